This design comes from an exercise in tuning for small area and a short achievable clock period on the open sky130 flow, not from production work.
Where RTL was checked, it was by simulation tests only, not by an equivalence proof against the original.
The runs stand in the order in which they began. Some may have run side by side, so a run need not build on the results above it, and the first need not be the original design.
The series may have gaps, and a smaller design here may also do less where the tests do not look.
The RTL of runs 2 and 3 was laid out without a check of its function.

## design/flow/run.sh

```bash
#!/bin/bash
# synth_recipe.tcl (not shown) runs the flow's synth.tcl, then flattens the netlist and writes it again
# the make line also repeats each setting of config.mk as NAME=value (left out here)
make -C /OpenROAD-flow-scripts/flow DESIGN_CONFIG=/design/flow/config.mk WORK_HOME=/design/flow/orfs CLKGATE_MAP_FILE= SYNTH_SCRIPT=/design/flow/synth_recipe.tcl finish
```

## design/flow/config.mk

```make
export PLATFORM = sky130hd
export DESIGN_NAME = ABC2
export DESIGN_NICKNAME = ABC2
export VERILOG_FILES = /design/flow/design.v
export SDC_FILE = /design/flow/constraint.sdc
export NUM_CORES = 4
export LEC_CHECK = 0
export CAP_MARGIN = 20
export CORE_MARGIN = 2
export CORE_UTILIZATION = 40
export PLACE_DENSITY = 0.6
export SLEW_MARGIN = 20
```

## design/flow/constraint.sdc

```tcl
create_clock -name core_clock -period 18.0 [get_ports {CLOCK_50}]
set_input_delay 3.6000 -clock core_clock [delete_from_list [all_inputs] [get_ports {CLOCK_50}]]
set_output_delay 3.6000 -clock core_clock [all_outputs]
set_load 0.01 [all_outputs]
```

## design/flow/design.v

```verilog
`timescale 1ns/10ps
module lsfr (
    o0,
    o3,
    clock,
    reset
);
output [31:0] o0;
reg [31:0] o0;
output [31:0] o3;
reg [31:0] o3;
input clock;
input reset;
reg [31:0] z3;
reg [31:0] z2;
reg [31:0] z1;
reg [31:0] z0;
always @(posedge clock, negedge reset) begin: LSFR_WORK
    if (reset == 0) begin
        z0 <= 364;
        o0 <= 0;
        o3 <= 0;
        z2 <= 2;
        z3 <= 3;
        z1 <= 1;
    end
    else begin
        z0 <= z1;
        z1 <= z2;
        z2 <= z3;
        z3 <= ((z2 ^ (z1 << 31)) ^ (z0 >>> 1));
        o0 <= z0;
        o3 <= z3;
    end
end
endmodule
module Register (input [31:0] D, input Clk, output reg [31:0] Q);
 always @(posedge Clk)
 Q <= D;
endmodule 
`timescale 1ns/10ps
module adder (
    out,
    y,
    z,
    clock,
    reset
);
output [31:0] out;
reg [31:0] out;
input [31:0] y;
input [31:0] z;
input clock;
input reset;
always @(posedge clock, negedge reset) begin: ADDER_ADDE
    if (reset == 0) begin
        out <= 0;
    end
    else begin
        out <= (y + z);
    end
end
endmodule
`timescale 1ns/10ps
module B (
    out,
    x,
    clock,
    reset
);
output [31:0] out;
reg [31:0] out;
input [31:0] x;
input clock;
input reset;
wire [31:0] d0;
wire [31:0] d1;
wire [31:0] d2;
assign d0 = 32'd1238144;
assign d1 = 32'd12738209;
assign d2 = 32'd281023108;
always @(posedge clock, negedge reset) begin: B_T
    if (reset == 0) begin
        out <= 0;
    end
    else begin
        out <= (((x ^ d0) + d1) ^ d2);
    end
end
endmodule
`timescale 1ns/10ps
module splitter (
    out1,
    out2,
    in
);
output [31:0] out1;
wire [31:0] out1;
output [31:0] out2;
wire [31:0] out2;
input [31:0] in;
assign out1 = in;
assign out2 = in;
endmodule
module pi( in, out );
input wire [31:0]in;
output wire [31:0]out;
genvar i;
generate
  for(i=0; i<32; i=i+1)
  begin  : generate_block
    assign out[31-i] = in[i];
  end
endgenerate
endmodule
`timescale 1ns/10ps
module C (
    out,
    x,
    a,
    clock,
    reset
);
output [31:0] out;
reg [31:0] out;
input [31:0] x;
input [31:0] a;
input clock;
input reset;
wire [31:0] e_0;
reg [31:0] e_1;
reg [31:0] e_2;
assign e_0 = 32'd23456297;
always @(posedge clock, negedge reset) begin: C_S
    if (reset == 0) begin
        e_2 <= 56456;
        e_1 <= 43017;
        out <= 0;
    end
    else begin
        e_1[32-1:16] <= a[32-1:16];
        e_2[32-1:16] <= a[16-1:0];
        out <= (($signed({1'b0, x}) * ($signed({1'b0, e_1}) + ($signed({1'b0, e_2}) * ($signed({1'b0, x}) - 32'h1)))) + e_0);
    end
end
endmodule
`timescale 1ns/10ps
module ABC2 (
    OUT,
    CLOCK_50,
    RESET_N
);
input CLOCK_50;
input RESET_N;
output [31:0] OUT;
wire reset;
wire clock;
assign reset = RESET_N;
assign clock = CLOCK_50;
wire [31:0] z0;
wire [31:0] z3;
wire  [31:0]  x_in_wire;
wire  [31:0] x_out_wire;
wire  [31:0] B_out_wire;
wire  [31:0]  B_in_wire;
wire  [31:0] pi_in_wire;
wire  [31:0] pol_out_wire;
wire  [31:0] pol_in_wire;
lsfr A(.o0(z0), .o3(z3), .clock(clock), .reset(reset));
Register x(
			.D(x_in_wire),
			.Q(x_out_wire),
			.Clk(clock)
			);
adder Add(
			.out(x_in_wire),
			.y(z0),
			.z(B_out_wire),
			.clock(clock),
			.reset(reset)
		);
B B_1(
		 .out(B_out_wire),
		 .x(B_in_wire),
		 .clock(clock),
		 .reset(reset)
		);
splitter S(
		 .out1(B_in_wire),
		 .out2(pi_in_wire),
		 .in(x_out_wire)
		);	
pi Pi(
		 .in(pi_in_wire),
		 .out(pol_in_wire)
);
C C_1(
		 .out(pol_out_wire),
		 .x(pol_in_wire),
		 .a(z3),
		 .clock(clock),
		 .reset(reset)
);
assign OUT = pol_out_wire;
endmodule
```

==> notes.md, run 1 <==
Buffers inserted to repair hold after CTS numbered 0. On the final layout, the worst clock skew is 0.0477 ns. The leftover overflow at the end of global routing came out at 0.

Global routing consumed, over all layers together, 20.7% of the routing resources. STA classifies the critical path endpoint as a flop. The share of synthesized flip-flops with an asynchronous set or reset came out at 89.0%.

The core footprint is 83600 um2. 34 I/O pins were placed. The run finished with no timing, DRC or antenna violations. After synthesis the cells add up to 33700 um2. The detailed-route vias per instance is 4.86. The critical path's most frequent cell is xnor2_1. The maximum cell stage delay along the critical path came out at ~0.55 ns. The first TritonRoute pass finished after 5 iterations. The max-slew violation count came out at 0.

The number of clock buffers inserted by TritonCTS came out at 36. In the final routed layout, each cell accounts on average for 18.9 um. The count of different cell masters after synthesis is 73. After clock tree synthesis, the repair step resized 0 gates.

The total wire length came out at 84600 um. The wire length of the first global-routing pass is 137000 um. The global-route track usage on met2 came out at 35.6%. The CTS tree is yes.

In this run the remaining antenna-violating nets after routing total 0. The worst hold margin came out at 0.339 ns. The area of all placed cells without fillers came out at 36800 um2. The gate count of the mapped netlist is 3342. 0 antenna diodes ended up in the layout.

The maximum number of pins on one net before global-route repair came out at roughly 120. The x dimension of the die is 294 um. The worst setup slack after layout is between 1 and 1.5 ns.

The sequential share of the synthesized area is 21.2%. Across all layers, the routed design uses 21.8k vias. The total of endpoints with negative setup slack in the final report is 0. The number of cell rows came out at approximately 110. After synthesis, the mean cell area works out to 10.1 um2. After detailed routing, the number of remaining DRC violations is 0.

The clock insertion delay at the later pin of the skew report is just under 0.6 ns. The half-perimeter wire length after detailed placement came out at 64800 um. In the final design database the tool counted 4270 nets. For this run, the leading register cell type out of synthesis is dfrtp_1.

During synthesis, Yosys emitted a total of 5 warnings. Data arrives at the worst endpoint at 16.96 ns. The standard cell area after detailed placement came out at 35500 um2. The slowest cell on the critical path is fa_1. The global-route track usage on met3 is around 2.7%. For the worst setup path, the data required time is 18.40 ns.

The headroom to the max-slew limit is a little over a quarter. The clock input transition at the sequential cells of the worst setup and hold paths is roughly 0.06 ns. The initial antenna violation count is 1. The max-cap violation count is 0. Dividing the final minimum period by the clock period gives 92.0%. The final RePlAce weighted congestion is 0.878. The class of the tightest hold or removal check is reg -> reg. The count of H-tree levels built during CTS is 2. Based on the critical path, the design can be clocked at up to 0.0604 GHz. The area of the die came out at 86600 um2.

The count of flip-flops with a built-in enable after synthesis came out at 0. The floorplan step set the die height to 294 um. STA classifies the critical path startpoint as a flop. The time the worst path needs with I/O delays and setup came out at around 17 ns. The busiest metal layer after global routing is met2. The number of setup buffers added after CTS is 0.

Setup repair after global routing left no endpoint under its margin. The fraction of final layout cells sized beyond drive strength 1 came out at 5.03%. In this run the worst path has a maximum fanout of 16. The CTS sink count is roughly 290. The tree is rooted in a clkbuf_16.

The area overhead of the layout relative to synthesis is 9.23%. Before CTS, the worst setup slack after placement is 1.47 ns. The met1 routing resource usage after global routing came out at a little over a quarter. The clock passes through at most 3 buffers. The count of input and output buffers came out at 33.

The number of global-route vias before repair is 24.0k. Summed over all failing endpoints, the final setup total negative slack is 0 ns. The slew at the pin closest to its max-slew limit is between 1 and 1.5 ns. The number of failing hold endpoints at the final stage is 0. The number of DRC violations after detailed-routing iteration 0 is 1293. The total of flip-flops plus latches after synthesis came out at a little under 300.

Once the floorplan was initialized, standard cells occupied 40.3% of the core. The worst setup path is of the reg -> reg kind.
## worst max-delay path, delay by kind of cell (launching register included)
family	cells	cell delay (ns)
buffers and inverters	9	0.91
adder cells (fa/ha/maj)	19	7.76
AND/OR/NAND/NOR	4	0.71
flip-flops	1	0.36
XOR/XNOR	22	4.69
AO/OA/AOI/OAI	10	1.92
## flip-flops by register name, indices dropped and copies added (netlist names)
register	cells
x.Q	32
A.z3	32
A.o3	32
C_1.e_1	1
A.z1	31
A.z2	1
C_1.out	32
B_1.out	32
A.z0	32
A.o0	32
C_1.e_2	2
Add.out	32
## cell type report
type,instances,area (um2)
Fill cell,7925,46700
Multi-Input combinational cell,2202,23400
Sequential cell,291,7130
Inverter,745,2800
Tap cell,1080,1350
Clock buffer,39,922
Timing Repair Buffer,96,808
Clock inverter,27,393
## Yosys cell counts (42+ instances only)
library cell	instances	area (um2)
xnor2_1	199	1740
inv_1	745	2800
nand2_1	311	1170
nor2b_1	50	313
dfrtp_1	250	6260
o21ai_0	42	210
xor2_1	77	674
clkbuf_1	98	368
nor2_1	100	375
fa_1	551	11000
ha_1	345	4320
and2_1	236	1480
a21oi_1	59	295
## logic make-up after synthesis
family	after synthesis	synth area share (%)
AOI/OAI and AO/OA	200	3.81
xor gates and xnor gates	284	7.70
adders and majority gates	896	45.5
buffers and inverters	849	9.49
DFF	291	21.2
muxes	2	0.0594
and+or+nand+nor	820	12.2
## layer usage
| layer | part of all wire [%] | up-vias |
|---|---|---|
| li1 | - | 10000 |
| met1 | 44 | 11200 |
| met2 | 49 | 464 |
| met3 | 4.8 | 147 |
| met4 | 3.0 | 0 |
| met5 | 0 | - |
## layout by cell type, fill, tap and decap left out, types with 32 or more instances in the layout
| master | Yosys | final |
|---|---|---|
| inv_1 | 745 | 745 |
| fa_1 | 551 | 551 |
| ha_1 | 345 | 345 |
| nand2_1 | 311 | 311 |
| dfrtp_1 | 250 | 250 |
| and2_1 | 236 | 236 |
| xnor2_1 | 199 | 195 |
| nor2_1 | 100 | 100 |
| xor2_1 | 77 | 76 |
| buf_4 | 0 | 63 |
| a21oi_1 | 59 | 59 |
| nor2b_1 | 50 | 50 |
| o21ai_0 | 42 | 41 |
| clkbuf_16 | 0 | 36 |
| nor3_1 | 32 | 32 |
| clkdlybuf4s50_1 | 0 | 32 |
## path summary, 6_finish.rpt
path | from | depth (start not counted) | endpoint | slack (ns)
max in group asynchronous | RESET_N | 3 | A.o0[9]$_DFF_PN0_ | 12.49
hold reg to reg | Add.out[18]$_DFF_PN0_ | 0 | x.Q[18]$_DFF_P_ | 0.34
setup reg to reg | x.Q[30]$_DFF_P_ | 64 | C_1.out[31]$_DFF_PN0_ | 1.45
min in group asynchronous | RESET_N | 1 | C_1.out[6]$_DFF_PN0_ | 3.08
setup / recovery | x.Q[30]$_DFF_P_ | 64 | C_1.out[31]$_DFF_PN0_ | 1.45
hold / removal | Add.out[18]$_DFF_PN0_ | 0 | x.Q[18]$_DFF_P_ | 0.34
## metrics by stage
stage,util (%),cells
floorplan,-,3342
global placement,42.5,4414
detailed placement,42.5,4414
finish,44.1,4480
global route,44.1,4480
CTS,44.1,4480
Power of run 1 is not shown: the default activity estimate is doubtful for this run.
--- run 2: outline of the changes from run 1 ---
design/flow/design.v: 205 -> 3277 lines; modules unchanged: 0
  ABC2: edited, 58 -> 3277 lines, shown in part
  removed: lsfr, Register, adder, B, splitter, pi, C
  code outside the modules changed too, not shown
==> module ABC2, changes in run 2, first 117 of 3322 lines <==
@@ -6,53 +6,3272 @@
 input CLOCK_50;
 input RESET_N;
 output [31:0] OUT;
-wire reset;
-wire clock;
-assign reset = RESET_N;
-assign clock = CLOCK_50;
-wire [31:0] z0;
-wire [31:0] z3;
-wire  [31:0]  x_in_wire;
-wire  [31:0] x_out_wire;
-wire  [31:0] B_out_wire;
-wire  [31:0]  B_in_wire;
-wire  [31:0] pi_in_wire;
-wire  [31:0] pol_out_wire;
-wire  [31:0] pol_in_wire;
-lsfr A(.o0(z0), .o3(z3), .clock(clock), .reset(reset));
-Register x(
-			.D(x_in_wire),
-			.Q(x_out_wire),
-			.Clk(clock)
-			);
-adder Add(
-			.out(x_in_wire),
-			.y(z0),
-			.z(B_out_wire),
-			.clock(clock),
-			.reset(reset)
-		);
-B B_1(
-		 .out(B_out_wire),
-		 .x(B_in_wire),
-		 .clock(clock),
-		 .reset(reset)
-		);
-splitter S(
-		 .out1(B_in_wire),
-		 .out2(pi_in_wire),
-		 .in(x_out_wire)
-		);	
-pi Pi(
-		 .in(pi_in_wire),
-		 .out(pol_in_wire)
-);
-C C_1(
-		 .out(pol_out_wire),
-		 .x(pol_in_wire),
-		 .a(z3),
-		 .clock(clock),
-		 .reset(reset)
-);
-assign OUT = pol_out_wire;
+reg [31:0] L0, L1, L2, L3;
+reg [31:0] XA, XB, BF;
+reg [28:1] PA;    
+reg [15:0] RA;    
+reg [31:0] TB;    
+reg [15:1] PL;    
+reg [31:0] OUT;
+wire pa1;
+wire pa2;
+wire pa3;
+wire pa4;
+wire pa5;
+wire pa6;
+wire pa7;
+wire pa8;
+wire pa9;
+wire pa10;
+wire pa11;
+wire pa12;
+wire pa13;
+wire pa14;
+wire pa15;
+wire pa16;
+wire pa17;
+wire pa18;
+wire pa19;
+wire pa20;
+wire pa21;
+wire pa22;
+wire pa23;
+wire pa24;
+wire pa25;
+wire pa26;
+wire pa27;
+wire pa28;
+wire pa29;
+wire pa30;
+wire pa31;
+wire pa32;
+wire pa33;
+wire pa34;
+wire pa35;
+wire pa36;
+wire pa37;
+wire pa38;
+wire pa39;
+wire pa40;
+wire pa41;
+wire pa42;
+wire pa43;
+wire pa44;
+wire pa45;
+wire pa46;
+wire pa47;
+wire pa48;
+wire pa49;
+wire pa50;
+wire pa51;
+wire pa52;
+wire pa53;
+wire pa54;
+wire pa55;
+wire pa56;
+wire pa57;
--- a/design/flow/config.mk
+++ b/design/flow/config.mk
@@ -5,6 +5,7 @@
 export SDC_FILE = /design/flow/constraint.sdc
 export NUM_CORES = 4
 export LEC_CHECK = 0
+export ABC_CLOCK_PERIOD_IN_PS = 4500
 export CAP_MARGIN = 20
 export CORE_MARGIN = 2
 export CORE_UTILIZATION = 40
==> run 2 against run 1 <==
Global-route usage down 1.3 points. Critical endpoint is now PA[27]$_DFF_P_. Clock skew shrank 0.018 ns. Flip-flop and latch count grew 56. Final area is 11% lower. First-iteration DRC count is 5.4% lower. Critical path depth decreased by 46. Largest cell class unchanged. Routed wire length down 15%. Non-clock buffer count decreased by 45.
==> notes.md, run 2 <==
The run finished with no timing, DRC or antenna violations. The cell count after placement is about 3.9k. At the worst endpoint, the required time is 18.47 ns.

The max-cap violation count came out at 0. The count of input and output buffers is 33. The setup slack of the most critical reg-to-reg path is 12.37 ns.

The maximum number of pins on one net before global-route repair is 92. The number of clock buffers inserted by TritonCTS is 39. In this run, distinct cell masters in the synthesized netlist total 71. The portion of synthesized cell area occupied by the leading cell type is 31.7%. The area overhead of the layout relative to synthesis came out at 9.18%. The sequential share of the synthesized area is 26.8%.

The post-synthesis area per instance came out at between 10 and 15 um2. The global-route usage over all layers came out at between 10% and 20%. The number of remaining DRC errors is 0. At the end of routability-driven placement, the weighted congestion stood at approximately 0.9. The time the worst path needs with I/O delays and setup is 5.63 ns. The core footprint came out at 74600 um2. The detail-routed net length per standard cell came out at 18.3 um. Once layout is complete, the cells apart from fillers number just under 4k. By startpoint and endpoint, the worst setup path is classified as reg -> reg.

The startpoint type of the worst setup path is a flop. The critical path capture point type is a flop. The number of antenna-violating nets in the routed design came out at 0. The achievable frequency is between 0.15 and 0.2 GHz. Summing every instance area after synthesis gives 30200 um2.

The number of failing hold endpoints at the final stage is 0. The die covers 77600 um2. The number of setup buffers added after CTS came out at 0.

The hold-fix buffer count after cts came out at 0. The initial antenna violation count is 2. The clock arrives with 0.0299 ns of skew.

Setup violations remaining at the end of the flow were counted as 0. The max-slew violation count came out at 0. Leaving out fill and tap cells, the most frequent cell in the layout is inv_1.

For the pin with the worst max-slew slack, the measured transition is 0.843 ns. The worst endpoint data arrival time came out at 6.10 ns. The clock input transition at the sequential cells of the worst setup and hold paths is 0.06 ns.

In the final layout, the share of cells above drive strength 1 is between 4 and 5%. Setup repair after global routing left no endpoint under its margin. The buffer depth of the longest clock path is 3. The overall via count from detail_route came out at 19.1k.

The headroom to the max-slew limit came out at a little over two fifths. The total of flip-flops plus latches after synthesis is 347. The count of cells resized by post-cts repair came out at 0.

The count of H-tree levels built during CTS is 2. The pre-antenna-repair detailed-routing pass consisted of 5 iterations. The half-perimeter wire length after detailed placement is about 56000 um. The clock insertion delay at the later pin of the skew report is 0.56 ns. For this block, the routed nets add up to about 72000 um of wire. Hold is met by 0.327 ns. The largest total area in the synthesized netlist belongs to fa_1. The CTS sink count came out at 347. TritonCTS built the clock tree. By area the synthesized netlist is led by fa_1, dfrtp_1, ha_1, dfxtp_1, inv_1. The tree is rooted in a clkbuf_16. Ranked by instance count, the synthesized netlist is headed by inv_1, fa_1, nand2_1, dfrtp_1, ha_1. The share of synthesized flip-flops with an asynchronous set or reset is 64.6%. The net count of the finished layout is between 3k and 4k. The worst setup slack after layout is 12.37 ns.

In this run the count of I/O pins placed on the die edge is 34. The detailed-route vias per instance is approximately 4.8. The worst-case reg-to-reg path depth is 18. Yosys mapped a number of flops with a built-in enable equal to 0.

The number of cell rows came out at 100. The x dimension of the die is between 200 and 300 um. By instance count, the leading cell after synthesis is inv_1. The gate count of the mapped netlist came out at 2913.

Leaving out fill and tap cells, the most frequent cells in the layout are inv_1, fa_1, nand2_1. The class of the tightest hold or removal check is reg -> reg. The biggest fanout along the worst timing path is 34.

The y dimension of the die is approximately 280 um. The number of global-route vias before repair is 20.4k. The starting density of the core came out at 40.4%. The worst setup slack before clock tree synthesis came out at 12.04 ns. Counting instances, the worst hold path has a depth of 0.

The warning count from the yosys run came out at 1. The number of DRC violations after detailed-routing iteration 0 came out at 1223. The aggregate negative setup slack came out at 0 ns. The leftover overflow at the end of global routing came out at 0. The wire length of the first global-routing pass came out at 117000 um. The most instantiated flip-flop cell in the synthesis netlist is dfrtp_1. The total inserted antenna cells is 0.

The fraction of the cycle the final worst path needs came out at 31.3%.
-- run 2: cells by family after synthesis --
group,Yosys count,synth area share [%]
xor+xnor,270,7.84
compound gates,267,5.95
fa+ha+maj,681,40.2
flops,347,26.8
simple gates,669,10.7
buf+inv,679,8.46
-- run 2: layout make-up --
class,count,area (um2)
well taps,969,1210
multi-input cells,1887,19500
repair buffers,51,470
clock inverters,15,145
clock buffers,57,1140
flip-flops and latches,347,8090
fillers,7122,41700
inverters,625,2350
-- run 2: stage by stage --
stage / util, % / cell area [um2]
finish: 44.1 / 32900
CTS: 44.1 / 32900
global placement: 42.4 / 31600
global route: 44.1 / 32900
detailed placement: 42.4 / 31600
floorplan: - / 30200
-- run 2: worst max-delay path, stage by stage, from the launching register on --
cell and delay (ns):
dfrtp_1 0.32, buf_4 0.44, inv_1 0.47, nor2_1 0.26, fa_1 0.46, fa_1 0.49, inv_1 0.05, fa_1 0.36
inv_1 0.08, fa_1 0.44, fa_1 0.46, ha_1 0.24, or2_2 0.33, nor2_1 0.10, o2111ai_1 0.16, a2111oi_2 0.40
o31ai_1 0.13, a21oi_1 0.19, xnor2_1 0.14
-- run 2: worst paths after layout --
kind                             startpoint                end
hold / removal               TB[10]$_DFF_P_  OUT[10]$_DFF_PN0_
min in group asynchronous           RESET_N    L3[2]$_DFF_PN0_
hold reg to reg              TB[10]$_DFF_P_  OUT[10]$_DFF_PN0_
setup reg to reg           XA[30]$_DFF_PN0_     PA[27]$_DFF_P_
max in group asynchronous           RESET_N   L3[28]$_DFF_PN0_
setup / recovery           XA[30]$_DFF_PN0_     PA[27]$_DFF_P_
-- run 2: per-layer routing --
metal	GRT usage, %	routed length, um	part of all wire, %	vias to the layer above
met2	32.1	33900	47	411
met1	27.4	33500	46	9667
met4	5.42	1810	2.5	0
met3	1.81	2970	4.1	116
met5	0	0	0	-
li1	-	-	-	8891
Power of run 2 is not shown: the default activity estimate is doubtful for this run.
==> run 3, diff against run 2 <==
--- a/design/flow/config.mk
+++ b/design/flow/config.mk
@@ -5,7 +5,6 @@
 export SDC_FILE = /design/flow/constraint.sdc
 export NUM_CORES = 4
 export LEC_CHECK = 0
-export ABC_CLOCK_PERIOD_IN_PS = 4500
 export CAP_MARGIN = 20
 export CORE_MARGIN = 2
 export CORE_UTILIZATION = 40
==> run 3 against run 2 <==
Via count unchanged. Die area unchanged. Global-route usage stayed put. Core utilization is the same. Worst setup slack did not move. Synthesized area stayed put. Sequential share of layout area is the same. Critical path depth did not move. Clock-buffer cell count is the same. First-iteration DRC count did not move. Critical endpoint unchanged. Synthesized cell count stayed put. Hold slack unchanged. Highest routed layer unchanged.
==> notes.md, run 3 <==
The routed design could run at a clock period as short as 5.63 ns. The number of failing hold endpoints at the final stage is 0. STA classifies the critical path startpoint as a flop. The library cell used most frequently in the layout, excluding fill and tap cells, is inv_1. The final RePlAce weighted congestion is just under 0.9. The leading cell type by number of instances after synthesis is inv_1. In this run, the number of DRC markers left after iteration 0 of detailed routing was about 1.2k. The count of different cell masters after synthesis is just over 70. The post-route clock skew came out at approximately 0.030 ns.

At the pin with the least slew margin, the transition time is 0.843 ns. The startpoint of the tightest hold check path is TB[10]$_DFF_P_. The CTS sink count came out at ~350.

The core footprint is 74600 um2. The number of clock buffers inserted by TritonCTS came out at 39. The most instantiated flip-flop cell in the synthesis netlist is dfrtp_1. The adder-cell area share of the yosys netlist is 40.2%.

The initial antenna violation count is 2. In this run the critical register-to-register path is captured at PA[27]$_DFF_P_. In the post-synthesis netlist, the biggest area contributors are fa_1, dfrtp_1, ha_1, dfxtp_1, inv_1.

The total wire length came out at 72200 um. Setup repair after global routing left no endpoint under its margin. Global routing used 19.4% of the available tracks.

The library cells used most frequently in the layout, excluding fill and tap cells, are inv_1, fa_1, nand2_1. The startpoint-to-endpoint class of the critical path is reg -> reg. The worst endpoint data arrival time is approximately 6.1 ns. The path with the worst hold slack has its endpoint at OUT[10]$_DFF_PN0_. In the final timing run, aggregate negative setup slack is 0 ns.

The number of global-route vias before repair came to 20.4k. The area of the die came out at 77600 um2. The gate count of the mapped netlist came out at just under 3k. The first detailed-routing pass ran for 5 iterations. The number of setup buffers added after CTS came out at 0. The setup slack of the most critical reg-to-reg path is about 12 ns. The worst register-to-register path begins at XA[30]$_DFF_PN0_. The overall via count from detail_route came out at between 15k and 20k.

The share of synthesized flip-flops with an asynchronous set or reset is 64.6%. Measured along the y axis, the die boundary spans 279 um. The number of antenna-violating nets in the routed design is 0. The number of cell rows came out at 100. The commonest cells after synthesis are inv_1, fa_1, nand2_1, dfrtp_1, ha_1. In the final design database the tool counted between 3k and 4k nets. The biggest fanout along the worst timing path is 34. The biggest area contributor in the post-synthesis netlist is fa_1.

The clock input transition at the sequential cells of the worst setup and hold paths is around 0.060 ns. Detailed placement ended at an HPWL of 55700 um. The count of H-tree levels built during CTS is 2. The max-cap violation count is 0. The detail-routed net length per standard cell is 18.3 um.

The area overhead of the layout relative to synthesis is 9.18%. The post-synthesis area per instance is ~10 um2. The max-slew violation count is 0. The hold-fix buffer count after cts is 0.

The portion of synthesized cell area occupied by the leading cell type came out at 31.7%. The x dimension of the die came out at 279 um. The total of flip-flops plus latches after synthesis is 347.

The total inserted antenna cells came out at 0. For this run, the top clock speed supported by timing is 0.178 GHz. The simple-gate share of the synthesized area came out at 10.7%. The total of endpoints with negative setup slack in the final report came out at 0.

The worst path uses 31.3% of the clock period. The first global-routing pass estimated 117000 um of wire. The worst setup path is captured at a flop. The clock root buffer is clkbuf_16.

The cell area that synthesis handed to floorplanning was 30200 um2. For this run, the register share of the synthesized area comes to a little over a quarter. The area fraction in compound gates after synthesis is 5.95%. The class of the tightest hold or removal check is reg -> reg. Counting cells, the worst reg-to-reg path comes to 18. The clock insertion delay at the later pin of the skew report came out at 0.56 ns. The xor and xnor fraction of the mapped netlist area is 7.84%. After synthesis, the share of cell area in mux cells is 0%. The maximum number of pins on one net before global-route repair came out at 92.

The starting density of the core is 40.4%. The count of input and output buffers is 33. The detailed-route vias per instance is 4.83.

The buffer depth of the longest clock path came out at 3. The count of flip-flops with a built-in enable after synthesis is 0. The headroom to the max-slew limit is 43.8%. The fraction of final layout cells sized beyond drive strength 1 is 4.53%. The run finished with no timing, DRC or antenna violations. The count of cells resized by post-cts repair is 0.

Global routing finished with a remaining overflow of 0. For this run, the number of Yosys warnings is 1. TritonCTS built the clock tree. The number of top-level pins is 34.

The number of cells traversed by the worst hold path is 0. In the routed design, unresolved DRC markers number 0. The required time of the worst setup path came out at between 15 and 20 ns. After synthesis, the largest family of logic cells by area is adder cells.
run 3: cell counts after synthesis:
Identical to the previous run, type by type.
run 3: layout make-up:
type / count / area [um2]
multi-input cells: 1887 / 19500
clock buffers: 57 / 1140
fillers: 7122 / 41700
well taps: 969 / 1210
inverters: 625 / 2350
flip-flops and latches: 347 / 8090
clock inverters: 15 / 145
repair buffers: 51 / 470
run 3: worst max-delay path by stage:
stage	startpoint	end	slack (ns)	cells after the start
after floorplan	XA[30]$_DFF_PN0_	PA[28]$_DFF_P_	13.01	20
after global placement	RESET_N	L2[28]$_DFF_PN0_	12.08	3
after detailed placement	RESET_N	L3[29]$_DFF_PN0_	12.04	3
after CTS	XA[30]$_DFF_PN0_	PA[27]$_DFF_P_	12.44	18
after global routing	XA[30]$_DFF_PN0_	PA[27]$_DFF_P_	12.18	18
final	XA[30]$_DFF_PN0_	PA[27]$_DFF_P_	12.37	18
run 3: logic make-up (layout without fill, tap and decap cells):
| group | Yosys count | after routing |
|---|---|---|
| fa+ha+maj | 681 | 681 |
| buf+inv | 679 | 748 |
| simple gates | 669 | 669 |
| flops | 347 | 347 |
| xor+xnor | 270 | 270 |
| compound gates | 267 | 267 |
run 3: worst max-delay path, stage by stage, from the launching register on:
cell and delay (ns):
dfrtp_1 0.32, buf_4 0.44, inv_1 0.47, nor2_1 0.26
fa_1 0.46, fa_1 0.49, inv_1 0.05, fa_1 0.36
inv_1 0.08, fa_1 0.44, fa_1 0.46, ha_1 0.24
or2_2 0.33, nor2_1 0.10, o2111ai_1 0.16, a2111oi_2 0.40
o31ai_1 0.13, a21oi_1 0.19, xnor2_1 0.14
run 3: metrics by stage:
step / setup slack [ns] / instance area [um2] / hold slack (ns) / cells / utilization [%]
global route: 12.18 / 32900 / 0.332 / 3951 / 44.1
CTS: 12.44 / 32900 / 0.328 / 3951 / 44.1
floorplan: 13.01 / 30200 / 0.316 / 2913 / -
finish: 12.37 / 32900 / 0.327 / 3951 / 44.1
detailed placement: 12.04 / 31600 / 0.320 / 3879 / 42.4
global placement: 12.08 / 31600 / 0.318 / 3879 / 42.4
run 3: routing by layer:
metal	share of wire [%]	routed length (um)	vias up	GRT usage, %
met1	46	33500	9667	27.4
met5	0	0	-	0
met4	2.5	1810	0	5.42
li1	-	-	8891	-
met2	47	33900	411	32.1
met3	4.1	2970	116	1.81
Power of run 3 is not shown: the default activity estimate is doubtful for this run.
==> run 4: too many edits to list; what changed since run 3 <==
design/flow/design.v: 3277 -> 2740 lines; modules unchanged: 0
  ABC2: edited, 3277 -> 2732 lines, shown in part
  FA: new, 4 lines
  HA: new, 4 lines
==> module ABC2, changes in run 4, first 127 of 4983 lines <==
@@ -211,1427 +211,1427 @@
 wire pa196;
 wire qas197;
 wire qac198;
-wire qas199;
-wire qac200;
-wire qas201;
-wire qac202;
+wire qas200;
+wire qac201;
 wire qas203;
 wire qac204;
-wire qas205;
-wire qac206;
-wire qas207;
-wire qac208;
+wire qas206;
+wire qac207;
 wire qas209;
-wire qas210;
-wire qas211;
+wire qac210;
 wire qas212;
 wire qac213;
-wire qas214;
-wire qac215;
+wire qas215;
 wire qas216;
-wire qac217;
+wire qas217;
 wire qas218;
 wire qac219;
-wire qas220;
-wire qac221;
-wire qas222;
-wire qac223;
+wire qas221;
+wire qac222;
 wire qas224;
 wire qac225;
-wire qas226;
-wire qac227;
-wire qas228;
-wire qac229;
+wire qas227;
+wire qac228;
 wire qas230;
 wire qac231;
-wire qas232;
-wire qac233;
-wire qas234;
-wire qac235;
+wire qas233;
+wire qac234;
 wire qas236;
 wire qac237;
-wire qas238;
-wire qac239;
-wire qas240;
-wire qac241;
+wire qas239;
+wire qac240;
 wire qas242;
 wire qac243;
-wire qas244;
-wire qac245;
-wire qas246;
-wire qac247;
+wire qas245;
+wire qac246;
 wire qas248;
 wire qac249;
-wire qas250;
-wire qac251;
-wire qas252;
-wire qac253;
+wire qas251;
+wire qac252;
 wire qas254;
 wire qac255;
-wire qas256;
-wire qac257;
-wire qas258;
-wire qac259;
+wire qas257;
+wire qac258;
 wire qas260;
 wire qac261;
-wire qas262;
-wire qac263;
-wire qas264;
-wire qac265;
+wire qas263;
+wire qac264;
 wire qas266;
 wire qac267;
-wire qas268;
-wire qac269;
-wire qas270;
-wire qac271;
+wire qas269;
+wire qac270;
 wire qas272;
 wire qac273;
-wire qas274;
-wire qac275;
-wire qas276;
-wire qac277;
+wire qas275;
+wire qac276;
 wire qas278;
 wire qac279;
-wire qas280;
-wire qac281;
-wire qas282;
-wire qac283;
+wire qas281;
+wire qac282;
 wire qas284;
-wire qas285;
-wire qas286;
+wire qac285;
 wire qas287;
-wire qas288;
-wire qac289;
+wire qac288;
 wire qas290;
==> module FA as of run 4 <==
module FA (input a, input b, input c, output s, output co);
assign s = a ^ b ^ c;
assign co = (a & b) | (a & c) | (b & c);
endmodule
==> module HA as of run 4 <==
module HA (input a, input b, output s, output co);
assign s = a ^ b;
assign co = a & b;
endmodule
--- a/design/flow/config.mk
+++ b/design/flow/config.mk
@@ -10,3 +10,4 @@
 export CORE_UTILIZATION = 40
 export PLACE_DENSITY = 0.6
 export SLEW_MARGIN = 20
+export SYNTH_HIERARCHICAL = 1
==> run 4 against run 3 <==
Largest cell class unchanged. Register-to-register slack got worse by 0.56 ns. Final area fell by 6.0%. Core utilization barely moved. Flip-flop and latch count did not move. Non-clock buffer count fell by 3. First-iteration DRC count fell by 9.2%.
==> notes.md, run 4 <==
Post-CTS repair changed the size of 0 cells. Yosys printed 7 warnings. Among all cell types in the netlist, the one instantiated most often is fa_1.

The CTS sink count came out at 347. TritonCTS built the clock tree. The clock insertion delay at the later pin of the skew report came out at between 0.5 and 0.6 ns. The overall via count from detail_route came out at 17.7k. The count of H-tree levels built during CTS came out at 2. The max-slew violation count was 0.

The total inserted antenna cells is 0. The number of remaining DRC errors is 0. The total wire length is around 71000 um. The core region is around 70000 um2. With fillers left out, the area of the finished cells amounts to ~31000 um2. Setup repair after global routing left no endpoint under its margin.

The sequential share of the synthesized area came out at roughly 29%. The library cells used most frequently in the layout, excluding fill and tap cells, are fa_1, and2_1, nor2_1. Yosys mapped the design onto 62 distinct sky130hd cell types.

The number of setup buffers added after CTS is 0. The total of endpoints with negative setup slack in the final report is 0. The time the worst path needs with I/O delays and setup came out at ~6.2 ns. Summed over its instances, the top area cell type makes up 33.9% of the synthesized netlist area. The standard cell area after detailed placement came out at 29700 um2.

The worst setup path is captured at a flop. The hold-fix buffer count after cts is 0. The biggest area contributor in the post-synthesis netlist is fa_1.

The number of global-route vias before repair is 19.7k. The achievable frequency came out at 0.162 GHz. After synthesis, the cell types taking the most area are fa_1, dfrtp_1, dfxtp_1, ha_1, xnor2_1.

The fraction of the cycle the final worst path needs came out at 34.4%. Row generation in the floorplan step produced 97 rows. The count of input and output buffers is 33.

After detailed routing, the average wire length per cell comes to 20.8 um. After routing, the total negative slack on setup checks comes to 0 ns. The gate count of the mapped netlist is 2397. The detailed-route vias per instance is 5.22.

Among all flip-flop cells after synthesis, the most frequent one is dfrtp_1. The worst endpoint data arrival time is 6.68 ns. The library cell used most frequently in the layout, excluding fill and tap cells, is fa_1. The number of clock buffers inserted by TritonCTS is 38.

The number of antenna-violating nets in the routed design is 0. The number of failing hold endpoints at the final stage came to 0. The clock root buffer is clkbuf_16.

The headroom to the max-slew limit came out at 31.9%. The mapped cell area came out at 28300 um2. The starting density of the core is 40.4%. After the first detailed-routing iteration, the DRC count stood at 1111. Each instance of the synthesized netlist takes up on average 11.8 um2. The count of flip-flops with a built-in enable after synthesis came out at 0. Entering global routing, the biggest net connects 94 pins. 34 I/O pins were placed. The run finished with no timing, DRC or antenna violations. The clock input transition at the sequential cells of the worst setup and hold paths is 0.06 ns. In this run the worst path has a maximum fanout of 26. The initial antenna violation count came to 0.

The die covers 72800 um2. The die is 270 um wide. The slew at the pin closest to its max-slew limit is 1.02 ns. Measured along the y axis, the die boundary spans 270 um. Cells with a size suffix above 1 make up 4.36% of the layout. The commonest cells after synthesis are fa_1, and2_1, nor2_1, dfrtp_1, ha_1. For the worst setup path, the data required time is about 18 ns. The synthesized design contains ~350 register bits.

The number of nets at the end of the flow came out at just over 3k. The wire length of the first global-routing pass is between 100000 and 150000 um. The number of fill cells in the layout came out at approximately 6.4k. Of all flip-flops after synthesis, the portion carrying an async set or reset was 64.6%.

The area overhead of the layout relative to synthesis is 9.51%. The final RePlAce weighted congestion is 0.902. The max-cap violation count came out at 0. The startpoint-to-endpoint class of the critical path is reg -> reg.

The first detailed-routing pass took 5 iterations. The total overflow left after global routing is 0. The buffer depth of the longest clock path is 3.

Once detailed placement completed, the half-perimeter wirelength came to 54400 um. The post-route clock skew came out at 0.0299 ns. The global-route usage over all layers came out at around 20%.

The tightest min-delay check is of the reg -> reg type. The startpoint type of the worst setup path is a flop. The setup slack of the most critical reg-to-reg path came out at 11.81 ns.
[run 4: cell count changes after synthesis, moves of 6 or more]
cell,previous run,this run
nor2_1,131,225
inv_1,617,84
nor3_1,18,11
xnor2_1,195,186
o21ai_0,34,25
nand2_1,229,96
a21o_1,38,60
xor2_1,75,84
buf_1,1,7
o21ai_1,4,21
nand3_1,32,22
and2_1,198,233
ha_1,203,193
[run 4: final timing paths]
path / cells past startpoint / end / startpoint
setup / recovery: 16 / PA[28]$_DFF_P_ / XA[30]$_DFF_PN0_
hold / removal: 0 / OUT[5]$_DFF_PN0_ / TB[5]$_DFF_P_
setup reg to reg: 16 / PA[28]$_DFF_P_ / XA[30]$_DFF_PN0_
hold reg to reg: 0 / OUT[5]$_DFF_PN0_ / TB[5]$_DFF_P_
max in group asynchronous: 3 / L2[3]$_DFF_PN0_ / RESET_N
min in group asynchronous: 1 / L3[26]$_DFF_PN0_ / RESET_N
[run 4: layer usage]
layer | track usage [%] | share of wire (%) | up-vias
met5 | 0 | 0 | -
met4 | 5.70 | 2.6 | 0
met3 | 2.45 | 4.5 | 83
met2 | 32.7 | 48 | 456
met1 | 27.9 | 45 | 9303
li1 | - | - | 7871
[run 4: critical path: stages (launching register included)]
cell and delay [ns]:
dfrtp_1 0.80, clkinv_1 0.95, nor2_1 0.40, fa_1 0.46
fa_1 0.48, fa_1 0.54, fa_1 0.42, ha_1 0.37
a21o_1 0.18, a21o_1 0.17, a21oi_1 0.14, o21ai_0 0.16
a31o_1 0.26, a21oi_1 0.26, o2111ai_1 0.18, a21oi_1 0.22
xnor2_1 0.13
[run 4: Yosys stat by module (local to each module, per instance)]
module / cell area (um2) / times used / flops+latches
FA: 20.0 / 476 / 0
HA: 12.5 / 69 / 0
ABC2: 17900 / 1 / 347
[run 4: cell type report]
cell class	count	area, um2	area share, %
Sequential cell	347	8090	26.2
Clock inverter	13	155	0.501
Timing Repair Buffer	48	448	1.45
Tap cell	940	1180	3.80
Clock buffer	56	1140	3.68
Multi-Input combinational cell	1897	19600	63.3
Inverter	93	349	1.13
[run 4: cells by family (layout without fill, tap and decap cells)]
group	count (synthesis)	in the layout	synth area share [%]
compound gates	293	293	6.71
xor+xnor	270	270	8.37
flops	347	347	28.6
simple gates	662	662	11.8
fa+ha+maj	672	672	42.5
buf+inv	153	210	2.06
[run 4: per-stage QoR]
stage               cells  hold WS [ns]  utilization [%]  setup WS, ns
floorplan            2397         0.316                -         13.06
global placement     3325         0.316             42.3         12.03
detailed placement   3325         0.320             42.3         11.90
CTS                  3394         0.328             44.2         11.89
global route         3394         0.333             44.2         11.49
finish               3394         0.327             44.2         11.81
Power of run 4 is not shown: the default activity estimate is doubtful for this run.
==> run 5, diff against run 4 <==
==> design/flow/flow/run.sh (new file) <==
#!/bin/bash
# Standard ORFS layout (standard.sh, unchanged synthesis), asking the
# resizer's repair_timing for a larger setup margin at the same clock and SDC.
set -euo pipefail
bash standard.sh SETUP_SLACK_MARGIN=13.2 finish > flow_make.log 2>&1
==> design/flow/standard.sh (new file) <==
#!/bin/bash
# synth_recipe.tcl (not shown) runs the flow's synth.tcl, then flattens the netlist and writes it again
# the make line also repeats each setting of config.mk as NAME=value (left out here)
make -C /OpenROAD-flow-scripts/flow DESIGN_CONFIG=/design/flow/config.mk WORK_HOME=/design/flow/orfs CLKGATE_MAP_FILE= SYNTH_SCRIPT=/design/flow/synth_recipe.tcl "${@:-finish}"
removed: design/flow/run.sh
==> run 5 against run 4 <==
Core utilization up 2.4 points. Global-route usage rose by 0.63 points. Die area did not move. Clock skew increased by 0.0023 ns. Synthesized area unchanged. Synthesized cell count unchanged. Fmax is 28% higher. Final cell count increased by 3.2%. Critical path type unchanged. Non-clock buffer count up 100. Routed wire length up 5.9%. Clock-buffer cell count fell by 3.
==> notes.md, run 5 <==
Relative to the synthesized area, the layout overhead comes to 15.3%. In this run the biggest area consumer among cell types represents 33.9% of the synthesized area. The buffer depth of the longest clock path is 3. The share of synthesized flip-flops with an asynchronous set or reset is 64.6%. The worst setup path is of the reg -> reg kind. The starting density of the core is 40.4%. Counting every sink on the clock net gives 347.

The number of failing hold endpoints at the final stage is 0. The maximum number of pins on one net before global-route repair came out at 87. The number of clock buffers inserted by TritonCTS came out at 39.

The min-delay analysis places its worst path in the category reg -> reg. The number of nets at the end of the flow came out at 3206. The library cell used most frequently in the layout, excluding fill and tap cells, is fa_1. The count of input and output buffers is 33. Of the cells placed in the final design, the portion with a size suffix greater than 1 is 14.4%. The half-perimeter wire length after detailed placement came out at 54800 um. The pre-antenna-repair detailed-routing pass consisted of 5 iterations.

Once placement completed, the tool counted placed cells totaling 3325. The finished layout holds 3504 standard cells, fillers aside. The footprint of the multi-input gates is 20000 um2.

The total of endpoints with negative setup slack in the final report is 0. In the post-synthesis netlist, the cell with the most instances is fa_1. Among all flip-flop cells after synthesis, the most frequent one is dfrtp_1. The tree is rooted in a clkbuf_16.

The critical path capture point type is a flop. Each instance of the synthesized netlist takes up on average ~12 um2. Setup repair after global routing could not meet its margin everywhere. The gate count of the mapped netlist came out at 2397. At the end of routability-driven placement, the weighted congestion stood at 0.914. The number of fill cells in the layout is between 6k and 7k. The time the worst path needs with I/O delays and setup came out at 4.84 ns. The number of antenna-violating nets in the routed design is 0. The area of the die is around 73000 um2.

The initial antenna violation count came out at 0. The number of DRC violations after detailed-routing iteration 0 is approximately 1.3k. The hold-fix buffer count after cts is 0. The count of H-tree levels built during CTS is 2. The warning count from the yosys run came out at 7. The biggest fanout along the worst timing path came out at 9. The mapped cell area is 28300 um2. For the worst setup path, the data required time is 18.43 ns. The x dimension of the die is 270 um. Clock-pin slew was measured on the worst setup and hold paths at ~0.060 ns. The area used by sequential logic in the layout is 8160 um2. The total wire length came out at about 75000 um. The core footprint is 70000 um2.

The aggregate negative setup slack came out at 0 ns. In the layout the commonest cells are fa_1, and2_1, nor2_1. The count of different cell masters after synthesis is 62. The first global-routing pass estimated approximately 120000 um of wire.

The startpoint type of the worst setup path is a flop. The max-cap violation count is 0. The max-slew violation count came out at 0. The global-route usage over all layers is 20.6%. In the post-synthesis netlist, the biggest area contributors are fa_1, dfrtp_1, dfxtp_1, ha_1, xnor2_1. The clock insertion delay at the later pin of the skew report is between 0.5 and 0.6 ns. The achievable frequency is ~0.21 GHz.

The leftover overflow at the end of global routing is 0. The overall via count from detail_route is 18.3k. The y dimension of the die came out at 270 um. The setup check on the worst reg-to-reg path leaves a slack of 13.16 ns. The total of flip-flops plus latches after synthesis is 347.

The headroom to the max-slew limit is 50.5%. Dividing the detail-routed via count by the number of cells gives between 5 and 6. The post-route clock skew came out at roughly 0.032 ns. Sequential cells were found to cover about 29% of the synthesized design area.

The worst endpoint data arrival time came out at 5.27 ns. The number of global-route vias before repair was 19.9k. By count the netlist is led by fa_1, and2_1, nor2_1, dfrtp_1, ha_1. The number of remaining DRC errors is 0.

The run finished with no timing, DRC or antenna violations. Dividing the detail-routed wire length by the instance count gives 21.3 um. The CTS tree is yes. The slew at the pin closest to its max-slew limit is 0.737 ns.

After floorplanning, the core was divided into between 90 and 100 placement rows. The most area-hungry cell type in the Yosys netlist is fa_1. The fraction of the cycle the final worst path needs came out at 26.9%.

The number of top-level pins is 34. The count of flip-flops with a built-in enable after synthesis is 0.
## run 5: cell count changes in the layout (fill, tap and decap cells not counted), sizes merged
cell,delta
inv,-11
diode,+1
clkdlybuf4s15,+17
buf,+108
clkinvlp,+19
clkbuf,+4
bufinv,+3
clkinv,+1
clkdlybuf4s50,-32
## run 5: worst paths after layout
path	cells after the start	from	end
min in group asynchronous	1	RESET_N	L0[26]$_DFF_PN0_
hold reg to reg	0	TB[2]$_DFF_P_	OUT[2]$_DFF_PN0_
max in group asynchronous	3	RESET_N	XA[14]$_DFF_PN0_
hold / removal	0	TB[2]$_DFF_P_	OUT[2]$_DFF_PN0_
setup / recovery	16	XA[20]$_DFF_PN0_	PA[27]$_DFF_P_
setup reg to reg	16	XA[20]$_DFF_PN0_	PA[27]$_DFF_P_
## run 5: cells by family (layout without fill, tap and decap cells)
| family | count (synthesis) | in the layout | share of synthesized area (%) |
|---|---|---|---|
| flip-flops | 347 | 347 | 28.6 |
| other | 0 | 1 | 0 |
| AO/OA/AOI/OAI | 293 | 293 | 6.71 |
| XOR/XNOR | 270 | 270 | 8.37 |
| buffers and inverters | 153 | 319 | 2.06 |
| adder cells (fa/ha/maj) | 672 | 672 | 42.5 |
| AND/OR/NAND/NOR | 662 | 662 | 11.8 |
## run 5: layer usage
layer,track usage [%],vias to the layer above,wire (um)
li1,-,8087,-
met1,28.3,9553,33300
met2,33.6,554,35300
met3,3.10,131,3730
met4,6.29,0,2350
met5,0,-,0
## run 5: per-stage QoR
stage | utilization (%) | cell area, um2 | setup slack [ns] | hold WS [ns]
2_1_floorplan | - | 28300 | 13.21 | 0.316
3_3_place_gp | 42.3 | 29700 | 12.05 | 0.317
3_5_place_dp | 42.3 | 29700 | 11.95 | 0.320
4_1_cts | 45.4 | 31800 | 13.18 | 0.315
5_1_grt | 46.5 | 32600 | 13.07 | 0.323
6_report | 46.5 | 32600 | 13.16 | 0.317
## run 5: cell type report
class,count,area share [%]
repair buffers,148,4.03
clock buffers,53,3.37
flip-flops and latches,347,25.0
inverters,93,1.47
diodes,1,0.00768
repair inverters,6,0.142
multi-input cells,1897,61.5
clock inverters,19,0.837
well taps,940,3.61
## run 5: Yosys stat by module, one instance, submodules excluded
module,flops+latches,cells,times used
ABC2,347,1852,1
HA,0,1,69
FA,0,1,476
## run 5: repair_timing
item | CTS | global route
gates resized for setup | 196 | 111
gates cloned | 5 | 2
pin swaps | 3 | 44
endpoints found under the hold margin | 0 | 0
setup buffers | 43 | 56
setup endpoints to repair | 139 | 109
## run 5: critical path: stages, from the launching register on
cell and delay, ns:
dfrtp_1 0.38, buf_12 0.15, clkinvlp_4 0.19, buf_4 0.21, buf_4 0.18, nor2_1 0.14
fa_1 0.46, fa_1 0.49, fa_1 0.41, fa_1 0.54, fa_1 0.46, ha_4 0.34
and3b_1 0.18, a21oi_1 0.04, o21ai_1 0.12, nor4_1 0.08, a311o_1 0.32
Power of run 5 is not shown: the default activity estimate is doubtful for this run.
==> run 6, diff against run 5 <==
--- a/design/flow/config.mk
+++ b/design/flow/config.mk
@@ -7,7 +7,7 @@
 export LEC_CHECK = 0
 export CAP_MARGIN = 20
 export CORE_MARGIN = 2
-export CORE_UTILIZATION = 40
-export PLACE_DENSITY = 0.6
+export CORE_UTILIZATION = 65
+export PLACE_DENSITY = 0.8
 export SLEW_MARGIN = 20
 export SYNTH_HIERARCHICAL = 1
==> run 6 against run 5 <==
Final area down 1.9%. Clock skew up 0.0011 ns. Largest cell class unchanged. Worst setup slack better by 0.010 ns. Critical endpoint is now PA[28]$_DFF_P_. Routed wire length up 0.86%. Synthesized area unchanged. Via count up 4.0%. Critical path depth up 1. Global-route usage up 13 points. Core utilization up 28 points. Final cell count down 11%. Non-clock buffer count down 18.
==> notes.md, run 6 <==
The mapped cell area came out at about 28000 um2. The number of top-level pins came out at 34. The global-route track usage on met3 is 6.22%. The total of endpoints with negative setup slack in the final report is 0. TritonCTS built the clock tree. Walking the worst path, the cells encountered are buf_12, clkinvlp_4, buf_4, nor2_1, fa_1, fa_1, fa_1, fa_1, ha_2, a21o_1, a21oi_2, o21ai_1, a31o_1, a21oi_2, o2111ai_1, a21oi_1, xnor2_1. The fraction of final layout cells sized beyond drive strength 1 is between 10 and 15%. The count of H-tree levels built during CTS is 2. The count of different cell masters after synthesis is 62.

Data on the critical path is required at its endpoint by 18.46 ns. The number of antenna-violating nets in the routed design is 0. The area of the die is 45200 um2. The starting density of the core is 65.7%. The met1 routing resource usage after global routing came out at a little over two fifths.

Counting instances, the worst hold path has a depth of 0. The biggest fanout along the worst timing path came out at 8. The critical path's most frequent cell is fa_1. The flow ran to the end and the layout has no timing, DRC or antenna violations. Summed over all instances, the cell type with the most area after synthesis is fa_1. The busiest metal layer after global routing is met2. The half-perimeter wire length after detailed placement is about 53000 um. The cell count after synthesis came out at 2397. STA classifies the critical path startpoint as a flop. The tree is rooted in a clkbuf_16. The final RePlAce weighted congestion is 0.958.

The leftover overflow at the end of global routing is 0. The number of failing hold endpoints at the final stage came out at 0. The total wire length came out at 75300 um. The aggregate negative setup slack came out at 0 ns. The share of synthesized flip-flops with an asynchronous set or reset is 64.6%. The y dimension of the die is 213 um. The max-cap violation count came out at 0. Buffers inserted during clock tree synthesis total 35. The achievable frequency came out at 0.207 GHz.

For this design, the slowest cell found on the critical path is fa_1. The net count of the finished layout is about 3.2k. The warning count from the yosys run is 7. The maximum number of pins on one net before global-route repair is 91.

The initialized floorplan defines between 70 and 80 standard-cell rows. The detailed-router iteration count before antenna repair is 6. The worst setup path is captured at a flop.

The global-route usage over all layers came out at 34.0%. In this run the horizontal extent of the chip is 213 um. The CTS sink count is 347. After layout, the minimum clock period comes to 4.83 ns.

The first routing iteration left 1573 violations. The clock insertion delay at the later pin of the skew report came out at 0.55 ns. A synthesized cell averages 11.8 um2.

The count of flip-flops with a built-in enable after synthesis came out at 0. The count of input and output buffers is 33. The fraction of the cycle the final worst path needs is 26.8%. The headroom to the max-slew limit is 45.0%. After detailed routing, the average wire length per cell comes to 24.1 um.

After clock tree synthesis, the clock-pin slew on the worst setup and hold paths is 0.07 ns. The area overhead of the layout relative to synthesis came out at 13.2%. The slew at the pin closest to its max-slew limit came out at a little over 0.8 ns.

Leaving out fill and tap cells, the most frequent cell in the layout is fa_1. The buffer depth of the longest clock path is 3. The commonest cells after synthesis are fa_1, and2_1, nor2_1, dfrtp_1, ha_1. After detailed routing, the number of remaining DRC violations is 0. The total of flip-flops plus latches after synthesis came out at 347. The overall via count from detail_route is 19.1k.

The number of global-route vias before repair is 20.8k. The worst-case reg-to-reg path depth is 17. The tightest min-delay check is of the reg -> reg type. Setup repair after global routing could not meet its margin everywhere. Across the routed clock network, the largest skew measured is 0.0333 ns.

After synthesis, flip-flops and latches occupy roughly 29% of the total area. The initial antenna violation count is 2. The global-route track usage on met2 is 56.2%. The critical path in this run is classified as reg -> reg. Yosys instantiated no cell more often than fa_1.

The wire length of the first global-routing pass came out at 115000 um. The maximum cell stage delay along the critical path came out at around 0.54 ns. In the post-synthesis netlist, the biggest area contributors are fa_1, dfrtp_1, dfxtp_1, ha_1, xnor2_1. The portion of synthesized cell area occupied by the leading cell type is 33.9%. The max-slew violation count was 0. In the synthesized netlist the dominant register cell turns out to be dfrtp_1. The worst endpoint data arrival time is 5.29 ns. The detailed-route vias per instance is 6.10. The core footprint is 43000 um2. The top cell types in the final layout, fill and taps aside, are fa_1, and2_1, nor2_1.
run 6: cell counts after synthesis:
No cell type changed its count.
run 6: layout make-up:
type | instances | area, um2
Multi-Input combinational cell | 1897 | 20100
Fill cell | 2718 | 11000
Sequential cell | 347 | 8170
Timing Repair Buffer | 130 | 1250
Clock buffer | 49 | 970
Tap cell | 585 | 732
Inverter | 93 | 467
Clock inverter | 15 | 221
Timing Repair inverter | 6 | 45.0
Antenna cell | 1 | 2.50
run 6: per-stage QoR:
stage	setup slack (ns)	std cells	hold slack (ns)	instance area, um2	utilization [%]
2_1_floorplan	13.21	2397	0.316	28300	-
3_3_place_gp	12.31	2969	0.317	29200	67.9
3_5_place_dp	12.14	2969	0.321	29200	67.9
4_1_cts	13.12	3074	0.325	31100	72.3
5_1_grt	13.07	3122	0.333	32000	74.4
6_report	13.17	3123	0.323	32000	74.4
run 6: critical path, delay by kind of cell, from the launching register on:
family | cells | cell delay [ns]
adders and majority gates | 5 | 2.25
AOI/OAI and AO/OA | 7 | 1.21
buffers and inverters | 3 | 0.64
DFF | 1 | 0.37
xor gates and xnor gates | 1 | 0.14
and+or+nand+nor | 1 | 0.12
run 6: logic make-up (layout without fill, tap and decap cells):
group,count (synthesis),in the layout,synth area share [%]
AO/OA/AOI/OAI,293,293,6.71
buffers and inverters,153,293,2.06
XOR/XNOR,270,270,8.37
other,0,1,0
flip-flops,347,347,28.6
AND/OR/NAND/NOR,662,662,11.8
adder cells (fa/ha/maj),672,672,42.5
run 6: metal layers:
metal / up-vias / routed length [um]
li1: 8052 / -
met1: 9692 / 28300
met2: 1031 / 36000
met3: 275 / 6450
met4: 2 / 4490
met5: - / 8
run 6: final timing paths:
kind,from,slack (ns),endpoint
setup / recovery,XA[19]$_DFF_PN0_,13.17,PA[28]$_DFF_P_
hold / removal,TB[7]$_DFF_P_,0.32,OUT[7]$_DFF_PN0_
setup reg to reg,XA[19]$_DFF_PN0_,13.17,PA[28]$_DFF_P_
hold reg to reg,TB[7]$_DFF_P_,0.32,OUT[7]$_DFF_PN0_
max in group asynchronous,RESET_N,13.68,XA[29]$_DFF_PN0_
min in group asynchronous,RESET_N,3.02,OUT[6]$_DFF_PN0_
run 6: repair_timing:
action,CTS,global route
gates resized for setup,144,144
gates cloned,6,1
buffers inserted,35,47
pin swaps,6,53
hold buffers,0,0
setup endpoints to repair,55,28
run 6: per-module statistics from Yosys (local to each module, per instance):
module	times used	cell area, um2	flops+latches
ABC2	1	17900	347
HA	69	12.5	0
FA	476	20.0	0
Power of run 6 is not shown: the default activity estimate is doubtful for this run.
## Run 7: large edit since run 6, in outline
design/flow/design.v: 2740 -> 3168 lines; modules unchanged: 2
  ABC2: edited, 2732 -> 3160 lines, shown in part
==> module ABC2 as of run 7, first 153 of 3160 lines <==
module ABC2 (
    OUT,
    CLOCK_50,
    RESET_N
);
input CLOCK_50;
input RESET_N;
output [31:0] OUT;
reg [31:0] L0, L1, L2, L3;
reg [31:0] XA, XB, BF;
reg [28:1] PA;    
reg [15:0] RA;     
reg [31:0] TB;     
reg [15:1] PL;    
reg [31:0] OUT;
wire pt1;
wire pt2;
wire pt3;
wire pt4;
wire pt5;
wire pt6;
wire pt7;
wire pt8;
wire pt9;
wire pt10;
wire pt11;
wire pt12;
wire pt13;
wire pt14;
wire pt15;
wire pt16;
wire pt17;
wire pt18;
wire pt19;
wire pt20;
wire pt21;
wire pt22;
wire pt23;
wire pt24;
wire pt25;
wire pt26;
wire pt27;
wire pt28;
wire pt29;
wire pt30;
wire pt31;
wire pt32;
wire pt33;
wire pt34;
wire pt35;
wire pt36;
wire pt37;
wire pt38;
wire pt39;
wire pt40;
wire pt41;
wire pt42;
wire pt43;
wire pt44;
wire pt45;
wire pt46;
wire pt47;
wire pt48;
wire pt49;
wire pt50;
wire pt51;
wire pt52;
wire pt53;
wire pt54;
wire pt55;
wire pt56;
wire pt57;
wire pt58;
wire pt59;
wire pt60;
wire pt61;
wire pt62;
wire pt63;
wire pt64;
wire pt65;
wire pt66;
wire pt67;
wire pt68;
wire pt69;
wire pt70;
wire pt71;
wire pt72;
wire pt73;
wire pt74;
wire pt75;
wire pt76;
wire pt77;
wire pt78;
wire pt79;
wire pt80;
wire pt81;
wire pt82;
wire pt83;
wire pt84;
wire pt85;
wire pt86;
wire pt87;
wire pt88;
wire pt89;
wire pt90;
wire pt91;
wire pt92;
wire pt93;
wire pt94;
wire pt95;
wire pt96;
wire pt97;
wire pt98;
wire pt99;
wire pt100;
wire pt101;
wire pt102;
wire pt103;
wire pt104;
wire pt105;
wire pt106;
wire pt107;
wire pt108;
wire pt109;
wire pt110;
wire pt111;
wire pt112;
wire pt113;
wire pt114;
wire pt115;
wire pt116;
wire pt117;
wire pt118;
wire pt119;
wire pt120;
wire pt121;
wire pt122;
wire pt123;
wire pt124;
wire pt125;
wire pt126;
wire pt127;
wire pt128;
wire pt129;
wire pt130;
wire pt131;
wire pt132;
wire pt133;
wire pt134;
wire pt135;
wire pt136;
wire pt137;
wire pt138;
--- a/design/flow/config.mk
+++ b/design/flow/config.mk
@@ -8,6 +8,8 @@
 export CAP_MARGIN = 20
 export CORE_MARGIN = 2
 export CORE_UTILIZATION = 65
+export CTS_CLUSTER_DIAMETER = 60
+export CTS_CLUSTER_SIZE = 40
 export PLACE_DENSITY = 0.8
 export SLEW_MARGIN = 20
 export SYNTH_HIERARCHICAL = 1
==> run 7 against run 6 <==
Still clean on timing, DRC and antenna. Hold slack improved by 0.0077 ns. Final cell count rose by 0.29%. Final area fell by 1.2%. Die area rose by 0.11%. Fmax fell by 0.35%. Core utilization fell by 0.92 points. Non-clock buffer count rose by 13. First-iteration DRC count rose by 9.7%. Critical path type unchanged. Highest routed layer is now met4.
==> notes.md, run 7 <==
The run finished with no timing, DRC or antenna violations. After technology mapping, the gate count stands at 2411. The detailed-router iteration count before antenna repair is 6.

The global-route usage over all layers came out at 33.3%. The number of cell rows is 76. On the critical path, the stage with the largest delay is an instance of fa_2. The detail-routed net length per standard cell is roughly 23 um. The worst pin sits at a relative slew slack of 36.2%.

The max-cap violation count is 0. The total of flip-flops plus latches after synthesis came out at around 350. After synthesis, the most frequently instantiated cells are fa_1, nor2_1, and2_1, dfrtp_1, ha_1. The final instance count without filler cells is 3132. The smallest clock period supported by the final layout is computed as about 4.8 ns. The core footprint is approximately 43000 um2. The hold-fix buffer count after cts is 0. The standard cell area after detailed placement is 29200 um2.

The x dimension of the die came out at roughly 210 um. Setup repair after global routing could not meet its margin everywhere. The leftover overflow at the end of global routing is 0. The initial antenna violation count is 0. The critical path capture point type is a flop. The maximum number of pins on one net before global-route repair came out at between 80 and 90.

The starting density of the core came out at approximately 66%. On the worst path, the slowest cell contributes a delay of 0.56 ns. Along the worst path, the maximum fanout reaches 4.

The number of global-route vias before repair came out at 20.6k. The area of the die is 45200 um2. The count of input and output buffers came out at 33. The required time of the worst setup path came out at 18.44 ns.

The portion of synthesized cell area occupied by the leading cell type came out at 33.9%. The number of DRC violations after detailed-routing iteration 0 came out at 1726. The clock input transition at the sequential cells of the worst setup and hold paths is 0.09 ns. The cell count after placement came out at 2984. Routability-driven placement finished with a final weighted congestion of 0.957.

The slew at the pin closest to its max-slew limit is 0.957 ns. The most instantiated flip-flop cell in the synthesis netlist is dfrtp_1. The total of endpoints with negative setup slack in the final report came out at 0. The sequential share of the synthesized area came out at 28.6%.

The clock insertion delay at the later pin of the skew report came out at ~0.58 ns. The achievable frequency is 0.207 GHz. Wires add up to 73200 um.

In this run the number of H-tree levels came out at 1. By instance count, the leading cell after synthesis is fa_1. The y dimension of the die came out at approximately 210 um. TritonCTS built the clock tree.

The number of antenna-violating nets in the routed design came out at 0. The final core utilization is 73.5%. The overall via count from detail_route is ~19k. The count of flip-flops with a built-in enable after synthesis is 0. The worst endpoint data arrival time came out at 5.28 ns.

The CTS sink count is ~350. The buffer depth of the longest clock path is 3. Leaving out fill and tap cells, the most frequent cell in the layout is fa_1. The worst hold path belongs to the class reg -> reg. After the last flow step, the layout net total stands at 3202.

The signal on the critical path passes through clkinvlp_4, ha_1, inv_1, fa_1, fa_2, fa_2, fa_1, ha_4, and2_4, and4_1, and2_4, nand3_1, a31oi_4, o221ai_2, a31o_2, mux2i_1, o2111ai_1. The tree is rooted in a clkbuf_16. The wire length of the first global-routing pass came out at 113000 um. The worst path uses 26.9% of the clock period. Synthesis instantiated 74 different standard cells from the library.

Counting the buffers created by CTS gives 24. On the final layout, the worst clock skew is 0.0236 ns. The mapped cell area is 28300 um2.

Sorting the synthesized cells by area gives the leading types as fa_1, dfrtp_1, dfxtp_1, ha_1, and2_1. STA classifies the critical path startpoint as a flop. The detailed-route vias per instance came out at between 6 and 7. The number of fill cells in the layout is 2787. The max-slew violation count came out at 0.

The area of all placed cells without fillers came out at approximately 32000 um2. In the routed design, unresolved DRC markers number 0. The aggregate negative setup slack is 0 ns. The fraction of final layout cells sized beyond drive strength 1 came out at 12.9%. The most area-hungry cell type in the Yosys netlist is fa_1. The area overhead of the layout relative to synthesis came out at 11.6%. The share of synthesized flip-flops with an asynchronous set or reset is 64.6%.

The number of failing hold endpoints at the final stage came out at 0. The critical path in this run is classified as reg -> reg. The half-perimeter wire length after detailed placement came out at 51800 um. The setup slack of the most critical reg-to-reg path came out at 13.16 ns. The top cell types in the final layout, fill and taps aside, are fa_1, nor2_1, and2_1. Dividing the synthesized area by the synthesized cell count gives 11.7 um2. The number of top-level pins came out at 34. The warning count from the yosys run is 7.
==> run 7: cell types whose count changed in the layout (fill, tap and decap cells not counted), moves of 14 or more <==
| cell | change |
|---|---|
| a21o_1 | -28 |
| nor3_1 | +14 |
| xnor2_1 | -18 |
| buf_4 | +18 |
| nor2_1 | +34 |
| o21ai_0 | +17 |
| o21ai_1 | -18 |
==> run 7: final timing paths <==
path                            cells past startpoint            from               end
worst min register to register                      0   TB[2]$_DFF_P_  OUT[2]$_DFF_PN0_
worst min-delay path                                0   TB[2]$_DFF_P_  OUT[2]$_DFF_PN0_
min in group asynchronous                           1         RESET_N  OUT[4]$_DFF_PN0_
max in group asynchronous                           2         RESET_N   BF[1]$_DFF_PN0_
worst max-delay path                               17  PA[10]$_DFF_P_    TB[30]$_DFF_P_
worst max register to register                     17  PA[10]$_DFF_P_    TB[30]$_DFF_P_
==> run 7: what timing repair did <==
action	in CTS	in global routing
gates cloned	5	3
endpoints found under the setup margin	59	25
resized for setup	178	88
pin swaps	16	31
buffers inserted	51	44
==> run 7: area by class of cell <==
cell class / instances / area [um2] / share of cell area [%]
Antenna cell: 1 / 2.50 / 0.00792
Clock buffer: 28 / 637 / 2.02
Clock inverter: 16 / 238 / 0.753
Inverter: 89 / 455 / 1.44
Multi-Input combinational cell: 1918 / 20000 / 63.3
Sequential cell: 347 / 8170 / 25.9
Tap cell: 585 / 732 / 2.32
Timing Repair Buffer: 143 / 1310 / 4.16
Timing Repair inverter: 5 / 37.5 / 0.119
==> run 7: cell families after synthesis <==
| group | count (synthesis) | synth area share (%) |
|---|---|---|
| AO/OA/AOI/OAI | 271 | 6.40 |
| AND/OR/NAND/NOR | 718 | 12.6 |
| adder cells (fa/ha/maj) | 672 | 42.4 |
| buffers and inverters | 146 | 1.95 |
| flip-flops | 347 | 28.6 |
| XOR/XNOR | 256 | 7.93 |
| multiplexers | 1 | 0.0354 |
==> run 7: Yosys stat by module, one instance, submodules excluded <==
module,copies in the design,flip-flops and latches
ABC2,1,347
HA,69,0
FA,476,0
==> run 7: worst max-delay path: cells and delay by family, from the launching register on <==
kind            cells  cell delay [ns]
fa+ha+maj           6             2.50
flops               1             0.39
mux                 1             0.16
buf+inv             2             0.22
simple gates        4             0.68
compound gates      4             0.77
==> run 7: metrics by stage <==
stage	hold WS [ns]	worst slack, ns
global placement	0.317	12.02
global route	0.334	13.00
floorplan	0.316	13.21
CTS	0.332	13.12
finish	0.331	13.16
detailed placement	0.320	11.85
==> run 7: routing by layer <==
metal	track usage (%)	routed length [um]
met1	44.0	29100
met2	55.6	36000
met3	5.17	5210
met4	13.5	2840
met5	0	0
Power of run 7 is not shown: the default activity estimate is doubtful for this run.
## Run 8: large edit since run 7, in outline
design/flow/design.v: 3168 -> 3602 lines; modules unchanged: 2
  ABC2: edited, 3160 -> 3591 lines, shown in part
  GC: new, 3 lines
==> module ABC2, changes in run 8, first 121 of 4332 lines <==
@@ -6,12 +6,13 @@
 input CLOCK_50;
 input RESET_N;
 output [31:0] OUT;
-reg [31:0] L0, L1, L2, L3;
-reg [31:0] XA, XB, BF;
-reg [28:1] PA;    
-reg [15:0] RA;     
-reg [31:0] TB;     
-reg [15:1] PL;    
+reg [31:0] L0, L1, L2, L3;    
+reg [31:0] XA, XB;            
+reg [31:0] BF;                
+reg [28:1] PA;        
+reg [15:0] RA;        
+reg [31:0] TB;        
+reg [15:1] PL;        
 reg [31:0] OUT;
 wire pt1;
 wire pt2;
@@ -616,341 +617,341 @@
 wire s601;
 wire c602;
 wire s603;
-wire [28:0] pay604;
-wire pas605;
-wire pas606;
-wire pas607;
-wire pas608;
-wire pas609;
-wire pas610;
-wire pas611;
-wire pas612;
-wire pas613;
-wire pas614;
-wire pas615;
-wire pas616;
-wire pas617;
-wire pas618;
-wire pas619;
-wire pas620;
-wire pas621;
-wire pas622;
-wire pas623;
-wire pas624;
-wire pas625;
-wire pas626;
-wire pas627;
-wire pas628;
-wire pas629;
-wire pas630;
-wire pas631;
-wire pas632;
-wire pas633;
-wire pt634;
-wire pt635;
-wire pt636;
-wire pt637;
-wire pt638;
-wire pt639;
-wire pt640;
-wire pt641;
-wire pt642;
-wire pt643;
-wire pt644;
-wire pt645;
-wire pt646;
-wire pt647;
-wire pt648;
-wire pt649;
-wire pt650;
-wire pt651;
-wire pt652;
-wire pt653;
-wire pt654;
-wire pt655;
-wire pt656;
-wire pt657;
-wire pt658;
-wire pt659;
-wire pt660;
-wire pt661;
-wire pt662;
-wire pt663;
-wire pt664;
-wire pt665;
-wire pt666;
-wire pt667;
-wire pt668;
-wire pt669;
-wire pt670;
-wire pt671;
-wire pt672;
-wire pt673;
-wire pt674;
-wire pt675;
-wire pt676;
-wire pt677;
-wire pt678;
-wire pt679;
-wire pt680;
-wire pt681;
-wire pt682;
-wire pt683;
-wire pt684;
-wire pt685;
-wire pt686;
-wire pt687;
-wire pt688;
-wire pt689;
-wire pt690;
-wire pt691;
-wire pt692;
-wire pt693;
-wire pt694;
-wire pt695;
-wire pt696;
-wire pt697;
-wire pt698;
-wire pt699;
-wire pt700;
==> module GC as of run 8 <==
module GC (input gh, input ph, input gl, output g);
assign g = gh | (ph & gl);
endmodule
==> run 8 against run 7 <==
Routed wire length shrank 1.7%. Critical path type unchanged. Critical path depth shrank 2. Global-route usage shrank 1.6 points. Register-to-register slack gained 0.097 ns. Clock skew grew 0.022 ns. Core utilization shrank 0.33 points. Largest cell class unchanged. Non-clock buffer count shrank 2.
==> notes.md, run 8 <==
The aggregate negative setup slack is 0 ns. The clock root buffer is clkbuf_16. At the later pin of the worst-skew pair, clock insertion delay measures 0.62 ns. In the global route stage, overall resource usage came out at 31.7%. The number of global-route vias before repair is 20.7k. The total of endpoints with negative setup slack in the final report came out at 0. The area overhead of the layout relative to synthesis came out at 11.8%. The post-route clock skew is 0.0459 ns. From left edge to right edge, the die measures 214 um. The mapped cell area is 28700 um2. The sequential share of the synthesized area is 28.2%. The share of synthesized flip-flops with an asynchronous set or reset came out at 64.6%. STA puts the critical path data required time at 18.47 ns. A synthesized cell averages ~12 um2.

The most common cell in the synthesized netlist is fa_1. The fraction of final layout cells sized beyond drive strength 1 is 13.4%. The max-cap violation count is 0. The class of the tightest hold or removal check is reg -> reg. Of all cell types, the one taking the most synthesized area is fa_1. The area of the die came out at 45900 um2. The time the worst path needs with I/O delays and setup is 4.75 ns. In the layout the commonest cells are fa_1, and2_1, nor2_1. The startpoint-to-endpoint class of the critical path is reg -> reg.

In this run the deepest clock path goes through 3 buffers. The routed design has ~70000 um of wire. By count the netlist is led by fa_1, and2_1, nor2_1, dfrtp_1, ha_1. The family with the most delay on the worst path is adder cells.

The number of top-level pins came out at 34. The synthesized design contains 0 enable-type register cells. The tree built by TritonCTS fans out to 347 sinks. The number of clock buffers inserted by TritonCTS came out at 26.

Setup repair after global routing could not meet its margin everywhere. The maximum number of pins on one net before global-route repair is 110. After floorplanning, the core was sized to cover 43900 um2. The first global-routing pass estimated about 110000 um of wire.

The overall via count from detail_route is 19.0k. Timing would allow up to ~0.21 GHz. In the routed design, unresolved DRC markers number 0. The max-slew violation count was 0. After synthesis, the cell types taking the most area are fa_1, dfrtp_1, dfxtp_1, ha_1, and2_1.

The clock input transition at the sequential cells of the worst setup and hold paths came out at ~0.10 ns. The number of buffer and inverter stages on the critical path is 2. The detail-routed net length per standard cell came out at roughly 23 um.

The worst endpoint data arrival time came out at ~5.2 ns. On the critical path, the stage with the largest delay is an instance of fa_1. The worst setup path is launched from a flop. After the first detailed-routing iteration, the DRC count stood at 1572. At the end of routability-driven placement, the weighted congestion stood at 0.960. The warning count from the yosys run came out at 7.

For this run, the leading register cell type out of synthesis is dfrtp_1. The detailed-route vias per instance is 6.02. The biggest fanout along the worst timing path came out at 28. For this run, the slowest stage of the critical path takes 0.54 ns.

The portion of synthesized cell area occupied by the leading cell type is 33.4%. In the finished design, the share of the clock period the worst path needs comes to approximately a quarter. The worst setup path is captured at a flop.

The starting density of the core came out at approximately 65%. The final layout contains 3223 nets. Synthesis handed over a netlist of roughly 2.4k instances. The slew at the pin closest to its max-slew limit is 0.949 ns. The number of antenna-violating nets in the routed design came out at 0. The headroom to the max-slew limit came out at 36.4%.

The leftover overflow at the end of global routing is 0. The count of H-tree levels built during CTS came out at 1. The initial antenna violation count is 4. The number of failing hold endpoints at the final stage is 0. The count of input and output buffers is 33. The y dimension of the die came out at 214 um. Synthesis inferred 347 register bits. The number of cell rows came out at between 70 and 80.

The critical path's most frequent cell is fa_1. The half-perimeter wire length after detailed placement came out at 52600 um. The flow ran to the end and the layout has no timing, DRC or antenna violations. Before antenna repair, the detailed router went through 7 iterations. The most common library cell in the layout ignoring fill and taps is fa_1. TritonCTS built the clock tree. The count of different cell masters after synthesis came out at 62. The signal on the critical path passes through buf_12, clkinv_16, nor2_1, fa_1, fa_1, fa_1, fa_1, fa_1, ha_4, and3_1, and2_4, a21o_4, a21o_1, a21o_1, xor2_1.
-- run 8: repair_timing --
action,in CTS,in global routing
buffers inserted,33,57
hold buffers,0,0
resized for setup,187,114
endpoints found under the setup margin,112,45
cloned,5,2
pin swaps,1,22
-- run 8: worst paths after layout --
| check | startpoint | end | slack (ns) | cells past startpoint |
|---|---|---|---|---|
| max | XA[31]$_DFF_PN0_ | PA[28]$_DFF_P_ | 13.25 | 15 |
| max in group asynchronous | RESET_N | XA[27]$_DFF_PN0_ | 13.66 | 3 |
| min in group asynchronous | RESET_N | OUT[23]$_DFF_PN0_ | 2.89 | 1 |
| max reg2reg | XA[31]$_DFF_PN0_ | PA[28]$_DFF_P_ | 13.25 | 15 |
| min | TB[12]$_DFF_P_ | OUT[12]$_DFF_PN0_ | 0.31 | 0 |
| min reg2reg | TB[12]$_DFF_P_ | OUT[12]$_DFF_PN0_ | 0.31 | 0 |
-- run 8: metal layers --
layer | GRT usage (%) | share of wire [%]
met4 | 12.4 | 3.8
met2 | 53.1 | 50
met3 | 5.62 | 7.3
met5 | 0 | 0.038
met1 | 41.5 | 39
-- run 8: per-module statistics from Yosys (local to each module, per instance) --
module	times used	cell area (um2)	flops+latches
GC	144	7.51	0
ABC2	1	16500	347
HA	127	12.5	0
FA	476	20.0	0
-- run 8: worst reg2reg max path: stages (launching register included) --
cell	delay, ns
dfrtp_2	0.40
buf_12	0.17
clkinv_16	0.13
nor2_1	0.18
fa_1	0.48
fa_1	0.49
fa_1	0.40
fa_1	0.46
fa_1	0.54
ha_4	0.22
and3_1	0.22
and2_4	0.20
a21o_4	0.24
a21o_1	0.17
a21o_1	0.16
xor2_1	0.15
-- run 8: area by class of cell --
type | count | area [um2]
Clock buffer | 26 | 651
Sequential cell | 347 | 8160
Antenna cell | 3 | 7.51
Timing Repair inverter | 4 | 27.5
Timing Repair Buffer | 141 | 1220
Tap cell | 592 | 741
Fill cell | 2858 | 11800
Inverter | 82 | 435
Multi-Input combinational cell | 1947 | 20400
Clock inverter | 22 | 465
-- run 8: logic make-up (layout without fill, tap and decap cells) --
logic type      after synthesis  in the layout  synth area share (%)
fa+ha+maj                   672            672                  41.8
simple gates                712            712                  12.7
xor+xnor                    271            271                  8.26
compound gates              290            290                  7.25
flops                       347            347                  28.2
other cells                   1              5                0.0130
buf+inv                     140            275                  1.85
-- run 8: through the flow --
stage	hold WS, ns	util, %	worst slack [ns]	instances	instance area [um2]
3_3_place_gp	0.316	67.6	12.39	3016	29700
3_5_place_dp	0.320	67.6	12.29	3016	29700
2_1_floorplan	0.316	-	13.20	2434	28800
4_1_cts	0.320	71.1	13.16	3102	31300
5_1_grt	0.310	73.1	13.14	3161	32100
6_report	0.312	73.2	13.25	3164	32100
Power of run 8 is not shown: the default activity estimate is doubtful for this run.
==> run 9, diff against run 8 <==
==> design/flow/design.v (replaced) <==
module ABC2 (
    OUT,
    CLOCK_50,
    RESET_N
);
input CLOCK_50;
input RESET_N;
output [31:0] OUT;
reg [31:0] L0, L1, L2, L3;    
reg [31:0] XA, XB;            
reg [31:0] BF;                
reg [28:2] PA;        
reg [15:0] RA;        
reg [31:0] TB;        
reg [15:1] PL;        
reg [31:0] OUT;
wire pt1;
wire pt2;
wire pt3;
wire pt4;
wire pt5;
wire pt6;
wire pt7;
wire pt8;
wire pt9;
wire pt10;
wire pt11;
wire pt12;
wire pt13;
wire pt14;
wire pt15;
wire pt16;
wire pt17;
wire pt18;
wire pt19;
wire pt20;
wire pt21;
wire pt22;
wire pt23;
wire pt24;
wire pt25;
wire pt26;
wire pt27;
wire pt28;
wire pt29;
wire pt30;
wire pt31;
wire pt32;
wire pt33;
wire pt34;
wire pt35;
wire pt36;
wire pt37;
wire pt38;
wire pt39;
wire pt40;
wire pt41;
wire pt42;
wire pt43;
wire pt44;
wire pt45;
wire pt46;
wire pt47;
wire pt48;
wire pt49;
wire pt50;
wire pt51;
wire pt52;
wire pt53;
wire pt54;
wire pt55;
wire pt56;
wire pt57;
wire pt58;
wire pt59;
wire pt60;
wire pt61;
wire pt62;
wire pt63;
wire pt64;
wire pt65;
wire pt66;
wire pt67;
wire pt68;
wire pt69;
wire pt70;
wire pt71;
wire pt72;
wire pt73;
wire pt74;
wire pt75;
wire pt76;
wire pt77;
wire pt78;
wire pt79;
wire pt80;
wire pt81;
wire pt82;
wire pt83;
wire pt84;
wire pt85;
wire pt86;
wire pt87;
wire pt88;
wire pt89;
wire pt90;
wire pt91;
wire pt92;
wire pt93;
wire pt94;
wire pt95;
wire pt96;
wire pt97;
wire pt98;
wire pt99;
wire pt100;
wire pt101;
wire pt102;
wire pt103;
wire pt104;
wire pt105;
wire pt106;
wire pt107;
wire pt108;
wire pt109;
wire pt110;
wire pt111;
wire pt112;
wire pt113;
wire pt114;
wire pt115;
wire pt116;
wire pt117;
wire pt118;
wire pt119;
wire pt120;
wire pt121;
wire pt122;
wire pt123;
wire pt124;
wire pt125;
wire pt126;
wire pt127;
wire pt128;
wire pt129;
wire pt130;
wire pt131;
wire pt132;
wire pt133;
wire pt134;
wire pt135;
wire pt136;
wire pt137;
wire pt138;
wire pt139;
wire pt140;
wire pt141;
wire pt142;
wire pt143;
wire pt144;
wire pt145;
wire pt146;
wire pt147;
wire pt148;
wire pt149;
wire pt150;
wire pt151;
wire pt152;
wire pt153;
wire pt154;
wire pt155;
wire pt156;
wire pt157;
wire pt158;
wire pt159;
wire pt160;
wire pt161;
wire pt162;
wire pt163;
wire pt164;
wire pt165;
wire pt166;
wire pt167;
wire pt168;
wire pt169;
wire pt170;
wire pt171;
wire pt172;
wire pt173;
wire pt174;
wire pt175;
wire pt176;
wire pt177;
wire pt178;
wire pt179;
wire pt180;
wire pt181;
wire pt182;
wire pt183;
wire pt184;
wire pt185;
wire pt186;
wire pt187;
wire pt188;
wire pt189;
wire pt190;
wire pt191;
wire pt192;
wire pt193;
wire pt194;
wire pt195;
wire pt196;
wire s197;
wire c198;
wire s199;
wire c200;
wire s201;
wire s202;
wire s203;
wire c204;
wire s205;
wire c206;
wire s207;
wire c208;
wire s209;
wire c210;
wire s211;
wire c212;
wire s213;
wire c214;
wire s215;
wire c216;
wire s217;
wire c218;
wire s219;
wire c220;
wire s221;
wire c222;
wire s223;
wire c224;
wire s225;
wire c226;
wire s227;
wire c228;
wire s229;
wire c230;
wire s231;
wire c232;
wire s233;
wire c234;
wire s235;
wire c236;
wire s237;
wire c238;
wire s239;
wire c240;
wire s241;
wire c242;
wire s243;
wire c244;
wire s245;
wire c246;
wire s247;
wire c248;
wire s249;
wire c250;
wire s251;
wire c252;
wire s253;
wire c254;
wire s255;
wire c256;
wire s257;
wire c258;
wire s259;
wire s260;
wire s261;
wire s262;
wire s263;
wire c264;
wire s265;
wire c266;
wire s267;
wire c268;
wire s269;
wire c270;
wire s271;
wire c272;
wire s273;
wire c274;
wire s275;
wire c276;
wire s277;
wire c278;
wire s279;
wire c280;
wire s281;
wire c282;
wire s283;
wire c284;
wire s285;
wire c286;
wire s287;
wire c288;
wire s289;
wire c290;
wire s291;
wire c292;
wire s293;
wire c294;
wire s295;
wire c296;
wire s297;
wire c298;
wire s299;
wire c300;
wire s301;
wire c302;
wire s303;
wire c304;
wire s305;
wire c306;
wire s307;
wire c308;
wire s309;
wire c310;
wire s311;
wire c312;
wire s313;
wire c314;
wire s315;
wire c316;
wire s317;
wire c318;
wire s319;
wire c320;
wire s321;
wire c322;
wire s323;
wire c324;
wire s325;
wire c326;
wire s327;
wire c328;
wire s329;
wire c330;
wire s331;
wire c332;
wire s333;
wire c334;
wire s335;
wire c336;
wire s337;
wire c338;
wire s339;
wire c340;
wire s341;
wire c342;
wire s343;
wire c344;
wire s345;
wire c346;
wire s347;
wire s348;
wire s349;
wire s350;
wire c351;
wire s352;
wire c353;
wire s354;
wire c355;
wire s356;
wire c357;
wire s358;
wire c359;
wire s360;
wire c361;
wire s362;
wire c363;
wire s364;
wire c365;
wire s366;
wire c367;
wire s368;
wire c369;
wire s370;
wire c371;
wire s372;
wire c373;
wire s374;
wire c375;
wire s376;
wire c377;
wire s378;
wire c379;
wire s380;
wire c381;
wire s382;
wire c383;
wire s384;
wire c385;
wire s386;
wire c387;
wire s388;
wire c389;
wire s390;
wire c391;
wire s392;
wire c393;
wire s394;
wire c395;
wire s396;
wire c397;
wire s398;
wire c399;
wire s400;
wire c401;
wire s402;
wire c403;
wire s404;
wire c405;
wire s406;
wire c407;
wire s408;
wire c409;
wire s410;
wire c411;
wire s412;
wire c413;
wire s414;
wire c415;
wire s416;
wire c417;
wire s418;
wire c419;
wire s420;
wire c421;
wire s422;
wire c423;
wire s424;
wire c425;
wire s426;
wire s427;
wire s428;
wire c429;
wire s430;
wire c431;
wire s432;
wire c433;
wire s434;
wire c435;
wire s436;
wire c437;
wire s438;
wire c439;
wire s440;
wire c441;
wire s442;
wire c443;
wire s444;
wire c445;
wire s446;
wire c447;
wire s448;
wire c449;
wire s450;
wire c451;
wire s452;
wire c453;
wire s454;
wire c455;
wire s456;
wire c457;
wire s458;
wire c459;
wire s460;
wire c461;
wire s462;
wire c463;
wire s464;
wire c465;
wire s466;
wire c467;
wire s468;
wire c469;
wire s470;
wire c471;
wire s472;
wire s473;
wire c474;
wire s475;
wire c476;
wire s477;
wire c478;
wire s479;
wire c480;
wire s481;
wire c482;
wire s483;
wire c484;
wire s485;
wire c486;
wire s487;
wire c488;
wire s489;
wire c490;
wire s491;
wire c492;
wire s493;
wire c494;
wire s495;
wire c496;
wire s497;
wire c498;
wire s499;
wire c500;
wire s501;
wire c502;
wire s503;
wire c504;
wire s505;
wire c506;
wire s507;
wire c508;
wire s509;
wire c510;
wire s511;
wire c512;
wire s513;
wire c514;
wire s515;
wire c516;
wire s517;
wire c518;
wire s519;
wire c520;
wire s521;
wire [28:0] qay522;
wire pt523;
wire pt524;
wire pt525;
wire pt526;
wire pt527;
wire pt528;
wire pt529;
wire pt530;
wire pt531;
wire pt532;
wire pt533;
wire pt534;
wire pt535;
wire pt536;
wire pt537;
wire pt538;
wire pt539;
wire pt540;
wire pt541;
wire pt542;
wire pt543;
wire pt544;
wire pt545;
wire pt546;
wire pt547;
wire pt548;
wire pt549;
wire pt550;
wire pt551;
wire pt552;
wire pt553;
wire pt554;
wire pt555;
wire pt556;
wire pt557;
wire pt558;
wire pt559;
wire pt560;
wire pt561;
wire pt562;
wire pt563;
wire pt564;
wire pt565;
wire pt566;
wire pt567;
wire pt568;
wire pt569;
wire pt570;
wire pt571;
wire pt572;
wire pt573;
wire pt574;
wire pt575;
wire pt576;
wire pt577;
wire pt578;
wire pt579;
wire pt580;
wire pt581;
wire pt582;
wire pt583;
wire pt584;
wire pt585;
wire pt586;
wire pt587;
wire pt588;
wire pt589;
wire pt590;
wire pt591;
wire pt592;
wire pt593;
wire pt594;
wire pt595;
wire pt596;
wire pt597;
wire pt598;
wire pt599;
wire pt600;
wire pt601;
wire pt602;
wire pt603;
wire pt604;
wire pt605;
wire pt606;
wire pt607;
wire pt608;
wire pt609;
wire pt610;
wire pt611;
wire pt612;
wire pt613;
wire pt614;
wire pt615;
wire pt616;
wire pt617;
wire pt618;
wire pt619;
wire pt620;
wire pt621;
wire pt622;
wire pt623;
wire pt624;
wire pt625;
wire pt626;
wire pt627;
wire pt628;
wire pt629;
wire pt630;
wire pt631;
wire pt632;
wire pt633;
wire pt634;
wire pt635;
wire pt636;
wire pt637;
wire pt638;
wire pt639;
wire pt640;
wire pt641;
wire pt642;
wire pt643;
wire pt644;
wire pt645;
wire pt646;
wire pt647;
wire pt648;
wire pt649;
wire pt650;
wire pt651;
wire pt652;
wire pt653;
wire pt654;
wire pt655;
wire pt656;
wire pt657;
wire pt658;
wire s659;
wire c660;
wire s661;
wire c662;
wire s663;
wire c664;
wire s665;
wire s666;
wire s667;
wire s668;
wire c669;
wire s670;
wire c671;
wire s672;
wire c673;
wire s674;
wire c675;
wire s676;
wire c677;
wire s678;
wire c679;
wire s680;
wire c681;
wire s682;
wire c683;
wire s684;
wire c685;
wire s686;
wire c687;
wire s688;
wire c689;
wire s690;
wire c691;
wire s692;
wire c693;
wire s694;
wire c695;
wire s696;
wire c697;
wire s698;
wire c699;
wire s700;
wire c701;
wire s702;
wire c703;
wire s704;
wire s705;
wire s706;
wire s707;
wire s708;
wire c709;
wire s710;
wire c711;
wire s712;
wire c713;
wire s714;
wire c715;
wire s716;
wire c717;
wire s718;
wire c719;
wire s720;
wire c721;
wire s722;
wire c723;
wire s724;
wire c725;
wire s726;
wire c727;
wire s728;
wire c729;
wire s730;
wire c731;
wire s732;
wire c733;
wire s734;
wire c735;
wire s736;
wire c737;
wire s738;
wire c739;
wire s740;
wire c741;
wire s742;
wire c743;
wire s744;
wire c745;
wire s746;
wire c747;
wire s748;
wire c749;
wire s750;
wire c751;
wire s752;
wire c753;
wire s754;
wire c755;
wire s756;
wire s757;
wire s758;
wire s759;
wire c760;
wire s761;
wire c762;
wire s763;
wire c764;
wire s765;
wire c766;
wire s767;
wire c768;
wire s769;
wire c770;
wire s771;
wire c772;
wire s773;
wire c774;
wire s775;
wire c776;
wire s777;
wire c778;
wire s779;
wire c780;
wire s781;
wire c782;
wire s783;
wire c784;
wire s785;
wire c786;
wire s787;
wire c788;
wire s789;
wire c790;
wire s791;
wire c792;
wire s793;
wire c794;
wire s795;
wire c796;
wire s797;
wire c798;
wire s799;
wire c800;
wire s801;
wire s802;
wire s803;
wire c804;
wire s805;
wire c806;
wire s807;
wire c808;
wire s809;
wire c810;
wire s811;
wire c812;
wire s813;
wire c814;
wire s815;
wire c816;
wire s817;
wire c818;
wire s819;
wire c820;
wire s821;
wire c822;
wire s823;
wire c824;
wire s825;
wire c826;
wire s827;
wire s828;
wire c829;
wire s830;
wire c831;
wire s832;
wire c833;
wire s834;
wire c835;
wire s836;
wire c837;
wire s838;
wire c839;
wire s840;
wire c841;
wire s842;
wire c843;
wire s844;
wire c845;
wire s846;
wire c847;
wire s848;
wire c849;
wire s850;
wire c851;
wire s852;
wire c853;
wire s854;
wire [15:0] ray855;
wire iv856;
wire iv857;
wire iv858;
wire iv859;
wire iv860;
wire iv861;
wire iv862;
wire iv863;
wire iv864;
wire iv865;
wire iv866;
wire iv867;
wire iv868;
wire iv869;
wire iv870;
wire iv871;
wire iv872;
wire iv873;
wire iv874;
wire iv875;
wire iv876;
wire iv877;
wire iv878;
wire iv879;
wire iv880;
wire iv881;
wire iv882;
wire iv883;
wire iv884;
wire iv885;
wire iv886;
wire iv887;
wire iv888;
wire iv889;
wire iv890;
wire iv891;
wire iv892;
wire iv893;
wire iv894;
wire iv895;
wire iv896;
wire iv897;
wire iv898;
wire iv899;
wire iv900;
wire [15:0] plw901;
wire s902;
wire c903;
wire s904;
wire c905;
wire s906;
wire c907;
wire s908;
wire c909;
wire s910;
wire c911;
wire s912;
wire c913;
wire s914;
wire c915;
wire s916;
wire c917;
wire s918;
wire c919;
wire s920;
wire c921;
wire s922;
wire c923;
wire s924;
wire c925;
wire s926;
wire c927;
wire s928;
wire c929;
wire s930;
wire c931;
wire s932;
wire c933;
wire s934;
wire c935;
wire s936;
wire c937;
wire s938;
wire c939;
wire s940;
wire c941;
wire s942;
wire c943;
wire s944;
wire c945;
wire s946;
wire c947;
wire s948;
wire c949;
wire s950;
wire c951;
wire s952;
wire c953;
wire s954;
wire c955;
wire s956;
wire c957;
wire s958;
wire c959;
wire s960;
wire c961;
wire s962;
wire c963;
wire s964;
wire c965;
wire s966;
wire c967;
wire s968;
wire c969;
wire s970;
wire c971;
wire s972;
wire c973;
wire s974;
wire c975;
wire s976;
wire c977;
wire s978;
wire c979;
wire s980;
wire c981;
wire s982;
wire c983;
wire s984;
wire c985;
wire s986;
wire c987;
wire s988;
wire s989;
wire s990;
wire s991;
wire c992;
wire s993;
wire c994;
wire s995;
wire c996;
wire s997;
wire c998;
wire s999;
wire c1000;
wire s1001;
wire c1002;
wire s1003;
wire c1004;
wire s1005;
wire c1006;
wire s1007;
wire c1008;
wire s1009;
wire c1010;
wire s1011;
wire c1012;
wire s1013;
wire c1014;
wire s1015;
wire c1016;
wire s1017;
wire c1018;
wire s1019;
wire c1020;
wire s1021;
wire c1022;
wire s1023;
wire c1024;
wire s1025;
wire c1026;
wire s1027;
wire c1028;
wire s1029;
wire c1030;
wire s1031;
wire c1032;
wire s1033;
wire c1034;
wire s1035;
wire c1036;
wire s1037;
wire c1038;
wire s1039;
wire c1040;
wire s1041;
wire c1042;
wire s1043;
wire c1044;
wire s1045;
wire c1046;
wire s1047;
wire c1048;
wire s1049;
wire c1050;
wire s1051;
wire c1052;
wire s1053;
wire c1054;
wire s1055;
wire c1056;
wire s1057;
wire c1058;
wire s1059;
wire c1060;
wire s1061;
wire c1062;
wire s1063;
wire c1064;
wire s1065;
wire c1066;
wire s1067;
wire c1068;
wire s1069;
wire c1070;
wire s1071;
wire c1072;
wire s1073;
wire c1074;
wire s1075;
wire c1076;
wire s1077;
wire c1078;
wire s1079;
wire c1080;
wire s1081;
wire c1082;
wire s1083;
wire c1084;
wire s1085;
wire c1086;
wire s1087;
wire c1088;
wire s1089;
wire c1090;
wire s1091;
wire c1092;
wire s1093;
wire c1094;
wire s1095;
wire c1096;
wire s1097;
wire s1098;
wire s1099;
wire s1100;
wire c1101;
wire s1102;
wire c1103;
wire s1104;
wire c1105;
wire s1106;
wire c1107;
wire s1108;
wire c1109;
wire s1110;
wire c1111;
wire s1112;
wire c1113;
wire s1114;
wire c1115;
wire s1116;
wire c1117;
wire s1118;
wire c1119;
wire s1120;
wire c1121;
wire s1122;
wire c1123;
wire s1124;
wire c1125;
wire s1126;
wire c1127;
wire s1128;
wire c1129;
wire s1130;
wire c1131;
wire s1132;
wire c1133;
wire s1134;
wire c1135;
wire s1136;
wire c1137;
wire s1138;
wire c1139;
wire s1140;
wire c1141;
wire s1142;
wire c1143;
wire s1144;
wire c1145;
wire s1146;
wire c1147;
wire s1148;
wire c1149;
wire s1150;
wire c1151;
wire s1152;
wire c1153;
wire s1154;
wire c1155;
wire s1156;
wire c1157;
wire s1158;
wire c1159;
wire s1160;
wire c1161;
wire s1162;
wire c1163;
wire s1164;
wire c1165;
wire s1166;
wire c1167;
wire s1168;
wire c1169;
wire s1170;
wire c1171;
wire s1172;
wire c1173;
wire s1174;
wire c1175;
wire s1176;
wire c1177;
wire s1178;
wire c1179;
wire s1180;
wire c1181;
wire s1182;
wire c1183;
wire s1184;
wire s1185;
wire s1186;
wire c1187;
wire s1188;
wire c1189;
wire s1190;
wire c1191;
wire s1192;
wire c1193;
wire s1194;
wire c1195;
wire s1196;
wire c1197;
wire s1198;
wire c1199;
wire s1200;
wire c1201;
wire s1202;
wire c1203;
wire s1204;
wire c1205;
wire s1206;
wire c1207;
wire s1208;
wire c1209;
wire s1210;
wire c1211;
wire s1212;
wire c1213;
wire s1214;
wire c1215;
wire s1216;
wire c1217;
wire s1218;
wire c1219;
wire s1220;
wire c1221;
wire s1222;
wire c1223;
wire s1224;
wire c1225;
wire s1226;
wire c1227;
wire s1228;
wire c1229;
wire s1230;
wire c1231;
wire s1232;
wire c1233;
wire s1234;
wire s1235;
wire c1236;
wire s1237;
wire c1238;
wire s1239;
wire c1240;
wire s1241;
wire c1242;
wire s1243;
wire c1244;
wire s1245;
wire c1246;
wire s1247;
wire c1248;
wire s1249;
wire c1250;
wire s1251;
wire c1252;
wire s1253;
wire c1254;
wire s1255;
wire c1256;
wire s1257;
wire c1258;
wire s1259;
wire c1260;
wire s1261;
wire c1262;
wire s1263;
wire c1264;
wire s1265;
wire c1266;
wire s1267;
wire c1268;
wire s1269;
wire c1270;
wire s1271;
wire c1272;
wire s1273;
wire c1274;
wire s1275;
wire c1276;
wire s1277;
wire c1278;
wire s1279;
wire c1280;
wire s1281;
wire c1282;
wire s1283;
wire c1284;
wire s1285;
wire [31:0] tby1286;
wire pt1287;
wire pt1288;
wire pt1289;
wire pt1290;
wire pt1291;
wire pt1292;
wire pt1293;
wire pt1294;
wire pt1295;
wire pt1296;
wire pt1297;
wire pt1298;
wire pt1299;
wire pt1300;
wire pt1301;
wire pt1302;
wire pt1303;
wire pt1304;
wire pt1305;
wire pt1306;
wire pt1307;
wire pt1308;
wire pt1309;
wire pt1310;
wire pt1311;
wire pt1312;
wire pt1313;
wire pt1314;
wire pt1315;
wire pt1316;
wire pt1317;
wire pt1318;
wire pt1319;
wire pt1320;
wire pt1321;
wire pt1322;
wire pt1323;
wire pt1324;
wire pt1325;
wire pt1326;
wire pt1327;
wire pt1328;
wire pt1329;
wire pt1330;
wire pt1331;
wire pt1332;
wire pt1333;
wire pt1334;
wire pt1335;
wire pt1336;
wire pt1337;
wire pt1338;
wire pt1339;
wire pt1340;
wire pt1341;
wire pt1342;
wire pt1343;
wire pt1344;
wire pt1345;
wire pt1346;
wire pt1347;
wire pt1348;
wire pt1349;
wire pt1350;
wire pt1351;
wire pt1352;
wire pt1353;
wire pt1354;
wire pt1355;
wire pt1356;
wire pt1357;
wire pt1358;
wire pt1359;
wire pt1360;
wire pt1361;
wire pt1362;
wire pt1363;
wire pt1364;
wire pt1365;
wire pt1366;
wire pt1367;
wire pt1368;
wire pt1369;
wire pt1370;
wire pt1371;
wire pt1372;
wire pt1373;
wire pt1374;
wire pt1375;
wire pt1376;
wire pt1377;
wire pt1378;
wire pt1379;
wire pt1380;
wire pt1381;
wire pt1382;
wire pt1383;
wire pt1384;
wire pt1385;
wire pt1386;
wire pt1387;
wire pt1388;
wire pt1389;
wire pt1390;
wire pt1391;
wire pt1392;
wire pt1393;
wire pt1394;
wire pt1395;
wire pt1396;
wire pt1397;
wire pt1398;
wire pt1399;
wire pt1400;
wire pt1401;
wire pt1402;
wire pt1403;
wire pt1404;
wire pt1405;
wire pt1406;
wire s1407;
wire c1408;
wire s1409;
wire c1410;
wire s1411;
wire c1412;
wire s1413;
wire s1414;
wire s1415;
wire s1416;
wire c1417;
wire s1418;
wire c1419;
wire s1420;
wire c1421;
wire s1422;
wire c1423;
wire s1424;
wire c1425;
wire s1426;
wire c1427;
wire s1428;
wire c1429;
wire s1430;
wire c1431;
wire s1432;
wire c1433;
wire s1434;
wire c1435;
wire s1436;
wire c1437;
wire s1438;
wire c1439;
wire s1440;
wire c1441;
wire s1442;
wire c1443;
wire s1444;
wire c1445;
wire s1446;
wire c1447;
wire s1448;
wire c1449;
wire s1450;
wire c1451;
wire s1452;
wire s1453;
wire s1454;
wire s1455;
wire s1456;
wire c1457;
wire s1458;
wire c1459;
wire s1460;
wire c1461;
wire s1462;
wire c1463;
wire s1464;
wire c1465;
wire s1466;
wire c1467;
wire s1468;
wire c1469;
wire s1470;
wire c1471;
wire s1472;
wire c1473;
wire s1474;
wire c1475;
wire s1476;
wire c1477;
wire s1478;
wire c1479;
wire s1480;
wire c1481;
wire s1482;
wire c1483;
wire s1484;
wire c1485;
wire s1486;
wire c1487;
wire s1488;
wire c1489;
wire s1490;
wire c1491;
wire s1492;
wire c1493;
wire s1494;
wire c1495;
wire s1496;
wire c1497;
wire s1498;
wire c1499;
wire s1500;
wire c1501;
wire s1502;
wire c1503;
wire s1504;
wire s1505;
wire s1506;
wire s1507;
wire c1508;
wire s1509;
wire c1510;
wire s1511;
wire c1512;
wire s1513;
wire c1514;
wire s1515;
wire c1516;
wire s1517;
wire c1518;
wire s1519;
wire c1520;
wire s1521;
wire c1522;
wire s1523;
wire c1524;
wire s1525;
wire c1526;
wire s1527;
wire c1528;
wire s1529;
wire c1530;
wire s1531;
wire c1532;
wire s1533;
wire c1534;
wire s1535;
wire c1536;
wire s1537;
wire c1538;
wire s1539;
wire c1540;
wire s1541;
wire c1542;
wire s1543;
wire c1544;
wire s1545;
wire c1546;
wire s1547;
wire c1548;
wire s1549;
wire s1550;
wire s1551;
wire c1552;
wire s1553;
wire c1554;
wire s1555;
wire c1556;
wire s1557;
wire c1558;
wire s1559;
wire c1560;
wire s1561;
wire c1562;
wire s1563;
wire c1564;
wire s1565;
wire c1566;
wire s1567;
wire c1568;
wire s1569;
wire c1570;
wire s1571;
wire c1572;
wire s1573;
wire c1574;
wire s1575;
wire s1576;
wire c1577;
wire s1578;
wire c1579;
wire s1580;
wire c1581;
wire s1582;
wire c1583;
wire s1584;
wire c1585;
wire s1586;
wire c1587;
wire s1588;
wire c1589;
wire s1590;
wire c1591;
wire s1592;
wire c1593;
wire s1594;
wire c1595;
wire s1596;
wire c1597;
wire s1598;
wire c1599;
wire s1600;
wire c1601;
wire s1602;
wire [15:0] ocy1603;
wire [31:0] fx1604;
assign pt1 = XA[31] & XA[30];
assign pt2 = XA[31] & XA[29];
assign pt3 = XA[31] & XA[28];
assign pt4 = XA[31] & XA[27];
assign pt5 = XA[31] & XA[26];
assign pt6 = XA[31] & XA[25];
assign pt7 = XA[31] & XA[24];
assign pt8 = XA[31] & XA[23];
assign pt9 = XA[31] & XA[22];
assign pt10 = XA[31] & XA[21];
assign pt11 = XA[31] & XA[20];
assign pt12 = XA[31] & XA[19];
assign pt13 = XA[31] & XA[18];
assign pt14 = XA[31] & XA[17];
assign pt15 = XA[31] & XA[16];
assign pt16 = XA[31] & XA[15];
assign pt17 = XA[31] & XA[14];
assign pt18 = XA[31] & XA[13];
assign pt19 = XA[31] & XA[12];
assign pt20 = XA[31] & XA[11];
assign pt21 = XA[31] & XA[10];
assign pt22 = XA[31] & XA[9];
assign pt23 = XA[31] & XA[8];
assign pt24 = XA[31] & XA[7];
assign pt25 = XA[31] & XA[6];
assign pt26 = XA[31] & XA[5];
assign pt27 = XA[31] & XA[4];
assign pt28 = XA[30] & XA[29];
assign pt29 = XA[30] & XA[28];
assign pt30 = XA[30] & XA[27];
assign pt31 = XA[30] & XA[26];
assign pt32 = XA[30] & XA[25];
assign pt33 = XA[30] & XA[24];
assign pt34 = XA[30] & XA[23];
assign pt35 = XA[30] & XA[22];
assign pt36 = XA[30] & XA[21];
assign pt37 = XA[30] & XA[20];
assign pt38 = XA[30] & XA[19];
assign pt39 = XA[30] & XA[18];
assign pt40 = XA[30] & XA[17];
assign pt41 = XA[30] & XA[16];
assign pt42 = XA[30] & XA[15];
assign pt43 = XA[30] & XA[14];
assign pt44 = XA[30] & XA[13];
assign pt45 = XA[30] & XA[12];
assign pt46 = XA[30] & XA[11];
assign pt47 = XA[30] & XA[10];
assign pt48 = XA[30] & XA[9];
assign pt49 = XA[30] & XA[8];
assign pt50 = XA[30] & XA[7];
assign pt51 = XA[30] & XA[6];
assign pt52 = XA[30] & XA[5];
assign pt53 = XA[29] & XA[28];
assign pt54 = XA[29] & XA[27];
assign pt55 = XA[29] & XA[26];
assign pt56 = XA[29] & XA[25];
assign pt57 = XA[29] & XA[24];
assign pt58 = XA[29] & XA[23];
assign pt59 = XA[29] & XA[22];
assign pt60 = XA[29] & XA[21];
assign pt61 = XA[29] & XA[20];
assign pt62 = XA[29] & XA[19];
assign pt63 = XA[29] & XA[18];
assign pt64 = XA[29] & XA[17];
assign pt65 = XA[29] & XA[16];
assign pt66 = XA[29] & XA[15];
assign pt67 = XA[29] & XA[14];
assign pt68 = XA[29] & XA[13];
assign pt69 = XA[29] & XA[12];
assign pt70 = XA[29] & XA[11];
assign pt71 = XA[29] & XA[10];
assign pt72 = XA[29] & XA[9];
assign pt73 = XA[29] & XA[8];
assign pt74 = XA[29] & XA[7];
assign pt75 = XA[29] & XA[6];
assign pt76 = XA[28] & XA[27];
assign pt77 = XA[28] & XA[26];
assign pt78 = XA[28] & XA[25];
assign pt79 = XA[28] & XA[24];
assign pt80 = XA[28] & XA[23];
assign pt81 = XA[28] & XA[22];
assign pt82 = XA[28] & XA[21];
assign pt83 = XA[28] & XA[20];
assign pt84 = XA[28] & XA[19];
assign pt85 = XA[28] & XA[18];
assign pt86 = XA[28] & XA[17];
assign pt87 = XA[28] & XA[16];
assign pt88 = XA[28] & XA[15];
assign pt89 = XA[28] & XA[14];
assign pt90 = XA[28] & XA[13];
assign pt91 = XA[28] & XA[12];
assign pt92 = XA[28] & XA[11];
assign pt93 = XA[28] & XA[10];
assign pt94 = XA[28] & XA[9];
assign pt95 = XA[28] & XA[8];
assign pt96 = XA[28] & XA[7];
assign pt97 = XA[27] & XA[26];
assign pt98 = XA[27] & XA[25];
assign pt99 = XA[27] & XA[24];
assign pt100 = XA[27] & XA[23];
assign pt101 = XA[27] & XA[22];
assign pt102 = XA[27] & XA[21];
assign pt103 = XA[27] & XA[20];
assign pt104 = XA[27] & XA[19];
assign pt105 = XA[27] & XA[18];
assign pt106 = XA[27] & XA[17];
assign pt107 = XA[27] & XA[16];
assign pt108 = XA[27] & XA[15];
assign pt109 = XA[27] & XA[14];
assign pt110 = XA[27] & XA[13];
assign pt111 = XA[27] & XA[12];
assign pt112 = XA[27] & XA[11];
assign pt113 = XA[27] & XA[10];
assign pt114 = XA[27] & XA[9];
assign pt115 = XA[27] & XA[8];
assign pt116 = XA[26] & XA[25];
assign pt117 = XA[26] & XA[24];
assign pt118 = XA[26] & XA[23];
assign pt119 = XA[26] & XA[22];
assign pt120 = XA[26] & XA[21];
assign pt121 = XA[26] & XA[20];
assign pt122 = XA[26] & XA[19];
assign pt123 = XA[26] & XA[18];
assign pt124 = XA[26] & XA[17];
assign pt125 = XA[26] & XA[16];
assign pt126 = XA[26] & XA[15];
assign pt127 = XA[26] & XA[14];
assign pt128 = XA[26] & XA[13];
assign pt129 = XA[26] & XA[12];
assign pt130 = XA[26] & XA[11];
assign pt131 = XA[26] & XA[10];
assign pt132 = XA[26] & XA[9];
assign pt133 = XA[25] & XA[24];
assign pt134 = XA[25] & XA[23];
assign pt135 = XA[25] & XA[22];
assign pt136 = XA[25] & XA[21];
assign pt137 = XA[25] & XA[20];
assign pt138 = XA[25] & XA[19];
assign pt139 = XA[25] & XA[18];
assign pt140 = XA[25] & XA[17];
assign pt141 = XA[25] & XA[16];
assign pt142 = XA[25] & XA[15];
assign pt143 = XA[25] & XA[14];
assign pt144 = XA[25] & XA[13];
assign pt145 = XA[25] & XA[12];
assign pt146 = XA[25] & XA[11];
assign pt147 = XA[25] & XA[10];
assign pt148 = XA[24] & XA[23];
assign pt149 = XA[24] & XA[22];
assign pt150 = XA[24] & XA[21];
assign pt151 = XA[24] & XA[20];
assign pt152 = XA[24] & XA[19];
assign pt153 = XA[24] & XA[18];
assign pt154 = XA[24] & XA[17];
assign pt155 = XA[24] & XA[16];
assign pt156 = XA[24] & XA[15];
assign pt157 = XA[24] & XA[14];
assign pt158 = XA[24] & XA[13];
assign pt159 = XA[24] & XA[12];
assign pt160 = XA[24] & XA[11];
assign pt161 = XA[23] & XA[22];
assign pt162 = XA[23] & XA[21];
assign pt163 = XA[23] & XA[20];
assign pt164 = XA[23] & XA[19];
assign pt165 = XA[23] & XA[18];
assign pt166 = XA[23] & XA[17];
assign pt167 = XA[23] & XA[16];
assign pt168 = XA[23] & XA[15];
assign pt169 = XA[23] & XA[14];
assign pt170 = XA[23] & XA[13];
assign pt171 = XA[23] & XA[12];
assign pt172 = XA[22] & XA[21];
assign pt173 = XA[22] & XA[20];
assign pt174 = XA[22] & XA[19];
assign pt175 = XA[22] & XA[18];
assign pt176 = XA[22] & XA[17];
assign pt177 = XA[22] & XA[16];
assign pt178 = XA[22] & XA[15];
assign pt179 = XA[22] & XA[14];
assign pt180 = XA[22] & XA[13];
assign pt181 = XA[21] & XA[20];
assign pt182 = XA[21] & XA[19];
assign pt183 = XA[21] & XA[18];
assign pt184 = XA[21] & XA[17];
assign pt185 = XA[21] & XA[16];
assign pt186 = XA[21] & XA[15];
assign pt187 = XA[21] & XA[14];
assign pt188 = XA[20] & XA[19];
assign pt189 = XA[20] & XA[18];
assign pt190 = XA[20] & XA[17];
assign pt191 = XA[20] & XA[16];
assign pt192 = XA[20] & XA[15];
assign pt193 = XA[19] & XA[18];
assign pt194 = XA[19] & XA[17];
assign pt195 = XA[19] & XA[16];
assign pt196 = XA[18] & XA[17];
HA u198 (.a(XA[18]), .b(pt25), .s(s197), .co(c198));
HA u200 (.a(pt26), .b(pt51), .s(s199), .co(c200));
assign s201 = XA[17] ^ pt27 ^ pt52;
assign s202 = pt75 ^ pt96;
HA u204 (.a(XA[22]), .b(pt17), .s(s203), .co(c204));
HA u206 (.a(pt18), .b(pt43), .s(s205), .co(c206));
FA u208 (.a(XA[21]), .b(pt19), .c(pt44), .s(s207), .co(c208));
HA u210 (.a(pt67), .b(pt88), .s(s209), .co(c210));
FA u212 (.a(pt20), .b(pt45), .c(pt68), .s(s211), .co(c212));
HA u214 (.a(pt89), .b(pt108), .s(s213), .co(c214));
FA u216 (.a(XA[20]), .b(pt21), .c(pt46), .s(s215), .co(c216));
FA u218 (.a(pt69), .b(pt90), .c(pt109), .s(s217), .co(c218));
HA u220 (.a(pt126), .b(pt141), .s(s219), .co(c220));
FA u222 (.a(pt22), .b(pt47), .c(pt70), .s(s221), .co(c222));
FA u224 (.a(pt91), .b(pt110), .c(pt127), .s(s223), .co(c224));
HA u226 (.a(pt142), .b(pt155), .s(s225), .co(c226));
FA u228 (.a(XA[19]), .b(pt23), .c(pt48), .s(s227), .co(c228));
FA u230 (.a(pt71), .b(pt92), .c(pt111), .s(s229), .co(c230));
FA u232 (.a(pt128), .b(pt143), .c(pt156), .s(s231), .co(c232));
HA u234 (.a(pt167), .b(pt176), .s(s233), .co(c234));
FA u236 (.a(pt24), .b(pt49), .c(pt72), .s(s235), .co(c236));
FA u238 (.a(pt93), .b(pt112), .c(pt129), .s(s237), .co(c238));
FA u240 (.a(pt144), .b(pt157), .c(pt168), .s(s239), .co(c240));
HA u242 (.a(pt177), .b(pt184), .s(s241), .co(c242));
FA u244 (.a(pt50), .b(pt73), .c(pt94), .s(s243), .co(c244));
FA u246 (.a(pt113), .b(pt130), .c(pt145), .s(s245), .co(c246));
FA u248 (.a(pt158), .b(pt169), .c(pt178), .s(s247), .co(c248));
FA u250 (.a(pt185), .b(pt190), .c(pt193), .s(s249), .co(c250));
FA u252 (.a(pt74), .b(pt95), .c(pt114), .s(s251), .co(c252));
FA u254 (.a(pt131), .b(pt146), .c(pt159), .s(s253), .co(c254));
FA u256 (.a(pt170), .b(pt179), .c(pt186), .s(s255), .co(c256));
FA u258 (.a(pt191), .b(pt194), .c(c198), .s(s257), .co(c258));
assign s259 = pt115 ^ pt132 ^ pt147;
assign s260 = pt160 ^ pt171 ^ pt180;
assign s261 = pt187 ^ pt192 ^ pt195;
assign s262 = pt196 ^ c200 ^ s202;
HA u264 (.a(XA[25]), .b(pt11), .s(s263), .co(c264));
HA u266 (.a(pt12), .b(pt37), .s(s265), .co(c266));
FA u268 (.a(XA[24]), .b(pt13), .c(pt38), .s(s267), .co(c268));
HA u270 (.a(pt61), .b(pt82), .s(s269), .co(c270));
FA u272 (.a(pt14), .b(pt39), .c(pt62), .s(s271), .co(c272));
HA u274 (.a(pt83), .b(pt102), .s(s273), .co(c274));
FA u276 (.a(XA[23]), .b(pt15), .c(pt40), .s(s275), .co(c276));
FA u278 (.a(pt63), .b(pt84), .c(pt103), .s(s277), .co(c278));
HA u280 (.a(pt120), .b(pt135), .s(s279), .co(c280));
FA u282 (.a(pt16), .b(pt41), .c(pt64), .s(s281), .co(c282));
FA u284 (.a(pt85), .b(pt104), .c(pt121), .s(s283), .co(c284));
HA u286 (.a(pt136), .b(pt149), .s(s285), .co(c286));
FA u288 (.a(pt42), .b(pt65), .c(pt86), .s(s287), .co(c288));
FA u290 (.a(pt105), .b(pt122), .c(pt137), .s(s289), .co(c290));
FA u292 (.a(pt150), .b(pt161), .c(s203), .s(s291), .co(c292));
FA u294 (.a(pt66), .b(pt87), .c(pt106), .s(s293), .co(c294));
FA u296 (.a(pt123), .b(pt138), .c(pt151), .s(s295), .co(c296));
FA u298 (.a(pt162), .b(c204), .c(s205), .s(s297), .co(c298));
FA u300 (.a(pt107), .b(pt124), .c(pt139), .s(s299), .co(c300));
FA u302 (.a(pt152), .b(pt163), .c(pt172), .s(s301), .co(c302));
FA u304 (.a(c206), .b(s209), .c(s207), .s(s303), .co(c304));
FA u306 (.a(pt125), .b(pt140), .c(pt153), .s(s305), .co(c306));
FA u308 (.a(pt164), .b(pt173), .c(c210), .s(s307), .co(c308));
FA u310 (.a(s213), .b(c208), .c(s211), .s(s309), .co(c310));
FA u312 (.a(pt154), .b(pt165), .c(pt174), .s(s311), .co(c312));
FA u314 (.a(pt181), .b(c214), .c(s219), .s(s313), .co(c314));
FA u316 (.a(c212), .b(s215), .c(s217), .s(s315), .co(c316));
FA u318 (.a(pt166), .b(pt175), .c(pt182), .s(s317), .co(c318));
FA u320 (.a(c220), .b(s225), .c(c216), .s(s319), .co(c320));
FA u322 (.a(c218), .b(s221), .c(s223), .s(s321), .co(c322));
FA u324 (.a(pt183), .b(pt188), .c(c226), .s(s323), .co(c324));
FA u326 (.a(s233), .b(c222), .c(c224), .s(s325), .co(c326));
FA u328 (.a(s227), .b(s229), .c(s231), .s(s327), .co(c328));
FA u330 (.a(pt189), .b(c234), .c(s241), .s(s329), .co(c330));
FA u332 (.a(c228), .b(c230), .c(c232), .s(s331), .co(c332));
FA u334 (.a(s235), .b(s237), .c(s239), .s(s333), .co(c334));
FA u336 (.a(c242), .b(s197), .c(c236), .s(s335), .co(c336));
FA u338 (.a(c238), .b(c240), .c(s243), .s(s337), .co(c338));
FA u340 (.a(s245), .b(s247), .c(s249), .s(s339), .co(c340));
FA u342 (.a(s199), .b(c244), .c(c246), .s(s341), .co(c342));
FA u344 (.a(c248), .b(c250), .c(s251), .s(s343), .co(c344));
FA u346 (.a(s253), .b(s255), .c(s257), .s(s345), .co(c346));
assign s347 = c252 ^ c254 ^ c256;
assign s348 = s259 ^ s260 ^ s261;
assign s349 = s201 ^ c258 ^ s262;
HA u351 (.a(XA[27]), .b(pt7), .s(s350), .co(c351));
HA u353 (.a(pt8), .b(pt33), .s(s352), .co(c353));
FA u355 (.a(XA[26]), .b(pt9), .c(pt34), .s(s354), .co(c355));
HA u357 (.a(pt57), .b(pt78), .s(s356), .co(c357));
FA u359 (.a(pt10), .b(pt35), .c(pt58), .s(s358), .co(c359));
HA u361 (.a(pt79), .b(pt98), .s(s360), .co(c361));
FA u363 (.a(pt36), .b(pt59), .c(pt80), .s(s362), .co(c363));
FA u365 (.a(pt99), .b(pt116), .c(s263), .s(s364), .co(c365));
FA u367 (.a(pt60), .b(pt81), .c(pt100), .s(s366), .co(c367));
FA u369 (.a(pt117), .b(c264), .c(s265), .s(s368), .co(c369));
FA u371 (.a(pt101), .b(pt118), .c(pt133), .s(s370), .co(c371));
FA u373 (.a(c266), .b(s269), .c(s267), .s(s372), .co(c373));
FA u375 (.a(pt119), .b(pt134), .c(c270), .s(s374), .co(c375));
FA u377 (.a(s273), .b(c268), .c(s271), .s(s376), .co(c377));
FA u379 (.a(pt148), .b(c274), .c(s279), .s(s378), .co(c379));
FA u381 (.a(c272), .b(s275), .c(s277), .s(s380), .co(c381));
FA u383 (.a(c280), .b(s285), .c(c276), .s(s382), .co(c383));
FA u385 (.a(c278), .b(s281), .c(s283), .s(s384), .co(c385));
FA u387 (.a(c286), .b(c282), .c(c284), .s(s386), .co(c387));
FA u389 (.a(s287), .b(s289), .c(s291), .s(s388), .co(c389));
FA u391 (.a(c288), .b(c290), .c(s293), .s(s390), .co(c391));
FA u393 (.a(s295), .b(c292), .c(s297), .s(s392), .co(c393));
FA u395 (.a(c294), .b(c296), .c(s299), .s(s394), .co(c395));
FA u397 (.a(s301), .b(c298), .c(s303), .s(s396), .co(c397));
FA u399 (.a(c300), .b(c302), .c(s305), .s(s398), .co(c399));
FA u401 (.a(s307), .b(c304), .c(s309), .s(s400), .co(c401));
FA u403 (.a(c306), .b(s311), .c(c308), .s(s402), .co(c403));
FA u405 (.a(s313), .b(c310), .c(s315), .s(s404), .co(c405));
FA u407 (.a(c312), .b(s317), .c(c314), .s(s406), .co(c407));
FA u409 (.a(c316), .b(s319), .c(s321), .s(s408), .co(c409));
FA u411 (.a(c318), .b(s323), .c(c320), .s(s410), .co(c411));
FA u413 (.a(c322), .b(s325), .c(s327), .s(s412), .co(c413));
FA u415 (.a(c324), .b(s329), .c(c326), .s(s414), .co(c415));
FA u417 (.a(c328), .b(s331), .c(s333), .s(s416), .co(c417));
FA u419 (.a(c330), .b(c332), .c(c334), .s(s418), .co(c419));
FA u421 (.a(s335), .b(s337), .c(s339), .s(s420), .co(c421));
FA u423 (.a(c336), .b(c338), .c(c340), .s(s422), .co(c423));
FA u425 (.a(s341), .b(s343), .c(s345), .s(s424), .co(c425));
assign s426 = c342 ^ c344 ^ s347;
assign s427 = s348 ^ c346 ^ s349;
HA u429 (.a(XA[28]), .b(pt5), .s(s428), .co(c429));
HA u431 (.a(pt6), .b(pt31), .s(s430), .co(c431));
FA u433 (.a(pt32), .b(pt55), .c(pt76), .s(s432), .co(c433));
FA u435 (.a(pt56), .b(pt77), .c(c351), .s(s434), .co(c435));
FA u437 (.a(pt97), .b(c353), .c(s356), .s(s436), .co(c437));
FA u439 (.a(c357), .b(s360), .c(c355), .s(s438), .co(c439));
FA u441 (.a(c361), .b(c359), .c(s362), .s(s440), .co(c441));
FA u443 (.a(c363), .b(s366), .c(c365), .s(s442), .co(c443));
FA u445 (.a(c367), .b(s370), .c(c369), .s(s444), .co(c445));
FA u447 (.a(c371), .b(s374), .c(c373), .s(s446), .co(c447));
FA u449 (.a(c375), .b(s378), .c(c377), .s(s448), .co(c449));
FA u451 (.a(c379), .b(c381), .c(s382), .s(s450), .co(c451));
FA u453 (.a(c383), .b(c385), .c(s386), .s(s452), .co(c453));
FA u455 (.a(c387), .b(s390), .c(c389), .s(s454), .co(c455));
FA u457 (.a(c391), .b(s394), .c(c393), .s(s456), .co(c457));
FA u459 (.a(c395), .b(s398), .c(c397), .s(s458), .co(c459));
FA u461 (.a(c399), .b(s402), .c(c401), .s(s460), .co(c461));
FA u463 (.a(c403), .b(s406), .c(c405), .s(s462), .co(c463));
FA u465 (.a(c407), .b(s410), .c(c409), .s(s464), .co(c465));
FA u467 (.a(c411), .b(s414), .c(c413), .s(s466), .co(c467));
FA u469 (.a(c415), .b(s418), .c(c417), .s(s468), .co(c469));
FA u471 (.a(c419), .b(s422), .c(c421), .s(s470), .co(c471));
assign s472 = c423 ^ s426 ^ c425;
HA u474 (.a(XA[29]), .b(pt3), .s(s473), .co(c474));
HA u476 (.a(pt4), .b(pt29), .s(s475), .co(c476));
FA u478 (.a(pt30), .b(pt53), .c(s428), .s(s477), .co(c478));
FA u480 (.a(pt54), .b(c429), .c(s430), .s(s479), .co(c480));
FA u482 (.a(c431), .b(s350), .c(s432), .s(s481), .co(c482));
FA u484 (.a(s352), .b(c433), .c(s434), .s(s483), .co(c484));
FA u486 (.a(s354), .b(c435), .c(s436), .s(s485), .co(c486));
FA u488 (.a(s358), .b(c437), .c(s438), .s(s487), .co(c488));
FA u490 (.a(s364), .b(c439), .c(s440), .s(s489), .co(c490));
FA u492 (.a(s368), .b(c441), .c(s442), .s(s491), .co(c492));
FA u494 (.a(s372), .b(c443), .c(s444), .s(s493), .co(c494));
FA u496 (.a(s376), .b(c445), .c(s446), .s(s495), .co(c496));
FA u498 (.a(s380), .b(c447), .c(s448), .s(s497), .co(c498));
FA u500 (.a(s384), .b(c449), .c(s450), .s(s499), .co(c500));
FA u502 (.a(s388), .b(c451), .c(s452), .s(s501), .co(c502));
FA u504 (.a(s392), .b(c453), .c(s454), .s(s503), .co(c504));
FA u506 (.a(s396), .b(c455), .c(s456), .s(s505), .co(c506));
FA u508 (.a(s400), .b(c457), .c(s458), .s(s507), .co(c508));
FA u510 (.a(s404), .b(c459), .c(s460), .s(s509), .co(c510));
FA u512 (.a(s408), .b(c461), .c(s462), .s(s511), .co(c512));
FA u514 (.a(s412), .b(c463), .c(s464), .s(s513), .co(c514));
FA u516 (.a(s416), .b(c465), .c(s466), .s(s515), .co(c516));
FA u518 (.a(s420), .b(c467), .c(s468), .s(s517), .co(c518));
FA u520 (.a(s424), .b(c469), .c(s470), .s(s519), .co(c520));
assign s521 = s427 ^ c471 ^ s472;
assign qay522 = {c520, c518, c516, c514, c512, c510, c508, c506, c504, c502, c500, c498, c496, c494, c492, c490, c488, c486, c484, c482, c480, c478, c476, c474, s473, pt2, XA[30], 1'b0, XA[31]} + {s521, s519, s517, s515, s513, s511, s509, s507, s505, s503, s501, s499, s497, s495, s493, s491, s489, s487, s485, s483, s481, s479, s477, s475, pt28, 1'b0, pt1, 1'b0, 1'b0};
assign pt523 = L3[16] & XA[31];
assign pt524 = L3[16] & XA[30];
assign pt525 = L3[16] & XA[29];
assign pt526 = L3[16] & XA[28];
assign pt527 = L3[16] & XA[27];
assign pt528 = L3[16] & XA[26];
assign pt529 = L3[16] & XA[25];
assign pt530 = L3[16] & XA[24];
assign pt531 = L3[16] & XA[23];
assign pt532 = L3[16] & XA[22];
assign pt533 = L3[16] & XA[21];
assign pt534 = L3[16] & XA[20];
assign pt535 = L3[16] & XA[19];
assign pt536 = L3[16] & XA[18];
assign pt537 = L3[16] & XA[17];
assign pt538 = L3[16] & XA[16];
assign pt539 = L3[17] & XA[31];
assign pt540 = L3[17] & XA[30];
assign pt541 = L3[17] & XA[29];
assign pt542 = L3[17] & XA[28];
assign pt543 = L3[17] & XA[27];
assign pt544 = L3[17] & XA[26];
assign pt545 = L3[17] & XA[25];
assign pt546 = L3[17] & XA[24];
assign pt547 = L3[17] & XA[23];
assign pt548 = L3[17] & XA[22];
assign pt549 = L3[17] & XA[21];
assign pt550 = L3[17] & XA[20];
assign pt551 = L3[17] & XA[19];
assign pt552 = L3[17] & XA[18];
assign pt553 = L3[17] & XA[17];
assign pt554 = L3[18] & XA[31];
assign pt555 = L3[18] & XA[30];
assign pt556 = L3[18] & XA[29];
assign pt557 = L3[18] & XA[28];
assign pt558 = L3[18] & XA[27];
assign pt559 = L3[18] & XA[26];
assign pt560 = L3[18] & XA[25];
assign pt561 = L3[18] & XA[24];
assign pt562 = L3[18] & XA[23];
assign pt563 = L3[18] & XA[22];
assign pt564 = L3[18] & XA[21];
assign pt565 = L3[18] & XA[20];
assign pt566 = L3[18] & XA[19];
assign pt567 = L3[18] & XA[18];
assign pt568 = L3[19] & XA[31];
assign pt569 = L3[19] & XA[30];
assign pt570 = L3[19] & XA[29];
assign pt571 = L3[19] & XA[28];
assign pt572 = L3[19] & XA[27];
assign pt573 = L3[19] & XA[26];
assign pt574 = L3[19] & XA[25];
assign pt575 = L3[19] & XA[24];
assign pt576 = L3[19] & XA[23];
assign pt577 = L3[19] & XA[22];
assign pt578 = L3[19] & XA[21];
assign pt579 = L3[19] & XA[20];
assign pt580 = L3[19] & XA[19];
assign pt581 = L3[20] & XA[31];
assign pt582 = L3[20] & XA[30];
assign pt583 = L3[20] & XA[29];
assign pt584 = L3[20] & XA[28];
assign pt585 = L3[20] & XA[27];
assign pt586 = L3[20] & XA[26];
assign pt587 = L3[20] & XA[25];
assign pt588 = L3[20] & XA[24];
assign pt589 = L3[20] & XA[23];
assign pt590 = L3[20] & XA[22];
assign pt591 = L3[20] & XA[21];
assign pt592 = L3[20] & XA[20];
assign pt593 = L3[21] & XA[31];
assign pt594 = L3[21] & XA[30];
assign pt595 = L3[21] & XA[29];
assign pt596 = L3[21] & XA[28];
assign pt597 = L3[21] & XA[27];
assign pt598 = L3[21] & XA[26];
assign pt599 = L3[21] & XA[25];
assign pt600 = L3[21] & XA[24];
assign pt601 = L3[21] & XA[23];
assign pt602 = L3[21] & XA[22];
assign pt603 = L3[21] & XA[21];
assign pt604 = L3[22] & XA[31];
assign pt605 = L3[22] & XA[30];
assign pt606 = L3[22] & XA[29];
assign pt607 = L3[22] & XA[28];
assign pt608 = L3[22] & XA[27];
assign pt609 = L3[22] & XA[26];
assign pt610 = L3[22] & XA[25];
assign pt611 = L3[22] & XA[24];
assign pt612 = L3[22] & XA[23];
assign pt613 = L3[22] & XA[22];
assign pt614 = L3[23] & XA[31];
assign pt615 = L3[23] & XA[30];
assign pt616 = L3[23] & XA[29];
assign pt617 = L3[23] & XA[28];
assign pt618 = L3[23] & XA[27];
assign pt619 = L3[23] & XA[26];
assign pt620 = L3[23] & XA[25];
assign pt621 = L3[23] & XA[24];
assign pt622 = L3[23] & XA[23];
assign pt623 = L3[24] & XA[31];
assign pt624 = L3[24] & XA[30];
assign pt625 = L3[24] & XA[29];
assign pt626 = L3[24] & XA[28];
assign pt627 = L3[24] & XA[27];
assign pt628 = L3[24] & XA[26];
assign pt629 = L3[24] & XA[25];
assign pt630 = L3[24] & XA[24];
assign pt631 = L3[25] & XA[31];
assign pt632 = L3[25] & XA[30];
assign pt633 = L3[25] & XA[29];
assign pt634 = L3[25] & XA[28];
assign pt635 = L3[25] & XA[27];
assign pt636 = L3[25] & XA[26];
assign pt637 = L3[25] & XA[25];
assign pt638 = L3[26] & XA[31];
assign pt639 = L3[26] & XA[30];
assign pt640 = L3[26] & XA[29];
assign pt641 = L3[26] & XA[28];
assign pt642 = L3[26] & XA[27];
assign pt643 = L3[26] & XA[26];
assign pt644 = L3[27] & XA[31];
assign pt645 = L3[27] & XA[30];
assign pt646 = L3[27] & XA[29];
assign pt647 = L3[27] & XA[28];
assign pt648 = L3[27] & XA[27];
assign pt649 = L3[28] & XA[31];
assign pt650 = L3[28] & XA[30];
assign pt651 = L3[28] & XA[29];
assign pt652 = L3[28] & XA[28];
assign pt653 = L3[29] & XA[31];
assign pt654 = L3[29] & XA[30];
assign pt655 = L3[29] & XA[29];
assign pt656 = L3[30] & XA[31];
assign pt657 = L3[30] & XA[30];
assign pt658 = L3[31] & XA[31];
HA u660 (.a(pt536), .b(pt551), .s(s659), .co(c660));
FA u662 (.a(pt537), .b(pt552), .c(pt566), .s(s661), .co(c662));
HA u664 (.a(pt579), .b(pt591), .s(s663), .co(c664));
assign s665 = pt538 ^ pt553 ^ pt567;
assign s666 = pt580 ^ pt592 ^ pt603;
assign s667 = pt613 ^ pt622;
HA u669 (.a(pt532), .b(pt547), .s(s668), .co(c669));
FA u671 (.a(pt533), .b(pt548), .c(pt562), .s(s670), .co(c671));
HA u673 (.a(pt575), .b(pt587), .s(s672), .co(c673));
FA u675 (.a(pt534), .b(pt549), .c(pt563), .s(s674), .co(c675));
FA u677 (.a(pt576), .b(pt588), .c(pt599), .s(s676), .co(c677));
HA u679 (.a(pt609), .b(pt618), .s(s678), .co(c679));
FA u681 (.a(pt535), .b(pt550), .c(pt564), .s(s680), .co(c681));
FA u683 (.a(pt577), .b(pt589), .c(pt600), .s(s682), .co(c683));
FA u685 (.a(pt610), .b(pt619), .c(pt627), .s(s684), .co(c685));
HA u687 (.a(pt634), .b(pt640), .s(s686), .co(c687));
FA u689 (.a(pt565), .b(pt578), .c(pt590), .s(s688), .co(c689));
FA u691 (.a(pt601), .b(pt611), .c(pt620), .s(s690), .co(c691));
FA u693 (.a(pt628), .b(pt635), .c(pt641), .s(s692), .co(c693));
FA u695 (.a(pt646), .b(pt650), .c(pt653), .s(s694), .co(c695));
FA u697 (.a(pt602), .b(pt612), .c(pt621), .s(s696), .co(c697));
FA u699 (.a(pt629), .b(pt636), .c(pt642), .s(s698), .co(c699));
FA u701 (.a(pt647), .b(pt651), .c(pt654), .s(s700), .co(c701));
FA u703 (.a(pt656), .b(c660), .c(s663), .s(s702), .co(c703));
assign s704 = pt630 ^ pt637 ^ pt643;
assign s705 = pt648 ^ pt652 ^ pt655;
assign s706 = pt657 ^ pt658 ^ c664;
assign s707 = s667 ^ c662 ^ s665;
HA u709 (.a(pt529), .b(pt544), .s(s708), .co(c709));
FA u711 (.a(pt530), .b(pt545), .c(pt559), .s(s710), .co(c711));
HA u713 (.a(pt572), .b(pt584), .s(s712), .co(c713));
FA u715 (.a(pt531), .b(pt546), .c(pt560), .s(s714), .co(c715));
FA u717 (.a(pt573), .b(pt585), .c(pt596), .s(s716), .co(c717));
HA u719 (.a(pt606), .b(pt615), .s(s718), .co(c719));
FA u721 (.a(pt561), .b(pt574), .c(pt586), .s(s720), .co(c721));
FA u723 (.a(pt597), .b(pt607), .c(pt616), .s(s722), .co(c723));
FA u725 (.a(pt624), .b(pt631), .c(s668), .s(s724), .co(c725));
FA u727 (.a(pt598), .b(pt608), .c(pt617), .s(s726), .co(c727));
FA u729 (.a(pt625), .b(pt632), .c(pt638), .s(s728), .co(c729));
FA u731 (.a(c669), .b(s672), .c(s670), .s(s730), .co(c731));
FA u733 (.a(pt626), .b(pt633), .c(pt639), .s(s732), .co(c733));
FA u735 (.a(pt644), .b(c673), .c(s678), .s(s734), .co(c735));
FA u737 (.a(c671), .b(s674), .c(s676), .s(s736), .co(c737));
FA u739 (.a(pt645), .b(pt649), .c(c679), .s(s738), .co(c739));
FA u741 (.a(s686), .b(c675), .c(c677), .s(s740), .co(c741));
FA u743 (.a(s680), .b(s682), .c(s684), .s(s742), .co(c743));
FA u745 (.a(c687), .b(s659), .c(c681), .s(s744), .co(c745));
FA u747 (.a(c683), .b(c685), .c(s688), .s(s746), .co(c747));
FA u749 (.a(s690), .b(s692), .c(s694), .s(s748), .co(c749));
FA u751 (.a(c689), .b(c691), .c(c693), .s(s750), .co(c751));
FA u753 (.a(c695), .b(s696), .c(s698), .s(s752), .co(c753));
FA u755 (.a(s700), .b(s661), .c(s702), .s(s754), .co(c755));
assign s756 = c697 ^ c699 ^ c701;
assign s757 = s704 ^ s705 ^ s666;
assign s758 = c703 ^ s706 ^ s707;
HA u760 (.a(pt527), .b(pt542), .s(s759), .co(c760));
FA u762 (.a(pt528), .b(pt543), .c(pt557), .s(s761), .co(c762));
HA u764 (.a(pt570), .b(pt582), .s(s763), .co(c764));
FA u766 (.a(pt558), .b(pt571), .c(pt583), .s(s765), .co(c766));
FA u768 (.a(pt594), .b(pt604), .c(s708), .s(s767), .co(c768));
FA u770 (.a(pt595), .b(pt605), .c(pt614), .s(s769), .co(c770));
FA u772 (.a(c709), .b(s712), .c(s710), .s(s771), .co(c772));
FA u774 (.a(pt623), .b(c713), .c(s718), .s(s773), .co(c774));
FA u776 (.a(c711), .b(s714), .c(s716), .s(s775), .co(c776));
FA u778 (.a(c719), .b(c715), .c(c717), .s(s777), .co(c778));
FA u780 (.a(s720), .b(s722), .c(s724), .s(s779), .co(c780));
FA u782 (.a(c721), .b(c723), .c(s726), .s(s781), .co(c782));
FA u784 (.a(s728), .b(c725), .c(s730), .s(s783), .co(c784));
FA u786 (.a(c727), .b(c729), .c(s732), .s(s785), .co(c786));
FA u788 (.a(s734), .b(c731), .c(s736), .s(s787), .co(c788));
FA u790 (.a(c733), .b(c735), .c(s738), .s(s789), .co(c790));
FA u792 (.a(c737), .b(s740), .c(s742), .s(s791), .co(c792));
FA u794 (.a(c739), .b(c741), .c(c743), .s(s793), .co(c794));
FA u796 (.a(s744), .b(s746), .c(s748), .s(s795), .co(c796));
FA u798 (.a(c745), .b(c747), .c(c749), .s(s797), .co(c798));
FA u800 (.a(s750), .b(s752), .c(s754), .s(s799), .co(c800));
assign s801 = c751 ^ c753 ^ s756;
assign s802 = s757 ^ c755 ^ s758;
HA u804 (.a(pt526), .b(pt541), .s(s803), .co(c804));
FA u806 (.a(pt556), .b(pt569), .c(pt581), .s(s805), .co(c806));
FA u808 (.a(pt593), .b(c760), .c(s763), .s(s807), .co(c808));
FA u810 (.a(c764), .b(c762), .c(s765), .s(s809), .co(c810));
FA u812 (.a(c766), .b(s769), .c(c768), .s(s811), .co(c812));
FA u814 (.a(c770), .b(s773), .c(c772), .s(s813), .co(c814));
FA u816 (.a(c774), .b(c776), .c(s777), .s(s815), .co(c816));
FA u818 (.a(c778), .b(s781), .c(c780), .s(s817), .co(c818));
FA u820 (.a(c782), .b(s785), .c(c784), .s(s819), .co(c820));
FA u822 (.a(c786), .b(s789), .c(c788), .s(s821), .co(c822));
FA u824 (.a(c790), .b(s793), .c(c792), .s(s823), .co(c824));
FA u826 (.a(c794), .b(s797), .c(c796), .s(s825), .co(c826));
assign s827 = c798 ^ s801 ^ c800;
HA u829 (.a(pt525), .b(pt540), .s(s828), .co(c829));
FA u831 (.a(pt555), .b(pt568), .c(s803), .s(s830), .co(c831));
FA u833 (.a(c804), .b(s759), .c(s805), .s(s832), .co(c833));
FA u835 (.a(c806), .b(s761), .c(s807), .s(s834), .co(c835));
FA u837 (.a(c808), .b(s767), .c(s809), .s(s836), .co(c837));
FA u839 (.a(c810), .b(s771), .c(s811), .s(s838), .co(c839));
FA u841 (.a(s775), .b(c812), .c(s813), .s(s840), .co(c841));
FA u843 (.a(s779), .b(c814), .c(s815), .s(s842), .co(c843));
FA u845 (.a(c816), .b(s783), .c(s817), .s(s844), .co(c845));
FA u847 (.a(s787), .b(c818), .c(s819), .s(s846), .co(c847));
FA u849 (.a(s791), .b(c820), .c(s821), .s(s848), .co(c849));
FA u851 (.a(s795), .b(c822), .c(s823), .s(s850), .co(c851));
FA u853 (.a(s799), .b(c824), .c(s825), .s(s852), .co(c853));
assign s854 = c826 ^ s802 ^ s827;
assign ray855 = {c853, c851, c849, c847, c845, c843, c841, c839, c837, c835, c833, c831, c829, s828, pt524, pt523} + {s854, s852, s850, s848, s846, s844, s842, s840, s838, s836, s834, s832, s830, pt554, pt539, 1'b0};
assign iv856 = ~XB[31];
assign iv857 = ~PA[2];
assign iv858 = ~PA[3];
assign iv859 = ~PA[4];
assign iv860 = ~PA[5];
assign iv861 = ~PA[6];
assign iv862 = ~PA[7];
assign iv863 = ~PA[8];
assign iv864 = ~PA[9];
assign iv865 = ~PA[10];
assign iv866 = ~PA[11];
assign iv867 = ~PA[12];
assign iv868 = ~PA[13];
assign iv869 = ~PA[14];
assign iv870 = ~PA[15];
assign iv871 = ~PA[16];
assign iv872 = ~PA[17];
assign iv873 = ~PA[18];
assign iv874 = ~PA[19];
assign iv875 = ~PA[20];
assign iv876 = ~PA[21];
assign iv877 = ~XB[30];
assign iv878 = ~XB[29];
assign iv879 = ~XB[28];
assign iv880 = ~XB[27];
assign iv881 = ~XB[26];
assign iv882 = ~XB[25];
assign iv883 = ~XB[24];
assign iv884 = ~XB[23];
assign iv885 = ~XB[22];
assign iv886 = ~XB[21];
assign iv887 = ~XB[20];
assign iv888 = ~XB[19];
assign iv889 = ~XB[18];
assign iv890 = ~XB[17];
assign iv891 = ~XB[16];
assign iv892 = ~XB[15];
assign iv893 = ~XB[14];
assign iv894 = ~XB[13];
assign iv895 = ~XB[12];
assign iv896 = ~XB[11];
assign iv897 = ~XB[10];
assign iv898 = ~XB[9];
assign iv899 = ~XB[8];
assign iv900 = ~XB[7];
assign plw901 = {PA[15], PA[14], PA[13], PA[12], PA[11], PA[10], PA[9], PA[8], PA[7], PA[6], PA[5], PA[4], PA[3], PA[2], 1'b0, XB[31]} - {XB[16], XB[17], XB[18], XB[19], XB[20], XB[21], XB[22], XB[23], XB[24], XB[25], XB[26], XB[27], XB[28], XB[29], XB[30], XB[31]};
FA u903 (.a(PA[13]), .b(PA[9]), .c(iv861), .s(s902), .co(c903));
HA u905 (.a(iv858), .b(XB[31]), .s(s904), .co(c905));
assign s906 = ~(PA[14] ^ PA[10]);
assign c907 = PA[14] | PA[10];
FA u909 (.a(iv862), .b(iv859), .c(RA[1]), .s(s908), .co(c909));
assign s910 = ~(PA[15] ^ PA[11]);
assign c911 = PA[15] | PA[11];
FA u913 (.a(iv863), .b(iv860), .c(PA[2]), .s(s912), .co(c913));
HA u915 (.a(RA[2]), .b(XB[13]), .s(s914), .co(c915));
FA u917 (.a(PA[16]), .b(PA[12]), .c(iv864), .s(s916), .co(c917));
FA u919 (.a(iv861), .b(PA[3]), .c(RA[3]), .s(s918), .co(c919));
HA u921 (.a(XB[12]), .b(iv888), .s(s920), .co(c921));
FA u923 (.a(PA[17]), .b(PA[13]), .c(iv865), .s(s922), .co(c923));
FA u925 (.a(iv862), .b(PA[4]), .c(RA[4]), .s(s924), .co(c925));
HA u927 (.a(XB[11]), .b(iv889), .s(s926), .co(c927));
assign s928 = ~(PA[18] ^ PA[14]);
assign c929 = PA[18] | PA[14];
FA u931 (.a(iv866), .b(iv863), .c(PA[5]), .s(s930), .co(c931));
FA u933 (.a(RA[5]), .b(XB[10]), .c(iv890), .s(s932), .co(c933));
assign s934 = ~(PA[19] ^ PA[15]);
assign c935 = PA[19] | PA[15];
FA u937 (.a(iv867), .b(iv864), .c(PA[6]), .s(s936), .co(c937));
FA u939 (.a(RA[6]), .b(XB[9]), .c(iv891), .s(s938), .co(c939));
FA u941 (.a(PA[20]), .b(PA[16]), .c(iv868), .s(s940), .co(c941));
FA u943 (.a(iv865), .b(PA[7]), .c(RA[7]), .s(s942), .co(c943));
HA u945 (.a(XB[8]), .b(iv892), .s(s944), .co(c945));
assign s946 = ~(PA[21] ^ PA[17]);
assign c947 = PA[21] | PA[17];
FA u949 (.a(iv869), .b(iv866), .c(PA[8]), .s(s948), .co(c949));
FA u951 (.a(RA[8]), .b(XB[7]), .c(iv893), .s(s950), .co(c951));
FA u953 (.a(PA[22]), .b(PA[18]), .c(iv870), .s(s952), .co(c953));
FA u955 (.a(iv867), .b(PA[9]), .c(RA[9]), .s(s954), .co(c955));
HA u957 (.a(XB[6]), .b(iv894), .s(s956), .co(c957));
FA u959 (.a(PA[23]), .b(PA[19]), .c(iv871), .s(s958), .co(c959));
FA u961 (.a(iv868), .b(PA[10]), .c(RA[10]), .s(s960), .co(c961));
HA u963 (.a(XB[5]), .b(iv895), .s(s962), .co(c963));
FA u965 (.a(PA[24]), .b(PA[20]), .c(iv872), .s(s964), .co(c965));
FA u967 (.a(iv869), .b(PA[11]), .c(RA[11]), .s(s966), .co(c967));
HA u969 (.a(XB[4]), .b(iv896), .s(s968), .co(c969));
FA u971 (.a(PA[25]), .b(PA[21]), .c(iv873), .s(s970), .co(c971));
FA u973 (.a(iv870), .b(PA[12]), .c(RA[12]), .s(s972), .co(c973));
HA u975 (.a(XB[3]), .b(iv897), .s(s974), .co(c975));
FA u977 (.a(PA[26]), .b(PA[22]), .c(iv874), .s(s976), .co(c977));
FA u979 (.a(iv871), .b(PA[13]), .c(RA[13]), .s(s978), .co(c979));
HA u981 (.a(XB[2]), .b(iv898), .s(s980), .co(c981));
FA u983 (.a(PA[27]), .b(PA[23]), .c(iv875), .s(s982), .co(c983));
FA u985 (.a(iv872), .b(PA[14]), .c(RA[14]), .s(s984), .co(c985));
HA u987 (.a(XB[1]), .b(iv899), .s(s986), .co(c987));
assign s988 = PA[28] ^ PA[24] ^ iv876;
assign s989 = iv873 ^ PA[15] ^ RA[15];
assign s990 = XB[0] ^ iv900;
assign s991 = ~(PA[9] ^ PA[5]);
assign c992 = PA[9] | PA[5];
FA u994 (.a(PA[10]), .b(PA[6]), .c(iv858), .s(s993), .co(c994));
HA u996 (.a(iv856), .b(XB[18]), .s(s995), .co(c996));
FA u998 (.a(PA[11]), .b(PA[7]), .c(iv859), .s(s997), .co(c998));
FA u1000 (.a(XB[17]), .b(iv883), .c(iv880), .s(s999), .co(c1000));
FA u1002 (.a(PA[8]), .b(iv860), .c(iv857), .s(s1001), .co(c1002));
FA u1004 (.a(XB[16]), .b(iv884), .c(iv881), .s(s1003), .co(c1004));
HA u1006 (.a(XB[28]), .b(iv877), .s(s1005), .co(c1006));
FA u1008 (.a(RA[0]), .b(XB[15]), .c(iv885), .s(s1007), .co(c1008));
FA u1010 (.a(iv882), .b(XB[27]), .c(iv878), .s(s1009), .co(c1010));
FA u1012 (.a(PA[12]), .b(s904), .c(s902), .s(s1011), .co(c1012));
FA u1014 (.a(XB[14]), .b(iv886), .c(iv883), .s(s1013), .co(c1014));
FA u1016 (.a(XB[26]), .b(iv879), .c(c905), .s(s1015), .co(c1016));
FA u1018 (.a(c903), .b(s906), .c(s908), .s(s1017), .co(c1018));
FA u1020 (.a(iv887), .b(iv884), .c(XB[25]), .s(s1019), .co(c1020));
FA u1022 (.a(iv880), .b(c907), .c(c909), .s(s1021), .co(c1022));
FA u1024 (.a(s910), .b(s912), .c(s914), .s(s1023), .co(c1024));
FA u1026 (.a(iv885), .b(XB[24]), .c(iv881), .s(s1025), .co(c1026));
FA u1028 (.a(c911), .b(c913), .c(c915), .s(s1027), .co(c1028));
FA u1030 (.a(s916), .b(s918), .c(s920), .s(s1029), .co(c1030));
FA u1032 (.a(iv886), .b(XB[23]), .c(iv882), .s(s1031), .co(c1032));
FA u1034 (.a(c917), .b(c919), .c(c921), .s(s1033), .co(c1034));
FA u1036 (.a(s922), .b(s924), .c(s926), .s(s1035), .co(c1036));
FA u1038 (.a(iv887), .b(XB[22]), .c(iv883), .s(s1037), .co(c1038));
FA u1040 (.a(c923), .b(c925), .c(c927), .s(s1039), .co(c1040));
FA u1042 (.a(s928), .b(s930), .c(s932), .s(s1041), .co(c1042));
FA u1044 (.a(iv888), .b(XB[21]), .c(iv884), .s(s1043), .co(c1044));
FA u1046 (.a(c929), .b(c931), .c(s934), .s(s1045), .co(c1046));
FA u1048 (.a(s936), .b(c933), .c(s938), .s(s1047), .co(c1048));
FA u1050 (.a(iv889), .b(XB[20]), .c(iv885), .s(s1049), .co(c1050));
FA u1052 (.a(c935), .b(c937), .c(s940), .s(s1051), .co(c1052));
FA u1054 (.a(s942), .b(s944), .c(c939), .s(s1053), .co(c1054));
FA u1056 (.a(iv890), .b(XB[19]), .c(iv886), .s(s1055), .co(c1056));
FA u1058 (.a(c941), .b(c943), .c(c945), .s(s1057), .co(c1058));
FA u1060 (.a(s946), .b(s948), .c(s950), .s(s1059), .co(c1060));
FA u1062 (.a(iv891), .b(XB[18]), .c(iv887), .s(s1061), .co(c1062));
FA u1064 (.a(c947), .b(c949), .c(s952), .s(s1063), .co(c1064));
FA u1066 (.a(s954), .b(s956), .c(c951), .s(s1065), .co(c1066));
FA u1068 (.a(iv892), .b(XB[17]), .c(iv888), .s(s1067), .co(c1068));
FA u1070 (.a(c953), .b(c955), .c(c957), .s(s1069), .co(c1070));
FA u1072 (.a(s958), .b(s960), .c(s962), .s(s1071), .co(c1072));
FA u1074 (.a(iv893), .b(XB[16]), .c(iv889), .s(s1073), .co(c1074));
FA u1076 (.a(c959), .b(c961), .c(c963), .s(s1075), .co(c1076));
FA u1078 (.a(s964), .b(s966), .c(s968), .s(s1077), .co(c1078));
FA u1080 (.a(iv894), .b(XB[15]), .c(iv890), .s(s1079), .co(c1080));
FA u1082 (.a(c965), .b(c967), .c(c969), .s(s1081), .co(c1082));
FA u1084 (.a(s970), .b(s972), .c(s974), .s(s1083), .co(c1084));
FA u1086 (.a(iv895), .b(XB[14]), .c(iv891), .s(s1085), .co(c1086));
FA u1088 (.a(c971), .b(c973), .c(c975), .s(s1087), .co(c1088));
FA u1090 (.a(s976), .b(s978), .c(s980), .s(s1089), .co(c1090));
FA u1092 (.a(iv896), .b(XB[13]), .c(iv892), .s(s1091), .co(c1092));
FA u1094 (.a(c977), .b(c979), .c(c981), .s(s1093), .co(c1094));
FA u1096 (.a(s982), .b(s984), .c(s986), .s(s1095), .co(c1096));
assign s1097 = iv897 ^ XB[12] ^ iv893;
assign s1098 = c983 ^ c985 ^ c987;
assign s1099 = s988 ^ s989 ^ s990;
FA u1101 (.a(PA[7]), .b(PA[3]), .c(iv856), .s(s1100), .co(c1101));
HA u1103 (.a(XB[21]), .b(iv879), .s(s1102), .co(c1103));
assign s1104 = ~(PA[8] ^ PA[4]);
assign c1105 = PA[8] | PA[4];
FA u1107 (.a(XB[20]), .b(iv880), .c(iv877), .s(s1106), .co(c1107));
FA u1109 (.a(iv857), .b(XB[19]), .c(iv881), .s(s1108), .co(c1109));
FA u1111 (.a(iv878), .b(XB[31]), .c(s991), .s(s1110), .co(c1111));
FA u1113 (.a(iv882), .b(iv879), .c(XB[30]), .s(s1112), .co(c1113));
FA u1115 (.a(c992), .b(s993), .c(s995), .s(s1114), .co(c1115));
FA u1117 (.a(XB[29]), .b(iv856), .c(c994), .s(s1116), .co(c1117));
FA u1119 (.a(c996), .b(s997), .c(s999), .s(s1118), .co(c1119));
FA u1121 (.a(iv867), .b(c998), .c(s1001), .s(s1120), .co(c1121));
FA u1123 (.a(s1005), .b(c1000), .c(s1003), .s(s1122), .co(c1123));
FA u1125 (.a(c1002), .b(c1006), .c(c1004), .s(s1124), .co(c1125));
FA u1127 (.a(s1007), .b(s1009), .c(s1011), .s(s1126), .co(c1127));
FA u1129 (.a(c1008), .b(c1010), .c(s1013), .s(s1128), .co(c1129));
FA u1131 (.a(s1015), .b(c1012), .c(s1017), .s(s1130), .co(c1131));
FA u1133 (.a(c1014), .b(c1016), .c(s1019), .s(s1132), .co(c1133));
FA u1135 (.a(s1021), .b(c1018), .c(s1023), .s(s1134), .co(c1135));
FA u1137 (.a(c1020), .b(s1025), .c(c1022), .s(s1136), .co(c1137));
FA u1139 (.a(c1024), .b(s1027), .c(s1029), .s(s1138), .co(c1139));
FA u1141 (.a(c1026), .b(s1031), .c(c1028), .s(s1140), .co(c1141));
FA u1143 (.a(c1030), .b(s1033), .c(s1035), .s(s1142), .co(c1143));
FA u1145 (.a(c1032), .b(s1037), .c(c1034), .s(s1144), .co(c1145));
FA u1147 (.a(c1036), .b(s1039), .c(s1041), .s(s1146), .co(c1147));
FA u1149 (.a(c1038), .b(s1043), .c(c1040), .s(s1148), .co(c1149));
FA u1151 (.a(s1045), .b(c1042), .c(s1047), .s(s1150), .co(c1151));
FA u1153 (.a(c1044), .b(s1049), .c(c1046), .s(s1152), .co(c1153));
FA u1155 (.a(s1051), .b(c1048), .c(s1053), .s(s1154), .co(c1155));
FA u1157 (.a(c1050), .b(s1055), .c(c1052), .s(s1156), .co(c1157));
FA u1159 (.a(s1057), .b(c1054), .c(s1059), .s(s1158), .co(c1159));
FA u1161 (.a(c1056), .b(s1061), .c(c1058), .s(s1160), .co(c1161));
FA u1163 (.a(s1063), .b(c1060), .c(s1065), .s(s1162), .co(c1163));
FA u1165 (.a(c1062), .b(s1067), .c(c1064), .s(s1164), .co(c1165));
FA u1167 (.a(s1069), .b(s1071), .c(c1066), .s(s1166), .co(c1167));
FA u1169 (.a(c1068), .b(s1073), .c(c1070), .s(s1168), .co(c1169));
FA u1171 (.a(c1072), .b(s1075), .c(s1077), .s(s1170), .co(c1171));
FA u1173 (.a(c1074), .b(s1079), .c(c1076), .s(s1172), .co(c1173));
FA u1175 (.a(c1078), .b(s1081), .c(s1083), .s(s1174), .co(c1175));
FA u1177 (.a(c1080), .b(s1085), .c(c1082), .s(s1176), .co(c1177));
FA u1179 (.a(c1084), .b(s1087), .c(s1089), .s(s1178), .co(c1179));
FA u1181 (.a(c1086), .b(s1091), .c(c1088), .s(s1180), .co(c1181));
FA u1183 (.a(c1090), .b(s1093), .c(s1095), .s(s1182), .co(c1183));
assign s1184 = c1092 ^ s1097 ^ c1094;
assign s1185 = c1096 ^ s1098 ^ s1099;
HA u1187 (.a(XB[31]), .b(XB[24]), .s(s1186), .co(c1187));
FA u1189 (.a(PA[5]), .b(XB[23]), .c(iv877), .s(s1188), .co(c1189));
FA u1191 (.a(PA[2]), .b(XB[22]), .c(iv878), .s(s1190), .co(c1191));
FA u1193 (.a(iv856), .b(PA[6]), .c(s1100), .s(s1192), .co(c1193));
FA u1195 (.a(c1101), .b(c1103), .c(s1104), .s(s1194), .co(c1195));
FA u1197 (.a(c1105), .b(c1107), .c(s1108), .s(s1196), .co(c1197));
FA u1199 (.a(c1109), .b(s1112), .c(c1111), .s(s1198), .co(c1199));
FA u1201 (.a(c1113), .b(s1116), .c(c1115), .s(s1200), .co(c1201));
FA u1203 (.a(c1117), .b(s1120), .c(c1119), .s(s1202), .co(c1203));
FA u1205 (.a(c1121), .b(c1123), .c(s1124), .s(s1204), .co(c1205));
FA u1207 (.a(c1125), .b(s1128), .c(c1127), .s(s1206), .co(c1207));
FA u1209 (.a(c1129), .b(s1132), .c(c1131), .s(s1208), .co(c1209));
FA u1211 (.a(c1133), .b(s1136), .c(c1135), .s(s1210), .co(c1211));
FA u1213 (.a(c1137), .b(s1140), .c(c1139), .s(s1212), .co(c1213));
FA u1215 (.a(c1141), .b(s1144), .c(c1143), .s(s1214), .co(c1215));
FA u1217 (.a(c1145), .b(s1148), .c(c1147), .s(s1216), .co(c1217));
FA u1219 (.a(c1149), .b(s1152), .c(s1154), .s(s1218), .co(c1219));
FA u1221 (.a(c1153), .b(s1156), .c(c1155), .s(s1220), .co(c1221));
FA u1223 (.a(c1157), .b(s1160), .c(s1162), .s(s1222), .co(c1223));
FA u1225 (.a(c1161), .b(s1164), .c(c1163), .s(s1224), .co(c1225));
FA u1227 (.a(c1165), .b(s1168), .c(c1167), .s(s1226), .co(c1227));
FA u1229 (.a(c1169), .b(s1172), .c(c1171), .s(s1228), .co(c1229));
FA u1231 (.a(c1173), .b(s1176), .c(c1175), .s(s1230), .co(c1231));
FA u1233 (.a(c1177), .b(s1180), .c(c1179), .s(s1232), .co(c1233));
assign s1234 = c1181 ^ s1184 ^ c1183;
HA u1236 (.a(PA[3]), .b(XB[25]), .s(s1235), .co(c1236));
FA u1238 (.a(iv856), .b(iv859), .c(s1186), .s(s1237), .co(c1238));
FA u1240 (.a(PA[4]), .b(c1187), .c(s1188), .s(s1239), .co(c1240));
FA u1242 (.a(iv861), .b(c1189), .c(s1190), .s(s1241), .co(c1242));
FA u1244 (.a(s1102), .b(c1191), .c(s1192), .s(s1243), .co(c1244));
FA u1246 (.a(s1106), .b(c1193), .c(s1194), .s(s1245), .co(c1246));
FA u1248 (.a(c1195), .b(s1110), .c(s1196), .s(s1247), .co(c1248));
FA u1250 (.a(s1114), .b(c1197), .c(s1198), .s(s1249), .co(c1250));
FA u1252 (.a(s1118), .b(c1199), .c(s1200), .s(s1251), .co(c1252));
FA u1254 (.a(s1122), .b(c1201), .c(s1202), .s(s1253), .co(c1254));
FA u1256 (.a(s1126), .b(c1203), .c(s1204), .s(s1255), .co(c1256));
FA u1258 (.a(s1130), .b(c1205), .c(s1206), .s(s1257), .co(c1258));
FA u1260 (.a(s1134), .b(c1207), .c(s1208), .s(s1259), .co(c1260));
FA u1262 (.a(s1138), .b(c1209), .c(s1210), .s(s1261), .co(c1262));
FA u1264 (.a(s1142), .b(c1211), .c(s1212), .s(s1263), .co(c1264));
FA u1266 (.a(s1146), .b(c1213), .c(s1214), .s(s1265), .co(c1266));
FA u1268 (.a(s1150), .b(c1215), .c(s1216), .s(s1267), .co(c1268));
FA u1270 (.a(c1151), .b(c1217), .c(s1218), .s(s1269), .co(c1270));
FA u1272 (.a(s1158), .b(s1220), .c(c1219), .s(s1271), .co(c1272));
FA u1274 (.a(c1159), .b(c1221), .c(s1222), .s(s1273), .co(c1274));
FA u1276 (.a(s1166), .b(s1224), .c(c1223), .s(s1275), .co(c1276));
FA u1278 (.a(s1170), .b(c1225), .c(s1226), .s(s1277), .co(c1278));
FA u1280 (.a(s1174), .b(c1227), .c(s1228), .s(s1279), .co(c1280));
FA u1282 (.a(s1178), .b(c1229), .c(s1230), .s(s1281), .co(c1282));
FA u1284 (.a(s1182), .b(c1231), .c(s1232), .s(s1283), .co(c1284));
assign s1285 = s1185 ^ c1233 ^ s1234;
assign tby1286 = {c1284, c1282, c1280, c1278, c1276, c1274, c1272, c1270, c1268, c1266, c1264, c1262, c1260, c1258, c1256, c1254, c1252, c1250, c1248, c1246, c1244, c1242, c1240, c1238, c1236, PA[2], iv857, XB[31], iv856, XB[29], XB[30], 1'b1} + {s1285, s1283, s1281, s1279, s1277, s1275, s1273, s1271, s1269, s1267, s1265, s1263, s1261, s1259, s1257, s1255, s1253, s1251, s1249, s1247, s1245, s1243, s1241, s1239, s1237, s1235, XB[26], XB[27], XB[28], 1'b0, 1'b0, XB[31]};
assign pt1287 = L1[0] & PL[1];
assign pt1288 = L1[0] & PL[2];
assign pt1289 = L1[0] & PL[3];
assign pt1290 = L1[0] & PL[4];
assign pt1291 = L1[0] & PL[5];
assign pt1292 = L1[0] & PL[6];
assign pt1293 = L1[0] & PL[7];
assign pt1294 = L1[0] & PL[8];
assign pt1295 = L1[0] & PL[9];
assign pt1296 = L1[0] & PL[10];
assign pt1297 = L1[0] & PL[11];
assign pt1298 = L1[0] & PL[12];
assign pt1299 = L1[0] & PL[13];
assign pt1300 = L1[0] & PL[14];
assign pt1301 = L1[0] & PL[15];
assign pt1302 = L1[1] & PL[1];
assign pt1303 = L1[1] & PL[2];
assign pt1304 = L1[1] & PL[3];
assign pt1305 = L1[1] & PL[4];
assign pt1306 = L1[1] & PL[5];
assign pt1307 = L1[1] & PL[6];
assign pt1308 = L1[1] & PL[7];
assign pt1309 = L1[1] & PL[8];
assign pt1310 = L1[1] & PL[9];
assign pt1311 = L1[1] & PL[10];
assign pt1312 = L1[1] & PL[11];
assign pt1313 = L1[1] & PL[12];
assign pt1314 = L1[1] & PL[13];
assign pt1315 = L1[1] & PL[14];
assign pt1316 = L1[2] & PL[1];
assign pt1317 = L1[2] & PL[2];
assign pt1318 = L1[2] & PL[3];
assign pt1319 = L1[2] & PL[4];
assign pt1320 = L1[2] & PL[5];
assign pt1321 = L1[2] & PL[6];
assign pt1322 = L1[2] & PL[7];
assign pt1323 = L1[2] & PL[8];
assign pt1324 = L1[2] & PL[9];
assign pt1325 = L1[2] & PL[10];
assign pt1326 = L1[2] & PL[11];
assign pt1327 = L1[2] & PL[12];
assign pt1328 = L1[2] & PL[13];
assign pt1329 = L1[3] & PL[1];
assign pt1330 = L1[3] & PL[2];
assign pt1331 = L1[3] & PL[3];
assign pt1332 = L1[3] & PL[4];
assign pt1333 = L1[3] & PL[5];
assign pt1334 = L1[3] & PL[6];
assign pt1335 = L1[3] & PL[7];
assign pt1336 = L1[3] & PL[8];
assign pt1337 = L1[3] & PL[9];
assign pt1338 = L1[3] & PL[10];
assign pt1339 = L1[3] & PL[11];
assign pt1340 = L1[3] & PL[12];
assign pt1341 = L1[4] & PL[1];
assign pt1342 = L1[4] & PL[2];
assign pt1343 = L1[4] & PL[3];
assign pt1344 = L1[4] & PL[4];
assign pt1345 = L1[4] & PL[5];
assign pt1346 = L1[4] & PL[6];
assign pt1347 = L1[4] & PL[7];
assign pt1348 = L1[4] & PL[8];
assign pt1349 = L1[4] & PL[9];
assign pt1350 = L1[4] & PL[10];
assign pt1351 = L1[4] & PL[11];
assign pt1352 = L1[5] & PL[1];
assign pt1353 = L1[5] & PL[2];
assign pt1354 = L1[5] & PL[3];
assign pt1355 = L1[5] & PL[4];
assign pt1356 = L1[5] & PL[5];
assign pt1357 = L1[5] & PL[6];
assign pt1358 = L1[5] & PL[7];
assign pt1359 = L1[5] & PL[8];
assign pt1360 = L1[5] & PL[9];
assign pt1361 = L1[5] & PL[10];
assign pt1362 = L1[6] & PL[1];
assign pt1363 = L1[6] & PL[2];
assign pt1364 = L1[6] & PL[3];
assign pt1365 = L1[6] & PL[4];
assign pt1366 = L1[6] & PL[5];
assign pt1367 = L1[6] & PL[6];
assign pt1368 = L1[6] & PL[7];
assign pt1369 = L1[6] & PL[8];
assign pt1370 = L1[6] & PL[9];
assign pt1371 = L1[7] & PL[1];
assign pt1372 = L1[7] & PL[2];
assign pt1373 = L1[7] & PL[3];
assign pt1374 = L1[7] & PL[4];
assign pt1375 = L1[7] & PL[5];
assign pt1376 = L1[7] & PL[6];
assign pt1377 = L1[7] & PL[7];
assign pt1378 = L1[7] & PL[8];
assign pt1379 = L1[8] & PL[1];
assign pt1380 = L1[8] & PL[2];
assign pt1381 = L1[8] & PL[3];
assign pt1382 = L1[8] & PL[4];
assign pt1383 = L1[8] & PL[5];
assign pt1384 = L1[8] & PL[6];
assign pt1385 = L1[8] & PL[7];
assign pt1386 = L1[9] & PL[1];
assign pt1387 = L1[9] & PL[2];
assign pt1388 = L1[9] & PL[3];
assign pt1389 = L1[9] & PL[4];
assign pt1390 = L1[9] & PL[5];
assign pt1391 = L1[9] & PL[6];
assign pt1392 = L1[10] & PL[1];
assign pt1393 = L1[10] & PL[2];
assign pt1394 = L1[10] & PL[3];
assign pt1395 = L1[10] & PL[4];
assign pt1396 = L1[10] & PL[5];
assign pt1397 = L1[11] & PL[1];
assign pt1398 = L1[11] & PL[2];
assign pt1399 = L1[11] & PL[3];
assign pt1400 = L1[11] & PL[4];
assign pt1401 = L1[12] & PL[1];
assign pt1402 = L1[12] & PL[2];
assign pt1403 = L1[12] & PL[3];
assign pt1404 = L1[13] & PL[1];
assign pt1405 = L1[13] & PL[2];
assign pt1406 = L1[14] & PL[1];
HA u1408 (.a(TB[29]), .b(pt1299), .s(s1407), .co(c1408));
FA u1410 (.a(TB[30]), .b(pt1300), .c(pt1314), .s(s1409), .co(c1410));
HA u1412 (.a(pt1327), .b(pt1339), .s(s1411), .co(c1412));
assign s1413 = TB[31] ^ pt1301 ^ pt1315;
assign s1414 = pt1328 ^ pt1340 ^ pt1351;
assign s1415 = pt1361 ^ pt1370;
HA u1417 (.a(TB[25]), .b(pt1295), .s(s1416), .co(c1417));
FA u1419 (.a(TB[26]), .b(pt1296), .c(pt1310), .s(s1418), .co(c1419));
HA u1421 (.a(pt1323), .b(pt1335), .s(s1420), .co(c1421));
FA u1423 (.a(TB[27]), .b(pt1297), .c(pt1311), .s(s1422), .co(c1423));
FA u1425 (.a(pt1324), .b(pt1336), .c(pt1347), .s(s1424), .co(c1425));
HA u1427 (.a(pt1357), .b(pt1366), .s(s1426), .co(c1427));
FA u1429 (.a(TB[28]), .b(pt1298), .c(pt1312), .s(s1428), .co(c1429));
FA u1431 (.a(pt1325), .b(pt1337), .c(pt1348), .s(s1430), .co(c1431));
FA u1433 (.a(pt1358), .b(pt1367), .c(pt1375), .s(s1432), .co(c1433));
HA u1435 (.a(pt1382), .b(pt1388), .s(s1434), .co(c1435));
FA u1437 (.a(pt1313), .b(pt1326), .c(pt1338), .s(s1436), .co(c1437));
FA u1439 (.a(pt1349), .b(pt1359), .c(pt1368), .s(s1438), .co(c1439));
FA u1441 (.a(pt1376), .b(pt1383), .c(pt1389), .s(s1440), .co(c1441));
FA u1443 (.a(pt1394), .b(pt1398), .c(pt1401), .s(s1442), .co(c1443));
FA u1445 (.a(pt1350), .b(pt1360), .c(pt1369), .s(s1444), .co(c1445));
FA u1447 (.a(pt1377), .b(pt1384), .c(pt1390), .s(s1446), .co(c1447));
FA u1449 (.a(pt1395), .b(pt1399), .c(pt1402), .s(s1448), .co(c1449));
FA u1451 (.a(pt1404), .b(c1408), .c(s1411), .s(s1450), .co(c1451));
assign s1452 = pt1378 ^ pt1385 ^ pt1391;
assign s1453 = pt1396 ^ pt1400 ^ pt1403;
assign s1454 = pt1405 ^ pt1406 ^ c1412;
assign s1455 = s1415 ^ c1410 ^ s1413;
HA u1457 (.a(TB[22]), .b(pt1292), .s(s1456), .co(c1457));
FA u1459 (.a(TB[23]), .b(pt1293), .c(pt1307), .s(s1458), .co(c1459));
HA u1461 (.a(pt1320), .b(pt1332), .s(s1460), .co(c1461));
FA u1463 (.a(TB[24]), .b(pt1294), .c(pt1308), .s(s1462), .co(c1463));
FA u1465 (.a(pt1321), .b(pt1333), .c(pt1344), .s(s1464), .co(c1465));
HA u1467 (.a(pt1354), .b(pt1363), .s(s1466), .co(c1467));
FA u1469 (.a(pt1309), .b(pt1322), .c(pt1334), .s(s1468), .co(c1469));
FA u1471 (.a(pt1345), .b(pt1355), .c(pt1364), .s(s1470), .co(c1471));
FA u1473 (.a(pt1372), .b(pt1379), .c(s1416), .s(s1472), .co(c1473));
FA u1475 (.a(pt1346), .b(pt1356), .c(pt1365), .s(s1474), .co(c1475));
FA u1477 (.a(pt1373), .b(pt1380), .c(pt1386), .s(s1476), .co(c1477));
FA u1479 (.a(c1417), .b(s1420), .c(s1418), .s(s1478), .co(c1479));
FA u1481 (.a(pt1374), .b(pt1381), .c(pt1387), .s(s1480), .co(c1481));
FA u1483 (.a(pt1392), .b(c1421), .c(s1426), .s(s1482), .co(c1483));
FA u1485 (.a(c1419), .b(s1422), .c(s1424), .s(s1484), .co(c1485));
FA u1487 (.a(pt1393), .b(pt1397), .c(c1427), .s(s1486), .co(c1487));
FA u1489 (.a(s1434), .b(c1423), .c(c1425), .s(s1488), .co(c1489));
FA u1491 (.a(s1428), .b(s1430), .c(s1432), .s(s1490), .co(c1491));
FA u1493 (.a(c1435), .b(s1407), .c(c1429), .s(s1492), .co(c1493));
FA u1495 (.a(c1431), .b(c1433), .c(s1436), .s(s1494), .co(c1495));
FA u1497 (.a(s1438), .b(s1440), .c(s1442), .s(s1496), .co(c1497));
FA u1499 (.a(c1437), .b(c1439), .c(c1441), .s(s1498), .co(c1499));
FA u1501 (.a(c1443), .b(s1444), .c(s1446), .s(s1500), .co(c1501));
FA u1503 (.a(s1448), .b(s1409), .c(s1450), .s(s1502), .co(c1503));
assign s1504 = c1445 ^ c1447 ^ c1449;
assign s1505 = s1452 ^ s1453 ^ s1414;
assign s1506 = c1451 ^ s1454 ^ s1455;
HA u1508 (.a(TB[20]), .b(pt1290), .s(s1507), .co(c1508));
FA u1510 (.a(TB[21]), .b(pt1291), .c(pt1305), .s(s1509), .co(c1510));
HA u1512 (.a(pt1318), .b(pt1330), .s(s1511), .co(c1512));
FA u1514 (.a(pt1306), .b(pt1319), .c(pt1331), .s(s1513), .co(c1514));
FA u1516 (.a(pt1342), .b(pt1352), .c(s1456), .s(s1515), .co(c1516));
FA u1518 (.a(pt1343), .b(pt1353), .c(pt1362), .s(s1517), .co(c1518));
FA u1520 (.a(c1457), .b(s1460), .c(s1458), .s(s1519), .co(c1520));
FA u1522 (.a(pt1371), .b(c1461), .c(s1466), .s(s1521), .co(c1522));
FA u1524 (.a(c1459), .b(s1462), .c(s1464), .s(s1523), .co(c1524));
FA u1526 (.a(c1467), .b(c1463), .c(c1465), .s(s1525), .co(c1526));
FA u1528 (.a(s1468), .b(s1470), .c(s1472), .s(s1527), .co(c1528));
FA u1530 (.a(c1469), .b(c1471), .c(s1474), .s(s1529), .co(c1530));
FA u1532 (.a(s1476), .b(c1473), .c(s1478), .s(s1531), .co(c1532));
FA u1534 (.a(c1475), .b(c1477), .c(s1480), .s(s1533), .co(c1534));
FA u1536 (.a(s1482), .b(c1479), .c(s1484), .s(s1535), .co(c1536));
FA u1538 (.a(c1481), .b(c1483), .c(s1486), .s(s1537), .co(c1538));
FA u1540 (.a(c1485), .b(s1488), .c(s1490), .s(s1539), .co(c1540));
FA u1542 (.a(c1487), .b(c1489), .c(c1491), .s(s1541), .co(c1542));
FA u1544 (.a(s1492), .b(s1494), .c(s1496), .s(s1543), .co(c1544));
FA u1546 (.a(c1493), .b(c1495), .c(c1497), .s(s1545), .co(c1546));
FA u1548 (.a(s1498), .b(s1500), .c(s1502), .s(s1547), .co(c1548));
assign s1549 = c1499 ^ c1501 ^ s1504;
assign s1550 = s1505 ^ c1503 ^ s1506;
HA u1552 (.a(TB[19]), .b(pt1289), .s(s1551), .co(c1552));
FA u1554 (.a(pt1304), .b(pt1317), .c(pt1329), .s(s1553), .co(c1554));
FA u1556 (.a(pt1341), .b(c1508), .c(s1511), .s(s1555), .co(c1556));
FA u1558 (.a(c1512), .b(c1510), .c(s1513), .s(s1557), .co(c1558));
FA u1560 (.a(c1514), .b(s1517), .c(c1516), .s(s1559), .co(c1560));
FA u1562 (.a(c1518), .b(s1521), .c(c1520), .s(s1561), .co(c1562));
FA u1564 (.a(c1522), .b(c1524), .c(s1525), .s(s1563), .co(c1564));
FA u1566 (.a(c1526), .b(s1529), .c(c1528), .s(s1565), .co(c1566));
FA u1568 (.a(c1530), .b(s1533), .c(c1532), .s(s1567), .co(c1568));
FA u1570 (.a(c1534), .b(s1537), .c(c1536), .s(s1569), .co(c1570));
FA u1572 (.a(c1538), .b(c1540), .c(s1541), .s(s1571), .co(c1572));
FA u1574 (.a(c1542), .b(c1544), .c(s1545), .s(s1573), .co(c1574));
assign s1575 = c1546 ^ s1549 ^ c1548;
HA u1577 (.a(TB[18]), .b(pt1288), .s(s1576), .co(c1577));
FA u1579 (.a(pt1303), .b(pt1316), .c(s1551), .s(s1578), .co(c1579));
FA u1581 (.a(c1552), .b(s1507), .c(s1553), .s(s1580), .co(c1581));
FA u1583 (.a(c1554), .b(s1509), .c(s1555), .s(s1582), .co(c1583));
FA u1585 (.a(c1556), .b(s1515), .c(s1557), .s(s1584), .co(c1585));
FA u1587 (.a(c1558), .b(s1519), .c(s1559), .s(s1586), .co(c1587));
FA u1589 (.a(s1523), .b(c1560), .c(s1561), .s(s1588), .co(c1589));
FA u1591 (.a(s1527), .b(c1562), .c(s1563), .s(s1590), .co(c1591));
FA u1593 (.a(c1564), .b(s1531), .c(s1565), .s(s1592), .co(c1593));
FA u1595 (.a(s1535), .b(c1566), .c(s1567), .s(s1594), .co(c1595));
FA u1597 (.a(s1539), .b(c1568), .c(s1569), .s(s1596), .co(c1597));
FA u1599 (.a(s1543), .b(c1570), .c(s1571), .s(s1598), .co(c1599));
FA u1601 (.a(s1547), .b(c1572), .c(s1573), .s(s1600), .co(c1601));
assign s1602 = c1574 ^ s1550 ^ s1575;
assign ocy1603 = {c1601, c1599, c1597, c1595, c1593, c1591, c1589, c1587, c1585, c1583, c1581, c1579, c1577, s1576, TB[17], TB[16]} + {s1602, s1600, s1598, s1596, s1594, s1592, s1590, s1588, s1586, s1584, s1582, s1580, s1578, pt1302, pt1287, 1'b0};
assign fx1604 = ((XB ^ 32'd1238144) + 32'd12738209) ^ 32'd281023108;
always @(posedge CLOCK_50, negedge RESET_N) begin
    if (!RESET_N) begin
        L0 <= 32'd364; L1 <= 32'd1; L2 <= 32'd2; L3 <= 32'd3;
        XA <= 32'd0;
        BF <= 32'd269832613;
        OUT <= 32'd0;
    end else begin
        L0 <= L1; L1 <= L2; L2 <= L3;
        L3 <= L2 ^ {L1[0], 31'd0} ^ {1'b0, L0[31:1]};
        XA <= L0 + BF;
        BF <= fx1604;
        OUT <= {{ocy1603[15], ocy1603[14], ocy1603[13], ocy1603[12], ocy1603[11], ocy1603[10], ocy1603[9], ocy1603[8], ocy1603[7], ocy1603[6], ocy1603[5], ocy1603[4], ocy1603[3], ocy1603[2], ocy1603[1], ocy1603[0]}, TB[15:0]};
    end
end
always @(posedge CLOCK_50) begin
    XB <= XA;
    PA <= {qay522[28], qay522[27], qay522[26], qay522[25], qay522[24], qay522[23], qay522[22], qay522[21], qay522[20], qay522[19], qay522[18], qay522[17], qay522[16], qay522[15], qay522[14], qay522[13], qay522[12], qay522[11], qay522[10], qay522[9], qay522[8], qay522[7], qay522[6], qay522[5], qay522[4], qay522[3], qay522[2]};
    RA <= {ray855[15], ray855[14], ray855[13], ray855[12], ray855[11], ray855[10], ray855[9], ray855[8], ray855[7], ray855[6], ray855[5], ray855[4], ray855[3], ray855[2], ray855[1], ray855[0]};
    TB <= {tby1286[31], tby1286[30], tby1286[29], tby1286[28], tby1286[27], tby1286[26], tby1286[25], tby1286[24], tby1286[23], tby1286[22], tby1286[21], tby1286[20], tby1286[19], tby1286[18], tby1286[17], tby1286[16], tby1286[15], tby1286[14], tby1286[13], tby1286[12], tby1286[11], tby1286[10], tby1286[9], tby1286[8], tby1286[7], tby1286[6], tby1286[5], tby1286[4], tby1286[3], tby1286[2], tby1286[1], tby1286[0]};
    PL <= {plw901[15], plw901[14], plw901[13], plw901[12], plw901[11], plw901[10], plw901[9], plw901[8], plw901[7], plw901[6], plw901[5], plw901[4], plw901[3], plw901[2], plw901[1]};
end
endmodule
module FA (input a, input b, input c, output s, output co);
assign s = a ^ b ^ c;
assign co = (a & b) | (a & c) | (b & c);
endmodule
module HA (input a, input b, output s, output co);
assign s = a ^ b;
assign co = a & b;
endmodule
==> run 9 against run 8 <==
Worst setup slack got worse by 0.022 ns. Critical path type is now reg -> out. Non-clock buffer count decreased by 65. Highest routed layer unchanged. Clock-buffer cell count decreased by 4. Largest cell class unchanged. Die area increased by 0.57%. Synthesized area increased by 0.57%. First-iteration DRC count decreased by 4.7%.
==> notes.md, run 9 <==
The initial antenna violation count is 1. The maximum cell stage delay along the critical path is 0.38 ns. On the final layout, the worst clock skew is 0.0233 ns. The area of the die came out at 46200 um2. The detailed-routed wire length on met2 is 35000 um. In this run the clock root is driven by a clkbuf_16.

The half-perimeter wire length after detailed placement is 52700 um. The achievable frequency is 0.210 GHz. The overall via count from detail_route is 19.0k. The post-route netlist has 8.36% of its cells at a drive strength greater than 1. Yosys mapped a number of flops with a built-in enable equal to 0. The number of antenna-violating nets in the routed design came out at 0. The mapped cell area is 28900 um2. The number of nets at the end of the flow came out at 3180. The share of synthesized flip-flops with an asynchronous set or reset came out at approximately two thirds. The number of antenna diodes in the final layout is 0.

Once the floorplan was initialized, standard cells occupied 65.7% of the core. Setup repair after global routing could not meet its margin everywhere. The total of endpoints with negative setup slack in the final report came out at 0. The final RePlAce weighted congestion is 0.961. Following the worst setup path forward leads to its endpoint at OUT[5].

The detailed-router iteration count before antenna repair came out at 6. After floorplanning, the core was sized to cover 44000 um2. The number of failing hold endpoints at the final stage came out at 0. The number of clock buffers inserted by TritonCTS came out at 22. Together, buffers and inverters on the worst path number 1. In the final layout, the multi-input gates occupy 20400 um2.

STA puts the critical path data arrival time at 1.17 ns. The number of cell rows is 77. The leftover overflow at the end of global routing is 0. The most area-hungry cell type in the Yosys netlist is fa_1. The CTS tree is yes. The y dimension of the die is 215 um. By count the netlist is led by fa_1, and2_1, dfrtp_1, ha_1, xnor2_1. The setup slack of the most critical reg-to-reg path came out at 13.28 ns. STA classifies the critical path endpoint as an output port.

The flow ran to the end and the layout has no timing, DRC or antenna violations. The cell count after placement came out at 3062. The x dimension of the die is between 200 and 250 um. Among all stages on the critical path, the largest delay is contributed by dfrtp_1. During synthesis, Yosys emitted a total of 7 warnings.

Using the TritonRoute via totals, the vias-per-cell ratio works out to 6.06. The sequential share of the synthesized area is 27.9%. The headroom to the max-slew limit is between 40% and 50%.

Broken down by cell family, the worst path's largest delay share belongs to flip-flops. The number of fill cells in the layout is 3121. The endpoint of the lowest-slack register-to-register path is TB[25]$_DFF_P_. The clock insertion delay at the later pin of the skew report is just under 0.6 ns. The highest metal layer with signal wires is met5. The number of DRC violations after detailed-routing iteration 0 is 1498. The wire length of the first global-routing pass is 112000 um. The routed metal-1 wirelength is 29000 um. The final layout contains routed wiring with a total length of 70200 um. The count of different cell masters after synthesis is 70. Dividing the detail-routed wire length by the instance count gives 22.4 um. The worst register-to-register path has a depth of 14. After synthesis, the cell types taking the most area are fa_1, dfrtp_1, and2_1, ha_1, dfxtp_1. The max-cap violation count came out at 0. Yosys instantiated no cell more often than fa_1. The max-slew violation count was 0. The smallest clock period supported by the final layout is computed as between 4 and 5 ns.

The area used by sequential logic in the layout came out at ~8000 um2. After clock tree synthesis, the clock-pin slew on the worst setup and hold paths is around 0.10 ns. In this run the worst setup path begins at OUT[5]$_DFF_PN0_. The count of input and output buffers came out at 33. CTS built an H-tree with a depth of 1. The critical path is of the reg -> out type. The portion of synthesized cell area occupied by the leading cell type came out at between 30% and 40%. The post-synthesis area per instance came out at 11.6 um2.

For this run, the leading register cell type out of synthesis is dfrtp_1. The length of routed met3 wiring came out at 4160 um. The startpoint type of the worst setup path is a flop. The number of top-level pins came out at 34. For the pin with the worst max-slew slack, the measured transition is 0.883 ns. In the layout the commonest cells are fa_1, and2_1, ha_1. In this run the worst hold path is classified as reg -> reg. The required time of the worst setup path is 14.40 ns.

The number of global-route vias before repair is 20.6k. The depth of the critical timing path with buffers and inverters included came out at 1. Of the available clock period, the critical path in the final layout requires 26.5%. Traced cell by cell, the critical path runs through clkdlybuf4s15_1. The total of flip-flops plus latches after synthesis is 346. The launch instance of the worst register-to-register path is PA[6]$_DFF_P_. The clock passes through at most 3 buffers. The biggest fanout along the worst timing path is 1. The library cell used most frequently in the layout, excluding fill and tap cells, is fa_1. Across every metal layer, demand over resource in global routing totals 31.0%.

The CTS sink count came out at 346. The maximum number of pins on one net before global-route repair came out at 94. The number of remaining DRC errors came out at 0. The area growth from synthesis to layout is 7.98%. The gate count of the mapped netlist is ~2.5k. Summed over all failing endpoints, the final setup total negative slack is 0 ns. Once layout is complete, the cells apart from fillers number ~3.1k.
## run 9: kinds of logic after synthesis
group / share of synthesized area (%)
buffers and inverters: 2.09
and+or+nand+nor: 14.3
adders and majority gates: 40.3
xor gates and xnor gates: 7.91
AOI/OAI and AO/OA: 7.37
DFF: 27.9
muxes: 0.143
## run 9: through the flow
stage	hold WS, ns	setup slack, ns	utilization, %	area [um2]
2_1_floorplan	0.316	13.33	-	28900
4_1_cts	0.334	13.20	70.2	30900
6_report	0.333	13.23	70.9	31200
3_3_place_gp	0.318	12.33	67.8	29900
5_1_grt	0.338	13.14	70.9	31200
3_5_place_dp	0.320	12.21	67.8	29900
## run 9: worst min-delay path by stage
stage	slack [ns]	cells past startpoint	end	startpoint
2_1_floorplan	0.32	0	OUT[0]$_DFF_PN0_	TB[0]$_DFF_P_
3_3_place_gp	0.32	0	OUT[16]$_DFF_PN0_	TB[16]$_DFF_P_
3_5_place_dp	0.32	0	OUT[2]$_DFF_PN0_	TB[2]$_DFF_P_
4_1_cts	0.33	0	OUT[5]$_DFF_PN0_	TB[5]$_DFF_P_
5_1_grt	0.34	0	OUT[5]$_DFF_PN0_	TB[5]$_DFF_P_
6_report	0.33	0	OUT[7]$_DFF_PN0_	TB[7]$_DFF_P_
## run 9: layer usage
metal	vias up	global-route usage [%]
met5	-	0
met4	2	9.10
met3	152	3.86
met2	736	52.6
met1	9839	42.4
li1	8243	-
## run 9: modules after synthesis, one instance, submodules excluded
module  flip-flops and latches  area [um2]
FA                           0        20.0
ABC2                       346       19000
HA                           0        12.5
## run 9: final cells by class
cell class	count	area share [%]
Multi-Input combinational cell	1982	65.3
Tap cell	592	2.37
Timing Repair Buffer	76	2.22
Clock buffer	22	1.76
Sequential cell	346	26.1
Clock inverter	18	1.01
Inverter	93	1.20
## run 9: timing repair
| item | 4_1_cts | 5_1_grt |
|---|---|---|
| setup endpoints to repair | 104 | 85 |
| pin swaps | 2 | 7 |
| cloned | 0 | 1 |
| setup buffers | 8 | 18 |
| resized for setup | 132 | 76 |
| hold buffers | 0 | 0 |
Power of run 9 is not shown: the default activity estimate is doubtful for this run.
==> run 10, diff against run 9 <==
==> design/flow/design.v (replaced) <==
module ABC2 (
    OUT,
    CLOCK_50,
    RESET_N
);
input CLOCK_50;
input RESET_N;
output [31:0] OUT;
reg [31:0] L0, L1, L2, L3;    
reg [31:0] XA, XB;            
reg [31:0] BF;                
reg [28:1] PA;        
reg [15:0] RA;        
reg [31:0] TB;        
reg [15:1] PL;        
reg [31:0] OUT;
wire pt1;
wire pt2;
wire pt3;
wire pt4;
wire pt5;
wire pt6;
wire pt7;
wire pt8;
wire pt9;
wire pt10;
wire pt11;
wire pt12;
wire pt13;
wire pt14;
wire pt15;
wire pt16;
wire pt17;
wire pt18;
wire pt19;
wire pt20;
wire pt21;
wire pt22;
wire pt23;
wire pt24;
wire pt25;
wire pt26;
wire pt27;
wire pt28;
wire pt29;
wire pt30;
wire pt31;
wire pt32;
wire pt33;
wire pt34;
wire pt35;
wire pt36;
wire pt37;
wire pt38;
wire pt39;
wire pt40;
wire pt41;
wire pt42;
wire pt43;
wire pt44;
wire pt45;
wire pt46;
wire pt47;
wire pt48;
wire pt49;
wire pt50;
wire pt51;
wire pt52;
wire pt53;
wire pt54;
wire pt55;
wire pt56;
wire pt57;
wire pt58;
wire pt59;
wire pt60;
wire pt61;
wire pt62;
wire pt63;
wire pt64;
wire pt65;
wire pt66;
wire pt67;
wire pt68;
wire pt69;
wire pt70;
wire pt71;
wire pt72;
wire pt73;
wire pt74;
wire pt75;
wire pt76;
wire pt77;
wire pt78;
wire pt79;
wire pt80;
wire pt81;
wire pt82;
wire pt83;
wire pt84;
wire pt85;
wire pt86;
wire pt87;
wire pt88;
wire pt89;
wire pt90;
wire pt91;
wire pt92;
wire pt93;
wire pt94;
wire pt95;
wire pt96;
wire pt97;
wire pt98;
wire pt99;
wire pt100;
wire pt101;
wire pt102;
wire pt103;
wire pt104;
wire pt105;
wire pt106;
wire pt107;
wire pt108;
wire pt109;
wire pt110;
wire pt111;
wire pt112;
wire pt113;
wire pt114;
wire pt115;
wire pt116;
wire pt117;
wire pt118;
wire pt119;
wire pt120;
wire pt121;
wire pt122;
wire pt123;
wire pt124;
wire pt125;
wire pt126;
wire pt127;
wire pt128;
wire pt129;
wire pt130;
wire pt131;
wire pt132;
wire pt133;
wire pt134;
wire pt135;
wire pt136;
wire pt137;
wire pt138;
wire pt139;
wire pt140;
wire pt141;
wire pt142;
wire pt143;
wire pt144;
wire pt145;
wire pt146;
wire pt147;
wire pt148;
wire pt149;
wire pt150;
wire pt151;
wire pt152;
wire pt153;
wire pt154;
wire pt155;
wire pt156;
wire pt157;
wire pt158;
wire pt159;
wire pt160;
wire pt161;
wire pt162;
wire pt163;
wire pt164;
wire pt165;
wire pt166;
wire pt167;
wire pt168;
wire pt169;
wire pt170;
wire pt171;
wire pt172;
wire pt173;
wire pt174;
wire pt175;
wire pt176;
wire pt177;
wire pt178;
wire pt179;
wire pt180;
wire pt181;
wire pt182;
wire pt183;
wire pt184;
wire pt185;
wire pt186;
wire pt187;
wire pt188;
wire pt189;
wire pt190;
wire pt191;
wire pt192;
wire pt193;
wire pt194;
wire pt195;
wire pt196;
wire iv197;
wire iv198;
wire iv199;
wire iv200;
wire iv201;
wire iv202;
wire iv203;
wire iv204;
wire iv205;
wire iv206;
wire iv207;
wire iv208;
wire iv209;
wire iv210;
wire iv211;
wire iv212;
wire s213;
wire c214;
wire s215;
wire c216;
wire s217;
wire s218;
wire s219;
wire c220;
wire s221;
wire c222;
wire s223;
wire c224;
wire s225;
wire c226;
wire s227;
wire c228;
wire s229;
wire c230;
wire s231;
wire c232;
wire s233;
wire c234;
wire s235;
wire c236;
wire s237;
wire c238;
wire s239;
wire c240;
wire s241;
wire c242;
wire s243;
wire c244;
wire s245;
wire c246;
wire s247;
wire c248;
wire s249;
wire c250;
wire s251;
wire c252;
wire s253;
wire c254;
wire s255;
wire c256;
wire s257;
wire c258;
wire s259;
wire c260;
wire s261;
wire c262;
wire s263;
wire c264;
wire s265;
wire c266;
wire s267;
wire c268;
wire s269;
wire c270;
wire s271;
wire c272;
wire s273;
wire c274;
wire s275;
wire s276;
wire s277;
wire s278;
wire s279;
wire c280;
wire s281;
wire c282;
wire s283;
wire c284;
wire s285;
wire c286;
wire s287;
wire c288;
wire s289;
wire c290;
wire s291;
wire c292;
wire s293;
wire c294;
wire s295;
wire c296;
wire s297;
wire c298;
wire s299;
wire c300;
wire s301;
wire c302;
wire s303;
wire c304;
wire s305;
wire c306;
wire s307;
wire c308;
wire s309;
wire c310;
wire s311;
wire c312;
wire s313;
wire c314;
wire s315;
wire c316;
wire s317;
wire c318;
wire s319;
wire c320;
wire s321;
wire c322;
wire s323;
wire c324;
wire s325;
wire c326;
wire s327;
wire c328;
wire s329;
wire c330;
wire s331;
wire c332;
wire s333;
wire c334;
wire s335;
wire c336;
wire s337;
wire c338;
wire s339;
wire c340;
wire s341;
wire c342;
wire s343;
wire c344;
wire s345;
wire c346;
wire s347;
wire c348;
wire s349;
wire c350;
wire s351;
wire c352;
wire s353;
wire c354;
wire s355;
wire c356;
wire s357;
wire c358;
wire s359;
wire c360;
wire s361;
wire c362;
wire s363;
wire c364;
wire s365;
wire c366;
wire s367;
wire c368;
wire s369;
wire c370;
wire s371;
wire c372;
wire s373;
wire c374;
wire s375;
wire s376;
wire s377;
wire s378;
wire c379;
wire s380;
wire c381;
wire s382;
wire c383;
wire s384;
wire c385;
wire s386;
wire c387;
wire s388;
wire c389;
wire s390;
wire c391;
wire s392;
wire c393;
wire s394;
wire c395;
wire s396;
wire c397;
wire s398;
wire c399;
wire s400;
wire c401;
wire s402;
wire c403;
wire s404;
wire c405;
wire s406;
wire c407;
wire s408;
wire c409;
wire s410;
wire c411;
wire s412;
wire c413;
wire s414;
wire c415;
wire s416;
wire c417;
wire s418;
wire c419;
wire s420;
wire c421;
wire s422;
wire c423;
wire s424;
wire c425;
wire s426;
wire c427;
wire s428;
wire c429;
wire s430;
wire c431;
wire s432;
wire c433;
wire s434;
wire c435;
wire s436;
wire c437;
wire s438;
wire c439;
wire s440;
wire c441;
wire s442;
wire c443;
wire s444;
wire c445;
wire s446;
wire c447;
wire s448;
wire c449;
wire s450;
wire c451;
wire s452;
wire c453;
wire s454;
wire c455;
wire s456;
wire c457;
wire s458;
wire c459;
wire s460;
wire c461;
wire s462;
wire s463;
wire s464;
wire c465;
wire s466;
wire c467;
wire s468;
wire c469;
wire s470;
wire c471;
wire s472;
wire c473;
wire s474;
wire c475;
wire s476;
wire c477;
wire s478;
wire c479;
wire s480;
wire c481;
wire s482;
wire c483;
wire s484;
wire c485;
wire s486;
wire c487;
wire s488;
wire c489;
wire s490;
wire c491;
wire s492;
wire c493;
wire s494;
wire c495;
wire s496;
wire c497;
wire s498;
wire c499;
wire s500;
wire c501;
wire s502;
wire c503;
wire s504;
wire c505;
wire s506;
wire c507;
wire s508;
wire c509;
wire s510;
wire c511;
wire s512;
wire s513;
wire c514;
wire s515;
wire c516;
wire s517;
wire c518;
wire s519;
wire c520;
wire s521;
wire c522;
wire s523;
wire c524;
wire s525;
wire c526;
wire s527;
wire c528;
wire s529;
wire c530;
wire s531;
wire c532;
wire s533;
wire c534;
wire s535;
wire c536;
wire s537;
wire c538;
wire s539;
wire c540;
wire s541;
wire c542;
wire s543;
wire c544;
wire s545;
wire c546;
wire s547;
wire c548;
wire s549;
wire c550;
wire s551;
wire c552;
wire s553;
wire c554;
wire s555;
wire c556;
wire s557;
wire c558;
wire s559;
wire c560;
wire s561;
wire c562;
wire s563;
wire c564;
wire s565;
wire [28:0] pay566;
wire pt567;
wire pt568;
wire pt569;
wire pt570;
wire pt571;
wire pt572;
wire pt573;
wire pt574;
wire pt575;
wire pt576;
wire pt577;
wire pt578;
wire pt579;
wire pt580;
wire pt581;
wire pt582;
wire pt583;
wire pt584;
wire pt585;
wire pt586;
wire pt587;
wire pt588;
wire pt589;
wire pt590;
wire pt591;
wire pt592;
wire pt593;
wire pt594;
wire pt595;
wire pt596;
wire pt597;
wire pt598;
wire pt599;
wire pt600;
wire pt601;
wire pt602;
wire pt603;
wire pt604;
wire pt605;
wire pt606;
wire pt607;
wire pt608;
wire pt609;
wire pt610;
wire pt611;
wire pt612;
wire pt613;
wire pt614;
wire pt615;
wire pt616;
wire pt617;
wire pt618;
wire pt619;
wire pt620;
wire pt621;
wire pt622;
wire pt623;
wire pt624;
wire pt625;
wire pt626;
wire pt627;
wire pt628;
wire pt629;
wire pt630;
wire pt631;
wire pt632;
wire pt633;
wire pt634;
wire pt635;
wire pt636;
wire pt637;
wire pt638;
wire pt639;
wire pt640;
wire pt641;
wire pt642;
wire pt643;
wire pt644;
wire pt645;
wire pt646;
wire pt647;
wire pt648;
wire pt649;
wire pt650;
wire pt651;
wire pt652;
wire pt653;
wire pt654;
wire pt655;
wire pt656;
wire pt657;
wire pt658;
wire pt659;
wire pt660;
wire pt661;
wire pt662;
wire pt663;
wire pt664;
wire pt665;
wire pt666;
wire pt667;
wire pt668;
wire pt669;
wire pt670;
wire pt671;
wire pt672;
wire pt673;
wire pt674;
wire pt675;
wire pt676;
wire pt677;
wire pt678;
wire pt679;
wire pt680;
wire pt681;
wire pt682;
wire pt683;
wire pt684;
wire pt685;
wire pt686;
wire pt687;
wire pt688;
wire pt689;
wire pt690;
wire pt691;
wire pt692;
wire pt693;
wire pt694;
wire pt695;
wire pt696;
wire pt697;
wire pt698;
wire pt699;
wire pt700;
wire pt701;
wire pt702;
wire s703;
wire c704;
wire s705;
wire c706;
wire s707;
wire c708;
wire s709;
wire s710;
wire s711;
wire s712;
wire c713;
wire s714;
wire c715;
wire s716;
wire c717;
wire s718;
wire c719;
wire s720;
wire c721;
wire s722;
wire c723;
wire s724;
wire c725;
wire s726;
wire c727;
wire s728;
wire c729;
wire s730;
wire c731;
wire s732;
wire c733;
wire s734;
wire c735;
wire s736;
wire c737;
wire s738;
wire c739;
wire s740;
wire c741;
wire s742;
wire c743;
wire s744;
wire c745;
wire s746;
wire c747;
wire s748;
wire s749;
wire s750;
wire s751;
wire s752;
wire c753;
wire s754;
wire c755;
wire s756;
wire c757;
wire s758;
wire c759;
wire s760;
wire c761;
wire s762;
wire c763;
wire s764;
wire c765;
wire s766;
wire c767;
wire s768;
wire c769;
wire s770;
wire c771;
wire s772;
wire c773;
wire s774;
wire c775;
wire s776;
wire c777;
wire s778;
wire c779;
wire s780;
wire c781;
wire s782;
wire c783;
wire s784;
wire c785;
wire s786;
wire c787;
wire s788;
wire c789;
wire s790;
wire c791;
wire s792;
wire c793;
wire s794;
wire c795;
wire s796;
wire c797;
wire s798;
wire c799;
wire s800;
wire s801;
wire s802;
wire s803;
wire c804;
wire s805;
wire c806;
wire s807;
wire c808;
wire s809;
wire c810;
wire s811;
wire c812;
wire s813;
wire c814;
wire s815;
wire c816;
wire s817;
wire c818;
wire s819;
wire c820;
wire s821;
wire c822;
wire s823;
wire c824;
wire s825;
wire c826;
wire s827;
wire c828;
wire s829;
wire c830;
wire s831;
wire c832;
wire s833;
wire c834;
wire s835;
wire c836;
wire s837;
wire c838;
wire s839;
wire c840;
wire s841;
wire c842;
wire s843;
wire c844;
wire s845;
wire s846;
wire s847;
wire c848;
wire s849;
wire c850;
wire s851;
wire c852;
wire s853;
wire c854;
wire s855;
wire c856;
wire s857;
wire c858;
wire s859;
wire c860;
wire s861;
wire c862;
wire s863;
wire c864;
wire s865;
wire c866;
wire s867;
wire c868;
wire s869;
wire c870;
wire s871;
wire s872;
wire c873;
wire s874;
wire c875;
wire s876;
wire c877;
wire s878;
wire c879;
wire s880;
wire c881;
wire s882;
wire c883;
wire s884;
wire c885;
wire s886;
wire c887;
wire s888;
wire c889;
wire s890;
wire c891;
wire s892;
wire c893;
wire s894;
wire c895;
wire s896;
wire c897;
wire s898;
wire [15:0] ray899;
wire iv900;
wire iv901;
wire iv902;
wire iv903;
wire iv904;
wire iv905;
wire iv906;
wire iv907;
wire iv908;
wire iv909;
wire iv910;
wire iv911;
wire iv912;
wire iv913;
wire iv914;
wire iv915;
wire iv916;
wire iv917;
wire iv918;
wire iv919;
wire iv920;
wire iv921;
wire iv922;
wire iv923;
wire iv924;
wire iv925;
wire iv926;
wire iv927;
wire iv928;
wire iv929;
wire s930;
wire c931;
wire s932;
wire c933;
wire s934;
wire c935;
wire s936;
wire c937;
wire s938;
wire c939;
wire s940;
wire c941;
wire s942;
wire c943;
wire s944;
wire c945;
wire s946;
wire c947;
wire s948;
wire c949;
wire s950;
wire c951;
wire s952;
wire c953;
wire s954;
wire c955;
wire s956;
wire c957;
wire s958;
wire c959;
wire s960;
wire c961;
wire s962;
wire c963;
wire s964;
wire c965;
wire s966;
wire c967;
wire s968;
wire c969;
wire s970;
wire c971;
wire s972;
wire c973;
wire s974;
wire c975;
wire s976;
wire c977;
wire s978;
wire c979;
wire s980;
wire c981;
wire s982;
wire c983;
wire s984;
wire c985;
wire s986;
wire c987;
wire s988;
wire c989;
wire s990;
wire c991;
wire s992;
wire c993;
wire s994;
wire c995;
wire s996;
wire c997;
wire s998;
wire c999;
wire s1000;
wire c1001;
wire s1002;
wire c1003;
wire s1004;
wire c1005;
wire s1006;
wire c1007;
wire s1008;
wire c1009;
wire s1010;
wire s1011;
wire s1012;
wire s1013;
wire c1014;
wire s1015;
wire c1016;
wire s1017;
wire c1018;
wire s1019;
wire c1020;
wire s1021;
wire c1022;
wire s1023;
wire c1024;
wire s1025;
wire c1026;
wire s1027;
wire c1028;
wire s1029;
wire c1030;
wire s1031;
wire c1032;
wire s1033;
wire c1034;
wire s1035;
wire c1036;
wire s1037;
wire c1038;
wire s1039;
wire c1040;
wire s1041;
wire c1042;
wire s1043;
wire c1044;
wire s1045;
wire c1046;
wire s1047;
wire c1048;
wire s1049;
wire c1050;
wire s1051;
wire c1052;
wire s1053;
wire c1054;
wire s1055;
wire c1056;
wire s1057;
wire c1058;
wire s1059;
wire c1060;
wire s1061;
wire c1062;
wire s1063;
wire c1064;
wire s1065;
wire c1066;
wire s1067;
wire c1068;
wire s1069;
wire c1070;
wire s1071;
wire c1072;
wire s1073;
wire c1074;
wire s1075;
wire c1076;
wire s1077;
wire c1078;
wire s1079;
wire c1080;
wire s1081;
wire c1082;
wire s1083;
wire c1084;
wire s1085;
wire c1086;
wire s1087;
wire c1088;
wire s1089;
wire c1090;
wire s1091;
wire c1092;
wire s1093;
wire c1094;
wire s1095;
wire c1096;
wire s1097;
wire c1098;
wire s1099;
wire c1100;
wire s1101;
wire c1102;
wire s1103;
wire c1104;
wire s1105;
wire c1106;
wire s1107;
wire c1108;
wire s1109;
wire c1110;
wire s1111;
wire c1112;
wire s1113;
wire c1114;
wire s1115;
wire c1116;
wire s1117;
wire s1118;
wire s1119;
wire s1120;
wire c1121;
wire s1122;
wire c1123;
wire s1124;
wire c1125;
wire s1126;
wire c1127;
wire s1128;
wire c1129;
wire s1130;
wire c1131;
wire s1132;
wire c1133;
wire s1134;
wire c1135;
wire s1136;
wire c1137;
wire s1138;
wire c1139;
wire s1140;
wire c1141;
wire s1142;
wire c1143;
wire s1144;
wire c1145;
wire s1146;
wire c1147;
wire s1148;
wire c1149;
wire s1150;
wire c1151;
wire s1152;
wire c1153;
wire s1154;
wire c1155;
wire s1156;
wire c1157;
wire s1158;
wire c1159;
wire s1160;
wire c1161;
wire s1162;
wire c1163;
wire s1164;
wire c1165;
wire s1166;
wire c1167;
wire s1168;
wire c1169;
wire s1170;
wire c1171;
wire s1172;
wire c1173;
wire s1174;
wire c1175;
wire s1176;
wire c1177;
wire s1178;
wire c1179;
wire s1180;
wire c1181;
wire s1182;
wire c1183;
wire s1184;
wire c1185;
wire s1186;
wire c1187;
wire s1188;
wire c1189;
wire s1190;
wire c1191;
wire s1192;
wire c1193;
wire s1194;
wire c1195;
wire s1196;
wire c1197;
wire s1198;
wire c1199;
wire s1200;
wire c1201;
wire s1202;
wire s1203;
wire s1204;
wire c1205;
wire s1206;
wire c1207;
wire s1208;
wire c1209;
wire s1210;
wire c1211;
wire s1212;
wire c1213;
wire s1214;
wire c1215;
wire s1216;
wire c1217;
wire s1218;
wire c1219;
wire s1220;
wire c1221;
wire s1222;
wire c1223;
wire s1224;
wire c1225;
wire s1226;
wire c1227;
wire s1228;
wire c1229;
wire s1230;
wire c1231;
wire s1232;
wire c1233;
wire s1234;
wire c1235;
wire s1236;
wire c1237;
wire s1238;
wire c1239;
wire s1240;
wire c1241;
wire s1242;
wire c1243;
wire s1244;
wire c1245;
wire s1246;
wire c1247;
wire s1248;
wire c1249;
wire s1250;
wire c1251;
wire s1252;
wire c1253;
wire s1254;
wire iv1255;
wire s1256;
wire c1257;
wire s1258;
wire c1259;
wire s1260;
wire c1261;
wire s1262;
wire c1263;
wire s1264;
wire c1265;
wire s1266;
wire c1267;
wire s1268;
wire c1269;
wire s1270;
wire c1271;
wire s1272;
wire c1273;
wire s1274;
wire c1275;
wire s1276;
wire c1277;
wire s1278;
wire c1279;
wire s1280;
wire c1281;
wire s1282;
wire c1283;
wire s1284;
wire c1285;
wire s1286;
wire c1287;
wire s1288;
wire c1289;
wire s1290;
wire c1291;
wire s1292;
wire c1293;
wire s1294;
wire c1295;
wire s1296;
wire c1297;
wire s1298;
wire c1299;
wire s1300;
wire c1301;
wire s1302;
wire c1303;
wire s1304;
wire c1305;
wire s1306;
wire c1307;
wire s1308;
wire c1309;
wire s1310;
wire [31:0] tby1311;
wire pt1312;
wire pt1313;
wire pt1314;
wire pt1315;
wire pt1316;
wire pt1317;
wire pt1318;
wire pt1319;
wire pt1320;
wire pt1321;
wire pt1322;
wire pt1323;
wire pt1324;
wire pt1325;
wire pt1326;
wire pt1327;
wire pt1328;
wire pt1329;
wire pt1330;
wire pt1331;
wire pt1332;
wire pt1333;
wire pt1334;
wire pt1335;
wire pt1336;
wire pt1337;
wire pt1338;
wire pt1339;
wire pt1340;
wire pt1341;
wire pt1342;
wire pt1343;
wire pt1344;
wire pt1345;
wire pt1346;
wire pt1347;
wire pt1348;
wire pt1349;
wire pt1350;
wire pt1351;
wire pt1352;
wire pt1353;
wire pt1354;
wire pt1355;
wire pt1356;
wire pt1357;
wire pt1358;
wire pt1359;
wire pt1360;
wire pt1361;
wire pt1362;
wire pt1363;
wire pt1364;
wire pt1365;
wire pt1366;
wire pt1367;
wire pt1368;
wire pt1369;
wire pt1370;
wire pt1371;
wire pt1372;
wire pt1373;
wire pt1374;
wire pt1375;
wire pt1376;
wire pt1377;
wire pt1378;
wire pt1379;
wire pt1380;
wire pt1381;
wire pt1382;
wire pt1383;
wire pt1384;
wire pt1385;
wire pt1386;
wire pt1387;
wire pt1388;
wire pt1389;
wire pt1390;
wire pt1391;
wire pt1392;
wire pt1393;
wire pt1394;
wire pt1395;
wire pt1396;
wire pt1397;
wire pt1398;
wire pt1399;
wire pt1400;
wire pt1401;
wire pt1402;
wire pt1403;
wire pt1404;
wire pt1405;
wire pt1406;
wire pt1407;
wire pt1408;
wire pt1409;
wire pt1410;
wire pt1411;
wire pt1412;
wire pt1413;
wire pt1414;
wire pt1415;
wire pt1416;
wire pt1417;
wire pt1418;
wire pt1419;
wire pt1420;
wire pt1421;
wire pt1422;
wire pt1423;
wire pt1424;
wire pt1425;
wire pt1426;
wire pt1427;
wire pt1428;
wire pt1429;
wire pt1430;
wire pt1431;
wire s1432;
wire c1433;
wire s1434;
wire c1435;
wire s1436;
wire c1437;
wire s1438;
wire s1439;
wire s1440;
wire s1441;
wire c1442;
wire s1443;
wire c1444;
wire s1445;
wire c1446;
wire s1447;
wire c1448;
wire s1449;
wire c1450;
wire s1451;
wire c1452;
wire s1453;
wire c1454;
wire s1455;
wire c1456;
wire s1457;
wire c1458;
wire s1459;
wire c1460;
wire s1461;
wire c1462;
wire s1463;
wire c1464;
wire s1465;
wire c1466;
wire s1467;
wire c1468;
wire s1469;
wire c1470;
wire s1471;
wire c1472;
wire s1473;
wire c1474;
wire s1475;
wire c1476;
wire s1477;
wire s1478;
wire s1479;
wire s1480;
wire s1481;
wire c1482;
wire s1483;
wire c1484;
wire s1485;
wire c1486;
wire s1487;
wire c1488;
wire s1489;
wire c1490;
wire s1491;
wire c1492;
wire s1493;
wire c1494;
wire s1495;
wire c1496;
wire s1497;
wire c1498;
wire s1499;
wire c1500;
wire s1501;
wire c1502;
wire s1503;
wire c1504;
wire s1505;
wire c1506;
wire s1507;
wire c1508;
wire s1509;
wire c1510;
wire s1511;
wire c1512;
wire s1513;
wire c1514;
wire s1515;
wire c1516;
wire s1517;
wire c1518;
wire s1519;
wire c1520;
wire s1521;
wire c1522;
wire s1523;
wire c1524;
wire s1525;
wire c1526;
wire s1527;
wire c1528;
wire s1529;
wire s1530;
wire s1531;
wire s1532;
wire c1533;
wire s1534;
wire c1535;
wire s1536;
wire c1537;
wire s1538;
wire c1539;
wire s1540;
wire c1541;
wire s1542;
wire c1543;
wire s1544;
wire c1545;
wire s1546;
wire c1547;
wire s1548;
wire c1549;
wire s1550;
wire c1551;
wire s1552;
wire c1553;
wire s1554;
wire c1555;
wire s1556;
wire c1557;
wire s1558;
wire c1559;
wire s1560;
wire c1561;
wire s1562;
wire c1563;
wire s1564;
wire c1565;
wire s1566;
wire c1567;
wire s1568;
wire c1569;
wire s1570;
wire c1571;
wire s1572;
wire c1573;
wire s1574;
wire s1575;
wire s1576;
wire c1577;
wire s1578;
wire c1579;
wire s1580;
wire c1581;
wire s1582;
wire c1583;
wire s1584;
wire c1585;
wire s1586;
wire c1587;
wire s1588;
wire c1589;
wire s1590;
wire c1591;
wire s1592;
wire c1593;
wire s1594;
wire c1595;
wire s1596;
wire c1597;
wire s1598;
wire c1599;
wire s1600;
wire s1601;
wire c1602;
wire s1603;
wire c1604;
wire s1605;
wire c1606;
wire s1607;
wire c1608;
wire s1609;
wire c1610;
wire s1611;
wire c1612;
wire s1613;
wire c1614;
wire s1615;
wire c1616;
wire s1617;
wire c1618;
wire s1619;
wire c1620;
wire s1621;
wire c1622;
wire s1623;
wire c1624;
wire s1625;
wire c1626;
wire s1627;
wire [15:0] ocy1628;
wire [31:0] fx1629;
assign pt1 = ~XA[31] & ~XA[30];
assign pt2 = ~XA[31] & ~XA[29];
assign pt3 = ~XA[31] & ~XA[28];
assign pt4 = ~XA[31] & ~XA[27];
assign pt5 = ~XA[31] & ~XA[26];
assign pt6 = ~XA[31] & ~XA[25];
assign pt7 = ~XA[31] & ~XA[24];
assign pt8 = ~XA[31] & ~XA[23];
assign pt9 = ~XA[31] & ~XA[22];
assign pt10 = ~XA[31] & ~XA[21];
assign pt11 = ~XA[31] & ~XA[20];
assign pt12 = ~XA[31] & ~XA[19];
assign pt13 = ~XA[31] & ~XA[18];
assign pt14 = ~XA[31] & ~XA[17];
assign pt15 = ~XA[31] & ~XA[16];
assign pt16 = ~XA[31] & ~XA[15];
assign pt17 = ~XA[31] & ~XA[14];
assign pt18 = ~XA[31] & ~XA[13];
assign pt19 = ~XA[31] & ~XA[12];
assign pt20 = ~XA[31] & ~XA[11];
assign pt21 = ~XA[31] & ~XA[10];
assign pt22 = ~XA[31] & ~XA[9];
assign pt23 = ~XA[31] & ~XA[8];
assign pt24 = ~XA[31] & ~XA[7];
assign pt25 = ~XA[31] & ~XA[6];
assign pt26 = ~XA[31] & ~XA[5];
assign pt27 = ~XA[31] & ~XA[4];
assign pt28 = ~XA[30] & ~XA[29];
assign pt29 = ~XA[30] & ~XA[28];
assign pt30 = ~XA[30] & ~XA[27];
assign pt31 = ~XA[30] & ~XA[26];
assign pt32 = ~XA[30] & ~XA[25];
assign pt33 = ~XA[30] & ~XA[24];
assign pt34 = ~XA[30] & ~XA[23];
assign pt35 = ~XA[30] & ~XA[22];
assign pt36 = ~XA[30] & ~XA[21];
assign pt37 = ~XA[30] & ~XA[20];
assign pt38 = ~XA[30] & ~XA[19];
assign pt39 = ~XA[30] & ~XA[18];
assign pt40 = ~XA[30] & ~XA[17];
assign pt41 = ~XA[30] & ~XA[16];
assign pt42 = ~XA[30] & ~XA[15];
assign pt43 = ~XA[30] & ~XA[14];
assign pt44 = ~XA[30] & ~XA[13];
assign pt45 = ~XA[30] & ~XA[12];
assign pt46 = ~XA[30] & ~XA[11];
assign pt47 = ~XA[30] & ~XA[10];
assign pt48 = ~XA[30] & ~XA[9];
assign pt49 = ~XA[30] & ~XA[8];
assign pt50 = ~XA[30] & ~XA[7];
assign pt51 = ~XA[30] & ~XA[6];
assign pt52 = ~XA[30] & ~XA[5];
assign pt53 = ~XA[29] & ~XA[28];
assign pt54 = ~XA[29] & ~XA[27];
assign pt55 = ~XA[29] & ~XA[26];
assign pt56 = ~XA[29] & ~XA[25];
assign pt57 = ~XA[29] & ~XA[24];
assign pt58 = ~XA[29] & ~XA[23];
assign pt59 = ~XA[29] & ~XA[22];
assign pt60 = ~XA[29] & ~XA[21];
assign pt61 = ~XA[29] & ~XA[20];
assign pt62 = ~XA[29] & ~XA[19];
assign pt63 = ~XA[29] & ~XA[18];
assign pt64 = ~XA[29] & ~XA[17];
assign pt65 = ~XA[29] & ~XA[16];
assign pt66 = ~XA[29] & ~XA[15];
assign pt67 = ~XA[29] & ~XA[14];
assign pt68 = ~XA[29] & ~XA[13];
assign pt69 = ~XA[29] & ~XA[12];
assign pt70 = ~XA[29] & ~XA[11];
assign pt71 = ~XA[29] & ~XA[10];
assign pt72 = ~XA[29] & ~XA[9];
assign pt73 = ~XA[29] & ~XA[8];
assign pt74 = ~XA[29] & ~XA[7];
assign pt75 = ~XA[29] & ~XA[6];
assign pt76 = ~XA[28] & ~XA[27];
assign pt77 = ~XA[28] & ~XA[26];
assign pt78 = ~XA[28] & ~XA[25];
assign pt79 = ~XA[28] & ~XA[24];
assign pt80 = ~XA[28] & ~XA[23];
assign pt81 = ~XA[28] & ~XA[22];
assign pt82 = ~XA[28] & ~XA[21];
assign pt83 = ~XA[28] & ~XA[20];
assign pt84 = ~XA[28] & ~XA[19];
assign pt85 = ~XA[28] & ~XA[18];
assign pt86 = ~XA[28] & ~XA[17];
assign pt87 = ~XA[28] & ~XA[16];
assign pt88 = ~XA[28] & ~XA[15];
assign pt89 = ~XA[28] & ~XA[14];
assign pt90 = ~XA[28] & ~XA[13];
assign pt91 = ~XA[28] & ~XA[12];
assign pt92 = ~XA[28] & ~XA[11];
assign pt93 = ~XA[28] & ~XA[10];
assign pt94 = ~XA[28] & ~XA[9];
assign pt95 = ~XA[28] & ~XA[8];
assign pt96 = ~XA[28] & ~XA[7];
assign pt97 = ~XA[27] & ~XA[26];
assign pt98 = ~XA[27] & ~XA[25];
assign pt99 = ~XA[27] & ~XA[24];
assign pt100 = ~XA[27] & ~XA[23];
assign pt101 = ~XA[27] & ~XA[22];
assign pt102 = ~XA[27] & ~XA[21];
assign pt103 = ~XA[27] & ~XA[20];
assign pt104 = ~XA[27] & ~XA[19];
assign pt105 = ~XA[27] & ~XA[18];
assign pt106 = ~XA[27] & ~XA[17];
assign pt107 = ~XA[27] & ~XA[16];
assign pt108 = ~XA[27] & ~XA[15];
assign pt109 = ~XA[27] & ~XA[14];
assign pt110 = ~XA[27] & ~XA[13];
assign pt111 = ~XA[27] & ~XA[12];
assign pt112 = ~XA[27] & ~XA[11];
assign pt113 = ~XA[27] & ~XA[10];
assign pt114 = ~XA[27] & ~XA[9];
assign pt115 = ~XA[27] & ~XA[8];
assign pt116 = ~XA[26] & ~XA[25];
assign pt117 = ~XA[26] & ~XA[24];
assign pt118 = ~XA[26] & ~XA[23];
assign pt119 = ~XA[26] & ~XA[22];
assign pt120 = ~XA[26] & ~XA[21];
assign pt121 = ~XA[26] & ~XA[20];
assign pt122 = ~XA[26] & ~XA[19];
assign pt123 = ~XA[26] & ~XA[18];
assign pt124 = ~XA[26] & ~XA[17];
assign pt125 = ~XA[26] & ~XA[16];
assign pt126 = ~XA[26] & ~XA[15];
assign pt127 = ~XA[26] & ~XA[14];
assign pt128 = ~XA[26] & ~XA[13];
assign pt129 = ~XA[26] & ~XA[12];
assign pt130 = ~XA[26] & ~XA[11];
assign pt131 = ~XA[26] & ~XA[10];
assign pt132 = ~XA[26] & ~XA[9];
assign pt133 = ~XA[25] & ~XA[24];
assign pt134 = ~XA[25] & ~XA[23];
assign pt135 = ~XA[25] & ~XA[22];
assign pt136 = ~XA[25] & ~XA[21];
assign pt137 = ~XA[25] & ~XA[20];
assign pt138 = ~XA[25] & ~XA[19];
assign pt139 = ~XA[25] & ~XA[18];
assign pt140 = ~XA[25] & ~XA[17];
assign pt141 = ~XA[25] & ~XA[16];
assign pt142 = ~XA[25] & ~XA[15];
assign pt143 = ~XA[25] & ~XA[14];
assign pt144 = ~XA[25] & ~XA[13];
assign pt145 = ~XA[25] & ~XA[12];
assign pt146 = ~XA[25] & ~XA[11];
assign pt147 = ~XA[25] & ~XA[10];
assign pt148 = ~XA[24] & ~XA[23];
assign pt149 = ~XA[24] & ~XA[22];
assign pt150 = ~XA[24] & ~XA[21];
assign pt151 = ~XA[24] & ~XA[20];
assign pt152 = ~XA[24] & ~XA[19];
assign pt153 = ~XA[24] & ~XA[18];
assign pt154 = ~XA[24] & ~XA[17];
assign pt155 = ~XA[24] & ~XA[16];
assign pt156 = ~XA[24] & ~XA[15];
assign pt157 = ~XA[24] & ~XA[14];
assign pt158 = ~XA[24] & ~XA[13];
assign pt159 = ~XA[24] & ~XA[12];
assign pt160 = ~XA[24] & ~XA[11];
assign pt161 = ~XA[23] & ~XA[22];
assign pt162 = ~XA[23] & ~XA[21];
assign pt163 = ~XA[23] & ~XA[20];
assign pt164 = ~XA[23] & ~XA[19];
assign pt165 = ~XA[23] & ~XA[18];
assign pt166 = ~XA[23] & ~XA[17];
assign pt167 = ~XA[23] & ~XA[16];
assign pt168 = ~XA[23] & ~XA[15];
assign pt169 = ~XA[23] & ~XA[14];
assign pt170 = ~XA[23] & ~XA[13];
assign pt171 = ~XA[23] & ~XA[12];
assign pt172 = ~XA[22] & ~XA[21];
assign pt173 = ~XA[22] & ~XA[20];
assign pt174 = ~XA[22] & ~XA[19];
assign pt175 = ~XA[22] & ~XA[18];
assign pt176 = ~XA[22] & ~XA[17];
assign pt177 = ~XA[22] & ~XA[16];
assign pt178 = ~XA[22] & ~XA[15];
assign pt179 = ~XA[22] & ~XA[14];
assign pt180 = ~XA[22] & ~XA[13];
assign pt181 = ~XA[21] & ~XA[20];
assign pt182 = ~XA[21] & ~XA[19];
assign pt183 = ~XA[21] & ~XA[18];
assign pt184 = ~XA[21] & ~XA[17];
assign pt185 = ~XA[21] & ~XA[16];
assign pt186 = ~XA[21] & ~XA[15];
assign pt187 = ~XA[21] & ~XA[14];
assign pt188 = ~XA[20] & ~XA[19];
assign pt189 = ~XA[20] & ~XA[18];
assign pt190 = ~XA[20] & ~XA[17];
assign pt191 = ~XA[20] & ~XA[16];
assign pt192 = ~XA[20] & ~XA[15];
assign pt193 = ~XA[19] & ~XA[18];
assign pt194 = ~XA[19] & ~XA[17];
assign pt195 = ~XA[19] & ~XA[16];
assign pt196 = ~XA[18] & ~XA[17];
assign iv197 = ~~XA[31];
assign iv198 = ~~XA[30];
assign iv199 = ~~XA[29];
assign iv200 = ~~XA[28];
assign iv201 = ~~XA[27];
assign iv202 = ~~XA[26];
assign iv203 = ~~XA[25];
assign iv204 = ~~XA[24];
assign iv205 = ~~XA[23];
assign iv206 = ~~XA[22];
assign iv207 = ~~XA[21];
assign iv208 = ~~XA[20];
assign iv209 = ~~XA[19];
assign iv210 = ~~XA[18];
assign iv211 = ~~XA[17];
assign iv212 = ~~XA[16];
HA u214 (.a(~XA[18]), .b(pt25), .s(s213), .co(c214));
HA u216 (.a(pt26), .b(pt51), .s(s215), .co(c216));
assign s217 = ~XA[17] ^ pt27 ^ pt52;
assign s218 = pt75 ^ pt96;
HA u220 (.a(~XA[22]), .b(pt17), .s(s219), .co(c220));
HA u222 (.a(pt18), .b(pt43), .s(s221), .co(c222));
FA u224 (.a(~XA[21]), .b(pt19), .c(pt44), .s(s223), .co(c224));
HA u226 (.a(pt67), .b(pt88), .s(s225), .co(c226));
FA u228 (.a(pt20), .b(pt45), .c(pt68), .s(s227), .co(c228));
HA u230 (.a(pt89), .b(pt108), .s(s229), .co(c230));
FA u232 (.a(~XA[20]), .b(pt21), .c(pt46), .s(s231), .co(c232));
FA u234 (.a(pt69), .b(pt90), .c(pt109), .s(s233), .co(c234));
HA u236 (.a(pt126), .b(pt141), .s(s235), .co(c236));
FA u238 (.a(pt22), .b(pt47), .c(pt70), .s(s237), .co(c238));
FA u240 (.a(pt91), .b(pt110), .c(pt127), .s(s239), .co(c240));
HA u242 (.a(pt142), .b(pt155), .s(s241), .co(c242));
FA u244 (.a(~XA[19]), .b(pt23), .c(pt48), .s(s243), .co(c244));
FA u246 (.a(pt71), .b(pt92), .c(pt111), .s(s245), .co(c246));
FA u248 (.a(pt128), .b(pt143), .c(pt156), .s(s247), .co(c248));
HA u250 (.a(pt167), .b(pt176), .s(s249), .co(c250));
FA u252 (.a(pt24), .b(pt49), .c(pt72), .s(s251), .co(c252));
FA u254 (.a(pt93), .b(pt112), .c(pt129), .s(s253), .co(c254));
FA u256 (.a(pt144), .b(pt157), .c(pt168), .s(s255), .co(c256));
HA u258 (.a(pt177), .b(pt184), .s(s257), .co(c258));
FA u260 (.a(pt50), .b(pt73), .c(pt94), .s(s259), .co(c260));
FA u262 (.a(pt113), .b(pt130), .c(pt145), .s(s261), .co(c262));
FA u264 (.a(pt158), .b(pt169), .c(pt178), .s(s263), .co(c264));
FA u266 (.a(pt185), .b(pt190), .c(pt193), .s(s265), .co(c266));
FA u268 (.a(pt74), .b(pt95), .c(pt114), .s(s267), .co(c268));
FA u270 (.a(pt131), .b(pt146), .c(pt159), .s(s269), .co(c270));
FA u272 (.a(pt170), .b(pt179), .c(pt186), .s(s271), .co(c272));
FA u274 (.a(pt191), .b(pt194), .c(c214), .s(s273), .co(c274));
assign s275 = pt115 ^ pt132 ^ pt147;
assign s276 = pt160 ^ pt171 ^ pt180;
assign s277 = pt187 ^ pt192 ^ pt195;
assign s278 = pt196 ^ c216 ^ s218;
HA u280 (.a(~XA[26]), .b(iv207), .s(s279), .co(c280));
HA u282 (.a(iv208), .b(pt10), .s(s281), .co(c282));
FA u284 (.a(~XA[25]), .b(iv209), .c(pt11), .s(s283), .co(c284));
HA u286 (.a(pt36), .b(pt59), .s(s285), .co(c286));
FA u288 (.a(iv210), .b(pt12), .c(pt37), .s(s287), .co(c288));
HA u290 (.a(pt60), .b(pt81), .s(s289), .co(c290));
FA u292 (.a(~XA[24]), .b(iv211), .c(pt13), .s(s291), .co(c292));
FA u294 (.a(pt38), .b(pt61), .c(pt82), .s(s293), .co(c294));
HA u296 (.a(pt101), .b(pt118), .s(s295), .co(c296));
FA u298 (.a(iv212), .b(pt14), .c(pt39), .s(s297), .co(c298));
FA u300 (.a(pt62), .b(pt83), .c(pt102), .s(s299), .co(c300));
HA u302 (.a(pt119), .b(pt134), .s(s301), .co(c302));
FA u304 (.a(~XA[23]), .b(pt15), .c(pt40), .s(s303), .co(c304));
FA u306 (.a(pt63), .b(pt84), .c(pt103), .s(s305), .co(c306));
FA u308 (.a(pt120), .b(pt135), .c(pt148), .s(s307), .co(c308));
FA u310 (.a(pt16), .b(pt41), .c(pt64), .s(s309), .co(c310));
FA u312 (.a(pt85), .b(pt104), .c(pt121), .s(s311), .co(c312));
HA u314 (.a(pt136), .b(pt149), .s(s313), .co(c314));
FA u316 (.a(pt42), .b(pt65), .c(pt86), .s(s315), .co(c316));
FA u318 (.a(pt105), .b(pt122), .c(pt137), .s(s317), .co(c318));
FA u320 (.a(pt150), .b(pt161), .c(s219), .s(s319), .co(c320));
FA u322 (.a(pt66), .b(pt87), .c(pt106), .s(s321), .co(c322));
FA u324 (.a(pt123), .b(pt138), .c(pt151), .s(s323), .co(c324));
FA u326 (.a(pt162), .b(c220), .c(s221), .s(s325), .co(c326));
FA u328 (.a(pt107), .b(pt124), .c(pt139), .s(s327), .co(c328));
FA u330 (.a(pt152), .b(pt163), .c(pt172), .s(s329), .co(c330));
FA u332 (.a(c222), .b(s225), .c(s223), .s(s331), .co(c332));
FA u334 (.a(pt125), .b(pt140), .c(pt153), .s(s333), .co(c334));
FA u336 (.a(pt164), .b(pt173), .c(c226), .s(s335), .co(c336));
FA u338 (.a(s229), .b(c224), .c(s227), .s(s337), .co(c338));
FA u340 (.a(pt154), .b(pt165), .c(pt174), .s(s339), .co(c340));
FA u342 (.a(pt181), .b(c230), .c(s235), .s(s341), .co(c342));
FA u344 (.a(c228), .b(s231), .c(s233), .s(s343), .co(c344));
FA u346 (.a(pt166), .b(pt175), .c(pt182), .s(s345), .co(c346));
FA u348 (.a(c236), .b(s241), .c(c232), .s(s347), .co(c348));
FA u350 (.a(c234), .b(s237), .c(s239), .s(s349), .co(c350));
FA u352 (.a(pt183), .b(pt188), .c(c242), .s(s351), .co(c352));
FA u354 (.a(s249), .b(c238), .c(c240), .s(s353), .co(c354));
FA u356 (.a(s243), .b(s245), .c(s247), .s(s355), .co(c356));
FA u358 (.a(pt189), .b(c250), .c(s257), .s(s357), .co(c358));
FA u360 (.a(c244), .b(c246), .c(c248), .s(s359), .co(c360));
FA u362 (.a(s251), .b(s253), .c(s255), .s(s361), .co(c362));
FA u364 (.a(c258), .b(s213), .c(c252), .s(s363), .co(c364));
FA u366 (.a(c254), .b(c256), .c(s259), .s(s365), .co(c366));
FA u368 (.a(s261), .b(s263), .c(s265), .s(s367), .co(c368));
FA u370 (.a(s215), .b(c260), .c(c262), .s(s369), .co(c370));
FA u372 (.a(c264), .b(c266), .c(s267), .s(s371), .co(c372));
FA u374 (.a(s269), .b(s271), .c(s273), .s(s373), .co(c374));
assign s375 = c268 ^ c270 ^ c272;
assign s376 = s275 ^ s276 ^ s277;
assign s377 = s217 ^ c274 ^ s278;
HA u379 (.a(~XA[28]), .b(iv203), .s(s378), .co(c379));
HA u381 (.a(iv204), .b(pt6), .s(s380), .co(c381));
FA u383 (.a(~XA[27]), .b(iv205), .c(pt7), .s(s382), .co(c383));
HA u385 (.a(pt32), .b(pt55), .s(s384), .co(c385));
FA u387 (.a(iv206), .b(pt8), .c(pt33), .s(s386), .co(c387));
HA u389 (.a(pt56), .b(pt77), .s(s388), .co(c389));
FA u391 (.a(pt9), .b(pt34), .c(pt57), .s(s390), .co(c391));
FA u393 (.a(pt78), .b(pt97), .c(s279), .s(s392), .co(c393));
FA u395 (.a(pt35), .b(pt58), .c(pt79), .s(s394), .co(c395));
FA u397 (.a(pt98), .b(c280), .c(s281), .s(s396), .co(c397));
FA u399 (.a(pt80), .b(pt99), .c(pt116), .s(s398), .co(c399));
FA u401 (.a(c282), .b(s285), .c(s283), .s(s400), .co(c401));
FA u403 (.a(pt100), .b(pt117), .c(c286), .s(s402), .co(c403));
FA u405 (.a(s289), .b(c284), .c(s287), .s(s404), .co(c405));
FA u407 (.a(pt133), .b(c290), .c(s295), .s(s406), .co(c407));
FA u409 (.a(c288), .b(s291), .c(s293), .s(s408), .co(c409));
FA u411 (.a(c296), .b(s301), .c(c292), .s(s410), .co(c411));
FA u413 (.a(c294), .b(s297), .c(s299), .s(s412), .co(c413));
FA u415 (.a(c302), .b(c298), .c(c300), .s(s414), .co(c415));
FA u417 (.a(s303), .b(s305), .c(s307), .s(s416), .co(c417));
FA u419 (.a(s313), .b(c304), .c(c306), .s(s418), .co(c419));
FA u421 (.a(c308), .b(s309), .c(s311), .s(s420), .co(c421));
FA u423 (.a(c314), .b(c310), .c(c312), .s(s422), .co(c423));
FA u425 (.a(s315), .b(s317), .c(s319), .s(s424), .co(c425));
FA u427 (.a(c316), .b(c318), .c(s321), .s(s426), .co(c427));
FA u429 (.a(s323), .b(c320), .c(s325), .s(s428), .co(c429));
FA u431 (.a(c322), .b(c324), .c(s327), .s(s430), .co(c431));
FA u433 (.a(s329), .b(c326), .c(s331), .s(s432), .co(c433));
FA u435 (.a(c328), .b(c330), .c(s333), .s(s434), .co(c435));
FA u437 (.a(s335), .b(c332), .c(s337), .s(s436), .co(c437));
FA u439 (.a(c334), .b(s339), .c(c336), .s(s438), .co(c439));
FA u441 (.a(s341), .b(c338), .c(s343), .s(s440), .co(c441));
FA u443 (.a(c340), .b(s345), .c(c342), .s(s442), .co(c443));
FA u445 (.a(c344), .b(s347), .c(s349), .s(s444), .co(c445));
FA u447 (.a(c346), .b(s351), .c(c348), .s(s446), .co(c447));
FA u449 (.a(c350), .b(s353), .c(s355), .s(s448), .co(c449));
FA u451 (.a(c352), .b(s357), .c(c354), .s(s450), .co(c451));
FA u453 (.a(c356), .b(s359), .c(s361), .s(s452), .co(c453));
FA u455 (.a(c358), .b(c360), .c(c362), .s(s454), .co(c455));
FA u457 (.a(s363), .b(s365), .c(s367), .s(s456), .co(c457));
FA u459 (.a(c364), .b(c366), .c(c368), .s(s458), .co(c459));
FA u461 (.a(s369), .b(s371), .c(s373), .s(s460), .co(c461));
assign s462 = c370 ^ c372 ^ s375;
assign s463 = s376 ^ c374 ^ s377;
HA u465 (.a(~XA[29]), .b(iv201), .s(s464), .co(c465));
HA u467 (.a(iv202), .b(pt4), .s(s466), .co(c467));
FA u469 (.a(pt5), .b(pt30), .c(pt53), .s(s468), .co(c469));
FA u471 (.a(pt31), .b(pt54), .c(c379), .s(s470), .co(c471));
FA u473 (.a(pt76), .b(c381), .c(s384), .s(s472), .co(c473));
FA u475 (.a(c385), .b(s388), .c(c383), .s(s474), .co(c475));
FA u477 (.a(c389), .b(c387), .c(s390), .s(s476), .co(c477));
FA u479 (.a(c391), .b(s394), .c(c393), .s(s478), .co(c479));
FA u481 (.a(c395), .b(s398), .c(c397), .s(s480), .co(c481));
FA u483 (.a(c399), .b(s402), .c(c401), .s(s482), .co(c483));
FA u485 (.a(c403), .b(s406), .c(c405), .s(s484), .co(c485));
FA u487 (.a(c407), .b(c409), .c(s410), .s(s486), .co(c487));
FA u489 (.a(c411), .b(c413), .c(s414), .s(s488), .co(c489));
FA u491 (.a(c415), .b(c417), .c(s418), .s(s490), .co(c491));
FA u493 (.a(c419), .b(c421), .c(s422), .s(s492), .co(c493));
FA u495 (.a(c423), .b(s426), .c(c425), .s(s494), .co(c495));
FA u497 (.a(c427), .b(s430), .c(c429), .s(s496), .co(c497));
FA u499 (.a(c431), .b(s434), .c(c433), .s(s498), .co(c499));
FA u501 (.a(c435), .b(s438), .c(c437), .s(s500), .co(c501));
FA u503 (.a(c439), .b(s442), .c(c441), .s(s502), .co(c503));
FA u505 (.a(c443), .b(s446), .c(c445), .s(s504), .co(c505));
FA u507 (.a(c447), .b(s450), .c(c449), .s(s506), .co(c507));
FA u509 (.a(c451), .b(s454), .c(c453), .s(s508), .co(c509));
FA u511 (.a(c455), .b(s458), .c(c457), .s(s510), .co(c511));
assign s512 = c459 ^ s462 ^ c461;
HA u514 (.a(~XA[30]), .b(iv199), .s(s513), .co(c514));
HA u516 (.a(iv200), .b(pt2), .s(s515), .co(c516));
FA u518 (.a(pt3), .b(pt28), .c(s464), .s(s517), .co(c518));
FA u520 (.a(pt29), .b(c465), .c(s466), .s(s519), .co(c520));
FA u522 (.a(s378), .b(c467), .c(s468), .s(s521), .co(c522));
FA u524 (.a(s380), .b(c469), .c(s470), .s(s523), .co(c524));
FA u526 (.a(s382), .b(c471), .c(s472), .s(s525), .co(c526));
FA u528 (.a(s386), .b(c473), .c(s474), .s(s527), .co(c528));
FA u530 (.a(s392), .b(c475), .c(s476), .s(s529), .co(c530));
FA u532 (.a(s396), .b(c477), .c(s478), .s(s531), .co(c532));
FA u534 (.a(s400), .b(c479), .c(s480), .s(s533), .co(c534));
FA u536 (.a(s404), .b(c481), .c(s482), .s(s535), .co(c536));
FA u538 (.a(s408), .b(c483), .c(s484), .s(s537), .co(c538));
FA u540 (.a(s412), .b(c485), .c(s486), .s(s539), .co(c540));
FA u542 (.a(s416), .b(c487), .c(s488), .s(s541), .co(c542));
FA u544 (.a(s420), .b(c489), .c(s490), .s(s543), .co(c544));
FA u546 (.a(s424), .b(c491), .c(s492), .s(s545), .co(c546));
FA u548 (.a(s428), .b(c493), .c(s494), .s(s547), .co(c548));
FA u550 (.a(s432), .b(c495), .c(s496), .s(s549), .co(c550));
FA u552 (.a(s436), .b(c497), .c(s498), .s(s551), .co(c552));
FA u554 (.a(s440), .b(c499), .c(s500), .s(s553), .co(c554));
FA u556 (.a(s444), .b(c501), .c(s502), .s(s555), .co(c556));
FA u558 (.a(s448), .b(c503), .c(s504), .s(s557), .co(c558));
FA u560 (.a(s452), .b(c505), .c(s506), .s(s559), .co(c560));
FA u562 (.a(s456), .b(c507), .c(s508), .s(s561), .co(c562));
FA u564 (.a(s460), .b(c509), .c(s510), .s(s563), .co(c564));
assign s565 = s463 ^ c511 ^ s512;
assign pay566 = {c564, c562, c560, c558, c556, c554, c552, c550, c548, c546, c544, c542, c540, c538, c536, c534, c532, c530, c528, c526, c524, c522, c520, c518, c516, c514, s513, ~XA[31], iv197} + {s565, s563, s561, s559, s557, s555, s553, s551, s549, s547, s545, s543, s541, s539, s537, s535, s533, s531, s529, s527, s525, s523, s521, s519, s517, s515, pt1, iv198, iv197};
assign pt567 = ~L3[16] & ~XA[31];
assign pt568 = ~L3[16] & ~XA[30];
assign pt569 = ~L3[16] & ~XA[29];
assign pt570 = ~L3[16] & ~XA[28];
assign pt571 = ~L3[16] & ~XA[27];
assign pt572 = ~L3[16] & ~XA[26];
assign pt573 = ~L3[16] & ~XA[25];
assign pt574 = ~L3[16] & ~XA[24];
assign pt575 = ~L3[16] & ~XA[23];
assign pt576 = ~L3[16] & ~XA[22];
assign pt577 = ~L3[16] & ~XA[21];
assign pt578 = ~L3[16] & ~XA[20];
assign pt579 = ~L3[16] & ~XA[19];
assign pt580 = ~L3[16] & ~XA[18];
assign pt581 = ~L3[16] & ~XA[17];
assign pt582 = ~L3[16] & ~XA[16];
assign pt583 = ~L3[17] & ~XA[31];
assign pt584 = ~L3[17] & ~XA[30];
assign pt585 = ~L3[17] & ~XA[29];
assign pt586 = ~L3[17] & ~XA[28];
assign pt587 = ~L3[17] & ~XA[27];
assign pt588 = ~L3[17] & ~XA[26];
assign pt589 = ~L3[17] & ~XA[25];
assign pt590 = ~L3[17] & ~XA[24];
assign pt591 = ~L3[17] & ~XA[23];
assign pt592 = ~L3[17] & ~XA[22];
assign pt593 = ~L3[17] & ~XA[21];
assign pt594 = ~L3[17] & ~XA[20];
assign pt595 = ~L3[17] & ~XA[19];
assign pt596 = ~L3[17] & ~XA[18];
assign pt597 = ~L3[17] & ~XA[17];
assign pt598 = ~L3[18] & ~XA[31];
assign pt599 = ~L3[18] & ~XA[30];
assign pt600 = ~L3[18] & ~XA[29];
assign pt601 = ~L3[18] & ~XA[28];
assign pt602 = ~L3[18] & ~XA[27];
assign pt603 = ~L3[18] & ~XA[26];
assign pt604 = ~L3[18] & ~XA[25];
assign pt605 = ~L3[18] & ~XA[24];
assign pt606 = ~L3[18] & ~XA[23];
assign pt607 = ~L3[18] & ~XA[22];
assign pt608 = ~L3[18] & ~XA[21];
assign pt609 = ~L3[18] & ~XA[20];
assign pt610 = ~L3[18] & ~XA[19];
assign pt611 = ~L3[18] & ~XA[18];
assign pt612 = ~L3[19] & ~XA[31];
assign pt613 = ~L3[19] & ~XA[30];
assign pt614 = ~L3[19] & ~XA[29];
assign pt615 = ~L3[19] & ~XA[28];
assign pt616 = ~L3[19] & ~XA[27];
assign pt617 = ~L3[19] & ~XA[26];
assign pt618 = ~L3[19] & ~XA[25];
assign pt619 = ~L3[19] & ~XA[24];
assign pt620 = ~L3[19] & ~XA[23];
assign pt621 = ~L3[19] & ~XA[22];
assign pt622 = ~L3[19] & ~XA[21];
assign pt623 = ~L3[19] & ~XA[20];
assign pt624 = ~L3[19] & ~XA[19];
assign pt625 = ~L3[20] & ~XA[31];
assign pt626 = ~L3[20] & ~XA[30];
assign pt627 = ~L3[20] & ~XA[29];
assign pt628 = ~L3[20] & ~XA[28];
assign pt629 = ~L3[20] & ~XA[27];
assign pt630 = ~L3[20] & ~XA[26];
assign pt631 = ~L3[20] & ~XA[25];
assign pt632 = ~L3[20] & ~XA[24];
assign pt633 = ~L3[20] & ~XA[23];
assign pt634 = ~L3[20] & ~XA[22];
assign pt635 = ~L3[20] & ~XA[21];
assign pt636 = ~L3[20] & ~XA[20];
assign pt637 = ~L3[21] & ~XA[31];
assign pt638 = ~L3[21] & ~XA[30];
assign pt639 = ~L3[21] & ~XA[29];
assign pt640 = ~L3[21] & ~XA[28];
assign pt641 = ~L3[21] & ~XA[27];
assign pt642 = ~L3[21] & ~XA[26];
assign pt643 = ~L3[21] & ~XA[25];
assign pt644 = ~L3[21] & ~XA[24];
assign pt645 = ~L3[21] & ~XA[23];
assign pt646 = ~L3[21] & ~XA[22];
assign pt647 = ~L3[21] & ~XA[21];
assign pt648 = ~L3[22] & ~XA[31];
assign pt649 = ~L3[22] & ~XA[30];
assign pt650 = ~L3[22] & ~XA[29];
assign pt651 = ~L3[22] & ~XA[28];
assign pt652 = ~L3[22] & ~XA[27];
assign pt653 = ~L3[22] & ~XA[26];
assign pt654 = ~L3[22] & ~XA[25];
assign pt655 = ~L3[22] & ~XA[24];
assign pt656 = ~L3[22] & ~XA[23];
assign pt657 = ~L3[22] & ~XA[22];
assign pt658 = ~L3[23] & ~XA[31];
assign pt659 = ~L3[23] & ~XA[30];
assign pt660 = ~L3[23] & ~XA[29];
assign pt661 = ~L3[23] & ~XA[28];
assign pt662 = ~L3[23] & ~XA[27];
assign pt663 = ~L3[23] & ~XA[26];
assign pt664 = ~L3[23] & ~XA[25];
assign pt665 = ~L3[23] & ~XA[24];
assign pt666 = ~L3[23] & ~XA[23];
assign pt667 = ~L3[24] & ~XA[31];
assign pt668 = ~L3[24] & ~XA[30];
assign pt669 = ~L3[24] & ~XA[29];
assign pt670 = ~L3[24] & ~XA[28];
assign pt671 = ~L3[24] & ~XA[27];
assign pt672 = ~L3[24] & ~XA[26];
assign pt673 = ~L3[24] & ~XA[25];
assign pt674 = ~L3[24] & ~XA[24];
assign pt675 = ~L3[25] & ~XA[31];
assign pt676 = ~L3[25] & ~XA[30];
assign pt677 = ~L3[25] & ~XA[29];
assign pt678 = ~L3[25] & ~XA[28];
assign pt679 = ~L3[25] & ~XA[27];
assign pt680 = ~L3[25] & ~XA[26];
assign pt681 = ~L3[25] & ~XA[25];
assign pt682 = ~L3[26] & ~XA[31];
assign pt683 = ~L3[26] & ~XA[30];
assign pt684 = ~L3[26] & ~XA[29];
assign pt685 = ~L3[26] & ~XA[28];
assign pt686 = ~L3[26] & ~XA[27];
assign pt687 = ~L3[26] & ~XA[26];
assign pt688 = ~L3[27] & ~XA[31];
assign pt689 = ~L3[27] & ~XA[30];
assign pt690 = ~L3[27] & ~XA[29];
assign pt691 = ~L3[27] & ~XA[28];
assign pt692 = ~L3[27] & ~XA[27];
assign pt693 = ~L3[28] & ~XA[31];
assign pt694 = ~L3[28] & ~XA[30];
assign pt695 = ~L3[28] & ~XA[29];
assign pt696 = ~L3[28] & ~XA[28];
assign pt697 = ~L3[29] & ~XA[31];
assign pt698 = ~L3[29] & ~XA[30];
assign pt699 = ~L3[29] & ~XA[29];
assign pt700 = ~L3[30] & ~XA[31];
assign pt701 = ~L3[30] & ~XA[30];
assign pt702 = ~L3[31] & ~XA[31];
HA u704 (.a(pt580), .b(pt595), .s(s703), .co(c704));
FA u706 (.a(pt581), .b(pt596), .c(pt610), .s(s705), .co(c706));
HA u708 (.a(pt623), .b(pt635), .s(s707), .co(c708));
assign s709 = pt582 ^ pt597 ^ pt611;
assign s710 = pt624 ^ pt636 ^ pt647;
assign s711 = pt657 ^ pt666;
HA u713 (.a(pt576), .b(pt591), .s(s712), .co(c713));
FA u715 (.a(pt577), .b(pt592), .c(pt606), .s(s714), .co(c715));
HA u717 (.a(pt619), .b(pt631), .s(s716), .co(c717));
FA u719 (.a(pt578), .b(pt593), .c(pt607), .s(s718), .co(c719));
FA u721 (.a(pt620), .b(pt632), .c(pt643), .s(s720), .co(c721));
HA u723 (.a(pt653), .b(pt662), .s(s722), .co(c723));
FA u725 (.a(pt579), .b(pt594), .c(pt608), .s(s724), .co(c725));
FA u727 (.a(pt621), .b(pt633), .c(pt644), .s(s726), .co(c727));
FA u729 (.a(pt654), .b(pt663), .c(pt671), .s(s728), .co(c729));
HA u731 (.a(pt678), .b(pt684), .s(s730), .co(c731));
FA u733 (.a(pt609), .b(pt622), .c(pt634), .s(s732), .co(c733));
FA u735 (.a(pt645), .b(pt655), .c(pt664), .s(s734), .co(c735));
FA u737 (.a(pt672), .b(pt679), .c(pt685), .s(s736), .co(c737));
FA u739 (.a(pt690), .b(pt694), .c(pt697), .s(s738), .co(c739));
FA u741 (.a(pt646), .b(pt656), .c(pt665), .s(s740), .co(c741));
FA u743 (.a(pt673), .b(pt680), .c(pt686), .s(s742), .co(c743));
FA u745 (.a(pt691), .b(pt695), .c(pt698), .s(s744), .co(c745));
FA u747 (.a(pt700), .b(c704), .c(s707), .s(s746), .co(c747));
assign s748 = pt674 ^ pt681 ^ pt687;
assign s749 = pt692 ^ pt696 ^ pt699;
assign s750 = pt701 ^ pt702 ^ c708;
assign s751 = s711 ^ c706 ^ s709;
HA u753 (.a(pt573), .b(pt588), .s(s752), .co(c753));
FA u755 (.a(pt574), .b(pt589), .c(pt603), .s(s754), .co(c755));
HA u757 (.a(pt616), .b(pt628), .s(s756), .co(c757));
FA u759 (.a(pt575), .b(pt590), .c(pt604), .s(s758), .co(c759));
FA u761 (.a(pt617), .b(pt629), .c(pt640), .s(s760), .co(c761));
HA u763 (.a(pt650), .b(pt659), .s(s762), .co(c763));
FA u765 (.a(pt605), .b(pt618), .c(pt630), .s(s764), .co(c765));
FA u767 (.a(pt641), .b(pt651), .c(pt660), .s(s766), .co(c767));
FA u769 (.a(pt668), .b(pt675), .c(s712), .s(s768), .co(c769));
FA u771 (.a(pt642), .b(pt652), .c(pt661), .s(s770), .co(c771));
FA u773 (.a(pt669), .b(pt676), .c(pt682), .s(s772), .co(c773));
FA u775 (.a(c713), .b(s716), .c(s714), .s(s774), .co(c775));
FA u777 (.a(pt670), .b(pt677), .c(pt683), .s(s776), .co(c777));
FA u779 (.a(pt688), .b(c717), .c(s722), .s(s778), .co(c779));
FA u781 (.a(c715), .b(s718), .c(s720), .s(s780), .co(c781));
FA u783 (.a(pt689), .b(pt693), .c(c723), .s(s782), .co(c783));
FA u785 (.a(s730), .b(c719), .c(c721), .s(s784), .co(c785));
FA u787 (.a(s724), .b(s726), .c(s728), .s(s786), .co(c787));
FA u789 (.a(c731), .b(s703), .c(c725), .s(s788), .co(c789));
FA u791 (.a(c727), .b(c729), .c(s732), .s(s790), .co(c791));
FA u793 (.a(s734), .b(s736), .c(s738), .s(s792), .co(c793));
FA u795 (.a(c733), .b(c735), .c(c737), .s(s794), .co(c795));
FA u797 (.a(c739), .b(s740), .c(s742), .s(s796), .co(c797));
FA u799 (.a(s744), .b(s705), .c(s746), .s(s798), .co(c799));
assign s800 = c741 ^ c743 ^ c745;
assign s801 = s748 ^ s749 ^ s710;
assign s802 = c747 ^ s750 ^ s751;
HA u804 (.a(pt571), .b(pt586), .s(s803), .co(c804));
FA u806 (.a(pt572), .b(pt587), .c(pt601), .s(s805), .co(c806));
HA u808 (.a(pt614), .b(pt626), .s(s807), .co(c808));
FA u810 (.a(pt602), .b(pt615), .c(pt627), .s(s809), .co(c810));
FA u812 (.a(pt638), .b(pt648), .c(s752), .s(s811), .co(c812));
FA u814 (.a(pt639), .b(pt649), .c(pt658), .s(s813), .co(c814));
FA u816 (.a(c753), .b(s756), .c(s754), .s(s815), .co(c816));
FA u818 (.a(pt667), .b(c757), .c(s762), .s(s817), .co(c818));
FA u820 (.a(c755), .b(s758), .c(s760), .s(s819), .co(c820));
FA u822 (.a(c763), .b(c759), .c(c761), .s(s821), .co(c822));
FA u824 (.a(s764), .b(s766), .c(s768), .s(s823), .co(c824));
FA u826 (.a(c765), .b(c767), .c(s770), .s(s825), .co(c826));
FA u828 (.a(s772), .b(c769), .c(s774), .s(s827), .co(c828));
FA u830 (.a(c771), .b(c773), .c(s776), .s(s829), .co(c830));
FA u832 (.a(s778), .b(c775), .c(s780), .s(s831), .co(c832));
FA u834 (.a(c777), .b(c779), .c(s782), .s(s833), .co(c834));
FA u836 (.a(c781), .b(s784), .c(s786), .s(s835), .co(c836));
FA u838 (.a(c783), .b(c785), .c(c787), .s(s837), .co(c838));
FA u840 (.a(s788), .b(s790), .c(s792), .s(s839), .co(c840));
FA u842 (.a(c789), .b(c791), .c(c793), .s(s841), .co(c842));
FA u844 (.a(s794), .b(s796), .c(s798), .s(s843), .co(c844));
assign s845 = c795 ^ c797 ^ s800;
assign s846 = s801 ^ c799 ^ s802;
HA u848 (.a(pt570), .b(pt585), .s(s847), .co(c848));
FA u850 (.a(pt600), .b(pt613), .c(pt625), .s(s849), .co(c850));
FA u852 (.a(pt637), .b(c804), .c(s807), .s(s851), .co(c852));
FA u854 (.a(c808), .b(c806), .c(s809), .s(s853), .co(c854));
FA u856 (.a(c810), .b(s813), .c(c812), .s(s855), .co(c856));
FA u858 (.a(c814), .b(s817), .c(c816), .s(s857), .co(c858));
FA u860 (.a(c818), .b(c820), .c(s821), .s(s859), .co(c860));
FA u862 (.a(c822), .b(s825), .c(c824), .s(s861), .co(c862));
FA u864 (.a(c826), .b(s829), .c(c828), .s(s863), .co(c864));
FA u866 (.a(c830), .b(s833), .c(c832), .s(s865), .co(c866));
FA u868 (.a(c834), .b(s837), .c(c836), .s(s867), .co(c868));
FA u870 (.a(c838), .b(s841), .c(c840), .s(s869), .co(c870));
assign s871 = c842 ^ s845 ^ c844;
HA u873 (.a(pt569), .b(pt584), .s(s872), .co(c873));
FA u875 (.a(pt599), .b(pt612), .c(s847), .s(s874), .co(c875));
FA u877 (.a(c848), .b(s803), .c(s849), .s(s876), .co(c877));
FA u879 (.a(c850), .b(s805), .c(s851), .s(s878), .co(c879));
FA u881 (.a(c852), .b(s811), .c(s853), .s(s880), .co(c881));
FA u883 (.a(c854), .b(s815), .c(s855), .s(s882), .co(c883));
FA u885 (.a(s819), .b(c856), .c(s857), .s(s884), .co(c885));
FA u887 (.a(s823), .b(c858), .c(s859), .s(s886), .co(c887));
FA u889 (.a(c860), .b(s827), .c(s861), .s(s888), .co(c889));
FA u891 (.a(s831), .b(c862), .c(s863), .s(s890), .co(c891));
FA u893 (.a(s835), .b(c864), .c(s865), .s(s892), .co(c893));
FA u895 (.a(s839), .b(c866), .c(s867), .s(s894), .co(c895));
FA u897 (.a(s843), .b(c868), .c(s869), .s(s896), .co(c897));
assign s898 = c870 ^ s846 ^ s871;
assign ray899 = {c897, c895, c893, c891, c889, c887, c885, c883, c881, c879, c877, c875, c873, s872, pt568, pt567} + {s898, s896, s894, s892, s890, s888, s886, s884, s882, s880, s878, s876, s874, pt598, pt583, 1'b0};
assign iv900 = ~PA[1];
assign iv901 = ~PA[2];
assign iv902 = ~PA[3];
assign iv903 = ~PA[4];
assign iv904 = ~PA[5];
assign iv905 = ~PA[6];
assign iv906 = ~PA[7];
assign iv907 = ~PA[8];
assign iv908 = ~PA[9];
assign iv909 = ~PA[10];
assign iv910 = ~PA[11];
assign iv911 = ~PA[12];
assign iv912 = ~PA[13];
assign iv913 = ~PA[14];
assign iv914 = ~PA[15];
assign iv915 = ~PA[16];
assign iv916 = ~PA[17];
assign iv917 = ~PA[18];
assign iv918 = ~PA[19];
assign iv919 = ~PA[20];
assign iv920 = ~PA[21];
assign iv921 = ~~XB[15];
assign iv922 = ~~XB[14];
assign iv923 = ~~XB[13];
assign iv924 = ~~XB[12];
assign iv925 = ~~XB[11];
assign iv926 = ~~XB[10];
assign iv927 = ~~XB[9];
assign iv928 = ~~XB[8];
assign iv929 = ~~XB[7];
HA u931 (.a(PA[13]), .b(PA[9]), .s(s930), .co(c931));
assign s932 = ~(PA[14] ^ PA[10]);
assign c933 = PA[14] | PA[10];
FA u935 (.a(iv906), .b(iv903), .c(PA[1]), .s(s934), .co(c935));
assign s936 = ~(PA[15] ^ PA[11]);
assign c937 = PA[15] | PA[11];
FA u939 (.a(iv907), .b(iv904), .c(PA[2]), .s(s938), .co(c939));
HA u941 (.a(RA[2]), .b(~XB[16]), .s(s940), .co(c941));
assign s942 = ~(PA[16] ^ PA[12]);
assign c943 = PA[16] | PA[12];
FA u945 (.a(iv908), .b(iv905), .c(PA[3]), .s(s944), .co(c945));
HA u947 (.a(RA[3]), .b(~XB[23]), .s(s946), .co(c947));
assign s948 = ~(PA[17] ^ PA[13]);
assign c949 = PA[17] | PA[13];
FA u951 (.a(iv909), .b(iv906), .c(PA[4]), .s(s950), .co(c951));
HA u953 (.a(RA[4]), .b(~XB[22]), .s(s952), .co(c953));
FA u955 (.a(PA[18]), .b(PA[14]), .c(iv910), .s(s954), .co(c955));
FA u957 (.a(iv907), .b(PA[5]), .c(RA[5]), .s(s956), .co(c957));
assign s958 = ~(PA[19] ^ PA[15]);
assign c959 = PA[19] | PA[15];
FA u961 (.a(iv911), .b(iv908), .c(PA[6]), .s(s960), .co(c961));
FA u963 (.a(PA[20]), .b(PA[16]), .c(iv912), .s(s962), .co(c963));
FA u965 (.a(iv909), .b(PA[7]), .c(RA[7]), .s(s964), .co(c965));
assign s966 = ~(PA[21] ^ PA[17]);
assign c967 = PA[21] | PA[17];
FA u969 (.a(iv913), .b(iv910), .c(PA[8]), .s(s968), .co(c969));
HA u971 (.a(RA[8]), .b(~XB[18]), .s(s970), .co(c971));
FA u973 (.a(PA[22]), .b(PA[18]), .c(iv914), .s(s972), .co(c973));
FA u975 (.a(iv911), .b(PA[9]), .c(RA[9]), .s(s974), .co(c975));
HA u977 (.a(~XB[17]), .b(~XB[19]), .s(s976), .co(c977));
FA u979 (.a(PA[23]), .b(PA[19]), .c(iv915), .s(s978), .co(c979));
FA u981 (.a(iv912), .b(PA[10]), .c(RA[10]), .s(s980), .co(c981));
FA u983 (.a(~XB[16]), .b(~XB[18]), .c(~XB[20]), .s(s982), .co(c983));
assign s984 = ~(PA[24] ^ PA[20]);
assign c985 = PA[24] | PA[20];
FA u987 (.a(iv916), .b(iv913), .c(PA[11]), .s(s986), .co(c987));
FA u989 (.a(RA[11]), .b(~XB[17]), .c(~XB[19]), .s(s988), .co(c989));
FA u991 (.a(PA[25]), .b(PA[21]), .c(iv917), .s(s990), .co(c991));
FA u993 (.a(iv914), .b(PA[12]), .c(RA[12]), .s(s992), .co(c993));
FA u995 (.a(~XB[16]), .b(~XB[18]), .c(~XB[3]), .s(s994), .co(c995));
assign s996 = ~(PA[26] ^ PA[22]);
assign c997 = PA[26] | PA[22];
FA u999 (.a(iv918), .b(iv915), .c(PA[13]), .s(s998), .co(c999));
FA u1001 (.a(RA[13]), .b(~XB[17]), .c(~XB[2]), .s(s1000), .co(c1001));
assign s1002 = ~(PA[27] ^ PA[23]);
assign c1003 = PA[27] | PA[23];
FA u1005 (.a(iv919), .b(iv916), .c(PA[14]), .s(s1004), .co(c1005));
FA u1007 (.a(RA[14]), .b(~XB[16]), .c(~XB[1]), .s(s1006), .co(c1007));
HA u1009 (.a(iv928), .b(iv925), .s(s1008), .co(c1009));
assign s1010 = PA[28] ^ PA[24] ^ iv920;
assign s1011 = iv917 ^ PA[15] ^ RA[15];
assign s1012 = ~XB[0] ^ iv929 ^ iv926;
assign s1013 = ~(PA[10] ^ PA[6]);
assign c1014 = PA[10] | PA[6];
HA u1016 (.a(iv902), .b(~XB[18]), .s(s1015), .co(c1016));
FA u1018 (.a(PA[11]), .b(PA[7]), .c(iv903), .s(s1017), .co(c1018));
FA u1020 (.a(iv900), .b(~XB[17]), .c(~XB[20]), .s(s1019), .co(c1020));
FA u1022 (.a(PA[12]), .b(PA[8]), .c(iv904), .s(s1021), .co(c1022));
FA u1024 (.a(iv901), .b(~XB[16]), .c(~XB[19]), .s(s1023), .co(c1024));
HA u1026 (.a(~XB[27]), .b(~XB[29]), .s(s1025), .co(c1026));
FA u1028 (.a(iv905), .b(iv902), .c(RA[0]), .s(s1027), .co(c1028));
FA u1030 (.a(~XB[18]), .b(~XB[26]), .c(~XB[28]), .s(s1029), .co(c1030));
FA u1032 (.a(~XB[30]), .b(~XB[15]), .c(s930), .s(s1031), .co(c1032));
FA u1034 (.a(RA[1]), .b(~XB[17]), .c(~XB[25]), .s(s1033), .co(c1034));
FA u1036 (.a(~XB[27]), .b(~XB[29]), .c(~XB[14]), .s(s1035), .co(c1036));
FA u1038 (.a(c931), .b(s932), .c(s934), .s(s1037), .co(c1038));
FA u1040 (.a(~XB[24]), .b(~XB[26]), .c(~XB[28]), .s(s1039), .co(c1040));
FA u1042 (.a(~XB[13]), .b(c933), .c(c935), .s(s1041), .co(c1042));
FA u1044 (.a(s936), .b(s938), .c(s940), .s(s1043), .co(c1044));
FA u1046 (.a(~XB[25]), .b(~XB[27]), .c(~XB[12]), .s(s1045), .co(c1046));
FA u1048 (.a(c937), .b(c939), .c(c941), .s(s1047), .co(c1048));
FA u1050 (.a(s942), .b(s944), .c(s946), .s(s1049), .co(c1050));
FA u1052 (.a(~XB[24]), .b(~XB[26]), .c(~XB[11]), .s(s1051), .co(c1052));
FA u1054 (.a(c943), .b(c945), .c(c947), .s(s1053), .co(c1054));
FA u1056 (.a(s948), .b(s950), .c(s952), .s(s1055), .co(c1056));
FA u1058 (.a(~XB[21]), .b(~XB[23]), .c(~XB[25]), .s(s1057), .co(c1058));
FA u1060 (.a(~XB[10]), .b(c949), .c(c951), .s(s1059), .co(c1060));
FA u1062 (.a(c953), .b(s954), .c(s956), .s(s1061), .co(c1062));
FA u1064 (.a(RA[6]), .b(~XB[20]), .c(~XB[22]), .s(s1063), .co(c1064));
FA u1066 (.a(~XB[24]), .b(~XB[9]), .c(c955), .s(s1065), .co(c1066));
FA u1068 (.a(c957), .b(s958), .c(s960), .s(s1067), .co(c1068));
FA u1070 (.a(~XB[19]), .b(~XB[21]), .c(~XB[23]), .s(s1069), .co(c1070));
FA u1072 (.a(~XB[8]), .b(iv921), .c(c959), .s(s1071), .co(c1072));
FA u1074 (.a(c961), .b(s962), .c(s964), .s(s1073), .co(c1074));
FA u1076 (.a(~XB[20]), .b(~XB[22]), .c(~XB[7]), .s(s1075), .co(c1076));
FA u1078 (.a(iv922), .b(c963), .c(c965), .s(s1077), .co(c1078));
FA u1080 (.a(s966), .b(s968), .c(s970), .s(s1079), .co(c1080));
FA u1082 (.a(~XB[21]), .b(~XB[6]), .c(iv923), .s(s1081), .co(c1082));
FA u1084 (.a(c967), .b(c969), .c(c971), .s(s1083), .co(c1084));
FA u1086 (.a(s972), .b(s974), .c(s976), .s(s1085), .co(c1086));
FA u1088 (.a(~XB[5]), .b(iv924), .c(iv921), .s(s1087), .co(c1088));
FA u1090 (.a(c973), .b(c975), .c(c977), .s(s1089), .co(c1090));
FA u1092 (.a(s978), .b(s980), .c(s982), .s(s1091), .co(c1092));
FA u1094 (.a(~XB[4]), .b(iv925), .c(iv922), .s(s1093), .co(c1094));
FA u1096 (.a(c979), .b(c981), .c(s984), .s(s1095), .co(c1096));
FA u1098 (.a(s986), .b(c983), .c(s988), .s(s1097), .co(c1098));
FA u1100 (.a(iv926), .b(iv923), .c(~XB[15]), .s(s1099), .co(c1100));
FA u1102 (.a(c985), .b(c987), .c(s990), .s(s1101), .co(c1102));
FA u1104 (.a(s992), .b(c989), .c(s994), .s(s1103), .co(c1104));
FA u1106 (.a(iv927), .b(iv924), .c(~XB[14]), .s(s1105), .co(c1106));
FA u1108 (.a(c991), .b(c993), .c(s996), .s(s1107), .co(c1108));
FA u1110 (.a(s998), .b(c995), .c(s1000), .s(s1109), .co(c1110));
FA u1112 (.a(~XB[13]), .b(iv921), .c(c997), .s(s1111), .co(c1112));
FA u1114 (.a(c999), .b(s1002), .c(s1004), .s(s1113), .co(c1114));
FA u1116 (.a(s1008), .b(c1001), .c(s1006), .s(s1115), .co(c1116));
assign s1117 = ~XB[12] ^ iv922 ^ c1003;
assign s1118 = c1005 ^ c1009 ^ s1010;
assign s1119 = s1011 ^ c1007 ^ s1012;
HA u1121 (.a(PA[7]), .b(PA[3]), .s(s1120), .co(c1121));
FA u1123 (.a(PA[8]), .b(PA[4]), .c(iv900), .s(s1122), .co(c1123));
HA u1125 (.a(~XB[20]), .b(~XB[23]), .s(s1124), .co(c1125));
FA u1127 (.a(PA[5]), .b(iv901), .c(~XB[19]), .s(s1126), .co(c1127));
FA u1129 (.a(~XB[22]), .b(~XB[30]), .c(iv908), .s(s1128), .co(c1129));
FA u1131 (.a(~XB[21]), .b(~XB[29]), .c(~XB[31]), .s(s1130), .co(c1131));
FA u1133 (.a(PA[9]), .b(s1013), .c(s1015), .s(s1132), .co(c1133));
FA u1135 (.a(~XB[28]), .b(~XB[30]), .c(c1014), .s(s1134), .co(c1135));
FA u1137 (.a(c1016), .b(s1017), .c(s1019), .s(s1136), .co(c1137));
FA u1139 (.a(~XB[31]), .b(c1018), .c(s1021), .s(s1138), .co(c1139));
FA u1141 (.a(s1025), .b(c1020), .c(s1023), .s(s1140), .co(c1141));
FA u1143 (.a(c1022), .b(c1026), .c(s1027), .s(s1142), .co(c1143));
FA u1145 (.a(c1024), .b(s1029), .c(s1031), .s(s1144), .co(c1145));
FA u1147 (.a(c1028), .b(c1030), .c(c1032), .s(s1146), .co(c1147));
FA u1149 (.a(s1033), .b(s1035), .c(s1037), .s(s1148), .co(c1149));
FA u1151 (.a(c1034), .b(c1036), .c(s1039), .s(s1150), .co(c1151));
FA u1153 (.a(s1041), .b(c1038), .c(s1043), .s(s1152), .co(c1153));
FA u1155 (.a(c1040), .b(s1045), .c(c1042), .s(s1154), .co(c1155));
FA u1157 (.a(c1044), .b(s1047), .c(s1049), .s(s1156), .co(c1157));
FA u1159 (.a(c1046), .b(s1051), .c(c1048), .s(s1158), .co(c1159));
FA u1161 (.a(c1050), .b(s1053), .c(s1055), .s(s1160), .co(c1161));
FA u1163 (.a(c1052), .b(s1057), .c(c1054), .s(s1162), .co(c1163));
FA u1165 (.a(s1059), .b(c1056), .c(s1061), .s(s1164), .co(c1165));
FA u1167 (.a(c1058), .b(s1063), .c(c1060), .s(s1166), .co(c1167));
FA u1169 (.a(s1065), .b(c1062), .c(s1067), .s(s1168), .co(c1169));
FA u1171 (.a(c1064), .b(s1069), .c(c1066), .s(s1170), .co(c1171));
FA u1173 (.a(s1071), .b(c1068), .c(s1073), .s(s1172), .co(c1173));
FA u1175 (.a(c1070), .b(s1075), .c(c1072), .s(s1174), .co(c1175));
FA u1177 (.a(s1077), .b(c1074), .c(s1079), .s(s1176), .co(c1177));
FA u1179 (.a(c1076), .b(s1081), .c(c1078), .s(s1178), .co(c1179));
FA u1181 (.a(c1080), .b(s1083), .c(s1085), .s(s1180), .co(c1181));
FA u1183 (.a(c1082), .b(s1087), .c(c1084), .s(s1182), .co(c1183));
FA u1185 (.a(c1086), .b(s1089), .c(s1091), .s(s1184), .co(c1185));
FA u1187 (.a(c1088), .b(s1093), .c(c1090), .s(s1186), .co(c1187));
FA u1189 (.a(s1095), .b(c1092), .c(s1097), .s(s1188), .co(c1189));
FA u1191 (.a(c1094), .b(s1099), .c(c1096), .s(s1190), .co(c1191));
FA u1193 (.a(s1101), .b(c1098), .c(s1103), .s(s1192), .co(c1193));
FA u1195 (.a(c1100), .b(s1105), .c(c1102), .s(s1194), .co(c1195));
FA u1197 (.a(s1107), .b(c1104), .c(s1109), .s(s1196), .co(c1197));
FA u1199 (.a(c1106), .b(s1111), .c(c1108), .s(s1198), .co(c1199));
FA u1201 (.a(s1113), .b(c1110), .c(s1115), .s(s1200), .co(c1201));
assign s1202 = c1112 ^ s1117 ^ c1114;
assign s1203 = s1118 ^ c1116 ^ s1119;
HA u1205 (.a(PA[3]), .b(~XB[25]), .s(s1204), .co(c1205));
HA u1207 (.a(PA[4]), .b(~XB[24]), .s(s1206), .co(c1207));
FA u1209 (.a(PA[5]), .b(PA[1]), .c(~XB[23]), .s(s1208), .co(c1209));
FA u1211 (.a(PA[2]), .b(~XB[22]), .c(~XB[25]), .s(s1210), .co(c1211));
FA u1213 (.a(~XB[21]), .b(~XB[24]), .c(PA[6]), .s(s1212), .co(c1213));
FA u1215 (.a(~XB[31]), .b(c1121), .c(s1122), .s(s1214), .co(c1215));
FA u1217 (.a(c1123), .b(c1125), .c(s1126), .s(s1216), .co(c1217));
FA u1219 (.a(c1127), .b(c1129), .c(s1130), .s(s1218), .co(c1219));
FA u1221 (.a(c1131), .b(s1134), .c(c1133), .s(s1220), .co(c1221));
FA u1223 (.a(c1135), .b(s1138), .c(c1137), .s(s1222), .co(c1223));
FA u1225 (.a(c1139), .b(s1142), .c(c1141), .s(s1224), .co(c1225));
FA u1227 (.a(c1143), .b(s1146), .c(c1145), .s(s1226), .co(c1227));
FA u1229 (.a(c1147), .b(s1150), .c(c1149), .s(s1228), .co(c1229));
FA u1231 (.a(c1151), .b(s1154), .c(c1153), .s(s1230), .co(c1231));
FA u1233 (.a(c1155), .b(s1158), .c(c1157), .s(s1232), .co(c1233));
FA u1235 (.a(c1159), .b(s1162), .c(c1161), .s(s1234), .co(c1235));
FA u1237 (.a(c1163), .b(s1166), .c(c1165), .s(s1236), .co(c1237));
FA u1239 (.a(c1167), .b(s1170), .c(c1169), .s(s1238), .co(c1239));
FA u1241 (.a(c1171), .b(s1174), .c(c1173), .s(s1240), .co(c1241));
FA u1243 (.a(c1175), .b(s1178), .c(c1177), .s(s1242), .co(c1243));
FA u1245 (.a(c1179), .b(s1182), .c(c1181), .s(s1244), .co(c1245));
FA u1247 (.a(c1183), .b(s1186), .c(c1185), .s(s1246), .co(c1247));
FA u1249 (.a(c1187), .b(s1190), .c(c1189), .s(s1248), .co(c1249));
FA u1251 (.a(c1191), .b(s1194), .c(c1193), .s(s1250), .co(c1251));
FA u1253 (.a(c1195), .b(s1198), .c(c1197), .s(s1252), .co(c1253));
assign s1254 = c1199 ^ s1202 ^ c1201;
assign iv1255 = ~~XB[28];
FA u1257 (.a(PA[1]), .b(~XB[27]), .c(~XB[30]), .s(s1256), .co(c1257));
FA u1259 (.a(~XB[26]), .b(~XB[29]), .c(iv901), .s(s1258), .co(c1259));
FA u1261 (.a(~XB[28]), .b(PA[2]), .c(s1204), .s(s1260), .co(c1261));
FA u1263 (.a(~XB[27]), .b(c1205), .c(s1206), .s(s1262), .co(c1263));
FA u1265 (.a(~XB[26]), .b(c1207), .c(s1208), .s(s1264), .co(c1265));
FA u1267 (.a(iv905), .b(c1209), .c(s1210), .s(s1266), .co(c1267));
FA u1269 (.a(s1120), .b(c1211), .c(s1212), .s(s1268), .co(c1269));
FA u1271 (.a(s1124), .b(c1213), .c(s1214), .s(s1270), .co(c1271));
FA u1273 (.a(s1128), .b(c1215), .c(s1216), .s(s1272), .co(c1273));
FA u1275 (.a(s1132), .b(c1217), .c(s1218), .s(s1274), .co(c1275));
FA u1277 (.a(c1219), .b(s1136), .c(s1220), .s(s1276), .co(c1277));
FA u1279 (.a(s1140), .b(c1221), .c(s1222), .s(s1278), .co(c1279));
FA u1281 (.a(s1144), .b(c1223), .c(s1224), .s(s1280), .co(c1281));
FA u1283 (.a(s1148), .b(c1225), .c(s1226), .s(s1282), .co(c1283));
FA u1285 (.a(s1152), .b(c1227), .c(s1228), .s(s1284), .co(c1285));
FA u1287 (.a(s1156), .b(c1229), .c(s1230), .s(s1286), .co(c1287));
FA u1289 (.a(s1160), .b(c1231), .c(s1232), .s(s1288), .co(c1289));
FA u1291 (.a(s1164), .b(c1233), .c(s1234), .s(s1290), .co(c1291));
FA u1293 (.a(s1168), .b(c1235), .c(s1236), .s(s1292), .co(c1293));
FA u1295 (.a(s1172), .b(c1237), .c(s1238), .s(s1294), .co(c1295));
FA u1297 (.a(s1176), .b(c1239), .c(s1240), .s(s1296), .co(c1297));
FA u1299 (.a(s1180), .b(c1241), .c(s1242), .s(s1298), .co(c1299));
FA u1301 (.a(s1184), .b(c1243), .c(s1244), .s(s1300), .co(c1301));
FA u1303 (.a(s1188), .b(c1245), .c(s1246), .s(s1302), .co(c1303));
FA u1305 (.a(s1192), .b(c1247), .c(s1248), .s(s1304), .co(c1305));
FA u1307 (.a(s1196), .b(c1249), .c(s1250), .s(s1306), .co(c1307));
FA u1309 (.a(s1200), .b(c1251), .c(s1252), .s(s1308), .co(c1309));
assign s1310 = s1203 ^ c1253 ^ s1254;
assign tby1311 = {c1309, c1307, c1305, c1303, c1301, c1299, c1297, c1295, c1293, c1291, c1289, c1287, c1285, c1283, c1281, c1279, c1277, c1275, c1273, c1271, c1269, c1267, c1265, c1263, c1261, c1259, c1257, ~XB[28], iv1255, ~XB[29], ~XB[30], 1'b1} + {s1310, s1308, s1306, s1304, s1302, s1300, s1298, s1296, s1294, s1292, s1290, s1288, s1286, s1284, s1282, s1280, s1278, s1276, s1274, s1272, s1270, s1268, s1266, s1264, s1262, s1260, s1258, s1256, ~XB[31], 1'b0, 1'b0, ~XB[31]};
assign pt1312 = ~L1[0] & ~PL[1];
assign pt1313 = ~L1[0] & ~PL[2];
assign pt1314 = ~L1[0] & ~PL[3];
assign pt1315 = ~L1[0] & ~PL[4];
assign pt1316 = ~L1[0] & ~PL[5];
assign pt1317 = ~L1[0] & ~PL[6];
assign pt1318 = ~L1[0] & ~PL[7];
assign pt1319 = ~L1[0] & ~PL[8];
assign pt1320 = ~L1[0] & ~PL[9];
assign pt1321 = ~L1[0] & ~PL[10];
assign pt1322 = ~L1[0] & ~PL[11];
assign pt1323 = ~L1[0] & ~PL[12];
assign pt1324 = ~L1[0] & ~PL[13];
assign pt1325 = ~L1[0] & ~PL[14];
assign pt1326 = ~L1[0] & ~PL[15];
assign pt1327 = ~L1[1] & ~PL[1];
assign pt1328 = ~L1[1] & ~PL[2];
assign pt1329 = ~L1[1] & ~PL[3];
assign pt1330 = ~L1[1] & ~PL[4];
assign pt1331 = ~L1[1] & ~PL[5];
assign pt1332 = ~L1[1] & ~PL[6];
assign pt1333 = ~L1[1] & ~PL[7];
assign pt1334 = ~L1[1] & ~PL[8];
assign pt1335 = ~L1[1] & ~PL[9];
assign pt1336 = ~L1[1] & ~PL[10];
assign pt1337 = ~L1[1] & ~PL[11];
assign pt1338 = ~L1[1] & ~PL[12];
assign pt1339 = ~L1[1] & ~PL[13];
assign pt1340 = ~L1[1] & ~PL[14];
assign pt1341 = ~L1[2] & ~PL[1];
assign pt1342 = ~L1[2] & ~PL[2];
assign pt1343 = ~L1[2] & ~PL[3];
assign pt1344 = ~L1[2] & ~PL[4];
assign pt1345 = ~L1[2] & ~PL[5];
assign pt1346 = ~L1[2] & ~PL[6];
assign pt1347 = ~L1[2] & ~PL[7];
assign pt1348 = ~L1[2] & ~PL[8];
assign pt1349 = ~L1[2] & ~PL[9];
assign pt1350 = ~L1[2] & ~PL[10];
assign pt1351 = ~L1[2] & ~PL[11];
assign pt1352 = ~L1[2] & ~PL[12];
assign pt1353 = ~L1[2] & ~PL[13];
assign pt1354 = ~L1[3] & ~PL[1];
assign pt1355 = ~L1[3] & ~PL[2];
assign pt1356 = ~L1[3] & ~PL[3];
assign pt1357 = ~L1[3] & ~PL[4];
assign pt1358 = ~L1[3] & ~PL[5];
assign pt1359 = ~L1[3] & ~PL[6];
assign pt1360 = ~L1[3] & ~PL[7];
assign pt1361 = ~L1[3] & ~PL[8];
assign pt1362 = ~L1[3] & ~PL[9];
assign pt1363 = ~L1[3] & ~PL[10];
assign pt1364 = ~L1[3] & ~PL[11];
assign pt1365 = ~L1[3] & ~PL[12];
assign pt1366 = ~L1[4] & ~PL[1];
assign pt1367 = ~L1[4] & ~PL[2];
assign pt1368 = ~L1[4] & ~PL[3];
assign pt1369 = ~L1[4] & ~PL[4];
assign pt1370 = ~L1[4] & ~PL[5];
assign pt1371 = ~L1[4] & ~PL[6];
assign pt1372 = ~L1[4] & ~PL[7];
assign pt1373 = ~L1[4] & ~PL[8];
assign pt1374 = ~L1[4] & ~PL[9];
assign pt1375 = ~L1[4] & ~PL[10];
assign pt1376 = ~L1[4] & ~PL[11];
assign pt1377 = ~L1[5] & ~PL[1];
assign pt1378 = ~L1[5] & ~PL[2];
assign pt1379 = ~L1[5] & ~PL[3];
assign pt1380 = ~L1[5] & ~PL[4];
assign pt1381 = ~L1[5] & ~PL[5];
assign pt1382 = ~L1[5] & ~PL[6];
assign pt1383 = ~L1[5] & ~PL[7];
assign pt1384 = ~L1[5] & ~PL[8];
assign pt1385 = ~L1[5] & ~PL[9];
assign pt1386 = ~L1[5] & ~PL[10];
assign pt1387 = ~L1[6] & ~PL[1];
assign pt1388 = ~L1[6] & ~PL[2];
assign pt1389 = ~L1[6] & ~PL[3];
assign pt1390 = ~L1[6] & ~PL[4];
assign pt1391 = ~L1[6] & ~PL[5];
assign pt1392 = ~L1[6] & ~PL[6];
assign pt1393 = ~L1[6] & ~PL[7];
assign pt1394 = ~L1[6] & ~PL[8];
assign pt1395 = ~L1[6] & ~PL[9];
assign pt1396 = ~L1[7] & ~PL[1];
assign pt1397 = ~L1[7] & ~PL[2];
assign pt1398 = ~L1[7] & ~PL[3];
assign pt1399 = ~L1[7] & ~PL[4];
assign pt1400 = ~L1[7] & ~PL[5];
assign pt1401 = ~L1[7] & ~PL[6];
assign pt1402 = ~L1[7] & ~PL[7];
assign pt1403 = ~L1[7] & ~PL[8];
assign pt1404 = ~L1[8] & ~PL[1];
assign pt1405 = ~L1[8] & ~PL[2];
assign pt1406 = ~L1[8] & ~PL[3];
assign pt1407 = ~L1[8] & ~PL[4];
assign pt1408 = ~L1[8] & ~PL[5];
assign pt1409 = ~L1[8] & ~PL[6];
assign pt1410 = ~L1[8] & ~PL[7];
assign pt1411 = ~L1[9] & ~PL[1];
assign pt1412 = ~L1[9] & ~PL[2];
assign pt1413 = ~L1[9] & ~PL[3];
assign pt1414 = ~L1[9] & ~PL[4];
assign pt1415 = ~L1[9] & ~PL[5];
assign pt1416 = ~L1[9] & ~PL[6];
assign pt1417 = ~L1[10] & ~PL[1];
assign pt1418 = ~L1[10] & ~PL[2];
assign pt1419 = ~L1[10] & ~PL[3];
assign pt1420 = ~L1[10] & ~PL[4];
assign pt1421 = ~L1[10] & ~PL[5];
assign pt1422 = ~L1[11] & ~PL[1];
assign pt1423 = ~L1[11] & ~PL[2];
assign pt1424 = ~L1[11] & ~PL[3];
assign pt1425 = ~L1[11] & ~PL[4];
assign pt1426 = ~L1[12] & ~PL[1];
assign pt1427 = ~L1[12] & ~PL[2];
assign pt1428 = ~L1[12] & ~PL[3];
assign pt1429 = ~L1[13] & ~PL[1];
assign pt1430 = ~L1[13] & ~PL[2];
assign pt1431 = ~L1[14] & ~PL[1];
HA u1433 (.a(TB[29]), .b(pt1324), .s(s1432), .co(c1433));
FA u1435 (.a(TB[30]), .b(pt1325), .c(pt1339), .s(s1434), .co(c1435));
HA u1437 (.a(pt1352), .b(pt1364), .s(s1436), .co(c1437));
assign s1438 = TB[31] ^ pt1326 ^ pt1340;
assign s1439 = pt1353 ^ pt1365 ^ pt1376;
assign s1440 = pt1386 ^ pt1395;
HA u1442 (.a(TB[25]), .b(pt1320), .s(s1441), .co(c1442));
FA u1444 (.a(TB[26]), .b(pt1321), .c(pt1335), .s(s1443), .co(c1444));
HA u1446 (.a(pt1348), .b(pt1360), .s(s1445), .co(c1446));
FA u1448 (.a(TB[27]), .b(pt1322), .c(pt1336), .s(s1447), .co(c1448));
FA u1450 (.a(pt1349), .b(pt1361), .c(pt1372), .s(s1449), .co(c1450));
HA u1452 (.a(pt1382), .b(pt1391), .s(s1451), .co(c1452));
FA u1454 (.a(TB[28]), .b(pt1323), .c(pt1337), .s(s1453), .co(c1454));
FA u1456 (.a(pt1350), .b(pt1362), .c(pt1373), .s(s1455), .co(c1456));
FA u1458 (.a(pt1383), .b(pt1392), .c(pt1400), .s(s1457), .co(c1458));
HA u1460 (.a(pt1407), .b(pt1413), .s(s1459), .co(c1460));
FA u1462 (.a(pt1338), .b(pt1351), .c(pt1363), .s(s1461), .co(c1462));
FA u1464 (.a(pt1374), .b(pt1384), .c(pt1393), .s(s1463), .co(c1464));
FA u1466 (.a(pt1401), .b(pt1408), .c(pt1414), .s(s1465), .co(c1466));
FA u1468 (.a(pt1419), .b(pt1423), .c(pt1426), .s(s1467), .co(c1468));
FA u1470 (.a(pt1375), .b(pt1385), .c(pt1394), .s(s1469), .co(c1470));
FA u1472 (.a(pt1402), .b(pt1409), .c(pt1415), .s(s1471), .co(c1472));
FA u1474 (.a(pt1420), .b(pt1424), .c(pt1427), .s(s1473), .co(c1474));
FA u1476 (.a(pt1429), .b(c1433), .c(s1436), .s(s1475), .co(c1476));
assign s1477 = pt1403 ^ pt1410 ^ pt1416;
assign s1478 = pt1421 ^ pt1425 ^ pt1428;
assign s1479 = pt1430 ^ pt1431 ^ c1437;
assign s1480 = s1440 ^ c1435 ^ s1438;
HA u1482 (.a(TB[22]), .b(pt1317), .s(s1481), .co(c1482));
FA u1484 (.a(TB[23]), .b(pt1318), .c(pt1332), .s(s1483), .co(c1484));
HA u1486 (.a(pt1345), .b(pt1357), .s(s1485), .co(c1486));
FA u1488 (.a(TB[24]), .b(pt1319), .c(pt1333), .s(s1487), .co(c1488));
FA u1490 (.a(pt1346), .b(pt1358), .c(pt1369), .s(s1489), .co(c1490));
HA u1492 (.a(pt1379), .b(pt1388), .s(s1491), .co(c1492));
FA u1494 (.a(pt1334), .b(pt1347), .c(pt1359), .s(s1493), .co(c1494));
FA u1496 (.a(pt1370), .b(pt1380), .c(pt1389), .s(s1495), .co(c1496));
FA u1498 (.a(pt1397), .b(pt1404), .c(s1441), .s(s1497), .co(c1498));
FA u1500 (.a(pt1371), .b(pt1381), .c(pt1390), .s(s1499), .co(c1500));
FA u1502 (.a(pt1398), .b(pt1405), .c(pt1411), .s(s1501), .co(c1502));
FA u1504 (.a(c1442), .b(s1445), .c(s1443), .s(s1503), .co(c1504));
FA u1506 (.a(pt1399), .b(pt1406), .c(pt1412), .s(s1505), .co(c1506));
FA u1508 (.a(pt1417), .b(c1446), .c(s1451), .s(s1507), .co(c1508));
FA u1510 (.a(c1444), .b(s1447), .c(s1449), .s(s1509), .co(c1510));
FA u1512 (.a(pt1418), .b(pt1422), .c(c1452), .s(s1511), .co(c1512));
FA u1514 (.a(s1459), .b(c1448), .c(c1450), .s(s1513), .co(c1514));
FA u1516 (.a(s1453), .b(s1455), .c(s1457), .s(s1515), .co(c1516));
FA u1518 (.a(c1460), .b(s1432), .c(c1454), .s(s1517), .co(c1518));
FA u1520 (.a(c1456), .b(c1458), .c(s1461), .s(s1519), .co(c1520));
FA u1522 (.a(s1463), .b(s1465), .c(s1467), .s(s1521), .co(c1522));
FA u1524 (.a(c1462), .b(c1464), .c(c1466), .s(s1523), .co(c1524));
FA u1526 (.a(c1468), .b(s1469), .c(s1471), .s(s1525), .co(c1526));
FA u1528 (.a(s1473), .b(s1434), .c(s1475), .s(s1527), .co(c1528));
assign s1529 = c1470 ^ c1472 ^ c1474;
assign s1530 = s1477 ^ s1478 ^ s1439;
assign s1531 = c1476 ^ s1479 ^ s1480;
HA u1533 (.a(TB[20]), .b(pt1315), .s(s1532), .co(c1533));
FA u1535 (.a(TB[21]), .b(pt1316), .c(pt1330), .s(s1534), .co(c1535));
HA u1537 (.a(pt1343), .b(pt1355), .s(s1536), .co(c1537));
FA u1539 (.a(pt1331), .b(pt1344), .c(pt1356), .s(s1538), .co(c1539));
FA u1541 (.a(pt1367), .b(pt1377), .c(s1481), .s(s1540), .co(c1541));
FA u1543 (.a(pt1368), .b(pt1378), .c(pt1387), .s(s1542), .co(c1543));
FA u1545 (.a(c1482), .b(s1485), .c(s1483), .s(s1544), .co(c1545));
FA u1547 (.a(pt1396), .b(c1486), .c(s1491), .s(s1546), .co(c1547));
FA u1549 (.a(c1484), .b(s1487), .c(s1489), .s(s1548), .co(c1549));
FA u1551 (.a(c1492), .b(c1488), .c(c1490), .s(s1550), .co(c1551));
FA u1553 (.a(s1493), .b(s1495), .c(s1497), .s(s1552), .co(c1553));
FA u1555 (.a(c1494), .b(c1496), .c(s1499), .s(s1554), .co(c1555));
FA u1557 (.a(s1501), .b(c1498), .c(s1503), .s(s1556), .co(c1557));
FA u1559 (.a(c1500), .b(c1502), .c(s1505), .s(s1558), .co(c1559));
FA u1561 (.a(s1507), .b(c1504), .c(s1509), .s(s1560), .co(c1561));
FA u1563 (.a(c1506), .b(c1508), .c(s1511), .s(s1562), .co(c1563));
FA u1565 (.a(c1510), .b(s1513), .c(s1515), .s(s1564), .co(c1565));
FA u1567 (.a(c1512), .b(c1514), .c(c1516), .s(s1566), .co(c1567));
FA u1569 (.a(s1517), .b(s1519), .c(s1521), .s(s1568), .co(c1569));
FA u1571 (.a(c1518), .b(c1520), .c(c1522), .s(s1570), .co(c1571));
FA u1573 (.a(s1523), .b(s1525), .c(s1527), .s(s1572), .co(c1573));
assign s1574 = c1524 ^ c1526 ^ s1529;
assign s1575 = s1530 ^ c1528 ^ s1531;
HA u1577 (.a(TB[19]), .b(pt1314), .s(s1576), .co(c1577));
FA u1579 (.a(pt1329), .b(pt1342), .c(pt1354), .s(s1578), .co(c1579));
FA u1581 (.a(pt1366), .b(c1533), .c(s1536), .s(s1580), .co(c1581));
FA u1583 (.a(c1537), .b(c1535), .c(s1538), .s(s1582), .co(c1583));
FA u1585 (.a(c1539), .b(s1542), .c(c1541), .s(s1584), .co(c1585));
FA u1587 (.a(c1543), .b(s1546), .c(c1545), .s(s1586), .co(c1587));
FA u1589 (.a(c1547), .b(c1549), .c(s1550), .s(s1588), .co(c1589));
FA u1591 (.a(c1551), .b(s1554), .c(c1553), .s(s1590), .co(c1591));
FA u1593 (.a(c1555), .b(s1558), .c(c1557), .s(s1592), .co(c1593));
FA u1595 (.a(c1559), .b(s1562), .c(c1561), .s(s1594), .co(c1595));
FA u1597 (.a(c1563), .b(c1565), .c(s1566), .s(s1596), .co(c1597));
FA u1599 (.a(c1567), .b(c1569), .c(s1570), .s(s1598), .co(c1599));
assign s1600 = c1571 ^ s1574 ^ c1573;
HA u1602 (.a(TB[18]), .b(pt1313), .s(s1601), .co(c1602));
FA u1604 (.a(pt1328), .b(pt1341), .c(s1576), .s(s1603), .co(c1604));
FA u1606 (.a(c1577), .b(s1532), .c(s1578), .s(s1605), .co(c1606));
FA u1608 (.a(c1579), .b(s1534), .c(s1580), .s(s1607), .co(c1608));
FA u1610 (.a(c1581), .b(s1540), .c(s1582), .s(s1609), .co(c1610));
FA u1612 (.a(c1583), .b(s1544), .c(s1584), .s(s1611), .co(c1612));
FA u1614 (.a(s1548), .b(c1585), .c(s1586), .s(s1613), .co(c1614));
FA u1616 (.a(s1552), .b(c1587), .c(s1588), .s(s1615), .co(c1616));
FA u1618 (.a(c1589), .b(s1556), .c(s1590), .s(s1617), .co(c1618));
FA u1620 (.a(s1560), .b(c1591), .c(s1592), .s(s1619), .co(c1620));
FA u1622 (.a(s1564), .b(c1593), .c(s1594), .s(s1621), .co(c1622));
FA u1624 (.a(s1568), .b(c1595), .c(s1596), .s(s1623), .co(c1624));
FA u1626 (.a(s1572), .b(c1597), .c(s1598), .s(s1625), .co(c1626));
assign s1627 = c1599 ^ s1575 ^ s1600;
assign ocy1628 = {c1626, c1624, c1622, c1620, c1618, c1616, c1614, c1612, c1610, c1608, c1606, c1604, c1602, s1601, TB[17], TB[16]} + {s1627, s1625, s1623, s1621, s1619, s1617, s1615, s1613, s1611, s1609, s1607, s1605, s1603, pt1327, pt1312, 1'b0};
assign fx1629 = ((~XB ^ 32'd1238144) + 32'd12738209) ^ 32'd281023108;
always @(posedge CLOCK_50, negedge RESET_N) begin
    if (!RESET_N) begin
        L0 <= ~32'd364; L1 <= ~32'd1; L2 <= ~32'd2; L3 <= ~32'd3;
        XA <= ~32'd0;
        BF <= 32'd269832613;
        OUT <= 32'd0;
    end else begin
        L0 <= L1; L1 <= L2; L2 <= L3;
        L3 <= ~(~L2 ^ {~L1[0], 31'd0} ^ {1'b0, ~L0[31:1]});
        XA <= ~(~L0 + BF);
        BF <= fx1629;
        OUT <= {{ocy1628[15], ocy1628[14], ocy1628[13], ocy1628[12], ocy1628[11], ocy1628[10], ocy1628[9], ocy1628[8], ocy1628[7], ocy1628[6], ocy1628[5], ocy1628[4], ocy1628[3], ocy1628[2], ocy1628[1], ocy1628[0]}, TB[15:0]};
    end
end
always @(posedge CLOCK_50) begin
    XB <= XA;
    PA <= {pay566[28], pay566[27], pay566[26], pay566[25], pay566[24], pay566[23], pay566[22], pay566[21], pay566[20], pay566[19], pay566[18], pay566[17], pay566[16], pay566[15], pay566[14], pay566[13], pay566[12], pay566[11], pay566[10], pay566[9], pay566[8], pay566[7], pay566[6], pay566[5], pay566[4], pay566[3], pay566[2], pay566[1]};
    RA <= {ray899[15], ray899[14], ray899[13], ray899[12], ray899[11], ray899[10], ray899[9], ray899[8], ray899[7], ray899[6], ray899[5], ray899[4], ray899[3], ray899[2], ray899[1], ray899[0]};
    TB <= {tby1311[31], tby1311[30], tby1311[29], tby1311[28], tby1311[27], tby1311[26], tby1311[25], tby1311[24], tby1311[23], tby1311[22], tby1311[21], tby1311[20], tby1311[19], tby1311[18], tby1311[17], tby1311[16], tby1311[15], tby1311[14], tby1311[13], tby1311[12], tby1311[11], tby1311[10], tby1311[9], tby1311[8], tby1311[7], tby1311[6], tby1311[5], tby1311[4], tby1311[3], tby1311[2], tby1311[1], tby1311[0]};
    PL <= {~PA[15], ~PA[14], ~PA[13], ~PA[12], ~PA[11], ~PA[10], ~PA[9], ~PA[8], ~PA[7], ~PA[6], ~PA[5], ~PA[4], ~PA[3], ~PA[2], ~PA[1]};
end
endmodule
module FA (input a, input b, input c, output s, output co);
assign s = a ^ b ^ c;
assign co = (a & b) | (a & c) | (b & c);
endmodule
module HA (input a, input b, output s, output co);
assign s = a ^ b;
assign co = a & b;
endmodule
==> run 10 against run 9 <==
Still clean on timing, DRC and antenna. Final cell count shrank 0.48%. Die area shrank 3.1%. Critical path depth grew 11. Core utilization grew 2.0 points. Worst setup slack lost 0.030 ns. Non-clock buffer count grew 69. Final area is essentially flat. Largest cell class unchanged.
==> notes.md, run 10 <==
The flow ran to the end and the layout has no timing, DRC or antenna violations. The max-slew violation count came out at 0. Clock-pin slew was measured on the worst setup and hold paths at 0.09 ns. The floorplan step set the die height to 212 um. The total wire length came out at 72900 um. The tool flagged a number of max-cap violations equal to 0. The maximum cell stage delay along the critical path came out at 0.71 ns. The worst hold margin is 0.325 ns. In this run the core area contains 76 standard-cell rows.

The portion of synthesized cell area occupied by the leading cell type came out at 33.3%. The worst path uses between 20% and 30% of the clock period. After filler insertion, the fill cell instance count of the layout stands at 2800. The number of top-level pins is 34. The kind of cell with the highest combined delay along the critical path is adder cells. Yosys instantiated no cell more often than nor2_1. The detail-routed net length per standard cell came out at ~23 um.

Setup repair after global routing could not meet its margin everywhere. The overall via count from detail_route is 19.2k. The mux contribution to synthesized area came out at 0.0715%. The number of DRC violations after detailed-routing iteration 0 is 1843.

CTS saw 347 sinks. The number of remaining DRC errors came out at 0. The area overhead of the layout relative to synthesis is 11.4%. The critical path's most frequent cell is fa_1. The number of global-route vias before repair came out at around 20k. The most area-hungry cell type in the Yosys netlist is fa_1.

By count the netlist is led by nor2_1, fa_1, xnor2_1, ha_1, dfstp_2. The total of endpoints with negative setup slack in the final report came out at 0. The dominant combinational cell family by area after synthesis is adder cells. The signal on the critical path passes through buf_4, buf_8, nor2_1, fa_1, fa_1, fa_1, fa_1, fa_1, ha_1, a21oi_1, a31oi_2, xor2_1. The area of all placed cells without fillers is 31200 um2. After floorplanning, the core was sized to cover 42800 um2.

In this run the cell area of the synthesized design comes to 28000 um2. The critical path capture point type is a flop. The initial antenna violation count came out at 1. The slew at the pin closest to its max-slew limit is ~0.84 ns. The number of antenna-violating nets in the routed design is 0.

The post-synthesis area per instance is 11.4 um2. Synthesis instantiated 81 different standard cells from the library. The half-perimeter wire length after detailed placement is just over 50000 um. The number of buffer and inverter stages on the critical path came out at 2. Among all stages on the critical path, the largest delay is contributed by dfstp_4. The clock passes through at most 3 buffers. The area of the die came out at roughly 45000 um2. The achievable frequency is 0.208 GHz. The number of clock buffers inserted by TritonCTS came out at 25. The tightest min-delay check is of the reg -> reg type. The warning count from the yosys run came out at 7.

The most instantiated flip-flop cell in the synthesis netlist is dfstp_2. The die is ~210 um wide. Dividing the detail-routed via count by the number of cells gives 6.15. The CTS tree is yes. Sequential elements use 29.5% of the synthesized area.

Of the total synthesized cell area, the portion taken by AND, OR, NAND and NOR gates is under 10%. The wire length of the first global-routing pass is 112000 um. After the last flow step, the layout net total stands at 3206.

The most common library cell in the layout ignoring fill and taps is nor2_1. Once the floorplan was initialized, standard cells occupied about two thirds of the core. The required time of the worst setup path came out at 18.42 ns. The share of synthesized flip-flops with an asynchronous set or reset came out at 64.6%.

The worst endpoint data arrival time is 5.22 ns. By area the synthesized netlist is led by fa_1, dfstp_2, dfxtp_1, ha_1, nor2_1. The setup path with the least slack is of type reg -> reg. The post-route clock skew is approximately 0.015 ns.

The standard cell area after detailed placement is 28800 um2. Routability-driven placement finished with a final weighted congestion of 0.930. CTS placed an instance of clkbuf_16 at the clock tree root. The area fraction in compound gates after synthesis is 7.10%. The count of input and output buffers came out at 33. For this run, the total global-route usage over all layers was measured as roughly a third. The headroom to the max-slew limit came out at 44.0%. Entering global routing, the biggest net connects 88 pins. The adder-cell area share of the yosys netlist is 41.9%. The clock insertion delay at the later pin of the skew report came out at approximately 0.57 ns.

The aggregate negative setup slack came out at 0 ns. Of the cells placed in the final design, the portion with a size suffix greater than 1 is 18.2%. The total of flip-flops plus latches after synthesis is 347. The count of H-tree levels built during CTS is 1. STA classifies the critical path startpoint as a flop. The detailed-router iteration count before antenna repair came out at 6. The library cells used most frequently in the layout, excluding fill and tap cells, are nor2_1, fa_1, xnor2_1. The biggest fanout along the worst timing path came out at 17.

For the finished layout, the period the worst path requires is ~4.8 ns. Summing the areas of all xor and xnor instances in the mapped netlist gives 8.32% of the synthesized area. The total overflow left after global routing is 0. The number of failing hold endpoints at the final stage is 0. The count of flip-flops with a built-in enable after synthesis came out at 0. The gate count of the mapped netlist is 2464.
[run 10: changes by cell type in the layout (fill, tap and decap cells not counted), moves of 13 or more]
cell | before | now
dfstp_2 | 19 | 148
dfstp_4 | 1 | 14
xnor2_1 | 185 | 213
dfrtp_1 | 192 | 61
nand2_1 | 106 | 57
buf_4 | 31 | 80
nor2_1 | 74 | 504
and2_1 | 419 | 5
inv_1 | 86 | 130
fa_2 | 3 | 19
nor3_1 | 33 | 15
xor2_1 | 76 | 51
ha_1 | 195 | 176
[run 10: cell type report]
cell class | instances | area [um2] | share of cell area, %
diodes | 4 | 10.0 | 0.0321
well taps | 546 | 683 | 2.19
clock inverters | 19 | 245 | 0.786
flip-flops and latches | 347 | 8360 | 26.8
clock buffers | 26 | 639 | 2.05
multi-input cells | 1882 | 19200 | 61.5
repair buffers | 145 | 1510 | 4.83
inverters | 145 | 574 | 1.84
[run 10: cell families (layout without fill, tap and decap cells)]
logic type / count (synthesis) / in the layout
adder cells (fa/ha/maj): 658 / 658
multiplexers: 2 / 2
buffers and inverters: 235 / 335
XOR/XNOR: 266 / 266
AND/OR/NAND/NOR: 668 / 668
flip-flops: 347 / 347
AO/OA/AOI/OAI: 288 / 288
other: 0 / 4
[run 10: path summary, 6_finish.rpt]
kind	slack (ns)	depth (start not counted)	to	startpoint
hold reg to reg	0.33	0	OUT[14]$_DFF_PN0_	TB[14]$_DFF_P_
max in group asynchronous	13.77	2	BF[26]$_DFF_PN0_	RESET_N
hold / removal	0.33	0	OUT[14]$_DFF_PN0_	TB[14]$_DFF_P_
min in group asynchronous	2.98	1	OUT[18]$_DFF_PN0_	RESET_N
setup / recovery	13.20	12	RA[13]$_DFF_P_	XA[25]$_DFF_PN1_
setup reg to reg	13.20	12	RA[13]$_DFF_P_	XA[25]$_DFF_PN1_
[run 10: Yosys stat by module (local to each module, per instance)]
module,flip-flops and latches,copies in the design,cell area (um2)
HA,0,64,12.5
ABC2,347,1,17900
FA,0,463,20.0
[run 10: worst register-to-register path, stage by stage (launching register included)]
cell	delay [ns]
dfstp_4	0.71
buf_4	0.23
buf_8	0.21
nor2_1	0.09
fa_1	0.51
fa_1	0.45
fa_1	0.41
fa_1	0.54
fa_1	0.42
ha_1	0.36
a21oi_1	0.11
a31oi_2	0.21
xor2_1	0.39
[run 10: timing repair]
action | CTS | global route
endpoints found under the hold margin | 0 | 0
setup buffers | 25 | 71
pin swaps | 1 | 34
hold buffers | 0 | 0
setup endpoints to repair | 47 | 24
resized for setup | 115 | 98
gates cloned | 6 | 3
[run 10: per-layer routing]
layer / up-vias / GRT usage, % / wire length, um
li1: 8087 / - / -
met1: 9752 / 42.7 / 27900
met2: 1058 / 55.7 / 35400
met3: 263 / 4.78 / 5940
met4: 2 / 14.1 / 3700
met5: - / 0 / 13
[run 10: per-stage QoR]
stage | setup WS (ns) | utilization (%) | std cells
floorplan | 13.17 | - | 2464
global placement | 12.48 | 67.2 | 2960
detailed placement | 12.43 | 67.2 | 2960
CTS | 13.07 | 70.6 | 3036
global route | 13.08 | 72.9 | 3110
finish | 13.20 | 72.9 | 3114
Power of run 10 is not shown: the default activity estimate is doubtful for this run.

[what the ideal ports hide]
In the flow no input, the clock included, has a driving cell. The finished layouts below were timed again as built, in two steps.
Step 1 (the two cells are an assumption about what drives the block):
set clk [get_ports {CLOCK_50}]
set_driving_cell -lib_cell sky130_fd_sc_hd__clkbuf_16 $clk
set_driving_cell -lib_cell sky130_fd_sc_hd__buf_2 [delete_from_list [all_inputs] $clk]
Step 2 also shifts input and output timing later by t, the mid clock arrival at the registers, as if the neighbouring blocks saw the same clock.
a / b / c = ideal ports / drivers / drivers and shift; a / b = the first two.
run	t (ns)	slack for setup (ns)	clock arrival spread, ns
run 1	0.637	1.446 / 1.446 / 1.446	0.049 / 0.049
run 2	0.610	12.370 / 12.370 / 12.212	0.031 / 0.030
run 3	0.610	12.370 / 12.370 / 12.212	0.031 / 0.030
run 4	0.601	11.811 / 11.811 / 11.811	0.029 / 0.030
run 5	0.615	13.164 / 13.164 / 12.954	0.032 / 0.032
run 6	0.585	13.175 / 13.168 / 13.095	0.033 / 0.034
run 7	0.620	13.158 / 13.158 / 12.950	0.031 / 0.030
run 8	0.650	13.255 / 13.210 / 13.002	0.046 / 0.046
run 9	0.613	13.233 / 13.183 / 13.029	0.025 / 0.025
run 10	0.619	13.203 / 13.172 / 13.157	0.015 / 0.015
After both steps setup and hold are still met in every run listed. For run 8, which loses most, drivers alone change the setup slack by -0.045 ns; drivers and shift together by -0.253 ns. Setup slack includes reset recovery checks.
